Context: an optimization exercise on an open-source flow, tuned for small area. The choices shown serve that exercise and are no tape-out recipe.
RTL that was checked went through simulation tests only; none was proved equivalent to the original.
Runs are listed by start time; runs that overlapped did not see each other's results, and the first one shown may already differ from the original design.
The series may have gaps, and a smaller design here may also do less where the tests do not look.
The RTL of runs 7 to 9, 13 and 14 was laid out without a check of its function.

File: config.mk
export PLATFORM = sky130hd
export DESIGN_NAME = pipelined_cordic
export DESIGN_NICKNAME = pipelined_cordic
export VERILOG_FILES = /design/flow/design.v
export SDC_FILE = /design/flow/constraint.sdc
export NUM_CORES = 4
export LEC_CHECK = 0
export CAP_MARGIN = 20
export CORE_MARGIN = 2
export CORE_UTILIZATION = 40
export PLACE_DENSITY = 0.6
export SLEW_MARGIN = 20
File: constraint.sdc
create_clock -name core_clock -period 4.5 [get_ports {Clk}]
set_input_delay 0.9000 -clock core_clock [delete_from_list [all_inputs] [get_ports {Clk}]]
set_output_delay 0.9000 -clock core_clock [all_outputs]
set_load 0.01 [all_outputs]
File: design.v
module pipelined_cordic(
    input Clk, Rst,
    input signed[15:0] x_in, y_in, 
    output reg signed[15:0] magnitude,
    output reg signed[15:0] angle
);
reg signed [15:0] x[0:15], y[0:15], theta[0:15], x_out[0:15], y_out[0:15], theta_out[0:15];
wire signed [15:0] atan_out [0:15];
reg [3:0] stage;  
assign atan_out[0] = 16'b0011001001000100;
assign atan_out[1] = 16'b0001110110101100;
assign atan_out[2] = 16'b0000111110101101;
assign atan_out[3] = 16'b0000011111110101;
assign atan_out[4] = 16'b0000001111111110;
assign atan_out[5] = 16'b0000001000000000;
assign atan_out[6] = 16'b0000000100000000;
assign atan_out[7] = 16'b0000000010000000;
assign atan_out[8] = 16'b0000000001000000;
assign atan_out[9] = 16'b0000000000100000;
assign atan_out[10] = 16'b0000000000010000;
assign atan_out[11] = 16'b0000000000001000;
assign atan_out[12] = 16'b0000000000000100;
assign atan_out[13] = 16'b0000000000000010;
assign atan_out[14] = 16'b0000000000000001;
assign atan_out[15] = 16'b0000000000000000;
genvar i;
generate
    for (i = 0; i < 16; i = i + 1) begin : stages
        always @(posedge Clk or posedge Rst) begin
            if (Rst)
                begin
                    x[i] <= 0;
                    y[i] <= 0;
                    theta[i] <= 0;
                end
            else 
                begin
                    if (i == 0) begin
                        x[i] <= x_in;
                        y[i] <= y_in;
                        theta[i] <= 16'd0;
                    end else begin
                        x[i] <= x_out[i-1];
                        y[i] <= y_out[i-1];
                        theta[i] <= theta_out[i-1];
                    end
                end
        end
        always @(*) begin
            if (y[i][15] == 0) begin
                x_out[i] = x[i] + (y[i] >>> (i));
                y_out[i] = y[i] - (x[i] >>> (i));
                theta_out[i] = theta[i] + atan_out[i];
            end else begin
                x_out[i] = x[i] - (y[i] >>> (i));
                y_out[i] = y[i] + (x[i] >>> (i));
                theta_out[i] = theta[i] - atan_out[i];
            end
        end
    end
endgenerate
always @(posedge Clk or posedge Rst) begin
    if (Rst) begin
        angle <= 0; 
        magnitude <= 0; 
    end else begin
        angle <= theta_out[15];  
        magnitude <= x_out[15];  
    end
end
endmodule
File: run.sh
#!/bin/bash
# synth_recipe.tcl (not shown) runs the flow's synth.tcl, then flattens the netlist and writes it again
# the make line also repeats each setting of config.mk as NAME=value (left out here)
make -C /OpenROAD-flow-scripts/flow DESIGN_CONFIG=/design/flow/config.mk WORK_HOME=/design/flow/orfs CLKGATE_MAP_FILE= SYNTH_SCRIPT=/design/flow/synth_recipe.tcl finish
==> results of run 1 <==
[worst reg2reg max path: cells and delay by family (launching register included)]
family | cells | cell delay [ps]
AND/OR/NAND/NOR | 4 | 1230
AO/OA/AOI/OAI | 5 | 1080
adder cells (fa/ha/maj) | 2 | 500
flip-flops | 1 | 420
XOR/XNOR | 1 | 120
buffers and inverters | 1 | 80
[kinds of logic after synthesis]
kind of cell / synth area share [%]
XOR/XNOR: 11.2
multiplexers: 0.945
flip-flops: 35.9
other: 0.00717
buffers and inverters: 3.01
AO/OA/AOI/OAI: 17.5
adder cells (fa/ha/maj): 18.3
AND/OR/NAND/NOR: 13.1
[cell usage in the layout (no fill, tap or decap), types with 37 or more instances in the layout]
| master | n |
|---|---|
| xor2_1 | 221 |
| nand2_1 | 250 |
| o211ai_1 | 39 |
| nor2_1 | 442 |
| nor4_1 | 51 |
| clkbuf_16 | 87 |
| xnor2_1 | 447 |
| nor2b_1 | 82 |
| nor3_1 | 178 |
| a31oi_1 | 46 |
| o21bai_1 | 60 |
| o21ai_0 | 235 |
| a21oi_1 | 490 |
| clkdlybuf4s50_1 | 65 |
| o21a_1 | 76 |
| o21ai_1 | 38 |
| a211oi_1 | 37 |
| nand3_1 | 86 |
| inv_1 | 345 |
| ha_1 | 690 |
| fa_1 | 46 |
| dfrtp_1 | 750 |
| nand2b_1 | 73 |
| and3_1 | 52 |
| a21o_1 | 175 |
[per-layer routing]
metal	routed length (um)	GRT usage, %	up-vias
li1	-	-	19700
met1	52800	22.1	18900
met2	62600	33.6	520
met3	3200	2.19	167
met4	2920	4.96	0
met5	0	0	-
[layout make-up]
type | count | area share, %
multi-input combinational | 4290 | 54.9
sequential | 750 | 32.3
clock buffer | 113 | 4.17
tap | 1742 | 3.75
inverter | 349 | 2.26
timing repair buffer | 99 | 1.66
clock inverter | 45 | 1.00
antenna | 2 | 0.00860
[how the worst min path moves through the flow]
| stage | start | to | slack (ps) |
|---|---|---|---|
| floorplan | theta[15][0] | angle[0] | 330 |
| CTS | theta[9][1] | theta[10][1] | 320 |
| global route | theta[9][1] | theta[10][1] | 330 |
| detailed placement | theta[7][0] | theta[8][0] | 330 |
| finish | theta[9][1] | theta[10][1] | 340 |
| global placement | theta[7][1] | theta[8][1] | 330 |
[flip-flops by register name (all words and copies together) (netlist names)]
name and flops:
angle 16, magnitude 16, theta 222, x 255, y 241
[stage by stage]
step | cell area (um^2) | utilization [%] | hold WS (ps)
finish | 58200 | 44.9 | 337
floorplan | 52300 | - | 331
global placement | 55200 | 42.5 | 332
global route | 58200 | 44.9 | 334
CTS | 58200 | 44.9 | 322
detailed placement | 55200 | 42.5 | 335
==> metrics.md, run 1 <==
| Metric | Value |
|---|---|
| Sink Count | `750` |
| YS warnings | `7` |
| Netlist cell types | `88` |
| DR iter-0 viols | `2203` |
| Setup Skew | `23.7 ps` |
| Crit path kind | `reg -> reg` |
| Residual DRC | `0` |
| Initial antenna violation count | `0` |
| Max incr delay on CP | `490 ps` |
| Critical Path End | `x[6][14]` |
| Most numerous cell in the Yosys netlist | `dfrtp_1` |
| Synth Register Bits | `750` |
| First-pass GRT wire length | `198000 um` |
| Sum Neg Setup Slack | `0 ps` |
| Initial DRT Pass Iterations | `5` |
| Hold_buf cts | `0` |
| Area of the multi-input gates | `about 32000 um^2` |
| Boundary pin count | `66` |
| Routability cong. | `between 0.9 and 1` |
| Fin nets | `6347` |
| DR vias/cell | `5.31` |
| DPL Wire Length | `96000 um` |
| Grt total ovfl | `0` |
| Worst slew margin | `38.6%` |
| CP bufs+invs | `1` |
| Total wire length | `122000 um` |
| Number of stages on the worst setup path | `13` |
| Nature of the critical path startpoint | `flop` |
| Post-synth top cells | `dfrtp_1, ha_1, a21oi_1` |
| Required time worst endpoint | `5090 ps` |
| Placed cell count | `7230` |
| Top cells by area, synth | `dfrtp_1, ha_1, xnor2_1, a21oi_1, xor2_1` |
| CTS root buffer | `clkbuf_16` |
| CTS Buf Count | `87` |
| CP Capture Type | `flop` |
| Worst-Margin Slew | `slightly above 900 ps` |
| Crit path from | `y[5][5]` |
| Fraction of registers with async set/reset | `100%` |
| Max clock buf depth | `3` |
| Layout area overhead | `11.3%` |
| Detail Route Antenna Nets | `0` |
| Pre-CTS WS | `approximately 1000 ps` |
| RSZ-0062 raised after global routing | `no` |
| Reg-to-Reg Start | `y[5][5]` |
| Share of cells above drive strength 1 | `between 4 and 5%` |
| R2R Path End | `x[6][14]` |
| Non-Filler Instances | `7390` |
| Peak Freq | `285 MHz` |
| Vias in the first global route | `38400` |
| Largest net degree at the start of global routing | `143` |
| Cell Area, Synth | `roughly 52000 um^2` |
| EDFF count, synth | `0` |
| Die height | `366 um` |
| IO Port Bufs | `65` |
| Max cap viols | `0` |
| Delay-heaviest family, CP | `simple AND/OR/NAND/NOR gates` |
| Worst Hold Depth | `0` |
| CTS tree | `built` |
| Worst-skew pair later-pin latency | `690 ps` |
| Setup ws final | `996 ps` |
| Final Hold Viols | `0` |
| Min Tclk post-route | `approximately 3500 ps` |
| Pins Over Slew Limit | `0` |
| Reg clk slew, reported paths | `~60 ps` |
| Slowest cell on crit path | `or4_1` |
| Vias post-DR | `39200` |
| Row count | `~130` |
| Cells after Synth | `5456` |
| Final Cycle Share | `77.9%` |
| Initial core utilization | `40.3%` |
| Routed WL per cell | `16.5 um` |
| Syn Area/Cell | `about 9.6 um^2` |
| Ys flop type | `dfrtp_1` |
| R2r worst-path depth | `13` |
| Worst-path fanout max | `5` |
| H-tree levels | `3` |
| Postcts setup bufs | `0` |
| Endpoints failing setup | `0` |
| Status | `finished clean` |
| Fillcell total | `about 12000` |
| Yosys top cell area share | `35.9%` |
| WP data arrival | `4100 ps` |
| Total track usage | `around 18%` |
| Die span in x | `366 um` |
| Die area | `134000 um^2` |
| Synth area leader | `dfrtp_1` |
| Seq/Total Area, Yosys | `35.9%` |
| Hold crit path type | `reg -> reg` |
| Crit-path cells | `inv_1 -> ha_1 -> nand2b_1 -> or4_1 -> and2_1 -> xnor2_1 -> ha_1 -> a211o_1 -> a21oi_1 -> o31ai_1 -> or4_1 -> a2111o_1 -> o211ai_1` |
| CORE AREA | `130000 um^2` |
| PostCTS Resize Cnt | `0` |
| Flop2flop setup slack | `about 1000 ps` |
| Register area | `18800 um^2` |
Power of run 1 is left out: the tool's default activity adds up to more than one toggle a clock period on the data nets, which glitch-free logic cannot reach.
==> run 2, diff against run 1 <==
==> design.v (replaced) <==
module pipelined_cordic(
    input Clk, Rst,
    input signed [15:0] x_in, y_in,
    output signed [15:0] magnitude,
    output signed [15:0] angle
);
reg [14:0] x0;
reg [15:0] y0;
reg [14:0] x1;
reg [15:0] y1;
reg [0:0] d1;
reg [14:0] x2;
reg [14:0] y2;
reg [1:0] d2;
reg [14:0] x3;
reg [13:0] y3;
reg [2:0] d3;
reg [14:0] x4;
reg [12:0] y4;
reg [3:0] d4;
reg [14:0] x5;
reg [11:0] y5;
reg [4:0] d5;
reg [14:0] x6;
reg [10:0] y6;
reg [5:0] d6;
reg [14:0] x7;
reg [9:0] y7;
reg [6:0] d7;
reg [14:0] x8;  
reg [8:0] y8;
reg [7:0] d8;
reg [14:0] x9;  
reg [7:0] y9;
reg [8:0] d9;
reg [14:0] x10;  
reg [6:0] y10;
reg [9:0] d10;
reg [14:0] x11;  
reg [5:0] y11;
reg [10:0] d11;
reg [14:0] x12;  
reg [5:0] y12;
reg [11:0] d12;
reg [14:0] x13;  
reg [4:0] y13;
reg [12:0] d13;
reg [14:0] x14;  
reg [4:0] y14;
reg [13:0] d14;
reg [14:0] x15;  
reg [4:0] y15;
reg [14:0] d15;
always @(posedge Clk) begin
    x0 <= x_in[14:0];
    y0 <= y_in;
end
wire s0 = y0[15];
wire [14:0] u0 = y0[14:0] ^ {15{s0}};
wire [14:0] xn0 = x0 + u0 + {14'd0, s0};
wire [15:0] xs0 = x0 >> 0;
wire [15:0] yn0 = y0[15:0] + (xs0 ^ {16{~s0}}) + {15'd0, ~s0};
wire [14:0] xo0 = xn0;
wire [0:0] dn0 = ~s0;
wire s1 = y1[15];
wire [13:0] u1 = y1[14:1] ^ {14{s1}};
wire [14:0] xn1 = x1 + {1'd0, u1} + {14'd0, s1};
wire [14:0] xs1 = x1 >> 1;
wire [14:0] yn1 = y1[14:0] + (xs1 ^ {15{~s1}}) + {14'd0, ~s1};
wire [14:0] xo1 = xn1;
wire [1:0] dn1 = {~s1, d1};
wire s2 = y2[14];
wire [11:0] u2 = y2[13:2] ^ {12{s2}};
wire [14:0] xn2 = x2 + {3'd0, u2} + {14'd0, s2};
wire [13:0] xs2 = x2 >> 2;
wire [13:0] yn2 = y2[13:0] + (xs2 ^ {14{~s2}}) + {13'd0, ~s2};
wire [14:0] xo2 = xn2;
wire [2:0] dn2 = {~s2, d2};
wire s3 = y3[13];
wire [9:0] u3 = y3[12:3] ^ {10{s3}};
wire [14:0] xn3 = x3 + {5'd0, u3} + {14'd0, s3};
wire [12:0] xs3 = x3 >> 3;
wire [12:0] yn3 = y3[12:0] + (xs3 ^ {13{~s3}}) + {12'd0, ~s3};
wire [14:0] xo3 = xn3;
wire [3:0] dn3 = {~s3, d3};
wire s4 = y4[12];
wire [7:0] u4 = y4[11:4] ^ {8{s4}};
wire [14:0] xn4 = x4 + {7'd0, u4} + {14'd0, s4};
wire [11:0] xs4 = x4 >> 4;
wire [11:0] yn4 = y4[11:0] + (xs4 ^ {12{~s4}}) + {11'd0, ~s4};
wire [14:0] xo4 = xn4;
wire [4:0] dn4 = {~s4, d4};
wire s5 = y5[11];
wire [5:0] u5 = y5[10:5] ^ {6{s5}};
wire [14:0] xn5 = x5 + {9'd0, u5} + {14'd0, s5};
wire [10:0] xs5 = x5 >> 5;
wire [10:0] yn5 = y5[10:0] + (xs5 ^ {11{~s5}}) + {10'd0, ~s5};
wire [14:0] xo5 = xn5;
wire [5:0] dn5 = {~s5, d5};
wire s6 = y6[10];
wire [3:0] u6 = y6[9:6] ^ {4{s6}};
wire [14:0] xn6 = x6 + {11'd0, u6} + {14'd0, s6};
wire [9:0] xs6 = x6 >> 6;
wire [9:0] yn6 = y6[9:0] + (xs6 ^ {10{~s6}}) + {9'd0, ~s6};
wire [14:0] xo6 = xn6;
wire [6:0] dn6 = {~s6, d6};
wire s7 = y7[9];
wire [1:0] u7 = y7[8:7] ^ {2{s7}};
wire [14:0] xn7 = x7 + {13'd0, u7} + {14'd0, s7};
wire [8:0] xs7 = x7 >> 7;
wire [8:0] yn7 = y7[8:0] + (xs7 ^ {9{~s7}}) + {8'd0, ~s7};
wire [14:0] xo7 = xn7;
wire [7:0] dn7 = {~s7, d7};
wire s8 = y8[8];
wire [2:0] c8 = 3'd0;
wire [8:0] cs8 = {1'b0, x8[7:0]} + {6'd0, c8};
wire cy8 = cs8[8];
wire [7:0] xs8 = x8 >> 8;
wire [7:0] yn8 = y8[7:0] + (xs8 ^ {8{~s8}}) + {7'd0, cy8 ^ ~s8};
wire [14:0] xo8 = x8;
wire [8:0] dn8 = {~s8, d8};
wire s9 = y9[7];
wire [2:0] c9 = ({3'd0,~d9[8]});
wire [9:0] cs9 = {1'b0, x9[8:0]} + {7'd0, c9};
wire cy9 = cs9[9];
wire [6:0] xs9 = x9 >> 9;
wire [6:0] yn9 = y9[6:0] + (xs9 ^ {7{~s9}}) + {6'd0, cy9 ^ ~s9};
wire [14:0] xo9 = x9;
wire [9:0] dn9 = {~s9, d9};
wire s10 = y10[6];
wire [2:0] c10 = ({3'd0,~d10[8]} + {3'd0,~d10[9]});
wire [10:0] cs10 = {1'b0, x10[9:0]} + {8'd0, c10};
wire cy10 = cs10[10];
wire [5:0] xs10 = x10 >> 10;
wire [5:0] yn10 = y10[5:0] + (xs10 ^ {6{~s10}}) + {5'd0, cy10 ^ ~s10};
wire [14:0] xo10 = x10;
wire [10:0] dn10 = {~s10, d10};
wire s11 = y11[5];
wire [2:0] c11 = ({3'd0,~d11[8]} + {3'd0,~d11[9]} + {3'd0,~d11[10]});
wire [11:0] cs11 = {1'b0, x11[10:0]} + {9'd0, c11};
wire cy11 = cs11[11];
wire [5:0] xs11 = x11 >> 11;
wire [5:0] yn11 = y11[5:0] + (xs11 ^ {6{~s11}}) + {5'd0, cy11 ^ ~s11};
wire [14:0] xo11 = x11;
wire [11:0] dn11 = {~s11, d11};
wire s12 = y12[5];
wire [2:0] c12 = ({3'd0,~d12[8]} + {3'd0,~d12[9]} + {3'd0,~d12[10]} + {3'd0,~d12[11]});
wire [12:0] cs12 = {1'b0, x12[11:0]} + {10'd0, c12};
wire cy12 = cs12[12];
wire [4:0] xs12 = x12 >> 12;
wire [4:0] yn12 = y12[4:0] + (xs12 ^ {5{~s12}}) + {4'd0, cy12 ^ ~s12};
wire [14:0] xo12 = x12;
wire [12:0] dn12 = {~s12, d12};
wire s13 = y13[4];
wire [2:0] c13 = ({3'd0,~d13[8]} + {3'd0,~d13[9]} + {3'd0,~d13[10]} + {3'd0,~d13[11]} + {3'd0,~d13[12]});
wire [13:0] cs13 = {1'b0, x13[12:0]} + {11'd0, c13};
wire cy13 = cs13[13];
wire [4:0] xs13 = x13 >> 13;
wire [4:0] yn13 = y13[4:0] + (xs13 ^ {5{~s13}}) + {4'd0, cy13 ^ ~s13};
wire [14:0] xo13 = x13;
wire [13:0] dn13 = {~s13, d13};
wire s14 = y14[4];
wire [2:0] c14 = ({3'd0,~d14[8]} + {3'd0,~d14[9]} + {3'd0,~d14[10]} + {3'd0,~d14[11]} + {3'd0,~d14[12]} + {3'd0,~d14[13]});
wire [14:0] cs14 = {1'b0, x14[13:0]} + {12'd0, c14};
wire cy14 = cs14[14];
wire [4:0] xs14 = x14 >> 14;
wire [4:0] yn14 = y14[4:0] + (xs14 ^ {5{~s14}}) + {4'd0, cy14 ^ ~s14};
wire [14:0] xo14 = x14;
wire [14:0] dn14 = {~s14, d14};
always @(posedge Clk) begin
    x1 <= xo0; y1 <= yn0; d1 <= dn0;
    x2 <= xo1; y2 <= yn1; d2 <= dn1;
    x3 <= xo2; y3 <= yn2; d3 <= dn2;
    x4 <= xo3; y4 <= yn3; d4 <= dn3;
    x5 <= xo4; y5 <= yn4; d5 <= dn4;
    x6 <= xo5; y6 <= yn5; d6 <= dn5;
    x7 <= xo6; y7 <= yn6; d7 <= dn6;
    x8 <= xo7; y8 <= yn7; d8 <= dn7;
    x9 <= xo8; y9 <= yn8; d9 <= dn8;
    x10 <= xo9; y10 <= yn9; d10 <= dn9;
    x11 <= xo10; y11 <= yn10; d11 <= dn10;
end
always @(*) begin x12 = xo11; y12 = yn11; d12 = dn11; end
always @(posedge Clk) begin x13 <= xo12; y13 <= yn12; d13 <= dn12; end
always @(*) begin x14 = xo13; y14 = yn13; d14 = dn13; end
reg [14:0] xL13; reg [14:0] dL13; reg sL13;
always @(posedge Clk) begin xL13 <= xo14; dL13 <= dn14; sL13 <= yn14[4]; end
reg [15:0] tr;
always @(*) begin
    case (dL13[4:0])
    5'd0: tr = 16'h9071;
    5'd1: tr = 16'hF4F9;
    5'd2: tr = 16'hCBC9;
    5'd3: tr = 16'h3051;
    5'd4: tr = 16'hAFCB;
    5'd5: tr = 16'h1453;
    5'd6: tr = 16'hEB23;
    5'd7: tr = 16'h4FAB;
    5'd8: tr = 16'hA05B;
    5'd9: tr = 16'h04E3;
    5'd10: tr = 16'hDBB3;
    5'd11: tr = 16'h403B;
    5'd12: tr = 16'hBFB5;
    5'd13: tr = 16'h243D;
    5'd14: tr = 16'hFB0D;
    5'd15: tr = 16'h5F95;
    5'd16: tr = 16'h986D;
    5'd17: tr = 16'hFCF5;
    5'd18: tr = 16'hD3C5;
    5'd19: tr = 16'h384D;
    5'd20: tr = 16'hB7C7;
    5'd21: tr = 16'h1C4F;
    5'd22: tr = 16'hF31F;
    5'd23: tr = 16'h57A7;
    5'd24: tr = 16'hA857;
    5'd25: tr = 16'h0CDF;
    5'd26: tr = 16'hE3AF;
    5'd27: tr = 16'h4837;
    5'd28: tr = 16'hC7B1;
    5'd29: tr = 16'h2C39;
    5'd30: tr = 16'h0309;
    5'd31: tr = 16'h6791;
    endcase
end
wire [3:0] cf = {3'd0,sL13} + {3'd0,~dL13[8]} + {3'd0,~dL13[9]} + {3'd0,~dL13[10]} + {3'd0,~dL13[11]} + {3'd0,~dL13[12]} + {3'd0,~dL13[13]} + {3'd0,~dL13[14]};
wire [14:0] mag_c = xL13 + {11'd0, cf};
wire [15:0] ang_c = tr + {5'd0, dL13[5], dL13[6], dL13[7], dL13[8], dL13[9], dL13[10], dL13[11], dL13[12], dL13[13], dL13[14], 1'b0};
reg [14:0] mag14, mag15; reg [15:0] ang14, ang15;
always @(posedge Clk) begin
    mag14 <= mag_c; ang14 <= ang_c;
    mag15 <= mag14; ang15 <= ang14;
end
reg [4:0] cnt;
always @(posedge Clk or posedge Rst) begin
    if (Rst) cnt <= 5'd0;
    else if (!cnt[4]) cnt <= cnt + 5'd1;
end
reg [15:0] rom;
always @(*) begin
    case (cnt[3:0])
    4'd0: rom = 16'h0000;
    4'd1: rom = 16'h0001;
    4'd2: rom = 16'h0003;
    4'd3: rom = 16'h0007;
    4'd4: rom = 16'h000F;
    4'd5: rom = 16'h001F;
    4'd6: rom = 16'h003F;
    4'd7: rom = 16'h007F;
    4'd8: rom = 16'h00FF;
    4'd9: rom = 16'h01FF;
    4'd10: rom = 16'h03FF;
    4'd11: rom = 16'h07FD;
    4'd12: rom = 16'h0FF2;
    4'd13: rom = 16'h1F9F;
    4'd14: rom = 16'h3D4B;
    4'd15: rom = 16'h6F8F;
    endcase
end
reg [14:0] mag_r; reg [15:0] ang_r;
always @(posedge Clk or posedge Rst) begin
    if (Rst) begin
        mag_r <= 15'd0; ang_r <= 16'd0;
    end else if (cnt[4]) begin
        mag_r <= mag15; ang_r <= ang15;
    end else begin
        mag_r <= 15'd0; ang_r <= rom;
    end
end
assign magnitude = {1'b0, mag_r};
assign angle = ang_r;
endmodule
==> metrics.md, run 2 <==
| Metric | Value |
|---|---|
| Post-synth top cells | `dfxtp_1, xnor2_1, ha_1 (was dfrtp_1, ha_1, a21oi_1)` |
| Nature of the critical path startpoint | `flop (unchanged)` |
| CTS tree | `built (unchanged)` |
| Routability cong. | `0.837 (was 0.906)` |
| Total wire length | `44800 um (was 122000 um)` |
| Max cap viols | `0 (unchanged)` |
| Worst-path fanout max | `2 (was 5)` |
| Top cells by area, synth | `dfxtp_1, ha_1, xnor2_1, xor2_1, dfrtp_1 (was dfrtp_1, ha_1, xnor2_1, a21oi_1, xor2_1)` |
| Worst slew margin | `36.1% (was 38.6%)` |
| DPL Wire Length | `34200 um (was 96000 um)` |
| Setup Skew | `27.9 ps (was 23.7 ps)` |
| Max clock buf depth | `3 (unchanged)` |
| DR iter-0 viols | `594 (was 2203)` |
| Worst-skew pair later-pin latency | `640 ps (was 690 ps)` |
| WP data arrival | `4940 ps (was 4100 ps)` |
| Sink Count | `551 (was 750)` |
| Initial antenna violation count | `1 (was 0)` |
| Netlist cell types | `74 (was 88)` |
| Initial DRT Pass Iterations | `5 (unchanged)` |
| Worst-Margin Slew | `935 ps (was 913 ps)` |
| Hold crit path type | `reg -> reg (unchanged)` |
| Row count | `89 (was 132)` |
| Synth Register Bits | `551 (was 750)` |
| Vias in the first global route | `15600 (was 38400)` |
| Required time worst endpoint | `5060 ps (was 5090 ps)` |
| Most common cell after layout, fill and taps aside | `dfxtp_1 (was dfrtp_1)` |
| Fin util | `46.9% (was 44.9%)` |
| Reg clk slew, reported paths | `60 ps (about the same)` |
| Residual DRC | `0 (unchanged)` |
| Peak Freq | `228 MHz (was 285 MHz)` |
| RSZ-0062 raised after global routing | `yes (was no)` |
| Max incr delay on CP | `490 ps (about the same)` |
| Initial core utilization | `40.6% (was 40.3%)` |
| H-tree levels | `2 (was 3)` |
| Status | `finished clean (unchanged)` |
| Final Cycle Share | `97.4% (was 77.9%)` |
| Commonest non-fill, non-tap cells in the layout | `dfxtp_1, xnor2_1, ha_1, xor2_1, a21oi_1 (was dfrtp_1, ha_1, a21oi_1, xnor2_1, nor2_1)` |
| N_diodes | `0 (was 2)` |
| Vias post-DR | `15400 (was 39200)` |
| Crit path kind | `reg -> reg (unchanged)` |
| Min Tclk post-route | `4380 ps (was 3500 ps)` |
| Synth area leader | `dfxtp_1 (was dfrtp_1)` |
| Die height | `249 um (was 366 um)` |
| Most numerous cell in the Yosys netlist | `dfxtp_1 (was dfrtp_1)` |
| Sum Neg Setup Slack | `0 ps (unchanged)` |
| CORE AREA | `59200 um^2 (was 130000 um^2)` |
| Area of the multi-input gates | `12400 um^2 (was 31900 um^2)` |
| Placed cell count | `3056 (was 7230)` |
| Share of cells above drive strength 1 | `6.85% (was 4.46%)` |
| CP Capture Type | `flop (unchanged)` |
| Fillcell total | `5445 (was 12300)` |
| Crit-path cells | `inv_2 -> fa_1 -> fa_2 -> ha_4 -> ha_4 -> a31oi_4 -> nor2b_1 -> o21ai_1 -> xnor2_1 -> fa_2 -> fa_2 -> a21o_1 -> a21oi_2 -> buf_4 -> xnor2_2 -> ha_2 -> nand3_2 -> a21oi_2 -> a211oi_2 (was inv_1 -> ha_1 -> nand2b_1 -> or4_1 -> and2_1 -> xnor2_1 -> ha_1 -> a211o_1 -> a21oi_1 -> o31ai_1 -> or4_1 -> a2111o_1 -> o211ai_1)` |
| Register area | `11200 um^2 (was 18800 um^2)` |
| Largest net degree at the start of global routing | `50 (was 143)` |
| Cell Area, Synth | `24000 um^2 (was 52300 um^2)` |
| Pins Over Slew Limit | `0 (unchanged)` |
| CTS Buf Count | `56 (was 87)` |
| EDFF count, synth | `0 (unchanged)` |
| Die span in x | `249 um (was 366 um)` |
| Most used cell, CP | `fa_2` |
| First-pass GRT wire length | `74700 um (was 198000 um)` |
| Routed WL per cell | `14.1 um (was 16.5 um)` |
| Fraction of registers with async set/reset | `6.53% (was 100%)` |
| Syn Area/Cell | `10.7 um^2 (was 9.58 um^2)` |
| Delay-heaviest family, CP | `adder cells (was simple AND/OR/NAND/NOR gates)` |
| CP bufs+invs | `2 (was 1)` |
| Cells after Synth | `2245 (was 5456)` |
| Layout area overhead | `15.6% (was 11.3%)` |
| IO Port Bufs | `63 (was 65)` |
| Grt total ovfl | `0 (unchanged)` |
| Final Hold Viols | `0 (unchanged)` |
| YS warnings | `1 (was 7)` |
| CTS root buffer | `clkbuf_16 (unchanged)` |
| Seq/Total Area, Yosys | `46.6% (was 35.9%)` |
| Fin nets | `2646 (was 6347)` |
| Slowest cell on crit path | `fa_1 (was or4_1)` |
| Non-Filler Instances | `3166 (was 7390)` |
| Boundary pin count | `66 (unchanged)` |
| Endpoints failing setup | `0 (unchanged)` |
| Ys flop type | `dfxtp_1 (was dfrtp_1)` |
| Die area | `62100 um^2 (was 134000 um^2)` |
| Largest registers | `ang_r x16, y0 x16, y1 x16 (was x x255, y x241, theta x222)` |
| Total track usage | `14.4% (was 18.2%)` |
| Yosys top cell area share | `42.9% (was 35.9%)` |
| DR vias/cell | `4.87 (was 5.31)` |
| Detail Route Antenna Nets | `0 (unchanged)` |
## run 2: cell count changes after synthesis, sizes merged, moves of 148 or more
cell	change
dfxtp	+515
o21ai	-192
a21oi	-357
inv	-241
nand2	-160
dfrtp	-714
xnor2	-180
nor2	-352
nor3	-148
ha	-466
## run 2: kinds of logic after synthesis
kind of cell    Yosys count  share of synthesized area [%]
flops                   551                           46.6
compound gates          430                           11.5
simple gates            428                           9.00
xor+xnor                415                           15.1
fa+ha+maj               261                           14.7
buf+inv                 145                           2.32
mux                      14                          0.640
other cells               1                         0.0156
## run 2: cell type report
class / count / area share [%]
Sequential cell: 551 / 40.4
Clock inverter: 19 / 1.24
Timing Repair Buffer: 87 / 2.93
Inverter: 106 / 1.43
Multi-Input combinational cell: 1549 / 44.7
Clock buffer: 81 / 5.85
Tap cell: 773 / 3.48
## run 2: what timing repair did
action	in CTS	in global routing
endpoints found under the hold margin	0	0
setup buffers	8	2
endpoints found under the setup margin	2	2
gates cloned	0	0
pin swaps	1	18
gates resized for setup	4	24
hold buffers	0	0
## run 2: layer usage
| metal | vias to the layer above | part of all wire, % | track usage, % |
|---|---|---|---|
| li1 | 7912 | - | - |
| met1 | 7207 | 45 | 17.6 |
| met2 | 212 | 49 | 25.5 |
| met3 | 89 | 3.7 | 2.70 |
| met4 | 0 | 2.6 | 4.49 |
| met5 | - | 0 | 0 |
## run 2: path summary, 6_finish.rpt
path / slack (ps) / start / cells after the start / end
worst max-delay path: 120 / d13[11] / 19 / sL13
worst max register to register: 120 / d13[11] / 19 / sL13
max in group asynchronous: 3520 / Rst / 3 / mag_r[7]
worst min register to register: 300 / d9[1] / 0 / d10[1]
min in group asynchronous: 670 / Rst / 3 / cnt[4]
worst min-delay path: 300 / d9[1] / 0 / d10[1]
## run 2: stage by stage
| step | setup slack, ps | instance area (um^2) | hold slack [ps] |
|---|---|---|---|
| 3_3_place_gp | 76.0 | 25600 | 310 |
| 2_1_floorplan | 150 | 24000 | 310 |
| 3_5_place_dp | -132 | 25600 | 312 |
| 4_1_cts | 6.32 | 27600 | 296 |
| 6_report | 119 | 27800 | 299 |
| 5_1_grt | -86.7 | 27800 | 300 |
Power of run 2 is left out for the same reason.
==> run 3, diff against run 2 <==
--- a/config.mk
+++ b/config.mk
@@ -10,2 +10,3 @@
 export CORE_UTILIZATION = 40
+export CTS_BUF_LIST = sky130_fd_sc_hd__clkbuf_4
 export PLACE_DENSITY = 0.6
==> metrics.md, run 3 <==
| Metric | Value |
|---|---|
| Grt total ovfl | `0 (unchanged)` |
| Non-Filler Instances | `3326 (was 3166)` |
| Boundary pin count | `66 (unchanged)` |
| Die span in x | `249 um (unchanged)` |
| Routed WL per cell | `13.6 um (was 14.1 um)` |
| Setup Skew | `45.6 ps (was 27.9 ps)` |
| DR iter-0 viols | `583 (was 594)` |
| Worst slew margin | `35.3% (was 36.1%)` |
| Top cells by area, synth | `dfxtp_1, ha_1, xnor2_1, xor2_1, dfrtp_1 (unchanged)` |
| Max cap viols | `0 (unchanged)` |
| Synth area leader | `dfxtp_1 (unchanged)` |
| Endpoints failing setup | `0 (unchanged)` |
| Cell Area, Synth | `24000 um^2 (unchanged)` |
| Placed cell count | `3056 (unchanged)` |
| WP data arrival | `5220 ps (was 4940 ps)` |
| Post-synth top cells | `dfxtp_1, xnor2_1, ha_1 (unchanged)` |
| Ys flop type | `dfxtp_1 (unchanged)` |
| CTS tree | `built (unchanged)` |
| Die height | `249 um (unchanged)` |
| RSZ-0062 raised after global routing | `yes (unchanged)` |
| Sink Count | `551 (unchanged)` |
| DR vias/cell | `4.80 (was 4.87)` |
| Total wire length | `45400 um (was 44800 um)` |
| GR Util met2 | `25.5% (about the same)` |
| DPL Wire Length | `34200 um (unchanged)` |
| Crit-path cells | `inv_2 -> fa_1 -> fa_2 -> ha_4 -> ha_4 -> a31oi_4 -> nor2b_1 -> o21ai_1 -> xnor2_1 -> fa_2 -> fa_2 -> a21o_1 -> a21oi_2 -> buf_4 -> xnor2_2 -> ha_2 -> nand3_2 -> a21oi_2 -> a211oi_2 (unchanged)` |
| Nature of the critical path startpoint | `flop (unchanged)` |
| EDFF count, synth | `0 (unchanged)` |
| Met3 Usage GRT | `3.91% (was 2.70%)` |
| Max clock buf depth | `3 (unchanged)` |
| CP Capture Type | `flop (unchanged)` |
| H-tree levels | `4 (was 2)` |
| Reg clk slew, reported paths | `70 ps (was 60 ps)` |
| Status | `finished clean (unchanged)` |
| Residual DRC | `0 (unchanged)` |
| Netlist cell types | `74 (unchanged)` |
| Grt met1 use | `17.3% (was 17.6%)` |
| Routability cong. | `0.837 (unchanged)` |
| Layout area overhead | `14.8% (was 15.6%)` |
| Detail Route Antenna Nets | `0 (unchanged)` |
| Largest net degree at the start of global routing | `50 (unchanged)` |
| Fraction of registers with async set/reset | `6.53% (unchanged)` |
| Worst-Margin Slew | `946 ps (was 935 ps)` |
| Required time worst endpoint | `5380 ps (was 5060 ps)` |
| Grt peak-use layer | `met2 (unchanged)` |
| First-pass GRT wire length | `75900 um (was 74700 um)` |
| Pins Over Slew Limit | `0 (unchanged)` |
| Peak Freq | `230 MHz (was 228 MHz)` |
| Slowest cell on crit path | `fa_1 (unchanged)` |
| Initial DRT Pass Iterations | `5 (unchanged)` |
| Area of the multi-input gates | `12400 um^2 (about the same)` |
| Row count | `89 (unchanged)` |
| Worst-path fanout max | `2 (unchanged)` |
| Final Hold Viols | `0 (unchanged)` |
| Yosys top cell area share | `42.9% (unchanged)` |
| YS warnings | `1 (unchanged)` |
| Pre-CTS WS | `-132 ps (unchanged)` |
| Crit path kind | `reg -> reg (unchanged)` |
| Total track usage | `14.8% (was 14.4%)` |
| Cells after Synth | `2245 (unchanged)` |
| Max incr delay on CP | `490 ps (about the same)` |
| Fillcell total | `5564 (was 5445)` |
| Die area | `62100 um^2 (unchanged)` |
| Vias post-DR | `16000 (was 15400)` |
| CORE AREA | `59200 um^2 (unchanged)` |
| Most used cell, CP | `fa_2 (unchanged)` |
| Min Tclk post-route | `4340 ps (was 4380 ps)` |
| Share of cells above drive strength 1 | `11.6% (was 6.85%)` |
| Final Cycle Share | `96.5% (was 97.4%)` |
| Commonest non-fill, non-tap cells in the layout | `dfxtp_1, xnor2_1, ha_1, clkbuf_4, xor2_1 (was dfxtp_1, xnor2_1, ha_1, xor2_1, a21oi_1)` |
| Hold crit path type | `reg -> reg (unchanged)` |
| Vias in the first global route | `16400 (was 15600)` |
| CTS root buffer | `clkbuf_4 (was clkbuf_16)` |
| Syn Area/Cell | `10.7 um^2 (unchanged)` |
| Most numerous cell in the Yosys netlist | `dfxtp_1 (unchanged)` |
| Fin nets | `2729 (was 2646)` |
| Register area | `11200 um^2 (unchanged)` |
| Seq/Total Area, Yosys | `46.6% (unchanged)` |
| CTS Buf Count | `144 (was 56)` |
| Sum Neg Setup Slack | `0 ps (unchanged)` |
| Setup ws final | `159 ps (was 119 ps)` |
| IO Port Bufs | `63 (unchanged)` |
| Initial core utilization | `40.6% (unchanged)` |
| Largest registers | `ang_r x16, y0 x16, y1 x16 (unchanged)` |
| Hold_buf cts | `0 (unchanged)` |
| Worst-skew pair later-pin latency | `980 ps (was 640 ps)` |
| Most common cell after layout, fill and taps aside | `dfxtp_1 (unchanged)` |
| Synth Register Bits | `551 (unchanged)` |
| Initial antenna violation count | `3 (was 1)` |
[run 3: cell counts after synthesis]
No cell type changed its count.
[run 3: path summary, 6_finish.rpt]
path                       slack [ps]    start  cells past startpoint         to
max                               160  d13[11]                     19       sL13
min                               300    d4[1]                      0      d5[1]
max reg2reg                       160  d13[11]                     19       sL13
min reg2reg                       300    d4[1]                      0      d5[1]
max in group asynchronous        3830      Rst                      3  mag_r[12]
min in group asynchronous         330      Rst                      3  ang_r[10]
[run 3: layout make-up]
cell class	instances	share of cell area (%)
clock buffers	203	5.52
inverters	106	1.44
multi-input cells	1549	45.0
flip-flops and latches	551	40.6
well taps	773	3.50
clock inverters	56	1.07
diodes	6	0.0544
repair buffers	82	2.81
[run 3: timing repair]
item,in CTS,in global routing
gates resized for setup,3,25
setup endpoints to repair,2,2
buffers inserted,2,3
pin swaps,1,16
[run 3: metrics by stage]
stage | hold WS [ps] | util [%] | cell area, um^2
after global routing | 302 | 46.6 | 27600
final | 295 | 46.6 | 27600
after floorplan | 310 | - | 24000
after CTS | 237 | 46.3 | 27400
after detailed placement | 312 | 43.2 | 25600
after global placement | 310 | 43.2 | 25600
[run 3: worst max-delay path, delay by kind of cell (launching register included)]
kind,cells,cell delay [ps]
flip-flops,1,330
buffers and inverters,2,180
AO/OA/AOI/OAI,6,750
AND/OR/NAND/NOR,2,180
adder cells (fa/ha/maj),7,2540
XOR/XNOR,2,290
[run 3: cell families after synthesis]
kind of cell | count (synthesis) | share of synthesized area (%)
flops | 551 | 46.6
compound gates | 430 | 11.5
simple gates | 428 | 9.00
xor+xnor | 415 | 15.1
fa+ha+maj | 261 | 14.7
buf+inv | 145 | 2.32
mux | 14 | 0.640
other cells | 1 | 0.0156
[run 3: routing by layer]
layer / vias to the layer above / wire length [um]
li1: 8206 / -
met1: 7402 / 20100
met2: 273 / 22200
met3: 94 / 1860
met4: 0 / 1190
met5: - / 0
Power of run 3 is left out for the same reason.
==> run 4, diff against run 3 <==
--- a/config.mk
+++ b/config.mk
@@ -10,3 +10,5 @@
 export CORE_UTILIZATION = 40
-export CTS_BUF_LIST = sky130_fd_sc_hd__clkbuf_4
+export CTS_BUF_LIST = sky130_fd_sc_hd__clkbuf_8
+export CTS_CLUSTER_DIAMETER = 80
+export CTS_CLUSTER_SIZE = 16
 export PLACE_DENSITY = 0.6
==> metrics.md, run 4 <==
| Metric | Value |
|---|---|
| Worst-Margin Slew | `981 ps (was 946 ps)` |
| Sink Count | `551 (unchanged)` |
| DR vias/cell | `4.90 (was 4.80)` |
| Synth Register Bits | `551 (unchanged)` |
| Total wire length | `44000 um (was 45400 um)` |
| Peak Freq | `235 MHz (was 230 MHz)` |
| Max clock buf depth | `3 (unchanged)` |
| Setup Skew | `28.4 ps (was 45.6 ps)` |
| Post-Synth Simple-Gate Area | `9.00% (unchanged)` |
| Commonest non-fill, non-tap cells in the layout | `dfxtp_1, xnor2_1, ha_1, xor2_1, a21oi_1 (was dfxtp_1, xnor2_1, ha_1, clkbuf_4, xor2_1)` |
| Share of cells above drive strength 1 | `4.65% (was 11.6%)` |
| WP data arrival | `4820 ps (was 5220 ps)` |
| N_diodes | `0 (was 6)` |
| Top cells by area, synth | `dfxtp_1, ha_1, xnor2_1, xor2_1, dfrtp_1 (unchanged)` |
| Syn Area/Cell | `10.7 um^2 (unchanged)` |
| Pins Over Slew Limit | `0 (unchanged)` |
| Cell Area, Synth | `24000 um^2 (unchanged)` |
| Nature of the critical path startpoint | `flop (unchanged)` |
| Synth area leader | `dfxtp_1 (unchanged)` |
| Seq/Total Area, Yosys | `46.6% (unchanged)` |
| Layout area overhead | `9.66% (was 14.8%)` |
| Setup ws final | `239 ps (was 159 ps)` |
| YS warnings | `1 (unchanged)` |
| Row count | `89 (unchanged)` |
| Fillcell total | `5597 (was 5564)` |
| Detail Route Antenna Nets | `0 (unchanged)` |
| Status | `finished clean (unchanged)` |
| Crit path kind | `reg -> reg (unchanged)` |
| Vias post-DR | `15300 (was 16000)` |
| Max cap viols | `0 (unchanged)` |
| Required time worst endpoint | `5060 ps (was 5380 ps)` |
| Worst slew margin | `32.9% (was 35.3%)` |
| CTS tree | `built (unchanged)` |
| Post-synth top cells | `dfxtp_1, xnor2_1, ha_1 (unchanged)` |
| Hold Slack | `317 ps (was 295 ps)` |
| CTS Buf Count | `40 (was 144)` |
| Grt total ovfl | `0 (unchanged)` |
| Total track usage | `14.2% (was 14.8%)` |
| Most common cell after layout, fill and taps aside | `dfxtp_1 (unchanged)` |
| Endpoints failing setup | `0 (unchanged)` |
| Routability cong. | `0.837 (unchanged)` |
| Fraction of registers with async set/reset | `6.53% (unchanged)` |
| Die height | `249 um (unchanged)` |
| Netlist cell types | `74 (unchanged)` |
| Fin nets | `2628 (was 2729)` |
| Mux contribution to synthesized area | `0.640% (unchanged)` |
| Worst-skew pair later-pin latency | `640 ps (was 980 ps)` |
| Pre-CTS WS | `-132 ps (unchanged)` |
| Ys flop type | `dfxtp_1 (unchanged)` |
| Die span in x | `249 um (unchanged)` |
| Initial DRT Pass Iterations | `5 (unchanged)` |
| Min Tclk post-route | `4260 ps (was 4340 ps)` |
| CTS root buffer | `clkbuf_8 (was clkbuf_4)` |
| Residual DRC | `0 (unchanged)` |
| Routed WL per cell | `14.1 um (was 13.6 um)` |
| Largest net degree at the start of global routing | `50 (unchanged)` |
| EDFF count, synth | `0 (unchanged)` |
| DPL Wire Length | `34200 um (unchanged)` |
| Final Hold Viols | `0 (unchanged)` |
| XOR/XNOR Fraction of Synth Area | `15.1% (unchanged)` |
| First-pass GRT wire length | `74000 um (was 75900 um)` |
| Flop2flop setup slack | `240 ps (was 160 ps)` |
| Cells after Synth | `2245 (unchanged)` |
| RSZ-0062 raised after global routing | `yes (unchanged)` |
| CORE AREA | `59200 um^2 (unchanged)` |
| Complex-gate fraction of the synthesized area | `11.5% (unchanged)` |
| Yosys top cell area share | `42.9% (unchanged)` |
| Largest family of logic cells by synthesized area | `XOR/XNOR gates (unchanged)` |
| Synth Area in Adders | `14.7% (unchanged)` |
| Reg clk slew, reported paths | `110 ps (was 70 ps)` |
| Boundary pin count | `66 (unchanged)` |
| Hold crit path type | `reg -> reg (unchanged)` |
| Initial antenna violation count | `1 (was 3)` |
| Worst-path fanout max | `4 (was 2)` |
| Final Cycle Share | `94.7% (was 96.5%)` |
| H-tree levels | `2 (was 4)` |
| DR iter-0 viols | `684 (was 583)` |
| CP Capture Type | `flop (unchanged)` |
| Die area | `62100 um^2 (unchanged)` |
| IO Port Bufs | `63 (unchanged)` |
| Most numerous cell in the Yosys netlist | `dfxtp_1 (unchanged)` |
| Vias in the first global route | `15400 (was 16400)` |
| Initial core utilization | `40.6% (unchanged)` |
| Largest registers | `ang_r x16, y0 x16, y1 x16 (unchanged)` |
## run 4: final timing paths
kind	startpoint	to	cells after the start
worst max-delay path	d13[11]	sL13	19
worst min-delay path	mag14[1]	mag15[1]	0
worst max register to register	d13[11]	sL13	19
worst min register to register	mag14[1]	mag15[1]	0
max in group asynchronous	Rst	mag_r[12]	3
min in group asynchronous	Rst	cnt[4]	3
## run 4: kinds of logic after synthesis
| family | after synthesis |
|---|---|
| fa+ha+maj | 261 |
| other cells | 1 |
| xor+xnor | 415 |
| buf+inv | 145 |
| flops | 551 |
| simple gates | 428 |
| compound gates | 430 |
| mux | 14 |
## run 4: per-layer routing
metal	wire length, um	share of wire [%]	global-route usage [%]	vias to the layer above
met5	0	0	0	-
met4	1060	2.4	4.15	0
met3	1430	3.2	2.41	78
met2	21400	49	25.2	202
met1	20200	46	17.8	7142
li1	-	-	-	7834
## run 4: layout make-up
| type | instances | area, um^2 | area share [%] |
|---|---|---|---|
| clock inverter | 10 | 80.1 | 0.304 |
| multi-input combinational | 1549 | 12300 | 46.8 |
| timing repair buffer | 85 | 796 | 3.02 |
| inverter | 106 | 398 | 1.51 |
| sequential | 551 | 11200 | 42.5 |
| clock buffer | 42 | 578 | 2.19 |
| tap | 773 | 967 | 3.67 |
## run 4: critical path: stages (launching register included)
cell and delay [ps]:
dfxtp_2 340, inv_1 60, fa_1 510, fa_2 380
ha_1 290, ha_1 280, a31oi_1 140, nor2b_1 60
o21ai_1 140, xnor2_1 120, fa_2 370, fa_2 360
a21o_1 180, a21oi_2 160, inv_2 80, buf_4 150
ha_1 300, nand2_1 70, a21oi_1 40, a211oi_1 170
## run 4: repair_timing
item | CTS | global route
pin swaps | 1 | 7
buffers inserted | 8 | 0
endpoints found under the setup margin | 2 | 2
hold buffers | 0 | 0
gates resized for setup | 3 | 12
## run 4: per-stage QoR
step	cells	cell area, um^2	util, %	setup TNS, ps
after detailed placement	3056	25600	43.2	-141
after CTS	3116	26300	44.4	0
after global routing	3116	26400	44.5	-67.4
final	3116	26400	44.5	0
after floorplan	2245	24000	-	0
after global placement	3056	25600	43.2	0
Power of run 4 is left out for the same reason.
==> run 5, diff against run 4 <==
--- a/config.mk
+++ b/config.mk
@@ -10,5 +10,5 @@
 export CORE_UTILIZATION = 40
-export CTS_BUF_LIST = sky130_fd_sc_hd__clkbuf_8
-export CTS_CLUSTER_DIAMETER = 80
-export CTS_CLUSTER_SIZE = 16
+export CTS_BUF_LIST = sky130_fd_sc_hd__clkbuf_16
+export CTS_CLUSTER_DIAMETER = 100
+export CTS_CLUSTER_SIZE = 30
 export PLACE_DENSITY = 0.6
==> metrics.md, run 5 <==
| Metric | Value |
|---|---|
| Status | `finished clean (unchanged)` |
| CTS tree | `built (unchanged)` |
| Slowest cell on crit path | `fa_2 (was fa_1)` |
| Netlist cell types | `74 (unchanged)` |
| Hold Slack | `322 ps (was 317 ps)` |
| Min Tclk post-route | `4240 ps (was 4260 ps)` |
| Row count | `89 (unchanged)` |
| First-pass GRT wire length | `72900 um (was 74000 um)` |
| Required time worst endpoint | `5000 ps (was 5060 ps)` |
| CTS root buffer | `clkbuf_16 (was clkbuf_8)` |
| Final Hold Viols | `0 (unchanged)` |
| Synth area leader | `dfxtp_1 (unchanged)` |
| DPL Wire Length | `34200 um (unchanged)` |
| Cells after Synth | `2245 (unchanged)` |
| Cell Area, Synth | `24000 um^2 (unchanged)` |
| Area of the multi-input gates | `12400 um^2 (was 12300 um^2)` |
| R2R Path End | `y13[4] (was sL13)` |
| N_diodes | `0 (unchanged)` |
| Routed WL per cell | `14.0 um (was 14.1 um)` |
| Total track usage | `13.9% (was 14.2%)` |
| Seq/Total Area, Yosys | `46.6% (unchanged)` |
| Vias post-DR | `15200 (was 15300)` |
| Worst-Margin Slew | `981 ps (about the same)` |
| Layout area overhead | `9.87% (was 9.66%)` |
| RSZ-0062 raised after global routing | `yes (unchanged)` |
| Most used cell, CP | `buf_4` |
| XOR/XNOR Fraction of Synth Area | `15.1% (unchanged)` |
| Worst-skew pair later-pin latency | `580 ps (was 640 ps)` |
| DR iter-0 viols | `637 (was 684)` |
| Syn Area/Cell | `10.7 um^2 (unchanged)` |
| Max clock buf depth | `3 (unchanged)` |
| Placed cell count | `3056 (unchanged)` |
| Residual DRC | `0 (unchanged)` |
| Most numerous cell in the Yosys netlist | `dfxtp_1 (unchanged)` |
| CP bufs+invs | `10 (was 3)` |
| Ys flop type | `dfxtp_1 (unchanged)` |
| Complex-gate fraction of the synthesized area | `11.5% (unchanged)` |
| Synth Area in Adders | `14.7% (unchanged)` |
| Max cap viols | `0 (unchanged)` |
| WP data arrival | `4740 ps (was 4820 ps)` |
| Post-Synth Simple-Gate Area | `9.00% (unchanged)` |
| Total wire length | `43500 um (was 44000 um)` |
| Largest registers | `ang_r x16, y0 x16, y1 x16 (unchanged)` |
| Die height | `249 um (unchanged)` |
| Max incr delay on CP | `400 ps (was 510 ps)` |
| Worst-path fanout max | `3 (was 4)` |
| EDFF count, synth | `0 (unchanged)` |
| YS warnings | `1 (unchanged)` |
| Initial DRT Pass Iterations | `4 (was 5)` |
| Share of cells above drive strength 1 | `4.30% (was 4.65%)` |
| H-tree levels | `1 (was 2)` |
| IO Port Bufs | `63 (unchanged)` |
| Hold crit path type | `reg -> reg (unchanged)` |
| Critical Path End | `y13[4] (was sL13)` |
| Reg-to-Reg Start | `d11[8] (was d13[11])` |
| Worst slew margin | `32.9% (about the same)` |
| Die span in x | `249 um (unchanged)` |
| Detail Route Antenna Nets | `0 (unchanged)` |
| Delay-heaviest family, CP | `adder cells (unchanged)` |
| Number of stages on the worst setup path | `25 (was 19)` |
| Hold_buf cts | `0 (unchanged)` |
| Vias in the first global route | `15200 (was 15400)` |
| Endpoints failing setup | `0 (unchanged)` |
| Top cells by area, synth | `dfxtp_1, ha_1, xnor2_1, xor2_1, dfrtp_1 (unchanged)` |
| Fillcell total | `5595 (was 5597)` |
| Non-Filler Instances | `3100 (was 3116)` |
| Fin nets | `2612 (was 2628)` |
| Pins Over Slew Limit | `0 (unchanged)` |
| Post-synth top cells | `dfxtp_1, xnor2_1, ha_1 (unchanged)` |
| Largest net degree at the start of global routing | `50 (unchanged)` |
| Register area | `11200 um^2 (unchanged)` |
| Grt total ovfl | `0 (unchanged)` |
| Mux contribution to synthesized area | `0.640% (unchanged)` |
| Routability cong. | `0.837 (unchanged)` |
| CP Capture Type | `flop (unchanged)` |
| DR vias/cell | `4.90 (about the same)` |
| Sink Count | `551 (unchanged)` |
| CTS Buf Count | `23 (was 40)` |
| Synth Register Bits | `551 (unchanged)` |
| Crit path from | `d11[8] (was d13[11])` |
| Yosys top cell area share | `42.9% (unchanged)` |
| Peak Freq | `236 MHz (was 235 MHz)` |
| Nature of the critical path startpoint | `flop (unchanged)` |
| Most common cell after layout, fill and taps aside | `dfxtp_1 (unchanged)` |
| Reg clk slew, reported paths | `110 ps (about the same)` |
| Boundary pin count | `66 (unchanged)` |
| Setup Skew | `18.6 ps (was 28.4 ps)` |
| Final Cycle Share | `94.3% (was 94.7%)` |
| Fraction of registers with async set/reset | `6.53% (unchanged)` |
| Flop2flop setup slack | `260 ps (was 240 ps)` |
| Initial antenna violation count | `1 (unchanged)` |
| CORE AREA | `59200 um^2 (unchanged)` |
| Largest family of logic cells by synthesized area | `XOR/XNOR gates (unchanged)` |
| R2r worst-path depth | `25 (was 19)` |
| Initial core utilization | `40.6% (unchanged)` |
| Crit path kind | `reg -> reg (unchanged)` |
| Die area | `62100 um^2 (unchanged)` |
| Commonest non-fill, non-tap cells in the layout | `dfxtp_1, xnor2_1, ha_1, xor2_1, a21oi_1 (unchanged)` |
[run 5: changes by cell type in the layout (fill, tap and decap cells not counted), sizes merged]
cell / before / now
clkinv: 1 / 3
inv: 114 / 115
clkbuf: 42 / 23
buf: 22 / 23
bufinv: 1 / 0
[run 5: through the flow]
step	worst slack, ps	utilization (%)	TNS [ps]	area (um^2)
floorplan	150	-	0	24000
global placement	76.0	43.2	0	25600
detailed placement	-132	43.2	-141	25600
CTS	37.2	44.4	0	26300
global route	4.38	44.6	0	26400
finish	256	44.6	0	26400
[run 5: final cells by class]
cell class,count,share of cell area [%]
Inverter,106,1.51
Clock inverter,12,0.322
Multi-Input combinational cell,1549,46.8
Timing Repair Buffer,86,3.06
Clock buffer,23,2.18
Sequential cell,551,42.4
Tap cell,773,3.66
[run 5: metal layers]
metal  track usage (%)  share of wire, %
met2              25.2                49
met4              3.29               2.2
met1              17.5                46
met3              1.66               2.4
met5                 0                 0
[run 5: repair_timing]
action	CTS	global route
resized for setup	5	17
gates cloned	0	0
pin swaps	1	9
setup endpoints to repair	2	2
endpoints found under the hold margin	0	0
buffers inserted	8	1
[run 5: worst min-delay path by stage]
stage / end / cells after the start / startpoint
finish: d11[0] / 0 / d10[0]
global route: mag15[1] / 0 / mag14[1]
CTS: d11[0] / 0 / d10[0]
detailed placement: d11[2] / 0 / d10[2]
global placement: mag15[5] / 0 / mag14[5]
floorplan: ang15[10] / 0 / ang14[10]
[run 5: cells by family (layout without fill, tap and decap cells)]
group | after synthesis | after routing
buffers and inverters | 145 | 227
adder cells (fa/ha/maj) | 261 | 261
AND/OR/NAND/NOR | 428 | 428
AO/OA/AOI/OAI | 430 | 430
multiplexers | 14 | 14
XOR/XNOR | 415 | 415
other | 1 | 1
flip-flops | 551 | 551
Power of run 5 is left out for the same reason.
==> run 6, diff against run 5 <==
==> design.v (replaced) <==
module pipelined_cordic(
    input Clk, Rst,
    input signed [15:0] x_in, y_in,
    output signed [15:0] magnitude,
    output signed [15:0] angle
);
reg [14:0] x0;
reg [15:0] y0;
reg [14:0] x1;
reg [15:0] y1;
reg [0:0] d1;
reg [14:0] x2;
reg [14:0] y2;
reg [1:0] d2;
reg [14:0] x3;
reg [13:0] y3;
reg [2:0] d3;
reg [14:0] x4;
reg [12:0] y4;
reg [3:0] d4;
reg [14:0] x5;
reg [11:0] y5;
reg [4:0] d5;
reg [14:0] x6;
reg [10:0] y6;
reg [5:0] d6;
reg [14:0] x7;
reg [9:0] y7;
reg [6:0] d7;
reg [14:0] x8;
reg [8:0] y8;
reg [7:0] d8;
reg [14:0] x9;  
reg [7:0] y9;
reg [8:0] d9;
reg cy9;  
reg [14:0] x10;  
reg [6:0] y10;
reg [9:0] d10;
reg cy10;  
reg [14:0] x11;  
reg [5:0] y11;
reg [10:0] d11;
reg cy11;  
reg [14:0] x12;  
reg [5:0] y12;
reg [11:0] d12;
reg cy12;  
reg [14:0] x13;  
reg [4:0] y13;
reg [12:0] d13;
reg cy13;  
reg [14:0] x14;  
reg [4:0] y14;
reg [13:0] d14;
reg cy14;  
reg [14:0] x15; reg [14:0] d15; reg s15;
always @(posedge Clk) begin
    x0 <= x_in[14:0];
    y0 <= y_in;
end
wire s0 = y0[15];
wire ns0 = ~s0;
wire [14:0] u0 = y0[14:0] ^ {15{s0}};
wire f_1_s, f_1_c; fa1 f_1 (.a(x0[0]), .b(u0[0]), .c(s0), .s(f_1_s), .co(f_1_c));
wire f_2_s, f_2_c; fa1 f_2 (.a(x0[1]), .b(u0[1]), .c(f_1_c), .s(f_2_s), .co(f_2_c));
wire f_3_s, f_3_c; fa1 f_3 (.a(x0[2]), .b(u0[2]), .c(f_2_c), .s(f_3_s), .co(f_3_c));
wire f_4_s, f_4_c; fa1 f_4 (.a(x0[3]), .b(u0[3]), .c(f_3_c), .s(f_4_s), .co(f_4_c));
wire f_5_s, f_5_c; fa1 f_5 (.a(x0[4]), .b(u0[4]), .c(f_4_c), .s(f_5_s), .co(f_5_c));
wire f_6_s, f_6_c; fa1 f_6 (.a(x0[5]), .b(u0[5]), .c(f_5_c), .s(f_6_s), .co(f_6_c));
wire f_7_s, f_7_c; fa1 f_7 (.a(x0[6]), .b(u0[6]), .c(f_6_c), .s(f_7_s), .co(f_7_c));
wire f_8_s, f_8_c; fa1 f_8 (.a(x0[7]), .b(u0[7]), .c(f_7_c), .s(f_8_s), .co(f_8_c));
wire h_9_s, h_9_c; ha1 h_9 (.a(x0[8]), .b(u0[8]), .s(h_9_s), .co(h_9_c));
wire f_10_s, f_10_c; fa1 f_10 (.a(x0[9]), .b(u0[9]), .c(h_9_c), .s(f_10_s), .co(f_10_c));
wire f_11_s, f_11_c; fa1 f_11 (.a(x0[10]), .b(u0[10]), .c(f_10_c), .s(f_11_s), .co(f_11_c));
wire f_12_s, f_12_c; fa1 f_12 (.a(x0[11]), .b(u0[11]), .c(f_11_c), .s(f_12_s), .co(f_12_c));
wire f_13_s, f_13_c; fa1 f_13 (.a(x0[12]), .b(u0[12]), .c(f_12_c), .s(f_13_s), .co(f_13_c));
wire f_14_s, f_14_c; fa1 f_14 (.a(x0[13]), .b(u0[13]), .c(f_13_c), .s(f_14_s), .co(f_14_c));
wire x_15 = x0[14] ^ u0[14] ^ f_14_c;
wire o_16_s = ~(x0[8] ^ u0[8]); wire o_16_c = x0[8] | u0[8];
wire f_17_s, f_17_c; fa1 f_17 (.a(x0[9]), .b(u0[9]), .c(o_16_c), .s(f_17_s), .co(f_17_c));
wire f_18_s, f_18_c; fa1 f_18 (.a(x0[10]), .b(u0[10]), .c(f_17_c), .s(f_18_s), .co(f_18_c));
wire f_19_s, f_19_c; fa1 f_19 (.a(x0[11]), .b(u0[11]), .c(f_18_c), .s(f_19_s), .co(f_19_c));
wire f_20_s, f_20_c; fa1 f_20 (.a(x0[12]), .b(u0[12]), .c(f_19_c), .s(f_20_s), .co(f_20_c));
wire f_21_s, f_21_c; fa1 f_21 (.a(x0[13]), .b(u0[13]), .c(f_20_c), .s(f_21_s), .co(f_21_c));
wire x_22 = x0[14] ^ u0[14] ^ f_21_c;
wire m_23 = f_8_c ? o_16_s : h_9_s;
wire m_24 = f_8_c ? f_17_s : f_10_s;
wire m_25 = f_8_c ? f_18_s : f_11_s;
wire m_26 = f_8_c ? f_19_s : f_12_s;
wire m_27 = f_8_c ? f_20_s : f_13_s;
wire m_28 = f_8_c ? f_21_s : f_14_s;
wire m_29 = f_8_c ? x_22 : x_15;
wire [14:0] xn0 = {m_29, m_28, m_27, m_26, m_25, m_24, m_23, f_8_s, f_7_s, f_6_s, f_5_s, f_4_s, f_3_s, f_2_s, f_1_s};
wire [15:0] xi0 = {1'b0, x0[14], x0[13], x0[12], x0[11], x0[10], x0[9], x0[8], x0[7], x0[6], x0[5], x0[4], x0[3], x0[2], x0[1], x0[0]} ^ {16{ns0}};
wire f_30_s, f_30_c; fa1 f_30 (.a(y0[0]), .b(xi0[0]), .c(ns0), .s(f_30_s), .co(f_30_c));
wire f_31_s, f_31_c; fa1 f_31 (.a(y0[1]), .b(xi0[1]), .c(f_30_c), .s(f_31_s), .co(f_31_c));
wire f_32_s, f_32_c; fa1 f_32 (.a(y0[2]), .b(xi0[2]), .c(f_31_c), .s(f_32_s), .co(f_32_c));
wire f_33_s, f_33_c; fa1 f_33 (.a(y0[3]), .b(xi0[3]), .c(f_32_c), .s(f_33_s), .co(f_33_c));
wire f_34_s, f_34_c; fa1 f_34 (.a(y0[4]), .b(xi0[4]), .c(f_33_c), .s(f_34_s), .co(f_34_c));
wire f_35_s, f_35_c; fa1 f_35 (.a(y0[5]), .b(xi0[5]), .c(f_34_c), .s(f_35_s), .co(f_35_c));
wire f_36_s, f_36_c; fa1 f_36 (.a(y0[6]), .b(xi0[6]), .c(f_35_c), .s(f_36_s), .co(f_36_c));
wire f_37_s, f_37_c; fa1 f_37 (.a(y0[7]), .b(xi0[7]), .c(f_36_c), .s(f_37_s), .co(f_37_c));
wire h_38_s, h_38_c; ha1 h_38 (.a(y0[8]), .b(xi0[8]), .s(h_38_s), .co(h_38_c));
wire f_39_s, f_39_c; fa1 f_39 (.a(y0[9]), .b(xi0[9]), .c(h_38_c), .s(f_39_s), .co(f_39_c));
wire f_40_s, f_40_c; fa1 f_40 (.a(y0[10]), .b(xi0[10]), .c(f_39_c), .s(f_40_s), .co(f_40_c));
wire f_41_s, f_41_c; fa1 f_41 (.a(y0[11]), .b(xi0[11]), .c(f_40_c), .s(f_41_s), .co(f_41_c));
wire f_42_s, f_42_c; fa1 f_42 (.a(y0[12]), .b(xi0[12]), .c(f_41_c), .s(f_42_s), .co(f_42_c));
wire f_43_s, f_43_c; fa1 f_43 (.a(y0[13]), .b(xi0[13]), .c(f_42_c), .s(f_43_s), .co(f_43_c));
wire f_44_s, f_44_c; fa1 f_44 (.a(y0[14]), .b(xi0[14]), .c(f_43_c), .s(f_44_s), .co(f_44_c));
wire x_45 = y0[15] ^ xi0[15] ^ f_44_c;
wire o_46_s = ~(y0[8] ^ xi0[8]); wire o_46_c = y0[8] | xi0[8];
wire f_47_s, f_47_c; fa1 f_47 (.a(y0[9]), .b(xi0[9]), .c(o_46_c), .s(f_47_s), .co(f_47_c));
wire f_48_s, f_48_c; fa1 f_48 (.a(y0[10]), .b(xi0[10]), .c(f_47_c), .s(f_48_s), .co(f_48_c));
wire f_49_s, f_49_c; fa1 f_49 (.a(y0[11]), .b(xi0[11]), .c(f_48_c), .s(f_49_s), .co(f_49_c));
wire f_50_s, f_50_c; fa1 f_50 (.a(y0[12]), .b(xi0[12]), .c(f_49_c), .s(f_50_s), .co(f_50_c));
wire f_51_s, f_51_c; fa1 f_51 (.a(y0[13]), .b(xi0[13]), .c(f_50_c), .s(f_51_s), .co(f_51_c));
wire f_52_s, f_52_c; fa1 f_52 (.a(y0[14]), .b(xi0[14]), .c(f_51_c), .s(f_52_s), .co(f_52_c));
wire x_53 = y0[15] ^ xi0[15] ^ f_52_c;
wire m_54 = f_37_c ? o_46_s : h_38_s;
wire m_55 = f_37_c ? f_47_s : f_39_s;
wire m_56 = f_37_c ? f_48_s : f_40_s;
wire m_57 = f_37_c ? f_49_s : f_41_s;
wire m_58 = f_37_c ? f_50_s : f_42_s;
wire m_59 = f_37_c ? f_51_s : f_43_s;
wire m_60 = f_37_c ? f_52_s : f_44_s;
wire m_61 = f_37_c ? x_53 : x_45;
wire [15:0] yn0 = {m_61, m_60, m_59, m_58, m_57, m_56, m_55, m_54, f_37_s, f_36_s, f_35_s, f_34_s, f_33_s, f_32_s, f_31_s, f_30_s};
wire [0:0] dn0 = {ns0};
wire s1 = y1[15];
wire ns1 = ~s1;
wire [13:0] u1 = y1[14:1] ^ {14{s1}};
wire f_62_s, f_62_c; fa1 f_62 (.a(x1[0]), .b(u1[0]), .c(s1), .s(f_62_s), .co(f_62_c));
wire f_63_s, f_63_c; fa1 f_63 (.a(x1[1]), .b(u1[1]), .c(f_62_c), .s(f_63_s), .co(f_63_c));
wire f_64_s, f_64_c; fa1 f_64 (.a(x1[2]), .b(u1[2]), .c(f_63_c), .s(f_64_s), .co(f_64_c));
wire f_65_s, f_65_c; fa1 f_65 (.a(x1[3]), .b(u1[3]), .c(f_64_c), .s(f_65_s), .co(f_65_c));
wire f_66_s, f_66_c; fa1 f_66 (.a(x1[4]), .b(u1[4]), .c(f_65_c), .s(f_66_s), .co(f_66_c));
wire f_67_s, f_67_c; fa1 f_67 (.a(x1[5]), .b(u1[5]), .c(f_66_c), .s(f_67_s), .co(f_67_c));
wire f_68_s, f_68_c; fa1 f_68 (.a(x1[6]), .b(u1[6]), .c(f_67_c), .s(f_68_s), .co(f_68_c));
wire f_69_s, f_69_c; fa1 f_69 (.a(x1[7]), .b(u1[7]), .c(f_68_c), .s(f_69_s), .co(f_69_c));
wire h_70_s, h_70_c; ha1 h_70 (.a(x1[8]), .b(u1[8]), .s(h_70_s), .co(h_70_c));
wire f_71_s, f_71_c; fa1 f_71 (.a(x1[9]), .b(u1[9]), .c(h_70_c), .s(f_71_s), .co(f_71_c));
wire f_72_s, f_72_c; fa1 f_72 (.a(x1[10]), .b(u1[10]), .c(f_71_c), .s(f_72_s), .co(f_72_c));
wire f_73_s, f_73_c; fa1 f_73 (.a(x1[11]), .b(u1[11]), .c(f_72_c), .s(f_73_s), .co(f_73_c));
wire f_74_s, f_74_c; fa1 f_74 (.a(x1[12]), .b(u1[12]), .c(f_73_c), .s(f_74_s), .co(f_74_c));
wire f_75_s, f_75_c; fa1 f_75 (.a(x1[13]), .b(u1[13]), .c(f_74_c), .s(f_75_s), .co(f_75_c));
wire x_76 = x1[14] ^ f_75_c;
wire o_77_s = ~(x1[8] ^ u1[8]); wire o_77_c = x1[8] | u1[8];
wire f_78_s, f_78_c; fa1 f_78 (.a(x1[9]), .b(u1[9]), .c(o_77_c), .s(f_78_s), .co(f_78_c));
wire f_79_s, f_79_c; fa1 f_79 (.a(x1[10]), .b(u1[10]), .c(f_78_c), .s(f_79_s), .co(f_79_c));
wire f_80_s, f_80_c; fa1 f_80 (.a(x1[11]), .b(u1[11]), .c(f_79_c), .s(f_80_s), .co(f_80_c));
wire f_81_s, f_81_c; fa1 f_81 (.a(x1[12]), .b(u1[12]), .c(f_80_c), .s(f_81_s), .co(f_81_c));
wire f_82_s, f_82_c; fa1 f_82 (.a(x1[13]), .b(u1[13]), .c(f_81_c), .s(f_82_s), .co(f_82_c));
wire x_83 = x1[14] ^ f_82_c;
wire m_84 = f_69_c ? o_77_s : h_70_s;
wire m_85 = f_69_c ? f_78_s : f_71_s;
wire m_86 = f_69_c ? f_79_s : f_72_s;
wire m_87 = f_69_c ? f_80_s : f_73_s;
wire m_88 = f_69_c ? f_81_s : f_74_s;
wire m_89 = f_69_c ? f_82_s : f_75_s;
wire m_90 = f_69_c ? x_83 : x_76;
wire [14:0] xn1 = {m_90, m_89, m_88, m_87, m_86, m_85, m_84, f_69_s, f_68_s, f_67_s, f_66_s, f_65_s, f_64_s, f_63_s, f_62_s};
wire [14:0] xi1 = {1'b0, x1[14], x1[13], x1[12], x1[11], x1[10], x1[9], x1[8], x1[7], x1[6], x1[5], x1[4], x1[3], x1[2], x1[1]} ^ {15{ns1}};
wire f_91_s, f_91_c; fa1 f_91 (.a(y1[0]), .b(xi1[0]), .c(ns1), .s(f_91_s), .co(f_91_c));
wire f_92_s, f_92_c; fa1 f_92 (.a(y1[1]), .b(xi1[1]), .c(f_91_c), .s(f_92_s), .co(f_92_c));
wire f_93_s, f_93_c; fa1 f_93 (.a(y1[2]), .b(xi1[2]), .c(f_92_c), .s(f_93_s), .co(f_93_c));
wire f_94_s, f_94_c; fa1 f_94 (.a(y1[3]), .b(xi1[3]), .c(f_93_c), .s(f_94_s), .co(f_94_c));
wire f_95_s, f_95_c; fa1 f_95 (.a(y1[4]), .b(xi1[4]), .c(f_94_c), .s(f_95_s), .co(f_95_c));
wire f_96_s, f_96_c; fa1 f_96 (.a(y1[5]), .b(xi1[5]), .c(f_95_c), .s(f_96_s), .co(f_96_c));
wire f_97_s, f_97_c; fa1 f_97 (.a(y1[6]), .b(xi1[6]), .c(f_96_c), .s(f_97_s), .co(f_97_c));
wire f_98_s, f_98_c; fa1 f_98 (.a(y1[7]), .b(xi1[7]), .c(f_97_c), .s(f_98_s), .co(f_98_c));
wire h_99_s, h_99_c; ha1 h_99 (.a(y1[8]), .b(xi1[8]), .s(h_99_s), .co(h_99_c));
wire f_100_s, f_100_c; fa1 f_100 (.a(y1[9]), .b(xi1[9]), .c(h_99_c), .s(f_100_s), .co(f_100_c));
wire f_101_s, f_101_c; fa1 f_101 (.a(y1[10]), .b(xi1[10]), .c(f_100_c), .s(f_101_s), .co(f_101_c));
wire f_102_s, f_102_c; fa1 f_102 (.a(y1[11]), .b(xi1[11]), .c(f_101_c), .s(f_102_s), .co(f_102_c));
wire f_103_s, f_103_c; fa1 f_103 (.a(y1[12]), .b(xi1[12]), .c(f_102_c), .s(f_103_s), .co(f_103_c));
wire f_104_s, f_104_c; fa1 f_104 (.a(y1[13]), .b(xi1[13]), .c(f_103_c), .s(f_104_s), .co(f_104_c));
wire x_105 = y1[14] ^ xi1[14] ^ f_104_c;
wire o_106_s = ~(y1[8] ^ xi1[8]); wire o_106_c = y1[8] | xi1[8];
wire f_107_s, f_107_c; fa1 f_107 (.a(y1[9]), .b(xi1[9]), .c(o_106_c), .s(f_107_s), .co(f_107_c));
wire f_108_s, f_108_c; fa1 f_108 (.a(y1[10]), .b(xi1[10]), .c(f_107_c), .s(f_108_s), .co(f_108_c));
wire f_109_s, f_109_c; fa1 f_109 (.a(y1[11]), .b(xi1[11]), .c(f_108_c), .s(f_109_s), .co(f_109_c));
wire f_110_s, f_110_c; fa1 f_110 (.a(y1[12]), .b(xi1[12]), .c(f_109_c), .s(f_110_s), .co(f_110_c));
wire f_111_s, f_111_c; fa1 f_111 (.a(y1[13]), .b(xi1[13]), .c(f_110_c), .s(f_111_s), .co(f_111_c));
wire x_112 = y1[14] ^ xi1[14] ^ f_111_c;
wire m_113 = f_98_c ? o_106_s : h_99_s;
wire m_114 = f_98_c ? f_107_s : f_100_s;
wire m_115 = f_98_c ? f_108_s : f_101_s;
wire m_116 = f_98_c ? f_109_s : f_102_s;
wire m_117 = f_98_c ? f_110_s : f_103_s;
wire m_118 = f_98_c ? f_111_s : f_104_s;
wire m_119 = f_98_c ? x_112 : x_105;
wire [14:0] yn1 = {m_119, m_118, m_117, m_116, m_115, m_114, m_113, f_98_s, f_97_s, f_96_s, f_95_s, f_94_s, f_93_s, f_92_s, f_91_s};
wire [1:0] dn1 = {ns1, d1};
wire s2 = y2[14];
wire ns2 = ~s2;
wire [11:0] u2 = y2[13:2] ^ {12{s2}};
wire f_120_s, f_120_c; fa1 f_120 (.a(x2[0]), .b(u2[0]), .c(s2), .s(f_120_s), .co(f_120_c));
wire f_121_s, f_121_c; fa1 f_121 (.a(x2[1]), .b(u2[1]), .c(f_120_c), .s(f_121_s), .co(f_121_c));
wire f_122_s, f_122_c; fa1 f_122 (.a(x2[2]), .b(u2[2]), .c(f_121_c), .s(f_122_s), .co(f_122_c));
wire f_123_s, f_123_c; fa1 f_123 (.a(x2[3]), .b(u2[3]), .c(f_122_c), .s(f_123_s), .co(f_123_c));
wire f_124_s, f_124_c; fa1 f_124 (.a(x2[4]), .b(u2[4]), .c(f_123_c), .s(f_124_s), .co(f_124_c));
wire f_125_s, f_125_c; fa1 f_125 (.a(x2[5]), .b(u2[5]), .c(f_124_c), .s(f_125_s), .co(f_125_c));
wire f_126_s, f_126_c; fa1 f_126 (.a(x2[6]), .b(u2[6]), .c(f_125_c), .s(f_126_s), .co(f_126_c));
wire h_127_s, h_127_c; ha1 h_127 (.a(x2[7]), .b(u2[7]), .s(h_127_s), .co(h_127_c));
wire f_128_s, f_128_c; fa1 f_128 (.a(x2[8]), .b(u2[8]), .c(h_127_c), .s(f_128_s), .co(f_128_c));
wire f_129_s, f_129_c; fa1 f_129 (.a(x2[9]), .b(u2[9]), .c(f_128_c), .s(f_129_s), .co(f_129_c));
wire f_130_s, f_130_c; fa1 f_130 (.a(x2[10]), .b(u2[10]), .c(f_129_c), .s(f_130_s), .co(f_130_c));
wire f_131_s, f_131_c; fa1 f_131 (.a(x2[11]), .b(u2[11]), .c(f_130_c), .s(f_131_s), .co(f_131_c));
wire h_132_s, h_132_c; ha1 h_132 (.a(x2[12]), .b(f_131_c), .s(h_132_s), .co(h_132_c));
wire h_133_s, h_133_c; ha1 h_133 (.a(x2[13]), .b(h_132_c), .s(h_133_s), .co(h_133_c));
wire x_134 = x2[14] ^ h_133_c;
wire o_135_s = ~(x2[7] ^ u2[7]); wire o_135_c = x2[7] | u2[7];
wire f_136_s, f_136_c; fa1 f_136 (.a(x2[8]), .b(u2[8]), .c(o_135_c), .s(f_136_s), .co(f_136_c));
wire f_137_s, f_137_c; fa1 f_137 (.a(x2[9]), .b(u2[9]), .c(f_136_c), .s(f_137_s), .co(f_137_c));
wire f_138_s, f_138_c; fa1 f_138 (.a(x2[10]), .b(u2[10]), .c(f_137_c), .s(f_138_s), .co(f_138_c));
wire f_139_s, f_139_c; fa1 f_139 (.a(x2[11]), .b(u2[11]), .c(f_138_c), .s(f_139_s), .co(f_139_c));
wire h_140_s, h_140_c; ha1 h_140 (.a(x2[12]), .b(f_139_c), .s(h_140_s), .co(h_140_c));
wire h_141_s, h_141_c; ha1 h_141 (.a(x2[13]), .b(h_140_c), .s(h_141_s), .co(h_141_c));
wire x_142 = x2[14] ^ h_141_c;
wire m_143 = f_126_c ? o_135_s : h_127_s;
wire m_144 = f_126_c ? f_136_s : f_128_s;
wire m_145 = f_126_c ? f_137_s : f_129_s;
wire m_146 = f_126_c ? f_138_s : f_130_s;
wire m_147 = f_126_c ? f_139_s : f_131_s;
wire m_148 = f_126_c ? h_140_s : h_132_s;
wire m_149 = f_126_c ? h_141_s : h_133_s;
wire m_150 = f_126_c ? x_142 : x_134;
wire [14:0] xn2 = {m_150, m_149, m_148, m_147, m_146, m_145, m_144, m_143, f_126_s, f_125_s, f_124_s, f_123_s, f_122_s, f_121_s, f_120_s};
wire [13:0] xi2 = {1'b0, x2[14], x2[13], x2[12], x2[11], x2[10], x2[9], x2[8], x2[7], x2[6], x2[5], x2[4], x2[3], x2[2]} ^ {14{ns2}};
wire f_151_s, f_151_c; fa1 f_151 (.a(y2[0]), .b(xi2[0]), .c(ns2), .s(f_151_s), .co(f_151_c));
wire f_152_s, f_152_c; fa1 f_152 (.a(y2[1]), .b(xi2[1]), .c(f_151_c), .s(f_152_s), .co(f_152_c));
wire f_153_s, f_153_c; fa1 f_153 (.a(y2[2]), .b(xi2[2]), .c(f_152_c), .s(f_153_s), .co(f_153_c));
wire f_154_s, f_154_c; fa1 f_154 (.a(y2[3]), .b(xi2[3]), .c(f_153_c), .s(f_154_s), .co(f_154_c));
wire f_155_s, f_155_c; fa1 f_155 (.a(y2[4]), .b(xi2[4]), .c(f_154_c), .s(f_155_s), .co(f_155_c));
wire f_156_s, f_156_c; fa1 f_156 (.a(y2[5]), .b(xi2[5]), .c(f_155_c), .s(f_156_s), .co(f_156_c));
wire f_157_s, f_157_c; fa1 f_157 (.a(y2[6]), .b(xi2[6]), .c(f_156_c), .s(f_157_s), .co(f_157_c));
wire h_158_s, h_158_c; ha1 h_158 (.a(y2[7]), .b(xi2[7]), .s(h_158_s), .co(h_158_c));
wire f_159_s, f_159_c; fa1 f_159 (.a(y2[8]), .b(xi2[8]), .c(h_158_c), .s(f_159_s), .co(f_159_c));
wire f_160_s, f_160_c; fa1 f_160 (.a(y2[9]), .b(xi2[9]), .c(f_159_c), .s(f_160_s), .co(f_160_c));
wire f_161_s, f_161_c; fa1 f_161 (.a(y2[10]), .b(xi2[10]), .c(f_160_c), .s(f_161_s), .co(f_161_c));
wire f_162_s, f_162_c; fa1 f_162 (.a(y2[11]), .b(xi2[11]), .c(f_161_c), .s(f_162_s), .co(f_162_c));
wire f_163_s, f_163_c; fa1 f_163 (.a(y2[12]), .b(xi2[12]), .c(f_162_c), .s(f_163_s), .co(f_163_c));
wire x_164 = y2[13] ^ xi2[13] ^ f_163_c;
wire o_165_s = ~(y2[7] ^ xi2[7]); wire o_165_c = y2[7] | xi2[7];
wire f_166_s, f_166_c; fa1 f_166 (.a(y2[8]), .b(xi2[8]), .c(o_165_c), .s(f_166_s), .co(f_166_c));
wire f_167_s, f_167_c; fa1 f_167 (.a(y2[9]), .b(xi2[9]), .c(f_166_c), .s(f_167_s), .co(f_167_c));
wire f_168_s, f_168_c; fa1 f_168 (.a(y2[10]), .b(xi2[10]), .c(f_167_c), .s(f_168_s), .co(f_168_c));
wire f_169_s, f_169_c; fa1 f_169 (.a(y2[11]), .b(xi2[11]), .c(f_168_c), .s(f_169_s), .co(f_169_c));
wire f_170_s, f_170_c; fa1 f_170 (.a(y2[12]), .b(xi2[12]), .c(f_169_c), .s(f_170_s), .co(f_170_c));
wire x_171 = y2[13] ^ xi2[13] ^ f_170_c;
wire m_172 = f_157_c ? o_165_s : h_158_s;
wire m_173 = f_157_c ? f_166_s : f_159_s;
wire m_174 = f_157_c ? f_167_s : f_160_s;
wire m_175 = f_157_c ? f_168_s : f_161_s;
wire m_176 = f_157_c ? f_169_s : f_162_s;
wire m_177 = f_157_c ? f_170_s : f_163_s;
wire m_178 = f_157_c ? x_171 : x_164;
wire [13:0] yn2 = {m_178, m_177, m_176, m_175, m_174, m_173, m_172, f_157_s, f_156_s, f_155_s, f_154_s, f_153_s, f_152_s, f_151_s};
wire [2:0] dn2 = {ns2, d2};
wire s3 = y3[13];
wire ns3 = ~s3;
wire [9:0] u3 = y3[12:3] ^ {10{s3}};
wire f_179_s, f_179_c; fa1 f_179 (.a(x3[0]), .b(u3[0]), .c(s3), .s(f_179_s), .co(f_179_c));
wire f_180_s, f_180_c; fa1 f_180 (.a(x3[1]), .b(u3[1]), .c(f_179_c), .s(f_180_s), .co(f_180_c));
wire f_181_s, f_181_c; fa1 f_181 (.a(x3[2]), .b(u3[2]), .c(f_180_c), .s(f_181_s), .co(f_181_c));
wire f_182_s, f_182_c; fa1 f_182 (.a(x3[3]), .b(u3[3]), .c(f_181_c), .s(f_182_s), .co(f_182_c));
wire f_183_s, f_183_c; fa1 f_183 (.a(x3[4]), .b(u3[4]), .c(f_182_c), .s(f_183_s), .co(f_183_c));
wire f_184_s, f_184_c; fa1 f_184 (.a(x3[5]), .b(u3[5]), .c(f_183_c), .s(f_184_s), .co(f_184_c));
wire f_185_s, f_185_c; fa1 f_185 (.a(x3[6]), .b(u3[6]), .c(f_184_c), .s(f_185_s), .co(f_185_c));
wire h_186_s, h_186_c; ha1 h_186 (.a(x3[7]), .b(u3[7]), .s(h_186_s), .co(h_186_c));
wire f_187_s, f_187_c; fa1 f_187 (.a(x3[8]), .b(u3[8]), .c(h_186_c), .s(f_187_s), .co(f_187_c));
wire f_188_s, f_188_c; fa1 f_188 (.a(x3[9]), .b(u3[9]), .c(f_187_c), .s(f_188_s), .co(f_188_c));
wire h_189_s, h_189_c; ha1 h_189 (.a(x3[10]), .b(f_188_c), .s(h_189_s), .co(h_189_c));
wire h_190_s, h_190_c; ha1 h_190 (.a(x3[11]), .b(h_189_c), .s(h_190_s), .co(h_190_c));
wire h_191_s, h_191_c; ha1 h_191 (.a(x3[12]), .b(h_190_c), .s(h_191_s), .co(h_191_c));
wire h_192_s, h_192_c; ha1 h_192 (.a(x3[13]), .b(h_191_c), .s(h_192_s), .co(h_192_c));
wire x_193 = x3[14] ^ h_192_c;
wire o_194_s = ~(x3[7] ^ u3[7]); wire o_194_c = x3[7] | u3[7];
wire f_195_s, f_195_c; fa1 f_195 (.a(x3[8]), .b(u3[8]), .c(o_194_c), .s(f_195_s), .co(f_195_c));
wire f_196_s, f_196_c; fa1 f_196 (.a(x3[9]), .b(u3[9]), .c(f_195_c), .s(f_196_s), .co(f_196_c));
wire h_197_s, h_197_c; ha1 h_197 (.a(x3[10]), .b(f_196_c), .s(h_197_s), .co(h_197_c));
wire h_198_s, h_198_c; ha1 h_198 (.a(x3[11]), .b(h_197_c), .s(h_198_s), .co(h_198_c));
wire h_199_s, h_199_c; ha1 h_199 (.a(x3[12]), .b(h_198_c), .s(h_199_s), .co(h_199_c));
wire h_200_s, h_200_c; ha1 h_200 (.a(x3[13]), .b(h_199_c), .s(h_200_s), .co(h_200_c));
wire x_201 = x3[14] ^ h_200_c;
wire m_202 = f_185_c ? o_194_s : h_186_s;
wire m_203 = f_185_c ? f_195_s : f_187_s;
wire m_204 = f_185_c ? f_196_s : f_188_s;
wire m_205 = f_185_c ? h_197_s : h_189_s;
wire m_206 = f_185_c ? h_198_s : h_190_s;
wire m_207 = f_185_c ? h_199_s : h_191_s;
wire m_208 = f_185_c ? h_200_s : h_192_s;
wire m_209 = f_185_c ? x_201 : x_193;
wire [14:0] xn3 = {m_209, m_208, m_207, m_206, m_205, m_204, m_203, m_202, f_185_s, f_184_s, f_183_s, f_182_s, f_181_s, f_180_s, f_179_s};
wire [12:0] xi3 = {1'b0, x3[14], x3[13], x3[12], x3[11], x3[10], x3[9], x3[8], x3[7], x3[6], x3[5], x3[4], x3[3]} ^ {13{ns3}};
wire f_210_s, f_210_c; fa1 f_210 (.a(y3[0]), .b(xi3[0]), .c(ns3), .s(f_210_s), .co(f_210_c));
wire f_211_s, f_211_c; fa1 f_211 (.a(y3[1]), .b(xi3[1]), .c(f_210_c), .s(f_211_s), .co(f_211_c));
wire f_212_s, f_212_c; fa1 f_212 (.a(y3[2]), .b(xi3[2]), .c(f_211_c), .s(f_212_s), .co(f_212_c));
wire f_213_s, f_213_c; fa1 f_213 (.a(y3[3]), .b(xi3[3]), .c(f_212_c), .s(f_213_s), .co(f_213_c));
wire f_214_s, f_214_c; fa1 f_214 (.a(y3[4]), .b(xi3[4]), .c(f_213_c), .s(f_214_s), .co(f_214_c));
wire f_215_s, f_215_c; fa1 f_215 (.a(y3[5]), .b(xi3[5]), .c(f_214_c), .s(f_215_s), .co(f_215_c));
wire f_216_s, f_216_c; fa1 f_216 (.a(y3[6]), .b(xi3[6]), .c(f_215_c), .s(f_216_s), .co(f_216_c));
wire h_217_s, h_217_c; ha1 h_217 (.a(y3[7]), .b(xi3[7]), .s(h_217_s), .co(h_217_c));
wire f_218_s, f_218_c; fa1 f_218 (.a(y3[8]), .b(xi3[8]), .c(h_217_c), .s(f_218_s), .co(f_218_c));
wire f_219_s, f_219_c; fa1 f_219 (.a(y3[9]), .b(xi3[9]), .c(f_218_c), .s(f_219_s), .co(f_219_c));
wire f_220_s, f_220_c; fa1 f_220 (.a(y3[10]), .b(xi3[10]), .c(f_219_c), .s(f_220_s), .co(f_220_c));
wire f_221_s, f_221_c; fa1 f_221 (.a(y3[11]), .b(xi3[11]), .c(f_220_c), .s(f_221_s), .co(f_221_c));
wire x_222 = y3[12] ^ xi3[12] ^ f_221_c;
wire o_223_s = ~(y3[7] ^ xi3[7]); wire o_223_c = y3[7] | xi3[7];
wire f_224_s, f_224_c; fa1 f_224 (.a(y3[8]), .b(xi3[8]), .c(o_223_c), .s(f_224_s), .co(f_224_c));
wire f_225_s, f_225_c; fa1 f_225 (.a(y3[9]), .b(xi3[9]), .c(f_224_c), .s(f_225_s), .co(f_225_c));
wire f_226_s, f_226_c; fa1 f_226 (.a(y3[10]), .b(xi3[10]), .c(f_225_c), .s(f_226_s), .co(f_226_c));
wire f_227_s, f_227_c; fa1 f_227 (.a(y3[11]), .b(xi3[11]), .c(f_226_c), .s(f_227_s), .co(f_227_c));
wire x_228 = y3[12] ^ xi3[12] ^ f_227_c;
wire m_229 = f_216_c ? o_223_s : h_217_s;
wire m_230 = f_216_c ? f_224_s : f_218_s;
wire m_231 = f_216_c ? f_225_s : f_219_s;
wire m_232 = f_216_c ? f_226_s : f_220_s;
wire m_233 = f_216_c ? f_227_s : f_221_s;
wire m_234 = f_216_c ? x_228 : x_222;
wire [12:0] yn3 = {m_234, m_233, m_232, m_231, m_230, m_229, f_216_s, f_215_s, f_214_s, f_213_s, f_212_s, f_211_s, f_210_s};
wire [3:0] dn3 = {ns3, d3};
wire s4 = y4[12];
wire ns4 = ~s4;
wire [7:0] u4 = y4[11:4] ^ {8{s4}};
wire f_235_s, f_235_c; fa1 f_235 (.a(x4[0]), .b(u4[0]), .c(s4), .s(f_235_s), .co(f_235_c));
wire f_236_s, f_236_c; fa1 f_236 (.a(x4[1]), .b(u4[1]), .c(f_235_c), .s(f_236_s), .co(f_236_c));
wire f_237_s, f_237_c; fa1 f_237 (.a(x4[2]), .b(u4[2]), .c(f_236_c), .s(f_237_s), .co(f_237_c));
wire f_238_s, f_238_c; fa1 f_238 (.a(x4[3]), .b(u4[3]), .c(f_237_c), .s(f_238_s), .co(f_238_c));
wire f_239_s, f_239_c; fa1 f_239 (.a(x4[4]), .b(u4[4]), .c(f_238_c), .s(f_239_s), .co(f_239_c));
wire f_240_s, f_240_c; fa1 f_240 (.a(x4[5]), .b(u4[5]), .c(f_239_c), .s(f_240_s), .co(f_240_c));
wire f_241_s, f_241_c; fa1 f_241 (.a(x4[6]), .b(u4[6]), .c(f_240_c), .s(f_241_s), .co(f_241_c));
wire h_242_s, h_242_c; ha1 h_242 (.a(x4[7]), .b(u4[7]), .s(h_242_s), .co(h_242_c));
wire h_243_s, h_243_c; ha1 h_243 (.a(x4[8]), .b(h_242_c), .s(h_243_s), .co(h_243_c));
wire h_244_s, h_244_c; ha1 h_244 (.a(x4[9]), .b(h_243_c), .s(h_244_s), .co(h_244_c));
wire h_245_s, h_245_c; ha1 h_245 (.a(x4[10]), .b(h_244_c), .s(h_245_s), .co(h_245_c));
wire h_246_s, h_246_c; ha1 h_246 (.a(x4[11]), .b(h_245_c), .s(h_246_s), .co(h_246_c));
wire h_247_s, h_247_c; ha1 h_247 (.a(x4[12]), .b(h_246_c), .s(h_247_s), .co(h_247_c));
wire h_248_s, h_248_c; ha1 h_248 (.a(x4[13]), .b(h_247_c), .s(h_248_s), .co(h_248_c));
wire x_249 = x4[14] ^ h_248_c;
wire o_250_s = ~(x4[7] ^ u4[7]); wire o_250_c = x4[7] | u4[7];
wire h_251_s, h_251_c; ha1 h_251 (.a(x4[8]), .b(o_250_c), .s(h_251_s), .co(h_251_c));
wire h_252_s, h_252_c; ha1 h_252 (.a(x4[9]), .b(h_251_c), .s(h_252_s), .co(h_252_c));
wire h_253_s, h_253_c; ha1 h_253 (.a(x4[10]), .b(h_252_c), .s(h_253_s), .co(h_253_c));
wire h_254_s, h_254_c; ha1 h_254 (.a(x4[11]), .b(h_253_c), .s(h_254_s), .co(h_254_c));
wire h_255_s, h_255_c; ha1 h_255 (.a(x4[12]), .b(h_254_c), .s(h_255_s), .co(h_255_c));
wire h_256_s, h_256_c; ha1 h_256 (.a(x4[13]), .b(h_255_c), .s(h_256_s), .co(h_256_c));
wire x_257 = x4[14] ^ h_256_c;
wire m_258 = f_241_c ? o_250_s : h_242_s;
wire m_259 = f_241_c ? h_251_s : h_243_s;
wire m_260 = f_241_c ? h_252_s : h_244_s;
wire m_261 = f_241_c ? h_253_s : h_245_s;
wire m_262 = f_241_c ? h_254_s : h_246_s;
wire m_263 = f_241_c ? h_255_s : h_247_s;
wire m_264 = f_241_c ? h_256_s : h_248_s;
wire m_265 = f_241_c ? x_257 : x_249;
wire [14:0] xn4 = {m_265, m_264, m_263, m_262, m_261, m_260, m_259, m_258, f_241_s, f_240_s, f_239_s, f_238_s, f_237_s, f_236_s, f_235_s};
wire [11:0] xi4 = {1'b0, x4[14], x4[13], x4[12], x4[11], x4[10], x4[9], x4[8], x4[7], x4[6], x4[5], x4[4]} ^ {12{ns4}};
wire f_266_s, f_266_c; fa1 f_266 (.a(y4[0]), .b(xi4[0]), .c(ns4), .s(f_266_s), .co(f_266_c));
wire f_267_s, f_267_c; fa1 f_267 (.a(y4[1]), .b(xi4[1]), .c(f_266_c), .s(f_267_s), .co(f_267_c));
wire f_268_s, f_268_c; fa1 f_268 (.a(y4[2]), .b(xi4[2]), .c(f_267_c), .s(f_268_s), .co(f_268_c));
wire f_269_s, f_269_c; fa1 f_269 (.a(y4[3]), .b(xi4[3]), .c(f_268_c), .s(f_269_s), .co(f_269_c));
wire f_270_s, f_270_c; fa1 f_270 (.a(y4[4]), .b(xi4[4]), .c(f_269_c), .s(f_270_s), .co(f_270_c));
wire f_271_s, f_271_c; fa1 f_271 (.a(y4[5]), .b(xi4[5]), .c(f_270_c), .s(f_271_s), .co(f_271_c));
wire h_272_s, h_272_c; ha1 h_272 (.a(y4[6]), .b(xi4[6]), .s(h_272_s), .co(h_272_c));
wire f_273_s, f_273_c; fa1 f_273 (.a(y4[7]), .b(xi4[7]), .c(h_272_c), .s(f_273_s), .co(f_273_c));
wire f_274_s, f_274_c; fa1 f_274 (.a(y4[8]), .b(xi4[8]), .c(f_273_c), .s(f_274_s), .co(f_274_c));
wire f_275_s, f_275_c; fa1 f_275 (.a(y4[9]), .b(xi4[9]), .c(f_274_c), .s(f_275_s), .co(f_275_c));
wire f_276_s, f_276_c; fa1 f_276 (.a(y4[10]), .b(xi4[10]), .c(f_275_c), .s(f_276_s), .co(f_276_c));
wire x_277 = y4[11] ^ xi4[11] ^ f_276_c;
wire o_278_s = ~(y4[6] ^ xi4[6]); wire o_278_c = y4[6] | xi4[6];
wire f_279_s, f_279_c; fa1 f_279 (.a(y4[7]), .b(xi4[7]), .c(o_278_c), .s(f_279_s), .co(f_279_c));
wire f_280_s, f_280_c; fa1 f_280 (.a(y4[8]), .b(xi4[8]), .c(f_279_c), .s(f_280_s), .co(f_280_c));
wire f_281_s, f_281_c; fa1 f_281 (.a(y4[9]), .b(xi4[9]), .c(f_280_c), .s(f_281_s), .co(f_281_c));
wire f_282_s, f_282_c; fa1 f_282 (.a(y4[10]), .b(xi4[10]), .c(f_281_c), .s(f_282_s), .co(f_282_c));
wire x_283 = y4[11] ^ xi4[11] ^ f_282_c;
wire m_284 = f_271_c ? o_278_s : h_272_s;
wire m_285 = f_271_c ? f_279_s : f_273_s;
wire m_286 = f_271_c ? f_280_s : f_274_s;
wire m_287 = f_271_c ? f_281_s : f_275_s;
wire m_288 = f_271_c ? f_282_s : f_276_s;
wire m_289 = f_271_c ? x_283 : x_277;
wire [11:0] yn4 = {m_289, m_288, m_287, m_286, m_285, m_284, f_271_s, f_270_s, f_269_s, f_268_s, f_267_s, f_266_s};
wire [4:0] dn4 = {ns4, d4};
wire s5 = y5[11];
wire ns5 = ~s5;
wire [5:0] u5 = y5[10:5] ^ {6{s5}};
wire f_290_s, f_290_c; fa1 f_290 (.a(x5[0]), .b(u5[0]), .c(s5), .s(f_290_s), .co(f_290_c));
wire f_291_s, f_291_c; fa1 f_291 (.a(x5[1]), .b(u5[1]), .c(f_290_c), .s(f_291_s), .co(f_291_c));
wire f_292_s, f_292_c; fa1 f_292 (.a(x5[2]), .b(u5[2]), .c(f_291_c), .s(f_292_s), .co(f_292_c));
wire f_293_s, f_293_c; fa1 f_293 (.a(x5[3]), .b(u5[3]), .c(f_292_c), .s(f_293_s), .co(f_293_c));
wire f_294_s, f_294_c; fa1 f_294 (.a(x5[4]), .b(u5[4]), .c(f_293_c), .s(f_294_s), .co(f_294_c));
wire f_295_s, f_295_c; fa1 f_295 (.a(x5[5]), .b(u5[5]), .c(f_294_c), .s(f_295_s), .co(f_295_c));
wire h_296_s, h_296_c; ha1 h_296 (.a(x5[6]), .b(f_295_c), .s(h_296_s), .co(h_296_c));
wire o_297_s = ~x5[7];
wire h_298_s, h_298_c; ha1 h_298 (.a(x5[8]), .b(x5[7]), .s(h_298_s), .co(h_298_c));
wire h_299_s, h_299_c; ha1 h_299 (.a(x5[9]), .b(h_298_c), .s(h_299_s), .co(h_299_c));
wire h_300_s, h_300_c; ha1 h_300 (.a(x5[10]), .b(h_299_c), .s(h_300_s), .co(h_300_c));
wire h_301_s, h_301_c; ha1 h_301 (.a(x5[11]), .b(h_300_c), .s(h_301_s), .co(h_301_c));
wire h_302_s, h_302_c; ha1 h_302 (.a(x5[12]), .b(h_301_c), .s(h_302_s), .co(h_302_c));
wire h_303_s, h_303_c; ha1 h_303 (.a(x5[13]), .b(h_302_c), .s(h_303_s), .co(h_303_c));
wire x_304 = x5[14] ^ h_303_c;
wire m_305 = h_296_c ? o_297_s : x5[7];
wire m_306 = h_296_c ? h_298_s : x5[8];
wire m_307 = h_296_c ? h_299_s : x5[9];
wire m_308 = h_296_c ? h_300_s : x5[10];
wire m_309 = h_296_c ? h_301_s : x5[11];
wire m_310 = h_296_c ? h_302_s : x5[12];
wire m_311 = h_296_c ? h_303_s : x5[13];
wire m_312 = h_296_c ? x_304 : x5[14];
wire [14:0] xn5 = {m_312, m_311, m_310, m_309, m_308, m_307, m_306, m_305, h_296_s, f_295_s, f_294_s, f_293_s, f_292_s, f_291_s, f_290_s};
wire [10:0] xi5 = {1'b0, x5[14], x5[13], x5[12], x5[11], x5[10], x5[9], x5[8], x5[7], x5[6], x5[5]} ^ {11{ns5}};
wire f_313_s, f_313_c; fa1 f_313 (.a(y5[0]), .b(xi5[0]), .c(ns5), .s(f_313_s), .co(f_313_c));
wire f_314_s, f_314_c; fa1 f_314 (.a(y5[1]), .b(xi5[1]), .c(f_313_c), .s(f_314_s), .co(f_314_c));
wire f_315_s, f_315_c; fa1 f_315 (.a(y5[2]), .b(xi5[2]), .c(f_314_c), .s(f_315_s), .co(f_315_c));
wire f_316_s, f_316_c; fa1 f_316 (.a(y5[3]), .b(xi5[3]), .c(f_315_c), .s(f_316_s), .co(f_316_c));
wire f_317_s, f_317_c; fa1 f_317 (.a(y5[4]), .b(xi5[4]), .c(f_316_c), .s(f_317_s), .co(f_317_c));
wire f_318_s, f_318_c; fa1 f_318 (.a(y5[5]), .b(xi5[5]), .c(f_317_c), .s(f_318_s), .co(f_318_c));
wire h_319_s, h_319_c; ha1 h_319 (.a(y5[6]), .b(xi5[6]), .s(h_319_s), .co(h_319_c));
wire f_320_s, f_320_c; fa1 f_320 (.a(y5[7]), .b(xi5[7]), .c(h_319_c), .s(f_320_s), .co(f_320_c));
wire f_321_s, f_321_c; fa1 f_321 (.a(y5[8]), .b(xi5[8]), .c(f_320_c), .s(f_321_s), .co(f_321_c));
wire f_322_s, f_322_c; fa1 f_322 (.a(y5[9]), .b(xi5[9]), .c(f_321_c), .s(f_322_s), .co(f_322_c));
wire x_323 = y5[10] ^ xi5[10] ^ f_322_c;
wire o_324_s = ~(y5[6] ^ xi5[6]); wire o_324_c = y5[6] | xi5[6];
wire f_325_s, f_325_c; fa1 f_325 (.a(y5[7]), .b(xi5[7]), .c(o_324_c), .s(f_325_s), .co(f_325_c));
wire f_326_s, f_326_c; fa1 f_326 (.a(y5[8]), .b(xi5[8]), .c(f_325_c), .s(f_326_s), .co(f_326_c));
wire f_327_s, f_327_c; fa1 f_327 (.a(y5[9]), .b(xi5[9]), .c(f_326_c), .s(f_327_s), .co(f_327_c));
wire x_328 = y5[10] ^ xi5[10] ^ f_327_c;
wire m_329 = f_318_c ? o_324_s : h_319_s;
wire m_330 = f_318_c ? f_325_s : f_320_s;
wire m_331 = f_318_c ? f_326_s : f_321_s;
wire m_332 = f_318_c ? f_327_s : f_322_s;
wire m_333 = f_318_c ? x_328 : x_323;
wire [10:0] yn5 = {m_333, m_332, m_331, m_330, m_329, f_318_s, f_317_s, f_316_s, f_315_s, f_314_s, f_313_s};
wire [5:0] dn5 = {ns5, d5};
wire s6 = y6[10];
wire ns6 = ~s6;
wire [3:0] u6 = y6[9:6] ^ {4{s6}};
wire f_334_s, f_334_c; fa1 f_334 (.a(x6[0]), .b(u6[0]), .c(s6), .s(f_334_s), .co(f_334_c));
wire f_335_s, f_335_c; fa1 f_335 (.a(x6[1]), .b(u6[1]), .c(f_334_c), .s(f_335_s), .co(f_335_c));
wire f_336_s, f_336_c; fa1 f_336 (.a(x6[2]), .b(u6[2]), .c(f_335_c), .s(f_336_s), .co(f_336_c));
wire f_337_s, f_337_c; fa1 f_337 (.a(x6[3]), .b(u6[3]), .c(f_336_c), .s(f_337_s), .co(f_337_c));
wire h_338_s, h_338_c; ha1 h_338 (.a(x6[4]), .b(f_337_c), .s(h_338_s), .co(h_338_c));
wire h_339_s, h_339_c; ha1 h_339 (.a(x6[5]), .b(h_338_c), .s(h_339_s), .co(h_339_c));
wire h_340_s, h_340_c; ha1 h_340 (.a(x6[6]), .b(h_339_c), .s(h_340_s), .co(h_340_c));
wire o_341_s = ~x6[7];
wire h_342_s, h_342_c; ha1 h_342 (.a(x6[8]), .b(x6[7]), .s(h_342_s), .co(h_342_c));
wire h_343_s, h_343_c; ha1 h_343 (.a(x6[9]), .b(h_342_c), .s(h_343_s), .co(h_343_c));
wire h_344_s, h_344_c; ha1 h_344 (.a(x6[10]), .b(h_343_c), .s(h_344_s), .co(h_344_c));
wire h_345_s, h_345_c; ha1 h_345 (.a(x6[11]), .b(h_344_c), .s(h_345_s), .co(h_345_c));
wire h_346_s, h_346_c; ha1 h_346 (.a(x6[12]), .b(h_345_c), .s(h_346_s), .co(h_346_c));
wire h_347_s, h_347_c; ha1 h_347 (.a(x6[13]), .b(h_346_c), .s(h_347_s), .co(h_347_c));
wire x_348 = x6[14] ^ h_347_c;
wire m_349 = h_340_c ? o_341_s : x6[7];
wire m_350 = h_340_c ? h_342_s : x6[8];
wire m_351 = h_340_c ? h_343_s : x6[9];
wire m_352 = h_340_c ? h_344_s : x6[10];
wire m_353 = h_340_c ? h_345_s : x6[11];
wire m_354 = h_340_c ? h_346_s : x6[12];
wire m_355 = h_340_c ? h_347_s : x6[13];
wire m_356 = h_340_c ? x_348 : x6[14];
wire [14:0] xn6 = {m_356, m_355, m_354, m_353, m_352, m_351, m_350, m_349, h_340_s, h_339_s, h_338_s, f_337_s, f_336_s, f_335_s, f_334_s};
wire [9:0] xi6 = {1'b0, x6[14], x6[13], x6[12], x6[11], x6[10], x6[9], x6[8], x6[7], x6[6]} ^ {10{ns6}};
wire f_357_s, f_357_c; fa1 f_357 (.a(y6[0]), .b(xi6[0]), .c(ns6), .s(f_357_s), .co(f_357_c));
wire f_358_s, f_358_c; fa1 f_358 (.a(y6[1]), .b(xi6[1]), .c(f_357_c), .s(f_358_s), .co(f_358_c));
wire f_359_s, f_359_c; fa1 f_359 (.a(y6[2]), .b(xi6[2]), .c(f_358_c), .s(f_359_s), .co(f_359_c));
wire f_360_s, f_360_c; fa1 f_360 (.a(y6[3]), .b(xi6[3]), .c(f_359_c), .s(f_360_s), .co(f_360_c));
wire f_361_s, f_361_c; fa1 f_361 (.a(y6[4]), .b(xi6[4]), .c(f_360_c), .s(f_361_s), .co(f_361_c));
wire f_362_s, f_362_c; fa1 f_362 (.a(y6[5]), .b(xi6[5]), .c(f_361_c), .s(f_362_s), .co(f_362_c));
wire f_363_s, f_363_c; fa1 f_363 (.a(y6[6]), .b(xi6[6]), .c(f_362_c), .s(f_363_s), .co(f_363_c));
wire f_364_s, f_364_c; fa1 f_364 (.a(y6[7]), .b(xi6[7]), .c(f_363_c), .s(f_364_s), .co(f_364_c));
wire f_365_s, f_365_c; fa1 f_365 (.a(y6[8]), .b(xi6[8]), .c(f_364_c), .s(f_365_s), .co(f_365_c));
wire x_366 = y6[9] ^ xi6[9] ^ f_365_c;
wire [9:0] yn6 = {x_366, f_365_s, f_364_s, f_363_s, f_362_s, f_361_s, f_360_s, f_359_s, f_358_s, f_357_s};
wire [6:0] dn6 = {ns6, d6};
wire s7 = y7[9];
wire ns7 = ~s7;
wire [1:0] u7 = y7[8:7] ^ {2{s7}};
wire f_367_s, f_367_c; fa1 f_367 (.a(x7[0]), .b(u7[0]), .c(s7), .s(f_367_s), .co(f_367_c));
wire f_368_s, f_368_c; fa1 f_368 (.a(x7[1]), .b(u7[1]), .c(f_367_c), .s(f_368_s), .co(f_368_c));
wire h_369_s, h_369_c; ha1 h_369 (.a(x7[2]), .b(f_368_c), .s(h_369_s), .co(h_369_c));
wire h_370_s, h_370_c; ha1 h_370 (.a(x7[3]), .b(h_369_c), .s(h_370_s), .co(h_370_c));
wire h_371_s, h_371_c; ha1 h_371 (.a(x7[4]), .b(h_370_c), .s(h_371_s), .co(h_371_c));
wire h_372_s, h_372_c; ha1 h_372 (.a(x7[5]), .b(h_371_c), .s(h_372_s), .co(h_372_c));
wire h_373_s, h_373_c; ha1 h_373 (.a(x7[6]), .b(h_372_c), .s(h_373_s), .co(h_373_c));
wire o_374_s = ~x7[7];
wire h_375_s, h_375_c; ha1 h_375 (.a(x7[8]), .b(x7[7]), .s(h_375_s), .co(h_375_c));
wire h_376_s, h_376_c; ha1 h_376 (.a(x7[9]), .b(h_375_c), .s(h_376_s), .co(h_376_c));
wire h_377_s, h_377_c; ha1 h_377 (.a(x7[10]), .b(h_376_c), .s(h_377_s), .co(h_377_c));
wire h_378_s, h_378_c; ha1 h_378 (.a(x7[11]), .b(h_377_c), .s(h_378_s), .co(h_378_c));
wire h_379_s, h_379_c; ha1 h_379 (.a(x7[12]), .b(h_378_c), .s(h_379_s), .co(h_379_c));
wire h_380_s, h_380_c; ha1 h_380 (.a(x7[13]), .b(h_379_c), .s(h_380_s), .co(h_380_c));
wire x_381 = x7[14] ^ h_380_c;
wire m_382 = h_373_c ? o_374_s : x7[7];
wire m_383 = h_373_c ? h_375_s : x7[8];
wire m_384 = h_373_c ? h_376_s : x7[9];
wire m_385 = h_373_c ? h_377_s : x7[10];
wire m_386 = h_373_c ? h_378_s : x7[11];
wire m_387 = h_373_c ? h_379_s : x7[12];
wire m_388 = h_373_c ? h_380_s : x7[13];
wire m_389 = h_373_c ? x_381 : x7[14];
wire [14:0] xn7 = {m_389, m_388, m_387, m_386, m_385, m_384, m_383, m_382, h_373_s, h_372_s, h_371_s, h_370_s, h_369_s, f_368_s, f_367_s};
wire [8:0] xi7 = {1'b0, x7[14], x7[13], x7[12], x7[11], x7[10], x7[9], x7[8], x7[7]} ^ {9{ns7}};
wire f_390_s, f_390_c; fa1 f_390 (.a(y7[0]), .b(xi7[0]), .c(ns7), .s(f_390_s), .co(f_390_c));
wire f_391_s, f_391_c; fa1 f_391 (.a(y7[1]), .b(xi7[1]), .c(f_390_c), .s(f_391_s), .co(f_391_c));
wire f_392_s, f_392_c; fa1 f_392 (.a(y7[2]), .b(xi7[2]), .c(f_391_c), .s(f_392_s), .co(f_392_c));
wire f_393_s, f_393_c; fa1 f_393 (.a(y7[3]), .b(xi7[3]), .c(f_392_c), .s(f_393_s), .co(f_393_c));
wire f_394_s, f_394_c; fa1 f_394 (.a(y7[4]), .b(xi7[4]), .c(f_393_c), .s(f_394_s), .co(f_394_c));
wire f_395_s, f_395_c; fa1 f_395 (.a(y7[5]), .b(xi7[5]), .c(f_394_c), .s(f_395_s), .co(f_395_c));
wire f_396_s, f_396_c; fa1 f_396 (.a(y7[6]), .b(xi7[6]), .c(f_395_c), .s(f_396_s), .co(f_396_c));
wire f_397_s, f_397_c; fa1 f_397 (.a(y7[7]), .b(xi7[7]), .c(f_396_c), .s(f_397_s), .co(f_397_c));
wire x_398 = y7[8] ^ xi7[8] ^ f_397_c;
wire [8:0] yn7 = {x_398, f_397_s, f_396_s, f_395_s, f_394_s, f_393_s, f_392_s, f_391_s, f_390_s};
wire [7:0] dn7 = {ns7, d7};
wire s8 = y8[8];
wire ns8 = ~s8;
wire [14:0] xn8 = x8;
wire [2:0] c8 = 3'd0;
wire [9:0] t0_8 = {1'b0, x8[8:0]} + {7'd0, c8};
wire [9:0] t1_8 = {1'b0, x8[8:0]} + {7'd0, c8} + 1'b1;
wire cyn8 = s8 ? t1_8[9] : t0_8[9];
wire [7:0] xi8 = {1'b0, x8[14], x8[13], x8[12], x8[11], x8[10], x8[9], x8[8]} ^ {8{ns8}};
wire f_399_s, f_399_c; fa1 f_399 (.a(y8[0]), .b(xi8[0]), .c(ns8), .s(f_399_s), .co(f_399_c));
wire f_400_s, f_400_c; fa1 f_400 (.a(y8[1]), .b(xi8[1]), .c(f_399_c), .s(f_400_s), .co(f_400_c));
wire f_401_s, f_401_c; fa1 f_401 (.a(y8[2]), .b(xi8[2]), .c(f_400_c), .s(f_401_s), .co(f_401_c));
wire f_402_s, f_402_c; fa1 f_402 (.a(y8[3]), .b(xi8[3]), .c(f_401_c), .s(f_402_s), .co(f_402_c));
wire f_403_s, f_403_c; fa1 f_403 (.a(y8[4]), .b(xi8[4]), .c(f_402_c), .s(f_403_s), .co(f_403_c));
wire f_404_s, f_404_c; fa1 f_404 (.a(y8[5]), .b(xi8[5]), .c(f_403_c), .s(f_404_s), .co(f_404_c));
wire f_405_s, f_405_c; fa1 f_405 (.a(y8[6]), .b(xi8[6]), .c(f_404_c), .s(f_405_s), .co(f_405_c));
wire x_406 = y8[7] ^ xi8[7] ^ f_405_c;
wire [7:0] yn8 = {x_406, f_405_s, f_404_s, f_403_s, f_402_s, f_401_s, f_400_s, f_399_s};
wire [8:0] dn8 = {ns8, d8};
wire s9 = y9[7];
wire ns9 = ~s9;
wire [14:0] xn9 = x9;
wire ci9 = cy9 ^ ns9;
wire [2:0] c9 = 3'd0 + {2'd0,~d9[8]};
wire [10:0] t0_9 = {1'b0, x9[9:0]} + {8'd0, c9};
wire [10:0] t1_9 = {1'b0, x9[9:0]} + {8'd0, c9} + 1'b1;
wire cyn9 = s9 ? t1_9[10] : t0_9[10];
wire [6:0] xi9 = {1'b0, x9[14], x9[13], x9[12], x9[11], x9[10], x9[9]} ^ {7{ns9}};
wire f_407_s, f_407_c; fa1 f_407 (.a(y9[0]), .b(xi9[0]), .c(ci9), .s(f_407_s), .co(f_407_c));
wire f_408_s, f_408_c; fa1 f_408 (.a(y9[1]), .b(xi9[1]), .c(f_407_c), .s(f_408_s), .co(f_408_c));
wire f_409_s, f_409_c; fa1 f_409 (.a(y9[2]), .b(xi9[2]), .c(f_408_c), .s(f_409_s), .co(f_409_c));
wire f_410_s, f_410_c; fa1 f_410 (.a(y9[3]), .b(xi9[3]), .c(f_409_c), .s(f_410_s), .co(f_410_c));
wire f_411_s, f_411_c; fa1 f_411 (.a(y9[4]), .b(xi9[4]), .c(f_410_c), .s(f_411_s), .co(f_411_c));
wire f_412_s, f_412_c; fa1 f_412 (.a(y9[5]), .b(xi9[5]), .c(f_411_c), .s(f_412_s), .co(f_412_c));
wire x_413 = y9[6] ^ xi9[6] ^ f_412_c;
wire [6:0] yn9 = {x_413, f_412_s, f_411_s, f_410_s, f_409_s, f_408_s, f_407_s};
wire [9:0] dn9 = {ns9, d9};
wire s10 = y10[6];
wire ns10 = ~s10;
wire [14:0] xn10 = x10;
wire ci10 = cy10 ^ ns10;
wire [2:0] c10 = 3'd0 + {2'd0,~d10[8]} + {2'd0,~d10[9]};
wire [11:0] t0_10 = {1'b0, x10[10:0]} + {9'd0, c10};
wire [11:0] t1_10 = {1'b0, x10[10:0]} + {9'd0, c10} + 1'b1;
wire cyn10 = s10 ? t1_10[11] : t0_10[11];
wire [5:0] xi10 = {1'b0, x10[14], x10[13], x10[12], x10[11], x10[10]} ^ {6{ns10}};
wire f_414_s, f_414_c; fa1 f_414 (.a(y10[0]), .b(xi10[0]), .c(ci10), .s(f_414_s), .co(f_414_c));
wire f_415_s, f_415_c; fa1 f_415 (.a(y10[1]), .b(xi10[1]), .c(f_414_c), .s(f_415_s), .co(f_415_c));
wire f_416_s, f_416_c; fa1 f_416 (.a(y10[2]), .b(xi10[2]), .c(f_415_c), .s(f_416_s), .co(f_416_c));
wire f_417_s, f_417_c; fa1 f_417 (.a(y10[3]), .b(xi10[3]), .c(f_416_c), .s(f_417_s), .co(f_417_c));
wire f_418_s, f_418_c; fa1 f_418 (.a(y10[4]), .b(xi10[4]), .c(f_417_c), .s(f_418_s), .co(f_418_c));
wire x_419 = y10[5] ^ xi10[5] ^ f_418_c;
wire [5:0] yn10 = {x_419, f_418_s, f_417_s, f_416_s, f_415_s, f_414_s};
wire [10:0] dn10 = {ns10, d10};
wire s11 = y11[5];
wire ns11 = ~s11;
wire [14:0] xn11 = x11;
wire ci11 = cy11 ^ ns11;
wire [2:0] c11 = 3'd0 + {2'd0,~d11[8]} + {2'd0,~d11[9]} + {2'd0,~d11[10]};
wire [12:0] t0_11 = {1'b0, x11[11:0]} + {10'd0, c11};
wire [12:0] t1_11 = {1'b0, x11[11:0]} + {10'd0, c11} + 1'b1;
wire cyn11 = s11 ? t1_11[12] : t0_11[12];
wire [5:0] xi11 = {1'b0, 1'b0, x11[14], x11[13], x11[12], x11[11]} ^ {6{ns11}};
wire f_420_s, f_420_c; fa1 f_420 (.a(y11[0]), .b(xi11[0]), .c(ci11), .s(f_420_s), .co(f_420_c));
wire f_421_s, f_421_c; fa1 f_421 (.a(y11[1]), .b(xi11[1]), .c(f_420_c), .s(f_421_s), .co(f_421_c));
wire f_422_s, f_422_c; fa1 f_422 (.a(y11[2]), .b(xi11[2]), .c(f_421_c), .s(f_422_s), .co(f_422_c));
wire f_423_s, f_423_c; fa1 f_423 (.a(y11[3]), .b(xi11[3]), .c(f_422_c), .s(f_423_s), .co(f_423_c));
wire f_424_s, f_424_c; fa1 f_424 (.a(y11[4]), .b(xi11[4]), .c(f_423_c), .s(f_424_s), .co(f_424_c));
wire x_425 = y11[5] ^ xi11[5] ^ f_424_c;
wire [5:0] yn11 = {x_425, f_424_s, f_423_s, f_422_s, f_421_s, f_420_s};
wire [11:0] dn11 = {ns11, d11};
wire s12 = y12[5];
wire ns12 = ~s12;
wire [14:0] xn12 = x12;
wire ci12 = cy12 ^ ns12;
wire [2:0] c12 = 3'd0 + {2'd0,~d12[8]} + {2'd0,~d12[9]} + {2'd0,~d12[10]} + {2'd0,~d12[11]};
wire [13:0] t0_12 = {1'b0, x12[12:0]} + {11'd0, c12};
wire [13:0] t1_12 = {1'b0, x12[12:0]} + {11'd0, c12} + 1'b1;
wire cyn12 = s12 ? t1_12[13] : t0_12[13];
wire [4:0] xi12 = {1'b0, 1'b0, x12[14], x12[13], x12[12]} ^ {5{ns12}};
wire f_426_s, f_426_c; fa1 f_426 (.a(y12[0]), .b(xi12[0]), .c(ci12), .s(f_426_s), .co(f_426_c));
wire f_427_s, f_427_c; fa1 f_427 (.a(y12[1]), .b(xi12[1]), .c(f_426_c), .s(f_427_s), .co(f_427_c));
wire f_428_s, f_428_c; fa1 f_428 (.a(y12[2]), .b(xi12[2]), .c(f_427_c), .s(f_428_s), .co(f_428_c));
wire f_429_s, f_429_c; fa1 f_429 (.a(y12[3]), .b(xi12[3]), .c(f_428_c), .s(f_429_s), .co(f_429_c));
wire x_430 = y12[4] ^ xi12[4] ^ f_429_c;
wire [4:0] yn12 = {x_430, f_429_s, f_428_s, f_427_s, f_426_s};
wire [12:0] dn12 = {ns12, d12};
wire s13 = y13[4];
wire ns13 = ~s13;
wire [14:0] xn13 = x13;
wire ci13 = cy13 ^ ns13;
wire [2:0] c13 = 3'd0 + {2'd0,~d13[8]} + {2'd0,~d13[9]} + {2'd0,~d13[10]} + {2'd0,~d13[11]} + {2'd0,~d13[12]};
wire [14:0] t0_13 = {1'b0, x13[13:0]} + {12'd0, c13};
wire [14:0] t1_13 = {1'b0, x13[13:0]} + {12'd0, c13} + 1'b1;
wire cyn13 = s13 ? t1_13[14] : t0_13[14];
wire [4:0] xi13 = {1'b0, 1'b0, 1'b0, x13[14], x13[13]} ^ {5{ns13}};
wire f_431_s, f_431_c; fa1 f_431 (.a(y13[0]), .b(xi13[0]), .c(ci13), .s(f_431_s), .co(f_431_c));
wire f_432_s, f_432_c; fa1 f_432 (.a(y13[1]), .b(xi13[1]), .c(f_431_c), .s(f_432_s), .co(f_432_c));
wire f_433_s, f_433_c; fa1 f_433 (.a(y13[2]), .b(xi13[2]), .c(f_432_c), .s(f_433_s), .co(f_433_c));
wire f_434_s, f_434_c; fa1 f_434 (.a(y13[3]), .b(xi13[3]), .c(f_433_c), .s(f_434_s), .co(f_434_c));
wire x_435 = y13[4] ^ xi13[4] ^ f_434_c;
wire [4:0] yn13 = {x_435, f_434_s, f_433_s, f_432_s, f_431_s};
wire [13:0] dn13 = {ns13, d13};
wire s14 = y14[4];
wire ns14 = ~s14;
wire [14:0] xn14 = x14;
wire ci14 = cy14 ^ ns14;
wire [2:0] c14 = 3'd0 + {2'd0,~d14[8]} + {2'd0,~d14[9]} + {2'd0,~d14[10]} + {2'd0,~d14[11]} + {2'd0,~d14[12]} + {2'd0,~d14[13]};
wire [15:0] t0_14 = {1'b0, x14[14:0]} + {13'd0, c14};
wire [15:0] t1_14 = {1'b0, x14[14:0]} + {13'd0, c14} + 1'b1;
wire cyn14 = s14 ? t1_14[15] : t0_14[15];
wire [4:0] xi14 = {1'b0, 1'b0, 1'b0, 1'b0, x14[14]} ^ {5{ns14}};
wire f_436_s, f_436_c; fa1 f_436 (.a(y14[0]), .b(xi14[0]), .c(ci14), .s(f_436_s), .co(f_436_c));
wire f_437_s, f_437_c; fa1 f_437 (.a(y14[1]), .b(xi14[1]), .c(f_436_c), .s(f_437_s), .co(f_437_c));
wire f_438_s, f_438_c; fa1 f_438 (.a(y14[2]), .b(xi14[2]), .c(f_437_c), .s(f_438_s), .co(f_438_c));
wire f_439_s, f_439_c; fa1 f_439 (.a(y14[3]), .b(xi14[3]), .c(f_438_c), .s(f_439_s), .co(f_439_c));
wire x_440 = y14[4] ^ xi14[4] ^ f_439_c;
wire [4:0] yn14 = {x_440, f_439_s, f_438_s, f_437_s, f_436_s};
wire [14:0] dn14 = {ns14, d14};
always @(posedge Clk) begin
    x1 <= xn0; y1 <= yn0; d1 <= dn0;
    x2 <= xn1; y2 <= yn1; d2 <= dn1;
    x3 <= xn2; y3 <= yn2; d3 <= dn2;
    x4 <= xn3; y4 <= yn3; d4 <= dn3;
    x5 <= xn4; y5 <= yn4; d5 <= dn4;
    x6 <= xn5; y6 <= yn5; d6 <= dn5;
    x7 <= xn6; y7 <= yn6; d7 <= dn6;
    x8 <= xn7; y8 <= yn7; d8 <= dn7;
    x9 <= xn8; y9 <= yn8; d9 <= dn8; cy9 <= cyn8;
    x10 <= xn9; y10 <= yn9; d10 <= dn9; cy10 <= cyn9;
    x11 <= xn10; y11 <= yn10; d11 <= dn10; cy11 <= cyn10;
    x12 <= xn11; y12 <= yn11; d12 <= dn11; cy12 <= cyn11;
    x13 <= xn12; y13 <= yn12; d13 <= dn12; cy13 <= cyn12;
    x14 <= xn13; y14 <= yn13; d14 <= dn13; cy14 <= cyn13;
    x15 <= xn14; d15 <= dn14; s15 <= yn14[4];
end
reg [15:0] tr;
always @(*) begin
    case (d15[4:0])
    5'd0: tr = 16'h9071;
    5'd1: tr = 16'hF4F9;
    5'd2: tr = 16'hCBC9;
    5'd3: tr = 16'h3051;
    5'd4: tr = 16'hAFCB;
    5'd5: tr = 16'h1453;
    5'd6: tr = 16'hEB23;
    5'd7: tr = 16'h4FAB;
    5'd8: tr = 16'hA05B;
    5'd9: tr = 16'h04E3;
    5'd10: tr = 16'hDBB3;
    5'd11: tr = 16'h403B;
    5'd12: tr = 16'hBFB5;
    5'd13: tr = 16'h243D;
    5'd14: tr = 16'hFB0D;
    5'd15: tr = 16'h5F95;
    5'd16: tr = 16'h986D;
    5'd17: tr = 16'hFCF5;
    5'd18: tr = 16'hD3C5;
    5'd19: tr = 16'h384D;
    5'd20: tr = 16'hB7C7;
    5'd21: tr = 16'h1C4F;
    5'd22: tr = 16'hF31F;
    5'd23: tr = 16'h57A7;
    5'd24: tr = 16'hA857;
    5'd25: tr = 16'h0CDF;
    5'd26: tr = 16'hE3AF;
    5'd27: tr = 16'h4837;
    5'd28: tr = 16'hC7B1;
    5'd29: tr = 16'h2C39;
    5'd30: tr = 16'h0309;
    5'd31: tr = 16'h6791;
    endcase
end
wire [3:0] cf = {3'd0,s15} + {3'd0,~d15[8]} + {3'd0,~d15[9]} + {3'd0,~d15[10]} + {3'd0,~d15[11]} + {3'd0,~d15[12]} + {3'd0,~d15[13]} + {3'd0,~d15[14]};
wire [14:0] mag_c = x15 + {11'd0, cf};
wire [15:0] ang_c = tr + {5'd0, d15[5], d15[6], d15[7], d15[8], d15[9], d15[10], d15[11], d15[12], d15[13], d15[14], 1'b0};
reg [4:0] cnt;
always @(posedge Clk or posedge Rst) begin
    if (Rst) cnt <= 5'd0;
    else if (!cnt[4]) cnt <= cnt + 5'd1;
end
reg [15:0] rom;
always @(*) begin
    case (cnt[3:0])
    4'd0: rom = 16'h0000;
    4'd1: rom = 16'h0001;
    4'd2: rom = 16'h0003;
    4'd3: rom = 16'h0007;
    4'd4: rom = 16'h000F;
    4'd5: rom = 16'h001F;
    4'd6: rom = 16'h003F;
    4'd7: rom = 16'h007F;
    4'd8: rom = 16'h00FF;
    4'd9: rom = 16'h01FF;
    4'd10: rom = 16'h03FF;
    4'd11: rom = 16'h07FD;
    4'd12: rom = 16'h0FF2;
    4'd13: rom = 16'h1F9F;
    4'd14: rom = 16'h3D4B;
    4'd15: rom = 16'h6F8F;
    endcase
end
reg [14:0] mag_r; reg [15:0] ang_r;
always @(posedge Clk or posedge Rst) begin
    if (Rst) begin
        mag_r <= 15'd0; ang_r <= 16'd0;
    end else if (cnt[4]) begin
        mag_r <= mag_c; ang_r <= ang_c;
    end else begin
        mag_r <= 15'd0; ang_r <= rom;
    end
end
assign magnitude = {1'b0, mag_r};
assign angle = ang_r;
endmodule
module fa1(input a, input b, input c, output s, output co);
    assign s = a ^ b ^ c;
    assign co = (a & b) | (c & (a ^ b));
endmodule
module ha1(input a, input b, output s, output co);
    assign s = a ^ b;
    assign co = a & b;
endmodule
--- a/config.mk
+++ b/config.mk
@@ -10,6 +10,8 @@
 export CORE_UTILIZATION = 40
-export CTS_BUF_LIST = sky130_fd_sc_hd__clkbuf_16
-export CTS_CLUSTER_DIAMETER = 100
-export CTS_CLUSTER_SIZE = 30
+export CTS_BUF_LIST = sky130_fd_sc_hd__clkbuf_8
+export CTS_CLUSTER_DIAMETER = 80
+export CTS_CLUSTER_SIZE = 16
 export PLACE_DENSITY = 0.6
 export SLEW_MARGIN = 20
+export SYNTH_HIERARCHICAL = 1
+export SYNTH_MINIMUM_KEEP_SIZE = 0
==> metrics.md, run 6 <==
| Metric | Value |
|---|---|
| Status | `finished clean (unchanged)` |
| Final Cycle Share | `96.7% (was 94.3%)` |
| DR iter-0 viols | `275 (was 637)` |
| Cell Area, Placed | `24700 um^2 (was 25600 um^2)` |
| Die height | `245 um (was 249 um)` |
| R2r worst-path depth | `11 (was 25)` |
| Endpoints failing setup | `0 (unchanged)` |
| Cell Area, Synth | `23200 um^2 (was 24000 um^2)` |
| Post-synth top cells | `dfxtp_1, fa_1, xnor2_1 (was dfxtp_1, xnor2_1, ha_1)` |
| CTS Buf Count | `42 (was 23)` |
| Worst slew margin | `34.5% (was 32.9%)` |
| RSZ-0062 raised after global routing | `no (was yes)` |
| H-tree levels | `2 (was 1)` |
| Most numerous cell in the Yosys netlist | `dfxtp_1 (unchanged)` |
| Top cells by area, synth | `dfxtp_1, fa_1, ha_1, xnor2_1, dfrtp_1 (was dfxtp_1, ha_1, xnor2_1, xor2_1, dfrtp_1)` |
| WP data arrival | `4850 ps (was 4740 ps)` |
| Routed WL per cell | `13.4 um (was 14.0 um)` |
| Seq/Total Area, Yosys | `49.4% (was 46.6%)` |
| Fin util | `44.2% (was 44.6%)` |
| R2R Path End | `y7[9] (was y13[4])` |
| Worst-path fanout max | `4 (was 3)` |
| Share of cells above drive strength 1 | `9.02% (was 4.30%)` |
| Placed cell count | `2485 (was 3056)` |
| Detail Route Antenna Nets | `0 (unchanged)` |
| Peak Freq | `230 MHz (was 236 MHz)` |
| Pre-CTS WS | `-23.0 ps (was -132 ps)` |
| Min Tclk post-route | `4350 ps (was 4240 ps)` |
| Setup Skew | `47.4 ps (was 18.6 ps)` |
| Max cap viols | `0 (unchanged)` |
| IO Port Bufs | `63 (unchanged)` |
| Fraction of registers with async set/reset | `6.37% (was 6.53%)` |
| Worst-skew pair later-pin latency | `650 ps (was 580 ps)` |
| Critical Path End | `y7[9] (was y13[4])` |
| Required time worst endpoint | `5000 ps (about the same)` |
| Initial antenna violation count | `0 (was 1)` |
| Layout area overhead | `9.44% (was 9.87%)` |
| Pins Over Slew Limit | `0 (unchanged)` |
| Commonest non-fill, non-tap cells in the layout | `dfxtp_1, fa_1, xnor2_1, ha_1, inv_1 (was dfxtp_1, xnor2_1, ha_1, xor2_1, a21oi_1)` |
| Non-Filler Instances | `2539 (was 3100)` |
| Initial core utilization | `40.4% (was 40.6%)` |
| Flop2flop setup slack | `150 ps (was 260 ps)` |
| CTS root buffer | `clkbuf_8 (was clkbuf_16)` |
| Initial DRT Pass Iterations | `4 (unchanged)` |
| Residual DRC | `0 (unchanged)` |
| Most common cell after layout, fill and taps aside | `dfxtp_1 (unchanged)` |
| CP Capture Type | `flop (unchanged)` |
| Total track usage | `12.1% (was 13.9%)` |
| Worst-Margin Slew | `982 ps (was 981 ps)` |
| Crit path from | `y6[10] (was d11[8])` |
| Die span in x | `245 um (was 249 um)` |
| Row count | `88 (was 89)` |
| EDFF count, synth | `0 (unchanged)` |
| Total wire length | `34000 um (was 43500 um)` |
| Vias in the first global route | `12500 (was 15200)` |
| Synth Register Bits | `565 (was 551)` |
| Fin nets | `2163 (was 2612)` |
| Reg clk slew, reported paths | `110 ps (about the same)` |
| Grt total ovfl | `0 (unchanged)` |
| First-pass GRT wire length | `59300 um (was 72900 um)` |
| Finished Cell Area | `25400 um^2 (was 26400 um^2)` |
| Ys flop type | `dfxtp_1 (unchanged)` |
| DR vias/cell | `4.41 (was 4.90)` |
| Sink Count | `565 (was 551)` |
| Netlist cell types | `60 (was 74)` |
| Largest net degree at the start of global routing | `39 (was 50)` |
| Routability cong. | `0.747 (was 0.837)` |
| DPL Wire Length | `27200 um (was 34200 um)` |
| Vias post-DR | `11200 (was 15200)` |
| Crit path kind | `reg -> reg (unchanged)` |
| Hold crit path type | `reg -> reg (unchanged)` |
| Nature of the critical path startpoint | `flop (unchanged)` |
| Final Hold Viols | `0 (unchanged)` |
| Synth area leader | `dfxtp_1 (unchanged)` |
| Cells after Synth | `1695 (was 2245)` |
| Reg-to-Reg Start | `y6[10] (was d11[8])` |
| Hold_buf cts | `0 (unchanged)` |
| Max clock buf depth | `3 (unchanged)` |
| Syn Area/Cell | `13.7 um^2 (was 10.7 um^2)` |
| CTS tree | `built (unchanged)` |
| Die area | `60100 um^2 (was 62100 um^2)` |
| N_diodes | `0 (unchanged)` |
| Boundary pin count | `66 (unchanged)` |
| CORE AREA | `57600 um^2 (was 59200 um^2)` |
| Yosys top cell area share | `45.6% (was 42.9%)` |
| Largest registers | `ang_r x16, y0 x16, y1 x16 (unchanged)` |
| YS warnings | `7 (was 1)` |
| Postcts setup bufs | `0 (was 8)` |
| Setup ws final | `148 ps (was 256 ps)` |
[run 6: changes by cell type after synthesis, moves of 50 or more]
| cell | before | now |
|---|---|---|
| ha_1 | 224 | 121 |
| a21o_1 | 60 | 10 |
| mux2_2 | 7 | 79 |
| xnor2_1 | 268 | 157 |
| a21oi_1 | 133 | 35 |
| o21ai_0 | 81 | 24 |
| xor2_1 | 147 | 87 |
| fa_1 | 37 | 244 |
| nor2_1 | 91 | 30 |
[run 6: cell type report]
class	count	area [um^2]
fill	5157	32100
sequential	565	11500
multi-input combinational	973	11200
tap	765	957
timing repair buffer	79	754
clock buffer	43	592
inverter	103	387
clock inverter	11	106
[run 6: worst max-delay path, stage by stage, from the launching register on]
cell	delay, ps
dfxtp_2	360
xnor2_1	140
fa_1	410
fa_1	390
fa_1	390
fa_1	380
fa_1	390
fa_1	390
fa_1	410
fa_1	400
fa_1	410
xnor2_1	140
[run 6: logic make-up (layout without fill, tap and decap cells)]
| logic type | count (synthesis) | count (layout) | share of synthesized area, % |
|---|---|---|---|
| compound gates | 107 | 107 | 2.94 |
| xor+xnor | 244 | 244 | 9.19 |
| fa+ha+maj | 365 | 365 | 27.5 |
| buf+inv | 157 | 236 | 2.65 |
| flops | 565 | 565 | 49.4 |
| mux | 100 | 100 | 4.73 |
| other cells | 1 | 1 | 0.0161 |
| simple gates | 156 | 156 | 3.52 |
[run 6: per-stage QoR]
stage	hold slack [ps]	TNS [ps]
CTS	316	0
finish	310	0
floorplan	310	-63.4
detailed placement	312	-23.0
global route	325	0
global placement	310	0
[run 6: worst min path at each step]
| stage | endpoint | startpoint | cells after the start | slack (ps) |
|---|---|---|---|---|
| 4_1_cts | d8[3] | d7[3] | 0 | 320 |
| 6_report | d8[3] | d7[3] | 0 | 310 |
| 2_1_floorplan | d10[0] | d9[0] | 0 | 310 |
| 3_5_place_dp | d15[9] | d14[9] | 0 | 310 |
| 3_3_place_gp | d14[3] | d13[3] | 0 | 310 |
| 5_1_grt | d15[9] | d14[9] | 0 | 330 |
[run 6: layer usage]
metal  track usage, %  share of wire [%]  vias to the layer above  wire length, um
met5                0                  0                        -                0
li1                 -                  -                     5537                -
met1             13.3                 40                     5487            13700
met4             3.93                2.7                        0              922
met2             23.2                 54                      119            18300
met3             2.42                3.1                       64             1070
[run 6: timing repair]
action                                  CTS  global route
hold endpoints to repair                  0             0
gates resized for setup                   2             6
cloned                                    0             0
endpoints found under the setup margin    1            21
[run 6: modules after synthesis, one instance, submodules excluded]
module | flip-flops and latches | times used | cells
fa1 | 0 | 229 | 1
ha1 | 0 | 62 | 1
pipelined_cordic | 565 | 1 | 1404
Power of run 6 is left out for the same reason.
## Run 7: large edit since run 6, in outline
design.v: 737 -> 731 lines; modules unchanged: 2
  pipelined_cordic: edited, 729 -> 723 lines, shown in part
==> module pipelined_cordic, changes in run 7, first 42 of 977 lines <==
@@ -32,10 +32,8 @@
 reg [7:0] d8;
-reg [14:0] x9;  
+reg [14:0] x9;
 reg [7:0] y9;
 reg [8:0] d9;
-reg cy9;  
-reg [14:0] x10;  
+reg [14:0] x10;
 reg [6:0] y10;
 reg [9:0] d10;
-reg cy10;  
 reg [14:0] x11;  
@@ -52,6 +50,6 @@
 reg cy13;  
-reg [14:0] x14;  
-reg [4:0] y14;
-reg [13:0] d14;
-reg cy14;  
+wire [14:0] x14;  
+wire [4:0] y14;
+wire [13:0] d14;
+wire cy14;  
 reg [14:0] x15; reg [14:0] d15; reg s15;
@@ -64,2 +62,3 @@
 wire [14:0] u0 = y0[14:0] ^ {15{s0}};
+wire [15:0] xi0 = {1'b0, x0} ^ {16{ns0}};
 wire f_1_s, f_1_c; fa1 f_1 (.a(x0[0]), .b(u0[0]), .c(s0), .s(f_1_s), .co(f_1_c));
@@ -72,59 +71,38 @@
 wire f_8_s, f_8_c; fa1 f_8 (.a(x0[7]), .b(u0[7]), .c(f_7_c), .s(f_8_s), .co(f_8_c));
-wire h_9_s, h_9_c; ha1 h_9 (.a(x0[8]), .b(u0[8]), .s(h_9_s), .co(h_9_c));
-wire f_10_s, f_10_c; fa1 f_10 (.a(x0[9]), .b(u0[9]), .c(h_9_c), .s(f_10_s), .co(f_10_c));
-wire f_11_s, f_11_c; fa1 f_11 (.a(x0[10]), .b(u0[10]), .c(f_10_c), .s(f_11_s), .co(f_11_c));
-wire f_12_s, f_12_c; fa1 f_12 (.a(x0[11]), .b(u0[11]), .c(f_11_c), .s(f_12_s), .co(f_12_c));
-wire f_13_s, f_13_c; fa1 f_13 (.a(x0[12]), .b(u0[12]), .c(f_12_c), .s(f_13_s), .co(f_13_c));
-wire f_14_s, f_14_c; fa1 f_14 (.a(x0[13]), .b(u0[13]), .c(f_13_c), .s(f_14_s), .co(f_14_c));
-wire x_15 = x0[14] ^ u0[14] ^ f_14_c;
-wire o_16_s = ~(x0[8] ^ u0[8]); wire o_16_c = x0[8] | u0[8];
-wire f_17_s, f_17_c; fa1 f_17 (.a(x0[9]), .b(u0[9]), .c(o_16_c), .s(f_17_s), .co(f_17_c));
-wire f_18_s, f_18_c; fa1 f_18 (.a(x0[10]), .b(u0[10]), .c(f_17_c), .s(f_18_s), .co(f_18_c));
-wire f_19_s, f_19_c; fa1 f_19 (.a(x0[11]), .b(u0[11]), .c(f_18_c), .s(f_19_s), .co(f_19_c));
-wire f_20_s, f_20_c; fa1 f_20 (.a(x0[12]), .b(u0[12]), .c(f_19_c), .s(f_20_s), .co(f_20_c));
--- a/config.mk
+++ b/config.mk
@@ -11,4 +11,4 @@
 export CTS_BUF_LIST = sky130_fd_sc_hd__clkbuf_8
-export CTS_CLUSTER_DIAMETER = 80
-export CTS_CLUSTER_SIZE = 16
+export CTS_CLUSTER_DIAMETER = 70
+export CTS_CLUSTER_SIZE = 19
 export PLACE_DENSITY = 0.6
==> metrics.md, run 7 <==
| Metric | Value |
|---|---|
| Delay-heaviest family, CP | `adder cells (unchanged)` |
| Largest net degree at the start of global routing | `31 (was 39)` |
| Crit path kind | `reg -> reg (unchanged)` |
| Die height | `242 um (was 245 um)` |
| Synth area leader | `dfxtp_1 (unchanged)` |
| Initial core utilization | `40.2% (was 40.4%)` |
| Vias post-DR | `10800 (was 11200)` |
| Setup Skew | `26.7 ps (was 47.4 ps)` |
| Total track usage | `12.1% (about the same)` |
| First-pass GRT wire length | `58100 um (was 59300 um)` |
| Fraction of registers with async set/reset | `6.42% (was 6.37%)` |
| Initial antenna violation count | `1 (was 0)` |
| Sink Count | `561 (was 565)` |
| Hold crit path type | `reg -> reg (unchanged)` |
| Worst-path fanout max | `2 (was 4)` |
| EDFF count, synth | `0 (unchanged)` |
| Ys flop type | `dfxtp_1 (unchanged)` |
| Initial DRT Pass Iterations | `4 (unchanged)` |
| Pins Over Slew Limit | `0 (unchanged)` |
| DPL Wire Length | `26400 um (was 27200 um)` |
| Worst slew margin | `49.7% (was 34.5%)` |
| Hold Slack | `328 ps (was 310 ps)` |
| CP bufs+invs | `0 (unchanged)` |
| Row count | `87 (was 88)` |
| Hold_buf cts | `0 (unchanged)` |
| Most numerous cell in the Yosys netlist | `dfxtp_1 (unchanged)` |
| DR vias/cell | `4.37 (was 4.41)` |
| Postcts setup bufs | `0 (unchanged)` |
| Fin nets | `2091 (was 2163)` |
| CORE AREA | `56200 um^2 (was 57600 um^2)` |
| Routed WL per cell | `13.5 um (was 13.4 um)` |
| Setup ws final | `153 ps (was 148 ps)` |
| Largest registers | `ang_r x16, y0 x16, y1 x16 (unchanged)` |
| Worst-skew pair later-pin latency | `620 ps (was 650 ps)` |
| YS warnings | `7 (unchanged)` |
| Endpoints failing setup | `0 (unchanged)` |
| Max incr delay on CP | `410 ps (about the same)` |
| CTS Buf Count | `38 (was 42)` |
| DR iter-0 viols | `262 (was 275)` |
| Max clock buf depth | `3 (unchanged)` |
| Cells after Synth | `1627 (was 1695)` |
| Grt total ovfl | `0 (unchanged)` |
| Peak Freq | `230 MHz (about the same)` |
| Nature of the critical path startpoint | `flop (unchanged)` |
| Commonest non-fill, non-tap cells in the layout | `dfxtp_1, fa_1, xnor2_1, ha_1, xor2_1 (was dfxtp_1, fa_1, xnor2_1, ha_1, inv_1)` |
| Die area | `58400 um^2 (was 60100 um^2)` |
| Routability cong. | `0.765 (was 0.747)` |
| PostCTS Resize Cnt | `0 (was 2)` |
| Synth Register Bits | `561 (was 565)` |
| Reg clk slew, reported paths | `120 ps (was 110 ps)` |
| Most common cell after layout, fill and taps aside | `dfxtp_1 (unchanged)` |
| Status | `finished clean (unchanged)` |
| Min Tclk post-route | `4350 ps (about the same)` |
| WP data arrival | `4850 ps (about the same)` |
| Detail Route Antenna Nets | `0 (unchanged)` |
| RSZ-0062 raised after global routing | `no (unchanged)` |
| IO Port Bufs | `63 (unchanged)` |
| Crit-path cells | `xnor2_1 -> fa_1 -> fa_1 -> fa_1 -> fa_1 -> fa_1 -> fa_1 -> fa_1 -> fa_1 -> fa_1 -> xnor2_1 (unchanged)` |
| H-tree levels | `2 (unchanged)` |
| CTS root buffer | `clkbuf_8 (unchanged)` |
| Most used cell, CP | `fa_1 (unchanged)` |
| Layout area overhead | `9.67% (was 9.44%)` |
| CP Capture Type | `flop (unchanged)` |
| Share of cells above drive strength 1 | `8.31% (was 9.02%)` |
| Boundary pin count | `66 (unchanged)` |
| Post-synth top cells | `dfxtp_1, fa_1, xnor2_1 (unchanged)` |
| Final Cycle Share | `96.6% (was 96.7%)` |
| Yosys top cell area share | `46.5% (was 45.6%)` |
| Final Hold Viols | `0 (unchanged)` |
| Pre-CTS WS | `42.0 ps (was -23.0 ps)` |
| Vias in the first global route | `12100 (was 12500)` |
| Slowest cell on crit path | `fa_1 (unchanged)` |
| Die span in x | `242 um (was 245 um)` |
| Worst-Margin Slew | `754 ps (was 982 ps)` |
| Max cap viols | `0 (unchanged)` |
| Total wire length | `33200 um (was 34000 um)` |
| Netlist cell types | `54 (was 60)` |
| Seq/Total Area, Yosys | `50.5% (was 49.4%)` |
| Syn Area/Cell | `13.9 um^2 (was 13.7 um^2)` |
| CTS tree | `built (unchanged)` |
| Residual DRC | `0 (unchanged)` |
| Cell Area, Synth | `22600 um^2 (was 23200 um^2)` |
| Top cells by area, synth | `dfxtp_1, fa_1, ha_1, xnor2_1, dfrtp_1 (unchanged)` |
| Required time worst endpoint | `5000 ps (about the same)` |
## run 7: cell types whose count changed in the layout (fill, tap and decap cells not counted), sizes merged, moves of 6 or more
cell,previous run,this run
inv,110,93
fa,244,228
and3,1,7
and2,13,4
ha,121,136
mux2,79,65
a21oi,37,25
## run 7: worst paths after layout
kind                       start  depth (start not counted)   endpoint  slack [ps]
min reg2reg                d9[6]                          0     d10[6]         330
max reg2reg                x6[6]                         11      y7[9]         150
min                        d9[6]                          0     d10[6]         330
max                        x6[6]                         11      y7[9]         150
min in group asynchronous    Rst                          2     cnt[4]         720
max in group asynchronous    Rst                          3  mag_r[11]        3110
## run 7: final cells by class
type	count	area (um^2)
antenna	1	2.50
clock buffer	44	606
clock inverter	11	93.8
fill	5235	31400
inverter	87	327
multi-input combinational	927	10700
sequential	561	11400
tap	756	946
timing repair buffer	78	747
## run 7: through the flow
step | instance area (um^2) | utilization, % | setup TNS, ps | cells
final | 24800 | 44.1 | 0 | 2465
after global routing | 24800 | 44.1 | 0 | 2465
after detailed placement | 24100 | 42.9 | 0 | 2409
after CTS | 24800 | 44.1 | 0 | 2464
after floorplan | 22600 | - | -15.3 | 1627
after global placement | 24100 | 42.9 | 0 | 2409
## run 7: cells by family after synthesis
logic type               Yosys count  synth area share (%)
AO/OA/AOI/OAI                     94                  2.69
other                              1                0.0166
AND/OR/NAND/NOR                  137                  3.00
multiplexers                      87                  4.21
buffers and inverters            139                  2.41
flip-flops                       561                  50.5
adder cells (fa/ha/maj)          364                  27.7
XOR/XNOR                         244                  9.46
## run 7: modules after synthesis, one instance, submodules excluded
| module | flip-flops and latches | cells | area (um^2) |
|---|---|---|---|
| pipelined_cordic | 561 | 1319 | 17100 |
| fa1 | 0 | 1 | 20.0 |
| ha1 | 0 | 1 | 12.5 |
## run 7: layer usage
metal	global-route usage (%)	wire length, um	part of all wire (%)	vias up
met5	0	0	0	-
met2	23.6	18200	55	100
met4	3.58	662	2.0	0
li1	-	-	-	5333
met1	13.4	13400	40	5279
met3	2.10	987	3.0	49
Power of run 7 is not shown: the default activity estimate is doubtful for this run.
==> run 8, diff against run 7 <==
--- a/config.mk
+++ b/config.mk
@@ -11,4 +11,4 @@
 export CTS_BUF_LIST = sky130_fd_sc_hd__clkbuf_8
-export CTS_CLUSTER_DIAMETER = 70
-export CTS_CLUSTER_SIZE = 19
+export CTS_CLUSTER_DIAMETER = 80
+export CTS_CLUSTER_SIZE = 16
 export PLACE_DENSITY = 0.6
==> metrics.md, run 8 <==
| Metric | Value |
|---|---|
| Pre-CTS WS | `42.0 ps (unchanged)` |
| Vias post-DR | `10800 (about the same)` |
| Reg-to-Reg Start | `x6[6] (unchanged)` |
| Reg clk slew, reported paths | `100 ps (was 120 ps)` |
| Share of cells above drive strength 1 | `8.26% (was 8.31%)` |
| Synth Register Bits | `561 (unchanged)` |
| Most common cell after layout, fill and taps aside | `dfxtp_1 (unchanged)` |
| Nature of the critical path startpoint | `flop (unchanged)` |
| Crit-path cells | `xnor2_1 -> fa_1 -> fa_1 -> fa_1 -> fa_1 -> fa_1 -> fa_1 -> fa_1 -> fa_1 -> fa_2 -> xnor2_2 (was xnor2_1 -> fa_1 -> fa_1 -> fa_1 -> fa_1 -> fa_1 -> fa_1 -> fa_1 -> fa_1 -> fa_1 -> xnor2_1)` |
| Final Cycle Share | `96.1% (was 96.6%)` |
| Max incr delay on CP | `410 ps (about the same)` |
| Most used cell, CP | `fa_1 (unchanged)` |
| Worst-path fanout max | `2 (unchanged)` |
| Crit path from | `x6[6] (unchanged)` |
| H-tree levels | `2 (unchanged)` |
| Sink Count | `561 (unchanged)` |
| Initial DRT Pass Iterations | `4 (unchanged)` |
| Fin nets | `2095 (was 2091)` |
| YS warnings | `7 (unchanged)` |
| Postcts setup bufs | `0 (unchanged)` |
| Total wire length | `33200 um (about the same)` |
| CP bufs+invs | `0 (unchanged)` |
| Largest net degree at the start of global routing | `31 (unchanged)` |
| Register area | `11400 um^2 (unchanged)` |
| CTS root buffer | `clkbuf_8 (unchanged)` |
| Max cap viols | `0 (unchanged)` |
| Grt total ovfl | `0 (unchanged)` |
| Syn Area/Cell | `13.9 um^2 (unchanged)` |
| DR vias/cell | `4.37 (about the same)` |
| Most numerous cell in the Yosys netlist | `dfxtp_1 (unchanged)` |
| Routed WL per cell | `13.5 um (about the same)` |
| IO Port Bufs | `63 (unchanged)` |
| Seq/Total Area, Yosys | `50.5% (unchanged)` |
| Status | `finished clean (unchanged)` |
| Fillcell total | `5225 (was 5235)` |
| Fraction of registers with async set/reset | `6.42% (unchanged)` |
| Cells after Synth | `1627 (unchanged)` |
| RSZ-0062 raised after global routing | `no (unchanged)` |
| WP data arrival | `4820 ps (was 4850 ps)` |
| Number of stages on the worst setup path | `11 (unchanged)` |
| Min Tclk post-route | `4320 ps (was 4350 ps)` |
| CTS tree | `built (unchanged)` |
| Netlist cell types | `54 (unchanged)` |
| Slowest cell on crit path | `fa_1 (unchanged)` |
| R2R Path End | `y7[9] (unchanged)` |
| Worst slew margin | `49.8% (was 49.7%)` |
| Flop2flop setup slack | `180 ps (was 150 ps)` |
| Required time worst endpoint | `5000 ps (about the same)` |
| Crit path kind | `reg -> reg (unchanged)` |
| Area of the multi-input gates | `10700 um^2 (about the same)` |
| Residual DRC | `0 (unchanged)` |
| Peak Freq | `231 MHz (was 230 MHz)` |
| Synth area leader | `dfxtp_1 (unchanged)` |
| Die span in x | `242 um (unchanged)` |
| Pins Over Slew Limit | `0 (unchanged)` |
| Final Hold Viols | `0 (unchanged)` |
| Total track usage | `12.2% (was 12.1%)` |
| Layout area overhead | `9.58% (was 9.67%)` |
| Commonest non-fill, non-tap cells in the layout | `dfxtp_1, fa_1, xnor2_1, ha_1, xor2_1 (unchanged)` |
| Initial core utilization | `40.2% (unchanged)` |
| CTS Buf Count | `42 (was 38)` |
| Setup Skew | `33.8 ps (was 26.7 ps)` |
| Die area | `58400 um^2 (unchanged)` |
| EDFF count, synth | `0 (unchanged)` |
| Top cells by area, synth | `dfxtp_1, fa_1, ha_1, xnor2_1, dfrtp_1 (unchanged)` |
| Critical Path End | `y7[9] (unchanged)` |
| CORE AREA | `56200 um^2 (unchanged)` |
| Hold crit path type | `reg -> reg (unchanged)` |
| Cell Area, Synth | `22600 um^2 (unchanged)` |
| DPL Wire Length | `26400 um (unchanged)` |
| Post-synth top cells | `dfxtp_1, fa_1, xnor2_1 (unchanged)` |
| Ys flop type | `dfxtp_1 (unchanged)` |
| Detail Route Antenna Nets | `0 (unchanged)` |
| Fin util | `44.1% (about the same)` |
| Vias in the first global route | `12200 (was 12100)` |
| Routability cong. | `0.765 (unchanged)` |
| First-pass GRT wire length | `58300 um (was 58100 um)` |
| Max clock buf depth | `3 (unchanged)` |
| R2r worst-path depth | `11 (unchanged)` |
| Yosys top cell area share | `46.5% (unchanged)` |
| Row count | `87 (unchanged)` |
| Setup ws final | `175 ps (was 153 ps)` |
| Die height | `242 um (unchanged)` |
| DR iter-0 viols | `289 (was 262)` |
| Endpoints failing setup | `0 (unchanged)` |
| Initial antenna violation count | `1 (unchanged)` |
| Largest registers | `ang_r x16, y0 x16, y1 x16 (unchanged)` |
| Boundary pin count | `66 (unchanged)` |
| Worst-Margin Slew | `752 ps (was 754 ps)` |
| CP Capture Type | `flop (unchanged)` |
| Worst-skew pair later-pin latency | `630 ps (was 620 ps)` |
| Delay-heaviest family, CP | `adder cells (unchanged)` |
==> run 8: cell counts after synthesis <==
No cell type changed its count.
==> run 8: how the worst min path moves through the flow <==
stage / start / end / slack (ps) / depth (start not counted)
final: d5[2] / d6[2] / 330 / 0
after global routing: d10[9] / d11[9] / 340 / 0
after CTS: ya[6] / y1[6] / 330 / 0
after detailed placement: d9[8] / d10[8] / 310 / 0
after global placement: d12[2] / d13[2] / 310 / 0
after floorplan: d9[0] / d10[0] / 310 / 0
==> run 8: routing by layer <==
metal | part of all wire (%) | vias to the layer above | GRT usage [%]
li1 | - | 5339 | -
met1 | 40 | 5276 | 13.4
met2 | 55 | 106 | 23.7
met3 | 3.1 | 46 | 2.12
met4 | 2.0 | 0 | 3.59
met5 | 0 | - | 0
==> run 8: per-stage QoR <==
step	setup TNS, ps	std cells	hold WS, ps	cell area, um^2
2_1_floorplan	-15.3	1627	310	22600
3_3_place_gp	0	2409	310	24100
3_5_place_dp	0	2409	312	24100
4_1_cts	0	2463	328	24700
5_1_grt	0	2465	336	24800
6_report	0	2465	328	24800
==> run 8: worst register-to-register path, stage by stage, from the launching register on <==
cell	delay (ps)
dfxtp_1	350
xnor2_1	150
fa_1	410
fa_1	390
fa_1	390
fa_1	400
fa_1	400
fa_1	400
fa_1	400
fa_1	400
fa_2	370
xnor2_2	140
==> run 8: layout make-up <==
type / count / area share, %
Clock inverter: 11 / 0.303
Timing Repair Buffer: 78 / 3.02
Tap cell: 756 / 3.82
Inverter: 87 / 1.32
Clock buffer: 43 / 2.39
Multi-Input combinational cell: 927 / 43.1
Sequential cell: 561 / 46.1
Antenna cell: 2 / 0.0202
==> run 8: repair_timing <==
action | 4_1_cts | 5_1_grt
setup endpoints to repair | 0 | 14
hold endpoints to repair | 0 | 0
gates resized for setup | 0 | 7
hold buffers | 0 | 0
==> run 8: cells by family after synthesis <==
logic type / share of synthesized area (%)
AO/OA/AOI/OAI: 2.69
AND/OR/NAND/NOR: 3.00
other: 0.0166
multiplexers: 4.21
adder cells (fa/ha/maj): 27.7
buffers and inverters: 2.41
flip-flops: 50.5
XOR/XNOR: 9.46
==> run 8: Yosys stat by module, one instance, submodules excluded <==
module | flops+latches | cells inside | copies in the design | cell area [um^2]
fa1 | 0 | 1 | 220 | 20.0
ha1 | 0 | 1 | 88 | 12.5
pipelined_cordic | 561 | 1319 | 1 | 17100
Power of run 8 is not shown: the default activity estimate is doubtful for this run.
==> run 9, diff against run 8 <==
==> flow/run.sh (new file) <==
#!/bin/bash
# Standard layout; the port buffers use the smallest buffer cell.
set -euo pipefail
export BUFFER_PORTS_ARGS="-buffer_cell sky130_fd_sc_hd__buf_1"
bash standard.sh > standard.log 2>&1
==> standard.sh (new file) <==
#!/bin/bash
# synth_recipe.tcl (not shown) runs the flow's synth.tcl, then flattens the netlist and writes it again
# the make line also repeats each setting of config.mk as NAME=value (left out here)
make -C /OpenROAD-flow-scripts/flow DESIGN_CONFIG=/design/flow/config.mk WORK_HOME=/design/flow/orfs CLKGATE_MAP_FILE= SYNTH_SCRIPT=/design/flow/synth_recipe.tcl "${@:-finish}"
removed: run.sh
==> metrics.md, run 9 <==
| Metric | Value |
|---|---|
| Non-Filler Instances | `2466 (was 2465)` |
| Setup ws final | `218 ps (was 175 ps)` |
| Total wire length | `33100 um (was 33200 um)` |
| CTS Buf Count | `42 (unchanged)` |
| Nature of the critical path startpoint | `flop (unchanged)` |
| Synth area leader | `dfxtp_1 (unchanged)` |
| Crit path kind | `reg -> reg (unchanged)` |
| Required time worst endpoint | `4990 ps (was 5000 ps)` |
| Boundary pin count | `66 (unchanged)` |
| Pre-CTS WS | `20.5 ps (was 42.0 ps)` |
| Pins Over Slew Limit | `0 (unchanged)` |
| CP Capture Type | `flop (unchanged)` |
| Yosys top cell area share | `46.5% (unchanged)` |
| Cells after Synth | `1627 (unchanged)` |
| CTS root buffer | `clkbuf_8 (unchanged)` |
| Worst slew margin | `53.6% (was 49.8%)` |
| RSZ-0062 raised after global routing | `no (unchanged)` |
| Final Cycle Share | `95.2% (was 96.1%)` |
| Vias post-DR | `10800 (about the same)` |
| Initial antenna violation count | `0 (was 1)` |
| Status | `finished clean (unchanged)` |
| Hold crit path type | `reg -> reg (unchanged)` |
| Synth Register Bits | `561 (unchanged)` |
| Die height | `242 um (unchanged)` |
| Initial core utilization | `40.2% (unchanged)` |
| Min Tclk post-route | `4280 ps (was 4320 ps)` |
| DR iter-0 viols | `226 (was 289)` |
| Crit path from | `x6[6] (unchanged)` |
| Syn Area/Cell | `13.9 um^2 (unchanged)` |
| N_diodes | `0 (was 2)` |
| Max cap viols | `0 (unchanged)` |
| Largest net degree at the start of global routing | `37 (was 31)` |
| Share of cells above drive strength 1 | `8.19% (was 8.26%)` |
| Total track usage | `12.0% (was 12.2%)` |
| Ys flop type | `dfxtp_1 (unchanged)` |
| Commonest non-fill, non-tap cells in the layout | `dfxtp_1, fa_1, xnor2_1, ha_1, inv_1 (was dfxtp_1, fa_1, xnor2_1, ha_1, xor2_1)` |
| Setup Skew | `28.2 ps (was 33.8 ps)` |
| Seq/Total Area, Yosys | `50.5% (unchanged)` |
| Reg clk slew, reported paths | `100 ps (about the same)` |
| Placed cell count | `2409 (unchanged)` |
| Residual DRC | `0 (unchanged)` |
| Postcts setup bufs | `0 (unchanged)` |
| Layout area overhead | `7.82% (was 9.58%)` |
| Peak Freq | `234 MHz (was 231 MHz)` |
| IO Port Bufs | `63 (unchanged)` |
| HP Start | `d8[0] (was d5[2])` |
| Grt total ovfl | `0 (unchanged)` |
| Endpoints failing setup | `0 (unchanged)` |
| DPL Wire Length | `26300 um (was 26400 um)` |
| Fin nets | `2095 (unchanged)` |
| First-pass GRT wire length | `57800 um (was 58300 um)` |
| Post-synth top cells | `dfxtp_1, fa_1, xnor2_1 (unchanged)` |
| DR vias/cell | `4.40 (was 4.37)` |
| Largest registers | `ang_r x16, y0 x16, y1 x16 (unchanged)` |
| Fraction of registers with async set/reset | `6.42% (unchanged)` |
| Cell Area, Synth | `22600 um^2 (unchanged)` |
| Sum Neg Setup Slack | `0 ps (unchanged)` |
| Worst-skew pair later-pin latency | `620 ps (was 630 ps)` |
| Final Hold Viols | `0 (unchanged)` |
| Routability cong. | `0.765 (about the same)` |
| Register area | `11400 um^2 (about the same)` |
| Sink Count | `561 (unchanged)` |
| Area of the multi-input gates | `10700 um^2 (about the same)` |
| WP data arrival | `4770 ps (was 4820 ps)` |
| Hold_buf cts | `0 (unchanged)` |
| Worst-path fanout max | `2 (unchanged)` |
| Row count | `87 (unchanged)` |
| Reg-to-Reg Start | `x6[6] (unchanged)` |
| Die area | `58400 um^2 (unchanged)` |
| YS warnings | `7 (unchanged)` |
| Fillcell total | `5191 (was 5225)` |
| EDFF count, synth | `0 (unchanged)` |
| Max clock buf depth | `3 (unchanged)` |
| Top cells by area, synth | `dfxtp_1, fa_1, ha_1, xnor2_1, dfrtp_1 (unchanged)` |
| CTS tree | `built (unchanged)` |
| H-tree levels | `2 (unchanged)` |
| Initial DRT Pass Iterations | `6 (was 4)` |
| Detail Route Antenna Nets | `0 (unchanged)` |
| Vias in the first global route | `12200 (about the same)` |
| Netlist cell types | `54 (unchanged)` |
| Most numerous cell in the Yosys netlist | `dfxtp_1 (unchanged)` |
| Routed WL per cell | `13.4 um (was 13.5 um)` |
| Die span in x | `242 um (unchanged)` |
| Most common cell after layout, fill and taps aside | `dfxtp_1 (unchanged)` |
| Worst-Margin Slew | `695 ps (was 752 ps)` |
| CORE AREA | `56200 um^2 (unchanged)` |
## run 9: cell count changes in the layout (fill, tap and decap cells not counted), sizes merged
cell / previous run / this run
buf: 15 / 78
clkdlybuf4s50: 63 / 0
inv: 92 / 95
clkinv: 4 / 2
clkinvlp: 2 / 4
diode: 2 / 0
## run 9: modules after synthesis, one instance, submodules excluded
module | area (um^2) | flops+latches | cells
ha1 | 12.5 | 0 | 1
pipelined_cordic | 17100 | 561 | 1319
fa1 | 20.0 | 0 | 1
## run 9: layout make-up
type / count / area share (%)
Clock inverter: 14 / 0.349
Clock buffer: 43 / 2.43
Tap cell: 756 / 3.88
Multi-Input combinational cell: 927 / 43.7
Sequential cell: 561 / 46.8
Timing Repair Buffer: 78 / 1.45
Inverter: 87 / 1.34
## run 9: cells by family after synthesis
| kind of cell | share of synthesized area (%) |
|---|---|
| AO/OA/AOI/OAI | 2.69 |
| XOR/XNOR | 9.46 |
| adder cells (fa/ha/maj) | 27.7 |
| buffers and inverters | 2.41 |
| flip-flops | 50.5 |
| multiplexers | 4.21 |
| other | 0.0166 |
| AND/OR/NAND/NOR | 3.00 |
## run 9: worst paths after layout
check	endpoint	slack [ps]	cells after the start
setup / recovery	y7[9]	220	11
hold / removal	d9[0]	320	0
setup reg to reg	y7[9]	220	11
hold reg to reg	d9[0]	320	0
max in group asynchronous	ang_r[3]	3850	3
min in group asynchronous	cnt[4]	330	3
## run 9: per-layer routing
metal | vias to the layer above | global-route usage (%) | routed length, um
li1 | 5340 | - | -
met1 | 5332 | 13.1 | 13100
met2 | 113 | 23.3 | 18000
met3 | 64 | 2.06 | 1020
met4 | 0 | 4.43 | 998
met5 | - | 0 | 0
## run 9: repair_timing
| item | CTS | global route |
|---|---|---|
| endpoints found under the hold margin | 0 | 0 |
| resized for setup | 1 | 5 |
| setup endpoints to repair | 1 | 9 |
## run 9: through the flow
step                hold WS, ps  util, %  cell area (um^2)
floorplan                   310        -             22600
global placement            310     42.2             23700
detailed placement          312     42.2             23700
CTS                         277     43.4             24400
global route                296     43.4             24400
finish                      319     43.4             24400
## run 9: worst max-delay path: stages, from the launching register on
cell,delay (ps)
dfxtp_2,350
xnor2_1,140
fa_1,410
fa_1,380
fa_1,400
fa_2,360
fa_1,390
fa_1,390
fa_1,400
fa_1,400
fa_1,390
xnor2_1,140
Power of run 9 is left out: the tool's default activity adds up to more than one toggle a clock period on the data nets, which glitch-free logic cannot reach.
==> run 10: too many edits to list; what changed since run 9 <==
design.v: 731 -> 758 lines; modules unchanged: 2
  pipelined_cordic: edited, 723 -> 750 lines, shown in part
==> module pipelined_cordic, changes in run 10, first 32 of 919 lines <==
@@ -125,48 +125,44 @@
 wire x_46 = x1[14] ^ f_45_c;
-wire o_47_s = ~(x1[8] ^ u1[8]); wire o_47_c = x1[8] | u1[8];
-wire f_48_s, f_48_c; fa1 f_48 (.a(x1[9]), .b(u1[9]), .c(o_47_c), .s(f_48_s), .co(f_48_c));
-wire f_49_s, f_49_c; fa1 f_49 (.a(x1[10]), .b(u1[10]), .c(f_48_c), .s(f_49_s), .co(f_49_c));
-wire f_50_s, f_50_c; fa1 f_50 (.a(x1[11]), .b(u1[11]), .c(f_49_c), .s(f_50_s), .co(f_50_c));
-wire f_51_s, f_51_c; fa1 f_51 (.a(x1[12]), .b(u1[12]), .c(f_50_c), .s(f_51_s), .co(f_51_c));
-wire f_52_s, f_52_c; fa1 f_52 (.a(x1[13]), .b(u1[13]), .c(f_51_c), .s(f_52_s), .co(f_52_c));
-wire x_53 = x1[14] ^ f_52_c;
-wire m_54 = f_39_c ? o_47_s : h_40_s;
-wire m_55 = f_39_c ? f_48_s : f_41_s;
-wire m_56 = f_39_c ? f_49_s : f_42_s;
-wire m_57 = f_39_c ? f_50_s : f_43_s;
-wire m_58 = f_39_c ? f_51_s : f_44_s;
-wire m_59 = f_39_c ? f_52_s : f_45_s;
-wire m_60 = f_39_c ? x_53 : x_46;
-wire [14:0] xn1 = {m_60, m_59, m_58, m_57, m_56, m_55, m_54, f_39_s, f_38_s, f_37_s, f_36_s, f_35_s, f_34_s, f_33_s, f_32_s};
+wire q_47 = h_40_s ^ f_39_c;
+wire q_48 = f_41_s ^ (f_39_c & h_40_s);
+wire r_49 = h_40_s & f_41_s;
+wire q_50 = f_42_s ^ (f_39_c & r_49);
+wire r_51 = r_49 & f_42_s;
+wire q_52 = f_43_s ^ (f_39_c & r_51);
+wire r_53 = r_51 & f_43_s;
+wire q_54 = f_44_s ^ (f_39_c & r_53);
+wire r_55 = r_53 & f_44_s;
+wire q_56 = f_45_s ^ (f_39_c & r_55);
+wire r_57 = r_55 & f_45_s;
+wire q_58 = x_46 ^ (f_39_c & r_57);
+wire [14:0] xn1 = {q_58, q_56, q_54, q_52, q_50, q_48, q_47, f_39_s, f_38_s, f_37_s, f_36_s, f_35_s, f_34_s, f_33_s, f_32_s};
 wire [14:0] xi1 = {1'b0, x1[14], x1[13], x1[12], x1[11], x1[10], x1[9], x1[8], x1[7], x1[6], x1[5], x1[4], x1[3], x1[2], x1[1]} ^ {15{ns1}};
-wire f_61_s, f_61_c; fa1 f_61 (.a(y1[0]), .b(xi1[0]), .c(ns1), .s(f_61_s), .co(f_61_c));
removed: flow/run.sh
removed: standard.sh
==> run.sh (new file) <==
#!/bin/bash
# synth_recipe.tcl (not shown) runs the flow's synth.tcl, then flattens the netlist and writes it again
# the make line also repeats each setting of config.mk as NAME=value (left out here)
make -C /OpenROAD-flow-scripts/flow DESIGN_CONFIG=/design/flow/config.mk WORK_HOME=/design/flow/orfs CLKGATE_MAP_FILE= SYNTH_SCRIPT=/design/flow/synth_recipe.tcl finish
==> metrics.md, run 10 <==
| Metric | Value |
|---|---|
| Status | `finished clean (unchanged)` |
| Crit-path cells | `inv_1 -> fa_1 -> inv_1 -> fa_1 -> ha_2 -> fa_1 -> fa_2 -> fa_2 -> fa_2 -> ha_1 -> ha_1 -> and4_1 -> and3_4 -> nand4_1 -> xnor2_1 -> and2_1 (was xnor2_1 -> fa_1 -> fa_1 -> fa_1 -> fa_2 -> fa_1 -> fa_1 -> fa_1 -> fa_1 -> fa_1 -> xnor2_1)` |
| Largest family of logic cells by synthesized area | `adder cells (unchanged)` |
| Max cap viols | `0 (unchanged)` |
| CORE AREA | `52600 um^2 (was 56200 um^2)` |
| Worst slew margin | `50.0% (was 53.6%)` |
| Cell Area, Synth | `21200 um^2 (was 22600 um^2)` |
| Fraction of registers with async set/reset | `6.42% (unchanged)` |
| Final Cycle Share | `96.1% (was 95.2%)` |
| WP data arrival | `4850 ps (was 4770 ps)` |
| Total wire length | `29600 um (was 33100 um)` |
| Fillcell total | `4801 (was 5191)` |
| Yosys top cell area share | `49.5% (was 46.5%)` |
| Postcts setup bufs | `0 (unchanged)` |
| Setup Skew | `38.7 ps (was 28.2 ps)` |
| Reg-to-Reg Start | `s15 (was x6[6])` |
| Top cells by area, synth | `dfxtp_1, fa_1, xnor2_1, ha_1, xor2_1 (was dfxtp_1, fa_1, ha_1, xnor2_1, dfrtp_1)` |
| Reg clk slew, reported paths | `110 ps (was 100 ps)` |
| Vias post-DR | `9982 (was 10800)` |
| Slowest cell on crit path | `fa_1 (unchanged)` |
| Commonest non-fill, non-tap cells in the layout | `dfxtp_1, xnor2_1, fa_1, xor2_1, ha_1 (was dfxtp_1, fa_1, xnor2_1, ha_1, inv_1)` |
| DR vias/cell | `4.33 (was 4.40)` |
| Routability cong. | `0.758 (was 0.765)` |
| Total track usage | `11.7% (was 12.0%)` |
| Placed cell count | `2252 (was 2409)` |
| Non-Filler Instances | `2304 (was 2466)` |
| Worst Hold Depth | `0 (unchanged)` |
| Final Hold Viols | `0 (unchanged)` |
| Mux contribution to synthesized area | `0.295% (was 4.21%)` |
| DR iter-0 viols | `270 (was 226)` |
| Worst-skew pair later-pin latency | `620 ps (about the same)` |
| Setup ws final | `177 ps (was 218 ps)` |
| Vias in the first global route | `10800 (was 12200)` |
| Synth Area in Adders | `24.9% (was 27.7%)` |
| XOR/XNOR Fraction of Synth Area | `13.1% (was 9.46%)` |
| IO Port Bufs | `63 (unchanged)` |
| Largest registers | `ang_r x16, y0 x16, y1 x16 (unchanged)` |
| Required time worst endpoint | `5030 ps (was 4990 ps)` |
| R2R Path End | `mag_r[14] (was y7[9])` |
| Boundary pin count | `66 (unchanged)` |
| Post-Synth Simple-Gate Area | `4.48% (was 3.00%)` |
| Pins Over Slew Limit | `0 (unchanged)` |
| Most numerous cell in the Yosys netlist | `dfxtp_1 (unchanged)` |
| H-tree levels | `2 (unchanged)` |
| Nature of the critical path startpoint | `flop (unchanged)` |
| Netlist cell types | `55 (was 54)` |
| EDFF count, synth | `0 (unchanged)` |
| HP Start | `d12[2] (was d8[0])` |
| Worst-path fanout max | `4 (was 2)` |
| Largest net degree at the start of global routing | `50 (was 37)` |
| Register area | `11400 um^2 (unchanged)` |
| Cells after Synth | `1520 (was 1627)` |
| Endpoints failing setup | `0 (unchanged)` |
| Syn Area/Cell | `14.0 um^2 (was 13.9 um^2)` |
| Initial core utilization | `40.4% (was 40.2%)` |
| Pre-CTS WS | `-14.8 ps (was 20.5 ps)` |
| Sink Count | `561 (unchanged)` |
| RSZ-0062 raised after global routing | `yes (was no)` |
| Area of the multi-input gates | `9440 um^2 (was 10700 um^2)` |
| Initial DRT Pass Iterations | `4 (was 6)` |
| Layout area overhead | `10.1% (was 7.82%)` |
| CTS root buffer | `clkbuf_8 (unchanged)` |
| Min Tclk post-route | `4320 ps (was 4280 ps)` |
| Peak Freq | `231 MHz (was 234 MHz)` |
| Die span in x | `234 um (was 242 um)` |
| Fin nets | `1939 (was 2095)` |
| Synth area leader | `dfxtp_1 (unchanged)` |
| Grt total ovfl | `0 (unchanged)` |
| Seq/Total Area, Yosys | `53.7% (was 50.5%)` |
| N_diodes | `0 (unchanged)` |
| Residual DRC | `0 (unchanged)` |
| YS warnings | `7 (unchanged)` |
| R2r worst-path depth | `16 (was 11)` |
| Share of cells above drive strength 1 | `5.20% (was 8.19%)` |
| CTS tree | `built (unchanged)` |
| Routed WL per cell | `12.8 um (was 13.4 um)` |
| CP Capture Type | `flop (unchanged)` |
| Die area | `54900 um^2 (was 58400 um^2)` |
| Hold endpoint | `d13[2] (was d9[0])` |
| Max incr delay on CP | `490 ps (was 410 ps)` |
| Initial antenna violation count | `0 (unchanged)` |
| Post-synth top cells | `dfxtp_1, fa_1, xnor2_1 (unchanged)` |
| Detail Route Antenna Nets | `0 (unchanged)` |
| Synth Register Bits | `561 (unchanged)` |
| Hold crit path type | `reg -> reg (unchanged)` |
| Worst-Margin Slew | `749 ps (was 695 ps)` |
| DPL Wire Length | `23100 um (was 26300 um)` |
| CP bufs+invs | `2 (was 0)` |
| Die height | `234 um (was 242 um)` |
| Complex-gate fraction of the synthesized area | `1.57% (was 2.69%)` |
| Max clock buf depth | `3 (unchanged)` |
| Most common cell after layout, fill and taps aside | `dfxtp_1 (unchanged)` |
| Crit path kind | `reg -> reg (unchanged)` |
| CTS Buf Count | `41 (was 42)` |
| Flop2flop setup slack | `180 ps (was 220 ps)` |
| Row count | `84 (was 87)` |
| Ys flop type | `dfxtp_1 (unchanged)` |
| Delay-heaviest family, CP | `adder cells (unchanged)` |
| First-pass GRT wire length | `51800 um (was 57800 um)` |
==> run 10: changes by cell type after synthesis, sizes merged, moves of 20 or more <==
cell / change
xor2: +21
inv: -25
xnor2: +53
nand3: +20
fa: -22
ha: -44
mux2: -63
==> run 10: worst reg2reg max path, cell delays in order, from the launching register on <==
cell     delay, ps
dfxtp_2        330
inv_1           40
fa_1           490
inv_1           50
fa_1           450
ha_2           190
fa_1           490
fa_2           360
fa_2           380
fa_2           330
ha_1           190
ha_1           180
and4_1         170
and3_4         200
nand4_1        140
xnor2_1         70
and2_1         150
==> run 10: cell type report <==
type,instances,area share [%]
sequential,561,48.8
timing repair buffer,81,3.28
clock inverter,8,0.252
clock buffer,44,2.59
inverter,60,0.964
tap,688,3.68
multi-input combinational,862,40.4
==> run 10: routing by layer <==
layer	vias up	GRT usage (%)	share of wire [%]	wire length (um)
met5	-	0	0	0
met4	0	4.11	2.8	819
met3	55	2.09	3.0	902
met2	107	22.3	53	15800
met1	4861	13.0	41	12100
li1	4959	-	-	-
==> run 10: cells by family after synthesis <==
family,Yosys count
compound gates,55
xor+xnor,318
fa+ha+maj,299
buf+inv,98
flops,561
mux,6
other cells,1
simple gates,182
==> run 10: metrics by stage <==
step	area [um^2]	TNS [ps]	hold WS [ps]	util, %
after global placement	22700	0	310	43.2
final	23400	0	317	44.5
after floorplan	21200	0	310	-
after global routing	23400	-14.9	330	44.5
after CTS	23400	0	321	44.4
after detailed placement	22700	-14.8	312	43.2
==> run 10: how the worst max path moves through the flow <==
stage / from / end / slack [ps] / cells after the start
2_1_floorplan: y6[10] / y7[9] / 20 / 13
3_5_place_dp: d15[10] / mag_r[14] / -10 / 15
6_report: s15 / mag_r[14] / 180 / 16
4_1_cts: s15 / mag_r[14] / 30 / 16
3_3_place_gp: s15 / mag_r[14] / 0.6 / 16
5_1_grt: s15 / mag_r[14] / -10 / 16
==> run 10: Yosys stat by module, one instance, submodules excluded <==
module            times used  flops+latches
pipelined_cordic           1            561
fa1                      200              0
ha1                       51              0
==> run 10: repair_timing <==
item	CTS	global route
endpoints found under the setup margin	1	8
hold buffers	0	0
endpoints found under the hold margin	0	0
gates resized for setup	1	6
pin swaps	0	5
Power of run 10 is left out for the same reason.
==> run 11, diff against run 10 <==
==> flow/run.sh (new file) <==
#!/bin/bash
# Standard layout; the port buffers use the smallest buffer cell and the
# clock tree is built without dummy loads.
set -euo pipefail
export BUFFER_PORTS_ARGS="-buffer_cell sky130_fd_sc_hd__buf_1"
export CTS_ARGS="-sink_clustering_enable -repair_clock_nets -sink_clustering_size 16 -sink_clustering_max_diameter 80 -buf_list sky130_fd_sc_hd__clkbuf_8 -dont_use_dummy_load"
bash standard.sh > standard.log 2>&1
==> standard.sh (new file) <==
#!/bin/bash
# synth_recipe.tcl (not shown) runs the flow's synth.tcl, then flattens the netlist and writes it again
# the make line also repeats each setting of config.mk as NAME=value (left out here)
make -C /OpenROAD-flow-scripts/flow DESIGN_CONFIG=/design/flow/config.mk WORK_HOME=/design/flow/orfs CLKGATE_MAP_FILE= SYNTH_SCRIPT=/design/flow/synth_recipe.tcl "${@:-finish}"
removed: run.sh
==> metrics.md, run 11 <==
| Metric | Value |
|---|---|
| Status | `finished clean (unchanged)` |
| Total wire length | `29500 um (was 29600 um)` |
| Routability cong. | `0.771 (was 0.758)` |
| Hold_buf cts | `0 (unchanged)` |
| Slowest cell on crit path | `fa_1 (unchanged)` |
| Largest net degree at the start of global routing | `50 (unchanged)` |
| Non-Filler Instances | `2292 (was 2304)` |
| CTS tree | `built (unchanged)` |
| Fillcell total | `4779 (was 4801)` |
| Top cells by area, synth | `dfxtp_1, fa_1, xnor2_1, ha_1, xor2_1 (unchanged)` |
| Most numerous cell in the Yosys netlist | `dfxtp_1 (unchanged)` |
| Number of stages on the worst setup path | `15 (was 16)` |
| Synth area leader | `dfxtp_1 (unchanged)` |
| Max cap viols | `0 (unchanged)` |
| Worst-skew pair later-pin latency | `640 ps (was 620 ps)` |
| Total track usage | `11.6% (was 11.7%)` |
| IO Port Bufs | `63 (unchanged)` |
| Residual DRC | `0 (unchanged)` |
| Setup Skew | `122 ps (was 38.7 ps)` |
| Grt met1 use | `12.5% (was 13.0%)` |
| Ys flop type | `dfxtp_1 (unchanged)` |
| RSZ-0062 raised after global routing | `no (was yes)` |
| DR iter-0 viols | `224 (was 270)` |
| Boundary pin count | `66 (unchanged)` |
| Layout area overhead | `7.75% (was 10.1%)` |
| Max clock buf depth | `3 (unchanged)` |
| Most used cell, CP | `fa_1` |
| Crit-path cells | `fa_1 -> inv_1 -> fa_1 -> ha_2 -> fa_1 -> fa_2 -> fa_2 -> fa_1 -> ha_2 -> ha_2 -> and4_4 -> and3_4 -> nand4_1 -> xnor2_1 -> and2_1 (was inv_1 -> fa_1 -> inv_1 -> fa_1 -> ha_2 -> fa_1 -> fa_2 -> fa_2 -> fa_2 -> ha_1 -> ha_1 -> and4_1 -> and3_4 -> nand4_1 -> xnor2_1 -> and2_1)` |
| CTS Buf Count | `41 (unchanged)` |
| Final Cycle Share | `96.5% (was 96.1%)` |
| Grt peak-use layer | `met2 (unchanged)` |
| Final Hold Viols | `0 (unchanged)` |
| Nature of the critical path startpoint | `flop (unchanged)` |
| Peak Freq | `230 MHz (was 231 MHz)` |
| Crit path kind | `reg -> reg (unchanged)` |
| Grt total ovfl | `0 (unchanged)` |
| GR Util met2 | `22.5% (was 22.3%)` |
| CTS root buffer | `clkbuf_8 (unchanged)` |
| Worst-path fanout max | `4 (unchanged)` |
| Pins Over Slew Limit | `0 (unchanged)` |
| Detail Route Antenna Nets | `0 (unchanged)` |
| DPL Wire Length | `23100 um (about the same)` |
| First-pass GRT wire length | `51100 um (was 51800 um)` |
| Min Tclk post-route | `4340 ps (was 4320 ps)` |
| Yosys top cell area share | `49.5% (unchanged)` |
| Area of the multi-input gates | `9450 um^2 (was 9440 um^2)` |
| Max incr delay on CP | `530 ps (was 490 ps)` |
| Routed WL per cell | `12.9 um (was 12.8 um)` |
| Most common cell after layout, fill and taps aside | `dfxtp_1 (unchanged)` |
| Share of cells above drive strength 1 | `4.93% (was 5.20%)` |
| Die height | `234 um (unchanged)` |
| Met3 Usage GRT | `2.27% (was 2.09%)` |
| Largest registers | `ang_r x16, y0 x16, y1 x16 (unchanged)` |
| Synth Register Bits | `561 (unchanged)` |
| Reg clk slew, reported paths | `100 ps (was 110 ps)` |
| Endpoints failing setup | `0 (unchanged)` |
| Cells after Synth | `1520 (unchanged)` |
| Required time worst endpoint | `5030 ps (about the same)` |
| Fraction of registers with async set/reset | `6.42% (unchanged)` |
| Netlist cell types | `55 (unchanged)` |
| CORE AREA | `52600 um^2 (unchanged)` |
| R2r worst-path depth | `15 (was 16)` |
| Worst Hold Depth | `0 (unchanged)` |
| Placed cell count | `2250 (was 2252)` |
| Commonest non-fill, non-tap cells in the layout | `dfxtp_1, xnor2_1, fa_1, xor2_1, ha_1 (unchanged)` |
| Seq/Total Area, Yosys | `53.7% (unchanged)` |
| YS warnings | `7 (unchanged)` |
| Post-synth top cells | `dfxtp_1, fa_1, xnor2_1 (unchanged)` |
| N_diodes | `0 (unchanged)` |
| WP data arrival | `4880 ps (was 4850 ps)` |
| Register area | `11400 um^2 (unchanged)` |
| CP Capture Type | `flop (unchanged)` |
| Fin nets | `1938 (was 1939)` |
| H-tree levels | `2 (unchanged)` |
| Row count | `84 (unchanged)` |
| Vias in the first global route | `11000 (was 10800)` |
| Initial core utilization | `40.4% (unchanged)` |
| Initial DRT Pass Iterations | `5 (was 4)` |
| Sink Count | `561 (unchanged)` |
| Die span in x | `234 um (unchanged)` |
| Worst slew margin | `50.6% (was 50.0%)` |
| EDFF count, synth | `0 (unchanged)` |
| Delay-heaviest family, CP | `adder cells (unchanged)` |
| Vias post-DR | `9883 (was 9982)` |
| Hold crit path type | `reg -> reg (unchanged)` |
| Worst-Margin Slew | `741 ps (was 749 ps)` |
| Cell Area, Synth | `21200 um^2 (unchanged)` |
| Die area | `54900 um^2 (unchanged)` |
| Initial antenna violation count | `0 (unchanged)` |
| DR vias/cell | `4.31 (was 4.33)` |
| Syn Area/Cell | `14.0 um^2 (unchanged)` |
| CP bufs+invs | `1 (was 2)` |
[run 11: changes by cell type in the layout (fill, tap and decap cells not counted), sizes merged]
cell           previous run  this run
buf                      18        80
clkbuf                   44        41
clkdlybuf4s50            63         0
clkinv                    2         0
clkinvlp                  1         0
inv                      65        60
[run 11: per-layer routing]
layer,wire length (um),vias to the layer above
met5,0,-
met4,625,0
met3,1040,49
met2,15900,111
met1,12000,4790
li1,-,4933
[run 11: Yosys stat by module (local to each module, per instance)]
module,area [um^2],cells inside,copies in the design
fa1,20.0,1,200
pipelined_cordic,16600,1269,1
ha1,12.5,1,51
[run 11: cell type report]
cell class	instances	share of cell area [%]
clock buffer	41	2.47
inverter	60	0.984
multi-input combinational	862	41.3
sequential	561	49.9
tap	688	3.76
timing repair buffer	80	1.61
[run 11: logic make-up (layout without fill, tap and decap cells)]
logic type               Yosys count  after routing  synth area share, %
buffers and inverters             98            181                 1.88
adder cells (fa/ha/maj)          299            299                 24.9
AND/OR/NAND/NOR                  182            182                 4.48
multiplexers                       6              6                0.295
XOR/XNOR                         318            318                 13.1
other                              1              2               0.0177
AO/OA/AOI/OAI                     55             55                 1.57
flip-flops                       561            561                 53.7
[run 11: timing repair]
action / 4_1_cts / 5_1_grt
pin swaps: 0 / 7
setup buffers: 0 / 1
cloned: 0 / 0
setup endpoints to repair: 4 / 11
resized for setup: 2 / 9
[run 11: final timing paths]
path | slack, ps | to | start
max | 160 | mag_r[14] | d15[10]
min | 290 | d8[5] | d7[5]
max reg2reg | 160 | mag_r[14] | d15[10]
min reg2reg | 290 | d8[5] | d7[5]
max in group asynchronous | 3830 | ang_r[2] | Rst
min in group asynchronous | 320 | mag_r[13] | Rst
[run 11: through the flow]
step / setup WS [ps] / hold WS (ps) / setup TNS, ps / instance area, um^2 / util, %
2_1_floorplan: 20.9 / 310 / 0 / 21200 / -
3_3_place_gp: 12.8 / 310 / 0 / 22300 / 42.4
3_5_place_dp: -54.7 / 312 / -93.4 / 22300 / 42.4
4_1_cts: 35.9 / 270 / 0 / 22800 / 43.5
5_1_grt: 0.877 / 289 / 0 / 22900 / 43.5
6_report: 156 / 290 / 0 / 22900 / 43.5
Power of run 11 is left out for the same reason.
==> run 12: too many edits to list; what changed since run 11 <==
design.v: 758 -> 719 lines; modules unchanged: 2
  pipelined_cordic: edited, 750 -> 711 lines, shown in part
==> module pipelined_cordic, changes in run 12, first 36 of 918 lines <==
@@ -178,5 +178,5 @@
 wire f_92_s, f_92_c; fa1 f_92 (.a(x2[6]), .b(u2[6]), .c(f_91_c), .s(f_92_s), .co(f_92_c));
-wire h_93_s, h_93_c; ha1 h_93 (.a(x2[7]), .b(u2[7]), .s(h_93_s), .co(h_93_c));
-wire f_94_s, f_94_c; fa1 f_94 (.a(x2[8]), .b(u2[8]), .c(h_93_c), .s(f_94_s), .co(f_94_c));
-wire f_95_s, f_95_c; fa1 f_95 (.a(x2[9]), .b(u2[9]), .c(f_94_c), .s(f_95_s), .co(f_95_c));
+wire f_93_s, f_93_c; fa1 f_93 (.a(x2[7]), .b(u2[7]), .c(f_92_c), .s(f_93_s), .co(f_93_c));
+wire h_94_s, h_94_c; ha1 h_94 (.a(x2[8]), .b(u2[8]), .s(h_94_s), .co(h_94_c));
+wire f_95_s, f_95_c; fa1 f_95 (.a(x2[9]), .b(u2[9]), .c(h_94_c), .s(f_95_s), .co(f_95_c));
 wire f_96_s, f_96_c; fa1 f_96 (.a(x2[10]), .b(u2[10]), .c(f_95_c), .s(f_96_s), .co(f_96_c));
@@ -186,45 +186,43 @@
 wire x_100 = x2[14] ^ h_99_c;
-wire q_101 = h_93_s ^ f_92_c;
-wire q_102 = f_94_s ^ (f_92_c & h_93_s);
-wire r_103 = h_93_s & f_94_s;
-wire q_104 = f_95_s ^ (f_92_c & r_103);
-wire r_105 = r_103 & f_95_s;
-wire q_106 = f_96_s ^ (f_92_c & r_105);
-wire r_107 = r_105 & f_96_s;
-wire q_108 = f_97_s ^ (f_92_c & r_107);
-wire r_109 = r_107 & f_97_s;
-wire q_110 = h_98_s ^ (f_92_c & r_109);
-wire r_111 = r_109 & h_98_s;
-wire q_112 = h_99_s ^ (f_92_c & r_111);
-wire r_113 = r_111 & h_99_s;
-wire q_114 = x_100 ^ (f_92_c & r_113);
-wire [14:0] xn2 = {q_114, q_112, q_110, q_108, q_106, q_104, q_102, q_101, f_92_s, f_91_s, f_90_s, f_89_s, f_88_s, f_87_s, f_86_s};
+wire q_101 = h_94_s ^ f_93_c;
+wire q_102 = f_95_s ^ (f_93_c & h_94_s);
+wire r_103 = h_94_s & f_95_s;
+wire q_104 = f_96_s ^ (f_93_c & r_103);
+wire r_105 = r_103 & f_96_s;
+wire q_106 = f_97_s ^ (f_93_c & r_105);
+wire r_107 = r_105 & f_97_s;
+wire q_108 = h_98_s ^ (f_93_c & r_107);
+wire r_109 = r_107 & h_98_s;
+wire q_110 = h_99_s ^ (f_93_c & r_109);
==> metrics.md, run 12 <==
| Metric | Value |
|---|---|
| Vias post-DR | `9774 (was 9883)` |
| Crit path from | `y6[10] (was d15[10])` |
| Worst-path fanout max | `3 (was 4)` |
| CTS Buf Count | `40 (was 41)` |
| R2R Path End | `y7[9] (was mag_r[14])` |
| Commonest non-fill, non-tap cells in the layout | `dfxtp_1, xnor2_1, fa_1, xor2_1, ha_1 (unchanged)` |
| H-tree levels | `2 (unchanged)` |
| HP Start | `x11[14] (was d7[5])` |
| First-pass GRT wire length | `50400 um (was 51100 um)` |
| Cells after Synth | `1484 (was 1520)` |
| Number of stages on the worst setup path | `11 (was 15)` |
| Slowest cell on crit path | `fa_1 (unchanged)` |
| Cell Area, Synth | `20900 um^2 (was 21200 um^2)` |
| Worst-Margin Slew | `593 ps (was 741 ps)` |
| Share of cells above drive strength 1 | `5.40% (was 4.93%)` |
| Row count | `83 (was 84)` |
| Initial DRT Pass Iterations | `4 (was 5)` |
| Die height | `233 um (was 234 um)` |
| Final Cycle Share | `96.9% (was 96.5%)` |
| Nature of the critical path startpoint | `flop (unchanged)` |
| Detail Route Antenna Nets | `0 (unchanged)` |
| Synth area leader | `dfxtp_1 (unchanged)` |
| CP Capture Type | `flop (unchanged)` |
| Ys flop type | `dfxtp_1 (unchanged)` |
| Fin nets | `1904 (was 1938)` |
| Postcts setup bufs | `0 (unchanged)` |
| EDFF count, synth | `0 (unchanged)` |
| Peak Freq | `229 MHz (was 230 MHz)` |
| Hold endpoint | `x12[14] (was d8[5])` |
| Setup ws final | `138 ps (was 156 ps)` |
| CP bufs+invs | `0 (was 1)` |
| Hold crit path type | `reg -> reg (unchanged)` |
| CORE AREA | `51500 um^2 (was 52600 um^2)` |
| Status | `finished clean (unchanged)` |
| Most numerous cell in the Yosys netlist | `dfxtp_1 (unchanged)` |
| Min Tclk post-route | `4360 ps (was 4340 ps)` |
| DR vias/cell | `4.33 (was 4.31)` |
| Initial antenna violation count | `0 (unchanged)` |
| Sum Neg Setup Slack | `0 ps (unchanged)` |
| Layout area overhead | `8.05% (was 7.75%)` |
| Largest registers | `ang_r x16, y0 x16, y1 x16 (unchanged)` |
| Worst slew margin | `60.4% (was 50.6%)` |
| R2r worst-path depth | `11 (was 15)` |
| IO Port Bufs | `63 (unchanged)` |
| Setup Skew | `79.4 ps (was 122 ps)` |
| Most common cell after layout, fill and taps aside | `dfxtp_1 (unchanged)` |
| Initial core utilization | `40.6% (was 40.4%)` |
| Vias in the first global route | `10700 (was 11000)` |
| Fraction of registers with async set/reset | `6.52% (was 6.42%)` |
| Yosys top cell area share | `49.4% (was 49.5%)` |
| Post-synth top cells | `dfxtp_1, fa_1, xnor2_1 (unchanged)` |
| Pins Over Slew Limit | `0 (unchanged)` |
| Worst Hold Depth | `0 (unchanged)` |
| Worst-skew pair later-pin latency | `620 ps (was 640 ps)` |
| Max clock buf depth | `3 (unchanged)` |
| Max incr delay on CP | `410 ps (was 530 ps)` |
| Largest net degree at the start of global routing | `41 (was 50)` |
| DR iter-0 viols | `382 (was 224)` |
| YS warnings | `7 (unchanged)` |
| Reg clk slew, reported paths | `100 ps (about the same)` |
| Crit path kind | `reg -> reg (unchanged)` |
| Seq/Total Area, Yosys | `53.7% (about the same)` |
| Grt total ovfl | `0 (unchanged)` |
| Reg-to-Reg Start | `y6[10] (was d15[10])` |
| Crit-path cells | `xnor2_1 -> fa_1 -> fa_1 -> fa_1 -> fa_1 -> fa_1 -> fa_1 -> fa_1 -> fa_1 -> fa_1 -> xnor2_1 (was fa_1 -> inv_1 -> fa_1 -> ha_2 -> fa_1 -> fa_2 -> fa_2 -> fa_1 -> ha_2 -> ha_2 -> and4_4 -> and3_4 -> nand4_1 -> xnor2_1 -> and2_1)` |
| Top cells by area, synth | `dfxtp_1, fa_1, xnor2_1, ha_1, xor2_1 (unchanged)` |
| Syn Area/Cell | `14.1 um^2 (was 14.0 um^2)` |
| Flop2flop setup slack | `140 ps (was 160 ps)` |
| Netlist cell types | `54 (was 55)` |
| Routed WL per cell | `12.8 um (was 12.9 um)` |
| WP data arrival | `4810 ps (was 4880 ps)` |
| Total wire length | `28800 um (was 29500 um)` |
| Boundary pin count | `66 (unchanged)` |
| CTS root buffer | `clkbuf_8 (unchanged)` |
| Most used cell, CP | `fa_1 (unchanged)` |
| Pre-CTS WS | `-16.2 ps (was -54.7 ps)` |
| Max cap viols | `0 (unchanged)` |
| Routability cong. | `0.822 (was 0.771)` |
| Synth Register Bits | `552 (was 561)` |
| Die span in x | `233 um (was 234 um)` |
| Delay-heaviest family, CP | `adder cells (unchanged)` |
| Required time worst endpoint | `4950 ps (was 5030 ps)` |
| Residual DRC | `0 (unchanged)` |
| Die area | `54200 um^2 (was 54900 um^2)` |
| Total track usage | `11.6% (about the same)` |
| Sink Count | `552 (was 561)` |
| DPL Wire Length | `22600 um (was 23100 um)` |
| Final Hold Viols | `0 (unchanged)` |
| Endpoints failing setup | `0 (unchanged)` |
| CTS tree | `built (unchanged)` |
| N_diodes | `0 (unchanged)` |
run 12: cell type report:
type / instances / area, um^2
Timing Repair Buffer: 87 / 420
Inverter: 60 / 225
Sequential cell: 552 / 11200
Fill cell: 4740 / 28900
Clock buffer: 40 / 551
Tap cell: 680 / 851
Multi-Input combinational cell: 836 / 9330
run 12: logic make-up (layout without fill, tap and decap cells):
kind of cell / after synthesis / count (layout) / share of synthesized area (%)
other: 1 / 2 / 0.0179
xor gates and xnor gates: 313 / 313 / 13.1
and+or+nand+nor: 158 / 158 / 4.28
buffers and inverters: 97 / 187 / 1.89
DFF: 552 / 552 / 53.7
muxes: 3 / 3 / 0.149
adders and majority gates: 294 / 294 / 25.0
AOI/OAI and AO/OA: 66 / 66 / 1.94
run 12: through the flow:
| stage | cells | hold WS (ps) | utilization [%] | area [um^2] |
|---|---|---|---|---|
| 2_1_floorplan | 1485 | 310 | - | 20900 |
| 6_report | 2255 | 310 | 43.9 | 22600 |
| 3_3_place_gp | 2215 | 310 | 42.8 | 22000 |
| 5_1_grt | 2255 | 310 | 43.9 | 22600 |
| 3_5_place_dp | 2215 | 312 | 42.8 | 22000 |
| 4_1_cts | 2255 | 283 | 43.8 | 22600 |
run 12: worst max-delay path by stage:
stage                end  slack (ps)
6_report           y7[9]         140
5_1_grt        mag_r[14]          -2
4_1_cts        mag_r[14]          30
3_5_place_dp   mag_r[14]         -20
3_3_place_gp   mag_r[14]          20
2_1_floorplan      y7[9]          20
run 12: Yosys stat by module, one instance, submodules excluded:
module	flops+latches	area [um^2]	cells inside
pipelined_cordic	552	16200	1226
fa1	0	20.0	1
ha1	0	12.5	1
run 12: per-layer routing:
metal | vias to the layer above | wire (um) | track usage, % | share of wire, %
met4 | 0 | 765 | 4.12 | 2.7
met3 | 54 | 1030 | 2.21 | 3.6
met1 | 4761 | 11400 | 12.5 | 39
met5 | - | 0 | 0 | 0
li1 | 4843 | - | - | -
met2 | 116 | 15600 | 22.2 | 54
run 12: repair_timing:
action,CTS,global route
resized for setup,1,12
hold buffers,0,0
setup endpoints to repair,3,15
hold endpoints to repair,0,0
cloned,0,0
pin swaps,0,5
run 12: worst reg2reg max path, stage by stage (launching register included):
cell and delay, ps:
dfxtp_1 340, xnor2_1 150, fa_1 410, fa_1 380
fa_1 390, fa_1 390, fa_1 390, fa_1 410
fa_1 400, fa_1 400, fa_1 390, xnor2_1 140
Power of run 12 is left out for the same reason.
## Run 13: large edit since run 12, in outline
design.v: 719 -> 701 lines; modules unchanged: 2
  pipelined_cordic: edited, 711 -> 693 lines, shown in part
==> module pipelined_cordic, changes in run 13, first 23 of 946 lines <==
@@ -62,3 +62,3 @@
 wire [14:0] u0 = y0[14:0] ^ {15{s0}};
-wire [15:0] xi0 = {1'b0, x0} ^ {16{ns0}};
+wire [14:0] z0 = ~u0;
 wire f_1_s, f_1_c; fa1 f_1 (.a(x0[0]), .b(u0[0]), .c(s0), .s(f_1_s), .co(f_1_c));
@@ -71,10 +71,10 @@
 wire f_8_s, f_8_c; fa1 f_8 (.a(x0[7]), .b(u0[7]), .c(f_7_c), .s(f_8_s), .co(f_8_c));
-wire f_9_s, f_9_c; fa1 f_9 (.a(y0[0]), .b(xi0[0]), .c(ns0), .s(f_9_s), .co(f_9_c));
-wire f_10_s, f_10_c; fa1 f_10 (.a(y0[1]), .b(xi0[1]), .c(f_9_c), .s(f_10_s), .co(f_10_c));
-wire f_11_s, f_11_c; fa1 f_11 (.a(y0[2]), .b(xi0[2]), .c(f_10_c), .s(f_11_s), .co(f_11_c));
-wire f_12_s, f_12_c; fa1 f_12 (.a(y0[3]), .b(xi0[3]), .c(f_11_c), .s(f_12_s), .co(f_12_c));
-wire f_13_s, f_13_c; fa1 f_13 (.a(y0[4]), .b(xi0[4]), .c(f_12_c), .s(f_13_s), .co(f_13_c));
-wire f_14_s, f_14_c; fa1 f_14 (.a(y0[5]), .b(xi0[5]), .c(f_13_c), .s(f_14_s), .co(f_14_c));
-wire f_15_s, f_15_c; fa1 f_15 (.a(y0[6]), .b(xi0[6]), .c(f_14_c), .s(f_15_s), .co(f_15_c));
-wire f_16_s, f_16_c; fa1 f_16 (.a(y0[7]), .b(xi0[7]), .c(f_15_c), .s(f_16_s), .co(f_16_c));
+wire h_9_s, h_9_c; ha1 h_9 (.a(z0[0]), .b(x0[0]), .s(h_9_s), .co(h_9_c));
+wire f_10_s, f_10_c; fa1 f_10 (.a(z0[1]), .b(x0[1]), .c(h_9_c), .s(f_10_s), .co(f_10_c));
+wire f_11_s, f_11_c; fa1 f_11 (.a(z0[2]), .b(x0[2]), .c(f_10_c), .s(f_11_s), .co(f_11_c));
+wire f_12_s, f_12_c; fa1 f_12 (.a(z0[3]), .b(x0[3]), .c(f_11_c), .s(f_12_s), .co(f_12_c));
+wire f_13_s, f_13_c; fa1 f_13 (.a(z0[4]), .b(x0[4]), .c(f_12_c), .s(f_13_s), .co(f_13_c));
+wire f_14_s, f_14_c; fa1 f_14 (.a(z0[5]), .b(x0[5]), .c(f_13_c), .s(f_14_s), .co(f_14_c));
+wire f_15_s, f_15_c; fa1 f_15 (.a(z0[6]), .b(x0[6]), .c(f_14_c), .s(f_15_s), .co(f_15_c));
+wire f_16_s, f_16_c; fa1 f_16 (.a(z0[7]), .b(x0[7]), .c(f_15_c), .s(f_16_s), .co(f_16_c));
==> metrics.md, run 13 <==
| Metric | Value |
|---|---|
| Crit path kind | `reg -> reg (unchanged)` |
| Netlist cell types | `51 (was 54)` |
| Row count | `82 (was 83)` |
| Post-synth top cells | `dfxtp_1, fa_1, xnor2_1 (unchanged)` |
| DR iter-0 viols | `288 (was 382)` |
| Sink Count | `552 (unchanged)` |
| Final Cycle Share | `96.4% (was 96.9%)` |
| DR vias/cell | `4.30 (was 4.33)` |
| Pins Over Slew Limit | `0 (unchanged)` |
| Cells after Synth | `1478 (was 1484)` |
| Fraction of registers with async set/reset | `6.52% (unchanged)` |
| Largest net degree at the start of global routing | `43 (was 41)` |
| WP data arrival | `4790 ps (was 4810 ps)` |
| YS warnings | `7 (unchanged)` |
| Final Hold Viols | `0 (unchanged)` |
| Syn Area/Cell | `13.8 um^2 (was 14.1 um^2)` |
| Vias post-DR | `9662 (was 9774)` |
| CORE AREA | `50300 um^2 (was 51500 um^2)` |
| Worst slew margin | `63.6% (was 60.4%)` |
| Worst-skew pair later-pin latency | `620 ps (about the same)` |
| Share of cells above drive strength 1 | `7.17% (was 5.40%)` |
| Finished Cell Area | `22300 um^2 (was 22600 um^2)` |
| CTS tree | `built (unchanged)` |
| Total wire length | `27300 um (was 28800 um)` |
| Worst-Margin Slew | `542 ps (was 593 ps)` |
| Setup ws final | `160 ps (was 138 ps)` |
| Most common cell after layout, fill and taps aside | `dfxtp_1 (unchanged)` |
| Min Tclk post-route | `4340 ps (was 4360 ps)` |
| Sum Neg Setup Slack | `0 ps (unchanged)` |
| Die area | `52900 um^2 (was 54200 um^2)` |
| Layout area overhead | `9.00% (was 8.05%)` |
| Peak Freq | `230 MHz (was 229 MHz)` |
| Detail Route Antenna Nets | `0 (unchanged)` |
| Ys flop type | `dfxtp_1 (unchanged)` |
| Boundary pin count | `66 (unchanged)` |
| Cell Area, Placed | `21500 um^2 (was 22000 um^2)` |
| IO Port Bufs | `63 (unchanged)` |
| Nature of the critical path startpoint | `flop (unchanged)` |
| N_diodes | `0 (unchanged)` |
| Cell Area, Synth | `20400 um^2 (was 20900 um^2)` |
| Synth area leader | `dfxtp_1 (unchanged)` |
| Die span in x | `230 um (was 233 um)` |
| Status | `finished clean (unchanged)` |
| EDFF count, synth | `0 (unchanged)` |
| Total track usage | `11.3% (was 11.6%)` |
| Required time worst endpoint | `4950 ps (about the same)` |
| Max incr delay on CP | `390 ps (was 410 ps)` |
| H-tree levels | `2 (unchanged)` |
| Routability cong. | `0.793 (was 0.822)` |
| RSZ-0062 raised after global routing | `no` |
| CP Capture Type | `flop (unchanged)` |
| Most used cell, CP | `fa_1 (unchanged)` |
| Reg clk slew, reported paths | `90 ps (was 100 ps)` |
| CTS root buffer | `clkbuf_8 (unchanged)` |
| Residual DRC | `0 (unchanged)` |
| Die height | `230 um (was 233 um)` |
| Seq/Total Area, Yosys | `55.0% (was 53.7%)` |
| Most numerous cell in the Yosys netlist | `dfxtp_1 (unchanged)` |
| Commonest non-fill, non-tap cells in the layout | `dfxtp_1, xnor2_1, fa_1, inv_1, ha_1 (was dfxtp_1, xnor2_1, fa_1, xor2_1, ha_1)` |
| CTS Buf Count | `41 (was 40)` |
| Hold crit path type | `reg -> reg (unchanged)` |
| Crit-path cells | `xnor2_1 -> ha_1 -> fa_1 -> fa_1 -> fa_2 -> fa_1 -> fa_2 -> fa_1 -> fa_1 -> fa_1 -> fa_1 -> xnor2_1 (was xnor2_1 -> fa_1 -> fa_1 -> fa_1 -> fa_1 -> fa_1 -> fa_1 -> fa_1 -> fa_1 -> fa_1 -> xnor2_1)` |
| Routed WL per cell | `12.1 um (was 12.8 um)` |
| Max clock buf depth | `3 (unchanged)` |
| Vias in the first global route | `10600 (was 10700)` |
| Grt total ovfl | `0 (unchanged)` |
| Slowest cell on crit path | `fa_1 (unchanged)` |
| Initial DRT Pass Iterations | `4 (unchanged)` |
| Initial antenna violation count | `1 (was 0)` |
| DPL Wire Length | `21500 um (was 22600 um)` |
| Fin nets | `1899 (was 1904)` |
| Setup Skew | `92.3 ps (was 79.4 ps)` |
| Top cells by area, synth | `dfxtp_1, fa_1, xnor2_1, ha_1, dfrtp_1 (was dfxtp_1, fa_1, xnor2_1, ha_1, xor2_1)` |
| Max cap viols | `0 (unchanged)` |
| Largest registers | `ang_r x16, y0 x16, y1 x16 (unchanged)` |
| Pre-CTS WS | `-56.9 ps (was -16.2 ps)` |
| Hold_buf cts | `0 (unchanged)` |
| Worst-path fanout max | `3 (unchanged)` |
| Endpoints failing setup | `0 (unchanged)` |
| Yosys top cell area share | `50.6% (was 49.4%)` |
| Initial core utilization | `40.6% (about the same)` |
| First-pass GRT wire length | `48700 um (was 50400 um)` |
| Synth Register Bits | `552 (unchanged)` |
-- run 13: changes by cell type after synthesis, sizes merged, moves of 8 or more --
cell | before | now
inv | 60 | 111
xor2 | 110 | 79
xnor2 | 203 | 185
fa | 206 | 189
ha | 87 | 98
buf | 24 | 16
-- run 13: worst paths after layout --
| path | depth (start not counted) | startpoint | slack (ps) | endpoint |
|---|---|---|---|---|
| worst max-delay path | 12 | y5[11] | 160 | y6[10] |
| worst min-delay path | 0 | d9[4] | 300 | d10[4] |
| worst max register to register | 12 | y5[11] | 160 | y6[10] |
| worst min register to register | 0 | d9[4] | 300 | d10[4] |
| max in group asynchronous | 3 | Rst | 3830 | ang_r[7] |
| min in group asynchronous | 3 | Rst | 350 | cnt[0] |
-- run 13: cell type report --
type,count,area [um^2]
inverters,111,417
flip-flops and latches,552,11200
clock buffers,41,564
repair buffers,92,462
well taps,672,841
multi-input cells,780,8730
fillers,4579,28000
-- run 13: metal layers --
metal	vias up	GRT usage [%]	wire length, um
met4	0	4.50	861
li1	4799	-	-
met3	58	2.06	898
met5	-	0	0
met2	110	21.8	14900
met1	4695	11.9	10600
-- run 13: per-module statistics from Yosys, one instance, submodules excluded --
module,area [um^2],times used
pipelined_cordic,15800,1
ha1,12.5,75
fa1,20.0,183
-- run 13: logic make-up after synthesis --
group           Yosys count  share of synthesized area [%]
compound gates           70                           2.14
xor+xnor                264                           11.3
fa+ha+maj               287                           24.5
buf+inv                 147                           2.79
flops                   552                           55.0
mux                       3                          0.159
other cells               1                         0.0184
simple gates            154                           4.01
-- run 13: critical path, delay by kind of cell (launching register included) --
kind	cells	cell delay, ps
flip-flops	1	350
XOR/XNOR	2	260
adder cells (fa/ha/maj)	10	3620
-- run 13: what timing repair did --
item                       in CTS  in global routing
setup endpoints to repair      10                 34
setup buffers                   1                  2
pin swaps                       2                  3
gates resized for setup         6                 32
-- run 13: through the flow --
| stage | hold WS (ps) | util [%] | std cells |
|---|---|---|---|
| after floorplan | 310 | - | 1479 |
| after detailed placement | 312 | 42.8 | 2204 |
| after global routing | 293 | 44.3 | 2248 |
| final | 299 | 44.3 | 2248 |
| after CTS | 291 | 44.0 | 2246 |
| after global placement | 310 | 42.8 | 2204 |
Power of run 13 is left out for the same reason.
==> run 14, diff against run 13 <==
--- a/config.mk
+++ b/config.mk
@@ -9,7 +9,4 @@
 export CORE_MARGIN = 2
-export CORE_UTILIZATION = 40
-export CTS_BUF_LIST = sky130_fd_sc_hd__clkbuf_8
-export CTS_CLUSTER_DIAMETER = 80
-export CTS_CLUSTER_SIZE = 16
-export PLACE_DENSITY = 0.6
+export CORE_UTILIZATION = 60
+export PLACE_DENSITY = 0.75
 export SLEW_MARGIN = 20
==> metrics.md, run 14 <==
| Metric | Value |
|---|---|
| Status | `finished clean (unchanged)` |
| Min Tclk post-route | `4330 ps (was 4340 ps)` |
| Worst-path fanout max | `3 (unchanged)` |
| Fraction of registers with async set/reset | `6.52% (unchanged)` |
| Row count | `67 (was 82)` |
| Grt total ovfl | `0 (unchanged)` |
| Worst-skew pair later-pin latency | `560 ps (was 620 ps)` |
| Synth Area in Adders | `24.5% (unchanged)` |
| IO Port Bufs | `63 (unchanged)` |
| WP data arrival | `4780 ps (was 4790 ps)` |
| Sink Count | `552 (unchanged)` |
| Cells after Synth | `1478 (unchanged)` |
| Initial core utilization | `60.9% (was 40.6%)` |
| Reg clk slew, reported paths | `100 ps (was 90 ps)` |
| Fin nets | `1894 (was 1899)` |
| First-pass GRT wire length | `47200 um (was 48700 um)` |
| Initial antenna violation count | `0 (was 1)` |
| Yosys top cell area share | `50.6% (unchanged)` |
| CP Capture Type | `flop (unchanged)` |
| CTS tree | `built (unchanged)` |
| Setup Skew | `28.3 ps (was 92.3 ps)` |
| Die area | `35500 um^2 (was 52900 um^2)` |
| Total track usage | `16.3% (was 11.3%)` |
| Layout area overhead | `7.25% (was 9.00%)` |
| Worst-Margin Slew | `648 ps (was 542 ps)` |
| Peak Freq | `231 MHz (was 230 MHz)` |
| Final Hold Viols | `0 (unchanged)` |
| Worst slew margin | `56.8% (was 63.6%)` |
| Detail Route Antenna Nets | `0 (unchanged)` |
| Largest registers | `ang_r x16, y0 x16, y1 x16 (unchanged)` |
| Max clock buf depth | `3 (unchanged)` |
| Most common cell after layout, fill and taps aside | `dfxtp_1 (unchanged)` |
| Ys flop type | `dfxtp_1 (unchanged)` |
| H-tree levels | `2 (unchanged)` |
| Complex-gate fraction of the synthesized area | `2.14% (unchanged)` |
| Cell Area, Synth | `20400 um^2 (unchanged)` |
| Hold_buf cts | `0 (unchanged)` |
| Hold crit path type | `reg -> reg (unchanged)` |
| Share of cells above drive strength 1 | `6.37% (was 7.17%)` |
| Vias in the first global route | `10600 (about the same)` |
| Fillcell total | `2467 (was 4579)` |
| Synth Register Bits | `552 (unchanged)` |
| Die span in x | `188 um (was 230 um)` |
| Initial DRT Pass Iterations | `4 (unchanged)` |
| Required time worst endpoint | `4950 ps (about the same)` |
| Top cells by area, synth | `dfxtp_1, fa_1, xnor2_1, ha_1, dfrtp_1 (unchanged)` |
| Boundary pin count | `66 (unchanged)` |
| Most numerous cell in the Yosys netlist | `dfxtp_1 (unchanged)` |
| Vias post-DR | `9652 (was 9662)` |
| Seq/Total Area, Yosys | `55.0% (unchanged)` |
| RSZ-0062 raised after global routing | `no (unchanged)` |
| Routability cong. | `0.872 (was 0.793)` |
| Synth area leader | `dfxtp_1 (unchanged)` |
| Nature of the critical path startpoint | `flop (unchanged)` |
| Mux contribution to synthesized area | `0.159% (unchanged)` |
| Final Cycle Share | `96.2% (was 96.4%)` |
| DR vias/cell | `4.78 (was 4.30)` |
| DPL Wire Length | `20600 um (was 21500 um)` |
| EDFF count, synth | `0 (unchanged)` |
| Largest net degree at the start of global routing | `47 (was 43)` |
| Syn Area/Cell | `13.8 um^2 (unchanged)` |
| Residual DRC | `0 (unchanged)` |
| Die height | `188 um (was 230 um)` |
| Commonest non-fill, non-tap cells in the layout | `dfxtp_1, fa_1, xnor2_1, inv_1, ha_1 (was dfxtp_1, xnor2_1, fa_1, inv_1, ha_1)` |
| Post-Synth Simple-Gate Area | `4.01% (unchanged)` |
| Largest family of logic cells by synthesized area | `adder cells (unchanged)` |
| DR iter-0 viols | `311 (was 288)` |
| CORE AREA | `33500 um^2 (was 50300 um^2)` |
| CTS root buffer | `clkbuf_8 (unchanged)` |
| Total wire length | `26300 um (was 27300 um)` |
| Netlist cell types | `51 (unchanged)` |
| Max cap viols | `0 (unchanged)` |
| YS warnings | `7 (unchanged)` |
| Pins Over Slew Limit | `0 (unchanged)` |
| XOR/XNOR Fraction of Synth Area | `11.3% (unchanged)` |
| Endpoints failing setup | `0 (unchanged)` |
| Sum Neg Setup Slack | `0 ps (unchanged)` |
| Crit path kind | `reg -> reg (unchanged)` |
| Routed WL per cell | `13.0 um (was 12.1 um)` |
| Post-synth top cells | `dfxtp_1, fa_1, xnor2_1 (unchanged)` |
| CTS Buf Count | `40 (was 41)` |
[run 14: cells by family after synthesis]
family / count (synthesis)
AO/OA/AOI/OAI: 70
multiplexers: 3
buffers and inverters: 147
adder cells (fa/ha/maj): 287
XOR/XNOR: 264
AND/OR/NAND/NOR: 154
flip-flops: 552
other: 1
[run 14: final cells by class]
class / count / area [um^2] / area share, %
Sequential cell: 552 / 11200 / 51.3
Multi-Input combinational cell: 780 / 8690 / 39.7
Tap cell: 448 / 561 / 2.56
Clock buffer: 40 / 551 / 2.51
Timing Repair Buffer: 88 / 432 / 1.97
Inverter: 111 / 417 / 1.90
Antenna cell: 1 / 2.50 / 0.0114
[run 14: modules after synthesis (local to each module, per instance)]
module / area (um^2) / flip-flops and latches / times used
pipelined_cordic: 15800 / 552 / 1
fa1: 20.0 / 0 / 183
ha1: 12.5 / 0 / 75
[run 14: per-stage QoR]
stage                     utilization, %  setup slack [ps]  cell area [um^2]  hold WS (ps)  instances
final                               65.3               171             21900           297       2020
after CTS                           65.0              14.8             21800           293       2017
after detailed placement            63.3              37.9             21200           312       1977
after floorplan                        -              1.40             20400           310       1479
after global placement              63.3              79.0             21200           311       1977
after global routing                65.3              11.4             21900           308       2019
[run 14: what timing repair did]
action / in CTS / in global routing
endpoints found under the hold margin: 0 / 0
gates resized for setup: 0 / 27
setup endpoints to repair: 0 / 30
buffers inserted: 0 / 2
[run 14: worst paths after layout]
check,startpoint,slack [ps],depth (start not counted),to
worst min-delay path,x0[9],300,0,xh[1]
worst min register to register,x0[9],300,0,xh[1]
worst max register to register,y5[11],170,12,y6[10]
worst max-delay path,y5[11],170,12,y6[10]
min in group asynchronous,Rst,390,3,ang_r[7]
max in group asynchronous,Rst,3780,3,cnt[4]
[run 14: critical path: stages, from the launching register on]
cell	delay [ps]
dfxtp_2	350
xnor2_1	130
ha_1	220
fa_1	380
fa_1	400
fa_1	400
fa_1	390
fa_2	350
fa_2	350
fa_2	350
fa_1	390
fa_1	380
xnor2_1	130
[run 14: metal layers]
metal | share of wire (%) | GRT usage, %
met5 | 0 | 0
met2 | 53 | 30.5
met1 | 42 | 19.0
met4 | 2.5 | 4.93
met3 | 3.3 | 2.87
Power of run 14 is left out for the same reason.
==> run 15, diff against run 14 <==
--- a/design.v
+++ b/design.v
@@ -373,30 +373,28 @@
 wire h_258_s, h_258_c; ha1 h_258 (.a(x6[5]), .b(h_257_c), .s(h_258_s), .co(h_258_c));
-wire q_259 = x6[6] ^ h_258_c;
-wire q_260 = x6[7] ^ (h_258_c & x6[6]);
-wire r_261 = x6[6] & x6[7];
-wire q_262 = x6[8] ^ (h_258_c & r_261);
-wire r_263 = r_261 & x6[8];
-wire q_264 = x6[9] ^ (h_258_c & r_263);
-wire r_265 = r_263 & x6[9];
-wire q_266 = x6[10] ^ (h_258_c & r_265);
-wire r_267 = r_265 & x6[10];
-wire q_268 = x6[11] ^ (h_258_c & r_267);
-wire r_269 = r_267 & x6[11];
-wire q_270 = x6[12] ^ (h_258_c & r_269);
-wire r_271 = r_269 & x6[12];
-wire q_272 = x6[13] ^ (h_258_c & r_271);
-wire r_273 = r_271 & x6[13];
-wire q_274 = x6[14] ^ (h_258_c & r_273);
-wire [14:0] xn6 = {q_274, q_272, q_270, q_268, q_266, q_264, q_262, q_260, q_259, h_258_s, h_257_s, f_256_s, f_255_s, f_254_s, f_253_s};
-wire h_275_s, h_275_c; ha1 h_275 (.a(z6[0]), .b(x6[6]), .s(h_275_s), .co(h_275_c));
-wire f_276_s, f_276_c; fa1 f_276 (.a(z6[1]), .b(x6[7]), .c(h_275_c), .s(f_276_s), .co(f_276_c));
-wire f_277_s, f_277_c; fa1 f_277 (.a(z6[2]), .b(x6[8]), .c(f_276_c), .s(f_277_s), .co(f_277_c));
-wire f_278_s, f_278_c; fa1 f_278 (.a(z6[3]), .b(x6[9]), .c(f_277_c), .s(f_278_s), .co(f_278_c));
-wire f_279_s, f_279_c; fa1 f_279 (.a(z6[4]), .b(x6[10]), .c(f_278_c), .s(f_279_s), .co(f_279_c));
-wire f_280_s, f_280_c; fa1 f_280 (.a(z6[5]), .b(x6[11]), .c(f_279_c), .s(f_280_s), .co(f_280_c));
-wire f_281_s, f_281_c; fa1 f_281 (.a(z6[6]), .b(x6[12]), .c(f_280_c), .s(f_281_s), .co(f_281_c));
-wire f_282_s, f_282_c; fa1 f_282 (.a(z6[7]), .b(x6[13]), .c(f_281_c), .s(f_282_s), .co(f_282_c));
-wire f_283_s, f_283_c; fa1 f_283 (.a(z6[8]), .b(x6[14]), .c(f_282_c), .s(f_283_s), .co(f_283_c));
-wire x_284 = z6[9] ^ f_283_c;
-wire [9:0] yn6 = {x_284, f_283_s, f_282_s, f_281_s, f_280_s, f_279_s, f_278_s, f_277_s, f_276_s, h_275_s};
+wire h_259_s, h_259_c; ha1 h_259 (.a(x6[6]), .b(h_258_c), .s(h_259_s), .co(h_259_c));
+wire h_260_s, h_260_c; ha1 h_260 (.a(x6[7]), .b(h_259_c), .s(h_260_s), .co(h_260_c));
+wire q_261 = x6[8] ^ h_260_c;
+wire q_262 = x6[9] ^ (h_260_c & x6[8]);
+wire r_263 = x6[8] & x6[9];
+wire q_264 = x6[10] ^ (h_260_c & r_263);
+wire r_265 = r_263 & x6[10];
+wire q_266 = x6[11] ^ (h_260_c & r_265);
+wire r_267 = r_265 & x6[11];
+wire q_268 = x6[12] ^ (h_260_c & r_267);
+wire r_269 = r_267 & x6[12];
+wire q_270 = x6[13] ^ (h_260_c & r_269);
+wire r_271 = r_269 & x6[13];
+wire q_272 = x6[14] ^ (h_260_c & r_271);
+wire [14:0] xn6 = {q_272, q_270, q_268, q_266, q_264, q_262, q_261, h_260_s, h_259_s, h_258_s, h_257_s, f_256_s, f_255_s, f_254_s, f_253_s};
+wire h_273_s, h_273_c; ha1 h_273 (.a(z6[0]), .b(x6[6]), .s(h_273_s), .co(h_273_c));
+wire f_274_s, f_274_c; fa1 f_274 (.a(z6[1]), .b(x6[7]), .c(h_273_c), .s(f_274_s), .co(f_274_c));
+wire f_275_s, f_275_c; fa1 f_275 (.a(z6[2]), .b(x6[8]), .c(f_274_c), .s(f_275_s), .co(f_275_c));
+wire f_276_s, f_276_c; fa1 f_276 (.a(z6[3]), .b(x6[9]), .c(f_275_c), .s(f_276_s), .co(f_276_c));
+wire f_277_s, f_277_c; fa1 f_277 (.a(z6[4]), .b(x6[10]), .c(f_276_c), .s(f_277_s), .co(f_277_c));
+wire f_278_s, f_278_c; fa1 f_278 (.a(z6[5]), .b(x6[11]), .c(f_277_c), .s(f_278_s), .co(f_278_c));
+wire f_279_s, f_279_c; fa1 f_279 (.a(z6[6]), .b(x6[12]), .c(f_278_c), .s(f_279_s), .co(f_279_c));
+wire f_280_s, f_280_c; fa1 f_280 (.a(z6[7]), .b(x6[13]), .c(f_279_c), .s(f_280_s), .co(f_280_c));
+wire f_281_s, f_281_c; fa1 f_281 (.a(z6[8]), .b(x6[14]), .c(f_280_c), .s(f_281_s), .co(f_281_c));
+wire x_282 = z6[9] ^ f_281_c;
+wire [9:0] yn6 = {x_282, f_281_s, f_280_s, f_279_s, f_278_s, f_277_s, f_276_s, f_275_s, f_274_s, h_273_s};
 wire [6:0] dn6 = {ns6, d6};
@@ -406,35 +404,32 @@
 wire [1:0] u7 = ~z7[8:7];
-wire f_285_s, f_285_c; fa1 f_285 (.a(x7[0]), .b(u7[0]), .c(s7), .s(f_285_s), .co(f_285_c));
-wire f_286_s, f_286_c; fa1 f_286 (.a(x7[1]), .b(u7[1]), .c(f_285_c), .s(f_286_s), .co(f_286_c));
-wire h_287_s, h_287_c; ha1 h_287 (.a(x7[2]), .b(f_286_c), .s(h_287_s), .co(h_287_c));
-wire h_288_s, h_288_c; ha1 h_288 (.a(x7[3]), .b(h_287_c), .s(h_288_s), .co(h_288_c));
-wire h_289_s, h_289_c; ha1 h_289 (.a(x7[4]), .b(h_288_c), .s(h_289_s), .co(h_289_c));
-wire h_290_s, h_290_c; ha1 h_290 (.a(x7[5]), .b(h_289_c), .s(h_290_s), .co(h_290_c));
-wire q_291 = x7[6] ^ h_290_c;
-wire q_292 = x7[7] ^ (h_290_c & x7[6]);
-wire r_293 = x7[6] & x7[7];
-wire q_294 = x7[8] ^ (h_290_c & r_293);
-wire r_295 = r_293 & x7[8];
-wire q_296 = x7[9] ^ (h_290_c & r_295);
-wire r_297 = r_295 & x7[9];
-wire q_298 = x7[10] ^ (h_290_c & r_297);
-wire r_299 = r_297 & x7[10];
-wire q_300 = x7[11] ^ (h_290_c & r_299);
-wire r_301 = r_299 & x7[11];
-wire q_302 = x7[12] ^ (h_290_c & r_301);
-wire r_303 = r_301 & x7[12];
-wire q_304 = x7[13] ^ (h_290_c & r_303);
-wire r_305 = r_303 & x7[13];
-wire q_306 = x7[14] ^ (h_290_c & r_305);
-wire [14:0] xn7 = {q_306, q_304, q_302, q_300, q_298, q_296, q_294, q_292, q_291, h_290_s, h_289_s, h_288_s, h_287_s, f_286_s, f_285_s};
-wire h_307_s, h_307_c; ha1 h_307 (.a(z7[0]), .b(x7[7]), .s(h_307_s), .co(h_307_c));
-wire f_308_s, f_308_c; fa1 f_308 (.a(z7[1]), .b(x7[8]), .c(h_307_c), .s(f_308_s), .co(f_308_c));
-wire f_309_s, f_309_c; fa1 f_309 (.a(z7[2]), .b(x7[9]), .c(f_308_c), .s(f_309_s), .co(f_309_c));
-wire f_310_s, f_310_c; fa1 f_310 (.a(z7[3]), .b(x7[10]), .c(f_309_c), .s(f_310_s), .co(f_310_c));
-wire f_311_s, f_311_c; fa1 f_311 (.a(z7[4]), .b(x7[11]), .c(f_310_c), .s(f_311_s), .co(f_311_c));
-wire f_312_s, f_312_c; fa1 f_312 (.a(z7[5]), .b(x7[12]), .c(f_311_c), .s(f_312_s), .co(f_312_c));
-wire f_313_s, f_313_c; fa1 f_313 (.a(z7[6]), .b(x7[13]), .c(f_312_c), .s(f_313_s), .co(f_313_c));
-wire f_314_s, f_314_c; fa1 f_314 (.a(z7[7]), .b(x7[14]), .c(f_313_c), .s(f_314_s), .co(f_314_c));
-wire x_315 = z7[8] ^ f_314_c;
-wire [8:0] yn7 = {x_315, f_314_s, f_313_s, f_312_s, f_311_s, f_310_s, f_309_s, f_308_s, h_307_s};
+wire f_283_s, f_283_c; fa1 f_283 (.a(x7[0]), .b(u7[0]), .c(s7), .s(f_283_s), .co(f_283_c));
+wire f_284_s, f_284_c; fa1 f_284 (.a(x7[1]), .b(u7[1]), .c(f_283_c), .s(f_284_s), .co(f_284_c));
+wire h_285_s, h_285_c; ha1 h_285 (.a(x7[2]), .b(f_284_c), .s(h_285_s), .co(h_285_c));
+wire h_286_s, h_286_c; ha1 h_286 (.a(x7[3]), .b(h_285_c), .s(h_286_s), .co(h_286_c));
+wire h_287_s, h_287_c; ha1 h_287 (.a(x7[4]), .b(h_286_c), .s(h_287_s), .co(h_287_c));
+wire h_288_s, h_288_c; ha1 h_288 (.a(x7[5]), .b(h_287_c), .s(h_288_s), .co(h_288_c));
+wire h_289_s, h_289_c; ha1 h_289 (.a(x7[6]), .b(h_288_c), .s(h_289_s), .co(h_289_c));
+wire h_290_s, h_290_c; ha1 h_290 (.a(x7[7]), .b(h_289_c), .s(h_290_s), .co(h_290_c));
+wire h_291_s, h_291_c; ha1 h_291 (.a(x7[8]), .b(h_290_c), .s(h_291_s), .co(h_291_c));
+wire q_292 = x7[9] ^ h_291_c;
+wire q_293 = x7[10] ^ (h_291_c & x7[9]);
+wire r_294 = x7[9] & x7[10];
+wire q_295 = x7[11] ^ (h_291_c & r_294);
+wire r_296 = r_294 & x7[11];
+wire q_297 = x7[12] ^ (h_291_c & r_296);
+wire r_298 = r_296 & x7[12];
+wire q_299 = x7[13] ^ (h_291_c & r_298);
+wire r_300 = r_298 & x7[13];
+wire q_301 = x7[14] ^ (h_291_c & r_300);
+wire [14:0] xn7 = {q_301, q_299, q_297, q_295, q_293, q_292, h_291_s, h_290_s, h_289_s, h_288_s, h_287_s, h_286_s, h_285_s, f_284_s, f_283_s};
+wire h_302_s, h_302_c; ha1 h_302 (.a(z7[0]), .b(x7[7]), .s(h_302_s), .co(h_302_c));
+wire f_303_s, f_303_c; fa1 f_303 (.a(z7[1]), .b(x7[8]), .c(h_302_c), .s(f_303_s), .co(f_303_c));
+wire f_304_s, f_304_c; fa1 f_304 (.a(z7[2]), .b(x7[9]), .c(f_303_c), .s(f_304_s), .co(f_304_c));
+wire f_305_s, f_305_c; fa1 f_305 (.a(z7[3]), .b(x7[10]), .c(f_304_c), .s(f_305_s), .co(f_305_c));
+wire f_306_s, f_306_c; fa1 f_306 (.a(z7[4]), .b(x7[11]), .c(f_305_c), .s(f_306_s), .co(f_306_c));
+wire f_307_s, f_307_c; fa1 f_307 (.a(z7[5]), .b(x7[12]), .c(f_306_c), .s(f_307_s), .co(f_307_c));
+wire f_308_s, f_308_c; fa1 f_308 (.a(z7[6]), .b(x7[13]), .c(f_307_c), .s(f_308_s), .co(f_308_c));
+wire f_309_s, f_309_c; fa1 f_309 (.a(z7[7]), .b(x7[14]), .c(f_308_c), .s(f_309_s), .co(f_309_c));
+wire x_310 = z7[8] ^ f_309_c;
+wire [8:0] yn7 = {x_310, f_309_s, f_308_s, f_307_s, f_306_s, f_305_s, f_304_s, f_303_s, h_302_s};
 wire [7:0] dn7 = {ns7, d7};
@@ -443,27 +438,27 @@
 wire [7:0] z8 = y8[7:0] ^ {8{~y8[8]}};
-wire h_316_s, h_316_c; ha1 h_316 (.a(x8[0]), .b(s8), .s(h_316_s), .co(h_316_c));
-wire h_317_s, h_317_c; ha1 h_317 (.a(x8[1]), .b(h_316_c), .s(h_317_s), .co(h_317_c));
-wire h_318_s, h_318_c; ha1 h_318 (.a(x8[2]), .b(h_317_c), .s(h_318_s), .co(h_318_c));
-wire h_319_s, h_319_c; ha1 h_319 (.a(x8[3]), .b(h_318_c), .s(h_319_s), .co(h_319_c));
-wire h_320_s, h_320_c; ha1 h_320 (.a(x8[4]), .b(h_319_c), .s(h_320_s), .co(h_320_c));
-wire h_321_s, h_321_c; ha1 h_321 (.a(x8[5]), .b(h_320_c), .s(h_321_s), .co(h_321_c));
-wire h_322_s, h_322_c; ha1 h_322 (.a(x8[6]), .b(h_321_c), .s(h_322_s), .co(h_322_c));
-wire h_323_s, h_323_c; ha1 h_323 (.a(x8[7]), .b(h_322_c), .s(h_323_s), .co(h_323_c));
-wire h_324_s, h_324_c; ha1 h_324 (.a(x8[8]), .b(h_323_c), .s(h_324_s), .co(h_324_c));
-wire h_325_s, h_325_c; ha1 h_325 (.a(x8[9]), .b(h_324_c), .s(h_325_s), .co(h_325_c));
-wire h_326_s, h_326_c; ha1 h_326 (.a(x8[10]), .b(h_325_c), .s(h_326_s), .co(h_326_c));
-wire h_327_s, h_327_c; ha1 h_327 (.a(x8[11]), .b(h_326_c), .s(h_327_s), .co(h_327_c));
-wire h_328_s, h_328_c; ha1 h_328 (.a(x8[12]), .b(h_327_c), .s(h_328_s), .co(h_328_c));
-wire h_329_s, h_329_c; ha1 h_329 (.a(x8[13]), .b(h_328_c), .s(h_329_s), .co(h_329_c));
-wire x_330 = x8[14] ^ h_329_c;
-wire [14:0] xn8 = {x_330, h_329_s, h_328_s, h_327_s, h_326_s, h_325_s, h_324_s, h_323_s, h_322_s, h_321_s, h_320_s, h_319_s, h_318_s, h_317_s, h_316_s};
-wire h_331_s, h_331_c; ha1 h_331 (.a(z8[0]), .b(x8[8]), .s(h_331_s), .co(h_331_c));
-wire f_332_s, f_332_c; fa1 f_332 (.a(z8[1]), .b(x8[9]), .c(h_331_c), .s(f_332_s), .co(f_332_c));
-wire f_333_s, f_333_c; fa1 f_333 (.a(z8[2]), .b(x8[10]), .c(f_332_c), .s(f_333_s), .co(f_333_c));
-wire f_334_s, f_334_c; fa1 f_334 (.a(z8[3]), .b(x8[11]), .c(f_333_c), .s(f_334_s), .co(f_334_c));
-wire f_335_s, f_335_c; fa1 f_335 (.a(z8[4]), .b(x8[12]), .c(f_334_c), .s(f_335_s), .co(f_335_c));
-wire f_336_s, f_336_c; fa1 f_336 (.a(z8[5]), .b(x8[13]), .c(f_335_c), .s(f_336_s), .co(f_336_c));
-wire f_337_s, f_337_c; fa1 f_337 (.a(z8[6]), .b(x8[14]), .c(f_336_c), .s(f_337_s), .co(f_337_c));
-wire x_338 = z8[7] ^ f_337_c;
-wire [7:0] yn8 = {x_338, f_337_s, f_336_s, f_335_s, f_334_s, f_333_s, f_332_s, h_331_s};
+wire h_311_s, h_311_c; ha1 h_311 (.a(x8[0]), .b(s8), .s(h_311_s), .co(h_311_c));
+wire h_312_s, h_312_c; ha1 h_312 (.a(x8[1]), .b(h_311_c), .s(h_312_s), .co(h_312_c));
+wire h_313_s, h_313_c; ha1 h_313 (.a(x8[2]), .b(h_312_c), .s(h_313_s), .co(h_313_c));
+wire h_314_s, h_314_c; ha1 h_314 (.a(x8[3]), .b(h_313_c), .s(h_314_s), .co(h_314_c));
+wire h_315_s, h_315_c; ha1 h_315 (.a(x8[4]), .b(h_314_c), .s(h_315_s), .co(h_315_c));
+wire h_316_s, h_316_c; ha1 h_316 (.a(x8[5]), .b(h_315_c), .s(h_316_s), .co(h_316_c));
+wire h_317_s, h_317_c; ha1 h_317 (.a(x8[6]), .b(h_316_c), .s(h_317_s), .co(h_317_c));
+wire h_318_s, h_318_c; ha1 h_318 (.a(x8[7]), .b(h_317_c), .s(h_318_s), .co(h_318_c));
+wire h_319_s, h_319_c; ha1 h_319 (.a(x8[8]), .b(h_318_c), .s(h_319_s), .co(h_319_c));
+wire h_320_s, h_320_c; ha1 h_320 (.a(x8[9]), .b(h_319_c), .s(h_320_s), .co(h_320_c));
+wire h_321_s, h_321_c; ha1 h_321 (.a(x8[10]), .b(h_320_c), .s(h_321_s), .co(h_321_c));
+wire h_322_s, h_322_c; ha1 h_322 (.a(x8[11]), .b(h_321_c), .s(h_322_s), .co(h_322_c));
+wire h_323_s, h_323_c; ha1 h_323 (.a(x8[12]), .b(h_322_c), .s(h_323_s), .co(h_323_c));
+wire h_324_s, h_324_c; ha1 h_324 (.a(x8[13]), .b(h_323_c), .s(h_324_s), .co(h_324_c));
+wire x_325 = x8[14] ^ h_324_c;
+wire [14:0] xn8 = {x_325, h_324_s, h_323_s, h_322_s, h_321_s, h_320_s, h_319_s, h_318_s, h_317_s, h_316_s, h_315_s, h_314_s, h_313_s, h_312_s, h_311_s};
+wire h_326_s, h_326_c; ha1 h_326 (.a(z8[0]), .b(x8[8]), .s(h_326_s), .co(h_326_c));
+wire f_327_s, f_327_c; fa1 f_327 (.a(z8[1]), .b(x8[9]), .c(h_326_c), .s(f_327_s), .co(f_327_c));
+wire f_328_s, f_328_c; fa1 f_328 (.a(z8[2]), .b(x8[10]), .c(f_327_c), .s(f_328_s), .co(f_328_c));
+wire f_329_s, f_329_c; fa1 f_329 (.a(z8[3]), .b(x8[11]), .c(f_328_c), .s(f_329_s), .co(f_329_c));
+wire f_330_s, f_330_c; fa1 f_330 (.a(z8[4]), .b(x8[12]), .c(f_329_c), .s(f_330_s), .co(f_330_c));
+wire f_331_s, f_331_c; fa1 f_331 (.a(z8[5]), .b(x8[13]), .c(f_330_c), .s(f_331_s), .co(f_331_c));
+wire f_332_s, f_332_c; fa1 f_332 (.a(z8[6]), .b(x8[14]), .c(f_331_c), .s(f_332_s), .co(f_332_c));
+wire x_333 = z8[7] ^ f_332_c;
+wire [7:0] yn8 = {x_333, f_332_s, f_331_s, f_330_s, f_329_s, f_328_s, f_327_s, h_326_s};
 wire [8:0] dn8 = {ns8, d8};
@@ -472,26 +467,26 @@
 wire [6:0] z9 = y9[6:0] ^ {7{~y9[7]}};
-wire h_339_s, h_339_c; ha1 h_339 (.a(x9[0]), .b(s9), .s(h_339_s), .co(h_339_c));
-wire h_340_s, h_340_c; ha1 h_340 (.a(x9[1]), .b(h_339_c), .s(h_340_s), .co(h_340_c));
-wire h_341_s, h_341_c; ha1 h_341 (.a(x9[2]), .b(h_340_c), .s(h_341_s), .co(h_341_c));
-wire h_342_s, h_342_c; ha1 h_342 (.a(x9[3]), .b(h_341_c), .s(h_342_s), .co(h_342_c));
-wire h_343_s, h_343_c; ha1 h_343 (.a(x9[4]), .b(h_342_c), .s(h_343_s), .co(h_343_c));
-wire h_344_s, h_344_c; ha1 h_344 (.a(x9[5]), .b(h_343_c), .s(h_344_s), .co(h_344_c));
-wire h_345_s, h_345_c; ha1 h_345 (.a(x9[6]), .b(h_344_c), .s(h_345_s), .co(h_345_c));
-wire h_346_s, h_346_c; ha1 h_346 (.a(x9[7]), .b(h_345_c), .s(h_346_s), .co(h_346_c));
-wire h_347_s, h_347_c; ha1 h_347 (.a(x9[8]), .b(h_346_c), .s(h_347_s), .co(h_347_c));
-wire h_348_s, h_348_c; ha1 h_348 (.a(x9[9]), .b(h_347_c), .s(h_348_s), .co(h_348_c));
-wire h_349_s, h_349_c; ha1 h_349 (.a(x9[10]), .b(h_348_c), .s(h_349_s), .co(h_349_c));
-wire h_350_s, h_350_c; ha1 h_350 (.a(x9[11]), .b(h_349_c), .s(h_350_s), .co(h_350_c));
-wire h_351_s, h_351_c; ha1 h_351 (.a(x9[12]), .b(h_350_c), .s(h_351_s), .co(h_351_c));
-wire h_352_s, h_352_c; ha1 h_352 (.a(x9[13]), .b(h_351_c), .s(h_352_s), .co(h_352_c));
-wire x_353 = x9[14] ^ h_352_c;
-wire [14:0] xn9 = {x_353, h_352_s, h_351_s, h_350_s, h_349_s, h_348_s, h_347_s, h_346_s, h_345_s, h_344_s, h_343_s, h_342_s, h_341_s, h_340_s, h_339_s};
-wire h_354_s, h_354_c; ha1 h_354 (.a(z9[0]), .b(x9[9]), .s(h_354_s), .co(h_354_c));
-wire f_355_s, f_355_c; fa1 f_355 (.a(z9[1]), .b(x9[10]), .c(h_354_c), .s(f_355_s), .co(f_355_c));
-wire f_356_s, f_356_c; fa1 f_356 (.a(z9[2]), .b(x9[11]), .c(f_355_c), .s(f_356_s), .co(f_356_c));
-wire f_357_s, f_357_c; fa1 f_357 (.a(z9[3]), .b(x9[12]), .c(f_356_c), .s(f_357_s), .co(f_357_c));
-wire f_358_s, f_358_c; fa1 f_358 (.a(z9[4]), .b(x9[13]), .c(f_357_c), .s(f_358_s), .co(f_358_c));
-wire f_359_s, f_359_c; fa1 f_359 (.a(z9[5]), .b(x9[14]), .c(f_358_c), .s(f_359_s), .co(f_359_c));
-wire x_360 = z9[6] ^ f_359_c;
-wire [6:0] yn9 = {x_360, f_359_s, f_358_s, f_357_s, f_356_s, f_355_s, h_354_s};
+wire h_334_s, h_334_c; ha1 h_334 (.a(x9[0]), .b(s9), .s(h_334_s), .co(h_334_c));
+wire h_335_s, h_335_c; ha1 h_335 (.a(x9[1]), .b(h_334_c), .s(h_335_s), .co(h_335_c));
+wire h_336_s, h_336_c; ha1 h_336 (.a(x9[2]), .b(h_335_c), .s(h_336_s), .co(h_336_c));
+wire h_337_s, h_337_c; ha1 h_337 (.a(x9[3]), .b(h_336_c), .s(h_337_s), .co(h_337_c));
+wire h_338_s, h_338_c; ha1 h_338 (.a(x9[4]), .b(h_337_c), .s(h_338_s), .co(h_338_c));
+wire h_339_s, h_339_c; ha1 h_339 (.a(x9[5]), .b(h_338_c), .s(h_339_s), .co(h_339_c));
+wire h_340_s, h_340_c; ha1 h_340 (.a(x9[6]), .b(h_339_c), .s(h_340_s), .co(h_340_c));
+wire h_341_s, h_341_c; ha1 h_341 (.a(x9[7]), .b(h_340_c), .s(h_341_s), .co(h_341_c));
+wire h_342_s, h_342_c; ha1 h_342 (.a(x9[8]), .b(h_341_c), .s(h_342_s), .co(h_342_c));
+wire h_343_s, h_343_c; ha1 h_343 (.a(x9[9]), .b(h_342_c), .s(h_343_s), .co(h_343_c));
+wire h_344_s, h_344_c; ha1 h_344 (.a(x9[10]), .b(h_343_c), .s(h_344_s), .co(h_344_c));
+wire h_345_s, h_345_c; ha1 h_345 (.a(x9[11]), .b(h_344_c), .s(h_345_s), .co(h_345_c));
+wire h_346_s, h_346_c; ha1 h_346 (.a(x9[12]), .b(h_345_c), .s(h_346_s), .co(h_346_c));
+wire h_347_s, h_347_c; ha1 h_347 (.a(x9[13]), .b(h_346_c), .s(h_347_s), .co(h_347_c));
+wire x_348 = x9[14] ^ h_347_c;
+wire [14:0] xn9 = {x_348, h_347_s, h_346_s, h_345_s, h_344_s, h_343_s, h_342_s, h_341_s, h_340_s, h_339_s, h_338_s, h_337_s, h_336_s, h_335_s, h_334_s};
+wire h_349_s, h_349_c; ha1 h_349 (.a(z9[0]), .b(x9[9]), .s(h_349_s), .co(h_349_c));
+wire f_350_s, f_350_c; fa1 f_350 (.a(z9[1]), .b(x9[10]), .c(h_349_c), .s(f_350_s), .co(f_350_c));
+wire f_351_s, f_351_c; fa1 f_351 (.a(z9[2]), .b(x9[11]), .c(f_350_c), .s(f_351_s), .co(f_351_c));
+wire f_352_s, f_352_c; fa1 f_352 (.a(z9[3]), .b(x9[12]), .c(f_351_c), .s(f_352_s), .co(f_352_c));
+wire f_353_s, f_353_c; fa1 f_353 (.a(z9[4]), .b(x9[13]), .c(f_352_c), .s(f_353_s), .co(f_353_c));
+wire f_354_s, f_354_c; fa1 f_354 (.a(z9[5]), .b(x9[14]), .c(f_353_c), .s(f_354_s), .co(f_354_c));
+wire x_355 = z9[6] ^ f_354_c;
+wire [6:0] yn9 = {x_355, f_354_s, f_353_s, f_352_s, f_351_s, f_350_s, h_349_s};
 wire [9:0] dn9 = {ns9, d9};
@@ -501,13 +496,12 @@
 wire [14:0] xn10 = x10;
-wire [2:0] c10 = 3'd0;
-wire [11:0] t0_10 = {1'b0, x10[10:0]} + {9'd0, c10};
-wire [11:0] t1_10 = {1'b0, x10[10:0]} + {9'd0, c10} + 1'b1;
-wire cyn10 = s10 ? t1_10[11] : t0_10[11];
-wire h_361_s, h_361_c; ha1 h_361 (.a(z10[0]), .b(x10[10]), .s(h_361_s), .co(h_361_c));
-wire f_362_s, f_362_c; fa1 f_362 (.a(z10[1]), .b(x10[11]), .c(h_361_c), .s(f_362_s), .co(f_362_c));
-wire f_363_s, f_363_c; fa1 f_363 (.a(z10[2]), .b(x10[12]), .c(f_362_c), .s(f_363_s), .co(f_363_c));
-wire f_364_s, f_364_c; fa1 f_364 (.a(z10[3]), .b(x10[13]), .c(f_363_c), .s(f_364_s), .co(f_364_c));
-wire f_365_s, f_365_c; fa1 f_365 (.a(z10[4]), .b(x10[14]), .c(f_364_c), .s(f_365_s), .co(f_365_c));
-wire x_366 = z10[5] ^ f_365_c;
-wire [5:0] yn10 = {x_366, f_365_s, f_364_s, f_363_s, f_362_s, h_361_s};
+wire [3:0] c10 = 4'd0 + {3'd0,s10};
+wire [3:0] t10 = {1'b0, x10[2:0]} + c10;
+wire cyn10 = (&x10[10:3]) & t10[3];
+wire h_356_s, h_356_c; ha1 h_356 (.a(z10[0]), .b(x10[10]), .s(h_356_s), .co(h_356_c));
+wire f_357_s, f_357_c; fa1 f_357 (.a(z10[1]), .b(x10[11]), .c(h_356_c), .s(f_357_s), .co(f_357_c));
+wire f_358_s, f_358_c; fa1 f_358 (.a(z10[2]), .b(x10[12]), .c(f_357_c), .s(f_358_s), .co(f_358_c));
+wire f_359_s, f_359_c; fa1 f_359 (.a(z10[3]), .b(x10[13]), .c(f_358_c), .s(f_359_s), .co(f_359_c));
+wire f_360_s, f_360_c; fa1 f_360 (.a(z10[4]), .b(x10[14]), .c(f_359_c), .s(f_360_s), .co(f_360_c));
+wire x_361 = z10[5] ^ f_360_c;
+wire [5:0] yn10 = {x_361, f_360_s, f_359_s, f_358_s, f_357_s, h_356_s};
 wire [10:0] dn10 = {ns10, d10};
@@ -517,13 +511,12 @@
 wire [14:0] xn11 = x11;
-wire [2:0] c11 = 3'd0 + {2'd0,~d11[10]};
-wire [12:0] t0_11 = {1'b0, x11[11:0]} + {10'd0, c11};
-wire [12:0] t1_11 = {1'b0, x11[11:0]} + {10'd0, c11} + 1'b1;
-wire cyn11 = s11 ? t1_11[12] : t0_11[12];
-wire f_367_s, f_367_c; fa1 f_367 (.a(z11[0]), .b(x11[11]), .c(cy11), .s(f_367_s), .co(f_367_c));
-wire f_368_s, f_368_c; fa1 f_368 (.a(z11[1]), .b(x11[12]), .c(f_367_c), .s(f_368_s), .co(f_368_c));
-wire f_369_s, f_369_c; fa1 f_369 (.a(z11[2]), .b(x11[13]), .c(f_368_c), .s(f_369_s), .co(f_369_c));
-wire f_370_s, f_370_c; fa1 f_370 (.a(z11[3]), .b(x11[14]), .c(f_369_c), .s(f_370_s), .co(f_370_c));
-wire h_371_s, h_371_c; ha1 h_371 (.a(z11[4]), .b(f_370_c), .s(h_371_s), .co(h_371_c));
-wire o_372_s = ~h_371_c;
-wire [5:0] yn11 = {o_372_s, h_371_s, f_370_s, f_369_s, f_368_s, f_367_s};
+wire [3:0] c11 = 4'd0 + {3'd0,~d11[10]} + {3'd0,s11};
+wire [3:0] t11 = {1'b0, x11[2:0]} + c11;
+wire cyn11 = (&x11[11:3]) & t11[3];
+wire f_362_s, f_362_c; fa1 f_362 (.a(z11[0]), .b(x11[11]), .c(cy11), .s(f_362_s), .co(f_362_c));
+wire f_363_s, f_363_c; fa1 f_363 (.a(z11[1]), .b(x11[12]), .c(f_362_c), .s(f_363_s), .co(f_363_c));
+wire f_364_s, f_364_c; fa1 f_364 (.a(z11[2]), .b(x11[13]), .c(f_363_c), .s(f_364_s), .co(f_364_c));
+wire f_365_s, f_365_c; fa1 f_365 (.a(z11[3]), .b(x11[14]), .c(f_364_c), .s(f_365_s), .co(f_365_c));
+wire h_366_s, h_366_c; ha1 h_366 (.a(z11[4]), .b(f_365_c), .s(h_366_s), .co(h_366_c));
+wire o_367_s = ~h_366_c;
+wire [5:0] yn11 = {o_367_s, h_366_s, f_365_s, f_364_s, f_363_s, f_362_s};
 wire [11:0] dn11 = {ns11, d11};
@@ -533,12 +526,11 @@
 wire [14:0] xn12 = x12;
-wire [2:0] c12 = 3'd0 + {2'd0,~d12[10]} + {2'd0,~d12[11]};
-wire [13:0] t0_12 = {1'b0, x12[12:0]} + {11'd0, c12};
-wire [13:0] t1_12 = {1'b0, x12[12:0]} + {11'd0, c12} + 1'b1;
-wire cyn12 = s12 ? t1_12[13] : t0_12[13];
-wire f_373_s, f_373_c; fa1 f_373 (.a(z12[0]), .b(x12[12]), .c(cy12), .s(f_373_s), .co(f_373_c));
-wire f_374_s, f_374_c; fa1 f_374 (.a(z12[1]), .b(x12[13]), .c(f_373_c), .s(f_374_s), .co(f_374_c));
-wire f_375_s, f_375_c; fa1 f_375 (.a(z12[2]), .b(x12[14]), .c(f_374_c), .s(f_375_s), .co(f_375_c));
-wire h_376_s, h_376_c; ha1 h_376 (.a(z12[3]), .b(f_375_c), .s(h_376_s), .co(h_376_c));
-wire x_377 = z12[4] ^ h_376_c;
-wire [4:0] yn12 = {x_377, h_376_s, f_375_s, f_374_s, f_373_s};
+wire [3:0] c12 = 4'd0 + {3'd0,~d12[10]} + {3'd0,~d12[11]} + {3'd0,s12};
+wire [3:0] t12 = {1'b0, x12[2:0]} + c12;
+wire cyn12 = (&x12[12:3]) & t12[3];
+wire f_368_s, f_368_c; fa1 f_368 (.a(z12[0]), .b(x12[12]), .c(cy12), .s(f_368_s), .co(f_368_c));
+wire f_369_s, f_369_c; fa1 f_369 (.a(z12[1]), .b(x12[13]), .c(f_368_c), .s(f_369_s), .co(f_369_c));
+wire f_370_s, f_370_c; fa1 f_370 (.a(z12[2]), .b(x12[14]), .c(f_369_c), .s(f_370_s), .co(f_370_c));
+wire h_371_s, h_371_c; ha1 h_371 (.a(z12[3]), .b(f_370_c), .s(h_371_s), .co(h_371_c));
+wire x_372 = z12[4] ^ h_371_c;
+wire [4:0] yn12 = {x_372, h_371_s, f_370_s, f_369_s, f_368_s};
 wire [12:0] dn12 = {ns12, d12};
@@ -548,12 +540,11 @@
 wire [14:0] xn13 = x13;
-wire [2:0] c13 = 3'd0 + {2'd0,~d13[10]} + {2'd0,~d13[11]} + {2'd0,~d13[12]};
-wire [14:0] t0_13 = {1'b0, x13[13:0]} + {12'd0, c13};
-wire [14:0] t1_13 = {1'b0, x13[13:0]} + {12'd0, c13} + 1'b1;
-wire cyn13 = s13 ? t1_13[14] : t0_13[14];
-wire f_378_s, f_378_c; fa1 f_378 (.a(z13[0]), .b(x13[13]), .c(cy13), .s(f_378_s), .co(f_378_c));
-wire f_379_s, f_379_c; fa1 f_379 (.a(z13[1]), .b(x13[14]), .c(f_378_c), .s(f_379_s), .co(f_379_c));
-wire h_380_s, h_380_c; ha1 h_380 (.a(z13[2]), .b(f_379_c), .s(h_380_s), .co(h_380_c));
-wire h_381_s, h_381_c; ha1 h_381 (.a(z13[3]), .b(h_380_c), .s(h_381_s), .co(h_381_c));
-wire o_382_s = ~h_381_c;
-wire [4:0] yn13 = {o_382_s, h_381_s, h_380_s, f_379_s, f_378_s};
+wire [3:0] c13 = 4'd0 + {3'd0,~d13[10]} + {3'd0,~d13[11]} + {3'd0,~d13[12]} + {3'd0,s13};
+wire [3:0] t13 = {1'b0, x13[2:0]} + c13;
+wire cyn13 = (&x13[13:3]) & t13[3];
+wire f_373_s, f_373_c; fa1 f_373 (.a(z13[0]), .b(x13[13]), .c(cy13), .s(f_373_s), .co(f_373_c));
+wire f_374_s, f_374_c; fa1 f_374 (.a(z13[1]), .b(x13[14]), .c(f_373_c), .s(f_374_s), .co(f_374_c));
+wire h_375_s, h_375_c; ha1 h_375 (.a(z13[2]), .b(f_374_c), .s(h_375_s), .co(h_375_c));
+wire h_376_s, h_376_c; ha1 h_376 (.a(z13[3]), .b(h_375_c), .s(h_376_s), .co(h_376_c));
+wire o_377_s = ~h_376_c;
+wire [4:0] yn13 = {o_377_s, h_376_s, h_375_s, f_374_s, f_373_s};
 wire [13:0] dn13 = {ns13, d13};
@@ -563,8 +554,8 @@
 wire [14:0] xn14 = x14;
-wire f_383_s, f_383_c; fa1 f_383 (.a(z14[0]), .b(x14[14]), .c(cy14), .s(f_383_s), .co(f_383_c));
-wire h_384_s, h_384_c; ha1 h_384 (.a(z14[1]), .b(f_383_c), .s(h_384_s), .co(h_384_c));
-wire h_385_s, h_385_c; ha1 h_385 (.a(z14[2]), .b(h_384_c), .s(h_385_s), .co(h_385_c));
-wire h_386_s, h_386_c; ha1 h_386 (.a(z14[3]), .b(h_385_c), .s(h_386_s), .co(h_386_c));
-wire o_387_s = ~h_386_c;
-wire [4:0] yn14 = {o_387_s, h_386_s, h_385_s, h_384_s, f_383_s};
+wire f_378_s, f_378_c; fa1 f_378 (.a(z14[0]), .b(x14[14]), .c(cy14), .s(f_378_s), .co(f_378_c));
+wire h_379_s, h_379_c; ha1 h_379 (.a(z14[1]), .b(f_378_c), .s(h_379_s), .co(h_379_c));
+wire h_380_s, h_380_c; ha1 h_380 (.a(z14[2]), .b(h_379_c), .s(h_380_s), .co(h_380_c));
+wire h_381_s, h_381_c; ha1 h_381 (.a(z14[3]), .b(h_380_c), .s(h_381_s), .co(h_381_c));
+wire o_382_s = ~h_381_c;
+wire [4:0] yn14 = {o_382_s, h_381_s, h_380_s, h_379_s, f_378_s};
 wire [14:0] dn14 = {ns14, d14};
@@ -605,55 +596,55 @@
 wire [3:0] cf = {3'd0,s15} + {3'd0,~d15[10]} + {3'd0,~d15[11]} + {3'd0,~d15[12]} + {3'd0,~d15[13]} + {3'd0,~d15[14]};
-wire h_388_s, h_388_c; ha1 h_388 (.a(x15[0]), .b(cf[0]), .s(h_388_s), .co(h_388_c));
-wire f_389_s, f_389_c; fa1 f_389 (.a(x15[1]), .b(cf[1]), .c(h_388_c), .s(f_389_s), .co(f_389_c));
-wire f_390_s, f_390_c; fa1 f_390 (.a(x15[2]), .b(cf[2]), .c(f_389_c), .s(f_390_s), .co(f_390_c));
-wire f_391_s, f_391_c; fa1 f_391 (.a(x15[3]), .b(cf[3]), .c(f_390_c), .s(f_391_s), .co(f_391_c));
-wire h_392_s, h_392_c; ha1 h_392 (.a(x15[4]), .b(f_391_c), .s(h_392_s), .co(h_392_c));
-wire h_393_s, h_393_c; ha1 h_393 (.a(x15[5]), .b(h_392_c), .s(h_393_s), .co(h_393_c));
-wire q_394 = x15[6] ^ h_393_c;
-wire q_395 = x15[7] ^ (h_393_c & x15[6]);
-wire r_396 = x15[6] & x15[7];
-wire q_397 = x15[8] ^ (h_393_c & r_396);
-wire r_398 = r_396 & x15[8];
-wire q_399 = x15[9] ^ (h_393_c & r_398);
-wire r_400 = r_398 & x15[9];
-wire q_401 = x15[10] ^ (h_393_c & r_400);
-wire r_402 = r_400 & x15[10];
-wire q_403 = x15[11] ^ (h_393_c & r_402);
-wire r_404 = r_402 & x15[11];
-wire q_405 = x15[12] ^ (h_393_c & r_404);
-wire r_406 = r_404 & x15[12];
-wire q_407 = x15[13] ^ (h_393_c & r_406);
-wire r_408 = r_406 & x15[13];
-wire q_409 = x15[14] ^ (h_393_c & r_408);
-wire [14:0] mag_c = {q_409, q_407, q_405, q_403, q_401, q_399, q_397, q_395, q_394, h_393_s, h_392_s, f_391_s, f_390_s, f_389_s, h_388_s};
-wire h_410_s, h_410_c; ha1 h_410 (.a(tr[1]), .b(d15[14]), .s(h_410_s), .co(h_410_c));
-wire f_411_s, f_411_c; fa1 f_411 (.a(tr[2]), .b(d15[13]), .c(h_410_c), .s(f_411_s), .co(f_411_c));
-wire f_412_s, f_412_c; fa1 f_412 (.a(tr[3]), .b(d15[12]), .c(f_411_c), .s(f_412_s), .co(f_412_c));
-wire f_413_s, f_413_c; fa1 f_413 (.a(tr[4]), .b(d15[11]), .c(f_412_c), .s(f_413_s), .co(f_413_c));
-wire f_414_s, f_414_c; fa1 f_414 (.a(tr[5]), .b(d15[10]), .c(f_413_c), .s(f_414_s), .co(f_414_c));
-wire f_415_s, f_415_c; fa1 f_415 (.a(tr[6]), .b(d15[9]), .c(f_414_c), .s(f_415_s), .co(f_415_c));
-wire f_416_s, f_416_c; fa1 f_416 (.a(tr[7]), .b(d15[8]), .c(f_415_c), .s(f_416_s), .co(f_416_c));
-wire h_417_s, h_417_c; ha1 h_417 (.a(tr[8]), .b(d15[7]), .s(h_417_s), .co(h_417_c));
-wire f_418_s, f_418_c; fa1 f_418 (.a(tr[9]), .b(d15[6]), .c(h_417_c), .s(f_418_s), .co(f_418_c));
-wire f_419_s, f_419_c; fa1 f_419 (.a(tr[10]), .b(d15[5]), .c(f_418_c), .s(f_419_s), .co(f_419_c));
-wire h_420_s, h_420_c; ha1 h_420 (.a(tr[11]), .b(f_419_c), .s(h_420_s), .co(h_420_c));
-wire h_421_s, h_421_c; ha1 h_421 (.a(tr[12]), .b(h_420_c), .s(h_421_s), .co(h_421_c));
-wire h_422_s, h_422_c; ha1 h_422 (.a(tr[13]), .b(h_421_c), .s(h_422_s), .co(h_422_c));
-wire h_423_s, h_423_c; ha1 h_423 (.a(tr[14]), .b(h_422_c), .s(h_423_s), .co(h_423_c));
-wire x_424 = tr[15] ^ h_423_c;
-wire q_425 = h_417_s ^ f_416_c;
-wire q_426 = f_418_s ^ (f_416_c & h_417_s);
-wire r_427 = h_417_s & f_418_s;
-wire q_428 = f_419_s ^ (f_416_c & r_427);
-wire r_429 = r_427 & f_419_s;
-wire q_430 = h_420_s ^ (f_416_c & r_429);
-wire r_431 = r_429 & h_420_s;
-wire q_432 = h_421_s ^ (f_416_c & r_431);
-wire r_433 = r_431 & h_421_s;
-wire q_434 = h_422_s ^ (f_416_c & r_433);
-wire r_435 = r_433 & h_422_s;
-wire q_436 = h_423_s ^ (f_416_c & r_435);
-wire r_437 = r_435 & h_423_s;
-wire q_438 = x_424 ^ (f_416_c & r_437);
-wire [15:0] ang_c = {q_438, q_436, q_434, q_432, q_430, q_428, q_426, q_425, f_416_s, f_415_s, f_414_s, f_413_s, f_412_s, f_411_s, h_410_s, tr[0]};
+wire h_383_s, h_383_c; ha1 h_383 (.a(x15[0]), .b(cf[0]), .s(h_383_s), .co(h_383_c));
+wire f_384_s, f_384_c; fa1 f_384 (.a(x15[1]), .b(cf[1]), .c(h_383_c), .s(f_384_s), .co(f_384_c));
+wire f_385_s, f_385_c; fa1 f_385 (.a(x15[2]), .b(cf[2]), .c(f_384_c), .s(f_385_s), .co(f_385_c));
+wire f_386_s, f_386_c; fa1 f_386 (.a(x15[3]), .b(cf[3]), .c(f_385_c), .s(f_386_s), .co(f_386_c));
+wire h_387_s, h_387_c; ha1 h_387 (.a(x15[4]), .b(f_386_c), .s(h_387_s), .co(h_387_c));
+wire h_388_s, h_388_c; ha1 h_388 (.a(x15[5]), .b(h_387_c), .s(h_388_s), .co(h_388_c));
+wire q_389 = x15[6] ^ h_388_c;
+wire q_390 = x15[7] ^ (h_388_c & x15[6]);
+wire r_391 = x15[6] & x15[7];
+wire q_392 = x15[8] ^ (h_388_c & r_391);
+wire r_393 = r_391 & x15[8];
+wire q_394 = x15[9] ^ (h_388_c & r_393);
+wire r_395 = r_393 & x15[9];
+wire q_396 = x15[10] ^ (h_388_c & r_395);
+wire r_397 = r_395 & x15[10];
+wire q_398 = x15[11] ^ (h_388_c & r_397);
+wire r_399 = r_397 & x15[11];
+wire q_400 = x15[12] ^ (h_388_c & r_399);
+wire r_401 = r_399 & x15[12];
+wire q_402 = x15[13] ^ (h_388_c & r_401);
+wire r_403 = r_401 & x15[13];
+wire q_404 = x15[14] ^ (h_388_c & r_403);
+wire [14:0] mag_c = {q_404, q_402, q_400, q_398, q_396, q_394, q_392, q_390, q_389, h_388_s, h_387_s, f_386_s, f_385_s, f_384_s, h_383_s};
+wire h_405_s, h_405_c; ha1 h_405 (.a(tr[1]), .b(d15[14]), .s(h_405_s), .co(h_405_c));
+wire f_406_s, f_406_c; fa1 f_406 (.a(tr[2]), .b(d15[13]), .c(h_405_c), .s(f_406_s), .co(f_406_c));
+wire f_407_s, f_407_c; fa1 f_407 (.a(tr[3]), .b(d15[12]), .c(f_406_c), .s(f_407_s), .co(f_407_c));
+wire f_408_s, f_408_c; fa1 f_408 (.a(tr[4]), .b(d15[11]), .c(f_407_c), .s(f_408_s), .co(f_408_c));
+wire f_409_s, f_409_c; fa1 f_409 (.a(tr[5]), .b(d15[10]), .c(f_408_c), .s(f_409_s), .co(f_409_c));
+wire f_410_s, f_410_c; fa1 f_410 (.a(tr[6]), .b(d15[9]), .c(f_409_c), .s(f_410_s), .co(f_410_c));
+wire f_411_s, f_411_c; fa1 f_411 (.a(tr[7]), .b(d15[8]), .c(f_410_c), .s(f_411_s), .co(f_411_c));
+wire h_412_s, h_412_c; ha1 h_412 (.a(tr[8]), .b(d15[7]), .s(h_412_s), .co(h_412_c));
+wire f_413_s, f_413_c; fa1 f_413 (.a(tr[9]), .b(d15[6]), .c(h_412_c), .s(f_413_s), .co(f_413_c));
+wire f_414_s, f_414_c; fa1 f_414 (.a(tr[10]), .b(d15[5]), .c(f_413_c), .s(f_414_s), .co(f_414_c));
+wire h_415_s, h_415_c; ha1 h_415 (.a(tr[11]), .b(f_414_c), .s(h_415_s), .co(h_415_c));
+wire h_416_s, h_416_c; ha1 h_416 (.a(tr[12]), .b(h_415_c), .s(h_416_s), .co(h_416_c));
+wire h_417_s, h_417_c; ha1 h_417 (.a(tr[13]), .b(h_416_c), .s(h_417_s), .co(h_417_c));
+wire h_418_s, h_418_c; ha1 h_418 (.a(tr[14]), .b(h_417_c), .s(h_418_s), .co(h_418_c));
+wire x_419 = tr[15] ^ h_418_c;
+wire q_420 = h_412_s ^ f_411_c;
+wire q_421 = f_413_s ^ (f_411_c & h_412_s);
+wire r_422 = h_412_s & f_413_s;
+wire q_423 = f_414_s ^ (f_411_c & r_422);
+wire r_424 = r_422 & f_414_s;
+wire q_425 = h_415_s ^ (f_411_c & r_424);
+wire r_426 = r_424 & h_415_s;
+wire q_427 = h_416_s ^ (f_411_c & r_426);
+wire r_428 = r_426 & h_416_s;
+wire q_429 = h_417_s ^ (f_411_c & r_428);
+wire r_430 = r_428 & h_417_s;
+wire q_431 = h_418_s ^ (f_411_c & r_430);
+wire r_432 = r_430 & h_418_s;
+wire q_433 = x_419 ^ (f_411_c & r_432);
+wire [15:0] ang_c = {q_433, q_431, q_429, q_427, q_425, q_423, q_421, q_420, f_411_s, f_410_s, f_409_s, f_408_s, f_407_s, f_406_s, h_405_s, tr[0]};
 reg [4:0] cnt;
==> flow/run.sh (replaced) <==
#!/bin/bash
# Standard layout; the port buffers use the smallest buffer cell and the
# clock tree is built without dummy loads.
set -euo pipefail
export BUFFER_PORTS_ARGS="-buffer_cell sky130_fd_sc_hd__buf_1"
export CTS_ARGS="-sink_clustering_enable -repair_clock_nets -sink_clustering_size 20 -sink_clustering_max_diameter 60 -buf_list sky130_fd_sc_hd__clkbuf_8 -dont_use_dummy_load"
bash standard.sh > standard.log 2>&1
--- a/config.mk
+++ b/config.mk
@@ -9,4 +9,4 @@
 export CORE_MARGIN = 2
-export CORE_UTILIZATION = 60
-export PLACE_DENSITY = 0.75
+export CORE_UTILIZATION = 70
+export PLACE_DENSITY = 0.85
 export SLEW_MARGIN = 20
==> metrics.md, run 15 <==
| Metric | Value |
|---|---|
| Synth Area in Adders | `24.8% (was 24.5%)` |
| Initial DRT Pass Iterations | `4 (unchanged)` |
| Total wire length | `28200 um (was 26300 um)` |
| Setup Skew | `86.1 ps (was 28.3 ps)` |
| Worst-path fanout max | `12 (was 3)` |
| Die area | `30200 um^2 (was 35500 um^2)` |
| Share of cells above drive strength 1 | `6.88% (was 6.37%)` |
| Reg-to-Reg Start | `y2[14] (was y5[11])` |
| Synth Register Bits | `552 (unchanged)` |
| Endpoints failing setup | `0 (unchanged)` |
| Die span in x | `174 um (was 188 um)` |
| Required time worst endpoint | `4950 ps (about the same)` |
| HP Start | `d6[4] (was x0[9])` |
| Post-Synth Simple-Gate Area | `3.53% (was 4.01%)` |
| Max cap viols | `0 (unchanged)` |
| First-pass GRT wire length | `48700 um (was 47200 um)` |
| CTS Buf Count | `35 (was 40)` |
| Max incr delay on CP | `420 ps (was 400 ps)` |
| Status | `finished clean (unchanged)` |
| Largest registers | `ang_r x16, y0 x16, y1 x16 (unchanged)` |
| Layout area overhead | `6.68% (was 7.25%)` |
| DR vias/cell | `5.03 (was 4.78)` |
| Synth area leader | `dfxtp_1 (unchanged)` |
| Post-synth top cells | `dfxtp_1, fa_1, xnor2_1 (unchanged)` |
| Most common cell after layout, fill and taps aside | `dfxtp_1 (unchanged)` |
| Worst-Margin Slew | `749 ps (was 648 ps)` |
| Nature of the critical path startpoint | `flop (unchanged)` |
| CP Capture Type | `flop (unchanged)` |
| Delay-heaviest family, CP | `adder cells (unchanged)` |
| RSZ-0062 raised after global routing | `no (unchanged)` |
| R2R Path End | `y3[13] (was y6[10])` |
| Critical Path End | `y3[13] (was y6[10])` |
| Slowest cell on crit path | `dfxtp_4 (was fa_1)` |
| Cell Area, Placed | `20900 um^2 (was 21200 um^2)` |
| EDFF count, synth | `0 (unchanged)` |
| Most used cell, CP | `fa_1 (unchanged)` |
| Residual DRC | `0 (unchanged)` |
| Hold_buf cts | `0 (unchanged)` |
| Ys flop type | `dfxtp_1 (unchanged)` |
| Cell Area, Synth | `20200 um^2 (was 20400 um^2)` |
| WP data arrival | `4860 ps (was 4780 ps)` |
| Yosys top cell area share | `51.1% (was 50.6%)` |
| CTS root buffer | `clkbuf_8 (unchanged)` |
| Final Hold Viols | `0 (unchanged)` |
| Crit path kind | `reg -> reg (unchanged)` |
| Complex-gate fraction of the synthesized area | `1.80% (was 2.14%)` |
| Fraction of registers with async set/reset | `6.52% (unchanged)` |
| Final Cycle Share | `98.1% (was 96.2%)` |
| Mux contribution to synthesized area | `0.211% (was 0.159%)` |
| Cells after Synth | `1440 (was 1478)` |
| Boundary pin count | `66 (unchanged)` |
| Top cells by area, synth | `dfxtp_1, fa_1, xnor2_1, ha_1, dfrtp_1 (unchanged)` |
| Routed WL per cell | `14.7 um (was 13.0 um)` |
| H-tree levels | `2 (unchanged)` |
| Detail Route Antenna Nets | `0 (unchanged)` |
| Hold Slack | `319 ps (was 297 ps)` |
| Flop2flop setup slack | `90 ps (was 170 ps)` |
| Crit path from | `y2[14] (was y5[11])` |
| Vias in the first global route | `10700 (was 10600)` |
| Vias post-DR | `9612 (was 9652)` |
| Number of stages on the worst setup path | `13 (was 12)` |
| CP bufs+invs | `1 (was 0)` |
| Finished Cell Area | `21500 um^2 (was 21900 um^2)` |
| Worst slew margin | `50.0% (was 56.8%)` |
| Most numerous cell in the Yosys netlist | `dfxtp_1 (unchanged)` |
| Commonest non-fill, non-tap cells in the layout | `dfxtp_1, xnor2_1, fa_1, inv_1, ha_1 (was dfxtp_1, fa_1, xnor2_1, inv_1, ha_1)` |
| Peak Freq | `227 MHz (was 231 MHz)` |
| Min Tclk post-route | `4410 ps (was 4330 ps)` |
| Die height | `174 um (was 188 um)` |
| DR iter-0 viols | `334 (was 311)` |
| Hold crit path type | `reg -> reg (unchanged)` |
| Worst-skew pair later-pin latency | `560 ps (about the same)` |
| Syn Area/Cell | `14.0 um^2 (was 13.8 um^2)` |
| Seq/Total Area, Yosys | `55.6% (was 55.0%)` |
| DPL Wire Length | `21700 um (was 20600 um)` |
| Sink Count | `552 (unchanged)` |
| Largest family of logic cells by synthesized area | `adder cells (unchanged)` |
| Crit-path cells | `buf_8 -> xnor2_1 -> ha_1 -> fa_1 -> fa_1 -> fa_1 -> fa_1 -> fa_1 -> fa_1 -> fa_1 -> and3_1 -> nand4_1 -> xnor2_1 (was xnor2_1 -> ha_1 -> fa_1 -> fa_1 -> fa_1 -> fa_1 -> fa_2 -> fa_2 -> fa_2 -> fa_1 -> fa_1 -> xnor2_1)` |
| Fin util | `75.5% (was 65.3%)` |
| XOR/XNOR Fraction of Synth Area | `11.2% (was 11.3%)` |
| Max clock buf depth | `3 (unchanged)` |
| CORE AREA | `28500 um^2 (was 33500 um^2)` |
| Reg clk slew, reported paths | `120 ps (was 100 ps)` |
| Routability cong. | `0.887 (was 0.872)` |
| YS warnings | `7 (unchanged)` |
| Sum Neg Setup Slack | `0 ps (unchanged)` |
| R2r worst-path depth | `13 (was 12)` |
| CTS tree | `built (unchanged)` |
| Fin nets | `1851 (was 1894)` |
| Largest net degree at the start of global routing | `37 (was 47)` |
| Row count | `62 (was 67)` |
| IO Port Bufs | `63 (unchanged)` |
| Initial core utilization | `70.7% (was 60.9%)` |
| Total track usage | `20.0% (was 16.3%)` |
| Pins Over Slew Limit | `0 (unchanged)` |
| Grt total ovfl | `0 (unchanged)` |
| Initial antenna violation count | `0 (unchanged)` |
| Netlist cell types | `52 (was 51)` |
==> run 15: cell count changes after synthesis, sizes merged, moves of 6 or more <==
cell    before  now
buf         16   28
clkbuf      20    9
inv        111  103
xnor2      185  178
nor2        22   28
==> run 15: cell type report <==
type / count / area (um^2)
diodes: 1 / 2.50
clock buffers: 35 / 482
fillers: 1725 / 7000
inverters: 103 / 387
multi-input cells: 749 / 8510
flip-flops and latches: 552 / 11200
well taps: 384 / 480
repair buffers: 88 / 435
==> run 15: cell families (layout without fill, tap and decap cells) <==
kind of cell	Yosys count	after routing
flops	552	552
buf+inv	140	226
simple gates	139	139
other cells	1	3
fa+ha+maj	288	288
xor+xnor	257	257
compound gates	59	59
mux	4	4
==> run 15: worst min-delay path by stage <==
stage / endpoint / slack (ps) / cells past startpoint
after floorplan: d10[0] / 310 / 0
after global placement: d15[3] / 310 / 0
after detailed placement: d5[1] / 310 / 0
after CTS: d7[4] / 300 / 0
after global routing: d7[4] / 310 / 0
final: d7[4] / 320 / 0
==> run 15: metrics by stage <==
step	instances	setup slack, ps
global route	1911	0.216
global placement	1873	76.5
CTS	1908	12.5
floorplan	1441	1.40
finish	1912	85.2
detailed placement	1873	-40.1
==> run 15: worst reg2reg max path, stage by stage (launching register included) <==
cell	delay (ps)
dfxtp_4	420
buf_8	180
xnor2_1	130
ha_1	250
fa_1	380
fa_1	390
fa_1	390
fa_1	400
fa_1	410
fa_1	400
fa_1	400
and3_1	260
nand4_1	140
xnor2_1	180
==> run 15: routing by layer <==
| layer | GRT usage (%) | vias to the layer above | share of wire [%] |
|---|---|---|---|
| li1 | - | 4669 | - |
| met1 | 23.1 | 4750 | 39 |
| met2 | 38.4 | 140 | 55 |
| met3 | 2.87 | 53 | 3.4 |
| met4 | 5.74 | 0 | 2.4 |
| met5 | 0 | - | 0 |
==> run 15: what timing repair did <==
item,4_1_cts,5_1_grt
hold endpoints to repair,0,0
pin swaps,0,11
setup buffers,0,3
endpoints found under the setup margin,13,31
resized for setup,12,33
==> run 15: Yosys stat by module, one instance, submodules excluded <==
| module | flip-flops and latches | cell area [um^2] |
|---|---|---|
| pipelined_cordic | 552 | 15500 |
| fa1 | 0 | 20.0 |
| ha1 | 0 | 12.5 |
Power of run 15 is left out for the same reason.
==> run 16, diff against run 15 <==
==> flow/run.sh (replaced) <==
#!/bin/bash
# Standard layout; the port buffers use the smallest buffer cell and the
# clock tree is built without dummy loads.
set -euo pipefail
export BUFFER_PORTS_ARGS="-buffer_cell sky130_fd_sc_hd__buf_1"
export CTS_ARGS="-sink_clustering_enable -repair_clock_nets -sink_clustering_size 16 -sink_clustering_max_diameter 80 -buf_list sky130_fd_sc_hd__clkbuf_8 -dont_use_dummy_load"
bash standard.sh > standard.log 2>&1
--- a/config.mk
+++ b/config.mk
@@ -9,4 +9,4 @@
 export CORE_MARGIN = 2
-export CORE_UTILIZATION = 70
-export PLACE_DENSITY = 0.85
+export CORE_UTILIZATION = 60
+export PLACE_DENSITY = 0.75
 export SLEW_MARGIN = 20
==> metrics.md, run 16 <==
| Metric | Value |
|---|---|
| Min Tclk post-route | `4340 ps (was 4410 ps)` |
| Sum Neg Setup Slack | `0 ps (unchanged)` |
| Max incr delay on CP | `390 ps (was 420 ps)` |
| Die area | `35100 um^2 (was 30200 um^2)` |
| Grt total ovfl | `0 (unchanged)` |
| WP data arrival | `4750 ps (was 4860 ps)` |
| Reg clk slew, reported paths | `100 ps (was 120 ps)` |
| CTS Buf Count | `40 (was 35)` |
| Endpoints failing setup | `0 (unchanged)` |
| Synth Register Bits | `552 (unchanged)` |
| Cell Area, Synth | `20200 um^2 (unchanged)` |
| DR vias/cell | `4.74 (was 5.03)` |
| Final Cycle Share | `96.5% (was 98.1%)` |
| Row count | `67 (was 62)` |
| Max cap viols | `0 (unchanged)` |
| Share of cells above drive strength 1 | `6.53% (was 6.88%)` |
| DR iter-0 viols | `281 (was 334)` |
| Seq/Total Area, Yosys | `55.6% (unchanged)` |
| Sink Count | `552 (unchanged)` |
| Worst-path fanout max | `3 (was 12)` |
| Fillcell total | `2434 (was 1725)` |
| Total track usage | `16.5% (was 20.0%)` |
| Setup Skew | `77.4 ps (was 86.1 ps)` |
| Layout area overhead | `7.18% (was 6.68%)` |
| DPL Wire Length | `20600 um (was 21700 um)` |
| Routability cong. | `0.831 (was 0.887)` |
| Nature of the critical path startpoint | `flop (unchanged)` |
| Initial DRT Pass Iterations | `4 (unchanged)` |
| Most used cell, CP | `fa_1 (unchanged)` |
| Die height | `187 um (was 174 um)` |
| Hold crit path type | `reg -> reg (unchanged)` |
| Commonest non-fill, non-tap cells in the layout | `dfxtp_1, fa_1, xnor2_1, inv_1, ha_1 (was dfxtp_1, xnor2_1, fa_1, inv_1, ha_1)` |
| Final Hold Viols | `0 (unchanged)` |
| CTS tree | `built (unchanged)` |
| Pins Over Slew Limit | `0 (unchanged)` |
| Fraction of registers with async set/reset | `6.52% (unchanged)` |
| Yosys top cell area share | `51.1% (unchanged)` |
| Largest registers | `ang_r x16, y0 x16, y1 x16 (unchanged)` |
| H-tree levels | `2 (unchanged)` |
| Peak Freq | `230 MHz (was 227 MHz)` |
| Most numerous cell in the Yosys netlist | `dfxtp_1 (unchanged)` |
| First-pass GRT wire length | `47100 um (was 48700 um)` |
| YS warnings | `7 (unchanged)` |
| Residual DRC | `0 (unchanged)` |
| Fin util | `64.9% (was 75.5%)` |
| CTS root buffer | `clkbuf_8 (unchanged)` |
| Boundary pin count | `66 (unchanged)` |
| Worst-Margin Slew | `754 ps (was 749 ps)` |
| Top cells by area, synth | `dfxtp_1, fa_1, xnor2_1, ha_1, dfrtp_1 (unchanged)` |
| Ys flop type | `dfxtp_1 (unchanged)` |
| CP Capture Type | `flop (unchanged)` |
| Die span in x | `187 um (was 174 um)` |
| Fin nets | `1855 (was 1851)` |
| Crit path kind | `reg -> reg (unchanged)` |
| Crit-path cells | `xnor2_1 -> ha_1 -> fa_1 -> fa_1 -> fa_1 -> fa_2 -> fa_1 -> fa_1 -> fa_1 -> fa_2 -> fa_1 -> xnor2_1 (was buf_8 -> xnor2_1 -> ha_1 -> fa_1 -> fa_1 -> fa_1 -> fa_1 -> fa_1 -> fa_1 -> fa_1 -> and3_1 -> nand4_1 -> xnor2_1)` |
| Most common cell after layout, fill and taps aside | `dfxtp_1 (unchanged)` |
| Initial antenna violation count | `0 (unchanged)` |
| Status | `finished clean (unchanged)` |
| Routed WL per cell | `13.4 um (was 14.7 um)` |
| N_diodes | `0 (was 1)` |
| Synth area leader | `dfxtp_1 (unchanged)` |
| Cells after Synth | `1440 (unchanged)` |
| Required time worst endpoint | `4910 ps (was 4950 ps)` |
| Initial core utilization | `60.5% (was 70.7%)` |
| Max clock buf depth | `3 (unchanged)` |
| Detail Route Antenna Nets | `0 (unchanged)` |
| Vias in the first global route | `10400 (was 10700)` |
| IO Port Bufs | `63 (unchanged)` |
| Netlist cell types | `52 (unchanged)` |
| Hold_buf cts | `0 (unchanged)` |
| Largest net degree at the start of global routing | `37 (unchanged)` |
| CORE AREA | `33400 um^2 (was 28500 um^2)` |
| Worst-skew pair later-pin latency | `570 ps (was 560 ps)` |
| Post-synth top cells | `dfxtp_1, fa_1, xnor2_1 (unchanged)` |
| Total wire length | `26500 um (was 28200 um)` |
| Worst slew margin | `49.7% (was 50.0%)` |
| Slowest cell on crit path | `fa_1 (was dfxtp_4)` |
| Syn Area/Cell | `14.0 um^2 (unchanged)` |
| Vias post-DR | `9376 (was 9612)` |
| EDFF count, synth | `0 (unchanged)` |
run 16: per-module statistics from Yosys, one instance, submodules excluded:
| module | area [um^2] | flops+latches | cells |
|---|---|---|---|
| fa1 | 20.0 | 0 | 1 |
| ha1 | 12.5 | 0 | 1 |
| pipelined_cordic | 15500 | 552 | 1177 |
run 16: metal layers:
layer  GRT usage (%)  up-vias  wire, um
met4            4.88        0       606
met3            2.50       47       816
met1            19.4     4550     10800
li1                -     4654         -
met2            31.2      125     14200
met5               0        -         0
run 16: area by class of cell:
type | instances | area (um^2) | share of cell area (%)
tap | 448 | 561 | 2.59
multi-input combinational | 749 | 8470 | 39.1
inverter | 103 | 387 | 1.79
timing repair buffer | 87 | 437 | 2.02
clock buffer | 40 | 551 | 2.54
sequential | 552 | 11200 | 51.9
run 16: timing repair:
action	in CTS	in global routing
gates resized for setup	9	27
endpoints found under the setup margin	8	27
buffers inserted	0	1
pin swaps	0	6
gates cloned	0	0
run 16: stage by stage:
| step | setup WS [ps] | instance area (um^2) | hold slack, ps | cells |
|---|---|---|---|---|
| final | 159 | 21600 | 315 | 1979 |
| after global routing | -28.5 | 21600 | 326 | 1979 |
| after CTS | 35.1 | 21500 | 319 | 1978 |
| after detailed placement | -65.2 | 21000 | 312 | 1938 |
| after global placement | 48.6 | 21000 | 311 | 1938 |
| after floorplan | 1.40 | 20200 | 310 | 1441 |
run 16: worst max-delay path: cells and delay by family, from the launching register on:
family     cells  cell delay [ps]
flops          1              350
fa+ha+maj     10             3630
xor+xnor       2              260
run 16: worst paths after layout:
path | from | endpoint | slack, ps | cells past startpoint
max | y5[11] | y6[10] | 160 | 12
max in group asynchronous | Rst | ang_r[6] | 3800 | 3
min reg2reg | d7[4] | d8[4] | 320 | 0
min in group asynchronous | Rst | mag_r[14] | 380 | 3
min | d7[4] | d8[4] | 320 | 0
max reg2reg | y5[11] | y6[10] | 160 | 12
run 16: cell families after synthesis:
kind of cell    Yosys count  synth area share (%)
simple gates            139                  3.53
mux                       4                 0.211
xor+xnor                257                  11.2
compound gates           59                  1.80
buf+inv                 140                  2.86
fa+ha+maj               288                  24.8
flops                   552                  55.6
other cells               1                0.0186
Power of run 16 is left out for the same reason.
==> run 17, diff against run 16 <==
==> flow/run.sh (replaced) <==
#!/bin/bash
# Standard layout; the port buffers use the smallest buffer cell and the
# clock tree is built without dummy loads.
set -euo pipefail
export BUFFER_PORTS_ARGS="-buffer_cell sky130_fd_sc_hd__buf_1"
export CTS_ARGS="-sink_clustering_enable -repair_clock_nets -sink_clustering_size 32 -sink_clustering_max_diameter 60 -buf_list sky130_fd_sc_hd__clkbuf_16 -dont_use_dummy_load"
bash standard.sh > standard.log 2>&1
==> metrics.md, run 17 <==
| Metric | Value |
|---|---|
| Cell Area, Synth | `20200 um^2 (unchanged)` |
| Initial antenna violation count | `0 (unchanged)` |
| CP Capture Type | `flop (unchanged)` |
| Grt total ovfl | `0 (unchanged)` |
| Commonest non-fill, non-tap cells in the layout | `dfxtp_1, fa_1, xnor2_1, inv_1, ha_1 (unchanged)` |
| DR iter-0 viols | `290 (was 281)` |
| Sink Count | `552 (unchanged)` |
| Die height | `187 um (unchanged)` |
| Worst-path fanout max | `3 (unchanged)` |
| Setup ws final | `141 ps (was 159 ps)` |
| Layout area overhead | `8.15% (was 7.18%)` |
| Cells after Synth | `1440 (unchanged)` |
| Endpoints failing setup | `0 (unchanged)` |
| CORE AREA | `33400 um^2 (unchanged)` |
| Max clock buf depth | `3 (unchanged)` |
| Crit path kind | `reg -> reg (unchanged)` |
| IO Port Bufs | `63 (unchanged)` |
| Vias in the first global route | `10400 (about the same)` |
| Routability cong. | `0.831 (unchanged)` |
| Fin nets | `1845 (was 1855)` |
| Synth area leader | `dfxtp_1 (unchanged)` |
| Die area | `35100 um^2 (unchanged)` |
| EDFF count, synth | `0 (unchanged)` |
| Final Hold Viols | `0 (unchanged)` |
| First-pass GRT wire length | `47000 um (was 47100 um)` |
| Total track usage | `16.3% (was 16.5%)` |
| Worst-skew pair later-pin latency | `580 ps (was 570 ps)` |
| Hold Slack | `298 ps (was 315 ps)` |
| Hold crit path type | `reg -> reg (unchanged)` |
| Post-synth top cells | `dfxtp_1, fa_1, xnor2_1 (unchanged)` |
| Peak Freq | `229 MHz (was 230 MHz)` |
| Vias post-DR | `9367 (was 9376)` |
| Row count | `67 (unchanged)` |
| YS warnings | `7 (unchanged)` |
| H-tree levels | `1 (was 2)` |
| Yosys top cell area share | `51.1% (unchanged)` |
| Most numerous cell in the Yosys netlist | `dfxtp_1 (unchanged)` |
| Hold_buf cts | `0 (unchanged)` |
| Detail Route Antenna Nets | `0 (unchanged)` |
| Fraction of registers with async set/reset | `6.52% (unchanged)` |
| Total wire length | `26400 um (was 26500 um)` |
| Initial DRT Pass Iterations | `6 (was 4)` |
| Initial core utilization | `60.5% (unchanged)` |
| Max cap viols | `0 (unchanged)` |
| Setup Skew | `52.2 ps (was 77.4 ps)` |
| Most common cell after layout, fill and taps aside | `dfxtp_1 (unchanged)` |
| DR vias/cell | `4.76 (was 4.74)` |
| Status | `finished clean (unchanged)` |
| CTS Buf Count | `30 (was 40)` |
| Seq/Total Area, Yosys | `55.6% (unchanged)` |
| Largest net degree at the start of global routing | `37 (unchanged)` |
| Boundary pin count | `66 (unchanged)` |
| CTS root buffer | `clkbuf_16 (was clkbuf_8)` |
| Worst-Margin Slew | `750 ps (was 754 ps)` |
| Residual DRC | `0 (unchanged)` |
| DPL Wire Length | `20600 um (unchanged)` |
| Pins Over Slew Limit | `0 (unchanged)` |
| CTS tree | `built (unchanged)` |
| Share of cells above drive strength 1 | `5.85% (was 6.53%)` |
| Reg clk slew, reported paths | `100 ps (about the same)` |
| Ys flop type | `dfxtp_1 (unchanged)` |
| Final Cycle Share | `96.9% (was 96.5%)` |
| Top cells by area, synth | `dfxtp_1, fa_1, xnor2_1, ha_1, dfrtp_1 (unchanged)` |
| Die span in x | `187 um (unchanged)` |
| Netlist cell types | `52 (unchanged)` |
| Min Tclk post-route | `4360 ps (was 4340 ps)` |
| Worst slew margin | `50.0% (was 49.7%)` |
| Synth Register Bits | `552 (unchanged)` |
| WP data arrival | `4820 ps (was 4750 ps)` |
| Required time worst endpoint | `4960 ps (was 4910 ps)` |
| N_diodes | `0 (unchanged)` |
| Syn Area/Cell | `14.0 um^2 (unchanged)` |
| Nature of the critical path startpoint | `flop (unchanged)` |
| Largest registers | `ang_r x16, y0 x16, y1 x16 (unchanged)` |
| Pre-CTS WS | `-65.2 ps (unchanged)` |
| Routed WL per cell | `13.4 um (about the same)` |
==> run 17: worst max-delay path, cell delays in order (launching register included) <==
cell	delay, ps
dfxtp_2	350
xnor2_1	130
ha_1	230
fa_1	390
fa_1	390
fa_1	390
fa_2	350
fa_1	380
fa_1	390
fa_1	390
fa_2	360
fa_1	390
xnor2_1	130
==> run 17: modules after synthesis, one instance, submodules excluded <==
| module | flops+latches | times used | cell area (um^2) | cells |
|---|---|---|---|---|
| fa1 | 0 | 183 | 20.0 | 1 |
| ha1 | 0 | 80 | 12.5 | 1 |
| pipelined_cordic | 552 | 1 | 15500 | 1177 |
==> run 17: cells by family after synthesis <==
family | after synthesis | synth area share, %
AO/OA/AOI/OAI | 59 | 1.80
XOR/XNOR | 257 | 11.2
adder cells (fa/ha/maj) | 288 | 24.8
buffers and inverters | 140 | 2.86
flip-flops | 552 | 55.6
multiplexers | 4 | 0.211
other | 1 | 0.0186
AND/OR/NAND/NOR | 139 | 3.53
==> run 17: repair_timing <==
item                       4_1_cts  5_1_grt
setup buffers                    0        1
setup endpoints to repair        9       34
pin swaps                        0        6
gates resized for setup          4       30
==> run 17: worst paths after layout <==
check / from / to / slack (ps) / cells past startpoint
min in group asynchronous: Rst / ang_r[15] / 370 / 3
max reg2reg: y5[11] / y6[10] / 140 / 12
min: d8[6] / d9[6] / 300 / 0
max: y5[11] / y6[10] / 140 / 12
min reg2reg: d8[6] / d9[6] / 300 / 0
max in group asynchronous: Rst / ang_r[9] / 3790 / 3
==> run 17: layer usage <==
metal	GRT usage (%)	up-vias	part of all wire, %
met4	4.21	0	2.3
met1	19.3	4575	41
met2	31.2	106	54
met3	2.05	39	2.6
li1	-	4647	-
met5	0	-	0
==> run 17: layout make-up <==
| class | instances | area (um^2) |
|---|---|---|
| Fill cell | 2414 | 11500 |
| Clock buffer | 30 | 751 |
| Timing Repair Buffer | 87 | 435 |
| Tap cell | 448 | 561 |
| Multi-Input combinational cell | 749 | 8470 |
| Inverter | 103 | 387 |
| Sequential cell | 552 | 11200 |
==> run 17: through the flow <==
stage	utilization (%)	cells	TNS, ps	instance area (um^2)
finish	65.5	1969	0	21800
global route	65.5	1969	-1.50	21800
CTS	65.1	1968	0	21700
detailed placement	62.9	1938	-248	21000
global placement	62.9	1938	0	21000
floorplan	-	1441	0	20200
Power of run 17 is left out for the same reason.
==> run 18, diff against run 17 <==
==> flow/run.sh (replaced) <==
#!/bin/bash
# Standard layout; the port buffers use the smallest buffer cell and the
# clock tree is built without dummy loads.
set -euo pipefail
export BUFFER_PORTS_ARGS="-buffer_cell sky130_fd_sc_hd__buf_1"
export CTS_ARGS="-sink_clustering_enable -repair_clock_nets -sink_clustering_size 16 -sink_clustering_max_diameter 80 -buf_list \"sky130_fd_sc_hd__clkbuf_4 sky130_fd_sc_hd__clkbuf_8\" -dont_use_dummy_load"
bash standard.sh > standard.log 2>&1
==> metrics.md, run 18 <==
| Metric | Value |
|---|---|
| DPL Wire Length | `20600 um (unchanged)` |
| Synth area leader | `dfxtp_1 (unchanged)` |
| Top cells by area, synth | `dfxtp_1, fa_1, xnor2_1, ha_1, dfrtp_1 (unchanged)` |
| Seq/Total Area, Yosys | `55.6% (unchanged)` |
| Initial core utilization | `60.5% (unchanged)` |
| CTS tree | `built (unchanged)` |
| Initial antenna violation count | `0 (unchanged)` |
| Slowest cell on crit path | `fa_1 (unchanged)` |
| WP data arrival | `4750 ps (was 4820 ps)` |
| Crit path kind | `reg -> reg (unchanged)` |
| Largest net degree at the start of global routing | `37 (unchanged)` |
| N_diodes | `0 (unchanged)` |
| Die span in x | `187 um (unchanged)` |
| Most common cell after layout, fill and taps aside | `dfxtp_1 (unchanged)` |
| Yosys top cell area share | `51.1% (unchanged)` |
| Share of cells above drive strength 1 | `6.53% (was 5.85%)` |
| Delay-heaviest family, CP | `adder cells (unchanged)` |
| Sink Count | `552 (unchanged)` |
| Netlist cell types | `52 (unchanged)` |
| Sum Neg Setup Slack | `0 ps (unchanged)` |
| Max incr delay on CP | `390 ps (about the same)` |
| Syn Area/Cell | `14.0 um^2 (unchanged)` |
| Die area | `35100 um^2 (unchanged)` |
| Detail Route Antenna Nets | `0 (unchanged)` |
| Initial DRT Pass Iterations | `4 (was 6)` |
| Final Hold Viols | `0 (unchanged)` |
| CP bufs+invs | `0 (unchanged)` |
| Max clock buf depth | `3 (unchanged)` |
| Hold crit path type | `reg -> reg (unchanged)` |
| First-pass GRT wire length | `47100 um (was 47000 um)` |
| Reg clk slew, reported paths | `100 ps (about the same)` |
| Required time worst endpoint | `4910 ps (was 4960 ps)` |
| Worst-skew pair later-pin latency | `570 ps (was 580 ps)` |
| Final Cycle Share | `96.5% (was 96.9%)` |
| Cells after Synth | `1440 (unchanged)` |
| Worst slew margin | `49.7% (was 50.0%)` |
| Post-synth top cells | `dfxtp_1, fa_1, xnor2_1 (unchanged)` |
| Hold_buf cts | `0 (unchanged)` |
| Largest registers | `ang_r x16, y0 x16, y1 x16 (unchanged)` |
| Min Tclk post-route | `4340 ps (was 4360 ps)` |
| Commonest non-fill, non-tap cells in the layout | `dfxtp_1, fa_1, xnor2_1, inv_1, ha_1 (unchanged)` |
| CORE AREA | `33400 um^2 (unchanged)` |
| Crit-path cells | `xnor2_1 -> ha_1 -> fa_1 -> fa_1 -> fa_1 -> fa_2 -> fa_1 -> fa_1 -> fa_1 -> fa_2 -> fa_1 -> xnor2_1 (unchanged)` |
| Status | `finished clean (unchanged)` |
| Cell Area, Placed | `21000 um^2 (unchanged)` |
| Most used cell, CP | `fa_1 (unchanged)` |
| Nature of the critical path startpoint | `flop (unchanged)` |
| Setup Skew | `77.4 ps (was 52.2 ps)` |
| Layout area overhead | `7.18% (was 8.15%)` |
| Vias in the first global route | `10400 (about the same)` |
| CTS root buffer | `clkbuf_8 (was clkbuf_16)` |
| Routed WL per cell | `13.4 um (about the same)` |
| Die height | `187 um (unchanged)` |
| DR vias/cell | `4.74 (was 4.76)` |
| Fin nets | `1855 (was 1845)` |
| CTS Buf Count | `40 (was 30)` |
| Peak Freq | `230 MHz (was 229 MHz)` |
| DR iter-0 viols | `281 (was 290)` |
| Endpoints failing setup | `0 (unchanged)` |
| H-tree levels | `2 (was 1)` |
| IO Port Bufs | `63 (unchanged)` |
| Routability cong. | `0.831 (unchanged)` |
| Row count | `67 (unchanged)` |
| Total wire length | `26500 um (was 26400 um)` |
| Max cap viols | `0 (unchanged)` |
| Vias post-DR | `9376 (was 9367)` |
| CP Capture Type | `flop (unchanged)` |
| YS warnings | `7 (unchanged)` |
| Residual DRC | `0 (unchanged)` |
| Most numerous cell in the Yosys netlist | `dfxtp_1 (unchanged)` |
| Fillcell total | `2434 (was 2414)` |
| Worst-path fanout max | `3 (unchanged)` |
| Pins Over Slew Limit | `0 (unchanged)` |
| Finished Cell Area | `21600 um^2 (was 21800 um^2)` |
| Ys flop type | `dfxtp_1 (unchanged)` |
| Grt total ovfl | `0 (unchanged)` |
| Total track usage | `16.5% (was 16.3%)` |
| Fraction of registers with async set/reset | `6.52% (unchanged)` |
| Synth Register Bits | `552 (unchanged)` |
| Hold Slack | `315 ps (was 298 ps)` |
| Worst-Margin Slew | `754 ps (was 750 ps)` |
| Boundary pin count | `66 (unchanged)` |
| EDFF count, synth | `0 (unchanged)` |
| Cell Area, Synth | `20200 um^2 (unchanged)` |
==> run 18: cell counts after synthesis <==
Identical to the previous run, type by type.
==> run 18: kinds of logic after synthesis <==
family / synth area share, %
AO/OA/AOI/OAI: 1.80
XOR/XNOR: 11.2
adder cells (fa/ha/maj): 24.8
buffers and inverters: 2.86
flip-flops: 55.6
multiplexers: 0.211
other: 0.0186
AND/OR/NAND/NOR: 3.53
==> run 18: worst paths after layout <==
path | startpoint | to | slack [ps] | cells after the start
max in group asynchronous | Rst | ang_r[6] | 3800 | 3
worst min register to register | d7[4] | d8[4] | 320 | 0
min in group asynchronous | Rst | mag_r[14] | 380 | 3
worst max-delay path | y5[11] | y6[10] | 160 | 12
worst min-delay path | d7[4] | d8[4] | 320 | 0
worst max register to register | y5[11] | y6[10] | 160 | 12
==> run 18: layout make-up <==
class                      instances  area (um^2)  share of cell area (%)
tap                              448          561                    2.59
clock buffer                      40          551                    2.54
inverter                         103          387                    1.79
multi-input combinational        749         8470                    39.1
sequential                       552        11200                    51.9
timing repair buffer              87          437                    2.02
==> run 18: timing repair <==
item | 4_1_cts | 5_1_grt
gates cloned | 0 | 0
endpoints found under the setup margin | 8 | 27
gates resized for setup | 9 | 27
setup buffers | 0 | 1
pin swaps | 0 | 6
==> run 18: layer usage <==
metal,wire [um],up-vias,share of wire (%),global-route usage [%]
met5,0,-,0,0
met4,606,0,2.3,4.88
met3,816,47,3.1,2.50
met2,14200,125,54,31.2
met1,10800,4550,41,19.4
li1,-,4654,-,-
==> run 18: per-stage QoR <==
step | util [%] | worst slack (ps) | std cells
6_report | 64.9 | 159 | 1979
5_1_grt | 64.9 | -28.5 | 1979
4_1_cts | 64.6 | 35.1 | 1978
3_5_place_dp | 62.9 | -65.2 | 1938
3_3_place_gp | 62.9 | 48.6 | 1938
2_1_floorplan | - | 1.40 | 1441
==> run 18: per-module statistics from Yosys (local to each module, per instance) <==
module | copies in the design | flip-flops and latches
fa1 | 183 | 0
ha1 | 80 | 0
pipelined_cordic | 1 | 552
Power of run 18 is left out for the same reason.
==> run 19, diff against run 18 <==
==> flow/run.sh (replaced) <==
#!/bin/bash
# Standard layout; the port buffers use the smallest buffer cell and the
# clock tree is built without dummy loads.
set -euo pipefail
export BUFFER_PORTS_ARGS="-buffer_cell sky130_fd_sc_hd__buf_1"
export CTS_ARGS="-sink_clustering_enable -repair_clock_nets -sink_clustering_size 16 -sink_clustering_max_diameter 80 -buf_list sky130_fd_sc_hd__clkbuf_8 -dont_use_dummy_load"
bash standard.sh > standard.log 2>&1
--- a/config.mk
+++ b/config.mk
@@ -7,3 +7,3 @@
 export LEC_CHECK = 0
-export CAP_MARGIN = 20
+export CAP_MARGIN = 0
 export CORE_MARGIN = 2
@@ -11,3 +11,3 @@
 export PLACE_DENSITY = 0.75
-export SLEW_MARGIN = 20
+export SLEW_MARGIN = 0
 export SYNTH_HIERARCHICAL = 1
==> metrics.md, run 19 <==
| Metric | Value |
|---|---|
| Row count | `67 (unchanged)` |
| Worst-skew pair later-pin latency | `570 ps (about the same)` |
| DPL Wire Length | `20600 um (unchanged)` |
| Seq/Total Area, Yosys | `55.6% (unchanged)` |
| DR iter-0 viols | `281 (unchanged)` |
| Sink Count | `552 (unchanged)` |
| Crit path from | `y5[11] (unchanged)` |
| Final Hold Viols | `0 (unchanged)` |
| Vias in the first global route | `10400 (unchanged)` |
| Die area | `35100 um^2 (unchanged)` |
| DR vias/cell | `4.74 (unchanged)` |
| Yosys top cell area share | `51.1% (unchanged)` |
| Final Cycle Share | `96.5% (unchanged)` |
| Ys flop type | `dfxtp_1 (unchanged)` |
| Area of the multi-input gates | `8470 um^2 (unchanged)` |
| Hold crit path type | `reg -> reg (unchanged)` |
| Fin nets | `1855 (unchanged)` |
| CP Capture Type | `flop (unchanged)` |
| Total wire length | `26500 um (unchanged)` |
| Grt total ovfl | `0 (unchanged)` |
| Initial DRT Pass Iterations | `4 (unchanged)` |
| Initial core utilization | `60.5% (unchanged)` |
| Finished Cell Area | `21600 um^2 (unchanged)` |
| Synth Register Bits | `552 (unchanged)` |
| Hold endpoint | `d8[4] (unchanged)` |
| Pins Over Slew Limit | `0 (unchanged)` |
| Top cells by area, synth | `dfxtp_1, fa_1, xnor2_1, ha_1, dfrtp_1 (unchanged)` |
| Synth area leader | `dfxtp_1 (unchanged)` |
| First-pass GRT wire length | `47100 um (unchanged)` |
| Setup Skew | `77.4 ps (unchanged)` |
| Residual DRC | `0 (unchanged)` |
| Worst slew margin | `49.7% (unchanged)` |
| Flop2flop setup slack | `160 ps (about the same)` |
| Post-synth top cells | `dfxtp_1, fa_1, xnor2_1 (unchanged)` |
| Nature of the critical path startpoint | `flop (unchanged)` |
| Peak Freq | `230 MHz (unchanged)` |
| Boundary pin count | `66 (unchanged)` |
| YS warnings | `7 (unchanged)` |
| Worst-path fanout max | `3 (unchanged)` |
| R2R Path End | `y6[10] (unchanged)` |
| Commonest non-fill, non-tap cells in the layout | `dfxtp_1, fa_1, xnor2_1, inv_1, ha_1 (unchanged)` |
| N_diodes | `0 (unchanged)` |
| Cells after Synth | `1440 (unchanged)` |
| Layout area overhead | `7.18% (unchanged)` |
| Largest registers | `ang_r x16, y0 x16, y1 x16 (unchanged)` |
| Cell Area, Synth | `20200 um^2 (unchanged)` |
| CTS Buf Count | `40 (unchanged)` |
| Register area | `11200 um^2 (unchanged)` |
| Crit path kind | `reg -> reg (unchanged)` |
| WP data arrival | `4750 ps (about the same)` |
| Fillcell total | `2434 (unchanged)` |
| Reg clk slew, reported paths | `100 ps (about the same)` |
| R2r worst-path depth | `12 (unchanged)` |
| Largest net degree at the start of global routing | `37 (unchanged)` |
| Die span in x | `187 um (unchanged)` |
| Netlist cell types | `52 (unchanged)` |
| CTS root buffer | `clkbuf_8 (unchanged)` |
| Share of cells above drive strength 1 | `6.53% (unchanged)` |
| Detail Route Antenna Nets | `0 (unchanged)` |
| Min Tclk post-route | `4340 ps (unchanged)` |
| Most numerous cell in the Yosys netlist | `dfxtp_1 (unchanged)` |
| Setup ws final | `159 ps (unchanged)` |
| Total track usage | `16.5% (unchanged)` |
| Max clock buf depth | `3 (unchanged)` |
| Hold_buf cts | `0 (unchanged)` |
| Die height | `187 um (unchanged)` |
| Reg-to-Reg Start | `y5[11] (unchanged)` |
| HP Start | `d7[4] (unchanged)` |
| Worst Hold Depth | `0 (unchanged)` |
| Pre-CTS WS | `-65.2 ps (unchanged)` |
| EDFF count, synth | `0 (unchanged)` |
| IO Port Bufs | `63 (unchanged)` |
| Sum Neg Setup Slack | `0 ps (unchanged)` |
| Max cap viols | `0 (unchanged)` |
| Required time worst endpoint | `4910 ps (about the same)` |
| Syn Area/Cell | `14.0 um^2 (unchanged)` |
| Initial antenna violation count | `0 (unchanged)` |
| Vias post-DR | `9376 (unchanged)` |
| CTS tree | `built (unchanged)` |
| Endpoints failing setup | `0 (unchanged)` |
| Routability cong. | `0.831 (unchanged)` |
| Status | `finished clean (unchanged)` |
| Routed WL per cell | `13.4 um (unchanged)` |
| Most common cell after layout, fill and taps aside | `dfxtp_1 (unchanged)` |
| Cell Area, Placed | `21000 um^2 (unchanged)` |
| Worst-Margin Slew | `754 ps (unchanged)` |
| Fraction of registers with async set/reset | `6.52% (unchanged)` |
| CORE AREA | `33400 um^2 (unchanged)` |
| H-tree levels | `2 (unchanged)` |
run 19: cell counts in the layout (fill, tap and decap cells not counted):
Identical to the previous run, type by type.
run 19: cell families (layout without fill, tap and decap cells):
family                   after synthesis  count (layout)  share of synthesized area (%)
AO/OA/AOI/OAI                         59              59                           1.80
XOR/XNOR                             257             257                           11.2
adder cells (fa/ha/maj)              288             288                           24.8
buffers and inverters                140             230                           2.86
flip-flops                           552             552                           55.6
multiplexers                           4               4                          0.211
other                                  1               2                         0.0186
AND/OR/NAND/NOR                      139             139                           3.53
run 19: modules after synthesis (local to each module, per instance):
| module | area [um^2] | times used | flip-flops and latches |
|---|---|---|---|
| pipelined_cordic | 15500 | 1 | 552 |
| fa1 | 20.0 | 183 | 0 |
| ha1 | 12.5 | 80 | 0 |
run 19: worst max-delay path: stages (launching register included):
cell	delay, ps
dfxtp_2	350
xnor2_1	130
ha_1	210
fa_1	380
fa_1	390
fa_1	390
fa_2	350
fa_1	380
fa_1	390
fa_1	390
fa_2	360
fa_1	390
xnor2_1	130
run 19: worst max path at each step:
stage / endpoint / slack, ps / cells after the start
final: y6[10] / 160 / 12
after global routing: x4[14] / -30 / 14
after CTS: x4[14] / 40 / 14
after detailed placement: mag_r[14] / -70 / 16
after global placement: x3[14] / 50 / 14
after floorplan: y5[10] / 1 / 14
run 19: final cells by class:
cell class,instances,share of cell area [%]
flip-flops and latches,552,51.9
multi-input cells,749,39.1
repair buffers,87,2.02
clock buffers,40,2.54
well taps,448,2.59
inverters,103,1.79
run 19: routing by layer:
| layer | vias to the layer above | GRT usage [%] | wire (um) | share of wire, % |
|---|---|---|---|---|
| met3 | 47 | 2.50 | 816 | 3.1 |
| met5 | - | 0 | 0 | 0 |
| met4 | 0 | 4.88 | 606 | 2.3 |
| met2 | 125 | 31.2 | 14200 | 54 |
| met1 | 4550 | 19.4 | 10800 | 41 |
| li1 | 4654 | - | - | - |
run 19: per-stage QoR:
stage	cells	hold WS [ps]	util, %
floorplan	1441	310	-
global placement	1938	311	62.9
detailed placement	1938	312	62.9
CTS	1978	319	64.6
global route	1979	326	64.9
finish	1979	315	64.9
run 19: timing repair:
| item | CTS | global route |
|---|---|---|
| setup endpoints to repair | 8 | 27 |
| buffers inserted | 0 | 1 |
| gates resized for setup | 9 | 27 |
| pin swaps | 0 | 6 |
Power of run 19 is left out for the same reason.
==> run 20, diff against run 19 <==
--- a/config.mk
+++ b/config.mk
@@ -7,7 +7,8 @@
 export LEC_CHECK = 0
-export CAP_MARGIN = 0
+export CAP_MARGIN = 20
 export CORE_MARGIN = 2
 export CORE_UTILIZATION = 60
+export GPL_TIMING_DRIVEN = 0
 export PLACE_DENSITY = 0.75
-export SLEW_MARGIN = 0
+export SLEW_MARGIN = 20
 export SYNTH_HIERARCHICAL = 1
==> metrics.md, run 20 <==
| Metric | Value |
|---|---|
| Peak Freq | `229 MHz (was 230 MHz)` |
| Largest net degree at the start of global routing | `37 (unchanged)` |
| Setup ws final | `127 ps (was 159 ps)` |
| CORE AREA | `33400 um^2 (unchanged)` |
| Most common cell after layout, fill and taps aside | `dfxtp_1 (unchanged)` |
| CP Capture Type | `flop (unchanged)` |
| Status | `finished clean (unchanged)` |
| Die span in x | `187 um (unchanged)` |
| Crit path kind | `reg -> reg (unchanged)` |
| Worst-path fanout max | `10 (was 3)` |
| Cells after Synth | `1440 (unchanged)` |
| Die height | `187 um (unchanged)` |
| Initial core utilization | `60.5% (unchanged)` |
| Post-synth top cells | `dfxtp_1, fa_1, xnor2_1 (unchanged)` |
| Netlist cell types | `52 (unchanged)` |
| Hold crit path type | `reg -> reg (unchanged)` |
| Ys flop type | `dfxtp_1 (unchanged)` |
| DPL Wire Length | `20600 um (about the same)` |
| Row count | `67 (unchanged)` |
| Max clock buf depth | `3 (unchanged)` |
| Seq/Total Area, Yosys | `55.6% (unchanged)` |
| Routability cong. | `0.869 (was 0.831)` |
| Synth area leader | `dfxtp_1 (unchanged)` |
| Synth Register Bits | `552 (unchanged)` |
| Initial antenna violation count | `0 (unchanged)` |
| Finished Cell Area | `21900 um^2 (was 21600 um^2)` |
| Max cap viols | `0 (unchanged)` |
| Cell Area, Placed | `21000 um^2 (about the same)` |
| CTS Buf Count | `40 (unchanged)` |
| Pins Over Slew Limit | `0 (unchanged)` |
| Non-Filler Instances | `2003 (was 1979)` |
| Placed cell count | `1952 (was 1938)` |
| Grt total ovfl | `0 (unchanged)` |
| Initial DRT Pass Iterations | `4 (unchanged)` |
| YS warnings | `7 (unchanged)` |
| CTS tree | `built (unchanged)` |
| EDFF count, synth | `0 (unchanged)` |
| Fillcell total | `2466 (was 2434)` |
| Residual DRC | `0 (unchanged)` |
| Most numerous cell in the Yosys netlist | `dfxtp_1 (unchanged)` |
| Boundary pin count | `66 (unchanged)` |
| Worst-Margin Slew | `710 ps (was 754 ps)` |
| IO Port Bufs | `63 (unchanged)` |
| Fin nets | `1879 (was 1855)` |
| Pre-CTS WS | `-274 ps (was -65.2 ps)` |
| Min Tclk post-route | `4370 ps (was 4340 ps)` |
| Fraction of registers with async set/reset | `6.52% (unchanged)` |
| Total track usage | `16.5% (about the same)` |
| Worst-skew pair later-pin latency | `580 ps (was 570 ps)` |
| Vias in the first global route | `10400 (about the same)` |
| Hold_buf cts | `0 (unchanged)` |
| Commonest non-fill, non-tap cells in the layout | `dfxtp_1, xnor2_1, fa_1, inv_1, ha_1 (was dfxtp_1, fa_1, xnor2_1, inv_1, ha_1)` |
| Nature of the critical path startpoint | `flop (unchanged)` |
| Endpoints failing setup | `0 (unchanged)` |
| Largest registers | `ang_r x16, y0 x16, y1 x16 (unchanged)` |
| Syn Area/Cell | `14.0 um^2 (unchanged)` |
| Cell Area, Synth | `20200 um^2 (unchanged)` |
| Required time worst endpoint | `4930 ps (was 4910 ps)` |
| Layout area overhead | `8.25% (was 7.18%)` |
| Worst slew margin | `52.6% (was 49.7%)` |
| Die area | `35100 um^2 (unchanged)` |
| Sink Count | `552 (unchanged)` |
| First-pass GRT wire length | `47400 um (was 47100 um)` |
| Vias post-DR | `9587 (was 9376)` |
| Setup Skew | `66.8 ps (was 77.4 ps)` |
| N_diodes | `0 (unchanged)` |
| Final Cycle Share | `97.2% (was 96.5%)` |
| Share of cells above drive strength 1 | `8.10% (was 6.53%)` |
| H-tree levels | `2 (unchanged)` |
| CTS root buffer | `clkbuf_8 (unchanged)` |
| Routed WL per cell | `13.3 um (was 13.4 um)` |
| Detail Route Antenna Nets | `0 (unchanged)` |
| WP data arrival | `4800 ps (was 4750 ps)` |
| DR vias/cell | `4.79 (was 4.74)` |
| Reg clk slew, reported paths | `100 ps (about the same)` |
| Top cells by area, synth | `dfxtp_1, fa_1, xnor2_1, ha_1, dfrtp_1 (unchanged)` |
| Total wire length | `26700 um (was 26500 um)` |
| Final Hold Viols | `0 (unchanged)` |
| Yosys top cell area share | `51.1% (unchanged)` |
| DR iter-0 viols | `288 (was 281)` |
-- run 20: cell counts after synthesis --
No cell type changed its count.
-- run 20: area by class of cell --
class / count / area, um^2 / area share, %
Buffer: 35 / 246 / 1.13
Timing Repair Buffer: 76 / 334 / 1.53
Tap cell: 448 / 561 / 2.56
Multi-Input combinational cell: 749 / 8540 / 39.1
Inverter: 103 / 387 / 1.77
Clock buffer: 40 / 551 / 2.52
Sequential cell: 552 / 11200 / 51.4
-- run 20: path summary, 6_finish.rpt --
check | to | start | cells past startpoint | slack, ps
max | y5[10] | y4[12] | 13 | 130
min | xh[4] | x0[12] | 0 | 290
max reg2reg | y5[10] | y4[12] | 13 | 130
min reg2reg | xh[4] | x0[12] | 0 | 290
max in group asynchronous | mag_r[12] | Rst | 2 | 3600
min in group asynchronous | ang_r[13] | Rst | 2 | 440
-- run 20: per-stage QoR --
step / TNS (ps) / hold WS, ps / util [%]
after detailed placement: -5090 / 312 / 62.9
after CTS: 0 / 293 / 65.0
after global placement: -2660 / 312 / 62.9
after floorplan: 0 / 310 / -
final: 0 / 291 / 65.5
after global routing: -3.06 / 294 / 65.5
-- run 20: per-layer routing --
layer  routed length (um)  vias to the layer above  part of all wire, %  track usage, %
met4                  631                        0                  2.4            5.00
met3                  871                       44                  3.3            2.57
met1                11100                     4692                   41            19.3
met5                    0                        -                    0               0
li1                     -                     4716                    -               -
met2                14200                      135                   53            31.2
-- run 20: timing repair --
| action | 4_1_cts | 5_1_grt |
|---|---|---|
| endpoints found under the setup margin | 45 | 49 |
| pin swaps | 4 | 9 |
| hold endpoints to repair | 0 | 0 |
| buffers inserted | 1 | 12 |
| gates resized for setup | 30 | 33 |
-- run 20: critical path, cell delays in order (launching register included) --
cell	delay, ps
dfxtp_4	400
buf_12	160
xnor2_1	130
ha_1	210
fa_1	380
fa_1	380
fa_1	390
fa_2	350
fa_1	400
fa_2	360
fa_2	350
fa_2	350
ha_1	210
xor2_1	150
-- run 20: kinds of logic (layout without fill, tap and decap cells) --
family                     count (synthesis)  in the layout  share of synthesized area [%]
AOI/OAI and AO/OA                         59             59                           1.80
other                                      1              2                         0.0186
buffers and inverters                    140            254                           2.86
muxes                                      4              4                          0.211
DFF                                      552            552                           55.6
xor gates and xnor gates                 257            257                           11.2
and+or+nand+nor                          139            139                           3.53
adders and majority gates                288            288                           24.8
-- run 20: Yosys stat by module (local to each module, per instance) --
module / cell area [um^2] / copies in the design
fa1: 20.0 / 183
pipelined_cordic: 15500 / 1
ha1: 12.5 / 80
Power of run 20 is left out for the same reason.
==> run 21, diff against run 20 <==
--- a/design.v
+++ b/design.v
@@ -35,3 +35,3 @@
 reg [8:0] d9;
-reg [14:0] x10;
+reg [14:0] x10;  
 reg [6:0] y10;
@@ -41,3 +41,2 @@
 reg [10:0] d11;
-reg cy11;  
 reg [14:0] x12;  
@@ -45,3 +44,2 @@
 reg [11:0] d12;
-reg cy12;  
 reg [14:0] x13;  
@@ -49,3 +47,2 @@
 reg [12:0] d13;
-reg cy13;  
 wire [14:0] x14;  
@@ -53,3 +50,2 @@
 wire [13:0] d14;
-wire cy14;  
 reg [14:0] x15; reg [14:0] d15; reg s15;
@@ -467,26 +463,11 @@
 wire [6:0] z9 = y9[6:0] ^ {7{~y9[7]}};
-wire h_334_s, h_334_c; ha1 h_334 (.a(x9[0]), .b(s9), .s(h_334_s), .co(h_334_c));
-wire h_335_s, h_335_c; ha1 h_335 (.a(x9[1]), .b(h_334_c), .s(h_335_s), .co(h_335_c));
-wire h_336_s, h_336_c; ha1 h_336 (.a(x9[2]), .b(h_335_c), .s(h_336_s), .co(h_336_c));
-wire h_337_s, h_337_c; ha1 h_337 (.a(x9[3]), .b(h_336_c), .s(h_337_s), .co(h_337_c));
-wire h_338_s, h_338_c; ha1 h_338 (.a(x9[4]), .b(h_337_c), .s(h_338_s), .co(h_338_c));
-wire h_339_s, h_339_c; ha1 h_339 (.a(x9[5]), .b(h_338_c), .s(h_339_s), .co(h_339_c));
-wire h_340_s, h_340_c; ha1 h_340 (.a(x9[6]), .b(h_339_c), .s(h_340_s), .co(h_340_c));
-wire h_341_s, h_341_c; ha1 h_341 (.a(x9[7]), .b(h_340_c), .s(h_341_s), .co(h_341_c));
-wire h_342_s, h_342_c; ha1 h_342 (.a(x9[8]), .b(h_341_c), .s(h_342_s), .co(h_342_c));
-wire h_343_s, h_343_c; ha1 h_343 (.a(x9[9]), .b(h_342_c), .s(h_343_s), .co(h_343_c));
-wire h_344_s, h_344_c; ha1 h_344 (.a(x9[10]), .b(h_343_c), .s(h_344_s), .co(h_344_c));
-wire h_345_s, h_345_c; ha1 h_345 (.a(x9[11]), .b(h_344_c), .s(h_345_s), .co(h_345_c));
-wire h_346_s, h_346_c; ha1 h_346 (.a(x9[12]), .b(h_345_c), .s(h_346_s), .co(h_346_c));
-wire h_347_s, h_347_c; ha1 h_347 (.a(x9[13]), .b(h_346_c), .s(h_347_s), .co(h_347_c));
-wire x_348 = x9[14] ^ h_347_c;
-wire [14:0] xn9 = {x_348, h_347_s, h_346_s, h_345_s, h_344_s, h_343_s, h_342_s, h_341_s, h_340_s, h_339_s, h_338_s, h_337_s, h_336_s, h_335_s, h_334_s};
-wire h_349_s, h_349_c; ha1 h_349 (.a(z9[0]), .b(x9[9]), .s(h_349_s), .co(h_349_c));
-wire f_350_s, f_350_c; fa1 f_350 (.a(z9[1]), .b(x9[10]), .c(h_349_c), .s(f_350_s), .co(f_350_c));
-wire f_351_s, f_351_c; fa1 f_351 (.a(z9[2]), .b(x9[11]), .c(f_350_c), .s(f_351_s), .co(f_351_c));
-wire f_352_s, f_352_c; fa1 f_352 (.a(z9[3]), .b(x9[12]), .c(f_351_c), .s(f_352_s), .co(f_352_c));
-wire f_353_s, f_353_c; fa1 f_353 (.a(z9[4]), .b(x9[13]), .c(f_352_c), .s(f_353_s), .co(f_353_c));
-wire f_354_s, f_354_c; fa1 f_354 (.a(z9[5]), .b(x9[14]), .c(f_353_c), .s(f_354_s), .co(f_354_c));
-wire x_355 = z9[6] ^ f_354_c;
-wire [6:0] yn9 = {x_355, f_354_s, f_353_s, f_352_s, f_351_s, f_350_s, h_349_s};
+wire [14:0] xn9 = x9;
+wire h_334_s, h_334_c; ha1 h_334 (.a(z9[0]), .b(x9[9]), .s(h_334_s), .co(h_334_c));
+wire f_335_s, f_335_c; fa1 f_335 (.a(z9[1]), .b(x9[10]), .c(h_334_c), .s(f_335_s), .co(f_335_c));
+wire f_336_s, f_336_c; fa1 f_336 (.a(z9[2]), .b(x9[11]), .c(f_335_c), .s(f_336_s), .co(f_336_c));
+wire f_337_s, f_337_c; fa1 f_337 (.a(z9[3]), .b(x9[12]), .c(f_336_c), .s(f_337_s), .co(f_337_c));
+wire f_338_s, f_338_c; fa1 f_338 (.a(z9[4]), .b(x9[13]), .c(f_337_c), .s(f_338_s), .co(f_338_c));
+wire f_339_s, f_339_c; fa1 f_339 (.a(z9[5]), .b(x9[14]), .c(f_338_c), .s(f_339_s), .co(f_339_c));
+wire x_340 = z9[6] ^ f_339_c;
+wire [6:0] yn9 = {x_340, f_339_s, f_338_s, f_337_s, f_336_s, f_335_s, h_334_s};
 wire [9:0] dn9 = {ns9, d9};
@@ -496,12 +477,12 @@
 wire [14:0] xn10 = x10;
-wire [3:0] c10 = 4'd0 + {3'd0,s10};
+wire [3:0] c10 = 4'd0 + {3'd0,~d10[9]};
 wire [3:0] t10 = {1'b0, x10[2:0]} + c10;
-wire cyn10 = (&x10[10:3]) & t10[3];
-wire h_356_s, h_356_c; ha1 h_356 (.a(z10[0]), .b(x10[10]), .s(h_356_s), .co(h_356_c));
-wire f_357_s, f_357_c; fa1 f_357 (.a(z10[1]), .b(x10[11]), .c(h_356_c), .s(f_357_s), .co(f_357_c));
-wire f_358_s, f_358_c; fa1 f_358 (.a(z10[2]), .b(x10[12]), .c(f_357_c), .s(f_358_s), .co(f_358_c));
-wire f_359_s, f_359_c; fa1 f_359 (.a(z10[3]), .b(x10[13]), .c(f_358_c), .s(f_359_s), .co(f_359_c));
-wire f_360_s, f_360_c; fa1 f_360 (.a(z10[4]), .b(x10[14]), .c(f_359_c), .s(f_360_s), .co(f_360_c));
-wire x_361 = z10[5] ^ f_360_c;
-wire [5:0] yn10 = {x_361, f_360_s, f_359_s, f_358_s, f_357_s, h_356_s};
+wire cy10 = (&x10[9:3]) & t10[3];
+wire f_341_s, f_341_c; fa1 f_341 (.a(z10[0]), .b(x10[10]), .c(cy10), .s(f_341_s), .co(f_341_c));
+wire f_342_s, f_342_c; fa1 f_342 (.a(z10[1]), .b(x10[11]), .c(f_341_c), .s(f_342_s), .co(f_342_c));
+wire f_343_s, f_343_c; fa1 f_343 (.a(z10[2]), .b(x10[12]), .c(f_342_c), .s(f_343_s), .co(f_343_c));
+wire f_344_s, f_344_c; fa1 f_344 (.a(z10[3]), .b(x10[13]), .c(f_343_c), .s(f_344_s), .co(f_344_c));
+wire f_345_s, f_345_c; fa1 f_345 (.a(z10[4]), .b(x10[14]), .c(f_344_c), .s(f_345_s), .co(f_345_c));
+wire x_346 = z10[5] ^ f_345_c;
+wire [5:0] yn10 = {x_346, f_345_s, f_344_s, f_343_s, f_342_s, f_341_s};
 wire [10:0] dn10 = {ns10, d10};
@@ -511,12 +492,12 @@
 wire [14:0] xn11 = x11;
-wire [3:0] c11 = 4'd0 + {3'd0,~d11[10]} + {3'd0,s11};
+wire [3:0] c11 = 4'd0 + {3'd0,~d11[9]} + {3'd0,~d11[10]};
 wire [3:0] t11 = {1'b0, x11[2:0]} + c11;
-wire cyn11 = (&x11[11:3]) & t11[3];
-wire f_362_s, f_362_c; fa1 f_362 (.a(z11[0]), .b(x11[11]), .c(cy11), .s(f_362_s), .co(f_362_c));
-wire f_363_s, f_363_c; fa1 f_363 (.a(z11[1]), .b(x11[12]), .c(f_362_c), .s(f_363_s), .co(f_363_c));
-wire f_364_s, f_364_c; fa1 f_364 (.a(z11[2]), .b(x11[13]), .c(f_363_c), .s(f_364_s), .co(f_364_c));
-wire f_365_s, f_365_c; fa1 f_365 (.a(z11[3]), .b(x11[14]), .c(f_364_c), .s(f_365_s), .co(f_365_c));
-wire h_366_s, h_366_c; ha1 h_366 (.a(z11[4]), .b(f_365_c), .s(h_366_s), .co(h_366_c));
-wire o_367_s = ~h_366_c;
-wire [5:0] yn11 = {o_367_s, h_366_s, f_365_s, f_364_s, f_363_s, f_362_s};
+wire cy11 = (&x11[10:3]) & t11[3];
+wire f_347_s, f_347_c; fa1 f_347 (.a(z11[0]), .b(x11[11]), .c(cy11), .s(f_347_s), .co(f_347_c));
+wire f_348_s, f_348_c; fa1 f_348 (.a(z11[1]), .b(x11[12]), .c(f_347_c), .s(f_348_s), .co(f_348_c));
+wire f_349_s, f_349_c; fa1 f_349 (.a(z11[2]), .b(x11[13]), .c(f_348_c), .s(f_349_s), .co(f_349_c));
+wire f_350_s, f_350_c; fa1 f_350 (.a(z11[3]), .b(x11[14]), .c(f_349_c), .s(f_350_s), .co(f_350_c));
+wire h_351_s, h_351_c; ha1 h_351 (.a(z11[4]), .b(f_350_c), .s(h_351_s), .co(h_351_c));
+wire o_352_s = ~h_351_c;
+wire [5:0] yn11 = {o_352_s, h_351_s, f_350_s, f_349_s, f_348_s, f_347_s};
 wire [11:0] dn11 = {ns11, d11};
@@ -526,11 +507,11 @@
 wire [14:0] xn12 = x12;
-wire [3:0] c12 = 4'd0 + {3'd0,~d12[10]} + {3'd0,~d12[11]} + {3'd0,s12};
+wire [3:0] c12 = 4'd0 + {3'd0,~d12[9]} + {3'd0,~d12[10]} + {3'd0,~d12[11]};
 wire [3:0] t12 = {1'b0, x12[2:0]} + c12;
-wire cyn12 = (&x12[12:3]) & t12[3];
-wire f_368_s, f_368_c; fa1 f_368 (.a(z12[0]), .b(x12[12]), .c(cy12), .s(f_368_s), .co(f_368_c));
-wire f_369_s, f_369_c; fa1 f_369 (.a(z12[1]), .b(x12[13]), .c(f_368_c), .s(f_369_s), .co(f_369_c));
-wire f_370_s, f_370_c; fa1 f_370 (.a(z12[2]), .b(x12[14]), .c(f_369_c), .s(f_370_s), .co(f_370_c));
-wire h_371_s, h_371_c; ha1 h_371 (.a(z12[3]), .b(f_370_c), .s(h_371_s), .co(h_371_c));
-wire x_372 = z12[4] ^ h_371_c;
-wire [4:0] yn12 = {x_372, h_371_s, f_370_s, f_369_s, f_368_s};
+wire cy12 = (&x12[11:3]) & t12[3];
+wire f_353_s, f_353_c; fa1 f_353 (.a(z12[0]), .b(x12[12]), .c(cy12), .s(f_353_s), .co(f_353_c));
+wire f_354_s, f_354_c; fa1 f_354 (.a(z12[1]), .b(x12[13]), .c(f_353_c), .s(f_354_s), .co(f_354_c));
+wire f_355_s, f_355_c; fa1 f_355 (.a(z12[2]), .b(x12[14]), .c(f_354_c), .s(f_355_s), .co(f_355_c));
+wire h_356_s, h_356_c; ha1 h_356 (.a(z12[3]), .b(f_355_c), .s(h_356_s), .co(h_356_c));
+wire x_357 = z12[4] ^ h_356_c;
+wire [4:0] yn12 = {x_357, h_356_s, f_355_s, f_354_s, f_353_s};
 wire [12:0] dn12 = {ns12, d12};
@@ -540,11 +521,11 @@
 wire [14:0] xn13 = x13;
-wire [3:0] c13 = 4'd0 + {3'd0,~d13[10]} + {3'd0,~d13[11]} + {3'd0,~d13[12]} + {3'd0,s13};
+wire [3:0] c13 = 4'd0 + {3'd0,~d13[9]} + {3'd0,~d13[10]} + {3'd0,~d13[11]} + {3'd0,~d13[12]};
 wire [3:0] t13 = {1'b0, x13[2:0]} + c13;
-wire cyn13 = (&x13[13:3]) & t13[3];
-wire f_373_s, f_373_c; fa1 f_373 (.a(z13[0]), .b(x13[13]), .c(cy13), .s(f_373_s), .co(f_373_c));
-wire f_374_s, f_374_c; fa1 f_374 (.a(z13[1]), .b(x13[14]), .c(f_373_c), .s(f_374_s), .co(f_374_c));
-wire h_375_s, h_375_c; ha1 h_375 (.a(z13[2]), .b(f_374_c), .s(h_375_s), .co(h_375_c));
-wire h_376_s, h_376_c; ha1 h_376 (.a(z13[3]), .b(h_375_c), .s(h_376_s), .co(h_376_c));
-wire o_377_s = ~h_376_c;
-wire [4:0] yn13 = {o_377_s, h_376_s, h_375_s, f_374_s, f_373_s};
+wire cy13 = (&x13[12:3]) & t13[3];
+wire f_358_s, f_358_c; fa1 f_358 (.a(z13[0]), .b(x13[13]), .c(cy13), .s(f_358_s), .co(f_358_c));
+wire f_359_s, f_359_c; fa1 f_359 (.a(z13[1]), .b(x13[14]), .c(f_358_c), .s(f_359_s), .co(f_359_c));
+wire h_360_s, h_360_c; ha1 h_360 (.a(z13[2]), .b(f_359_c), .s(h_360_s), .co(h_360_c));
+wire h_361_s, h_361_c; ha1 h_361 (.a(z13[3]), .b(h_360_c), .s(h_361_s), .co(h_361_c));
+wire o_362_s = ~h_361_c;
+wire [4:0] yn13 = {o_362_s, h_361_s, h_360_s, f_359_s, f_358_s};
 wire [13:0] dn13 = {ns13, d13};
@@ -554,8 +535,12 @@
 wire [14:0] xn14 = x14;
-wire f_378_s, f_378_c; fa1 f_378 (.a(z14[0]), .b(x14[14]), .c(cy14), .s(f_378_s), .co(f_378_c));
-wire h_379_s, h_379_c; ha1 h_379 (.a(z14[1]), .b(f_378_c), .s(h_379_s), .co(h_379_c));
-wire h_380_s, h_380_c; ha1 h_380 (.a(z14[2]), .b(h_379_c), .s(h_380_s), .co(h_380_c));
-wire h_381_s, h_381_c; ha1 h_381 (.a(z14[3]), .b(h_380_c), .s(h_381_s), .co(h_381_c));
-wire o_382_s = ~h_381_c;
-wire [4:0] yn14 = {o_382_s, h_381_s, h_380_s, h_379_s, f_378_s};
+wire [3:0] c14 = 4'd0 + {3'd0,~d14[9]} + {3'd0,~d14[10]} + {3'd0,~d14[11]} + {3'd0,~d14[12]};
+wire [3:0] t14 = {1'b0, x14[2:0]} + c14;
+wire [3:0] tp14 = {1'b0, x14[2:0]} + c14 + 4'd1;
+wire cy14 = (&x14[13:3]) & (d14[13] ? t14[3] : tp14[3]);
+wire f_363_s, f_363_c; fa1 f_363 (.a(z14[0]), .b(x14[14]), .c(cy14), .s(f_363_s), .co(f_363_c));
+wire h_364_s, h_364_c; ha1 h_364 (.a(z14[1]), .b(f_363_c), .s(h_364_s), .co(h_364_c));
+wire h_365_s, h_365_c; ha1 h_365 (.a(z14[2]), .b(h_364_c), .s(h_365_s), .co(h_365_c));
+wire h_366_s, h_366_c; ha1 h_366 (.a(z14[3]), .b(h_365_c), .s(h_366_s), .co(h_366_c));
+wire o_367_s = ~h_366_c;
+wire [4:0] yn14 = {o_367_s, h_366_s, h_365_s, h_364_s, f_363_s};
 wire [14:0] dn14 = {ns14, d14};
@@ -572,8 +557,8 @@
     x10 <= xn9; y10 <= yn9; d10 <= dn9;
-    x11 <= xn10; y11 <= yn10; d11 <= dn10; cy11 <= cyn10;
-    x12 <= xn11; y12 <= yn11; d12 <= dn11; cy12 <= cyn11;
-    x13 <= xn12; y13 <= yn12; d13 <= dn12; cy13 <= cyn12;
+    x11 <= xn10; y11 <= yn10; d11 <= dn10;
+    x12 <= xn11; y12 <= yn11; d12 <= dn11;
+    x13 <= xn12; y13 <= yn12; d13 <= dn12;
     x15 <= xn14; d15 <= dn14; s15 <= yn14[4] ^ ns14;
 end
-assign x14 = xn13; assign y14 = yn13; assign d14 = dn13; assign cy14 = cyn13;
+assign x14 = xn13; assign y14 = yn13; assign d14 = dn13;
 wire [15:0] tr;
@@ -595,56 +580,56 @@
 assign tr[15] = (d15[4:0] == 5'd0) | (d15[4:0] == 5'd1) | (d15[4:0] == 5'd2) | (d15[4:0] == 5'd4) | (d15[4:0] == 5'd6) | (d15[4:0] == 5'd8) | (d15[4:0] == 5'd10) | (d15[4:0] == 5'd12) | (d15[4:0] == 5'd14) | (d15[4:0] == 5'd16) | (d15[4:0] == 5'd17) | (d15[4:0] == 5'd18) | (d15[4:0] == 5'd20) | (d15[4:0] == 5'd22) | (d15[4:0] == 5'd24) | (d15[4:0] == 5'd26) | (d15[4:0] == 5'd28);
-wire [3:0] cf = {3'd0,s15} + {3'd0,~d15[10]} + {3'd0,~d15[11]} + {3'd0,~d15[12]} + {3'd0,~d15[13]} + {3'd0,~d15[14]};
-wire h_383_s, h_383_c; ha1 h_383 (.a(x15[0]), .b(cf[0]), .s(h_383_s), .co(h_383_c));
-wire f_384_s, f_384_c; fa1 f_384 (.a(x15[1]), .b(cf[1]), .c(h_383_c), .s(f_384_s), .co(f_384_c));
-wire f_385_s, f_385_c; fa1 f_385 (.a(x15[2]), .b(cf[2]), .c(f_384_c), .s(f_385_s), .co(f_385_c));
-wire f_386_s, f_386_c; fa1 f_386 (.a(x15[3]), .b(cf[3]), .c(f_385_c), .s(f_386_s), .co(f_386_c));
-wire h_387_s, h_387_c; ha1 h_387 (.a(x15[4]), .b(f_386_c), .s(h_387_s), .co(h_387_c));
-wire h_388_s, h_388_c; ha1 h_388 (.a(x15[5]), .b(h_387_c), .s(h_388_s), .co(h_388_c));
-wire q_389 = x15[6] ^ h_388_c;
-wire q_390 = x15[7] ^ (h_388_c & x15[6]);
-wire r_391 = x15[6] & x15[7];
-wire q_392 = x15[8] ^ (h_388_c & r_391);
-wire r_393 = r_391 & x15[8];
-wire q_394 = x15[9] ^ (h_388_c & r_393);
-wire r_395 = r_393 & x15[9];
-wire q_396 = x15[10] ^ (h_388_c & r_395);
-wire r_397 = r_395 & x15[10];
-wire q_398 = x15[11] ^ (h_388_c & r_397);
-wire r_399 = r_397 & x15[11];
-wire q_400 = x15[12] ^ (h_388_c & r_399);
-wire r_401 = r_399 & x15[12];
-wire q_402 = x15[13] ^ (h_388_c & r_401);
-wire r_403 = r_401 & x15[13];
-wire q_404 = x15[14] ^ (h_388_c & r_403);
-wire [14:0] mag_c = {q_404, q_402, q_400, q_398, q_396, q_394, q_392, q_390, q_389, h_388_s, h_387_s, f_386_s, f_385_s, f_384_s, h_383_s};
-wire h_405_s, h_405_c; ha1 h_405 (.a(tr[1]), .b(d15[14]), .s(h_405_s), .co(h_405_c));
-wire f_406_s, f_406_c; fa1 f_406 (.a(tr[2]), .b(d15[13]), .c(h_405_c), .s(f_406_s), .co(f_406_c));
-wire f_407_s, f_407_c; fa1 f_407 (.a(tr[3]), .b(d15[12]), .c(f_406_c), .s(f_407_s), .co(f_407_c));
-wire f_408_s, f_408_c; fa1 f_408 (.a(tr[4]), .b(d15[11]), .c(f_407_c), .s(f_408_s), .co(f_408_c));
-wire f_409_s, f_409_c; fa1 f_409 (.a(tr[5]), .b(d15[10]), .c(f_408_c), .s(f_409_s), .co(f_409_c));
-wire f_410_s, f_410_c; fa1 f_410 (.a(tr[6]), .b(d15[9]), .c(f_409_c), .s(f_410_s), .co(f_410_c));
-wire f_411_s, f_411_c; fa1 f_411 (.a(tr[7]), .b(d15[8]), .c(f_410_c), .s(f_411_s), .co(f_411_c));
-wire h_412_s, h_412_c; ha1 h_412 (.a(tr[8]), .b(d15[7]), .s(h_412_s), .co(h_412_c));
-wire f_413_s, f_413_c; fa1 f_413 (.a(tr[9]), .b(d15[6]), .c(h_412_c), .s(f_413_s), .co(f_413_c));
-wire f_414_s, f_414_c; fa1 f_414 (.a(tr[10]), .b(d15[5]), .c(f_413_c), .s(f_414_s), .co(f_414_c));
-wire h_415_s, h_415_c; ha1 h_415 (.a(tr[11]), .b(f_414_c), .s(h_415_s), .co(h_415_c));
-wire h_416_s, h_416_c; ha1 h_416 (.a(tr[12]), .b(h_415_c), .s(h_416_s), .co(h_416_c));
-wire h_417_s, h_417_c; ha1 h_417 (.a(tr[13]), .b(h_416_c), .s(h_417_s), .co(h_417_c));
-wire h_418_s, h_418_c; ha1 h_418 (.a(tr[14]), .b(h_417_c), .s(h_418_s), .co(h_418_c));
-wire x_419 = tr[15] ^ h_418_c;
-wire q_420 = h_412_s ^ f_411_c;
-wire q_421 = f_413_s ^ (f_411_c & h_412_s);
-wire r_422 = h_412_s & f_413_s;
-wire q_423 = f_414_s ^ (f_411_c & r_422);
-wire r_424 = r_422 & f_414_s;
-wire q_425 = h_415_s ^ (f_411_c & r_424);
-wire r_426 = r_424 & h_415_s;
-wire q_427 = h_416_s ^ (f_411_c & r_426);
-wire r_428 = r_426 & h_416_s;
-wire q_429 = h_417_s ^ (f_411_c & r_428);
-wire r_430 = r_428 & h_417_s;
-wire q_431 = h_418_s ^ (f_411_c & r_430);
-wire r_432 = r_430 & h_418_s;
-wire q_433 = x_419 ^ (f_411_c & r_432);
-wire [15:0] ang_c = {q_433, q_431, q_429, q_427, q_425, q_423, q_421, q_420, f_411_s, f_410_s, f_409_s, f_408_s, f_407_s, f_406_s, h_405_s, tr[0]};
+wire [3:0] cf = {3'd0,s15} + {3'd0,~d15[9]} + {3'd0,~d15[10]} + {3'd0,~d15[11]} + {3'd0,~d15[12]} + {3'd0,~d15[13]} + {3'd0,~d15[14]};
+wire h_368_s, h_368_c; ha1 h_368 (.a(x15[0]), .b(cf[0]), .s(h_368_s), .co(h_368_c));
+wire f_369_s, f_369_c; fa1 f_369 (.a(x15[1]), .b(cf[1]), .c(h_368_c), .s(f_369_s), .co(f_369_c));
+wire f_370_s, f_370_c; fa1 f_370 (.a(x15[2]), .b(cf[2]), .c(f_369_c), .s(f_370_s), .co(f_370_c));
+wire f_371_s, f_371_c; fa1 f_371 (.a(x15[3]), .b(cf[3]), .c(f_370_c), .s(f_371_s), .co(f_371_c));
+wire h_372_s, h_372_c; ha1 h_372 (.a(x15[4]), .b(f_371_c), .s(h_372_s), .co(h_372_c));
+wire h_373_s, h_373_c; ha1 h_373 (.a(x15[5]), .b(h_372_c), .s(h_373_s), .co(h_373_c));
+wire q_374 = x15[6] ^ h_373_c;
+wire q_375 = x15[7] ^ (h_373_c & x15[6]);
+wire r_376 = x15[6] & x15[7];
+wire q_377 = x15[8] ^ (h_373_c & r_376);
+wire r_378 = r_376 & x15[8];
+wire q_379 = x15[9] ^ (h_373_c & r_378);
+wire r_380 = r_378 & x15[9];
+wire q_381 = x15[10] ^ (h_373_c & r_380);
+wire r_382 = r_380 & x15[10];
+wire q_383 = x15[11] ^ (h_373_c & r_382);
+wire r_384 = r_382 & x15[11];
+wire q_385 = x15[12] ^ (h_373_c & r_384);
+wire r_386 = r_384 & x15[12];
+wire q_387 = x15[13] ^ (h_373_c & r_386);
+wire r_388 = r_386 & x15[13];
+wire q_389 = x15[14] ^ (h_373_c & r_388);
+wire [14:0] mag_c = {q_389, q_387, q_385, q_383, q_381, q_379, q_377, q_375, q_374, h_373_s, h_372_s, f_371_s, f_370_s, f_369_s, h_368_s};
+wire h_390_s, h_390_c; ha1 h_390 (.a(tr[1]), .b(d15[14]), .s(h_390_s), .co(h_390_c));
+wire f_391_s, f_391_c; fa1 f_391 (.a(tr[2]), .b(d15[13]), .c(h_390_c), .s(f_391_s), .co(f_391_c));
+wire f_392_s, f_392_c; fa1 f_392 (.a(tr[3]), .b(d15[12]), .c(f_391_c), .s(f_392_s), .co(f_392_c));
+wire f_393_s, f_393_c; fa1 f_393 (.a(tr[4]), .b(d15[11]), .c(f_392_c), .s(f_393_s), .co(f_393_c));
+wire f_394_s, f_394_c; fa1 f_394 (.a(tr[5]), .b(d15[10]), .c(f_393_c), .s(f_394_s), .co(f_394_c));
+wire f_395_s, f_395_c; fa1 f_395 (.a(tr[6]), .b(d15[9]), .c(f_394_c), .s(f_395_s), .co(f_395_c));
+wire f_396_s, f_396_c; fa1 f_396 (.a(tr[7]), .b(d15[8]), .c(f_395_c), .s(f_396_s), .co(f_396_c));
+wire h_397_s, h_397_c; ha1 h_397 (.a(tr[8]), .b(d15[7]), .s(h_397_s), .co(h_397_c));
+wire f_398_s, f_398_c; fa1 f_398 (.a(tr[9]), .b(d15[6]), .c(h_397_c), .s(f_398_s), .co(f_398_c));
+wire f_399_s, f_399_c; fa1 f_399 (.a(tr[10]), .b(d15[5]), .c(f_398_c), .s(f_399_s), .co(f_399_c));
+wire h_400_s, h_400_c; ha1 h_400 (.a(tr[11]), .b(f_399_c), .s(h_400_s), .co(h_400_c));
+wire h_401_s, h_401_c; ha1 h_401 (.a(tr[12]), .b(h_400_c), .s(h_401_s), .co(h_401_c));
+wire h_402_s, h_402_c; ha1 h_402 (.a(tr[13]), .b(h_401_c), .s(h_402_s), .co(h_402_c));
+wire h_403_s, h_403_c; ha1 h_403 (.a(tr[14]), .b(h_402_c), .s(h_403_s), .co(h_403_c));
+wire x_404 = tr[15] ^ h_403_c;
+wire q_405 = h_397_s ^ f_396_c;
+wire q_406 = f_398_s ^ (f_396_c & h_397_s);
+wire r_407 = h_397_s & f_398_s;
+wire q_408 = f_399_s ^ (f_396_c & r_407);
+wire r_409 = r_407 & f_399_s;
+wire q_410 = h_400_s ^ (f_396_c & r_409);
+wire r_411 = r_409 & h_400_s;
+wire q_412 = h_401_s ^ (f_396_c & r_411);
+wire r_413 = r_411 & h_401_s;
+wire q_414 = h_402_s ^ (f_396_c & r_413);
+wire r_415 = r_413 & h_402_s;
+wire q_416 = h_403_s ^ (f_396_c & r_415);
+wire r_417 = r_415 & h_403_s;
+wire q_418 = x_404 ^ (f_396_c & r_417);
+wire [15:0] ang_c = {q_418, q_416, q_414, q_412, q_410, q_408, q_406, q_405, f_396_s, f_395_s, f_394_s, f_393_s, f_392_s, f_391_s, h_390_s, tr[0]};
 reg [4:0] cnt;
--- a/config.mk
+++ b/config.mk
@@ -10,3 +10,2 @@
 export CORE_UTILIZATION = 60
-export GPL_TIMING_DRIVEN = 0
 export PLACE_DENSITY = 0.75
==> metrics.md, run 21 <==
| Metric | Value |
|---|---|
| Initial DRT Pass Iterations | `4 (unchanged)` |
| Synth Register Bits | `549 (was 552)` |
| Seq/Total Area, Yosys | `55.7% (was 55.6%)` |
| CTS tree | `built (unchanged)` |
| Endpoints failing setup | `0 (unchanged)` |
| R2R Path End | `y6[10] (was y5[10])` |
| Cell Area, Synth | `20000 um^2 (was 20200 um^2)` |
| Initial antenna violation count | `0 (unchanged)` |
| Max incr delay on CP | `390 ps (was 400 ps)` |
| Hold crit path type | `reg -> reg (unchanged)` |
| Routability cong. | `0.820 (was 0.869)` |
| Critical Path End | `y6[10] (was y5[10])` |
| Worst slew margin | `53.5% (was 52.6%)` |
| Post-synth top cells | `dfxtp_1, fa_1, xnor2_1 (unchanged)` |
| Fin nets | `1839 (was 1879)` |
| H-tree levels | `2 (unchanged)` |
| Most used cell, CP | `fa_1` |
| Fraction of registers with async set/reset | `6.56% (was 6.52%)` |
| WP data arrival | `4780 ps (was 4800 ps)` |
| Total wire length | `25700 um (was 26700 um)` |
| Worst-path fanout max | `3 (was 10)` |
| Reg-to-Reg Start | `y5[11] (was y4[12])` |
| Cell Area, Placed | `20800 um^2 (was 21000 um^2)` |
| Detail Route Antenna Nets | `0 (unchanged)` |
| DPL Wire Length | `20200 um (was 20600 um)` |
| Reg clk slew, reported paths | `100 ps (about the same)` |
| CORE AREA | `32700 um^2 (was 33400 um^2)` |
| Initial core utilization | `61.3% (was 60.5%)` |
| Fillcell total | `2325 (was 2466)` |
| First-pass GRT wire length | `46400 um (was 47400 um)` |
| Min Tclk post-route | `4370 ps (about the same)` |
| Pins Over Slew Limit | `0 (unchanged)` |
| Hold Slack | `303 ps (was 291 ps)` |
| Status | `finished clean (unchanged)` |
| CTS Buf Count | `40 (unchanged)` |
| Residual DRC | `0 (unchanged)` |
| Crit-path cells | `xnor2_1 -> ha_1 -> fa_1 -> fa_1 -> fa_1 -> fa_1 -> fa_1 -> fa_1 -> fa_2 -> fa_1 -> fa_1 -> xnor2_1 (was buf_12 -> xnor2_1 -> ha_1 -> fa_1 -> fa_1 -> fa_1 -> fa_2 -> fa_1 -> fa_2 -> fa_2 -> fa_2 -> ha_1 -> xor2_1)` |
| Final Hold Viols | `0 (unchanged)` |
| Max cap viols | `0 (unchanged)` |
| Nature of the critical path startpoint | `flop (unchanged)` |
| Die area | `34900 um^2 (was 35100 um^2)` |
| Slowest cell on crit path | `fa_1 (was dfxtp_4)` |
| DR vias/cell | `4.74 (was 4.79)` |
| Setup Skew | `51.6 ps (was 66.8 ps)` |
| Finished Cell Area | `21500 um^2 (was 21900 um^2)` |
| CP Capture Type | `flop (unchanged)` |
| N_diodes | `0 (unchanged)` |
| Vias post-DR | `9335 (was 9587)` |
| IO Port Bufs | `63 (unchanged)` |
| Most common cell after layout, fill and taps aside | `dfxtp_1 (unchanged)` |
| Boundary pin count | `66 (unchanged)` |
| Worst-skew pair later-pin latency | `560 ps (was 580 ps)` |
| Layout area overhead | `7.42% (was 8.25%)` |
| Total track usage | `16.0% (was 16.5%)` |
| Peak Freq | `229 MHz (about the same)` |
| Required time worst endpoint | `4910 ps (was 4930 ps)` |
| Netlist cell types | `48 (was 52)` |
| Synth area leader | `dfxtp_1 (unchanged)` |
| YS warnings | `7 (unchanged)` |
| Ys flop type | `dfxtp_1 (unchanged)` |
| Syn Area/Cell | `14.0 um^2 (about the same)` |
| Yosys top cell area share | `51.2% (was 51.1%)` |
| Vias in the first global route | `10300 (was 10400)` |
| Share of cells above drive strength 1 | `7.01% (was 8.10%)` |
| Area of the multi-input gates | `8390 um^2 (was 8540 um^2)` |
| Max clock buf depth | `3 (unchanged)` |
| Die height | `187 um (about the same)` |
| Most numerous cell in the Yosys netlist | `dfxtp_1 (unchanged)` |
| Cells after Synth | `1434 (was 1440)` |
| Commonest non-fill, non-tap cells in the layout | `dfxtp_1, fa_1, xnor2_1, inv_1, ha_1 (was dfxtp_1, xnor2_1, fa_1, inv_1, ha_1)` |
| Crit path from | `y5[11] (was y4[12])` |
| Largest net degree at the start of global routing | `37 (unchanged)` |
| Sink Count | `549 (was 552)` |
| Flop2flop setup slack | `130 ps (about the same)` |
| Register area | `11200 um^2 (about the same)` |
| Row count | `66 (was 67)` |
| Crit path kind | `reg -> reg (unchanged)` |
| Grt total ovfl | `0 (unchanged)` |
| Die span in x | `187 um (about the same)` |
| CTS root buffer | `clkbuf_8 (unchanged)` |
| DR iter-0 viols | `262 (was 288)` |
| Largest registers | `ang_r x16, y0 x16, y1 x16 (unchanged)` |
| CP bufs+invs | `0 (was 1)` |
| Delay-heaviest family, CP | `adder cells (unchanged)` |
| Final Cycle Share | `97.1% (was 97.2%)` |
| Number of stages on the worst setup path | `12 (was 13)` |
| R2r worst-path depth | `12 (was 13)` |
| Top cells by area, synth | `dfxtp_1, fa_1, xnor2_1, ha_1, dfrtp_1 (unchanged)` |
| Worst-Margin Slew | `698 ps (was 710 ps)` |
| EDFF count, synth | `0 (unchanged)` |
| Routed WL per cell | `13.1 um (was 13.3 um)` |
==> run 21: changes by cell type in the layout (fill, tap and decap cells not counted), moves of 9 or more <==
| cell | change |
|---|---|
| buf_2 | -16 |
| buf_4 | +9 |
| fa_1 | +11 |
| ha_1 | -17 |
==> run 21: area by class of cell <==
class / count / share of cell area (%)
Sequential cell: 549 / 51.9
Timing Repair Buffer: 91 / 2.13
Tap cell: 442 / 2.57
Clock buffer: 40 / 2.56
Inverter: 108 / 1.88
Multi-Input combinational cell: 738 / 38.9
==> run 21: metal layers <==
metal | share of wire, % | vias up | track usage, %
li1 | - | 4620 | -
met3 | 3.1 | 40 | 2.48
met2 | 53 | 129 | 30.3
met1 | 42 | 4546 | 19.0
met5 | 0 | - | 0
met4 | 1.9 | 0 | 3.97
==> run 21: timing repair <==
action                                 4_1_cts  5_1_grt
setup buffers                                0        4
pin swaps                                    0        7
setup endpoints to repair                   10       30
endpoints found under the hold margin        0        0
hold buffers                                 0        0
resized for setup                            8       30
==> run 21: logic make-up (layout without fill, tap and decap cells) <==
group	after synthesis	in the layout	share of synthesized area, %
DFF	549	549	55.7
adders and majority gates	277	277	24.5
xor gates and xnor gates	257	257	11.3
buffers and inverters	148	239	2.94
and+or+nand+nor	145	145	3.67
AOI/OAI and AO/OA	54	54	1.72
muxes	3	3	0.162
other	1	2	0.0187
==> run 21: worst min-delay path by stage <==
stage	from	to	slack, ps	depth (start not counted)
after global routing	x9[5]	x10[5]	320	0
after detailed placement	d10[8]	d11[8]	310	0
final	x9[5]	x10[5]	300	0
after floorplan	d9[0]	d10[0]	310	0
after global placement	x9[0]	x10[0]	310	0
after CTS	x9[5]	x10[5]	310	0
==> run 21: per-stage QoR <==
step	TNS [ps]	setup WS (ps)	cells	utilization, %
2_1_floorplan	0	1.40	1435	-
3_3_place_gp	0	17.8	1924	63.7
3_5_place_dp	-252	-63.0	1924	63.7
4_1_cts	0	10.8	1964	65.5
5_1_grt	-14.7	-8.19	1968	65.9
6_report	0	133	1968	65.9
==> run 21: worst reg2reg max path, delay by kind of cell (launching register included) <==
family | cells | cell delay [ps]
adders and majority gates | 10 | 3660
xor gates and xnor gates | 2 | 260
DFF | 1 | 350
==> run 21: per-module statistics from Yosys, one instance, submodules excluded <==
module	cell area [um^2]	cells	copies in the design
fa1	20.0	1	184
ha1	12.5	1	65
pipelined_cordic	15600	1185	1
Power of run 21 is left out for the same reason.
==> run 22, diff against run 21 <==
--- a/config.mk
+++ b/config.mk
@@ -9,4 +9,4 @@
 export CORE_MARGIN = 2
-export CORE_UTILIZATION = 60
-export PLACE_DENSITY = 0.75
+export CORE_UTILIZATION = 65
+export PLACE_DENSITY = 0.8
 export SLEW_MARGIN = 20
==> metrics.md, run 22 <==
| Metric | Value |
|---|---|
| Routability cong. | `0.868 (was 0.820)` |
| Initial DRT Pass Iterations | `4 (unchanged)` |
| Initial core utilization | `65.7% (was 61.3%)` |
| Netlist cell types | `48 (unchanged)` |
| Yosys top cell area share | `51.2% (unchanged)` |
| Slowest cell on crit path | `dfxtp_4 (was fa_1)` |
| Synth area leader | `dfxtp_1 (unchanged)` |
| Fin util | `70.3% (was 65.9%)` |
| Flop2flop setup slack | `180 ps (was 130 ps)` |
| Cell Area, Synth | `20000 um^2 (unchanged)` |
| M1 wire length | `10700 um (was 10800 um)` |
| Syn Area/Cell | `14.0 um^2 (unchanged)` |
| Register area | `11200 um^2 (about the same)` |
| Routed WL per cell | `13.8 um (was 13.1 um)` |
| Most used cell, CP | `fa_1 (unchanged)` |
| Status | `finished clean (unchanged)` |
| First-pass GRT wire length | `46500 um (was 46400 um)` |
| Setup Skew | `52.5 ps (was 51.6 ps)` |
| YS warnings | `7 (unchanged)` |
| Nature of the critical path startpoint | `flop (unchanged)` |
| Ys flop type | `dfxtp_1 (unchanged)` |
| Top cells by area, synth | `dfxtp_1, fa_1, xnor2_1, ha_1, dfrtp_1 (unchanged)` |
| Most common cell after layout, fill and taps aside | `dfxtp_1 (unchanged)` |
| Residual DRC | `0 (unchanged)` |
| CTS tree | `built (unchanged)` |
| Sum Neg Setup Slack | `0 ps (unchanged)` |
| Hold crit path type | `reg -> reg (unchanged)` |
| IO Port Bufs | `63 (unchanged)` |
| Max clock buf depth | `3 (unchanged)` |
| Max incr delay on CP | `390 ps (about the same)` |
| EDFF count, synth | `0 (unchanged)` |
| Hold_buf cts | `0 (unchanged)` |
| Synth Register Bits | `549 (unchanged)` |
| Grt total ovfl | `0 (unchanged)` |
| Sink Count | `549 (unchanged)` |
| Commonest non-fill, non-tap cells in the layout | `dfxtp_1, fa_1, xnor2_1, inv_1, ha_1 (unchanged)` |
| Worst slew margin | `54.8% (was 53.5%)` |
| Die area | `32300 um^2 (was 34900 um^2)` |
| Routed wl met2 | `14500 um (was 13600 um)` |
| DPL Wire Length | `20700 um (was 20200 um)` |
| HP Start | `x0[13] (was x9[5])` |
| WP data arrival | `4750 ps (was 4780 ps)` |
| Row count | `64 (was 66)` |
| Worst-Margin Slew | `678 ps (was 698 ps)` |
| Most numerous cell in the Yosys netlist | `dfxtp_1 (unchanged)` |
| Share of cells above drive strength 1 | `6.83% (was 7.01%)` |
| Final Hold Viols | `0 (unchanged)` |
| Final Cycle Share | `95.9% (was 97.1%)` |
| CORE AREA | `30500 um^2 (was 32700 um^2)` |
| Post-synth top cells | `dfxtp_1, fa_1, xnor2_1 (unchanged)` |
| Total track usage | `17.6% (was 16.0%)` |
| CTS Buf Count | `40 (unchanged)` |
| Fraction of registers with async set/reset | `6.56% (unchanged)` |
| Delay-heaviest family, CP | `adder cells (unchanged)` |
| CTS root buffer | `clkbuf_8 (unchanged)` |
| CP Capture Type | `flop (unchanged)` |
| Area of the multi-input gates | `8400 um^2 (was 8390 um^2)` |
| Die span in x | `180 um (was 187 um)` |
| Required time worst endpoint | `4930 ps (was 4910 ps)` |
| Layout area overhead | `7.05% (was 7.42%)` |
| Cells after Synth | `1434 (unchanged)` |
| Worst-path fanout max | `4 (was 3)` |
| Min Tclk post-route | `4320 ps (was 4370 ps)` |
| Seq/Total Area, Yosys | `55.7% (unchanged)` |
| H-tree levels | `2 (unchanged)` |
| Pins Over Slew Limit | `0 (unchanged)` |
| Die height | `180 um (was 187 um)` |
| Max cap viols | `0 (unchanged)` |
| Fin nets | `1835 (was 1839)` |
| Reg-to-Reg Start | `y4[12] (was y5[11])` |
| Crit-path cells | `xnor2_1 -> ha_1 -> fa_1 -> fa_1 -> fa_2 -> fa_1 -> fa_1 -> fa_2 -> fa_1 -> fa_2 -> nand3_1 -> xnor2_1 -> xnor2_1 (was xnor2_1 -> ha_1 -> fa_1 -> fa_1 -> fa_1 -> fa_1 -> fa_1 -> fa_1 -> fa_2 -> fa_1 -> fa_1 -> xnor2_1)` |
| Boundary pin count | `66 (unchanged)` |
| Initial antenna violation count | `0 (unchanged)` |
| Max Used Layer | `met4 (unchanged)` |
| Crit path from | `y4[12] (was y5[11])` |
| Largest registers | `ang_r x16, y0 x16, y1 x16 (unchanged)` |
| Endpoints failing setup | `0 (unchanged)` |
| Fillcell total | `2029 (was 2325)` |
| Worst-skew pair later-pin latency | `560 ps (about the same)` |
| Detail Route Antenna Nets | `0 (unchanged)` |
| Peak Freq | `232 MHz (was 229 MHz)` |
| Vias post-DR | `9398 (was 9335)` |
| DR iter-0 viols | `358 (was 262)` |
| DR WL met3 | `905 um (was 799 um)` |
| CP bufs+invs | `0 (unchanged)` |
| Reg clk slew, reported paths | `100 ps (about the same)` |
| Total wire length | `26500 um (was 25700 um)` |
| DR vias/cell | `4.90 (was 4.74)` |
| Vias in the first global route | `10400 (was 10300)` |
| N_diodes | `0 (unchanged)` |
| Crit path kind | `reg -> reg (unchanged)` |
| Largest net degree at the start of global routing | `37 (unchanged)` |
## run 22: cell counts after synthesis
No cell type changed its count.
## run 22: per-stage QoR
step / instances / hold slack (ps) / setup slack (ps) / instance area [um^2]
2_1_floorplan: 1435 / 310 / 1.40 / 20100
3_3_place_gp: 1876 / 311 / 12.6 / 20800
3_5_place_dp: 1876 / 312 / -38.5 / 20800
4_1_cts: 1916 / 282 / 1.89 / 21300
5_1_grt: 1918 / 283 / -16.3 / 21500
6_report: 1918 / 280 / 182 / 21500
## run 22: worst reg2reg max path: cells and delay by family (launching register included)
kind	cells	cell delay (ps)
xor+xnor	3	470
flops	1	390
fa+ha+maj	9	3220
simple gates	1	110
## run 22: worst paths after layout
check,end,cells after the start
setup / recovery,y5[11],13
hold / removal,xh[5],0
setup reg to reg,y5[11],13
hold reg to reg,xh[5],0
max in group asynchronous,ang_r[14],3
min in group asynchronous,mag_r[14],3
## run 22: logic make-up (layout without fill, tap and decap cells)
logic type,Yosys count,after routing,share of synthesized area [%]
xor+xnor,257,257,11.3
other cells,1,2,0.0187
compound gates,54,54,1.72
buf+inv,148,235,2.94
fa+ha+maj,277,277,24.5
mux,3,3,0.162
flops,549,549,55.7
simple gates,145,145,3.67
## run 22: repair_timing
item | in CTS | in global routing
pin swaps | 0 | 9
resized for setup | 5 | 36
endpoints found under the setup margin | 12 | 35
setup buffers | 0 | 2
## run 22: per-module statistics from Yosys (local to each module, per instance)
module / copies in the design / cells inside / flops+latches / cell area [um^2]
pipelined_cordic: 1 / 1185 / 549 / 15600
fa1: 184 / 1 / 0 / 20.0
ha1: 65 / 1 / 0 / 12.5
## run 22: routing by layer
layer	vias up	GRT usage (%)
met5	-	0
met3	37	2.67
met4	0	4.42
li1	4603	-
met1	4630	20.7
met2	128	33.5
## run 22: final cells by class
type / instances / share of cell area (%)
Tap cell: 396 / 2.31
Sequential cell: 549 / 52.1
Multi-Input combinational cell: 738 / 39.1
Clock buffer: 40 / 2.57
Inverter: 108 / 1.89
Timing Repair Buffer: 87 / 1.99
Power of run 22 is left out for the same reason.
==> run 23, diff against run 22 <==
--- a/config.mk
+++ b/config.mk
@@ -9,4 +9,4 @@
 export CORE_MARGIN = 2
-export CORE_UTILIZATION = 65
-export PLACE_DENSITY = 0.8
+export CORE_UTILIZATION = 55
+export PLACE_DENSITY = 0.7
 export SLEW_MARGIN = 20
==> metrics.md, run 23 <==
| Metric | Value |
|---|---|
| Hold_buf cts | `0 (unchanged)` |
| Flop2flop setup slack | `150 ps (was 180 ps)` |
| Nature of the critical path startpoint | `flop (unchanged)` |
| Setup ws final | `151 ps (was 182 ps)` |
| Cells after Synth | `1434 (unchanged)` |
| Setup Skew | `31.0 ps (was 52.5 ps)` |
| Commonest non-fill, non-tap cells in the layout | `dfxtp_1, fa_1, xnor2_1, inv_1, ha_1 (unchanged)` |
| Vias in the first global route | `10300 (was 10400)` |
| CTS tree | `built (unchanged)` |
| Initial DRT Pass Iterations | `4 (unchanged)` |
| Routed WL per cell | `13.0 um (was 13.8 um)` |
| N_diodes | `0 (unchanged)` |
| Grt total ovfl | `0 (unchanged)` |
| Die area | `38000 um^2 (was 32300 um^2)` |
| WP data arrival | `4820 ps (was 4750 ps)` |
| Netlist cell types | `48 (unchanged)` |
| Final Hold Viols | `0 (unchanged)` |
| Reg clk slew, reported paths | `90 ps (was 100 ps)` |
| Worst Hold Depth | `0 (unchanged)` |
| CTS Buf Count | `40 (unchanged)` |
| Worst slew margin | `53.6% (was 54.8%)` |
| Layout area overhead | `7.41% (was 7.05%)` |
| Worst-Margin Slew | `695 ps (was 678 ps)` |
| Initial antenna violation count | `0 (unchanged)` |
| CP Capture Type | `flop (unchanged)` |
| Hold crit path type | `reg -> reg (unchanged)` |
| Pins Over Slew Limit | `0 (unchanged)` |
| Cell Area, Synth | `20000 um^2 (unchanged)` |
| R2R Path End | `y6[10] (was y5[11])` |
| Most common cell after layout, fill and taps aside | `dfxtp_1 (unchanged)` |
| Crit path kind | `reg -> reg (unchanged)` |
| Status | `finished clean (unchanged)` |
| Residual DRC | `0 (unchanged)` |
| Final Cycle Share | `96.7% (was 95.9%)` |
| Boundary pin count | `66 (unchanged)` |
| Largest registers | `ang_r x16, y0 x16, y1 x16 (unchanged)` |
| Routability cong. | `0.852 (was 0.868)` |
| H-tree levels | `2 (unchanged)` |
| Syn Area/Cell | `14.0 um^2 (unchanged)` |
| Synth Register Bits | `549 (unchanged)` |
| Max clock buf depth | `3 (unchanged)` |
| Die span in x | `195 um (was 180 um)` |
| Most numerous cell in the Yosys netlist | `dfxtp_1 (unchanged)` |
| EDFF count, synth | `0 (unchanged)` |
| Total track usage | `15.2% (was 17.6%)` |
| Min Tclk post-route | `4350 ps (was 4320 ps)` |
| Largest net degree at the start of global routing | `37 (unchanged)` |
| Row count | `69 (was 64)` |
| Required time worst endpoint | `4970 ps (was 4930 ps)` |
| Fraction of registers with async set/reset | `6.56% (unchanged)` |
| Synth area leader | `dfxtp_1 (unchanged)` |
| Reg-to-Reg Start | `y5[11] (was y4[12])` |
| Ys flop type | `dfxtp_1 (unchanged)` |
| Worst-skew pair later-pin latency | `590 ps (was 560 ps)` |
| Hold endpoint | `xh[2] (was xh[5])` |
| Hold Slack | `307 ps (was 280 ps)` |
| YS warnings | `7 (unchanged)` |
| CTS root buffer | `clkbuf_8 (unchanged)` |
| Fin util | `60.3% (was 70.3%)` |
| DPL Wire Length | `20200 um (was 20700 um)` |
| Endpoints failing setup | `0 (unchanged)` |
| Vias post-DR | `9257 (was 9398)` |
| Peak Freq | `230 MHz (was 232 MHz)` |
| Share of cells above drive strength 1 | `6.56% (was 6.83%)` |
| Grt peak-use layer | `met2 (unchanged)` |
| Sum Neg Setup Slack | `0 ps (unchanged)` |
| DR vias/cell | `4.66 (was 4.90)` |
| Initial core utilization | `56.1% (was 65.7%)` |
| Detail Route Antenna Nets | `0 (unchanged)` |
| DR iter-0 viols | `190 (was 358)` |
| Die height | `195 um (was 180 um)` |
| Post-synth top cells | `dfxtp_1, fa_1, xnor2_1 (unchanged)` |
| Sink Count | `549 (unchanged)` |
| Worst-path fanout max | `3 (was 4)` |
| Grt met1 use | `17.6% (was 20.7%)` |
| GR Util met2 | `28.0% (was 33.5%)` |
| CORE AREA | `35700 um^2 (was 30500 um^2)` |
| Yosys top cell area share | `51.2% (unchanged)` |
| First-pass GRT wire length | `46700 um (was 46500 um)` |
| Fin nets | `1837 (was 1835)` |
| Pre-CTS WS | `-88.8 ps (was -38.5 ps)` |
| Top cells by area, synth | `dfxtp_1, fa_1, xnor2_1, ha_1, dfrtp_1 (unchanged)` |
| Met3 Usage GRT | `3.44% (was 2.67%)` |
| Max cap viols | `0 (unchanged)` |
| HP Start | `x0[10] (was x0[13])` |
| R2r worst-path depth | `12 (was 13)` |
| Total wire length | `25700 um (was 26500 um)` |
| Seq/Total Area, Yosys | `55.7% (unchanged)` |
| IO Port Bufs | `63 (unchanged)` |
==> run 23: cell count changes in the layout (fill, tap and decap cells not counted), sizes merged <==
| cell | change |
|---|---|
| buf | +2 |
==> run 23: kinds of logic (layout without fill, tap and decap cells) <==
logic type / Yosys count / after routing / share of synthesized area (%)
and+or+nand+nor: 145 / 145 / 3.67
muxes: 3 / 3 / 0.162
other: 1 / 2 / 0.0187
DFF: 549 / 549 / 55.7
adders and majority gates: 277 / 277 / 24.5
xor gates and xnor gates: 257 / 257 / 11.3
AOI/OAI and AO/OA: 54 / 54 / 1.72
buffers and inverters: 148 / 237 / 2.94
==> run 23: how the worst max path moves through the flow <==
stage	from	end	slack, ps	depth (start not counted)
floorplan	y4[12]	y5[10]	1	14
global placement	d15[9]	mag_r[13]	20	18
detailed placement	d15[9]	mag_r[13]	-90	18
CTS	y2[14]	x3[14]	2	14
global route	d15[9]	mag_r[13]	-10	18
finish	y5[11]	y6[10]	150	12
==> run 23: Yosys stat by module (local to each module, per instance) <==
module,area [um^2],times used
pipelined_cordic,15600,1
ha1,12.5,65
fa1,20.0,184
==> run 23: per-layer routing <==
layer  vias up  share of wire (%)
li1       4614                  -
met1      4489                 41
met2       111                 53
met3        43                3.9
met4         0                2.4
met5         -                  0
==> run 23: timing repair <==
item | 4_1_cts | 5_1_grt
buffers inserted | 0 | 2
gates cloned | 0 | 0
pin swaps | 1 | 6
endpoints found under the setup margin | 7 | 32
resized for setup | 5 | 27
==> run 23: critical path: stages, from the launching register on <==
cell	delay [ps]
dfxtp_2	350
xnor2_1	130
ha_1	210
fa_1	390
fa_2	360
fa_1	390
fa_1	380
fa_1	390
fa_1	390
fa_1	390
fa_2	350
fa_1	380
xnor2_1	130
==> run 23: final cells by class <==
| type | count | area [um^2] |
|---|---|---|
| Fill cell | 2802 | 14200 |
| Multi-Input combinational cell | 738 | 8380 |
| Sequential cell | 549 | 11200 |
| Timing Repair Buffer | 89 | 439 |
| Tap cell | 461 | 577 |
| Inverter | 108 | 405 |
| Clock buffer | 40 | 551 |
==> run 23: stage by stage <==
stage	instances	area (um^2)
after floorplan	1435	20100
after global placement	1943	20900
after detailed placement	1943	20900
after CTS	1983	21400
after global routing	1985	21500
final	1985	21500
Power of run 23 is left out for the same reason.
==> run 24, diff against run 23 <==
==> flow/run.sh (replaced) <==
#!/bin/bash
# Standard layout; the port buffers use the smallest buffer cell and the
# clock tree is built without dummy loads.
set -euo pipefail
export BUFFER_PORTS_ARGS="-buffer_cell sky130_fd_sc_hd__buf_1"
export CTS_ARGS="-sink_clustering_enable -repair_clock_nets -sink_clustering_size 10 -sink_clustering_max_diameter 50 -buf_list sky130_fd_sc_hd__clkbuf_4 -dont_use_dummy_load"
bash standard.sh > standard.log 2>&1
==> metrics.md, run 24 <==
| Metric | Value |
|---|---|
| Largest registers | `ang_r x16, y0 x16, y1 x16 (unchanged)` |
| Max cap viols | `0 (unchanged)` |
| Endpoints failing setup | `0 (unchanged)` |
| Worst slew margin | `53.7% (was 53.6%)` |
| Worst-skew pair later-pin latency | `720 ps (was 590 ps)` |
| Total track usage | `15.5% (was 15.2%)` |
| Yosys top cell area share | `51.2% (unchanged)` |
| CTS tree | `built (unchanged)` |
| WP data arrival | `4940 ps (was 4820 ps)` |
| Syn Area/Cell | `14.0 um^2 (unchanged)` |
| Status | `finished clean (unchanged)` |
| Share of cells above drive strength 1 | `8.26% (was 6.56%)` |
| Post-synth top cells | `dfxtp_1, fa_1, xnor2_1 (unchanged)` |
| Cell Area, Synth | `20000 um^2 (unchanged)` |
| EDFF count, synth | `0 (unchanged)` |
| Seq/Total Area, Yosys | `55.7% (unchanged)` |
| Grt peak-use layer | `met2 (unchanged)` |
| Met3 Usage GRT | `3.92% (was 3.44%)` |
| Worst-Margin Slew | `694 ps (was 695 ps)` |
| DR vias/cell | `4.69 (was 4.66)` |
| CORE AREA | `35700 um^2 (unchanged)` |
| Vias post-DR | `9442 (was 9257)` |
| IO Port Bufs | `63 (unchanged)` |
| Hold Slack | `203 ps (was 307 ps)` |
| Hold crit path type | `in -> async (was reg -> reg)` |
| Vias in the first global route | `10500 (was 10300)` |
| GR Util met2 | `28.0% (unchanged)` |
| Non-Filler Instances | `2013 (was 1985)` |
| Total wire length | `26200 um (was 25700 um)` |
| H-tree levels | `3 (was 2)` |
| CTS Buf Count | `66 (was 40)` |
| Final Hold Viols | `0 (unchanged)` |
| Synth Register Bits | `549 (unchanged)` |
| Min Tclk post-route | `4340 ps (was 4350 ps)` |
| Max clock buf depth | `3 (unchanged)` |
| YS warnings | `7 (unchanged)` |
| Grt total ovfl | `0 (unchanged)` |
| Worst-path fanout max | `3 (unchanged)` |
| Row count | `69 (unchanged)` |
| Reg clk slew, reported paths | `100 ps (was 90 ps)` |
| Largest net degree at the start of global routing | `37 (unchanged)` |
| Grt met1 use | `17.5% (was 17.6%)` |
| Layout area overhead | `7.19% (was 7.41%)` |
| DR iter-0 viols | `188 (was 190)` |
| Required time worst endpoint | `5110 ps (was 4970 ps)` |
| Die height | `195 um (unchanged)` |
| Sum Neg Setup Slack | `0 ps (unchanged)` |
| Routed WL per cell | `13.0 um (about the same)` |
| Nature of the critical path startpoint | `flop (unchanged)` |
| Routability cong. | `0.852 (unchanged)` |
| Detail Route Antenna Nets | `0 (unchanged)` |
| Crit path kind | `reg -> reg (unchanged)` |
| Pins Over Slew Limit | `0 (unchanged)` |
| Boundary pin count | `66 (unchanged)` |
| Placed cell count | `1943 (unchanged)` |
| Fillcell total | `2851 (was 2802)` |
| Die span in x | `195 um (unchanged)` |
| Initial antenna violation count | `2 (was 0)` |
| CP Capture Type | `flop (unchanged)` |
| Final Cycle Share | `96.4% (was 96.7%)` |
| Ys flop type | `dfxtp_1 (unchanged)` |
| Die area | `38000 um^2 (unchanged)` |
| First-pass GRT wire length | `47300 um (was 46700 um)` |
| Cells after Synth | `1434 (unchanged)` |
| Fin nets | `1863 (was 1837)` |
| Most common cell after layout, fill and taps aside | `dfxtp_1 (unchanged)` |
| Top cells by area, synth | `dfxtp_1, fa_1, xnor2_1, ha_1, dfrtp_1 (unchanged)` |
| Initial DRT Pass Iterations | `4 (unchanged)` |
| Commonest non-fill, non-tap cells in the layout | `dfxtp_1, fa_1, xnor2_1, inv_1, ha_1 (unchanged)` |
| CTS root buffer | `clkbuf_4 (was clkbuf_8)` |
| Netlist cell types | `48 (unchanged)` |
| Synth area leader | `dfxtp_1 (unchanged)` |
| Residual DRC | `0 (unchanged)` |
| Fraction of registers with async set/reset | `6.56% (unchanged)` |
| Setup Skew | `88.3 ps (was 31.0 ps)` |
| Sink Count | `549 (unchanged)` |
| Initial core utilization | `56.1% (unchanged)` |
| Most numerous cell in the Yosys netlist | `dfxtp_1 (unchanged)` |
| DPL Wire Length | `20200 um (unchanged)` |
| Peak Freq | `231 MHz (was 230 MHz)` |
[run 24: changes by cell type in the layout (fill, tap and decap cells not counted), sizes merged]
| cell | previous run | this run |
|---|---|---|
| clkbuf | 40 | 66 |
| diode | 0 | 2 |
[run 24: cell type report]
cell class / instances / area (um^2) / area share [%]
flip-flops and latches: 549 / 11200 / 52.0
multi-input cells: 738 / 8390 / 39.0
well taps: 461 / 577 / 2.68
clock buffers: 66 / 495 / 2.31
repair buffers: 89 / 439 / 2.04
inverters: 108 / 405 / 1.89
diodes: 2 / 5.00 / 0.0233
[run 24: routing by layer]
metal / vias to the layer above / wire length [um]
met4: 0 / 894
met2: 138 / 13600
li1: 4693 / -
met5: - / 0
met1: 4550 / 10700
met3: 61 / 1020
[run 24: path summary, 6_finish.rpt]
kind                       startpoint   endpoint  slack [ps]  cells after the start
max in group asynchronous         Rst  ang_r[15]        3940                      3
hold reg to reg                x0[12]      xh[4]         270                      0
hold / removal                    Rst   mag_r[1]         200                      3
setup reg to reg               y5[11]     y6[10]         160                     12
min in group core_clock       y_in[1]      y0[1]         250                      1
setup / recovery               y5[11]     y6[10]         160                     12
[run 24: cell families after synthesis]
logic type | synth area share, %
xor+xnor | 11.3
buf+inv | 2.94
other cells | 0.0187
fa+ha+maj | 24.5
simple gates | 3.67
mux | 0.162
flops | 55.7
compound gates | 1.72
[run 24: stage by stage]
stage	utilization, %	area (um^2)	setup slack [ps]
5_1_grt	60.1	21500	-8.85
6_report	60.1	21500	164
3_5_place_dp	58.4	20900	-88.8
3_3_place_gp	58.4	20900	17.9
4_1_cts	59.8	21400	1.58
2_1_floorplan	-	20100	1.40
[run 24: modules after synthesis, one instance, submodules excluded]
module,flip-flops and latches,area [um^2],cells inside,times used
fa1,0,20.0,1,184
ha1,0,12.5,1,65
pipelined_cordic,549,15600,1185,1
[run 24: worst max-delay path: stages, from the launching register on]
cell	delay (ps)
dfxtp_2	360
xnor2_1	130
ha_1	210
fa_1	390
fa_2	360
fa_1	390
fa_1	380
fa_1	390
fa_1	390
fa_1	390
fa_2	350
fa_1	380
xnor2_1	130
[run 24: repair_timing]
| item | CTS | global route |
|---|---|---|
| hold buffers | 0 | 0 |
| pin swaps | 0 | 4 |
| setup buffers | 0 | 2 |
| setup endpoints to repair | 8 | 31 |
| gates resized for setup | 6 | 28 |
Power of run 24 is left out for the same reason.
==> run 25: too many edits to list; what changed since run 24 <==
design.v: 677 -> 660 lines; modules unchanged: 2
  pipelined_cordic: edited, 669 -> 652 lines, shown in part
==> module pipelined_cordic, changes in run 25, first 34 of 925 lines <==
@@ -6,4 +6,4 @@
 );
-reg [14:0] x0;
-reg [15:0] y0;
+wire [14:0] x0;
+wire [15:0] y0;
 reg [14:0] x1;
@@ -51,6 +51,4 @@
 reg [14:0] x15; reg [14:0] d15; reg s15;
-always @(posedge Clk) begin
-    x0 <= x_in[14:0];
-    y0 <= y_in;
-end
+assign x0 = x_in[14:0];
+assign y0 = y_in;
 wire s0 = y0[15];
@@ -66,38 +64,38 @@
 wire f_7_s, f_7_c; fa1 f_7 (.a(x0[6]), .b(u0[6]), .c(f_6_c), .s(f_7_s), .co(f_7_c));
-wire f_8_s, f_8_c; fa1 f_8 (.a(x0[7]), .b(u0[7]), .c(f_7_c), .s(f_8_s), .co(f_8_c));
-wire h_9_s, h_9_c; ha1 h_9 (.a(z0[0]), .b(x0[0]), .s(h_9_s), .co(h_9_c));
-wire f_10_s, f_10_c; fa1 f_10 (.a(z0[1]), .b(x0[1]), .c(h_9_c), .s(f_10_s), .co(f_10_c));
-wire f_11_s, f_11_c; fa1 f_11 (.a(z0[2]), .b(x0[2]), .c(f_10_c), .s(f_11_s), .co(f_11_c));
-wire f_12_s, f_12_c; fa1 f_12 (.a(z0[3]), .b(x0[3]), .c(f_11_c), .s(f_12_s), .co(f_12_c));
-wire f_13_s, f_13_c; fa1 f_13 (.a(z0[4]), .b(x0[4]), .c(f_12_c), .s(f_13_s), .co(f_13_c));
-wire f_14_s, f_14_c; fa1 f_14 (.a(z0[5]), .b(x0[5]), .c(f_13_c), .s(f_14_s), .co(f_14_c));
-wire f_15_s, f_15_c; fa1 f_15 (.a(z0[6]), .b(x0[6]), .c(f_14_c), .s(f_15_s), .co(f_15_c));
-wire f_16_s, f_16_c; fa1 f_16 (.a(z0[7]), .b(x0[7]), .c(f_15_c), .s(f_16_s), .co(f_16_c));
-reg [7:0] xa, ya; reg cxa, cya; reg [6:0] xh; reg [7:0] yh;
+wire h_8_s, h_8_c; ha1 h_8 (.a(z0[0]), .b(x0[0]), .s(h_8_s), .co(h_8_c));
+wire f_9_s, f_9_c; fa1 f_9 (.a(z0[1]), .b(x0[1]), .c(h_8_c), .s(f_9_s), .co(f_9_c));
+wire f_10_s, f_10_c; fa1 f_10 (.a(z0[2]), .b(x0[2]), .c(f_9_c), .s(f_10_s), .co(f_10_c));
+wire f_11_s, f_11_c; fa1 f_11 (.a(z0[3]), .b(x0[3]), .c(f_10_c), .s(f_11_s), .co(f_11_c));
+wire f_12_s, f_12_c; fa1 f_12 (.a(z0[4]), .b(x0[4]), .c(f_11_c), .s(f_12_s), .co(f_12_c));
+wire f_13_s, f_13_c; fa1 f_13 (.a(z0[5]), .b(x0[5]), .c(f_12_c), .s(f_13_s), .co(f_13_c));
==> metrics.md, run 25 <==
| Metric | Value |
|---|---|
| Most numerous cell in the Yosys netlist | `dfxtp_1 (unchanged)` |
| Share of cells above drive strength 1 | `8.44% (was 8.26%)` |
| Syn Area/Cell | `14.1 um^2 (was 14.0 um^2)` |
| DR iter-0 viols | `170 (was 188)` |
| Status | `finished clean (unchanged)` |
| Vias in the first global route | `10300 (was 10500)` |
| CP Capture Type | `flop (unchanged)` |
| Most common cell after layout, fill and taps aside | `dfxtp_1 (unchanged)` |
| Final Hold Viols | `0 (unchanged)` |
| DR WL met3 | `1110 um (was 1020 um)` |
| Grt total ovfl | `0 (unchanged)` |
| Slowest cell on crit path | `dfxtp_2 (was fa_1)` |
| Die area | `37800 um^2 (was 38000 um^2)` |
| Initial core utilization | `56.0% (was 56.1%)` |
| Post-synth top cells | `dfxtp_1, fa_1, xnor2_1 (unchanged)` |
| Peak Freq | `231 MHz (about the same)` |
| CORE AREA | `35700 um^2 (about the same)` |
| Boundary pin count | `66 (unchanged)` |
| Fraction of registers with async set/reset | `6.52% (was 6.56%)` |
| M1 wire length | `10900 um (was 10700 um)` |
| Initial antenna violation count | `1 (was 2)` |
| CTS tree | `built (unchanged)` |
| Die height | `194 um (was 195 um)` |
| Largest registers | `ang_r x16, y1 x16 (was ang_r x16, y0 x16, y1 x16)` |
| Netlist cell types | `53 (was 48)` |
| Final Cycle Share | `96.2% (was 96.4%)` |
| Setup Skew | `68.2 ps (was 88.3 ps)` |
| Max clock buf depth | `3 (unchanged)` |
| Largest net degree at the start of global routing | `37 (unchanged)` |
| Max cap viols | `0 (unchanged)` |
| Crit-path cells | `buf_6 -> xnor2_1 -> ha_1 -> fa_1 -> fa_1 -> fa_1 -> fa_1 -> fa_1 -> fa_1 -> fa_1 -> and3_1 -> nand4_1 -> xnor2_1 (was xnor2_1 -> ha_1 -> fa_1 -> fa_2 -> fa_1 -> fa_1 -> fa_1 -> fa_1 -> fa_1 -> fa_2 -> fa_1 -> xnor2_1)` |
| Pins Over Slew Limit | `0 (unchanged)` |
| H-tree levels | `3 (unchanged)` |
| Fillcell total | `2818 (was 2851)` |
| Max incr delay on CP | `400 ps (was 390 ps)` |
| Synth area leader | `dfxtp_1 (unchanged)` |
| Sum Neg Setup Slack | `0 ps (unchanged)` |
| Seq/Total Area, Yosys | `56.3% (was 55.7%)` |
| Hold crit path type | `in -> async (unchanged)` |
| Worst slew margin | `48.9% (was 53.7%)` |
| Commonest non-fill, non-tap cells in the layout | `dfxtp_1, fa_1, xnor2_1, inv_1, ha_1 (unchanged)` |
| DPL Wire Length | `20300 um (was 20200 um)` |
| Die span in x | `194 um (was 195 um)` |
| Vias post-DR | `9398 (was 9442)` |
| Cell Area, Synth | `20000 um^2 (about the same)` |
| Nature of the critical path startpoint | `flop (unchanged)` |
| Max Used Layer | `met4 (unchanged)` |
| Reg clk slew, reported paths | `90 ps (was 100 ps)` |
| Worst-path fanout max | `12 (was 3)` |
| Routability cong. | `0.896 (was 0.852)` |
| Routed wl met2 | `13700 um (was 13600 um)` |
| Fin nets | `1840 (was 1863)` |
| Flop2flop setup slack | `170 ps (was 160 ps)` |
| Crit path kind | `reg -> reg (unchanged)` |
| Hold_buf cts | `0 (unchanged)` |
| Cells after Synth | `1412 (was 1434)` |
| Total track usage | `15.4% (was 15.5%)` |
| EDFF count, synth | `0 (unchanged)` |
| Ys flop type | `dfxtp_1 (unchanged)` |
| Total wire length | `26300 um (was 26200 um)` |
| Required time worst endpoint | `5090 ps (was 5110 ps)` |
| Endpoints failing setup | `0 (unchanged)` |
| CTS Buf Count | `67 (was 66)` |
| First-pass GRT wire length | `46800 um (was 47300 um)` |
| Initial DRT Pass Iterations | `4 (unchanged)` |
| CTS root buffer | `clkbuf_4 (unchanged)` |
| DR vias/cell | `4.72 (was 4.69)` |
| Worst-Margin Slew | `767 ps (was 694 ps)` |
| YS warnings | `7 (unchanged)` |
| Detail Route Antenna Nets | `0 (unchanged)` |
| WP data arrival | `4920 ps (was 4940 ps)` |
| Worst-skew pair later-pin latency | `730 ps (was 720 ps)` |
| Residual DRC | `0 (unchanged)` |
| Layout area overhead | `7.13% (was 7.19%)` |
| Top cells by area, synth | `dfxtp_1, fa_1, xnor2_1, ha_1, dfrtp_1 (unchanged)` |
| IO Port Bufs | `63 (unchanged)` |
| Min Tclk post-route | `4330 ps (was 4340 ps)` |
| Sink Count | `552 (was 549)` |
| Yosys top cell area share | `51.8% (was 51.2%)` |
| Row count | `69 (unchanged)` |
| Synth Register Bits | `552 (was 549)` |
| Routed WL per cell | `13.2 um (was 13.0 um)` |
| Most used cell, CP | `fa_1 (unchanged)` |
| Fin util | `60.0% (was 60.1%)` |
==> run 25: changes by cell type after synthesis, sizes merged, moves of 3 or more <==
cell / delta
nand2: -3
ha: -4
inv: -3
xnor2: -5
a21oi: +5
clkbuf: -4
nand3: -3
dfxtp: +3
xor2: -4
==> run 25: timing repair <==
item,4_1_cts,5_1_grt
gates cloned,0,0
resized for setup,4,27
setup buffers,0,2
endpoints found under the setup margin,5,25
pin swaps,0,7
==> run 25: worst max-delay path: cells and delay by family, from the launching register on <==
family	cells	cell delay [ps]
DFF	1	400
and+or+nand+nor	2	390
buffers and inverters	1	200
xor gates and xnor gates	2	270
adders and majority gates	8	2960
==> run 25: per-layer routing <==
layer  vias up  global-route usage [%]
met5         -                       0
li1       4625                       -
met2       157                    28.1
met3        66                    3.49
met4         0                    6.21
met1      4550                    17.5
==> run 25: through the flow <==
stage / setup slack (ps) / hold WS (ps) / cell area (um^2) / instances
after floorplan: 1.40 / 310 / 20000 / 1413
after global placement: 32.3 / 310 / 20800 / 1921
after detailed placement: -25.8 / 312 / 20800 / 1921
after CTS: 26.7 / 147 / 21300 / 1988
after global routing: -10.4 / 191 / 21400 / 1991
final: 171 / 222 / 21400 / 1991
==> run 25: Yosys stat by module, one instance, submodules excluded <==
module | cells inside | times used
pipelined_cordic | 1163 | 1
ha1 | 1 | 63
fa1 | 1 | 186
==> run 25: final timing paths <==
kind | from | end | cells past startpoint
worst min register to register | d12[7] | d13[7] | 0
worst max-delay path | y2[14] | y3[13] | 13
max in group asynchronous | Rst | mag_r[13] | 3
worst max register to register | y2[14] | y3[13] | 13
min in group core_clock | x_in[13] | xh[6] | 1
worst min-delay path | Rst | mag_r[6] | 3
==> run 25: layout make-up <==
class                           instances  area (um^2)  share of cell area [%]
Inverter                              105          394                    1.84
Sequential cell                       552        11200                    52.6
Clock buffer                           67          503                    2.35
Timing Repair Buffer                   87          420                    1.97
Multi-Input combinational cell        718         8250                    38.6
Antenna cell                            1         2.50                  0.0117
Tap cell                              461          577                    2.70
==> run 25: cell families (layout without fill, tap and decap cells) <==
group | after synthesis | in the layout | share of synthesized area [%]
adder cells (fa/ha/maj) | 275 | 275 | 24.5
flip-flops | 552 | 552 | 56.3
AO/OA/AOI/OAI | 56 | 56 | 1.75
buffers and inverters | 143 | 259 | 2.90
other | 1 | 3 | 0.0188
AND/OR/NAND/NOR | 134 | 134 | 3.42
XOR/XNOR | 247 | 247 | 10.9
multiplexers | 4 | 4 | 0.213
Power of run 25 is left out for the same reason.
==> run 26, diff against run 25 <==
--- a/config.mk
+++ b/config.mk
@@ -9,4 +9,4 @@
 export CORE_MARGIN = 2
-export CORE_UTILIZATION = 55
-export PLACE_DENSITY = 0.7
+export CORE_UTILIZATION = 65
+export PLACE_DENSITY = 0.8
 export SLEW_MARGIN = 20
==> metrics.md, run 26 <==
| Metric | Value |
|---|---|
| Status | `finished clean (unchanged)` |
| Synth Register Bits | `552 (unchanged)` |
| R2r worst-path depth | `12 (was 13)` |
| Required time worst endpoint | `5070 ps (was 5090 ps)` |
| Sink Count | `552 (unchanged)` |
| CTS Buf Count | `61 (was 67)` |
| Flop2flop setup slack | `160 ps (was 170 ps)` |
| Syn Area/Cell | `14.1 um^2 (unchanged)` |
| Residual DRC | `0 (unchanged)` |
| Worst slew margin | `47.9% (was 48.9%)` |
| Max clock buf depth | `3 (unchanged)` |
| Fin nets | `1832 (was 1840)` |
| Share of cells above drive strength 1 | `8.15% (was 8.44%)` |
| IO Port Bufs | `63 (unchanged)` |
| Pre-CTS WS | `-93.5 ps (was -25.8 ps)` |
| CTS root buffer | `clkbuf_4 (unchanged)` |
| Endpoints failing setup | `0 (unchanged)` |
| Reg-to-Reg Start | `y5[11] (was y2[14])` |
| Hold crit path type | `in -> async (unchanged)` |
| Max cap viols | `0 (unchanged)` |
| YS warnings | `7 (unchanged)` |
| Commonest non-fill, non-tap cells in the layout | `dfxtp_1, fa_1, xnor2_1, inv_1, ha_1 (unchanged)` |
| Initial antenna violation count | `1 (unchanged)` |
| Synth Area in Adders | `24.5% (unchanged)` |
| DR vias/cell | `4.90 (was 4.72)` |
| Largest net degree at the start of global routing | `37 (unchanged)` |
| Cells after Synth | `1412 (unchanged)` |
| Most common cell after layout, fill and taps aside | `dfxtp_1 (unchanged)` |
| Post-synth top cells | `dfxtp_1, fa_1, xnor2_1 (unchanged)` |
| Vias post-DR | `9398 (unchanged)` |
| Yosys top cell area share | `51.8% (unchanged)` |
| First-pass GRT wire length | `46500 um (was 46800 um)` |
| Ys flop type | `dfxtp_1 (unchanged)` |
| Setup Skew | `63.0 ps (was 68.2 ps)` |
| Worst-Margin Slew | `781 ps (was 767 ps)` |
| Detail Route Antenna Nets | `0 (unchanged)` |
| Die span in x | `179 um (was 194 um)` |
| Nature of the critical path startpoint | `flop (unchanged)` |
| Row count | `64 (was 69)` |
| Fillcell total | `2113 (was 2818)` |
| Seq/Total Area, Yosys | `56.3% (unchanged)` |
| Hold_buf cts | `0 (unchanged)` |
| R2R Path End | `y6[10] (was y3[13])` |
| Netlist cell types | `53 (unchanged)` |
| Post-Synth Simple-Gate Area | `3.42% (unchanged)` |
| WP data arrival | `4910 ps (was 4920 ps)` |
| Worst-path fanout max | `3 (was 12)` |
| Grt total ovfl | `0 (unchanged)` |
| Mux contribution to synthesized area | `0.213% (unchanged)` |
| Most numerous cell in the Yosys netlist | `dfxtp_1 (unchanged)` |
| Total wire length | `26500 um (was 26300 um)` |
| Peak Freq | `230 MHz (was 231 MHz)` |
| Min Tclk post-route | `4340 ps (was 4330 ps)` |
| Boundary pin count | `66 (unchanged)` |
| Final Hold Viols | `0 (unchanged)` |
| Final Cycle Share | `96.5% (was 96.2%)` |
| Setup ws final | `159 ps (was 171 ps)` |
| DR iter-0 viols | `313 (was 170)` |
| XOR/XNOR Fraction of Synth Area | `10.9% (unchanged)` |
| Initial DRT Pass Iterations | `5 (was 4)` |
| Fraction of registers with async set/reset | `6.52% (unchanged)` |
| Worst-skew pair later-pin latency | `720 ps (was 730 ps)` |
| Top cells by area, synth | `dfxtp_1, fa_1, xnor2_1, ha_1, dfrtp_1 (unchanged)` |
| CORE AREA | `30400 um^2 (was 35700 um^2)` |
| Crit path kind | `reg -> reg (unchanged)` |
| Routability cong. | `0.923 (was 0.896)` |
| Cell Area, Synth | `20000 um^2 (unchanged)` |
| Total track usage | `18.3% (was 15.4%)` |
| Reg clk slew, reported paths | `100 ps (was 90 ps)` |
| Initial core utilization | `65.6% (was 56.0%)` |
| Largest registers | `ang_r x16, y1 x16 (unchanged)` |
| H-tree levels | `2 (was 3)` |
| Pins Over Slew Limit | `0 (unchanged)` |
| Largest family of logic cells by synthesized area | `adder cells (unchanged)` |
| Routed WL per cell | `13.8 um (was 13.2 um)` |
| Die height | `179 um (was 194 um)` |
| Die area | `32100 um^2 (was 37800 um^2)` |
| Synth area leader | `dfxtp_1 (unchanged)` |
| EDFF count, synth | `0 (unchanged)` |
| Vias in the first global route | `10200 (was 10300)` |
| Complex-gate fraction of the synthesized area | `1.75% (unchanged)` |
| CP Capture Type | `flop (unchanged)` |
| CTS tree | `built (unchanged)` |
| Layout area overhead | `6.40% (was 7.13%)` |
| DPL Wire Length | `20700 um (was 20300 um)` |
-- run 26: cell count changes in the layout (fill, tap and decap cells not counted), sizes merged --
cell / change
clkbuf: -6
buf: -2
-- run 26: routing by layer --
metal  global-route usage, %  up-vias  part of all wire (%)
li1                        -     4610                     -
met1                    21.4     4587                    40
met2                    34.3      159                    55
met3                    3.22       42                   3.3
met4                    5.28        0                   1.7
met5                       0        -                     0
-- run 26: cell type report --
type,instances,area (um^2),area share [%]
Inverter,105,394,1.86
Clock buffer,61,458,2.16
Timing Repair Buffer,85,402,1.89
Sequential cell,552,11200,52.9
Tap cell,396,495,2.33
Antenna cell,1,2.50,0.0118
Multi-Input combinational cell,718,8240,38.8
-- run 26: modules after synthesis (local to each module, per instance) --
module,cell area (um^2),copies in the design,flops+latches,cells inside
fa1,20.0,186,0,1
pipelined_cordic,15400,1,552,1163
ha1,12.5,63,0,1
-- run 26: what timing repair did --
action,in CTS,in global routing
setup endpoints to repair,8,28
buffers inserted,0,1
resized for setup,5,29
pin swaps,0,11
-- run 26: worst max path at each step --
stage,cells after the start,start,endpoint,slack [ps]
finish,12,y5[11],y6[10],160
global placement,18,d15[9],mag_r[14],40
CTS,12,y5[11],y6[10],20
detailed placement,18,d15[9],mag_r[12],-90
floorplan,14,y4[12],y5[10],1
global route,14,y3[13],x4[14],-20
-- run 26: per-stage QoR --
stage | setup TNS (ps) | area (um^2) | hold slack (ps) | instances | util, %
after floorplan | 0 | 20000 | 310 | 1413 | -
after global placement | 0 | 20700 | 311 | 1855 | 67.9
after detailed placement | -265 | 20700 | 312 | 1855 | 67.9
after CTS | 0 | 21100 | 165 | 1916 | 69.4
after global routing | -39.3 | 21200 | 193 | 1918 | 69.8
final | 0 | 21200 | 242 | 1918 | 69.8
-- run 26: logic make-up after synthesis --
group                    after synthesis
AO/OA/AOI/OAI                         56
XOR/XNOR                             247
adder cells (fa/ha/maj)              275
buffers and inverters                143
flip-flops                           552
multiplexers                           4
other                                  1
AND/OR/NAND/NOR                      134
-- run 26: critical path, cell delays in order, from the launching register on --
cell     delay, ps
dfxtp_2        350
xnor2_1        150
ha_1           220
fa_1           380
fa_2           350
fa_1           380
fa_1           380
fa_1           380
fa_1           400
fa_1           410
fa_2           350
fa_2           340
xnor2_1        130
Power of run 26 is left out for the same reason.
==> run 27, diff against run 26 <==
--- a/config.mk
+++ b/config.mk
@@ -9,4 +9,4 @@
 export CORE_MARGIN = 2
-export CORE_UTILIZATION = 65
-export PLACE_DENSITY = 0.8
+export CORE_UTILIZATION = 70
+export PLACE_DENSITY = 0.85
 export SLEW_MARGIN = 20
==> metrics.md, run 27 <==
| Metric | Value |
|---|---|
| Initial core utilization | `71.4% (was 65.6%)` |
| Most common cell after layout, fill and taps aside | `dfxtp_1 (unchanged)` |
| Largest registers | `ang_r x16, y1 x16 (unchanged)` |
| CTS Buf Count | `61 (unchanged)` |
| Register area | `11200 um^2 (about the same)` |
| Hold_buf cts | `0 (unchanged)` |
| YS warnings | `7 (unchanged)` |
| Die area | `29900 um^2 (was 32100 um^2)` |
| Flop2flop setup slack | `80 ps (was 160 ps)` |
| Hold crit path type | `in -> reg (was in -> async)` |
| Residual DRC | `0 (unchanged)` |
| Commonest non-fill, non-tap cells in the layout | `dfxtp_1, fa_1, xnor2_1, inv_1, ha_1 (unchanged)` |
| Reg clk slew, reported paths | `110 ps (was 100 ps)` |
| Complex-gate fraction of the synthesized area | `1.75% (unchanged)` |
| Seq/Total Area, Yosys | `56.3% (unchanged)` |
| R2r worst-path depth | `12 (unchanged)` |
| Cell Area, Synth | `20000 um^2 (unchanged)` |
| Min Tclk post-route | `4420 ps (was 4340 ps)` |
| Pins Over Slew Limit | `0 (unchanged)` |
| Largest family of logic cells by synthesized area | `adder cells (unchanged)` |
| Max cap viols | `0 (unchanged)` |
| Vias in the first global route | `10600 (was 10200)` |
| Sink Count | `552 (unchanged)` |
| Setup ws final | `76.9 ps (was 159 ps)` |
| Final Cycle Share | `98.3% (was 96.5%)` |
| First-pass GRT wire length | `48900 um (was 46500 um)` |
| Fin nets | `1833 (was 1832)` |
| M1 wire length | `11100 um (was 10700 um)` |
| Required time worst endpoint | `5050 ps (was 5070 ps)` |
| Fraction of registers with async set/reset | `6.52% (unchanged)` |
| Boundary pin count | `66 (unchanged)` |
| Pre-CTS WS | `-144 ps (was -93.5 ps)` |
| Placed cell count | `1836 (was 1855)` |
| Largest net degree at the start of global routing | `37 (unchanged)` |
| CTS root buffer | `clkbuf_4 (unchanged)` |
| Die height | `173 um (was 179 um)` |
| Initial antenna violation count | `1 (unchanged)` |
| Post-Synth Simple-Gate Area | `3.42% (unchanged)` |
| Routed WL per cell | `15.0 um (was 13.8 um)` |
| Crit path kind | `reg -> reg (unchanged)` |
| CORE AREA | `27900 um^2 (was 30400 um^2)` |
| Worst-skew pair later-pin latency | `730 ps (was 720 ps)` |
| Most numerous cell in the Yosys netlist | `dfxtp_1 (unchanged)` |
| Worst-path fanout max | `11 (was 3)` |
| Max clock buf depth | `3 (unchanged)` |
| Status | `finished clean (unchanged)` |
| Share of cells above drive strength 1 | `9.07% (was 8.15%)` |
| H-tree levels | `2 (unchanged)` |
| Nature of the critical path startpoint | `flop (unchanged)` |
| Non-Filler Instances | `1901 (was 1918)` |
| Total track usage | `20.3% (was 18.3%)` |
| WP data arrival | `4980 ps (was 4910 ps)` |
| Mux contribution to synthesized area | `0.213% (unchanged)` |
| Setup Skew | `83.3 ps (was 63.0 ps)` |
| DR WL met3 | `953 um (was 885 um)` |
| CP Capture Type | `flop (unchanged)` |
| Fillcell total | `1681 (was 2113)` |
| Endpoints failing setup | `0 (unchanged)` |
| Routed wl met2 | `15700 um (was 14500 um)` |
| CTS tree | `built (unchanged)` |
| Netlist cell types | `53 (unchanged)` |
| Synth Register Bits | `552 (unchanged)` |
| EDFF count, synth | `0 (unchanged)` |
| Post-synth top cells | `dfxtp_1, fa_1, xnor2_1 (unchanged)` |
| DR vias/cell | `5.01 (was 4.90)` |
| Routability cong. | `0.904 (was 0.923)` |
| IO Port Bufs | `63 (unchanged)` |
| Hold Slack | `252 ps (was 242 ps)` |
| Grt total ovfl | `0 (unchanged)` |
| Yosys top cell area share | `51.8% (unchanged)` |
| Syn Area/Cell | `14.1 um^2 (unchanged)` |
| Layout area overhead | `6.60% (was 6.40%)` |
| Ys flop type | `dfxtp_1 (unchanged)` |
| Worst slew margin | `47.8% (was 47.9%)` |
| Max Used Layer | `met4 (unchanged)` |
| DR iter-0 viols | `328 (was 313)` |
| Vias post-DR | `9528 (was 9398)` |
| Die span in x | `173 um (was 179 um)` |
| Row count | `61 (was 64)` |
| Worst-Margin Slew | `782 ps (was 781 ps)` |
| Detail Route Antenna Nets | `0 (unchanged)` |
| Peak Freq | `226 MHz (was 230 MHz)` |
| Synth area leader | `dfxtp_1 (unchanged)` |
| Top cells by area, synth | `dfxtp_1, fa_1, xnor2_1, ha_1, dfrtp_1 (unchanged)` |
| Final Hold Viols | `0 (unchanged)` |
| Area of the multi-input gates | `8290 um^2 (was 8240 um^2)` |
| XOR/XNOR Fraction of Synth Area | `10.9% (unchanged)` |
| Synth Area in Adders | `24.5% (unchanged)` |
| Initial DRT Pass Iterations | `4 (was 5)` |
| Cells after Synth | `1412 (unchanged)` |
| DPL Wire Length | `21800 um (was 20700 um)` |
| Worst Hold Depth | `1` |
| Total wire length | `28600 um (was 26500 um)` |
[run 27: layout make-up]
cell class                 instances  area share [%]
timing repair buffer              86            1.92
antenna                            1          0.0118
inverter                         105            1.85
clock buffer                      61            2.15
tap                              378            2.22
sequential                       552            52.9
multi-input combinational        718            39.0
[run 27: path summary, 6_finish.rpt]
path	from	end
worst max register to register	y3[13]	y4[9]
worst min register to register	x9[5]	x10[5]
max in group asynchronous	Rst	mag_r[10]
worst min-delay path	x_in[14]	xh[7]
worst max-delay path	y3[13]	y4[9]
min in group asynchronous	Rst	cnt[3]
[run 27: cell families (layout without fill, tap and decap cells)]
kind of cell             count (synthesis)  in the layout
flip-flops                             552            552
AO/OA/AOI/OAI                           56             56
multiplexers                             4              4
AND/OR/NAND/NOR                        134            134
other                                    1              3
adder cells (fa/ha/maj)                275            275
XOR/XNOR                               247            247
buffers and inverters                  143            252
[run 27: worst max-delay path, cell delays in order, from the launching register on]
cell	delay [ps]
dfxtp_4	400
buf_4	240
xnor2_1	110
ha_1	220
fa_1	390
fa_1	400
fa_1	410
fa_1	410
fa_1	420
fa_1	400
fa_1	440
ha_1	240
xor2_1	170
[run 27: routing by layer]
metal	vias up	global-route usage, %
li1	4621	-
met1	4665	23.5
met2	172	38.3
met3	70	3.30
met4	0	6.25
met5	-	0
[run 27: what timing repair did]
item	CTS	global route
buffers inserted	0	3
endpoints found under the setup margin	17	29
resized for setup	12	39
pin swaps	2	14
hold endpoints to repair	0	0
[run 27: Yosys stat by module (local to each module, per instance)]
module | times used | cells | area, um^2 | flops+latches
ha1 | 63 | 1 | 12.5 | 0
pipelined_cordic | 1 | 1163 | 15400 | 552
fa1 | 186 | 1 | 20.0 | 0
[run 27: stage by stage]
step                      setup TNS [ps]  area [um^2]  util (%)
final                                  0        21300      76.2
after global routing                -175        21300      76.2
after CTS                              0        21100      75.6
after detailed placement            -798        20600      73.9
after global placement                 0        20600      73.9
after floorplan                        0        20000         -
Power of run 27 is left out for the same reason.
==> run 28, diff against run 27 <==
==> flow/run.sh (replaced) <==
#!/bin/bash
# Standard layout; the port buffers use the smallest buffer cell and the
# clock tree is built without dummy loads.
set -euo pipefail
export BUFFER_PORTS_ARGS="-buffer_cell sky130_fd_sc_hd__buf_1"
export CTS_ARGS="-sink_clustering_enable -repair_clock_nets -sink_clustering_size 11 -sink_clustering_max_diameter 45 -buf_list sky130_fd_sc_hd__clkbuf_4 -dont_use_dummy_load"
bash standard.sh > standard.log 2>&1
--- a/config.mk
+++ b/config.mk
@@ -9,4 +9,4 @@
 export CORE_MARGIN = 2
-export CORE_UTILIZATION = 70
-export PLACE_DENSITY = 0.85
+export CORE_UTILIZATION = 65
+export PLACE_DENSITY = 0.8
 export SLEW_MARGIN = 20
==> metrics.md, run 28 <==
| Metric | Value |
|---|---|
| Cell Area, Synth | `20000 um^2 (unchanged)` |
| CTS root buffer | `clkbuf_4 (unchanged)` |
| Initial DRT Pass Iterations | `5 (was 4)` |
| Delay-heaviest family, CP | `adder cells (unchanged)` |
| EDFF count, synth | `0 (unchanged)` |
| Finished Cell Area | `21200 um^2 (was 21300 um^2)` |
| Ys flop type | `dfxtp_1 (unchanged)` |
| First-pass GRT wire length | `46500 um (was 48900 um)` |
| CP Capture Type | `flop (unchanged)` |
| Hold Slack | `229 ps (was 252 ps)` |
| Reg-to-Reg Start | `y5[11] (was y3[13])` |
| Status | `finished clean (unchanged)` |
| Grt total ovfl | `0 (unchanged)` |
| Fillcell total | `2120 (was 1681)` |
| Commonest non-fill, non-tap cells in the layout | `dfxtp_1, fa_1, xnor2_1, inv_1, ha_1 (unchanged)` |
| Required time worst endpoint | `5020 ps (was 5050 ps)` |
| Netlist cell types | `53 (unchanged)` |
| R2R Path End | `y6[10] (was y4[9])` |
| Slowest cell on crit path | `fa_1 (unchanged)` |
| Hold crit path type | `in -> async (was in -> reg)` |
| Crit path from | `y5[11] (was y3[13])` |
| Area of the multi-input gates | `8250 um^2 (was 8290 um^2)` |
| WP data arrival | `4870 ps (was 4980 ps)` |
| Cells after Synth | `1412 (unchanged)` |
| Largest registers | `ang_r x16, y1 x16 (unchanged)` |
| Seq/Total Area, Yosys | `56.3% (unchanged)` |
| Worst-path fanout max | `3 (was 11)` |
| Hold_buf cts | `0 (unchanged)` |
| Max cap viols | `0 (unchanged)` |
| Die area | `32100 um^2 (was 29900 um^2)` |
| CORE AREA | `30400 um^2 (was 27900 um^2)` |
| Synth Register Bits | `552 (unchanged)` |
| Synth area leader | `dfxtp_1 (unchanged)` |
| Final Hold Viols | `0 (unchanged)` |
| DPL Wire Length | `20700 um (was 21800 um)` |
| Register area | `11200 um^2 (about the same)` |
| Row count | `64 (was 61)` |
| CTS Buf Count | `57 (was 61)` |
| Worst slew margin | `47.0% (was 47.8%)` |
| DR iter-0 viols | `337 (was 328)` |
| Initial core utilization | `65.6% (was 71.4%)` |
| RSZ-0062 raised after global routing | `yes` |
| Worst-Margin Slew | `795 ps (was 782 ps)` |
| Endpoints failing setup | `0 (unchanged)` |
| YS warnings | `7 (unchanged)` |
| Nature of the critical path startpoint | `flop (unchanged)` |
| Crit-path cells | `xnor2_1 -> ha_1 -> fa_1 -> fa_2 -> fa_1 -> fa_1 -> fa_1 -> fa_1 -> fa_2 -> fa_1 -> fa_2 -> xnor2_1 (was buf_4 -> xnor2_1 -> ha_1 -> fa_1 -> fa_1 -> fa_1 -> fa_1 -> fa_1 -> fa_1 -> fa_1 -> ha_1 -> xor2_1)` |
| Total wire length | `26700 um (was 28600 um)` |
| Min Tclk post-route | `4350 ps (was 4420 ps)` |
| Post-synth top cells | `dfxtp_1, fa_1, xnor2_1 (unchanged)` |
| CP bufs+invs | `0 (was 1)` |
| Flop2flop setup slack | `150 ps (was 80 ps)` |
| Largest net degree at the start of global routing | `37 (unchanged)` |
| Setup Skew | `93.5 ps (was 83.3 ps)` |
| Boundary pin count | `66 (unchanged)` |
| Vias in the first global route | `10300 (was 10600)` |
| Pins Over Slew Limit | `0 (unchanged)` |
| Total track usage | `18.3% (was 20.3%)` |
| Top cells by area, synth | `dfxtp_1, fa_1, xnor2_1, ha_1, dfrtp_1 (unchanged)` |
| Vias post-DR | `9370 (was 9528)` |
| Routability cong. | `0.923 (was 0.904)` |
| CTS tree | `built (unchanged)` |
| Final Cycle Share | `96.7% (was 98.3%)` |
| Layout area overhead | `6.31% (was 6.60%)` |
| Residual DRC | `0 (unchanged)` |
| Die height | `179 um (was 173 um)` |
| Setup ws final | `150 ps (was 76.9 ps)` |
| Pre-CTS WS | `-93.5 ps (was -144 ps)` |
| Max incr delay on CP | `400 ps (was 440 ps)` |
| Reg clk slew, reported paths | `110 ps (about the same)` |
| Most numerous cell in the Yosys netlist | `dfxtp_1 (unchanged)` |
| Initial antenna violation count | `1 (unchanged)` |
| Peak Freq | `230 MHz (was 226 MHz)` |
| Max clock buf depth | `3 (unchanged)` |
| R2r worst-path depth | `12 (unchanged)` |
| DR vias/cell | `4.90 (was 5.01)` |
| Fraction of registers with async set/reset | `6.52% (unchanged)` |
| Cell Area, Placed | `20700 um^2 (was 20600 um^2)` |
| Detail Route Antenna Nets | `0 (unchanged)` |
| Yosys top cell area share | `51.8% (unchanged)` |
| Die span in x | `179 um (was 173 um)` |
| Most used cell, CP | `fa_1 (unchanged)` |
| IO Port Bufs | `63 (unchanged)` |
| Fin nets | `1828 (was 1833)` |
| Crit path kind | `reg -> reg (unchanged)` |
| Share of cells above drive strength 1 | `8.11% (was 9.07%)` |
| Sink Count | `552 (unchanged)` |
| H-tree levels | `2 (unchanged)` |
| Syn Area/Cell | `14.1 um^2 (unchanged)` |
| Worst-skew pair later-pin latency | `720 ps (was 730 ps)` |
| Sum Neg Setup Slack | `0 ps (unchanged)` |
| Routed WL per cell | `14.0 um (was 15.0 um)` |
| Most common cell after layout, fill and taps aside | `dfxtp_1 (unchanged)` |
## run 28: cell counts after synthesis
No cell type changed its count.
## run 28: what timing repair did
action | 4_1_cts | 5_1_grt
pin swaps | 0 | 14
gates resized for setup | 7 | 32
endpoints found under the setup margin | 9 | 27
setup buffers | 0 | 1
## run 28: Yosys stat by module, one instance, submodules excluded
module	cell area (um^2)	cells inside
pipelined_cordic	15400	1163
ha1	12.5	1
fa1	20.0	1
## run 28: worst max path at each step
stage	to	slack, ps	depth (start not counted)
2_1_floorplan	y5[10]	1	14
3_3_place_gp	mag_r[14]	40	18
3_5_place_dp	mag_r[12]	-90	18
4_1_cts	x4[14]	10	14
5_1_grt	x5[14]	-70	14
6_report	y6[10]	150	12
## run 28: stage by stage
stage               util [%]  std cells
finish                  69.7       1914
CTS                     69.4       1912
floorplan                  -       1413
global route            69.7       1914
global placement        67.9       1855
detailed placement      67.9       1855
## run 28: kinds of logic after synthesis
logic type	share of synthesized area [%]
AOI/OAI and AO/OA	1.75
muxes	0.213
other	0.0188
buffers and inverters	2.90
adders and majority gates	24.5
xor gates and xnor gates	10.9
DFF	56.3
and+or+nand+nor	3.42
## run 28: tightest hold or removal path, delay by kind of cell
kind	cells	cell delay, ps
buffers and inverters	3	490
## run 28: per-layer routing
layer,GRT usage (%),part of all wire [%],vias up
met1,21.4,40,4540
met4,5.54,2.1,0
met5,0,0,-
li1,-,-,4603
met3,3.24,3.8,59
met2,34.2,54,168
## run 28: final cells by class
class / count / share of cell area (%)
antenna: 1 / 0.0118
clock buffer: 57 / 2.02
inverter: 105 / 1.86
multi-input combinational: 718 / 38.9
sequential: 552 / 53.0
tap: 396 / 2.34
timing repair buffer: 85 / 1.89
Power of run 28 is left out for the same reason.
==> run 29, diff against run 28 <==
--- a/design.v
+++ b/design.v
@@ -23,2 +23,3 @@
 reg [4:0] d5;
+reg pc5;  
 reg [14:0] x6;
@@ -26,2 +27,3 @@
 reg [5:0] d6;
+reg pc6;  
 reg [14:0] x7;
@@ -29,2 +31,3 @@
 reg [6:0] d7;
+reg pc7;  
 reg [14:0] x8;
@@ -32,2 +35,3 @@
 reg [7:0] d8;
+reg pc8;  
 reg [14:0] x9;
@@ -272,32 +276,21 @@
 wire f_168_s, f_168_c; fa1 f_168 (.a(x4[7]), .b(u4[7]), .c(f_167_c), .s(f_168_s), .co(f_168_c));
-wire q_169 = x4[8] ^ f_168_c;
-wire q_170 = x4[9] ^ (f_168_c & x4[8]);
-wire r_171 = x4[8] & x4[9];
-wire q_172 = x4[10] ^ (f_168_c & r_171);
-wire r_173 = r_171 & x4[10];
-wire q_174 = x4[11] ^ (f_168_c & r_173);
-wire r_175 = r_173 & x4[11];
-wire q_176 = x4[12] ^ (f_168_c & r_175);
-wire r_177 = r_175 & x4[12];
-wire q_178 = x4[13] ^ (f_168_c & r_177);
-wire r_179 = r_177 & x4[13];
-wire q_180 = x4[14] ^ (f_168_c & r_179);
-wire [14:0] xn4 = {q_180, q_178, q_176, q_174, q_172, q_170, q_169, f_168_s, f_167_s, f_166_s, f_165_s, f_164_s, f_163_s, f_162_s, f_161_s};
-wire h_181_s, h_181_c; ha1 h_181 (.a(z4[0]), .b(x4[4]), .s(h_181_s), .co(h_181_c));
-wire f_182_s, f_182_c; fa1 f_182 (.a(z4[1]), .b(x4[5]), .c(h_181_c), .s(f_182_s), .co(f_182_c));
-wire f_183_s, f_183_c; fa1 f_183 (.a(z4[2]), .b(x4[6]), .c(f_182_c), .s(f_183_s), .co(f_183_c));
-wire f_184_s, f_184_c; fa1 f_184 (.a(z4[3]), .b(x4[7]), .c(f_183_c), .s(f_184_s), .co(f_184_c));
-wire f_185_s, f_185_c; fa1 f_185 (.a(z4[4]), .b(x4[8]), .c(f_184_c), .s(f_185_s), .co(f_185_c));
-wire f_186_s, f_186_c; fa1 f_186 (.a(z4[5]), .b(x4[9]), .c(f_185_c), .s(f_186_s), .co(f_186_c));
-wire f_187_s, f_187_c; fa1 f_187 (.a(z4[6]), .b(x4[10]), .c(f_186_c), .s(f_187_s), .co(f_187_c));
-wire f_188_s, f_188_c; fa1 f_188 (.a(z4[7]), .b(x4[11]), .c(f_187_c), .s(f_188_s), .co(f_188_c));
-wire f_189_s, f_189_c; fa1 f_189 (.a(z4[8]), .b(x4[12]), .c(f_188_c), .s(f_189_s), .co(f_189_c));
-wire h_190_s, h_190_c; ha1 h_190 (.a(z4[9]), .b(x4[13]), .s(h_190_s), .co(h_190_c));
-wire f_191_s, f_191_c; fa1 f_191 (.a(z4[10]), .b(x4[14]), .c(h_190_c), .s(f_191_s), .co(f_191_c));
-wire x_192 = z4[11] ^ f_191_c;
-wire q_193 = h_190_s ^ f_189_c;
-wire q_194 = f_191_s ^ (f_189_c & h_190_s);
-wire r_195 = h_190_s & f_191_s;
-wire q_196 = x_192 ^ (f_189_c & r_195);
-wire [11:0] yn4 = {q_196, q_194, q_193, f_189_s, f_188_s, f_187_s, f_186_s, f_185_s, f_184_s, f_183_s, f_182_s, h_181_s};
+wire [14:0] xn4 = {x4[14], x4[13], x4[12], x4[11], x4[10], x4[9], x4[8], f_168_s, f_167_s, f_166_s, f_165_s, f_164_s, f_163_s, f_162_s, f_161_s};
+wire pcn4 = f_168_c;
+wire h_169_s, h_169_c; ha1 h_169 (.a(z4[0]), .b(x4[4]), .s(h_169_s), .co(h_169_c));
+wire f_170_s, f_170_c; fa1 f_170 (.a(z4[1]), .b(x4[5]), .c(h_169_c), .s(f_170_s), .co(f_170_c));
+wire f_171_s, f_171_c; fa1 f_171 (.a(z4[2]), .b(x4[6]), .c(f_170_c), .s(f_171_s), .co(f_171_c));
+wire f_172_s, f_172_c; fa1 f_172 (.a(z4[3]), .b(x4[7]), .c(f_171_c), .s(f_172_s), .co(f_172_c));
+wire f_173_s, f_173_c; fa1 f_173 (.a(z4[4]), .b(x4[8]), .c(f_172_c), .s(f_173_s), .co(f_173_c));
+wire f_174_s, f_174_c; fa1 f_174 (.a(z4[5]), .b(x4[9]), .c(f_173_c), .s(f_174_s), .co(f_174_c));
+wire f_175_s, f_175_c; fa1 f_175 (.a(z4[6]), .b(x4[10]), .c(f_174_c), .s(f_175_s), .co(f_175_c));
+wire f_176_s, f_176_c; fa1 f_176 (.a(z4[7]), .b(x4[11]), .c(f_175_c), .s(f_176_s), .co(f_176_c));
+wire f_177_s, f_177_c; fa1 f_177 (.a(z4[8]), .b(x4[12]), .c(f_176_c), .s(f_177_s), .co(f_177_c));
+wire h_178_s, h_178_c; ha1 h_178 (.a(z4[9]), .b(x4[13]), .s(h_178_s), .co(h_178_c));
+wire f_179_s, f_179_c; fa1 f_179 (.a(z4[10]), .b(x4[14]), .c(h_178_c), .s(f_179_s), .co(f_179_c));
+wire x_180 = z4[11] ^ f_179_c;
+wire q_181 = h_178_s ^ f_177_c;
+wire q_182 = f_179_s ^ (f_177_c & h_178_s);
+wire r_183 = h_178_s & f_179_s;
+wire q_184 = x_180 ^ (f_177_c & r_183);
+wire [11:0] yn4 = {q_184, q_182, q_181, f_177_s, f_176_s, f_175_s, f_174_s, f_173_s, f_172_s, f_171_s, f_170_s, h_169_s};
 wire [4:0] dn4 = {ns4, d4};
@@ -306,37 +299,31 @@
 wire [10:0] z5 = y5[10:0] ^ {11{~y5[11]}};
+wire h_185_s, h_185_c; ha1 h_185 (.a(x5[8]), .b(pc5), .s(h_185_s), .co(h_185_c));
+wire h_186_s, h_186_c; ha1 h_186 (.a(x5[9]), .b(h_185_c), .s(h_186_s), .co(h_186_c));
+wire h_187_s, h_187_c; ha1 h_187 (.a(x5[10]), .b(h_186_c), .s(h_187_s), .co(h_187_c));
+wire h_188_s, h_188_c; ha1 h_188 (.a(x5[11]), .b(h_187_c), .s(h_188_s), .co(h_188_c));
+wire h_189_s, h_189_c; ha1 h_189 (.a(x5[12]), .b(h_188_c), .s(h_189_s), .co(h_189_c));
+wire h_190_s, h_190_c; ha1 h_190 (.a(x5[13]), .b(h_189_c), .s(h_190_s), .co(h_190_c));
+wire x_191 = x5[14] ^ h_190_c;
+wire [14:0] xt5 = {x_191, h_190_s, h_189_s, h_188_s, h_187_s, h_186_s, h_185_s, x5[7], x5[6], x5[5], x5[4], x5[3], x5[2], x5[1], x5[0]};
 wire [5:0] u5 = ~z5[10:5];
-wire f_197_s, f_197_c; fa1 f_197 (.a(x5[0]), .b(u5[0]), .c(s5), .s(f_197_s), .co(f_197_c));
-wire f_198_s, f_198_c; fa1 f_198 (.a(x5[1]), .b(u5[1]), .c(f_197_c), .s(f_198_s), .co(f_198_c));
-wire f_199_s, f_199_c; fa1 f_199 (.a(x5[2]), .b(u5[2]), .c(f_198_c), .s(f_199_s), .co(f_199_c));
-wire f_200_s, f_200_c; fa1 f_200 (.a(x5[3]), .b(u5[3]), .c(f_199_c), .s(f_200_s), .co(f_200_c));
-wire f_201_s, f_201_c; fa1 f_201 (.a(x5[4]), .b(u5[4]), .c(f_200_c), .s(f_201_s), .co(f_201_c));
-wire f_202_s, f_202_c; fa1 f_202 (.a(x5[5]), .b(u5[5]), .c(f_201_c), .s(f_202_s), .co(f_202_c));
-wire h_203_s, h_203_c; ha1 h_203 (.a(x5[6]), .b(f_202_c), .s(h_203_s), .co(h_203_c));
-wire q_204 = x5[7] ^ h_203_c;
-wire q_205 = x5[8] ^ (h_203_c & x5[7]);
-wire r_206 = x5[7] & x5[8];
-wire q_207 = x5[9] ^ (h_203_c & r_206);
-wire r_208 = r_206 & x5[9];
-wire q_209 = x5[10] ^ (h_203_c & r_208);
-wire r_210 = r_208 & x5[10];
-wire q_211 = x5[11] ^ (h_203_c & r_210);
-wire r_212 = r_210 & x5[11];
-wire q_213 = x5[12] ^ (h_203_c & r_212);
-wire r_214 = r_212 & x5[12];
-wire q_215 = x5[13] ^ (h_203_c & r_214);
-wire r_216 = r_214 & x5[13];
-wire q_217 = x5[14] ^ (h_203_c & r_216);
-wire [14:0] xn5 = {q_217, q_215, q_213, q_211, q_209, q_207, q_205, q_204, h_203_s, f_202_s, f_201_s, f_200_s, f_199_s, f_198_s, f_197_s};
-wire h_218_s, h_218_c; ha1 h_218 (.a(z5[0]), .b(x5[5]), .s(h_218_s), .co(h_218_c));
-wire f_219_s, f_219_c; fa1 f_219 (.a(z5[1]), .b(x5[6]), .c(h_218_c), .s(f_219_s), .co(f_219_c));
-wire f_220_s, f_220_c; fa1 f_220 (.a(z5[2]), .b(x5[7]), .c(f_219_c), .s(f_220_s), .co(f_220_c));
-wire f_221_s, f_221_c; fa1 f_221 (.a(z5[3]), .b(x5[8]), .c(f_220_c), .s(f_221_s), .co(f_221_c));
-wire f_222_s, f_222_c; fa1 f_222 (.a(z5[4]), .b(x5[9]), .c(f_221_c), .s(f_222_s), .co(f_222_c));
-wire f_223_s, f_223_c; fa1 f_223 (.a(z5[5]), .b(x5[10]), .c(f_222_c), .s(f_223_s), .co(f_223_c));
-wire f_224_s, f_224_c; fa1 f_224 (.a(z5[6]), .b(x5[11]), .c(f_223_c), .s(f_224_s), .co(f_224_c));
-wire f_225_s, f_225_c; fa1 f_225 (.a(z5[7]), .b(x5[12]), .c(f_224_c), .s(f_225_s), .co(f_225_c));
-wire f_226_s, f_226_c; fa1 f_226 (.a(z5[8]), .b(x5[13]), .c(f_225_c), .s(f_226_s), .co(f_226_c));
-wire f_227_s, f_227_c; fa1 f_227 (.a(z5[9]), .b(x5[14]), .c(f_226_c), .s(f_227_s), .co(f_227_c));
-wire x_228 = z5[10] ^ f_227_c;
-wire [10:0] yn5 = {x_228, f_227_s, f_226_s, f_225_s, f_224_s, f_223_s, f_222_s, f_221_s, f_220_s, f_219_s, h_218_s};
+wire f_192_s, f_192_c; fa1 f_192 (.a(x5[0]), .b(u5[0]), .c(s5), .s(f_192_s), .co(f_192_c));
+wire f_193_s, f_193_c; fa1 f_193 (.a(x5[1]), .b(u5[1]), .c(f_192_c), .s(f_193_s), .co(f_193_c));
+wire f_194_s, f_194_c; fa1 f_194 (.a(x5[2]), .b(u5[2]), .c(f_193_c), .s(f_194_s), .co(f_194_c));
+wire f_195_s, f_195_c; fa1 f_195 (.a(x5[3]), .b(u5[3]), .c(f_194_c), .s(f_195_s), .co(f_195_c));
+wire f_196_s, f_196_c; fa1 f_196 (.a(x5[4]), .b(u5[4]), .c(f_195_c), .s(f_196_s), .co(f_196_c));
+wire f_197_s, f_197_c; fa1 f_197 (.a(x5[5]), .b(u5[5]), .c(f_196_c), .s(f_197_s), .co(f_197_c));
+wire [14:0] xn5 = {xt5[14], xt5[13], xt5[12], xt5[11], xt5[10], xt5[9], xt5[8], xt5[7], xt5[6], f_197_s, f_196_s, f_195_s, f_194_s, f_193_s, f_192_s};
+wire pcn5 = f_197_c;
+wire h_198_s, h_198_c; ha1 h_198 (.a(z5[0]), .b(xt5[5]), .s(h_198_s), .co(h_198_c));
+wire f_199_s, f_199_c; fa1 f_199 (.a(z5[1]), .b(xt5[6]), .c(h_198_c), .s(f_199_s), .co(f_199_c));
+wire f_200_s, f_200_c; fa1 f_200 (.a(z5[2]), .b(xt5[7]), .c(f_199_c), .s(f_200_s), .co(f_200_c));
+wire f_201_s, f_201_c; fa1 f_201 (.a(z5[3]), .b(xt5[8]), .c(f_200_c), .s(f_201_s), .co(f_201_c));
+wire f_202_s, f_202_c; fa1 f_202 (.a(z5[4]), .b(xt5[9]), .c(f_201_c), .s(f_202_s), .co(f_202_c));
+wire f_203_s, f_203_c; fa1 f_203 (.a(z5[5]), .b(xt5[10]), .c(f_202_c), .s(f_203_s), .co(f_203_c));
+wire f_204_s, f_204_c; fa1 f_204 (.a(z5[6]), .b(xt5[11]), .c(f_203_c), .s(f_204_s), .co(f_204_c));
+wire f_205_s, f_205_c; fa1 f_205 (.a(z5[7]), .b(xt5[12]), .c(f_204_c), .s(f_205_s), .co(f_205_c));
+wire f_206_s, f_206_c; fa1 f_206 (.a(z5[8]), .b(xt5[13]), .c(f_205_c), .s(f_206_s), .co(f_206_c));
+wire f_207_s, f_207_c; fa1 f_207 (.a(z5[9]), .b(xt5[14]), .c(f_206_c), .s(f_207_s), .co(f_207_c));
+wire x_208 = z5[10] ^ f_207_c;
+wire [10:0] yn5 = {x_208, f_207_s, f_206_s, f_205_s, f_204_s, f_203_s, f_202_s, f_201_s, f_200_s, f_199_s, h_198_s};
 wire [5:0] dn5 = {ns5, d5};
@@ -345,35 +332,30 @@
 wire [9:0] z6 = y6[9:0] ^ {10{~y6[10]}};
+wire h_209_s, h_209_c; ha1 h_209 (.a(x6[6]), .b(pc6), .s(h_209_s), .co(h_209_c));
+wire h_210_s, h_210_c; ha1 h_210 (.a(x6[7]), .b(h_209_c), .s(h_210_s), .co(h_210_c));
+wire h_211_s, h_211_c; ha1 h_211 (.a(x6[8]), .b(h_210_c), .s(h_211_s), .co(h_211_c));
+wire h_212_s, h_212_c; ha1 h_212 (.a(x6[9]), .b(h_211_c), .s(h_212_s), .co(h_212_c));
+wire h_213_s, h_213_c; ha1 h_213 (.a(x6[10]), .b(h_212_c), .s(h_213_s), .co(h_213_c));
+wire h_214_s, h_214_c; ha1 h_214 (.a(x6[11]), .b(h_213_c), .s(h_214_s), .co(h_214_c));
+wire h_215_s, h_215_c; ha1 h_215 (.a(x6[12]), .b(h_214_c), .s(h_215_s), .co(h_215_c));
+wire h_216_s, h_216_c; ha1 h_216 (.a(x6[13]), .b(h_215_c), .s(h_216_s), .co(h_216_c));
+wire x_217 = x6[14] ^ h_216_c;
+wire [14:0] xt6 = {x_217, h_216_s, h_215_s, h_214_s, h_213_s, h_212_s, h_211_s, h_210_s, h_209_s, x6[5], x6[4], x6[3], x6[2], x6[1], x6[0]};
 wire [3:0] u6 = ~z6[9:6];
-wire f_229_s, f_229_c; fa1 f_229 (.a(x6[0]), .b(u6[0]), .c(s6), .s(f_229_s), .co(f_229_c));
-wire f_230_s, f_230_c; fa1 f_230 (.a(x6[1]), .b(u6[1]), .c(f_229_c), .s(f_230_s), .co(f_230_c));
-wire f_231_s, f_231_c; fa1 f_231 (.a(x6[2]), .b(u6[2]), .c(f_230_c), .s(f_231_s), .co(f_231_c));
-wire f_232_s, f_232_c; fa1 f_232 (.a(x6[3]), .b(u6[3]), .c(f_231_c), .s(f_232_s), .co(f_232_c));
-wire h_233_s, h_233_c; ha1 h_233 (.a(x6[4]), .b(f_232_c), .s(h_233_s), .co(h_233_c));
-wire h_234_s, h_234_c; ha1 h_234 (.a(x6[5]), .b(h_233_c), .s(h_234_s), .co(h_234_c));
-wire h_235_s, h_235_c; ha1 h_235 (.a(x6[6]), .b(h_234_c), .s(h_235_s), .co(h_235_c));
-wire h_236_s, h_236_c; ha1 h_236 (.a(x6[7]), .b(h_235_c), .s(h_236_s), .co(h_236_c));
-wire q_237 = x6[8] ^ h_236_c;
-wire q_238 = x6[9] ^ (h_236_c & x6[8]);
-wire r_239 = x6[8] & x6[9];
-wire q_240 = x6[10] ^ (h_236_c & r_239);
-wire r_241 = r_239 & x6[10];
-wire q_242 = x6[11] ^ (h_236_c & r_241);
-wire r_243 = r_241 & x6[11];
-wire q_244 = x6[12] ^ (h_236_c & r_243);
-wire r_245 = r_243 & x6[12];
-wire q_246 = x6[13] ^ (h_236_c & r_245);
-wire r_247 = r_245 & x6[13];
-wire q_248 = x6[14] ^ (h_236_c & r_247);
-wire [14:0] xn6 = {q_248, q_246, q_244, q_242, q_240, q_238, q_237, h_236_s, h_235_s, h_234_s, h_233_s, f_232_s, f_231_s, f_230_s, f_229_s};
-wire h_249_s, h_249_c; ha1 h_249 (.a(z6[0]), .b(x6[6]), .s(h_249_s), .co(h_249_c));
-wire f_250_s, f_250_c; fa1 f_250 (.a(z6[1]), .b(x6[7]), .c(h_249_c), .s(f_250_s), .co(f_250_c));
-wire f_251_s, f_251_c; fa1 f_251 (.a(z6[2]), .b(x6[8]), .c(f_250_c), .s(f_251_s), .co(f_251_c));
-wire f_252_s, f_252_c; fa1 f_252 (.a(z6[3]), .b(x6[9]), .c(f_251_c), .s(f_252_s), .co(f_252_c));
-wire f_253_s, f_253_c; fa1 f_253 (.a(z6[4]), .b(x6[10]), .c(f_252_c), .s(f_253_s), .co(f_253_c));
-wire f_254_s, f_254_c; fa1 f_254 (.a(z6[5]), .b(x6[11]), .c(f_253_c), .s(f_254_s), .co(f_254_c));
-wire f_255_s, f_255_c; fa1 f_255 (.a(z6[6]), .b(x6[12]), .c(f_254_c), .s(f_255_s), .co(f_255_c));
-wire f_256_s, f_256_c; fa1 f_256 (.a(z6[7]), .b(x6[13]), .c(f_255_c), .s(f_256_s), .co(f_256_c));
-wire f_257_s, f_257_c; fa1 f_257 (.a(z6[8]), .b(x6[14]), .c(f_256_c), .s(f_257_s), .co(f_257_c));
-wire x_258 = z6[9] ^ f_257_c;
-wire [9:0] yn6 = {x_258, f_257_s, f_256_s, f_255_s, f_254_s, f_253_s, f_252_s, f_251_s, f_250_s, h_249_s};
+wire f_218_s, f_218_c; fa1 f_218 (.a(x6[0]), .b(u6[0]), .c(s6), .s(f_218_s), .co(f_218_c));
+wire f_219_s, f_219_c; fa1 f_219 (.a(x6[1]), .b(u6[1]), .c(f_218_c), .s(f_219_s), .co(f_219_c));
+wire f_220_s, f_220_c; fa1 f_220 (.a(x6[2]), .b(u6[2]), .c(f_219_c), .s(f_220_s), .co(f_220_c));
+wire f_221_s, f_221_c; fa1 f_221 (.a(x6[3]), .b(u6[3]), .c(f_220_c), .s(f_221_s), .co(f_221_c));
+wire [14:0] xn6 = {xt6[14], xt6[13], xt6[12], xt6[11], xt6[10], xt6[9], xt6[8], xt6[7], xt6[6], xt6[5], xt6[4], f_221_s, f_220_s, f_219_s, f_218_s};
+wire pcn6 = f_221_c;
+wire h_222_s, h_222_c; ha1 h_222 (.a(z6[0]), .b(xt6[6]), .s(h_222_s), .co(h_222_c));
+wire f_223_s, f_223_c; fa1 f_223 (.a(z6[1]), .b(xt6[7]), .c(h_222_c), .s(f_223_s), .co(f_223_c));
+wire f_224_s, f_224_c; fa1 f_224 (.a(z6[2]), .b(xt6[8]), .c(f_223_c), .s(f_224_s), .co(f_224_c));
+wire f_225_s, f_225_c; fa1 f_225 (.a(z6[3]), .b(xt6[9]), .c(f_224_c), .s(f_225_s), .co(f_225_c));
+wire f_226_s, f_226_c; fa1 f_226 (.a(z6[4]), .b(xt6[10]), .c(f_225_c), .s(f_226_s), .co(f_226_c));
+wire f_227_s, f_227_c; fa1 f_227 (.a(z6[5]), .b(xt6[11]), .c(f_226_c), .s(f_227_s), .co(f_227_c));
+wire f_228_s, f_228_c; fa1 f_228 (.a(z6[6]), .b(xt6[12]), .c(f_227_c), .s(f_228_s), .co(f_228_c));
+wire f_229_s, f_229_c; fa1 f_229 (.a(z6[7]), .b(xt6[13]), .c(f_228_c), .s(f_229_s), .co(f_229_c));
+wire f_230_s, f_230_c; fa1 f_230 (.a(z6[8]), .b(xt6[14]), .c(f_229_c), .s(f_230_s), .co(f_230_c));
+wire x_231 = z6[9] ^ f_230_c;
+wire [9:0] yn6 = {x_231, f_230_s, f_229_s, f_228_s, f_227_s, f_226_s, f_225_s, f_224_s, f_223_s, h_222_s};
 wire [6:0] dn6 = {ns6, d6};
@@ -382,33 +364,29 @@
 wire [8:0] z7 = y7[8:0] ^ {9{~y7[9]}};
+wire h_232_s, h_232_c; ha1 h_232 (.a(x7[4]), .b(pc7), .s(h_232_s), .co(h_232_c));
+wire h_233_s, h_233_c; ha1 h_233 (.a(x7[5]), .b(h_232_c), .s(h_233_s), .co(h_233_c));
+wire h_234_s, h_234_c; ha1 h_234 (.a(x7[6]), .b(h_233_c), .s(h_234_s), .co(h_234_c));
+wire h_235_s, h_235_c; ha1 h_235 (.a(x7[7]), .b(h_234_c), .s(h_235_s), .co(h_235_c));
+wire h_236_s, h_236_c; ha1 h_236 (.a(x7[8]), .b(h_235_c), .s(h_236_s), .co(h_236_c));
+wire h_237_s, h_237_c; ha1 h_237 (.a(x7[9]), .b(h_236_c), .s(h_237_s), .co(h_237_c));
+wire h_238_s, h_238_c; ha1 h_238 (.a(x7[10]), .b(h_237_c), .s(h_238_s), .co(h_238_c));
+wire h_239_s, h_239_c; ha1 h_239 (.a(x7[11]), .b(h_238_c), .s(h_239_s), .co(h_239_c));
+wire h_240_s, h_240_c; ha1 h_240 (.a(x7[12]), .b(h_239_c), .s(h_240_s), .co(h_240_c));
+wire h_241_s, h_241_c; ha1 h_241 (.a(x7[13]), .b(h_240_c), .s(h_241_s), .co(h_241_c));
+wire x_242 = x7[14] ^ h_241_c;
+wire [14:0] xt7 = {x_242, h_241_s, h_240_s, h_239_s, h_238_s, h_237_s, h_236_s, h_235_s, h_234_s, h_233_s, h_232_s, x7[3], x7[2], x7[1], x7[0]};
 wire [1:0] u7 = ~z7[8:7];
-wire f_259_s, f_259_c; fa1 f_259 (.a(x7[0]), .b(u7[0]), .c(s7), .s(f_259_s), .co(f_259_c));
-wire f_260_s, f_260_c; fa1 f_260 (.a(x7[1]), .b(u7[1]), .c(f_259_c), .s(f_260_s), .co(f_260_c));
-wire h_261_s, h_261_c; ha1 h_261 (.a(x7[2]), .b(f_260_c), .s(h_261_s), .co(h_261_c));
-wire h_262_s, h_262_c; ha1 h_262 (.a(x7[3]), .b(h_261_c), .s(h_262_s), .co(h_262_c));
-wire h_263_s, h_263_c; ha1 h_263 (.a(x7[4]), .b(h_262_c), .s(h_263_s), .co(h_263_c));
-wire h_264_s, h_264_c; ha1 h_264 (.a(x7[5]), .b(h_263_c), .s(h_264_s), .co(h_264_c));
-wire h_265_s, h_265_c; ha1 h_265 (.a(x7[6]), .b(h_264_c), .s(h_265_s), .co(h_265_c));
-wire h_266_s, h_266_c; ha1 h_266 (.a(x7[7]), .b(h_265_c), .s(h_266_s), .co(h_266_c));
-wire h_267_s, h_267_c; ha1 h_267 (.a(x7[8]), .b(h_266_c), .s(h_267_s), .co(h_267_c));
-wire q_268 = x7[9] ^ h_267_c;
-wire q_269 = x7[10] ^ (h_267_c & x7[9]);
-wire r_270 = x7[9] & x7[10];
-wire q_271 = x7[11] ^ (h_267_c & r_270);
-wire r_272 = r_270 & x7[11];
-wire q_273 = x7[12] ^ (h_267_c & r_272);
-wire r_274 = r_272 & x7[12];
-wire q_275 = x7[13] ^ (h_267_c & r_274);
-wire r_276 = r_274 & x7[13];
-wire q_277 = x7[14] ^ (h_267_c & r_276);
-wire [14:0] xn7 = {q_277, q_275, q_273, q_271, q_269, q_268, h_267_s, h_266_s, h_265_s, h_264_s, h_263_s, h_262_s, h_261_s, f_260_s, f_259_s};
-wire h_278_s, h_278_c; ha1 h_278 (.a(z7[0]), .b(x7[7]), .s(h_278_s), .co(h_278_c));
-wire f_279_s, f_279_c; fa1 f_279 (.a(z7[1]), .b(x7[8]), .c(h_278_c), .s(f_279_s), .co(f_279_c));
-wire f_280_s, f_280_c; fa1 f_280 (.a(z7[2]), .b(x7[9]), .c(f_279_c), .s(f_280_s), .co(f_280_c));
-wire f_281_s, f_281_c; fa1 f_281 (.a(z7[3]), .b(x7[10]), .c(f_280_c), .s(f_281_s), .co(f_281_c));
-wire f_282_s, f_282_c; fa1 f_282 (.a(z7[4]), .b(x7[11]), .c(f_281_c), .s(f_282_s), .co(f_282_c));
-wire f_283_s, f_283_c; fa1 f_283 (.a(z7[5]), .b(x7[12]), .c(f_282_c), .s(f_283_s), .co(f_283_c));
-wire f_284_s, f_284_c; fa1 f_284 (.a(z7[6]), .b(x7[13]), .c(f_283_c), .s(f_284_s), .co(f_284_c));
-wire f_285_s, f_285_c; fa1 f_285 (.a(z7[7]), .b(x7[14]), .c(f_284_c), .s(f_285_s), .co(f_285_c));
-wire x_286 = z7[8] ^ f_285_c;
-wire [8:0] yn7 = {x_286, f_285_s, f_284_s, f_283_s, f_282_s, f_281_s, f_280_s, f_279_s, h_278_s};
+wire f_243_s, f_243_c; fa1 f_243 (.a(x7[0]), .b(u7[0]), .c(s7), .s(f_243_s), .co(f_243_c));
+wire f_244_s, f_244_c; fa1 f_244 (.a(x7[1]), .b(u7[1]), .c(f_243_c), .s(f_244_s), .co(f_244_c));
+wire [14:0] xn7 = {xt7[14], xt7[13], xt7[12], xt7[11], xt7[10], xt7[9], xt7[8], xt7[7], xt7[6], xt7[5], xt7[4], xt7[3], xt7[2], f_244_s, f_243_s};
+wire pcn7 = f_244_c;
+wire h_245_s, h_245_c; ha1 h_245 (.a(z7[0]), .b(xt7[7]), .s(h_245_s), .co(h_245_c));
+wire f_246_s, f_246_c; fa1 f_246 (.a(z7[1]), .b(xt7[8]), .c(h_245_c), .s(f_246_s), .co(f_246_c));
+wire f_247_s, f_247_c; fa1 f_247 (.a(z7[2]), .b(xt7[9]), .c(f_246_c), .s(f_247_s), .co(f_247_c));
+wire f_248_s, f_248_c; fa1 f_248 (.a(z7[3]), .b(xt7[10]), .c(f_247_c), .s(f_248_s), .co(f_248_c));
+wire f_249_s, f_249_c; fa1 f_249 (.a(z7[4]), .b(xt7[11]), .c(f_248_c), .s(f_249_s), .co(f_249_c));
+wire f_250_s, f_250_c; fa1 f_250 (.a(z7[5]), .b(xt7[12]), .c(f_249_c), .s(f_250_s), .co(f_250_c));
+wire f_251_s, f_251_c; fa1 f_251 (.a(z7[6]), .b(xt7[13]), .c(f_250_c), .s(f_251_s), .co(f_251_c));
+wire f_252_s, f_252_c; fa1 f_252 (.a(z7[7]), .b(xt7[14]), .c(f_251_c), .s(f_252_s), .co(f_252_c));
+wire x_253 = z7[8] ^ f_252_c;
+wire [8:0] yn7 = {x_253, f_252_s, f_251_s, f_250_s, f_249_s, f_248_s, f_247_s, f_246_s, h_245_s};
 wire [7:0] dn7 = {ns7, d7};
@@ -417,27 +395,28 @@
 wire [7:0] z8 = y8[7:0] ^ {8{~y8[8]}};
-wire h_287_s, h_287_c; ha1 h_287 (.a(x8[0]), .b(s8), .s(h_287_s), .co(h_287_c));
-wire h_288_s, h_288_c; ha1 h_288 (.a(x8[1]), .b(h_287_c), .s(h_288_s), .co(h_288_c));
-wire h_289_s, h_289_c; ha1 h_289 (.a(x8[2]), .b(h_288_c), .s(h_289_s), .co(h_289_c));
-wire h_290_s, h_290_c; ha1 h_290 (.a(x8[3]), .b(h_289_c), .s(h_290_s), .co(h_290_c));
-wire h_291_s, h_291_c; ha1 h_291 (.a(x8[4]), .b(h_290_c), .s(h_291_s), .co(h_291_c));
-wire h_292_s, h_292_c; ha1 h_292 (.a(x8[5]), .b(h_291_c), .s(h_292_s), .co(h_292_c));
-wire h_293_s, h_293_c; ha1 h_293 (.a(x8[6]), .b(h_292_c), .s(h_293_s), .co(h_293_c));
-wire h_294_s, h_294_c; ha1 h_294 (.a(x8[7]), .b(h_293_c), .s(h_294_s), .co(h_294_c));
-wire h_295_s, h_295_c; ha1 h_295 (.a(x8[8]), .b(h_294_c), .s(h_295_s), .co(h_295_c));
-wire h_296_s, h_296_c; ha1 h_296 (.a(x8[9]), .b(h_295_c), .s(h_296_s), .co(h_296_c));
-wire h_297_s, h_297_c; ha1 h_297 (.a(x8[10]), .b(h_296_c), .s(h_297_s), .co(h_297_c));
-wire h_298_s, h_298_c; ha1 h_298 (.a(x8[11]), .b(h_297_c), .s(h_298_s), .co(h_298_c));
-wire h_299_s, h_299_c; ha1 h_299 (.a(x8[12]), .b(h_298_c), .s(h_299_s), .co(h_299_c));
-wire h_300_s, h_300_c; ha1 h_300 (.a(x8[13]), .b(h_299_c), .s(h_300_s), .co(h_300_c));
-wire x_301 = x8[14] ^ h_300_c;
-wire [14:0] xn8 = {x_301, h_300_s, h_299_s, h_298_s, h_297_s, h_296_s, h_295_s, h_294_s, h_293_s, h_292_s, h_291_s, h_290_s, h_289_s, h_288_s, h_287_s};
-wire h_302_s, h_302_c; ha1 h_302 (.a(z8[0]), .b(x8[8]), .s(h_302_s), .co(h_302_c));
-wire f_303_s, f_303_c; fa1 f_303 (.a(z8[1]), .b(x8[9]), .c(h_302_c), .s(f_303_s), .co(f_303_c));
-wire f_304_s, f_304_c; fa1 f_304 (.a(z8[2]), .b(x8[10]), .c(f_303_c), .s(f_304_s), .co(f_304_c));
-wire f_305_s, f_305_c; fa1 f_305 (.a(z8[3]), .b(x8[11]), .c(f_304_c), .s(f_305_s), .co(f_305_c));
-wire f_306_s, f_306_c; fa1 f_306 (.a(z8[4]), .b(x8[12]), .c(f_305_c), .s(f_306_s), .co(f_306_c));
-wire f_307_s, f_307_c; fa1 f_307 (.a(z8[5]), .b(x8[13]), .c(f_306_c), .s(f_307_s), .co(f_307_c));
-wire f_308_s, f_308_c; fa1 f_308 (.a(z8[6]), .b(x8[14]), .c(f_307_c), .s(f_308_s), .co(f_308_c));
-wire x_309 = z8[7] ^ f_308_c;
-wire [7:0] yn8 = {x_309, f_308_s, f_307_s, f_306_s, f_305_s, f_304_s, f_303_s, h_302_s};
+wire cyp8 = pc8 & (&x8[7:2]);
+wire h_254_s, h_254_c; ha1 h_254 (.a(x8[0]), .b(s8), .s(h_254_s), .co(h_254_c));
+wire h_255_s, h_255_c; ha1 h_255 (.a(x8[1]), .b(h_254_c), .s(h_255_s), .co(h_255_c));
+wire f_256_s, f_256_c; fa1 f_256 (.a(x8[2]), .b(pc8), .c(h_255_c), .s(f_256_s), .co(f_256_c));
+wire h_257_s, h_257_c; ha1 h_257 (.a(x8[3]), .b(f_256_c), .s(h_257_s), .co(h_257_c));
+wire h_258_s, h_258_c; ha1 h_258 (.a(x8[4]), .b(h_257_c), .s(h_258_s), .co(h_258_c));
+wire h_259_s, h_259_c; ha1 h_259 (.a(x8[5]), .b(h_258_c), .s(h_259_s), .co(h_259_c));
+wire h_260_s, h_260_c; ha1 h_260 (.a(x8[6]), .b(h_259_c), .s(h_260_s), .co(h_260_c));
+wire h_261_s, h_261_c; ha1 h_261 (.a(x8[7]), .b(h_260_c), .s(h_261_s), .co(h_261_c));
+wire h_262_s, h_262_c; ha1 h_262 (.a(x8[8]), .b(h_261_c), .s(h_262_s), .co(h_262_c));
+wire h_263_s, h_263_c; ha1 h_263 (.a(x8[9]), .b(h_262_c), .s(h_263_s), .co(h_263_c));
+wire h_264_s, h_264_c; ha1 h_264 (.a(x8[10]), .b(h_263_c), .s(h_264_s), .co(h_264_c));
+wire h_265_s, h_265_c; ha1 h_265 (.a(x8[11]), .b(h_264_c), .s(h_265_s), .co(h_265_c));
+wire h_266_s, h_266_c; ha1 h_266 (.a(x8[12]), .b(h_265_c), .s(h_266_s), .co(h_266_c));
+wire h_267_s, h_267_c; ha1 h_267 (.a(x8[13]), .b(h_266_c), .s(h_267_s), .co(h_267_c));
+wire x_268 = x8[14] ^ h_267_c;
+wire [14:0] xn8 = {x_268, h_267_s, h_266_s, h_265_s, h_264_s, h_263_s, h_262_s, h_261_s, h_260_s, h_259_s, h_258_s, h_257_s, f_256_s, h_255_s, h_254_s};
+wire f_269_s, f_269_c; fa1 f_269 (.a(z8[0]), .b(x8[8]), .c(cyp8), .s(f_269_s), .co(f_269_c));
+wire f_270_s, f_270_c; fa1 f_270 (.a(z8[1]), .b(x8[9]), .c(f_269_c), .s(f_270_s), .co(f_270_c));
+wire f_271_s, f_271_c; fa1 f_271 (.a(z8[2]), .b(x8[10]), .c(f_270_c), .s(f_271_s), .co(f_271_c));
+wire f_272_s, f_272_c; fa1 f_272 (.a(z8[3]), .b(x8[11]), .c(f_271_c), .s(f_272_s), .co(f_272_c));
+wire f_273_s, f_273_c; fa1 f_273 (.a(z8[4]), .b(x8[12]), .c(f_272_c), .s(f_273_s), .co(f_273_c));
+wire f_274_s, f_274_c; fa1 f_274 (.a(z8[5]), .b(x8[13]), .c(f_273_c), .s(f_274_s), .co(f_274_c));
+wire f_275_s, f_275_c; fa1 f_275 (.a(z8[6]), .b(x8[14]), .c(f_274_c), .s(f_275_s), .co(f_275_c));
+wire x_276 = z8[7] ^ f_275_c;
+wire [7:0] yn8 = {x_276, f_275_s, f_274_s, f_273_s, f_272_s, f_271_s, f_270_s, f_269_s};
 wire [8:0] dn8 = {ns8, d8};
@@ -447,10 +426,10 @@
 wire [14:0] xn9 = x9;
-wire h_310_s, h_310_c; ha1 h_310 (.a(z9[0]), .b(x9[9]), .s(h_310_s), .co(h_310_c));
-wire f_311_s, f_311_c; fa1 f_311 (.a(z9[1]), .b(x9[10]), .c(h_310_c), .s(f_311_s), .co(f_311_c));
-wire f_312_s, f_312_c; fa1 f_312 (.a(z9[2]), .b(x9[11]), .c(f_311_c), .s(f_312_s), .co(f_312_c));
-wire f_313_s, f_313_c; fa1 f_313 (.a(z9[3]), .b(x9[12]), .c(f_312_c), .s(f_313_s), .co(f_313_c));
-wire f_314_s, f_314_c; fa1 f_314 (.a(z9[4]), .b(x9[13]), .c(f_313_c), .s(f_314_s), .co(f_314_c));
-wire f_315_s, f_315_c; fa1 f_315 (.a(z9[5]), .b(x9[14]), .c(f_314_c), .s(f_315_s), .co(f_315_c));
-wire x_316 = z9[6] ^ f_315_c;
-wire [6:0] yn9 = {x_316, f_315_s, f_314_s, f_313_s, f_312_s, f_311_s, h_310_s};
+wire h_277_s, h_277_c; ha1 h_277 (.a(z9[0]), .b(x9[9]), .s(h_277_s), .co(h_277_c));
+wire f_278_s, f_278_c; fa1 f_278 (.a(z9[1]), .b(x9[10]), .c(h_277_c), .s(f_278_s), .co(f_278_c));
+wire f_279_s, f_279_c; fa1 f_279 (.a(z9[2]), .b(x9[11]), .c(f_278_c), .s(f_279_s), .co(f_279_c));
+wire f_280_s, f_280_c; fa1 f_280 (.a(z9[3]), .b(x9[12]), .c(f_279_c), .s(f_280_s), .co(f_280_c));
+wire f_281_s, f_281_c; fa1 f_281 (.a(z9[4]), .b(x9[13]), .c(f_280_c), .s(f_281_s), .co(f_281_c));
+wire f_282_s, f_282_c; fa1 f_282 (.a(z9[5]), .b(x9[14]), .c(f_281_c), .s(f_282_s), .co(f_282_c));
+wire x_283 = z9[6] ^ f_282_c;
+wire [6:0] yn9 = {x_283, f_282_s, f_281_s, f_280_s, f_279_s, f_278_s, h_277_s};
 wire [9:0] dn9 = {ns9, d9};
@@ -463,9 +442,9 @@
 wire cy10 = (&x10[9:3]) & t10[3];
-wire f_317_s, f_317_c; fa1 f_317 (.a(z10[0]), .b(x10[10]), .c(cy10), .s(f_317_s), .co(f_317_c));
-wire f_318_s, f_318_c; fa1 f_318 (.a(z10[1]), .b(x10[11]), .c(f_317_c), .s(f_318_s), .co(f_318_c));
-wire f_319_s, f_319_c; fa1 f_319 (.a(z10[2]), .b(x10[12]), .c(f_318_c), .s(f_319_s), .co(f_319_c));
-wire f_320_s, f_320_c; fa1 f_320 (.a(z10[3]), .b(x10[13]), .c(f_319_c), .s(f_320_s), .co(f_320_c));
-wire f_321_s, f_321_c; fa1 f_321 (.a(z10[4]), .b(x10[14]), .c(f_320_c), .s(f_321_s), .co(f_321_c));
-wire x_322 = z10[5] ^ f_321_c;
-wire [5:0] yn10 = {x_322, f_321_s, f_320_s, f_319_s, f_318_s, f_317_s};
+wire f_284_s, f_284_c; fa1 f_284 (.a(z10[0]), .b(x10[10]), .c(cy10), .s(f_284_s), .co(f_284_c));
+wire f_285_s, f_285_c; fa1 f_285 (.a(z10[1]), .b(x10[11]), .c(f_284_c), .s(f_285_s), .co(f_285_c));
+wire f_286_s, f_286_c; fa1 f_286 (.a(z10[2]), .b(x10[12]), .c(f_285_c), .s(f_286_s), .co(f_286_c));
+wire f_287_s, f_287_c; fa1 f_287 (.a(z10[3]), .b(x10[13]), .c(f_286_c), .s(f_287_s), .co(f_287_c));
+wire f_288_s, f_288_c; fa1 f_288 (.a(z10[4]), .b(x10[14]), .c(f_287_c), .s(f_288_s), .co(f_288_c));
+wire x_289 = z10[5] ^ f_288_c;
+wire [5:0] yn10 = {x_289, f_288_s, f_287_s, f_286_s, f_285_s, f_284_s};
 wire [10:0] dn10 = {ns10, d10};
@@ -478,9 +457,9 @@
 wire cy11 = (&x11[10:3]) & t11[3];
-wire f_323_s, f_323_c; fa1 f_323 (.a(z11[0]), .b(x11[11]), .c(cy11), .s(f_323_s), .co(f_323_c));
-wire f_324_s, f_324_c; fa1 f_324 (.a(z11[1]), .b(x11[12]), .c(f_323_c), .s(f_324_s), .co(f_324_c));
-wire f_325_s, f_325_c; fa1 f_325 (.a(z11[2]), .b(x11[13]), .c(f_324_c), .s(f_325_s), .co(f_325_c));
-wire f_326_s, f_326_c; fa1 f_326 (.a(z11[3]), .b(x11[14]), .c(f_325_c), .s(f_326_s), .co(f_326_c));
-wire h_327_s, h_327_c; ha1 h_327 (.a(z11[4]), .b(f_326_c), .s(h_327_s), .co(h_327_c));
-wire o_328_s = ~h_327_c;
-wire [5:0] yn11 = {o_328_s, h_327_s, f_326_s, f_325_s, f_324_s, f_323_s};
+wire f_290_s, f_290_c; fa1 f_290 (.a(z11[0]), .b(x11[11]), .c(cy11), .s(f_290_s), .co(f_290_c));
+wire f_291_s, f_291_c; fa1 f_291 (.a(z11[1]), .b(x11[12]), .c(f_290_c), .s(f_291_s), .co(f_291_c));
+wire f_292_s, f_292_c; fa1 f_292 (.a(z11[2]), .b(x11[13]), .c(f_291_c), .s(f_292_s), .co(f_292_c));
+wire f_293_s, f_293_c; fa1 f_293 (.a(z11[3]), .b(x11[14]), .c(f_292_c), .s(f_293_s), .co(f_293_c));
+wire h_294_s, h_294_c; ha1 h_294 (.a(z11[4]), .b(f_293_c), .s(h_294_s), .co(h_294_c));
+wire o_295_s = ~h_294_c;
+wire [5:0] yn11 = {o_295_s, h_294_s, f_293_s, f_292_s, f_291_s, f_290_s};
 wire [11:0] dn11 = {ns11, d11};
@@ -493,8 +472,8 @@
 wire cy12 = (&x12[11:3]) & t12[3];
-wire f_329_s, f_329_c; fa1 f_329 (.a(z12[0]), .b(x12[12]), .c(cy12), .s(f_329_s), .co(f_329_c));
-wire f_330_s, f_330_c; fa1 f_330 (.a(z12[1]), .b(x12[13]), .c(f_329_c), .s(f_330_s), .co(f_330_c));
-wire f_331_s, f_331_c; fa1 f_331 (.a(z12[2]), .b(x12[14]), .c(f_330_c), .s(f_331_s), .co(f_331_c));
-wire h_332_s, h_332_c; ha1 h_332 (.a(z12[3]), .b(f_331_c), .s(h_332_s), .co(h_332_c));
-wire x_333 = z12[4] ^ h_332_c;
-wire [4:0] yn12 = {x_333, h_332_s, f_331_s, f_330_s, f_329_s};
+wire f_296_s, f_296_c; fa1 f_296 (.a(z12[0]), .b(x12[12]), .c(cy12), .s(f_296_s), .co(f_296_c));
+wire f_297_s, f_297_c; fa1 f_297 (.a(z12[1]), .b(x12[13]), .c(f_296_c), .s(f_297_s), .co(f_297_c));
+wire f_298_s, f_298_c; fa1 f_298 (.a(z12[2]), .b(x12[14]), .c(f_297_c), .s(f_298_s), .co(f_298_c));
+wire h_299_s, h_299_c; ha1 h_299 (.a(z12[3]), .b(f_298_c), .s(h_299_s), .co(h_299_c));
+wire x_300 = z12[4] ^ h_299_c;
+wire [4:0] yn12 = {x_300, h_299_s, f_298_s, f_297_s, f_296_s};
 wire [12:0] dn12 = {ns12, d12};
@@ -507,8 +486,8 @@
 wire cy13 = (&x13[12:3]) & t13[3];
-wire f_334_s, f_334_c; fa1 f_334 (.a(z13[0]), .b(x13[13]), .c(cy13), .s(f_334_s), .co(f_334_c));
-wire f_335_s, f_335_c; fa1 f_335 (.a(z13[1]), .b(x13[14]), .c(f_334_c), .s(f_335_s), .co(f_335_c));
-wire h_336_s, h_336_c; ha1 h_336 (.a(z13[2]), .b(f_335_c), .s(h_336_s), .co(h_336_c));
-wire h_337_s, h_337_c; ha1 h_337 (.a(z13[3]), .b(h_336_c), .s(h_337_s), .co(h_337_c));
-wire o_338_s = ~h_337_c;
-wire [4:0] yn13 = {o_338_s, h_337_s, h_336_s, f_335_s, f_334_s};
+wire f_301_s, f_301_c; fa1 f_301 (.a(z13[0]), .b(x13[13]), .c(cy13), .s(f_301_s), .co(f_301_c));
+wire f_302_s, f_302_c; fa1 f_302 (.a(z13[1]), .b(x13[14]), .c(f_301_c), .s(f_302_s), .co(f_302_c));
+wire h_303_s, h_303_c; ha1 h_303 (.a(z13[2]), .b(f_302_c), .s(h_303_s), .co(h_303_c));
+wire h_304_s, h_304_c; ha1 h_304 (.a(z13[3]), .b(h_303_c), .s(h_304_s), .co(h_304_c));
+wire o_305_s = ~h_304_c;
+wire [4:0] yn13 = {o_305_s, h_304_s, h_303_s, f_302_s, f_301_s};
 wire [13:0] dn13 = {ns13, d13};
@@ -522,8 +501,8 @@
 wire cy14 = (&x14[13:3]) & (d14[13] ? t14[3] : tp14[3]);
-wire f_339_s, f_339_c; fa1 f_339 (.a(z14[0]), .b(x14[14]), .c(cy14), .s(f_339_s), .co(f_339_c));
-wire h_340_s, h_340_c; ha1 h_340 (.a(z14[1]), .b(f_339_c), .s(h_340_s), .co(h_340_c));
-wire h_341_s, h_341_c; ha1 h_341 (.a(z14[2]), .b(h_340_c), .s(h_341_s), .co(h_341_c));
-wire h_342_s, h_342_c; ha1 h_342 (.a(z14[3]), .b(h_341_c), .s(h_342_s), .co(h_342_c));
-wire o_343_s = ~h_342_c;
-wire [4:0] yn14 = {o_343_s, h_342_s, h_341_s, h_340_s, f_339_s};
+wire f_306_s, f_306_c; fa1 f_306 (.a(z14[0]), .b(x14[14]), .c(cy14), .s(f_306_s), .co(f_306_c));
+wire h_307_s, h_307_c; ha1 h_307 (.a(z14[1]), .b(f_306_c), .s(h_307_s), .co(h_307_c));
+wire h_308_s, h_308_c; ha1 h_308 (.a(z14[2]), .b(h_307_c), .s(h_308_s), .co(h_308_c));
+wire h_309_s, h_309_c; ha1 h_309 (.a(z14[3]), .b(h_308_c), .s(h_309_s), .co(h_309_c));
+wire o_310_s = ~h_309_c;
+wire [4:0] yn14 = {o_310_s, h_309_s, h_308_s, h_307_s, f_306_s};
 wire [14:0] dn14 = {ns14, d14};
@@ -534,6 +513,6 @@
     x4 <= xn3; y4 <= yn3; d4 <= dn3;
-    x5 <= xn4; y5 <= yn4; d5 <= dn4;
-    x6 <= xn5; y6 <= yn5; d6 <= dn5;
-    x7 <= xn6; y7 <= yn6; d7 <= dn6;
-    x8 <= xn7; y8 <= yn7; d8 <= dn7;
+    x5 <= xn4; y5 <= yn4; d5 <= dn4; pc5 <= pcn4;
+    x6 <= xn5; y6 <= yn5; d6 <= dn5; pc6 <= pcn5;
+    x7 <= xn6; y7 <= yn6; d7 <= dn6; pc7 <= pcn6;
+    x8 <= xn7; y8 <= yn7; d8 <= dn7; pc8 <= pcn7;
     x9 <= xn8; y9 <= yn8; d9 <= dn8;
@@ -564,55 +543,55 @@
 wire [3:0] cf = {3'd0,s15} + {3'd0,~d15[9]} + {3'd0,~d15[10]} + {3'd0,~d15[11]} + {3'd0,~d15[12]} + {3'd0,~d15[13]} + {3'd0,~d15[14]};
-wire h_344_s, h_344_c; ha1 h_344 (.a(x15[0]), .b(cf[0]), .s(h_344_s), .co(h_344_c));
-wire f_345_s, f_345_c; fa1 f_345 (.a(x15[1]), .b(cf[1]), .c(h_344_c), .s(f_345_s), .co(f_345_c));
-wire f_346_s, f_346_c; fa1 f_346 (.a(x15[2]), .b(cf[2]), .c(f_345_c), .s(f_346_s), .co(f_346_c));
-wire f_347_s, f_347_c; fa1 f_347 (.a(x15[3]), .b(cf[3]), .c(f_346_c), .s(f_347_s), .co(f_347_c));
-wire h_348_s, h_348_c; ha1 h_348 (.a(x15[4]), .b(f_347_c), .s(h_348_s), .co(h_348_c));
-wire h_349_s, h_349_c; ha1 h_349 (.a(x15[5]), .b(h_348_c), .s(h_349_s), .co(h_349_c));
-wire q_350 = x15[6] ^ h_349_c;
-wire q_351 = x15[7] ^ (h_349_c & x15[6]);
-wire r_352 = x15[6] & x15[7];
-wire q_353 = x15[8] ^ (h_349_c & r_352);
-wire r_354 = r_352 & x15[8];
-wire q_355 = x15[9] ^ (h_349_c & r_354);
-wire r_356 = r_354 & x15[9];
-wire q_357 = x15[10] ^ (h_349_c & r_356);
-wire r_358 = r_356 & x15[10];
-wire q_359 = x15[11] ^ (h_349_c & r_358);
-wire r_360 = r_358 & x15[11];
-wire q_361 = x15[12] ^ (h_349_c & r_360);
-wire r_362 = r_360 & x15[12];
-wire q_363 = x15[13] ^ (h_349_c & r_362);
-wire r_364 = r_362 & x15[13];
-wire q_365 = x15[14] ^ (h_349_c & r_364);
-wire [14:0] mag_c = {q_365, q_363, q_361, q_359, q_357, q_355, q_353, q_351, q_350, h_349_s, h_348_s, f_347_s, f_346_s, f_345_s, h_344_s};
-wire h_366_s, h_366_c; ha1 h_366 (.a(tr[1]), .b(d15[14]), .s(h_366_s), .co(h_366_c));
-wire f_367_s, f_367_c; fa1 f_367 (.a(tr[2]), .b(d15[13]), .c(h_366_c), .s(f_367_s), .co(f_367_c));
-wire f_368_s, f_368_c; fa1 f_368 (.a(tr[3]), .b(d15[12]), .c(f_367_c), .s(f_368_s), .co(f_368_c));
-wire f_369_s, f_369_c; fa1 f_369 (.a(tr[4]), .b(d15[11]), .c(f_368_c), .s(f_369_s), .co(f_369_c));
-wire f_370_s, f_370_c; fa1 f_370 (.a(tr[5]), .b(d15[10]), .c(f_369_c), .s(f_370_s), .co(f_370_c));
-wire f_371_s, f_371_c; fa1 f_371 (.a(tr[6]), .b(d15[9]), .c(f_370_c), .s(f_371_s), .co(f_371_c));
-wire f_372_s, f_372_c; fa1 f_372 (.a(tr[7]), .b(d15[8]), .c(f_371_c), .s(f_372_s), .co(f_372_c));
-wire h_373_s, h_373_c; ha1 h_373 (.a(tr[8]), .b(d15[7]), .s(h_373_s), .co(h_373_c));
-wire f_374_s, f_374_c; fa1 f_374 (.a(tr[9]), .b(d15[6]), .c(h_373_c), .s(f_374_s), .co(f_374_c));
-wire f_375_s, f_375_c; fa1 f_375 (.a(tr[10]), .b(d15[5]), .c(f_374_c), .s(f_375_s), .co(f_375_c));
-wire h_376_s, h_376_c; ha1 h_376 (.a(tr[11]), .b(f_375_c), .s(h_376_s), .co(h_376_c));
-wire h_377_s, h_377_c; ha1 h_377 (.a(tr[12]), .b(h_376_c), .s(h_377_s), .co(h_377_c));
-wire h_378_s, h_378_c; ha1 h_378 (.a(tr[13]), .b(h_377_c), .s(h_378_s), .co(h_378_c));
-wire h_379_s, h_379_c; ha1 h_379 (.a(tr[14]), .b(h_378_c), .s(h_379_s), .co(h_379_c));
-wire x_380 = tr[15] ^ h_379_c;
-wire q_381 = h_373_s ^ f_372_c;
-wire q_382 = f_374_s ^ (f_372_c & h_373_s);
-wire r_383 = h_373_s & f_374_s;
-wire q_384 = f_375_s ^ (f_372_c & r_383);
-wire r_385 = r_383 & f_375_s;
-wire q_386 = h_376_s ^ (f_372_c & r_385);
-wire r_387 = r_385 & h_376_s;
-wire q_388 = h_377_s ^ (f_372_c & r_387);
-wire r_389 = r_387 & h_377_s;
-wire q_390 = h_378_s ^ (f_372_c & r_389);
-wire r_391 = r_389 & h_378_s;
-wire q_392 = h_379_s ^ (f_372_c & r_391);
-wire r_393 = r_391 & h_379_s;
-wire q_394 = x_380 ^ (f_372_c & r_393);
-wire [15:0] ang_c = {q_394, q_392, q_390, q_388, q_386, q_384, q_382, q_381, f_372_s, f_371_s, f_370_s, f_369_s, f_368_s, f_367_s, h_366_s, tr[0]};
+wire h_311_s, h_311_c; ha1 h_311 (.a(x15[0]), .b(cf[0]), .s(h_311_s), .co(h_311_c));
+wire f_312_s, f_312_c; fa1 f_312 (.a(x15[1]), .b(cf[1]), .c(h_311_c), .s(f_312_s), .co(f_312_c));
+wire f_313_s, f_313_c; fa1 f_313 (.a(x15[2]), .b(cf[2]), .c(f_312_c), .s(f_313_s), .co(f_313_c));
+wire f_314_s, f_314_c; fa1 f_314 (.a(x15[3]), .b(cf[3]), .c(f_313_c), .s(f_314_s), .co(f_314_c));
+wire h_315_s, h_315_c; ha1 h_315 (.a(x15[4]), .b(f_314_c), .s(h_315_s), .co(h_315_c));
+wire h_316_s, h_316_c; ha1 h_316 (.a(x15[5]), .b(h_315_c), .s(h_316_s), .co(h_316_c));
+wire q_317 = x15[6] ^ h_316_c;
+wire q_318 = x15[7] ^ (h_316_c & x15[6]);
+wire r_319 = x15[6] & x15[7];
+wire q_320 = x15[8] ^ (h_316_c & r_319);
+wire r_321 = r_319 & x15[8];
+wire q_322 = x15[9] ^ (h_316_c & r_321);
+wire r_323 = r_321 & x15[9];
+wire q_324 = x15[10] ^ (h_316_c & r_323);
+wire r_325 = r_323 & x15[10];
+wire q_326 = x15[11] ^ (h_316_c & r_325);
+wire r_327 = r_325 & x15[11];
+wire q_328 = x15[12] ^ (h_316_c & r_327);
+wire r_329 = r_327 & x15[12];
+wire q_330 = x15[13] ^ (h_316_c & r_329);
+wire r_331 = r_329 & x15[13];
+wire q_332 = x15[14] ^ (h_316_c & r_331);
+wire [14:0] mag_c = {q_332, q_330, q_328, q_326, q_324, q_322, q_320, q_318, q_317, h_316_s, h_315_s, f_314_s, f_313_s, f_312_s, h_311_s};
+wire h_333_s, h_333_c; ha1 h_333 (.a(tr[1]), .b(d15[14]), .s(h_333_s), .co(h_333_c));
+wire f_334_s, f_334_c; fa1 f_334 (.a(tr[2]), .b(d15[13]), .c(h_333_c), .s(f_334_s), .co(f_334_c));
+wire f_335_s, f_335_c; fa1 f_335 (.a(tr[3]), .b(d15[12]), .c(f_334_c), .s(f_335_s), .co(f_335_c));
+wire f_336_s, f_336_c; fa1 f_336 (.a(tr[4]), .b(d15[11]), .c(f_335_c), .s(f_336_s), .co(f_336_c));
+wire f_337_s, f_337_c; fa1 f_337 (.a(tr[5]), .b(d15[10]), .c(f_336_c), .s(f_337_s), .co(f_337_c));
+wire f_338_s, f_338_c; fa1 f_338 (.a(tr[6]), .b(d15[9]), .c(f_337_c), .s(f_338_s), .co(f_338_c));
+wire f_339_s, f_339_c; fa1 f_339 (.a(tr[7]), .b(d15[8]), .c(f_338_c), .s(f_339_s), .co(f_339_c));
+wire h_340_s, h_340_c; ha1 h_340 (.a(tr[8]), .b(d15[7]), .s(h_340_s), .co(h_340_c));
+wire f_341_s, f_341_c; fa1 f_341 (.a(tr[9]), .b(d15[6]), .c(h_340_c), .s(f_341_s), .co(f_341_c));
+wire f_342_s, f_342_c; fa1 f_342 (.a(tr[10]), .b(d15[5]), .c(f_341_c), .s(f_342_s), .co(f_342_c));
+wire h_343_s, h_343_c; ha1 h_343 (.a(tr[11]), .b(f_342_c), .s(h_343_s), .co(h_343_c));
+wire h_344_s, h_344_c; ha1 h_344 (.a(tr[12]), .b(h_343_c), .s(h_344_s), .co(h_344_c));
+wire h_345_s, h_345_c; ha1 h_345 (.a(tr[13]), .b(h_344_c), .s(h_345_s), .co(h_345_c));
+wire h_346_s, h_346_c; ha1 h_346 (.a(tr[14]), .b(h_345_c), .s(h_346_s), .co(h_346_c));
+wire x_347 = tr[15] ^ h_346_c;
+wire q_348 = h_340_s ^ f_339_c;
+wire q_349 = f_341_s ^ (f_339_c & h_340_s);
+wire r_350 = h_340_s & f_341_s;
+wire q_351 = f_342_s ^ (f_339_c & r_350);
+wire r_352 = r_350 & f_342_s;
+wire q_353 = h_343_s ^ (f_339_c & r_352);
+wire r_354 = r_352 & h_343_s;
+wire q_355 = h_344_s ^ (f_339_c & r_354);
+wire r_356 = r_354 & h_344_s;
+wire q_357 = h_345_s ^ (f_339_c & r_356);
+wire r_358 = r_356 & h_345_s;
+wire q_359 = h_346_s ^ (f_339_c & r_358);
+wire r_360 = r_358 & h_346_s;
+wire q_361 = x_347 ^ (f_339_c & r_360);
+wire [15:0] ang_c = {q_361, q_359, q_357, q_355, q_353, q_351, q_349, q_348, f_339_s, f_338_s, f_337_s, f_336_s, f_335_s, f_334_s, h_333_s, tr[0]};
 reg [4:0] cnt;
==> metrics.md, run 29 <==
| Metric | Value |
|---|---|
| Status | `finished clean (unchanged)` |
| Reg-to-Reg Start | `y5[11] (unchanged)` |
| Sink Count | `556 (was 552)` |
| Initial antenna violation count | `1 (unchanged)` |
| CTS Buf Count | `58 (was 57)` |
| Max clock buf depth | `3 (unchanged)` |
| CTS root buffer | `clkbuf_4 (unchanged)` |
| Reg clk slew, reported paths | `110 ps (about the same)` |
| Initial core utilization | `66.5% (was 65.6%)` |
| First-pass GRT wire length | `47700 um (was 46500 um)` |
| Boundary pin count | `66 (unchanged)` |
| Ys flop type | `dfxtp_1 (unchanged)` |
| Synth Area in Adders | `25.2% (was 24.5%)` |
| Area of the multi-input gates | `8080 um^2 (was 8250 um^2)` |
| Fin nets | `1807 (was 1828)` |
| XOR/XNOR Fraction of Synth Area | `9.99% (was 10.9%)` |
| Initial DRT Pass Iterations | `5 (unchanged)` |
| EDFF count, synth | `0 (unchanged)` |
| Register area | `11300 um^2 (was 11200 um^2)` |
| Setup Skew | `88.5 ps (was 93.5 ps)` |
| Die area | `32000 um^2 (was 32100 um^2)` |
| Max cap viols | `0 (unchanged)` |
| R2r worst-path depth | `12 (unchanged)` |
| CP Capture Type | `flop (unchanged)` |
| Final Cycle Share | `96.8% (was 96.7%)` |
| DR iter-0 viols | `321 (was 337)` |
| Share of cells above drive strength 1 | `7.33% (was 8.11%)` |
| Detail Route Antenna Nets | `0 (unchanged)` |
| Synth area leader | `dfxtp_1 (unchanged)` |
| Worst-path fanout max | `3 (unchanged)` |
| Total track usage | `18.9% (was 18.3%)` |
| Hold Slack | `223 ps (was 229 ps)` |
| Flop2flop setup slack | `150 ps (about the same)` |
| DPL Wire Length | `20900 um (was 20700 um)` |
| Sum Neg Setup Slack | `0 ps (unchanged)` |
| Pre-CTS WS | `-2.62 ps (was -93.5 ps)` |
| Mux contribution to synthesized area | `0.107% (was 0.213%)` |
| Crit path from | `y5[11] (unchanged)` |
| Worst-skew pair later-pin latency | `710 ps (was 720 ps)` |
| Netlist cell types | `47 (was 53)` |
| Peak Freq | `230 MHz (about the same)` |
| Die height | `179 um (about the same)` |
| Cell Area, Synth | `19900 um^2 (was 20000 um^2)` |
| Die span in x | `179 um (about the same)` |
| Nature of the critical path startpoint | `flop (unchanged)` |
| Min Tclk post-route | `4350 ps (about the same)` |
| Yosys top cell area share | `52.4% (was 51.8%)` |
| DR vias/cell | `4.96 (was 4.90)` |
| Slowest cell on crit path | `fa_1 (unchanged)` |
| Post-synth top cells | `dfxtp_1, fa_1, xnor2_1 (unchanged)` |
| Residual DRC | `0 (unchanged)` |
| Vias in the first global route | `10400 (was 10300)` |
| Post-Synth Simple-Gate Area | `3.12% (was 3.42%)` |
| Top cells by area, synth | `dfxtp_1, fa_1, xnor2_1, ha_1, dfrtp_1 (unchanged)` |
| Most used cell, CP | `fa_1 (unchanged)` |
| Critical Path End | `y6[10] (unchanged)` |
| Crit-path cells | `xnor2_1 -> ha_1 -> fa_1 -> fa_1 -> fa_1 -> fa_2 -> fa_1 -> fa_1 -> fa_1 -> fa_1 -> fa_1 -> xnor2_1 (was xnor2_1 -> ha_1 -> fa_1 -> fa_2 -> fa_1 -> fa_1 -> fa_1 -> fa_1 -> fa_2 -> fa_1 -> fa_2 -> xnor2_1)` |
| Fin util | `70.6% (was 69.7%)` |
| Row count | `63 (was 64)` |
| Seq/Total Area, Yosys | `57.0% (was 56.3%)` |
| Layout area overhead | `6.26% (was 6.31%)` |
| Grt total ovfl | `0 (unchanged)` |
| Final Hold Viols | `0 (unchanged)` |
| Hold crit path type | `in -> async (unchanged)` |
| Complex-gate fraction of the synthesized area | `1.76% (was 1.75%)` |
| Commonest non-fill, non-tap cells in the layout | `dfxtp_1, fa_1, xnor2_1, inv_1, ha_1 (unchanged)` |
| WP data arrival | `4900 ps (was 4870 ps)` |
| Max incr delay on CP | `390 ps (was 400 ps)` |
| RSZ-0062 raised after global routing | `yes (unchanged)` |
| Largest net degree at the start of global routing | `37 (unchanged)` |
| YS warnings | `7 (unchanged)` |
| Cells after Synth | `1382 (was 1412)` |
| CTS tree | `built (unchanged)` |
| Crit path kind | `reg -> reg (unchanged)` |
| Syn Area/Cell | `14.4 um^2 (was 14.1 um^2)` |
| Required time worst endpoint | `5050 ps (was 5020 ps)` |
| Total wire length | `26900 um (was 26700 um)` |
| Worst slew margin | `52.9% (was 47.0%)` |
| Worst-Margin Slew | `706 ps (was 795 ps)` |
| Most numerous cell in the Yosys netlist | `dfxtp_1 (unchanged)` |
| Most common cell after layout, fill and taps aside | `dfxtp_1 (unchanged)` |
| Setup ws final | `146 ps (was 150 ps)` |
| Fillcell total | `1980 (was 2120)` |
| IO Port Bufs | `63 (unchanged)` |
| Endpoints failing setup | `0 (unchanged)` |
| CORE AREA | `29900 um^2 (was 30400 um^2)` |
| Routed WL per cell | `14.3 um (was 14.0 um)` |
| Synth Register Bits | `556 (was 552)` |
| Vias post-DR | `9320 (was 9370)` |
| R2R Path End | `y6[10] (unchanged)` |
| Routability cong. | `0.919 (was 0.923)` |
| Pins Over Slew Limit | `0 (unchanged)` |
| H-tree levels | `2 (unchanged)` |
| Largest registers | `ang_r x16, y1 x16 (unchanged)` |
| Largest family of logic cells by synthesized area | `adder cells (unchanged)` |
| Fraction of registers with async set/reset | `6.47% (was 6.52%)` |
==> run 29: worst min path at each step <==
stage / startpoint / end / slack [ps] / depth (start not counted)
after floorplan: d9[0] / d10[0] / 310 / 0
after global placement: y1[14] / y1h[6] / 310 / 0
after detailed placement: d12[3] / d13[3] / 310 / 0
after CTS: Rst / mag_r[3] / 150 / 3
after global routing: y_in[7] / yh[0] / 190 / 1
final: Rst / mag_r[5] / 220 / 3
==> run 29: kinds of logic after synthesis <==
family,count (synthesis)
xor+xnor,225
simple gates,121
fa+ha+maj,283
buf+inv,139
mux,2
other cells,1
compound gates,55
flops,556
==> run 29: per-layer routing <==
| metal | wire (um) | vias up | track usage [%] |
|---|---|---|---|
| met2 | 14500 | 167 | 35.3 |
| met5 | 0 | - | 0 |
| met1 | 10900 | 4593 | 22.3 |
| met4 | 568 | 0 | 5.86 |
| met3 | 978 | 53 | 2.91 |
| li1 | - | 4507 | - |
==> run 29: final cells by class <==
cell class | count | share of cell area (%)
Sequential cell | 556 | 53.6
Multi-Input combinational cell | 688 | 38.3
Tap cell | 390 | 2.31
Clock buffer | 58 | 2.06
Timing Repair Buffer | 84 | 1.89
Inverter | 102 | 1.81
Antenna cell | 1 | 0.0119
==> run 29: worst max-delay path: cells and delay by family, from the launching register on <==
kind | cells | cell delay (ps)
xor+xnor | 2 | 260
fa+ha+maj | 10 | 3650
flops | 1 | 350
==> run 29: modules after synthesis, one instance, submodules excluded <==
module,times used,cells,area (um^2),flip-flops and latches
fa1,188,1,20.0,0
ha1,73,1,12.5,0
pipelined_cordic,1,1121,15200,556
==> run 29: what timing repair did <==
item                       CTS  global route
hold buffers                 0             0
setup buffers                0             1
gates resized for setup      7            23
pin swaps                    0             3
setup endpoints to repair    7            24
==> run 29: stage by stage <==
step | area (um^2) | cells
after floorplan | 19900 | 1383
final | 21100 | 1879
after global placement | 20600 | 1819
after CTS | 21000 | 1877
after detailed placement | 20600 | 1819
after global routing | 21100 | 1879
Power of run 29 is left out for the same reason.
==> run 30, diff against run 29 <==
--- a/config.mk
+++ b/config.mk
@@ -9,4 +9,4 @@
 export CORE_MARGIN = 2
-export CORE_UTILIZATION = 65
-export PLACE_DENSITY = 0.8
+export CORE_UTILIZATION = 55
+export PLACE_DENSITY = 0.7
 export SLEW_MARGIN = 20
==> metrics.md, run 30 <==
| Metric | Value |
|---|---|
| Post-synth top cells | `dfxtp_1, fa_1, xnor2_1 (unchanged)` |
| Cells after Synth | `1382 (unchanged)` |
| DPL Wire Length | `19900 um (was 20900 um)` |
| Largest registers | `ang_r x16, y1 x16 (unchanged)` |
| Total wire length | `25700 um (was 26900 um)` |
| Most common cell after layout, fill and taps aside | `dfxtp_1 (unchanged)` |
| Delay-heaviest family, CP | `adder cells (unchanged)` |
| Initial antenna violation count | `1 (unchanged)` |
| H-tree levels | `2 (unchanged)` |
| Placed cell count | `1892 (was 1819)` |
| Max clock buf depth | `3 (unchanged)` |
| Yosys top cell area share | `52.4% (unchanged)` |
| Die span in x | `194 um (was 179 um)` |
| Vias post-DR | `9102 (was 9320)` |
| Layout area overhead | `6.72% (was 6.26%)` |
| Top cells by area, synth | `dfxtp_1, fa_1, xnor2_1, ha_1, dfrtp_1 (unchanged)` |
| Most used cell, CP | `fa_1 (unchanged)` |
| Non-Filler Instances | `1953 (was 1879)` |
| Flop2flop setup slack | `180 ps (was 150 ps)` |
| Setup Skew | `84.2 ps (was 88.5 ps)` |
| Vias in the first global route | `9961 (was 10400)` |
| Reg-to-Reg Start | `s15 (was y5[11])` |
| R2r worst-path depth | `17 (was 12)` |
| Synth area leader | `dfxtp_1 (unchanged)` |
| Residual DRC | `0 (unchanged)` |
| Worst-path fanout max | `6 (was 3)` |
| Nature of the critical path startpoint | `flop (unchanged)` |
| CORE AREA | `35600 um^2 (was 29900 um^2)` |
| Fin util | `59.6% (was 70.6%)` |
| DR vias/cell | `4.66 (was 4.96)` |
| Row count | `69 (was 63)` |
| Max cap viols | `0 (unchanged)` |
| Slowest cell on crit path | `fa_1 (unchanged)` |
| Fillcell total | `2808 (was 1980)` |
| Critical Path End | `mag_r[14] (was y6[10])` |
| Status | `finished clean (unchanged)` |
| Initial core utilization | `55.8% (was 66.5%)` |
| First-pass GRT wire length | `45900 um (was 47700 um)` |
| Grt total ovfl | `0 (unchanged)` |
| Crit-path cells | `inv_1 -> fa_1 -> inv_1 -> fa_1 -> fa_1 -> inv_1 -> fa_1 -> inv_1 -> fa_1 -> fa_2 -> fa_1 -> ha_1 -> ha_1 -> and4_4 -> nand4_1 -> xor2_1 -> nor2_1 (was xnor2_1 -> ha_1 -> fa_1 -> fa_1 -> fa_1 -> fa_2 -> fa_1 -> fa_1 -> fa_1 -> fa_1 -> fa_1 -> xnor2_1)` |
| Netlist cell types | `47 (unchanged)` |
| Min Tclk post-route | `4320 ps (was 4350 ps)` |
| Final Hold Viols | `0 (unchanged)` |
| Worst-Margin Slew | `688 ps (was 706 ps)` |
| CTS Buf Count | `58 (unchanged)` |
| Cell Area, Synth | `19900 um^2 (unchanged)` |
| Pins Over Slew Limit | `0 (unchanged)` |
| Syn Area/Cell | `14.4 um^2 (unchanged)` |
| Die area | `37600 um^2 (was 32000 um^2)` |
| Initial DRT Pass Iterations | `4 (was 5)` |
| DR iter-0 viols | `220 (was 321)` |
| Routability cong. | `0.906 (was 0.919)` |
| Ys flop type | `dfxtp_1 (unchanged)` |
| WP data arrival | `4980 ps (was 4900 ps)` |
| Worst-skew pair later-pin latency | `790 ps (was 710 ps)` |
| Sink Count | `556 (unchanged)` |
| Peak Freq | `232 MHz (was 230 MHz)` |
| Synth Register Bits | `556 (unchanged)` |
| Crit path kind | `reg -> reg (unchanged)` |
| Commonest non-fill, non-tap cells in the layout | `dfxtp_1, fa_1, xnor2_1, inv_1, ha_1 (unchanged)` |
| CTS tree | `built (unchanged)` |
| R2R Path End | `mag_r[14] (was y6[10])` |
| CP Capture Type | `flop (unchanged)` |
| CP bufs+invs | `4 (was 0)` |
| IO Port Bufs | `63 (unchanged)` |
| Number of stages on the worst setup path | `17 (was 12)` |
| Final Cycle Share | `95.9% (was 96.8%)` |
| Total track usage | `15.1% (was 18.9%)` |
| EDFF count, synth | `0 (unchanged)` |
| Setup ws final | `183 ps (was 146 ps)` |
| Seq/Total Area, Yosys | `57.0% (unchanged)` |
| CTS root buffer | `clkbuf_4 (unchanged)` |
| Required time worst endpoint | `5160 ps (was 5050 ps)` |
| Max incr delay on CP | `510 ps (was 390 ps)` |
| Detail Route Antenna Nets | `0 (unchanged)` |
| Boundary pin count | `66 (unchanged)` |
| Fin nets | `1810 (was 1807)` |
| Fraction of registers with async set/reset | `6.47% (unchanged)` |
| Pre-CTS WS | `32.2 ps (was -2.62 ps)` |
| YS warnings | `7 (unchanged)` |
| Crit path from | `s15 (was y5[11])` |
| Register area | `11300 um^2 (about the same)` |
| Hold crit path type | `in -> async (unchanged)` |
| Die height | `194 um (was 179 um)` |
| Routed WL per cell | `13.2 um (was 14.3 um)` |
| Reg clk slew, reported paths | `110 ps (about the same)` |
| Area of the multi-input gates | `8060 um^2 (was 8080 um^2)` |
| Endpoints failing setup | `0 (unchanged)` |
| Most numerous cell in the Yosys netlist | `dfxtp_1 (unchanged)` |
| Worst slew margin | `54.1% (was 52.9%)` |
| Largest net degree at the start of global routing | `37 (unchanged)` |
| Share of cells above drive strength 1 | `7.24% (was 7.33%)` |
==> run 30: cell counts after synthesis <==
No cell type changed its count.
==> run 30: per-module statistics from Yosys (local to each module, per instance) <==
module	cells inside	flops+latches	times used
fa1	1	0	188
ha1	1	0	73
pipelined_cordic	1121	556	1
==> run 30: layer usage <==
| layer | wire (um) | up-vias | track usage, % | share of wire, % |
|---|---|---|---|---|
| li1 | - | 4501 | - | - |
| met1 | 10600 | 4414 | 17.5 | 41 |
| met2 | 13400 | 133 | 27.2 | 52 |
| met3 | 960 | 54 | 2.85 | 3.7 |
| met4 | 710 | 0 | 6.17 | 2.8 |
| met5 | 0 | - | 0 | 0 |
==> run 30: how the worst min path moves through the flow <==
stage / start / endpoint / cells after the start
after floorplan: d9[0] / d10[0] / 0
after global placement: y1[14] / y1h[6] / 0
after detailed placement: d10[6] / d11[6] / 0
after CTS: Rst / mag_r[10] / 3
after global routing: y_in[8] / yh[1] / 1
final: Rst / mag_r[10] / 3
==> run 30: tightest hold or removal path, stage by stage <==
cell	delay [ps]
buf_1	70
inv_1	40
buf_4	360
==> run 30: metrics by stage <==
stage	hold WS [ps]	TNS, ps	cell area (um^2)
floorplan	310	0	19900
global placement	310	0	20700
detailed placement	312	0	20700
CTS	71.4	0	21100
global route	101	-10.1	21200
finish	142	0	21200
==> run 30: area by class of cell <==
type	instances	area share [%]
Multi-Input combinational cell	688	38.0
Clock buffer	58	2.05
Tap cell	461	2.72
Sequential cell	556	53.4
Inverter	102	1.81
Timing Repair Buffer	87	1.97
Antenna cell	1	0.0118
==> run 30: what timing repair did <==
action	4_1_cts	5_1_grt
setup endpoints to repair	4	19
hold buffers	0	0
pin swaps	1	2
gates resized for setup	4	21
buffers inserted	0	2
==> run 30: logic make-up (layout without fill, tap and decap cells) <==
| family | count (synthesis) | in the layout | share of synthesized area [%] |
|---|---|---|---|
| and+or+nand+nor | 121 | 121 | 3.12 |
| adders and majority gates | 283 | 283 | 25.2 |
| xor gates and xnor gates | 225 | 225 | 9.99 |
| other | 1 | 3 | 0.0189 |
| DFF | 556 | 556 | 57.0 |
| muxes | 2 | 2 | 0.107 |
| AOI/OAI and AO/OA | 55 | 55 | 1.76 |
| buffers and inverters | 139 | 247 | 2.81 |
Power of run 30 is left out for the same reason.
==> run 31, diff against run 30 <==
--- a/config.mk
+++ b/config.mk
@@ -9,4 +9,4 @@
 export CORE_MARGIN = 2
-export CORE_UTILIZATION = 55
-export PLACE_DENSITY = 0.7
+export CORE_UTILIZATION = 60
+export PLACE_DENSITY = 0.75
 export SLEW_MARGIN = 20
==> metrics.md, run 31 <==
| Metric | Value |
|---|---|
| Status | `finished clean (unchanged)` |
| Fin nets | `1808 (was 1810)` |
| Initial core utilization | `61.0% (was 55.8%)` |
| Total wire length | `25800 um (was 25700 um)` |
| Final Cycle Share | `96.8% (was 95.9%)` |
| Worst-path fanout max | `3 (was 6)` |
| Initial DRT Pass Iterations | `5 (was 4)` |
| Vias post-DR | `9218 (was 9102)` |
| Die span in x | `186 um (was 194 um)` |
| IO Port Bufs | `63 (unchanged)` |
| Cell Area, Synth | `19900 um^2 (unchanged)` |
| Max clock buf depth | `3 (unchanged)` |
| DR vias/cell | `4.77 (was 4.66)` |
| CTS root buffer | `clkbuf_4 (unchanged)` |
| Max incr delay on CP | `390 ps (was 510 ps)` |
| Synth Register Bits | `556 (unchanged)` |
| Cell Area, Placed | `20600 um^2 (was 20700 um^2)` |
| Setup Skew | `75.3 ps (was 84.2 ps)` |
| Max cap viols | `0 (unchanged)` |
| Ys flop type | `dfxtp_1 (unchanged)` |
| Initial antenna violation count | `1 (unchanged)` |
| DPL Wire Length | `19900 um (about the same)` |
| CP Capture Type | `flop (unchanged)` |
| Commonest non-fill, non-tap cells in the layout | `dfxtp_1, fa_1, xnor2_1, inv_1, ha_1 (unchanged)` |
| Worst-Margin Slew | `688 ps (about the same)` |
| Boundary pin count | `66 (unchanged)` |
| CP bufs+invs | `0 (was 4)` |
| Reg clk slew, reported paths | `110 ps (about the same)` |
| Crit path kind | `reg -> reg (unchanged)` |
| Detail Route Antenna Nets | `0 (unchanged)` |
| Pins Over Slew Limit | `0 (unchanged)` |
| Routed WL per cell | `13.3 um (was 13.2 um)` |
| Required time worst endpoint | `5050 ps (was 5160 ps)` |
| Seq/Total Area, Yosys | `57.0% (unchanged)` |
| Slowest cell on crit path | `fa_1 (unchanged)` |
| Most used cell, CP | `fa_1 (unchanged)` |
| Layout area overhead | `6.47% (was 6.72%)` |
| Largest registers | `ang_r x16, y1 x16 (unchanged)` |
| Vias in the first global route | `10100 (was 9961)` |
| Endpoints failing setup | `0 (unchanged)` |
| YS warnings | `7 (unchanged)` |
| Yosys top cell area share | `52.4% (unchanged)` |
| Routability cong. | `0.863 (was 0.906)` |
| Worst slew margin | `54.1% (about the same)` |
| Cells after Synth | `1382 (unchanged)` |
| Grt total ovfl | `0 (unchanged)` |
| Residual DRC | `0 (unchanged)` |
| CTS tree | `built (unchanged)` |
| Synth area leader | `dfxtp_1 (unchanged)` |
| Finished Cell Area | `21100 um^2 (was 21200 um^2)` |
| Syn Area/Cell | `14.4 um^2 (unchanged)` |
| DR iter-0 viols | `355 (was 220)` |
| Crit-path cells | `xnor2_1 -> ha_1 -> fa_1 -> fa_2 -> fa_2 -> fa_1 -> fa_1 -> fa_1 -> fa_1 -> fa_1 -> fa_1 -> xnor2_1 (was inv_1 -> fa_1 -> inv_1 -> fa_1 -> fa_1 -> inv_1 -> fa_1 -> inv_1 -> fa_1 -> fa_2 -> fa_1 -> ha_1 -> ha_1 -> and4_4 -> nand4_1 -> xor2_1 -> nor2_1)` |
| Most numerous cell in the Yosys netlist | `dfxtp_1 (unchanged)` |
| Worst-skew pair later-pin latency | `720 ps (was 790 ps)` |
| Hold crit path type | `in -> async (unchanged)` |
| Top cells by area, synth | `dfxtp_1, fa_1, xnor2_1, ha_1, dfrtp_1 (unchanged)` |
| Final Hold Viols | `0 (unchanged)` |
| Peak Freq | `230 MHz (was 232 MHz)` |
| CORE AREA | `32500 um^2 (was 35600 um^2)` |
| H-tree levels | `2 (unchanged)` |
| WP data arrival | `4910 ps (was 4980 ps)` |
| Total track usage | `16.5% (was 15.1%)` |
| CTS Buf Count | `58 (unchanged)` |
| Most common cell after layout, fill and taps aside | `dfxtp_1 (unchanged)` |
| Min Tclk post-route | `4360 ps (was 4320 ps)` |
| Post-synth top cells | `dfxtp_1, fa_1, xnor2_1 (unchanged)` |
| Die area | `34600 um^2 (was 37600 um^2)` |
| Nature of the critical path startpoint | `flop (unchanged)` |
| Hold_buf cts | `0 (unchanged)` |
| Delay-heaviest family, CP | `adder cells (unchanged)` |
| Share of cells above drive strength 1 | `7.19% (was 7.24%)` |
| Die height | `186 um (was 194 um)` |
| First-pass GRT wire length | `45300 um (was 45900 um)` |
| Sink Count | `556 (unchanged)` |
| Netlist cell types | `47 (unchanged)` |
| Row count | `66 (was 69)` |
| EDFF count, synth | `0 (unchanged)` |
| Fraction of registers with async set/reset | `6.47% (unchanged)` |
| Largest net degree at the start of global routing | `37 (unchanged)` |
[run 31: timing repair]
item	in CTS	in global routing
hold endpoints to repair	0	0
pin swaps	0	6
endpoints found under the setup margin	8	24
gates resized for setup	5	21
cloned	0	0
setup buffers	0	2
[run 31: metrics by stage]
stage / TNS (ps) / hold WS (ps) / cells / utilization [%] / setup WS (ps)
2_1_floorplan: 0 / 310 / 1383 / - / 1.39
3_3_place_gp: 0 / 310 / 1871 / 63.4 / 74.3
3_5_place_dp: -76.1 / 312 / 1871 / 63.4 / -31.9
4_1_cts: 0 / 156 / 1929 / 64.8 / 6.33
5_1_grt: -33.6 / 175 / 1932 / 65.0 / -21.9
6_report: 0 / 224 / 1932 / 65.0 / 143
[run 31: routing by layer]
metal | vias up | part of all wire [%] | global-route usage [%]
met5 | - | 0 | 0
met4 | 0 | 2.6 | 5.17
met3 | 58 | 4.0 | 3.09
met2 | 171 | 53 | 31.1
met1 | 4481 | 41 | 18.8
li1 | 4508 | - | -
[run 31: cell type report]
type	count	area [um^2]
Sequential cell	556	11300
Inverter	102	383
Multi-Input combinational cell	688	8040
Fill cell	2420	11400
Tap cell	442	553
Antenna cell	1	2.50
Timing Repair Buffer	85	402
Clock buffer	58	435
[run 31: logic make-up (layout without fill, tap and decap cells)]
kind of cell | Yosys count | count (layout) | share of synthesized area (%)
flip-flops | 556 | 556 | 57.0
XOR/XNOR | 225 | 225 | 9.99
other | 1 | 3 | 0.0189
adder cells (fa/ha/maj) | 283 | 283 | 25.2
multiplexers | 2 | 2 | 0.107
AO/OA/AOI/OAI | 55 | 55 | 1.76
AND/OR/NAND/NOR | 121 | 121 | 3.12
buffers and inverters | 139 | 245 | 2.81
[run 31: worst reg2reg max path, stage by stage (launching register included)]
cell,delay [ps]
dfxtp_2,360
xnor2_1,130
ha_1,210
fa_1,390
fa_2,350
fa_2,350
fa_1,380
fa_1,390
fa_1,390
fa_1,390
fa_1,390
fa_1,390
xnor2_1,130
[run 31: final timing paths]
kind / from / end / slack, ps / cells after the start
min reg2reg: x9[5] / x10[5] / 280 / 0
max: y5[11] / y6[10] / 140 / 12
max in group asynchronous: Rst / ang_r[13] / 3940 / 3
max reg2reg: y5[11] / y6[10] / 140 / 12
min in group core_clock: x9[5] / x10[5] / 280 / 0
min: Rst / mag_r[0] / 220 / 3
[run 31: modules after synthesis, one instance, submodules excluded]
module            cells inside  area, um^2  flip-flops and latches  times used
fa1                          1        20.0                       0         188
ha1                          1        12.5                       0          73
pipelined_cordic          1121       15200                     556           1
Power of run 31 is left out for the same reason.

## static timing again, ports no longer ideal
The results above use ideal ports. As a check the final layouts listed here were re-extracted and re-timed, cells and wires unchanged. Step 1 (the two cells are an assumption about what drives the block):
set clk [get_ports {Clk}]
set_driving_cell -lib_cell sky130_fd_sc_hd__clkbuf_16 $clk
set_driving_cell -lib_cell sky130_fd_sc_hd__buf_2 [delete_from_list [all_inputs] $clk]
Step 2 also shifts input and output timing later by t, the mid clock arrival at the registers, as if the neighbouring blocks saw the same clock. Slacks: ideal / step 1 / step 2; pairs: ideal / step 1.
| run | t (ns) | setup slack, ns | hold slack, ns | clock arrival spread, ns | worst register clock-pin slew, ns |
|---|---|---|---|---|---|
| run 1 | 0.751 | 0.996 / 0.996 / 0.996 | 0.337 / 0.337 / 0.337 | 0.028 / 0.028 | 0.06 / 0.06 |
| run 2 | 0.681 | 0.119 / 0.119 / 0.119 | 0.299 / 0.299 / 0.299 | 0.030 / 0.031 | 0.06 / 0.06 |
| run 3 | 1.000 | 0.159 / 0.159 / 0.159 | 0.295 / 0.295 / 0.295 | 0.054 / 0.054 | 0.07 / 0.07 |
| run 4 | 0.679 | 0.239 / 0.239 / 0.239 | 0.317 / 0.317 / 0.317 | 0.033 / 0.032 | 0.11 / 0.11 |
| run 5 | 0.629 | 0.256 / 0.256 / 0.256 | 0.322 / 0.322 / 0.322 | 0.020 / 0.020 | 0.11 / 0.11 |
| run 6 | 0.677 | 0.148 / 0.148 / 0.148 | 0.310 / 0.310 / 0.310 | 0.049 / 0.049 | 0.11 / 0.11 |
| run 7 | 0.661 | 0.153 / 0.153 / 0.153 | 0.328 / 0.328 / 0.328 | 0.030 / 0.029 | 0.12 / 0.12 |
| run 8 | 0.659 | 0.175 / 0.175 / 0.175 | 0.328 / 0.328 / 0.328 | 0.034 / 0.035 | 0.11 / 0.11 |
| run 9 | 0.659 | 0.218 / 0.218 / 0.218 | 0.319 / 0.304 / 0.319 | 0.030 / 0.030 | 0.11 / 0.11 |
| run 10 | 0.653 | 0.177 / 0.177 / 0.177 | 0.317 / 0.317 / 0.317 | 0.049 / 0.049 | 0.11 / 0.11 |
| run 11 | 0.626 | 0.156 / 0.156 / 0.156 | 0.290 / 0.290 / 0.290 | 0.127 / 0.127 | 0.10 / 0.10 |
| run 12 | 0.635 | 0.138 / 0.138 / 0.138 | 0.310 / 0.305 / 0.310 | 0.085 / 0.085 | 0.10 / 0.10 |
| run 13 | 0.627 | 0.160 / 0.160 / 0.160 | 0.299 / 0.299 / 0.299 | 0.093 / 0.093 | 0.10 / 0.10 |
| run 14 | 0.586 | 0.171 / 0.171 / 0.171 | 0.297 / 0.297 / 0.297 | 0.048 / 0.048 | 0.10 / 0.10 |
| run 15 | 0.568 | 0.085 / 0.085 / 0.085 | 0.319 / 0.319 / 0.319 | 0.090 / 0.090 | 0.12 / 0.12 |
| run 16 | 0.583 | 0.159 / 0.159 / 0.159 | 0.315 / 0.315 / 0.315 | 0.081 / 0.081 | 0.10 / 0.10 |
| run 17 | 0.605 | 0.141 / 0.141 / 0.141 | 0.298 / 0.298 / 0.298 | 0.060 / 0.059 | 0.10 / 0.10 |
| run 18 | 0.583 | 0.159 / 0.159 / 0.159 | 0.315 / 0.315 / 0.315 | 0.081 / 0.081 | 0.10 / 0.10 |
| run 19 | 0.583 | 0.159 / 0.159 / 0.159 | 0.315 / 0.315 / 0.315 | 0.081 / 0.081 | 0.10 / 0.10 |
| run 20 | 0.597 | 0.127 / 0.127 / 0.127 | 0.291 / 0.291 / 0.291 | 0.067 / 0.067 | 0.10 / 0.10 |
| run 21 | 0.578 | 0.133 / 0.133 / 0.133 | 0.303 / 0.303 / 0.303 | 0.051 / 0.052 | 0.10 / 0.10 |
| run 22 | 0.581 | 0.182 / 0.182 / 0.182 | 0.280 / 0.280 / 0.280 | 0.058 / 0.058 | 0.10 / 0.10 |
| run 23 | 0.626 | 0.151 / 0.151 / 0.151 | 0.307 / 0.307 / 0.307 | 0.038 / 0.038 | 0.10 / 0.10 |
| run 24 | 0.737 | 0.164 / 0.164 / 0.164 | 0.203 / 0.184 / 0.272 | 0.118 / 0.118 | 0.11 / 0.11 |
| run 25 | 0.739 | 0.171 / 0.171 / 0.171 | 0.222 / 0.200 / 0.287 | 0.068 / 0.068 | 0.11 / 0.11 |
| run 26 | 0.726 | 0.159 / 0.159 / 0.159 | 0.242 / 0.224 / 0.295 | 0.064 / 0.063 | 0.11 / 0.11 |
| run 27 | 0.731 | 0.077 / 0.077 / 0.077 | 0.252 / 0.233 / 0.301 | 0.086 / 0.086 | 0.11 / 0.11 |
| run 28 | 0.714 | 0.150 / 0.150 / 0.150 | 0.229 / 0.209 / 0.275 | 0.094 / 0.093 | 0.11 / 0.11 |
| run 29 | 0.719 | 0.146 / 0.146 / 0.146 | 0.223 / 0.200 / 0.271 | 0.100 / 0.100 | 0.11 / 0.11 |
| run 30 | 0.793 | 0.183 / 0.183 / 0.183 | 0.142 / 0.120 / 0.284 | 0.084 / 0.085 | 0.11 / 0.11 |
| run 31 | 0.730 | 0.143 / 0.143 / 0.143 | 0.224 / 0.200 / 0.277 | 0.083 / 0.082 | 0.11 / 0.11 |
After both steps setup and hold are still met in every run listed.
